From an optimization exercise on the open Yosys and OpenROAD flow, aimed at small area; shortcuts taken in it are not production practice.
In this exercise RTL edits were held to simulation tests only and were not proved equivalent to the original.
The runs stand in the order in which they began. Some may have run side by side, so a run need not build on the results above it, and the first need not be the original design.
The series may have gaps, and a smaller design here may also do less where the tests do not look.

==> flow/run.sh <==
#!/bin/bash
# synth_recipe.tcl (not shown) runs the flow's synth.tcl, then flattens the netlist and writes it again
# the make line also repeats each setting of config.mk as NAME=value (left out here)
make -C /OpenROAD-flow-scripts/flow DESIGN_CONFIG=/design/flow/config.mk WORK_HOME=/design/flow/orfs CLKGATE_MAP_FILE= SYNTH_SCRIPT=/design/flow/synth_recipe.tcl finish
==> flow/config.mk <==
export PLATFORM = sky130hd
export DESIGN_NAME = audio_core
export DESIGN_NICKNAME = audio_core
export VERILOG_FILES = /design/flow/design.v
export SDC_FILE = /design/flow/constraint.sdc
export NUM_CORES = 4
export LEC_CHECK = 0
export CAP_MARGIN = 20
export CORE_MARGIN = 2
export CORE_UTILIZATION = 40
export SLEW_MARGIN = 20
==> flow/constraint.sdc <==
create_clock -name core_clock -period 10.0 [get_ports {clk}]
set_input_delay 2.0000 -clock core_clock [delete_from_list [all_inputs] [get_ports {clk}]]
set_output_delay 2.0000 -clock core_clock [all_outputs]
set_load 0.01 [all_outputs]
==> flow/design.v <==
`timescale 1 ns / 1 ns
module DeltaSigma (clk, reset, enb, p, out);
  input clk, reset, enb;
  input signed [14:0] p;
  output out;
  reg signed [21:0] x;
  assign out = ~x[21];
  always @(posedge clk or posedge reset) begin
    if (reset) x <= 22'sd0;
    else if (enb) x <= x + p + (x[21] ? 22'sd4096 : -22'sd4096);
  end
endmodule   
`timescale 1 ns / 1 ns
module osc_c4 (clk, reset, enb, run, force0, forceph, val);
  input clk, reset, enb, run;
  input force0;    
  input forceph;   
  output reg signed [31:0] val;
  reg [5:0] j;
  reg [13:0] cd;
  reg [13:0] nl;
  wire [5:0] vsel = force0 ? 6'd54 : forceph ? 6'd53 : j;
  always @(*) begin
    case (j)
      6'd0: nl = 14'h1d8b;
      6'd1: nl = 14'h1ca9;
      6'd2: nl = 14'h1ca8;
      6'd3: nl = 14'h1d8b;
      6'd4: nl = 14'h1d8c;
      6'd5: nl = 14'h1668;
      6'd6: nl = 14'h1668;
      6'd7: nl = 14'h1d8b;
      6'd8: nl = 14'h1d8b;
      6'd9: nl = 14'h1ca9;
      6'd10: nl = 14'h1ca8;
      6'd11: nl = 14'h1d8b;
      6'd12: nl = 14'h247b;
      6'd13: nl = 14'h1d8b;
      6'd14: nl = 14'h1ca9;
      6'd15: nl = 14'h1ca8;
      6'd16: nl = 14'h1d8b;
      6'd17: nl = 14'h1d8c;
      6'd18: nl = 14'h1668;
      6'd19: nl = 14'h1667;
      6'd20: nl = 14'h1d8c;
      6'd21: nl = 14'h1d8b;
      6'd22: nl = 14'h1ca8;
      6'd23: nl = 14'h1ca9;
      6'd24: nl = 14'h1d8b;
      6'd25: nl = 14'h123d;
      6'd26: nl = 14'h123d;
      6'd27: nl = 14'h1d8b;
      6'd28: nl = 14'h1ca9;
      6'd29: nl = 14'h1ca8;
      6'd30: nl = 14'h1d8b;
      6'd31: nl = 14'h1d8c;
      6'd32: nl = 14'h1667;
      6'd33: nl = 14'h1668;
      6'd34: nl = 14'h1d8c;
      6'd35: nl = 14'h1d8b;
      6'd36: nl = 14'h1ca8;
      6'd37: nl = 14'h1ca9;
      6'd38: nl = 14'h1d8b;
      6'd39: nl = 14'h247b;
      6'd40: nl = 14'h1d8b;
      6'd41: nl = 14'h1ca8;
      6'd42: nl = 14'h1ca9;
      6'd43: nl = 14'h1d8b;
      6'd44: nl = 14'h1d8b;
      6'd45: nl = 14'h1668;
      6'd46: nl = 14'h1668;
      6'd47: nl = 14'h1d8c;
      6'd48: nl = 14'h1d8b;
      6'd49: nl = 14'h1ca8;
      6'd50: nl = 14'h1ca9;
      6'd51: nl = 14'h1d8b;
      6'd52: nl = 14'h123d;
      6'd53: nl = 14'h123d;
      default: nl = 14'h0;
    endcase
  end
  always @(*) begin
    case (vsel)
      6'd0: val = 32'hff0cf0d1;
      6'd1: val = 32'hf726aff2;
      6'd2: val = 32'hef53e0f0;
      6'd3: val = 32'he8438475;
      6'd4: val = 32'he10c4449;
      6'd5: val = 32'hda5d2116;
      6'd6: val = 32'hd4361ae0;
      6'd7: val = 32'hd1533466;
      6'd8: val = 32'hcc3c6826;
      6'd9: val = 32'hc7fb804c;
      6'd10: val = 32'hc4907cd8;
      6'd11: val = 32'hc235b35a;
      6'd12: val = 32'hc09d5c6a;
      6'd13: val = 32'hc001cd93;
      6'd14: val = 32'hc09d5c6a;
      6'd15: val = 32'hc235b35a;
      6'd16: val = 32'hc4907cd9;
      6'd17: val = 32'hc7fb804b;
      6'd18: val = 32'hcc3c6826;
      6'd19: val = 32'hd1533466;
      6'd20: val = 32'hd4361ae0;
      6'd21: val = 32'hda5d2116;
      6'd22: val = 32'he10c4449;
      6'd23: val = 32'he8438475;
      6'd24: val = 32'hef53e0f0;
      6'd25: val = 32'hf726aff2;
      6'd26: val = 32'hff0cf0d1;
      6'd27: val = 32'hf30f2f;
      6'd28: val = 32'h8d9500e;
      6'd29: val = 32'h10ac1f10;
      6'd30: val = 32'h17bc7b8b;
      6'd31: val = 32'h1ef3bbb7;
      6'd32: val = 32'h25a2deea;
      6'd33: val = 32'h2bc9e520;
      6'd34: val = 32'h2eaccb9a;
      6'd35: val = 32'h33c397da;
      6'd36: val = 32'h38047fb4;
      6'd37: val = 32'h3b6f8328;
      6'd38: val = 32'h3dca4ca6;
      6'd39: val = 32'h3f62a396;
      6'd40: val = 32'h3ffe326d;
      6'd41: val = 32'h3f62a396;
      6'd42: val = 32'h3dca4ca6;
      6'd43: val = 32'h3b6f8327;
      6'd44: val = 32'h38047fb5;
      6'd45: val = 32'h33c397da;
      6'd46: val = 32'h2eaccb9a;
      6'd47: val = 32'h2bc9e520;
      6'd48: val = 32'h25a2deea;
      6'd49: val = 32'h1ef3bbb7;
      6'd50: val = 32'h17bc7b8b;
      6'd51: val = 32'h10ac1f10;
      6'd52: val = 32'h8d9500e;
      6'd53: val = 32'hf30f2f;
      6'd54: val = 32'h0;
      default: val = 32'h0;
    endcase
  end
  wire last = (j == 6'd53);
  always @(posedge clk or posedge reset) begin
    if (reset) begin j <= 6'd0; cd <= 14'd4669; end
    else if (enb) begin
      if (!run) begin j <= 6'd0; cd <= 14'd4669; end
      else if (cd == 14'd0) begin j <= last ? 6'd0 : j + 6'd1; cd <= nl; end
      else cd <= cd - 14'd1;
    end
  end
endmodule
module osc_d4 (clk, reset, enb, run, force0, forceph, val);
  input clk, reset, enb, run;
  input force0;    
  input forceph;   
  output reg signed [31:0] val;
  reg [5:0] j;
  reg [13:0] cd;
  reg [13:0] nl;
  wire [5:0] vsel = force0 ? 6'd54 : forceph ? 6'd53 : j;
  always @(*) begin
    case (j)
      6'd0: nl = 14'h1a52;
      6'd1: nl = 14'h1989;
      6'd2: nl = 14'h1988;
      6'd3: nl = 14'h1a53;
      6'd4: nl = 14'h1a52;
      6'd5: nl = 14'h13f7;
      6'd6: nl = 14'h13f6;
      6'd7: nl = 14'h1a53;
      6'd8: nl = 14'h1a53;
      6'd9: nl = 14'h1988;
      6'd10: nl = 14'h1988;
      6'd11: nl = 14'h1a53;
      6'd12: nl = 14'h2081;
      6'd13: nl = 14'h1a52;
      6'd14: nl = 14'h1989;
      6'd15: nl = 14'h1988;
      6'd16: nl = 14'h1a53;
      6'd17: nl = 14'h1a52;
      6'd18: nl = 14'h13f7;
      6'd19: nl = 14'h13f6;
      6'd20: nl = 14'h1a53;
      6'd21: nl = 14'h1a52;
      6'd22: nl = 14'h1989;
      6'd23: nl = 14'h1988;
      6'd24: nl = 14'h1a53;
      6'd25: nl = 14'h103f;
      6'd26: nl = 14'h1040;
      6'd27: nl = 14'h1a53;
      6'd28: nl = 14'h1988;
      6'd29: nl = 14'h1989;
      6'd30: nl = 14'h1a52;
      6'd31: nl = 14'h1a53;
      6'd32: nl = 14'h13f6;
      6'd33: nl = 14'h13f7;
      6'd34: nl = 14'h1a52;
      6'd35: nl = 14'h1a53;
      6'd36: nl = 14'h1988;
      6'd37: nl = 14'h1989;
      6'd38: nl = 14'h1a52;
      6'd39: nl = 14'h2081;
      6'd40: nl = 14'h1a53;
      6'd41: nl = 14'h1988;
      6'd42: nl = 14'h1988;
      6'd43: nl = 14'h1a53;
      6'd44: nl = 14'h1a53;
      6'd45: nl = 14'h13f6;
      6'd46: nl = 14'h13f7;
      6'd47: nl = 14'h1a52;
      6'd48: nl = 14'h1a53;
      6'd49: nl = 14'h1988;
      6'd50: nl = 14'h1989;
      6'd51: nl = 14'h1a52;
      6'd52: nl = 14'h1040;
      6'd53: nl = 14'h1040;
      default: nl = 14'h0;
    endcase
  end
  always @(*) begin
    case (vsel)
      6'd0: val = 32'hff0cf0d1;
      6'd1: val = 32'hf726aff2;
      6'd2: val = 32'hef53e0f0;
      6'd3: val = 32'he8438475;
      6'd4: val = 32'he10c4449;
      6'd5: val = 32'hda5d2116;
      6'd6: val = 32'hd4361ae0;
      6'd7: val = 32'hd1533466;
      6'd8: val = 32'hcc3c6826;
      6'd9: val = 32'hc7fb804c;
      6'd10: val = 32'hc4907cd8;
      6'd11: val = 32'hc235b35a;
      6'd12: val = 32'hc09d5c6a;
      6'd13: val = 32'hc001cd93;
      6'd14: val = 32'hc09d5c6a;
      6'd15: val = 32'hc235b35a;
      6'd16: val = 32'hc4907cd9;
      6'd17: val = 32'hc7fb804b;
      6'd18: val = 32'hcc3c6826;
      6'd19: val = 32'hd1533466;
      6'd20: val = 32'hd4361ae0;
      6'd21: val = 32'hda5d2116;
      6'd22: val = 32'he10c4449;
      6'd23: val = 32'he8438475;
      6'd24: val = 32'hef53e0f0;
      6'd25: val = 32'hf726aff2;
      6'd26: val = 32'hff0cf0d1;
      6'd27: val = 32'hf30f2f;
      6'd28: val = 32'h8d9500e;
      6'd29: val = 32'h10ac1f10;
      6'd30: val = 32'h17bc7b8b;
      6'd31: val = 32'h1ef3bbb7;
      6'd32: val = 32'h25a2deea;
      6'd33: val = 32'h2bc9e520;
      6'd34: val = 32'h2eaccb9a;
      6'd35: val = 32'h33c397da;
      6'd36: val = 32'h38047fb4;
      6'd37: val = 32'h3b6f8328;
      6'd38: val = 32'h3dca4ca6;
      6'd39: val = 32'h3f62a396;
      6'd40: val = 32'h3ffe326d;
      6'd41: val = 32'h3f62a396;
      6'd42: val = 32'h3dca4ca6;
      6'd43: val = 32'h3b6f8327;
      6'd44: val = 32'h38047fb5;
      6'd45: val = 32'h33c397da;
      6'd46: val = 32'h2eaccb9a;
      6'd47: val = 32'h2bc9e520;
      6'd48: val = 32'h25a2deea;
      6'd49: val = 32'h1ef3bbb7;
      6'd50: val = 32'h17bc7b8b;
      6'd51: val = 32'h10ac1f10;
      6'd52: val = 32'h8d9500e;
      6'd53: val = 32'hf30f2f;
      6'd54: val = 32'h0;
      default: val = 32'h0;
    endcase
  end
  wire last = (j == 6'd53);
  always @(posedge clk or posedge reset) begin
    if (reset) begin j <= 6'd0; cd <= 14'd4160; end
    else if (enb) begin
      if (!run) begin j <= 6'd0; cd <= 14'd4160; end
      else if (cd == 14'd0) begin j <= last ? 6'd0 : j + 6'd1; cd <= nl; end
      else cd <= cd - 14'd1;
    end
  end
endmodule
module osc_e4 (clk, reset, enb, run, force0, forceph, val);
  input clk, reset, enb, run;
  input force0;    
  input forceph;   
  output reg signed [31:0] val;
  reg [5:0] j;
  reg [12:0] cd;
  reg [12:0] nl;
  wire [5:0] vsel = force0 ? 6'd54 : forceph ? 6'd53 : j;
  always @(*) begin
    case (j)
      6'd0: nl = 13'h1773;
      6'd1: nl = 13'h16be;
      6'd2: nl = 13'h16bf;
      6'd3: nl = 13'h1773;
      6'd4: nl = 13'h1773;
      6'd5: nl = 13'h11c8;
      6'd6: nl = 13'h11c8;
      6'd7: nl = 13'h1773;
      6'd8: nl = 13'h1773;
      6'd9: nl = 13'h16bf;
      6'd10: nl = 13'h16be;
      6'd11: nl = 13'h1773;
      6'd12: nl = 13'h1cf4;
      6'd13: nl = 13'h1773;
      6'd14: nl = 13'h16bf;
      6'd15: nl = 13'h16bf;
      6'd16: nl = 13'h1772;
      6'd17: nl = 13'h1773;
      6'd18: nl = 13'h11c9;
      6'd19: nl = 13'h11c8;
      6'd20: nl = 13'h1773;
      6'd21: nl = 13'h1773;
      6'd22: nl = 13'h16be;
      6'd23: nl = 13'h16bf;
      6'd24: nl = 13'h1773;
      6'd25: nl = 13'he79;
      6'd26: nl = 13'he7a;
      6'd27: nl = 13'h1773;
      6'd28: nl = 13'h16bf;
      6'd29: nl = 13'h16be;
      6'd30: nl = 13'h1773;
      6'd31: nl = 13'h1773;
      6'd32: nl = 13'h11c8;
      6'd33: nl = 13'h11c9;
      6'd34: nl = 13'h1773;
      6'd35: nl = 13'h1772;
      6'd36: nl = 13'h16bf;
      6'd37: nl = 13'h16bf;
      6'd38: nl = 13'h1773;
      6'd39: nl = 13'h1cf4;
      6'd40: nl = 13'h1773;
      6'd41: nl = 13'h16be;
      6'd42: nl = 13'h16bf;
      6'd43: nl = 13'h1773;
      6'd44: nl = 13'h1773;
      6'd45: nl = 13'h11c8;
      6'd46: nl = 13'h11c8;
      6'd47: nl = 13'h1773;
      6'd48: nl = 13'h1773;
      6'd49: nl = 13'h16bf;
      6'd50: nl = 13'h16be;
      6'd51: nl = 13'h1773;
      6'd52: nl = 13'he7a;
      6'd53: nl = 13'he7a;
      default: nl = 13'h0;
    endcase
  end
  always @(*) begin
    case (vsel)
      6'd0: val = 32'hff0cf0d1;
      6'd1: val = 32'hf726aff2;
      6'd2: val = 32'hef53e0f0;
      6'd3: val = 32'he8438475;
      6'd4: val = 32'he10c4449;
      6'd5: val = 32'hda5d2116;
      6'd6: val = 32'hd4361ae0;
      6'd7: val = 32'hd1533466;
      6'd8: val = 32'hcc3c6826;
      6'd9: val = 32'hc7fb804c;
      6'd10: val = 32'hc4907cd8;
      6'd11: val = 32'hc235b35a;
      6'd12: val = 32'hc09d5c6a;
      6'd13: val = 32'hc001cd93;
      6'd14: val = 32'hc09d5c6a;
      6'd15: val = 32'hc235b35a;
      6'd16: val = 32'hc4907cd9;
      6'd17: val = 32'hc7fb804b;
      6'd18: val = 32'hcc3c6826;
      6'd19: val = 32'hd1533466;
      6'd20: val = 32'hd4361ae0;
      6'd21: val = 32'hda5d2116;
      6'd22: val = 32'he10c4449;
      6'd23: val = 32'he8438475;
      6'd24: val = 32'hef53e0f0;
      6'd25: val = 32'hf726aff2;
      6'd26: val = 32'hff0cf0d1;
      6'd27: val = 32'hf30f2f;
      6'd28: val = 32'h8d9500e;
      6'd29: val = 32'h10ac1f10;
      6'd30: val = 32'h17bc7b8b;
      6'd31: val = 32'h1ef3bbb7;
      6'd32: val = 32'h25a2deea;
      6'd33: val = 32'h2bc9e520;
      6'd34: val = 32'h2eaccb9a;
      6'd35: val = 32'h33c397da;
      6'd36: val = 32'h38047fb4;
      6'd37: val = 32'h3b6f8328;
      6'd38: val = 32'h3dca4ca6;
      6'd39: val = 32'h3f62a396;
      6'd40: val = 32'h3ffe326d;
      6'd41: val = 32'h3f62a396;
      6'd42: val = 32'h3dca4ca6;
      6'd43: val = 32'h3b6f8327;
      6'd44: val = 32'h38047fb5;
      6'd45: val = 32'h33c397da;
      6'd46: val = 32'h2eaccb9a;
      6'd47: val = 32'h2bc9e520;
      6'd48: val = 32'h25a2deea;
      6'd49: val = 32'h1ef3bbb7;
      6'd50: val = 32'h17bc7b8b;
      6'd51: val = 32'h10ac1f10;
      6'd52: val = 32'h8d9500e;
      6'd53: val = 32'hf30f2f;
      6'd54: val = 32'h0;
      default: val = 32'h0;
    endcase
  end
  wire last = (j == 6'd53);
  always @(posedge clk or posedge reset) begin
    if (reset) begin j <= 6'd0; cd <= 13'd3706; end
    else if (enb) begin
      if (!run) begin j <= 6'd0; cd <= 13'd3706; end
      else if (cd == 13'd0) begin j <= last ? 6'd0 : j + 6'd1; cd <= nl; end
      else cd <= cd - 13'd1;
    end
  end
endmodule
module osc_f4 (clk, reset, enb, run, force0, forceph, val);
  input clk, reset, enb, run;
  input force0;    
  input forceph;   
  output reg signed [31:0] val;
  reg [5:0] j;
  reg [12:0] cd;
  reg [12:0] nl;
  wire [5:0] vsel = force0 ? 6'd54 : forceph ? 6'd53 : j;
  always @(*) begin
    case (j)
      6'd0: nl = 13'h1622;
      6'd1: nl = 13'h1579;
      6'd2: nl = 13'h1578;
      6'd3: nl = 13'h1623;
      6'd4: nl = 13'h1622;
      6'd5: nl = 13'h10c9;
      6'd6: nl = 13'h10ca;
      6'd7: nl = 13'h1622;
      6'd8: nl = 13'h1623;
      6'd9: nl = 13'h1578;
      6'd10: nl = 13'h1578;
      6'd11: nl = 13'h1623;
      6'd12: nl = 13'h1b55;
      6'd13: nl = 13'h1622;
      6'd14: nl = 13'h1579;
      6'd15: nl = 13'h1578;
      6'd16: nl = 13'h1622;
      6'd17: nl = 13'h1623;
      6'd18: nl = 13'h10c9;
      6'd19: nl = 13'h10c9;
      6'd20: nl = 13'h1623;
      6'd21: nl = 13'h1622;
      6'd22: nl = 13'h1579;
      6'd23: nl = 13'h1578;
      6'd24: nl = 13'h1623;
      6'd25: nl = 13'hda9;
      6'd26: nl = 13'hdaa;
      6'd27: nl = 13'h1623;
      6'd28: nl = 13'h1578;
      6'd29: nl = 13'h1579;
      6'd30: nl = 13'h1622;
      6'd31: nl = 13'h1623;
      6'd32: nl = 13'h10c9;
      6'd33: nl = 13'h10c9;
      6'd34: nl = 13'h1623;
      6'd35: nl = 13'h1622;
      6'd36: nl = 13'h1578;
      6'd37: nl = 13'h1579;
      6'd38: nl = 13'h1622;
      6'd39: nl = 13'h1b55;
      6'd40: nl = 13'h1623;
      6'd41: nl = 13'h1578;
      6'd42: nl = 13'h1578;
      6'd43: nl = 13'h1623;
      6'd44: nl = 13'h1622;
      6'd45: nl = 13'h10ca;
      6'd46: nl = 13'h10c9;
      6'd47: nl = 13'h1622;
      6'd48: nl = 13'h1623;
      6'd49: nl = 13'h1578;
      6'd50: nl = 13'h1579;
      6'd51: nl = 13'h1622;
      6'd52: nl = 13'hdaa;
      6'd53: nl = 13'hdaa;
      default: nl = 13'h0;
    endcase
  end
  always @(*) begin
    case (vsel)
      6'd0: val = 32'hff0cf0d1;
      6'd1: val = 32'hf726aff2;
      6'd2: val = 32'hef53e0f0;
      6'd3: val = 32'he8438475;
      6'd4: val = 32'he10c4449;
      6'd5: val = 32'hda5d2116;
      6'd6: val = 32'hd4361ae0;
      6'd7: val = 32'hd1533466;
      6'd8: val = 32'hcc3c6826;
      6'd9: val = 32'hc7fb804c;
      6'd10: val = 32'hc4907cd8;
      6'd11: val = 32'hc235b35a;
      6'd12: val = 32'hc09d5c6a;
      6'd13: val = 32'hc001cd93;
      6'd14: val = 32'hc09d5c6a;
      6'd15: val = 32'hc235b35a;
      6'd16: val = 32'hc4907cd9;
      6'd17: val = 32'hc7fb804b;
      6'd18: val = 32'hcc3c6826;
      6'd19: val = 32'hd1533466;
      6'd20: val = 32'hd4361ae0;
      6'd21: val = 32'hda5d2116;
      6'd22: val = 32'he10c4449;
      6'd23: val = 32'he8438475;
      6'd24: val = 32'hef53e0f0;
      6'd25: val = 32'hf726aff2;
      6'd26: val = 32'hff0cf0d1;
      6'd27: val = 32'hf30f2f;
      6'd28: val = 32'h8d9500e;
      6'd29: val = 32'h10ac1f10;
      6'd30: val = 32'h17bc7b8b;
      6'd31: val = 32'h1ef3bbb7;
      6'd32: val = 32'h25a2deea;
      6'd33: val = 32'h2bc9e520;
      6'd34: val = 32'h2eaccb9a;
      6'd35: val = 32'h33c397da;
      6'd36: val = 32'h38047fb4;
      6'd37: val = 32'h3b6f8328;
      6'd38: val = 32'h3dca4ca6;
      6'd39: val = 32'h3f62a396;
      6'd40: val = 32'h3ffe326d;
      6'd41: val = 32'h3f62a396;
      6'd42: val = 32'h3dca4ca6;
      6'd43: val = 32'h3b6f8327;
      6'd44: val = 32'h38047fb5;
      6'd45: val = 32'h33c397da;
      6'd46: val = 32'h2eaccb9a;
      6'd47: val = 32'h2bc9e520;
      6'd48: val = 32'h25a2deea;
      6'd49: val = 32'h1ef3bbb7;
      6'd50: val = 32'h17bc7b8b;
      6'd51: val = 32'h10ac1f10;
      6'd52: val = 32'h8d9500e;
      6'd53: val = 32'hf30f2f;
      6'd54: val = 32'h0;
      default: val = 32'h0;
    endcase
  end
  wire last = (j == 6'd53);
  always @(posedge clk or posedge reset) begin
    if (reset) begin j <= 6'd0; cd <= 13'd3498; end
    else if (enb) begin
      if (!run) begin j <= 6'd0; cd <= 13'd3498; end
      else if (cd == 13'd0) begin j <= last ? 6'd0 : j + 6'd1; cd <= nl; end
      else cd <= cd - 13'd1;
    end
  end
endmodule
`timescale 1 ns / 1 ns
module osc_370 (clk, reset, enb, run, val);
  input clk, reset, enb, run;
  output reg signed [20:0] val;
  reg [5:0] j;
  reg [12:0] cd;
  reg [12:0] nl;
  wire [5:0] vsel = j;
  always @(*) begin
    case (j)
      6'd0: nl = 13'h1538;
      6'd1: nl = 13'h1495;
      6'd2: nl = 13'h1495;
      6'd3: nl = 13'h1538;
      6'd4: nl = 13'h1538;
      6'd5: nl = 13'h1018;
      6'd6: nl = 13'h1018;
      6'd7: nl = 13'h1538;
      6'd8: nl = 13'h1538;
      6'd9: nl = 13'h1495;
      6'd10: nl = 13'h1495;
      6'd11: nl = 13'h1538;
      6'd12: nl = 13'hd1a;
      6'd13: nl = 13'hd19;
      6'd14: nl = 13'h1538;
      6'd15: nl = 13'h1495;
      6'd16: nl = 13'h1495;
      6'd17: nl = 13'h1538;
      6'd18: nl = 13'h1539;
      6'd19: nl = 13'h1017;
      6'd20: nl = 13'h1018;
      6'd21: nl = 13'h1538;
      6'd22: nl = 13'h1538;
      6'd23: nl = 13'h1495;
      6'd24: nl = 13'h1495;
      6'd25: nl = 13'h1539;
      6'd26: nl = 13'hd19;
      6'd27: nl = 13'hd19;
      6'd28: nl = 13'h1538;
      6'd29: nl = 13'h1495;
      6'd30: nl = 13'h1495;
      6'd31: nl = 13'h1539;
      6'd32: nl = 13'h1538;
      6'd33: nl = 13'h1017;
      6'd34: nl = 13'h1018;
      6'd35: nl = 13'h1538;
      6'd36: nl = 13'h1538;
      6'd37: nl = 13'h1495;
      6'd38: nl = 13'h1496;
      6'd39: nl = 13'h1538;
      6'd40: nl = 13'hd19;
      6'd41: nl = 13'hd19;
      6'd42: nl = 13'h1538;
      6'd43: nl = 13'h1495;
      6'd44: nl = 13'h1496;
      6'd45: nl = 13'h1538;
      6'd46: nl = 13'h1538;
      6'd47: nl = 13'h1018;
      6'd48: nl = 13'h1017;
      6'd49: nl = 13'h1538;
      6'd50: nl = 13'h1539;
      6'd51: nl = 13'h1495;
      6'd52: nl = 13'h1495;
      6'd53: nl = 13'h1538;
      6'd54: nl = 13'hd19;
      6'd55: nl = 13'hd1a;
      default: nl = 13'h0;
    endcase
  end
  always @(*) begin
    case (vsel)
      6'd0: val = 21'h1fe19d;
      6'd1: val = 21'h1ee4d4;
      6'd2: val = 21'h1dea7c;
      6'd3: val = 21'h1d0870;
      6'd4: val = 21'h1c2188;
      6'd5: val = 21'h1b4ba4;
      6'd6: val = 21'h1a86c4;
      6'd7: val = 21'h1a2a66;
      6'd8: val = 21'h19878e;
      6'd9: val = 21'h18ff70;
      6'd10: val = 21'h189210;
      6'd11: val = 21'h1846b6;
      6'd12: val = 21'h1813ac;
      6'd13: val = 21'h180039;
      6'd14: val = 21'h18003b;
      6'd15: val = 21'h1813ac;
      6'd16: val = 21'h1846b6;
      6'd17: val = 21'h18920f;
      6'd18: val = 21'h18ff6f;
      6'd19: val = 21'h19878d;
      6'd20: val = 21'h1a2a65;
      6'd21: val = 21'h1a86c4;
      6'd22: val = 21'h1b4ba4;
      6'd23: val = 21'h1c2188;
      6'd24: val = 21'h1d0870;
      6'd25: val = 21'h1dea7b;
      6'd26: val = 21'h1ee4d5;
      6'd27: val = 21'h1fe19d;
      6'd28: val = 21'h1e63;
      6'd29: val = 21'h11b2c;
      6'd30: val = 21'h21584;
      6'd31: val = 21'h2f790;
      6'd32: val = 21'h3de78;
      6'd33: val = 21'h4b45c;
      6'd34: val = 21'h5793c;
      6'd35: val = 21'h5d59a;
      6'd36: val = 21'h67872;
      6'd37: val = 21'h70090;
      6'd38: val = 21'h76df0;
      6'd39: val = 21'h7b94a;
      6'd40: val = 21'h7ec54;
      6'd41: val = 21'h7ffc7;
      6'd42: val = 21'h7ffc5;
      6'd43: val = 21'h7ec54;
      6'd44: val = 21'h7b94a;
      6'd45: val = 21'h76df1;
      6'd46: val = 21'h70091;
      6'd47: val = 21'h67873;
      6'd48: val = 21'h5d59b;
      6'd49: val = 21'h5793c;
      6'd50: val = 21'h4b45c;
      6'd51: val = 21'h3de78;
      6'd52: val = 21'h2f790;
      6'd53: val = 21'h21585;
      6'd54: val = 21'h11b2b;
      6'd55: val = 21'h1e63;
      default: val = 21'h0;
    endcase
  end
  wire last = (j == 6'd55);
  always @(posedge clk or posedge reset) begin
    if (reset) begin j <= 6'd0; cd <= 13'd3354; end
    else if (enb) begin
      if (run) begin
        if (cd == 13'd0) begin j <= last ? 6'd0 : j + 6'd1; cd <= nl; end
        else cd <= cd - 13'd1;
      end
    end
  end
endmodule
`timescale 1 ns / 1 ns
module Drum (clk, reset, enb, run, run2, sum);
  input clk, reset, enb;
  input run;     
  input run2;    
  output [21:0] sum;
  wire signed [20:0] y370;
  osc_370 u_370 (.clk(clk), .reset(reset), .enb(enb), .run(run), .val(y370));
  wire signed [19:0] s370 = y370[20:1];
  reg [24:0] fc;
  wire [18:0] F = fc[24:6];
  wire F_go = run & (F != 19'd0);
  wire [24:0] fc_n = !run ? 25'h1000000 : F_go ? fc - 25'd1 : fc;
  wire [18:0] F_n = fc_n[24:6];
  wire F_dec = F_go & (fc[5:0] == 6'd0);
  reg [18:0] c1, c2;
  reg t1, t2;
  wire z1 = (c1 == 19'd0);
  wire z2 = (c2 == 19'd0);
  wire T1 = t1 ^ z1;               
  wire T2 = t2 ^ z2;
  wire [18:0] c1_n = run2 ? (c1[18] ? 19'd0 : c1 + 19'd1) : c1;
  wire [18:0] c2_n = run2 ? ((c2 == 19'd524286) ? 19'd0 : c2 + 19'd3) : c2;
  wire z1_n = (c1_n == 19'd0);
  wire z2_n = (c2_n == 19'd0);
  wire T1_n = T1 ^ z1_n;
  wire T2_n = T2 ^ z2_n;
  wire [19:0] w1 = {1'b0, c1} - 20'd131072;
  wire [19:0] v1 = T1 ? -w1 : w1;
  wire [19:0] w2 = {1'b0, c2} - 20'd262144;
  wire [19:0] v2 = T2 ? -w2 : w2;
  wire signed [17:0] a1 = v1[18:1];
  wire signed [17:0] a2 = v2[19:2];
  wire up1 = run2 & ~T1 & c1[0];
  wire dn1 = run2 &  T1 & ~c1[0];
  wire up2 = run2 & ~T2 & (c2[1:0] != 2'd0);
  wire dn2 = run2 &  T2 & (c2[1:0] != 2'd1);
  wire signed [17:0] a1_n = a1 + {{17{dn1}}, up1 | dn1};
  wire signed [17:0] a2_n = a2 + {{17{dn2}}, up2 | dn2};
  reg [35:0] q1, q2;
  wire [35:0] Fx = {17'd0, F_n};
  wire [35:0] q1_inc = q1 + (up1 ? Fx : 36'd0) - (dn1 ? Fx : 36'd0)
                          - (F_dec ? {{18{a1[17]}}, a1} : 36'd0);
  wire [35:0] q2_inc = q2 + (up2 ? Fx : 36'd0) - (dn2 ? Fx : 36'd0)
                          - (F_dec ? {{18{a2[17]}}, a2} : 36'd0);
  wire [35:0] q1_n = !run ? (z1_n ? (T1_n ? 36'h400000000 : 36'hc00000000) : {a1_n, 18'd0}) :
                     z1_n ? (T1_n ? {1'b0, F_n, 16'd0} : -{1'b0, F_n, 16'd0}) : q1_inc;
  wire [35:0] q2_n = !run ? (z2_n ? (T2_n ? 36'h400000000 : 36'hc00000000) : {a2_n, 18'd0}) :
                     z2_n ? (T2_n ? {1'b0, F_n, 16'd0} : -{1'b0, F_n, 16'd0}) : q2_inc;
  always @(posedge clk or posedge reset) begin
    if (reset) begin
      fc <= 25'h1000000;
      c1 <= 19'd0; c2 <= 19'd0; t1 <= 1'b1; t2 <= 1'b1;
      q1 <= 36'hc00000000; q2 <= 36'hc00000000;
    end else if (enb) begin
      fc <= fc_n;
      c1 <= c1_n; c2 <= c2_n; t1 <= T1; t2 <= T2;
      q1 <= q1_n; q2 <= q2_n;
    end
  end
  wire sf_w1 = 1'b1 ^ (s370[1] & F[18]);
  wire sf_w2 = 1'b1 & (s370[1] & F[18]);
  wire sf_w3 = (s370[0] & F[13]) ^ (s370[1] & F[12]);
  wire sf_w4 = (s370[0] & F[13]) & (s370[1] & F[12]);
  wire sf_w5 = (s370[0] & F[14]) ^ (s370[1] & F[13]) ^ (s370[2] & F[12]);
  wire sf_w6 = ((s370[0] & F[14]) & (s370[1] & F[13])) | ((s370[0] & F[14]) & (s370[2] & F[12])) | ((s370[1] & F[13]) & (s370[2] & F[12]));
  wire sf_w7 = (s370[3] & F[11]) ^ (s370[4] & F[10]);
  wire sf_w8 = (s370[3] & F[11]) & (s370[4] & F[10]);
  wire sf_w9 = (s370[0] & F[15]) ^ (s370[1] & F[14]) ^ (s370[2] & F[13]);
  wire sf_w10 = ((s370[0] & F[15]) & (s370[1] & F[14])) | ((s370[0] & F[15]) & (s370[2] & F[13])) | ((s370[1] & F[14]) & (s370[2] & F[13]));
  wire sf_w11 = (s370[3] & F[12]) ^ (s370[4] & F[11]) ^ (s370[5] & F[10]);
  wire sf_w12 = ((s370[3] & F[12]) & (s370[4] & F[11])) | ((s370[3] & F[12]) & (s370[5] & F[10])) | ((s370[4] & F[11]) & (s370[5] & F[10]));
  wire sf_w13 = (s370[6] & F[9]) ^ (s370[7] & F[8]);
  wire sf_w14 = (s370[6] & F[9]) & (s370[7] & F[8]);
  wire sf_w15 = (s370[0] & F[16]) ^ (s370[1] & F[15]) ^ (s370[2] & F[14]);
  wire sf_w16 = ((s370[0] & F[16]) & (s370[1] & F[15])) | ((s370[0] & F[16]) & (s370[2] & F[14])) | ((s370[1] & F[15]) & (s370[2] & F[14]));
  wire sf_w17 = (s370[3] & F[13]) ^ (s370[4] & F[12]) ^ (s370[5] & F[11]);
  wire sf_w18 = ((s370[3] & F[13]) & (s370[4] & F[12])) | ((s370[3] & F[13]) & (s370[5] & F[11])) | ((s370[4] & F[12]) & (s370[5] & F[11]));
  wire sf_w19 = (s370[6] & F[10]) ^ (s370[7] & F[9]) ^ (s370[8] & F[8]);
  wire sf_w20 = ((s370[6] & F[10]) & (s370[7] & F[9])) | ((s370[6] & F[10]) & (s370[8] & F[8])) | ((s370[7] & F[9]) & (s370[8] & F[8]));
  wire sf_w21 = (s370[9] & F[7]) ^ (s370[10] & F[6]);
  wire sf_w22 = (s370[9] & F[7]) & (s370[10] & F[6]);
  wire sf_w23 = (s370[0] & F[17]) ^ (s370[1] & F[16]) ^ (s370[2] & F[15]);
  wire sf_w24 = ((s370[0] & F[17]) & (s370[1] & F[16])) | ((s370[0] & F[17]) & (s370[2] & F[15])) | ((s370[1] & F[16]) & (s370[2] & F[15]));
  wire sf_w25 = (s370[3] & F[14]) ^ (s370[4] & F[13]) ^ (s370[5] & F[12]);
  wire sf_w26 = ((s370[3] & F[14]) & (s370[4] & F[13])) | ((s370[3] & F[14]) & (s370[5] & F[12])) | ((s370[4] & F[13]) & (s370[5] & F[12]));
  wire sf_w27 = (s370[6] & F[11]) ^ (s370[7] & F[10]) ^ (s370[8] & F[9]);
  wire sf_w28 = ((s370[6] & F[11]) & (s370[7] & F[10])) | ((s370[6] & F[11]) & (s370[8] & F[9])) | ((s370[7] & F[10]) & (s370[8] & F[9]));
  wire sf_w29 = (s370[9] & F[8]) ^ (s370[10] & F[7]) ^ (s370[11] & F[6]);
  wire sf_w30 = ((s370[9] & F[8]) & (s370[10] & F[7])) | ((s370[9] & F[8]) & (s370[11] & F[6])) | ((s370[10] & F[7]) & (s370[11] & F[6]));
  wire sf_w31 = (s370[12] & F[5]) ^ (s370[13] & F[4]);
  wire sf_w32 = (s370[12] & F[5]) & (s370[13] & F[4]);
  wire sf_w33 = (s370[0] & F[18]) ^ (s370[1] & F[17]) ^ (s370[2] & F[16]);
  wire sf_w34 = ((s370[0] & F[18]) & (s370[1] & F[17])) | ((s370[0] & F[18]) & (s370[2] & F[16])) | ((s370[1] & F[17]) & (s370[2] & F[16]));
  wire sf_w35 = (s370[3] & F[15]) ^ (s370[4] & F[14]) ^ (s370[5] & F[13]);
  wire sf_w36 = ((s370[3] & F[15]) & (s370[4] & F[14])) | ((s370[3] & F[15]) & (s370[5] & F[13])) | ((s370[4] & F[14]) & (s370[5] & F[13]));
  wire sf_w37 = (s370[6] & F[12]) ^ (s370[7] & F[11]) ^ (s370[8] & F[10]);
  wire sf_w38 = ((s370[6] & F[12]) & (s370[7] & F[11])) | ((s370[6] & F[12]) & (s370[8] & F[10])) | ((s370[7] & F[11]) & (s370[8] & F[10]));
  wire sf_w39 = (s370[9] & F[9]) ^ (s370[10] & F[8]) ^ (s370[11] & F[7]);
  wire sf_w40 = ((s370[9] & F[9]) & (s370[10] & F[8])) | ((s370[9] & F[9]) & (s370[11] & F[7])) | ((s370[10] & F[8]) & (s370[11] & F[7]));
  wire sf_w41 = (s370[12] & F[6]) ^ (s370[13] & F[5]) ^ (s370[14] & F[4]);
  wire sf_w42 = ((s370[12] & F[6]) & (s370[13] & F[5])) | ((s370[12] & F[6]) & (s370[14] & F[4])) | ((s370[13] & F[5]) & (s370[14] & F[4]));
  wire sf_w43 = (s370[15] & F[3]) ^ (s370[16] & F[2]);
  wire sf_w44 = (s370[15] & F[3]) & (s370[16] & F[2]);
  wire sf_w45 = sf_w1 ^ (s370[2] & F[17]) ^ (s370[3] & F[16]);
  wire sf_w46 = (sf_w1 & (s370[2] & F[17])) | (sf_w1 & (s370[3] & F[16])) | ((s370[2] & F[17]) & (s370[3] & F[16]));
  wire sf_w47 = (s370[4] & F[15]) ^ (s370[5] & F[14]) ^ (s370[6] & F[13]);
  wire sf_w48 = ((s370[4] & F[15]) & (s370[5] & F[14])) | ((s370[4] & F[15]) & (s370[6] & F[13])) | ((s370[5] & F[14]) & (s370[6] & F[13]));
  wire sf_w49 = (s370[7] & F[12]) ^ (s370[8] & F[11]) ^ (s370[9] & F[10]);
  wire sf_w50 = ((s370[7] & F[12]) & (s370[8] & F[11])) | ((s370[7] & F[12]) & (s370[9] & F[10])) | ((s370[8] & F[11]) & (s370[9] & F[10]));
  wire sf_w51 = (s370[10] & F[9]) ^ (s370[11] & F[8]) ^ (s370[12] & F[7]);
  wire sf_w52 = ((s370[10] & F[9]) & (s370[11] & F[8])) | ((s370[10] & F[9]) & (s370[12] & F[7])) | ((s370[11] & F[8]) & (s370[12] & F[7]));
  wire sf_w53 = (s370[13] & F[6]) ^ (s370[14] & F[5]) ^ (s370[15] & F[4]);
  wire sf_w54 = ((s370[13] & F[6]) & (s370[14] & F[5])) | ((s370[13] & F[6]) & (s370[15] & F[4])) | ((s370[14] & F[5]) & (s370[15] & F[4]));
  wire sf_w55 = (s370[16] & F[3]) ^ (s370[17] & F[2]) ^ (s370[18] & F[1]);
  wire sf_w56 = ((s370[16] & F[3]) & (s370[17] & F[2])) | ((s370[16] & F[3]) & (s370[18] & F[1])) | ((s370[17] & F[2]) & (s370[18] & F[1]));
  wire sf_w57 = sf_w2 ^ (s370[2] & F[18]) ^ (s370[3] & F[17]);
  wire sf_w58 = (sf_w2 & (s370[2] & F[18])) | (sf_w2 & (s370[3] & F[17])) | ((s370[2] & F[18]) & (s370[3] & F[17]));
  wire sf_w59 = (s370[4] & F[16]) ^ (s370[5] & F[15]) ^ (s370[6] & F[14]);
  wire sf_w60 = ((s370[4] & F[16]) & (s370[5] & F[15])) | ((s370[4] & F[16]) & (s370[6] & F[14])) | ((s370[5] & F[15]) & (s370[6] & F[14]));
  wire sf_w61 = (s370[7] & F[13]) ^ (s370[8] & F[12]) ^ (s370[9] & F[11]);
  wire sf_w62 = ((s370[7] & F[13]) & (s370[8] & F[12])) | ((s370[7] & F[13]) & (s370[9] & F[11])) | ((s370[8] & F[12]) & (s370[9] & F[11]));
  wire sf_w63 = (s370[10] & F[10]) ^ (s370[11] & F[9]) ^ (s370[12] & F[8]);
  wire sf_w64 = ((s370[10] & F[10]) & (s370[11] & F[9])) | ((s370[10] & F[10]) & (s370[12] & F[8])) | ((s370[11] & F[9]) & (s370[12] & F[8]));
  wire sf_w65 = (s370[13] & F[7]) ^ (s370[14] & F[6]) ^ (s370[15] & F[5]);
  wire sf_w66 = ((s370[13] & F[7]) & (s370[14] & F[6])) | ((s370[13] & F[7]) & (s370[15] & F[5])) | ((s370[14] & F[6]) & (s370[15] & F[5]));
  wire sf_w67 = (s370[16] & F[4]) ^ (s370[17] & F[3]) ^ (s370[18] & F[2]);
  wire sf_w68 = ((s370[16] & F[4]) & (s370[17] & F[3])) | ((s370[16] & F[4]) & (s370[18] & F[2])) | ((s370[17] & F[3]) & (s370[18] & F[2]));
  wire sf_w69 = (s370[3] & F[18]) ^ (s370[4] & F[17]) ^ (s370[5] & F[16]);
  wire sf_w70 = ((s370[3] & F[18]) & (s370[4] & F[17])) | ((s370[3] & F[18]) & (s370[5] & F[16])) | ((s370[4] & F[17]) & (s370[5] & F[16]));
  wire sf_w71 = (s370[6] & F[15]) ^ (s370[7] & F[14]) ^ (s370[8] & F[13]);
  wire sf_w72 = ((s370[6] & F[15]) & (s370[7] & F[14])) | ((s370[6] & F[15]) & (s370[8] & F[13])) | ((s370[7] & F[14]) & (s370[8] & F[13]));
  wire sf_w73 = (s370[9] & F[12]) ^ (s370[10] & F[11]) ^ (s370[11] & F[10]);
  wire sf_w74 = ((s370[9] & F[12]) & (s370[10] & F[11])) | ((s370[9] & F[12]) & (s370[11] & F[10])) | ((s370[10] & F[11]) & (s370[11] & F[10]));
  wire sf_w75 = (s370[12] & F[9]) ^ (s370[13] & F[8]) ^ (s370[14] & F[7]);
  wire sf_w76 = ((s370[12] & F[9]) & (s370[13] & F[8])) | ((s370[12] & F[9]) & (s370[14] & F[7])) | ((s370[13] & F[8]) & (s370[14] & F[7]));
  wire sf_w77 = (s370[15] & F[6]) ^ (s370[16] & F[5]) ^ (s370[17] & F[4]);
  wire sf_w78 = ((s370[15] & F[6]) & (s370[16] & F[5])) | ((s370[15] & F[6]) & (s370[17] & F[4])) | ((s370[16] & F[5]) & (s370[17] & F[4]));
  wire sf_w79 = (s370[4] & F[18]) ^ (s370[5] & F[17]) ^ (s370[6] & F[16]);
  wire sf_w80 = ((s370[4] & F[18]) & (s370[5] & F[17])) | ((s370[4] & F[18]) & (s370[6] & F[16])) | ((s370[5] & F[17]) & (s370[6] & F[16]));
  wire sf_w81 = (s370[7] & F[15]) ^ (s370[8] & F[14]) ^ (s370[9] & F[13]);
  wire sf_w82 = ((s370[7] & F[15]) & (s370[8] & F[14])) | ((s370[7] & F[15]) & (s370[9] & F[13])) | ((s370[8] & F[14]) & (s370[9] & F[13]));
  wire sf_w83 = (s370[10] & F[12]) ^ (s370[11] & F[11]) ^ (s370[12] & F[10]);
  wire sf_w84 = ((s370[10] & F[12]) & (s370[11] & F[11])) | ((s370[10] & F[12]) & (s370[12] & F[10])) | ((s370[11] & F[11]) & (s370[12] & F[10]));
  wire sf_w85 = (s370[13] & F[9]) ^ (s370[14] & F[8]) ^ (s370[15] & F[7]);
  wire sf_w86 = ((s370[13] & F[9]) & (s370[14] & F[8])) | ((s370[13] & F[9]) & (s370[15] & F[7])) | ((s370[14] & F[8]) & (s370[15] & F[7]));
  wire sf_w87 = (s370[5] & F[18]) ^ (s370[6] & F[17]) ^ (s370[7] & F[16]);
  wire sf_w88 = ((s370[5] & F[18]) & (s370[6] & F[17])) | ((s370[5] & F[18]) & (s370[7] & F[16])) | ((s370[6] & F[17]) & (s370[7] & F[16]));
  wire sf_w89 = (s370[8] & F[15]) ^ (s370[9] & F[14]) ^ (s370[10] & F[13]);
  wire sf_w90 = ((s370[8] & F[15]) & (s370[9] & F[14])) | ((s370[8] & F[15]) & (s370[10] & F[13])) | ((s370[9] & F[14]) & (s370[10] & F[13]));
  wire sf_w91 = (s370[11] & F[12]) ^ (s370[12] & F[11]) ^ (s370[13] & F[10]);
  wire sf_w92 = ((s370[11] & F[12]) & (s370[12] & F[11])) | ((s370[11] & F[12]) & (s370[13] & F[10])) | ((s370[12] & F[11]) & (s370[13] & F[10]));
  wire sf_w93 = (s370[6] & F[18]) ^ (s370[7] & F[17]) ^ (s370[8] & F[16]);
  wire sf_w94 = ((s370[6] & F[18]) & (s370[7] & F[17])) | ((s370[6] & F[18]) & (s370[8] & F[16])) | ((s370[7] & F[17]) & (s370[8] & F[16]));
  wire sf_w95 = (s370[9] & F[15]) ^ (s370[10] & F[14]) ^ (s370[11] & F[13]);
  wire sf_w96 = ((s370[9] & F[15]) & (s370[10] & F[14])) | ((s370[9] & F[15]) & (s370[11] & F[13])) | ((s370[10] & F[14]) & (s370[11] & F[13]));
  wire sf_w97 = (s370[7] & F[18]) ^ (s370[8] & F[17]) ^ (s370[9] & F[16]);
  wire sf_w98 = ((s370[7] & F[18]) & (s370[8] & F[17])) | ((s370[7] & F[18]) & (s370[9] & F[16])) | ((s370[8] & F[17]) & (s370[9] & F[16]));
  wire sf_w99 = (s370[0] & F[9]) ^ (s370[1] & F[8]);
  wire sf_w100 = (s370[0] & F[9]) & (s370[1] & F[8]);
  wire sf_w101 = (s370[0] & F[10]) ^ (s370[1] & F[9]) ^ (s370[2] & F[8]);
  wire sf_w102 = ((s370[0] & F[10]) & (s370[1] & F[9])) | ((s370[0] & F[10]) & (s370[2] & F[8])) | ((s370[1] & F[9]) & (s370[2] & F[8]));
  wire sf_w103 = (s370[3] & F[7]) ^ (s370[4] & F[6]);
  wire sf_w104 = (s370[3] & F[7]) & (s370[4] & F[6]);
  wire sf_w105 = (s370[0] & F[11]) ^ (s370[1] & F[10]) ^ (s370[2] & F[9]);
  wire sf_w106 = ((s370[0] & F[11]) & (s370[1] & F[10])) | ((s370[0] & F[11]) & (s370[2] & F[9])) | ((s370[1] & F[10]) & (s370[2] & F[9]));
  wire sf_w107 = (s370[3] & F[8]) ^ (s370[4] & F[7]) ^ (s370[5] & F[6]);
  wire sf_w108 = ((s370[3] & F[8]) & (s370[4] & F[7])) | ((s370[3] & F[8]) & (s370[5] & F[6])) | ((s370[4] & F[7]) & (s370[5] & F[6]));
  wire sf_w109 = (s370[6] & F[5]) ^ (s370[7] & F[4]);
  wire sf_w110 = (s370[6] & F[5]) & (s370[7] & F[4]);
  wire sf_w111 = (s370[0] & F[12]) ^ (s370[1] & F[11]) ^ (s370[2] & F[10]);
  wire sf_w112 = ((s370[0] & F[12]) & (s370[1] & F[11])) | ((s370[0] & F[12]) & (s370[2] & F[10])) | ((s370[1] & F[11]) & (s370[2] & F[10]));
  wire sf_w113 = (s370[3] & F[9]) ^ (s370[4] & F[8]) ^ (s370[5] & F[7]);
  wire sf_w114 = ((s370[3] & F[9]) & (s370[4] & F[8])) | ((s370[3] & F[9]) & (s370[5] & F[7])) | ((s370[4] & F[8]) & (s370[5] & F[7]));
  wire sf_w115 = (s370[6] & F[6]) ^ (s370[7] & F[5]) ^ (s370[8] & F[4]);
  wire sf_w116 = ((s370[6] & F[6]) & (s370[7] & F[5])) | ((s370[6] & F[6]) & (s370[8] & F[4])) | ((s370[7] & F[5]) & (s370[8] & F[4]));
  wire sf_w117 = (s370[9] & F[3]) ^ (s370[10] & F[2]);
  wire sf_w118 = (s370[9] & F[3]) & (s370[10] & F[2]);
  wire sf_w119 = sf_w3 ^ (s370[2] & F[11]) ^ (s370[3] & F[10]);
  wire sf_w120 = (sf_w3 & (s370[2] & F[11])) | (sf_w3 & (s370[3] & F[10])) | ((s370[2] & F[11]) & (s370[3] & F[10]));
  wire sf_w121 = (s370[4] & F[9]) ^ (s370[5] & F[8]) ^ (s370[6] & F[7]);
  wire sf_w122 = ((s370[4] & F[9]) & (s370[5] & F[8])) | ((s370[4] & F[9]) & (s370[6] & F[7])) | ((s370[5] & F[8]) & (s370[6] & F[7]));
  wire sf_w123 = (s370[7] & F[6]) ^ (s370[8] & F[5]) ^ (s370[9] & F[4]);
  wire sf_w124 = ((s370[7] & F[6]) & (s370[8] & F[5])) | ((s370[7] & F[6]) & (s370[9] & F[4])) | ((s370[8] & F[5]) & (s370[9] & F[4]));
  wire sf_w125 = (s370[10] & F[3]) ^ (s370[11] & F[2]) ^ (s370[12] & F[1]);
  wire sf_w126 = ((s370[10] & F[3]) & (s370[11] & F[2])) | ((s370[10] & F[3]) & (s370[12] & F[1])) | ((s370[11] & F[2]) & (s370[12] & F[1]));
  wire sf_w127 = sf_w7 ^ sf_w5 ^ sf_w4;
  wire sf_w128 = (sf_w7 & sf_w5) | (sf_w7 & sf_w4) | (sf_w5 & sf_w4);
  wire sf_w129 = (s370[5] & F[9]) ^ (s370[6] & F[8]) ^ (s370[7] & F[7]);
  wire sf_w130 = ((s370[5] & F[9]) & (s370[6] & F[8])) | ((s370[5] & F[9]) & (s370[7] & F[7])) | ((s370[6] & F[8]) & (s370[7] & F[7]));
  wire sf_w131 = (s370[8] & F[6]) ^ (s370[9] & F[5]) ^ (s370[10] & F[4]);
  wire sf_w132 = ((s370[8] & F[6]) & (s370[9] & F[5])) | ((s370[8] & F[6]) & (s370[10] & F[4])) | ((s370[9] & F[5]) & (s370[10] & F[4]));
  wire sf_w133 = (s370[11] & F[3]) ^ (s370[12] & F[2]) ^ (s370[13] & F[1]);
  wire sf_w134 = ((s370[11] & F[3]) & (s370[12] & F[2])) | ((s370[11] & F[3]) & (s370[13] & F[1])) | ((s370[12] & F[2]) & (s370[13] & F[1]));
  wire sf_w135 = sf_w13 ^ sf_w11 ^ sf_w9;
  wire sf_w136 = (sf_w13 & sf_w11) | (sf_w13 & sf_w9) | (sf_w11 & sf_w9);
  wire sf_w137 = sf_w8 ^ sf_w6 ^ (s370[8] & F[7]);
  wire sf_w138 = (sf_w8 & sf_w6) | (sf_w8 & (s370[8] & F[7])) | (sf_w6 & (s370[8] & F[7]));
  wire sf_w139 = (s370[9] & F[6]) ^ (s370[10] & F[5]) ^ (s370[11] & F[4]);
  wire sf_w140 = ((s370[9] & F[6]) & (s370[10] & F[5])) | ((s370[9] & F[6]) & (s370[11] & F[4])) | ((s370[10] & F[5]) & (s370[11] & F[4]));
  wire sf_w141 = (s370[12] & F[3]) ^ (s370[13] & F[2]) ^ (s370[14] & F[1]);
  wire sf_w142 = ((s370[12] & F[3]) & (s370[13] & F[2])) | ((s370[12] & F[3]) & (s370[14] & F[1])) | ((s370[13] & F[2]) & (s370[14] & F[1]));
  wire sf_w143 = sf_w21 ^ sf_w19 ^ sf_w17;
  wire sf_w144 = (sf_w21 & sf_w19) | (sf_w21 & sf_w17) | (sf_w19 & sf_w17);
  wire sf_w145 = sf_w15 ^ sf_w14 ^ sf_w12;
  wire sf_w146 = (sf_w15 & sf_w14) | (sf_w15 & sf_w12) | (sf_w14 & sf_w12);
  wire sf_w147 = sf_w10 ^ (s370[11] & F[5]) ^ (s370[12] & F[4]);
  wire sf_w148 = (sf_w10 & (s370[11] & F[5])) | (sf_w10 & (s370[12] & F[4])) | ((s370[11] & F[5]) & (s370[12] & F[4]));
  wire sf_w149 = (s370[13] & F[3]) ^ (s370[14] & F[2]) ^ (s370[15] & F[1]);
  wire sf_w150 = ((s370[13] & F[3]) & (s370[14] & F[2])) | ((s370[13] & F[3]) & (s370[15] & F[1])) | ((s370[14] & F[2]) & (s370[15] & F[1]));
  wire sf_w151 = sf_w31 ^ sf_w29 ^ sf_w27;
  wire sf_w152 = (sf_w31 & sf_w29) | (sf_w31 & sf_w27) | (sf_w29 & sf_w27);
  wire sf_w153 = sf_w25 ^ sf_w23 ^ sf_w22;
  wire sf_w154 = (sf_w25 & sf_w23) | (sf_w25 & sf_w22) | (sf_w23 & sf_w22);
  wire sf_w155 = sf_w20 ^ sf_w18 ^ sf_w16;
  wire sf_w156 = (sf_w20 & sf_w18) | (sf_w20 & sf_w16) | (sf_w18 & sf_w16);
  wire sf_w157 = (s370[14] & F[3]) ^ (s370[15] & F[2]) ^ (s370[16] & F[1]);
  wire sf_w158 = ((s370[14] & F[3]) & (s370[15] & F[2])) | ((s370[14] & F[3]) & (s370[16] & F[1])) | ((s370[15] & F[2]) & (s370[16] & F[1]));
  wire sf_w159 = sf_w43 ^ sf_w41 ^ sf_w39;
  wire sf_w160 = (sf_w43 & sf_w41) | (sf_w43 & sf_w39) | (sf_w41 & sf_w39);
  wire sf_w161 = sf_w37 ^ sf_w35 ^ sf_w33;
  wire sf_w162 = (sf_w37 & sf_w35) | (sf_w37 & sf_w33) | (sf_w35 & sf_w33);
  wire sf_w163 = sf_w32 ^ sf_w30 ^ sf_w28;
  wire sf_w164 = (sf_w32 & sf_w30) | (sf_w32 & sf_w28) | (sf_w30 & sf_w28);
  wire sf_w165 = sf_w26 ^ sf_w24 ^ (s370[17] & F[1]);
  wire sf_w166 = (sf_w26 & sf_w24) | (sf_w26 & (s370[17] & F[1])) | (sf_w24 & (s370[17] & F[1]));
  wire sf_w167 = sf_w55 ^ sf_w53 ^ sf_w51;
  wire sf_w168 = (sf_w55 & sf_w53) | (sf_w55 & sf_w51) | (sf_w53 & sf_w51);
  wire sf_w169 = sf_w49 ^ sf_w47 ^ sf_w45;
  wire sf_w170 = (sf_w49 & sf_w47) | (sf_w49 & sf_w45) | (sf_w47 & sf_w45);
  wire sf_w171 = sf_w44 ^ sf_w42 ^ sf_w40;
  wire sf_w172 = (sf_w44 & sf_w42) | (sf_w44 & sf_w40) | (sf_w42 & sf_w40);
  wire sf_w173 = sf_w38 ^ sf_w36 ^ sf_w34;
  wire sf_w174 = (sf_w38 & sf_w36) | (sf_w38 & sf_w34) | (sf_w36 & sf_w34);
  wire sf_w175 = sf_w67 ^ sf_w65 ^ sf_w63;
  wire sf_w176 = (sf_w67 & sf_w65) | (sf_w67 & sf_w63) | (sf_w65 & sf_w63);
  wire sf_w177 = sf_w61 ^ sf_w59 ^ sf_w57;
  wire sf_w178 = (sf_w61 & sf_w59) | (sf_w61 & sf_w57) | (sf_w59 & sf_w57);
  wire sf_w179 = sf_w56 ^ sf_w54 ^ sf_w52;
  wire sf_w180 = (sf_w56 & sf_w54) | (sf_w56 & sf_w52) | (sf_w54 & sf_w52);
  wire sf_w181 = sf_w50 ^ sf_w48 ^ sf_w46;
  wire sf_w182 = (sf_w50 & sf_w48) | (sf_w50 & sf_w46) | (sf_w48 & sf_w46);
  wire sf_w183 = sf_w77 ^ sf_w75 ^ sf_w73;
  wire sf_w184 = (sf_w77 & sf_w75) | (sf_w77 & sf_w73) | (sf_w75 & sf_w73);
  wire sf_w185 = sf_w71 ^ sf_w69 ^ sf_w68;
  wire sf_w186 = (sf_w71 & sf_w69) | (sf_w71 & sf_w68) | (sf_w69 & sf_w68);
  wire sf_w187 = sf_w66 ^ sf_w64 ^ sf_w62;
  wire sf_w188 = (sf_w66 & sf_w64) | (sf_w66 & sf_w62) | (sf_w64 & sf_w62);
  wire sf_w189 = sf_w60 ^ sf_w58 ^ (s370[18] & F[3]);
  wire sf_w190 = (sf_w60 & sf_w58) | (sf_w60 & (s370[18] & F[3])) | (sf_w58 & (s370[18] & F[3]));
  wire sf_w191 = sf_w85 ^ sf_w83 ^ sf_w81;
  wire sf_w192 = (sf_w85 & sf_w83) | (sf_w85 & sf_w81) | (sf_w83 & sf_w81);
  wire sf_w193 = sf_w79 ^ sf_w78 ^ sf_w76;
  wire sf_w194 = (sf_w79 & sf_w78) | (sf_w79 & sf_w76) | (sf_w78 & sf_w76);
  wire sf_w195 = sf_w74 ^ sf_w72 ^ sf_w70;
  wire sf_w196 = (sf_w74 & sf_w72) | (sf_w74 & sf_w70) | (sf_w72 & sf_w70);
  wire sf_w197 = (s370[16] & F[6]) ^ (s370[17] & F[5]) ^ (s370[18] & F[4]);
  wire sf_w198 = ((s370[16] & F[6]) & (s370[17] & F[5])) | ((s370[16] & F[6]) & (s370[18] & F[4])) | ((s370[17] & F[5]) & (s370[18] & F[4]));
  wire sf_w199 = sf_w91 ^ sf_w89 ^ sf_w87;
  wire sf_w200 = (sf_w91 & sf_w89) | (sf_w91 & sf_w87) | (sf_w89 & sf_w87);
  wire sf_w201 = sf_w86 ^ sf_w84 ^ sf_w82;
  wire sf_w202 = (sf_w86 & sf_w84) | (sf_w86 & sf_w82) | (sf_w84 & sf_w82);
  wire sf_w203 = sf_w80 ^ (s370[14] & F[9]) ^ (s370[15] & F[8]);
  wire sf_w204 = (sf_w80 & (s370[14] & F[9])) | (sf_w80 & (s370[15] & F[8])) | ((s370[14] & F[9]) & (s370[15] & F[8]));
  wire sf_w205 = (s370[16] & F[7]) ^ (s370[17] & F[6]) ^ (s370[18] & F[5]);
  wire sf_w206 = ((s370[16] & F[7]) & (s370[17] & F[6])) | ((s370[16] & F[7]) & (s370[18] & F[5])) | ((s370[17] & F[6]) & (s370[18] & F[5]));
  wire sf_w207 = sf_w95 ^ sf_w93 ^ sf_w92;
  wire sf_w208 = (sf_w95 & sf_w93) | (sf_w95 & sf_w92) | (sf_w93 & sf_w92);
  wire sf_w209 = sf_w90 ^ sf_w88 ^ (s370[12] & F[12]);
  wire sf_w210 = (sf_w90 & sf_w88) | (sf_w90 & (s370[12] & F[12])) | (sf_w88 & (s370[12] & F[12]));
  wire sf_w211 = (s370[13] & F[11]) ^ (s370[14] & F[10]) ^ (s370[15] & F[9]);
  wire sf_w212 = ((s370[13] & F[11]) & (s370[14] & F[10])) | ((s370[13] & F[11]) & (s370[15] & F[9])) | ((s370[14] & F[10]) & (s370[15] & F[9]));
  wire sf_w213 = (s370[16] & F[8]) ^ (s370[17] & F[7]) ^ (s370[18] & F[6]);
  wire sf_w214 = ((s370[16] & F[8]) & (s370[17] & F[7])) | ((s370[16] & F[8]) & (s370[18] & F[6])) | ((s370[17] & F[7]) & (s370[18] & F[6]));
  wire sf_w215 = sf_w97 ^ sf_w96 ^ sf_w94;
  wire sf_w216 = (sf_w97 & sf_w96) | (sf_w97 & sf_w94) | (sf_w96 & sf_w94);
  wire sf_w217 = (s370[10] & F[15]) ^ (s370[11] & F[14]) ^ (s370[12] & F[13]);
  wire sf_w218 = ((s370[10] & F[15]) & (s370[11] & F[14])) | ((s370[10] & F[15]) & (s370[12] & F[13])) | ((s370[11] & F[14]) & (s370[12] & F[13]));
  wire sf_w219 = (s370[13] & F[12]) ^ (s370[14] & F[11]) ^ (s370[15] & F[10]);
  wire sf_w220 = ((s370[13] & F[12]) & (s370[14] & F[11])) | ((s370[13] & F[12]) & (s370[15] & F[10])) | ((s370[14] & F[11]) & (s370[15] & F[10]));
  wire sf_w221 = (s370[16] & F[9]) ^ (s370[17] & F[8]) ^ (s370[18] & F[7]);
  wire sf_w222 = ((s370[16] & F[9]) & (s370[17] & F[8])) | ((s370[16] & F[9]) & (s370[18] & F[7])) | ((s370[17] & F[8]) & (s370[18] & F[7]));
  wire sf_w223 = sf_w98 ^ (s370[8] & F[18]) ^ (s370[9] & F[17]);
  wire sf_w224 = (sf_w98 & (s370[8] & F[18])) | (sf_w98 & (s370[9] & F[17])) | ((s370[8] & F[18]) & (s370[9] & F[17]));
  wire sf_w225 = (s370[10] & F[16]) ^ (s370[11] & F[15]) ^ (s370[12] & F[14]);
  wire sf_w226 = ((s370[10] & F[16]) & (s370[11] & F[15])) | ((s370[10] & F[16]) & (s370[12] & F[14])) | ((s370[11] & F[15]) & (s370[12] & F[14]));
  wire sf_w227 = (s370[13] & F[13]) ^ (s370[14] & F[12]) ^ (s370[15] & F[11]);
  wire sf_w228 = ((s370[13] & F[13]) & (s370[14] & F[12])) | ((s370[13] & F[13]) & (s370[15] & F[11])) | ((s370[14] & F[12]) & (s370[15] & F[11]));
  wire sf_w229 = (s370[16] & F[10]) ^ (s370[17] & F[9]) ^ (s370[18] & F[8]);
  wire sf_w230 = ((s370[16] & F[10]) & (s370[17] & F[9])) | ((s370[16] & F[10]) & (s370[18] & F[8])) | ((s370[17] & F[9]) & (s370[18] & F[8]));
  wire sf_w231 = (s370[9] & F[18]) ^ (s370[10] & F[17]) ^ (s370[11] & F[16]);
  wire sf_w232 = ((s370[9] & F[18]) & (s370[10] & F[17])) | ((s370[9] & F[18]) & (s370[11] & F[16])) | ((s370[10] & F[17]) & (s370[11] & F[16]));
  wire sf_w233 = (s370[12] & F[15]) ^ (s370[13] & F[14]) ^ (s370[14] & F[13]);
  wire sf_w234 = ((s370[12] & F[15]) & (s370[13] & F[14])) | ((s370[12] & F[15]) & (s370[14] & F[13])) | ((s370[13] & F[14]) & (s370[14] & F[13]));
  wire sf_w235 = (s370[15] & F[12]) ^ (s370[16] & F[11]) ^ (s370[17] & F[10]);
  wire sf_w236 = ((s370[15] & F[12]) & (s370[16] & F[11])) | ((s370[15] & F[12]) & (s370[17] & F[10])) | ((s370[16] & F[11]) & (s370[17] & F[10]));
  wire sf_w237 = (s370[10] & F[18]) ^ (s370[11] & F[17]) ^ (s370[12] & F[16]);
  wire sf_w238 = ((s370[10] & F[18]) & (s370[11] & F[17])) | ((s370[10] & F[18]) & (s370[12] & F[16])) | ((s370[11] & F[17]) & (s370[12] & F[16]));
  wire sf_w239 = (s370[13] & F[15]) ^ (s370[14] & F[14]) ^ (s370[15] & F[13]);
  wire sf_w240 = ((s370[13] & F[15]) & (s370[14] & F[14])) | ((s370[13] & F[15]) & (s370[15] & F[13])) | ((s370[14] & F[14]) & (s370[15] & F[13]));
  wire sf_w241 = (s370[11] & F[18]) ^ (s370[12] & F[17]) ^ (s370[13] & F[16]);
  wire sf_w242 = ((s370[11] & F[18]) & (s370[12] & F[17])) | ((s370[11] & F[18]) & (s370[13] & F[16])) | ((s370[12] & F[17]) & (s370[13] & F[16]));
  wire sf_w243 = (s370[0] & F[6]) ^ (s370[1] & F[5]);
  wire sf_w244 = (s370[0] & F[6]) & (s370[1] & F[5]);
  wire sf_w245 = (s370[0] & F[7]) ^ (s370[1] & F[6]) ^ (s370[2] & F[5]);
  wire sf_w246 = ((s370[0] & F[7]) & (s370[1] & F[6])) | ((s370[0] & F[7]) & (s370[2] & F[5])) | ((s370[1] & F[6]) & (s370[2] & F[5]));
  wire sf_w247 = (s370[3] & F[4]) ^ (s370[4] & F[3]);
  wire sf_w248 = (s370[3] & F[4]) & (s370[4] & F[3]);
  wire sf_w249 = (s370[0] & F[8]) ^ (s370[1] & F[7]) ^ (s370[2] & F[6]);
  wire sf_w250 = ((s370[0] & F[8]) & (s370[1] & F[7])) | ((s370[0] & F[8]) & (s370[2] & F[6])) | ((s370[1] & F[7]) & (s370[2] & F[6]));
  wire sf_w251 = (s370[3] & F[5]) ^ (s370[4] & F[4]) ^ (s370[5] & F[3]);
  wire sf_w252 = ((s370[3] & F[5]) & (s370[4] & F[4])) | ((s370[3] & F[5]) & (s370[5] & F[3])) | ((s370[4] & F[4]) & (s370[5] & F[3]));
  wire sf_w253 = (s370[6] & F[2]) ^ (s370[7] & F[1]);
  wire sf_w254 = (s370[6] & F[2]) & (s370[7] & F[1]);
  wire sf_w255 = sf_w99 ^ (s370[2] & F[7]) ^ (s370[3] & F[6]);
  wire sf_w256 = (sf_w99 & (s370[2] & F[7])) | (sf_w99 & (s370[3] & F[6])) | ((s370[2] & F[7]) & (s370[3] & F[6]));
  wire sf_w257 = (s370[4] & F[5]) ^ (s370[5] & F[4]) ^ (s370[6] & F[3]);
  wire sf_w258 = ((s370[4] & F[5]) & (s370[5] & F[4])) | ((s370[4] & F[5]) & (s370[6] & F[3])) | ((s370[5] & F[4]) & (s370[6] & F[3]));
  wire sf_w259 = (s370[7] & F[2]) ^ (s370[8] & F[1]) ^ (s370[9] & F[0]);
  wire sf_w260 = ((s370[7] & F[2]) & (s370[8] & F[1])) | ((s370[7] & F[2]) & (s370[9] & F[0])) | ((s370[8] & F[1]) & (s370[9] & F[0]));
  wire sf_w261 = sf_w103 ^ sf_w101 ^ sf_w100;
  wire sf_w262 = (sf_w103 & sf_w101) | (sf_w103 & sf_w100) | (sf_w101 & sf_w100);
  wire sf_w263 = (s370[5] & F[5]) ^ (s370[6] & F[4]) ^ (s370[7] & F[3]);
  wire sf_w264 = ((s370[5] & F[5]) & (s370[6] & F[4])) | ((s370[5] & F[5]) & (s370[7] & F[3])) | ((s370[6] & F[4]) & (s370[7] & F[3]));
  wire sf_w265 = (s370[8] & F[2]) ^ (s370[9] & F[1]) ^ (s370[10] & F[0]);
  wire sf_w266 = ((s370[8] & F[2]) & (s370[9] & F[1])) | ((s370[8] & F[2]) & (s370[10] & F[0])) | ((s370[9] & F[1]) & (s370[10] & F[0]));
  wire sf_w267 = sf_w109 ^ sf_w107 ^ sf_w105;
  wire sf_w268 = (sf_w109 & sf_w107) | (sf_w109 & sf_w105) | (sf_w107 & sf_w105);
  wire sf_w269 = sf_w104 ^ sf_w102 ^ (s370[8] & F[3]);
  wire sf_w270 = (sf_w104 & sf_w102) | (sf_w104 & (s370[8] & F[3])) | (sf_w102 & (s370[8] & F[3]));
  wire sf_w271 = (s370[9] & F[2]) ^ (s370[10] & F[1]) ^ (s370[11] & F[0]);
  wire sf_w272 = ((s370[9] & F[2]) & (s370[10] & F[1])) | ((s370[9] & F[2]) & (s370[11] & F[0])) | ((s370[10] & F[1]) & (s370[11] & F[0]));
  wire sf_w273 = sf_w117 ^ sf_w115 ^ sf_w113;
  wire sf_w274 = (sf_w117 & sf_w115) | (sf_w117 & sf_w113) | (sf_w115 & sf_w113);
  wire sf_w275 = sf_w111 ^ sf_w110 ^ sf_w108;
  wire sf_w276 = (sf_w111 & sf_w110) | (sf_w111 & sf_w108) | (sf_w110 & sf_w108);
  wire sf_w277 = sf_w106 ^ (s370[11] & F[1]) ^ (s370[12] & F[0]);
  wire sf_w278 = (sf_w106 & (s370[11] & F[1])) | (sf_w106 & (s370[12] & F[0])) | ((s370[11] & F[1]) & (s370[12] & F[0]));
  wire sf_w279 = sf_w125 ^ sf_w123 ^ sf_w121;
  wire sf_w280 = (sf_w125 & sf_w123) | (sf_w125 & sf_w121) | (sf_w123 & sf_w121);
  wire sf_w281 = sf_w119 ^ sf_w118 ^ sf_w116;
  wire sf_w282 = (sf_w119 & sf_w118) | (sf_w119 & sf_w116) | (sf_w118 & sf_w116);
  wire sf_w283 = sf_w114 ^ sf_w112 ^ (s370[13] & F[0]);
  wire sf_w284 = (sf_w114 & sf_w112) | (sf_w114 & (s370[13] & F[0])) | (sf_w112 & (s370[13] & F[0]));
  wire sf_w285 = sf_w133 ^ sf_w131 ^ sf_w129;
  wire sf_w286 = (sf_w133 & sf_w131) | (sf_w133 & sf_w129) | (sf_w131 & sf_w129);
  wire sf_w287 = sf_w127 ^ sf_w126 ^ sf_w124;
  wire sf_w288 = (sf_w127 & sf_w126) | (sf_w127 & sf_w124) | (sf_w126 & sf_w124);
  wire sf_w289 = sf_w122 ^ sf_w120 ^ (s370[14] & F[0]);
  wire sf_w290 = (sf_w122 & sf_w120) | (sf_w122 & (s370[14] & F[0])) | (sf_w120 & (s370[14] & F[0]));
  wire sf_w291 = sf_w141 ^ sf_w139 ^ sf_w137;
  wire sf_w292 = (sf_w141 & sf_w139) | (sf_w141 & sf_w137) | (sf_w139 & sf_w137);
  wire sf_w293 = sf_w135 ^ sf_w134 ^ sf_w132;
  wire sf_w294 = (sf_w135 & sf_w134) | (sf_w135 & sf_w132) | (sf_w134 & sf_w132);
  wire sf_w295 = sf_w130 ^ sf_w128 ^ (s370[15] & F[0]);
  wire sf_w296 = (sf_w130 & sf_w128) | (sf_w130 & (s370[15] & F[0])) | (sf_w128 & (s370[15] & F[0]));
  wire sf_w297 = sf_w149 ^ sf_w147 ^ sf_w145;
  wire sf_w298 = (sf_w149 & sf_w147) | (sf_w149 & sf_w145) | (sf_w147 & sf_w145);
  wire sf_w299 = sf_w143 ^ sf_w142 ^ sf_w140;
  wire sf_w300 = (sf_w143 & sf_w142) | (sf_w143 & sf_w140) | (sf_w142 & sf_w140);
  wire sf_w301 = sf_w138 ^ sf_w136 ^ (s370[16] & F[0]);
  wire sf_w302 = (sf_w138 & sf_w136) | (sf_w138 & (s370[16] & F[0])) | (sf_w136 & (s370[16] & F[0]));
  wire sf_w303 = sf_w157 ^ sf_w155 ^ sf_w153;
  wire sf_w304 = (sf_w157 & sf_w155) | (sf_w157 & sf_w153) | (sf_w155 & sf_w153);
  wire sf_w305 = sf_w151 ^ sf_w150 ^ sf_w148;
  wire sf_w306 = (sf_w151 & sf_w150) | (sf_w151 & sf_w148) | (sf_w150 & sf_w148);
  wire sf_w307 = sf_w146 ^ sf_w144 ^ (s370[17] & F[0]);
  wire sf_w308 = (sf_w146 & sf_w144) | (sf_w146 & (s370[17] & F[0])) | (sf_w144 & (s370[17] & F[0]));
  wire sf_w309 = sf_w165 ^ sf_w163 ^ sf_w161;
  wire sf_w310 = (sf_w165 & sf_w163) | (sf_w165 & sf_w161) | (sf_w163 & sf_w161);
  wire sf_w311 = sf_w159 ^ sf_w158 ^ sf_w156;
  wire sf_w312 = (sf_w159 & sf_w158) | (sf_w159 & sf_w156) | (sf_w158 & sf_w156);
  wire sf_w313 = sf_w154 ^ sf_w152 ^ (s370[18] & F[0]);
  wire sf_w314 = (sf_w154 & sf_w152) | (sf_w154 & (s370[18] & F[0])) | (sf_w152 & (s370[18] & F[0]));
  wire sf_w315 = sf_w173 ^ sf_w171 ^ sf_w169;
  wire sf_w316 = (sf_w173 & sf_w171) | (sf_w173 & sf_w169) | (sf_w171 & sf_w169);
  wire sf_w317 = sf_w167 ^ sf_w166 ^ sf_w164;
  wire sf_w318 = (sf_w167 & sf_w166) | (sf_w167 & sf_w164) | (sf_w166 & sf_w164);
  wire sf_w319 = sf_w162 ^ sf_w160 ^ ~(s370[19] & F[0]);
  wire sf_w320 = (sf_w162 & sf_w160) | (sf_w162 & ~(s370[19] & F[0])) | (sf_w160 & ~(s370[19] & F[0]));
  wire sf_w321 = sf_w181 ^ sf_w179 ^ sf_w177;
  wire sf_w322 = (sf_w181 & sf_w179) | (sf_w181 & sf_w177) | (sf_w179 & sf_w177);
  wire sf_w323 = sf_w175 ^ sf_w174 ^ sf_w172;
  wire sf_w324 = (sf_w175 & sf_w174) | (sf_w175 & sf_w172) | (sf_w174 & sf_w172);
  wire sf_w325 = sf_w170 ^ sf_w168 ^ ~(s370[19] & F[1]);
  wire sf_w326 = (sf_w170 & sf_w168) | (sf_w170 & ~(s370[19] & F[1])) | (sf_w168 & ~(s370[19] & F[1]));
  wire sf_w327 = sf_w189 ^ sf_w187 ^ sf_w185;
  wire sf_w328 = (sf_w189 & sf_w187) | (sf_w189 & sf_w185) | (sf_w187 & sf_w185);
  wire sf_w329 = sf_w183 ^ sf_w182 ^ sf_w180;
  wire sf_w330 = (sf_w183 & sf_w182) | (sf_w183 & sf_w180) | (sf_w182 & sf_w180);
  wire sf_w331 = sf_w178 ^ sf_w176 ^ ~(s370[19] & F[2]);
  wire sf_w332 = (sf_w178 & sf_w176) | (sf_w178 & ~(s370[19] & F[2])) | (sf_w176 & ~(s370[19] & F[2]));
  wire sf_w333 = sf_w197 ^ sf_w195 ^ sf_w193;
  wire sf_w334 = (sf_w197 & sf_w195) | (sf_w197 & sf_w193) | (sf_w195 & sf_w193);
  wire sf_w335 = sf_w191 ^ sf_w190 ^ sf_w188;
  wire sf_w336 = (sf_w191 & sf_w190) | (sf_w191 & sf_w188) | (sf_w190 & sf_w188);
  wire sf_w337 = sf_w186 ^ sf_w184 ^ ~(s370[19] & F[3]);
  wire sf_w338 = (sf_w186 & sf_w184) | (sf_w186 & ~(s370[19] & F[3])) | (sf_w184 & ~(s370[19] & F[3]));
  wire sf_w339 = sf_w205 ^ sf_w203 ^ sf_w201;
  wire sf_w340 = (sf_w205 & sf_w203) | (sf_w205 & sf_w201) | (sf_w203 & sf_w201);
  wire sf_w341 = sf_w199 ^ sf_w198 ^ sf_w196;
  wire sf_w342 = (sf_w199 & sf_w198) | (sf_w199 & sf_w196) | (sf_w198 & sf_w196);
  wire sf_w343 = sf_w194 ^ sf_w192 ^ ~(s370[19] & F[4]);
  wire sf_w344 = (sf_w194 & sf_w192) | (sf_w194 & ~(s370[19] & F[4])) | (sf_w192 & ~(s370[19] & F[4]));
  wire sf_w345 = sf_w213 ^ sf_w211 ^ sf_w209;
  wire sf_w346 = (sf_w213 & sf_w211) | (sf_w213 & sf_w209) | (sf_w211 & sf_w209);
  wire sf_w347 = sf_w207 ^ sf_w206 ^ sf_w204;
  wire sf_w348 = (sf_w207 & sf_w206) | (sf_w207 & sf_w204) | (sf_w206 & sf_w204);
  wire sf_w349 = sf_w202 ^ sf_w200 ^ ~(s370[19] & F[5]);
  wire sf_w350 = (sf_w202 & sf_w200) | (sf_w202 & ~(s370[19] & F[5])) | (sf_w200 & ~(s370[19] & F[5]));
  wire sf_w351 = sf_w221 ^ sf_w219 ^ sf_w217;
  wire sf_w352 = (sf_w221 & sf_w219) | (sf_w221 & sf_w217) | (sf_w219 & sf_w217);
  wire sf_w353 = sf_w215 ^ sf_w214 ^ sf_w212;
  wire sf_w354 = (sf_w215 & sf_w214) | (sf_w215 & sf_w212) | (sf_w214 & sf_w212);
  wire sf_w355 = sf_w210 ^ sf_w208 ^ ~(s370[19] & F[6]);
  wire sf_w356 = (sf_w210 & sf_w208) | (sf_w210 & ~(s370[19] & F[6])) | (sf_w208 & ~(s370[19] & F[6]));
  wire sf_w357 = sf_w229 ^ sf_w227 ^ sf_w225;
  wire sf_w358 = (sf_w229 & sf_w227) | (sf_w229 & sf_w225) | (sf_w227 & sf_w225);
  wire sf_w359 = sf_w223 ^ sf_w222 ^ sf_w220;
  wire sf_w360 = (sf_w223 & sf_w222) | (sf_w223 & sf_w220) | (sf_w222 & sf_w220);
  wire sf_w361 = sf_w218 ^ sf_w216 ^ ~(s370[19] & F[7]);
  wire sf_w362 = (sf_w218 & sf_w216) | (sf_w218 & ~(s370[19] & F[7])) | (sf_w216 & ~(s370[19] & F[7]));
  wire sf_w363 = sf_w235 ^ sf_w233 ^ sf_w231;
  wire sf_w364 = (sf_w235 & sf_w233) | (sf_w235 & sf_w231) | (sf_w233 & sf_w231);
  wire sf_w365 = sf_w230 ^ sf_w228 ^ sf_w226;
  wire sf_w366 = (sf_w230 & sf_w228) | (sf_w230 & sf_w226) | (sf_w228 & sf_w226);
  wire sf_w367 = sf_w224 ^ (s370[18] & F[9]) ^ ~(s370[19] & F[8]);
  wire sf_w368 = (sf_w224 & (s370[18] & F[9])) | (sf_w224 & ~(s370[19] & F[8])) | ((s370[18] & F[9]) & ~(s370[19] & F[8]));
  wire sf_w369 = sf_w239 ^ sf_w237 ^ sf_w236;
  wire sf_w370 = (sf_w239 & sf_w237) | (sf_w239 & sf_w236) | (sf_w237 & sf_w236);
  wire sf_w371 = sf_w234 ^ sf_w232 ^ (s370[16] & F[12]);
  wire sf_w372 = (sf_w234 & sf_w232) | (sf_w234 & (s370[16] & F[12])) | (sf_w232 & (s370[16] & F[12]));
  wire sf_w373 = (s370[17] & F[11]) ^ (s370[18] & F[10]) ^ ~(s370[19] & F[9]);
  wire sf_w374 = ((s370[17] & F[11]) & (s370[18] & F[10])) | ((s370[17] & F[11]) & ~(s370[19] & F[9])) | ((s370[18] & F[10]) & ~(s370[19] & F[9]));
  wire sf_w375 = sf_w241 ^ sf_w240 ^ sf_w238;
  wire sf_w376 = (sf_w241 & sf_w240) | (sf_w241 & sf_w238) | (sf_w240 & sf_w238);
  wire sf_w377 = (s370[14] & F[15]) ^ (s370[15] & F[14]) ^ (s370[16] & F[13]);
  wire sf_w378 = ((s370[14] & F[15]) & (s370[15] & F[14])) | ((s370[14] & F[15]) & (s370[16] & F[13])) | ((s370[15] & F[14]) & (s370[16] & F[13]));
  wire sf_w379 = (s370[17] & F[12]) ^ (s370[18] & F[11]) ^ ~(s370[19] & F[10]);
  wire sf_w380 = ((s370[17] & F[12]) & (s370[18] & F[11])) | ((s370[17] & F[12]) & ~(s370[19] & F[10])) | ((s370[18] & F[11]) & ~(s370[19] & F[10]));
  wire sf_w381 = sf_w242 ^ (s370[12] & F[18]) ^ (s370[13] & F[17]);
  wire sf_w382 = (sf_w242 & (s370[12] & F[18])) | (sf_w242 & (s370[13] & F[17])) | ((s370[12] & F[18]) & (s370[13] & F[17]));
  wire sf_w383 = (s370[14] & F[16]) ^ (s370[15] & F[15]) ^ (s370[16] & F[14]);
  wire sf_w384 = ((s370[14] & F[16]) & (s370[15] & F[15])) | ((s370[14] & F[16]) & (s370[16] & F[14])) | ((s370[15] & F[15]) & (s370[16] & F[14]));
  wire sf_w385 = (s370[17] & F[13]) ^ (s370[18] & F[12]) ^ ~(s370[19] & F[11]);
  wire sf_w386 = ((s370[17] & F[13]) & (s370[18] & F[12])) | ((s370[17] & F[13]) & ~(s370[19] & F[11])) | ((s370[18] & F[12]) & ~(s370[19] & F[11]));
  wire sf_w387 = (s370[13] & F[18]) ^ (s370[14] & F[17]) ^ (s370[15] & F[16]);
  wire sf_w388 = ((s370[13] & F[18]) & (s370[14] & F[17])) | ((s370[13] & F[18]) & (s370[15] & F[16])) | ((s370[14] & F[17]) & (s370[15] & F[16]));
  wire sf_w389 = (s370[16] & F[15]) ^ (s370[17] & F[14]) ^ (s370[18] & F[13]);
  wire sf_w390 = ((s370[16] & F[15]) & (s370[17] & F[14])) | ((s370[16] & F[15]) & (s370[18] & F[13])) | ((s370[17] & F[14]) & (s370[18] & F[13]));
  wire sf_w391 = (s370[14] & F[18]) ^ (s370[15] & F[17]) ^ (s370[16] & F[16]);
  wire sf_w392 = ((s370[14] & F[18]) & (s370[15] & F[17])) | ((s370[14] & F[18]) & (s370[16] & F[16])) | ((s370[15] & F[17]) & (s370[16] & F[16]));
  wire sf_w393 = (s370[0] & F[4]) ^ (s370[1] & F[3]);
  wire sf_w394 = (s370[0] & F[4]) & (s370[1] & F[3]);
  wire sf_w395 = (s370[0] & F[5]) ^ (s370[1] & F[4]) ^ (s370[2] & F[3]);
  wire sf_w396 = ((s370[0] & F[5]) & (s370[1] & F[4])) | ((s370[0] & F[5]) & (s370[2] & F[3])) | ((s370[1] & F[4]) & (s370[2] & F[3]));
  wire sf_w397 = (s370[3] & F[2]) ^ (s370[4] & F[1]);
  wire sf_w398 = (s370[3] & F[2]) & (s370[4] & F[1]);
  wire sf_w399 = sf_w243 ^ (s370[2] & F[4]) ^ (s370[3] & F[3]);
  wire sf_w400 = (sf_w243 & (s370[2] & F[4])) | (sf_w243 & (s370[3] & F[3])) | ((s370[2] & F[4]) & (s370[3] & F[3]));
  wire sf_w401 = (s370[4] & F[2]) ^ (s370[5] & F[1]) ^ (s370[6] & F[0]);
  wire sf_w402 = ((s370[4] & F[2]) & (s370[5] & F[1])) | ((s370[4] & F[2]) & (s370[6] & F[0])) | ((s370[5] & F[1]) & (s370[6] & F[0]));
  wire sf_w403 = sf_w247 ^ sf_w245 ^ sf_w244;
  wire sf_w404 = (sf_w247 & sf_w245) | (sf_w247 & sf_w244) | (sf_w245 & sf_w244);
  wire sf_w405 = (s370[5] & F[2]) ^ (s370[6] & F[1]) ^ (s370[7] & F[0]);
  wire sf_w406 = ((s370[5] & F[2]) & (s370[6] & F[1])) | ((s370[5] & F[2]) & (s370[7] & F[0])) | ((s370[6] & F[1]) & (s370[7] & F[0]));
  wire sf_w407 = sf_w253 ^ sf_w251 ^ sf_w249;
  wire sf_w408 = (sf_w253 & sf_w251) | (sf_w253 & sf_w249) | (sf_w251 & sf_w249);
  wire sf_w409 = sf_w248 ^ sf_w246 ^ (s370[8] & F[0]);
  wire sf_w410 = (sf_w248 & sf_w246) | (sf_w248 & (s370[8] & F[0])) | (sf_w246 & (s370[8] & F[0]));
  wire sf_w411 = sf_w259 ^ sf_w257 ^ sf_w255;
  wire sf_w412 = (sf_w259 & sf_w257) | (sf_w259 & sf_w255) | (sf_w257 & sf_w255);
  wire sf_w413 = sf_w254 ^ sf_w252 ^ sf_w250;
  wire sf_w414 = (sf_w254 & sf_w252) | (sf_w254 & sf_w250) | (sf_w252 & sf_w250);
  wire sf_w415 = sf_w265 ^ sf_w263 ^ sf_w261;
  wire sf_w416 = (sf_w265 & sf_w263) | (sf_w265 & sf_w261) | (sf_w263 & sf_w261);
  wire sf_w417 = sf_w260 ^ sf_w258 ^ sf_w256;
  wire sf_w418 = (sf_w260 & sf_w258) | (sf_w260 & sf_w256) | (sf_w258 & sf_w256);
  wire sf_w419 = sf_w271 ^ sf_w269 ^ sf_w267;
  wire sf_w420 = (sf_w271 & sf_w269) | (sf_w271 & sf_w267) | (sf_w269 & sf_w267);
  wire sf_w421 = sf_w266 ^ sf_w264 ^ sf_w262;
  wire sf_w422 = (sf_w266 & sf_w264) | (sf_w266 & sf_w262) | (sf_w264 & sf_w262);
  wire sf_w423 = sf_w277 ^ sf_w275 ^ sf_w273;
  wire sf_w424 = (sf_w277 & sf_w275) | (sf_w277 & sf_w273) | (sf_w275 & sf_w273);
  wire sf_w425 = sf_w272 ^ sf_w270 ^ sf_w268;
  wire sf_w426 = (sf_w272 & sf_w270) | (sf_w272 & sf_w268) | (sf_w270 & sf_w268);
  wire sf_w427 = sf_w283 ^ sf_w281 ^ sf_w279;
  wire sf_w428 = (sf_w283 & sf_w281) | (sf_w283 & sf_w279) | (sf_w281 & sf_w279);
  wire sf_w429 = sf_w278 ^ sf_w276 ^ sf_w274;
  wire sf_w430 = (sf_w278 & sf_w276) | (sf_w278 & sf_w274) | (sf_w276 & sf_w274);
  wire sf_w431 = sf_w289 ^ sf_w287 ^ sf_w285;
  wire sf_w432 = (sf_w289 & sf_w287) | (sf_w289 & sf_w285) | (sf_w287 & sf_w285);
  wire sf_w433 = sf_w284 ^ sf_w282 ^ sf_w280;
  wire sf_w434 = (sf_w284 & sf_w282) | (sf_w284 & sf_w280) | (sf_w282 & sf_w280);
  wire sf_w435 = sf_w295 ^ sf_w293 ^ sf_w291;
  wire sf_w436 = (sf_w295 & sf_w293) | (sf_w295 & sf_w291) | (sf_w293 & sf_w291);
  wire sf_w437 = sf_w290 ^ sf_w288 ^ sf_w286;
  wire sf_w438 = (sf_w290 & sf_w288) | (sf_w290 & sf_w286) | (sf_w288 & sf_w286);
  wire sf_w439 = sf_w301 ^ sf_w299 ^ sf_w297;
  wire sf_w440 = (sf_w301 & sf_w299) | (sf_w301 & sf_w297) | (sf_w299 & sf_w297);
  wire sf_w441 = sf_w296 ^ sf_w294 ^ sf_w292;
  wire sf_w442 = (sf_w296 & sf_w294) | (sf_w296 & sf_w292) | (sf_w294 & sf_w292);
  wire sf_w443 = sf_w307 ^ sf_w305 ^ sf_w303;
  wire sf_w444 = (sf_w307 & sf_w305) | (sf_w307 & sf_w303) | (sf_w305 & sf_w303);
  wire sf_w445 = sf_w302 ^ sf_w300 ^ sf_w298;
  wire sf_w446 = (sf_w302 & sf_w300) | (sf_w302 & sf_w298) | (sf_w300 & sf_w298);
  wire sf_w447 = sf_w313 ^ sf_w311 ^ sf_w309;
  wire sf_w448 = (sf_w313 & sf_w311) | (sf_w313 & sf_w309) | (sf_w311 & sf_w309);
  wire sf_w449 = sf_w308 ^ sf_w306 ^ sf_w304;
  wire sf_w450 = (sf_w308 & sf_w306) | (sf_w308 & sf_w304) | (sf_w306 & sf_w304);
  wire sf_w451 = sf_w319 ^ sf_w317 ^ sf_w315;
  wire sf_w452 = (sf_w319 & sf_w317) | (sf_w319 & sf_w315) | (sf_w317 & sf_w315);
  wire sf_w453 = sf_w314 ^ sf_w312 ^ sf_w310;
  wire sf_w454 = (sf_w314 & sf_w312) | (sf_w314 & sf_w310) | (sf_w312 & sf_w310);
  wire sf_w455 = sf_w325 ^ sf_w323 ^ sf_w321;
  wire sf_w456 = (sf_w325 & sf_w323) | (sf_w325 & sf_w321) | (sf_w323 & sf_w321);
  wire sf_w457 = sf_w320 ^ sf_w318 ^ sf_w316;
  wire sf_w458 = (sf_w320 & sf_w318) | (sf_w320 & sf_w316) | (sf_w318 & sf_w316);
  wire sf_w459 = sf_w331 ^ sf_w329 ^ sf_w327;
  wire sf_w460 = (sf_w331 & sf_w329) | (sf_w331 & sf_w327) | (sf_w329 & sf_w327);
  wire sf_w461 = sf_w326 ^ sf_w324 ^ sf_w322;
  wire sf_w462 = (sf_w326 & sf_w324) | (sf_w326 & sf_w322) | (sf_w324 & sf_w322);
  wire sf_w463 = sf_w337 ^ sf_w335 ^ sf_w333;
  wire sf_w464 = (sf_w337 & sf_w335) | (sf_w337 & sf_w333) | (sf_w335 & sf_w333);
  wire sf_w465 = sf_w332 ^ sf_w330 ^ sf_w328;
  wire sf_w466 = (sf_w332 & sf_w330) | (sf_w332 & sf_w328) | (sf_w330 & sf_w328);
  wire sf_w467 = sf_w343 ^ sf_w341 ^ sf_w339;
  wire sf_w468 = (sf_w343 & sf_w341) | (sf_w343 & sf_w339) | (sf_w341 & sf_w339);
  wire sf_w469 = sf_w338 ^ sf_w336 ^ sf_w334;
  wire sf_w470 = (sf_w338 & sf_w336) | (sf_w338 & sf_w334) | (sf_w336 & sf_w334);
  wire sf_w471 = sf_w349 ^ sf_w347 ^ sf_w345;
  wire sf_w472 = (sf_w349 & sf_w347) | (sf_w349 & sf_w345) | (sf_w347 & sf_w345);
  wire sf_w473 = sf_w344 ^ sf_w342 ^ sf_w340;
  wire sf_w474 = (sf_w344 & sf_w342) | (sf_w344 & sf_w340) | (sf_w342 & sf_w340);
  wire sf_w475 = sf_w355 ^ sf_w353 ^ sf_w351;
  wire sf_w476 = (sf_w355 & sf_w353) | (sf_w355 & sf_w351) | (sf_w353 & sf_w351);
  wire sf_w477 = sf_w350 ^ sf_w348 ^ sf_w346;
  wire sf_w478 = (sf_w350 & sf_w348) | (sf_w350 & sf_w346) | (sf_w348 & sf_w346);
  wire sf_w479 = sf_w361 ^ sf_w359 ^ sf_w357;
  wire sf_w480 = (sf_w361 & sf_w359) | (sf_w361 & sf_w357) | (sf_w359 & sf_w357);
  wire sf_w481 = sf_w356 ^ sf_w354 ^ sf_w352;
  wire sf_w482 = (sf_w356 & sf_w354) | (sf_w356 & sf_w352) | (sf_w354 & sf_w352);
  wire sf_w483 = sf_w367 ^ sf_w365 ^ sf_w363;
  wire sf_w484 = (sf_w367 & sf_w365) | (sf_w367 & sf_w363) | (sf_w365 & sf_w363);
  wire sf_w485 = sf_w362 ^ sf_w360 ^ sf_w358;
  wire sf_w486 = (sf_w362 & sf_w360) | (sf_w362 & sf_w358) | (sf_w360 & sf_w358);
  wire sf_w487 = sf_w373 ^ sf_w371 ^ sf_w369;
  wire sf_w488 = (sf_w373 & sf_w371) | (sf_w373 & sf_w369) | (sf_w371 & sf_w369);
  wire sf_w489 = sf_w368 ^ sf_w366 ^ sf_w364;
  wire sf_w490 = (sf_w368 & sf_w366) | (sf_w368 & sf_w364) | (sf_w366 & sf_w364);
  wire sf_w491 = sf_w379 ^ sf_w377 ^ sf_w375;
  wire sf_w492 = (sf_w379 & sf_w377) | (sf_w379 & sf_w375) | (sf_w377 & sf_w375);
  wire sf_w493 = sf_w374 ^ sf_w372 ^ sf_w370;
  wire sf_w494 = (sf_w374 & sf_w372) | (sf_w374 & sf_w370) | (sf_w372 & sf_w370);
  wire sf_w495 = sf_w385 ^ sf_w383 ^ sf_w381;
  wire sf_w496 = (sf_w385 & sf_w383) | (sf_w385 & sf_w381) | (sf_w383 & sf_w381);
  wire sf_w497 = sf_w380 ^ sf_w378 ^ sf_w376;
  wire sf_w498 = (sf_w380 & sf_w378) | (sf_w380 & sf_w376) | (sf_w378 & sf_w376);
  wire sf_w499 = sf_w389 ^ sf_w387 ^ sf_w386;
  wire sf_w500 = (sf_w389 & sf_w387) | (sf_w389 & sf_w386) | (sf_w387 & sf_w386);
  wire sf_w501 = sf_w384 ^ sf_w382 ^ ~(s370[19] & F[12]);
  wire sf_w502 = (sf_w384 & sf_w382) | (sf_w384 & ~(s370[19] & F[12])) | (sf_w382 & ~(s370[19] & F[12]));
  wire sf_w503 = sf_w391 ^ sf_w390 ^ sf_w388;
  wire sf_w504 = (sf_w391 & sf_w390) | (sf_w391 & sf_w388) | (sf_w390 & sf_w388);
  wire sf_w505 = (s370[17] & F[15]) ^ (s370[18] & F[14]) ^ ~(s370[19] & F[13]);
  wire sf_w506 = ((s370[17] & F[15]) & (s370[18] & F[14])) | ((s370[17] & F[15]) & ~(s370[19] & F[13])) | ((s370[18] & F[14]) & ~(s370[19] & F[13]));
  wire sf_w507 = sf_w392 ^ (s370[15] & F[18]) ^ (s370[16] & F[17]);
  wire sf_w508 = (sf_w392 & (s370[15] & F[18])) | (sf_w392 & (s370[16] & F[17])) | ((s370[15] & F[18]) & (s370[16] & F[17]));
  wire sf_w509 = (s370[17] & F[16]) ^ (s370[18] & F[15]) ^ ~(s370[19] & F[14]);
  wire sf_w510 = ((s370[17] & F[16]) & (s370[18] & F[15])) | ((s370[17] & F[16]) & ~(s370[19] & F[14])) | ((s370[18] & F[15]) & ~(s370[19] & F[14]));
  wire sf_w511 = (s370[16] & F[18]) ^ (s370[17] & F[17]) ^ (s370[18] & F[16]);
  wire sf_w512 = ((s370[16] & F[18]) & (s370[17] & F[17])) | ((s370[16] & F[18]) & (s370[18] & F[16])) | ((s370[17] & F[17]) & (s370[18] & F[16]));
  wire sf_w513 = (s370[0] & F[3]) ^ (s370[1] & F[2]);
  wire sf_w514 = (s370[0] & F[3]) & (s370[1] & F[2]);
  wire sf_w515 = sf_w393 ^ (s370[2] & F[2]) ^ (s370[3] & F[1]);
  wire sf_w516 = (sf_w393 & (s370[2] & F[2])) | (sf_w393 & (s370[3] & F[1])) | ((s370[2] & F[2]) & (s370[3] & F[1]));
  wire sf_w517 = sf_w397 ^ sf_w395 ^ sf_w394;
  wire sf_w518 = (sf_w397 & sf_w395) | (sf_w397 & sf_w394) | (sf_w395 & sf_w394);
  wire sf_w519 = sf_w401 ^ sf_w399 ^ sf_w398;
  wire sf_w520 = (sf_w401 & sf_w399) | (sf_w401 & sf_w398) | (sf_w399 & sf_w398);
  wire sf_w521 = sf_w405 ^ sf_w403 ^ sf_w402;
  wire sf_w522 = (sf_w405 & sf_w403) | (sf_w405 & sf_w402) | (sf_w403 & sf_w402);
  wire sf_w523 = sf_w409 ^ sf_w407 ^ sf_w406;
  wire sf_w524 = (sf_w409 & sf_w407) | (sf_w409 & sf_w406) | (sf_w407 & sf_w406);
  wire sf_w525 = sf_w413 ^ sf_w411 ^ sf_w410;
  wire sf_w526 = (sf_w413 & sf_w411) | (sf_w413 & sf_w410) | (sf_w411 & sf_w410);
  wire sf_w527 = sf_w417 ^ sf_w415 ^ sf_w414;
  wire sf_w528 = (sf_w417 & sf_w415) | (sf_w417 & sf_w414) | (sf_w415 & sf_w414);
  wire sf_w529 = sf_w421 ^ sf_w419 ^ sf_w418;
  wire sf_w530 = (sf_w421 & sf_w419) | (sf_w421 & sf_w418) | (sf_w419 & sf_w418);
  wire sf_w531 = sf_w425 ^ sf_w423 ^ sf_w422;
  wire sf_w532 = (sf_w425 & sf_w423) | (sf_w425 & sf_w422) | (sf_w423 & sf_w422);
  wire sf_w533 = sf_w429 ^ sf_w427 ^ sf_w426;
  wire sf_w534 = (sf_w429 & sf_w427) | (sf_w429 & sf_w426) | (sf_w427 & sf_w426);
  wire sf_w535 = sf_w433 ^ sf_w431 ^ sf_w430;
  wire sf_w536 = (sf_w433 & sf_w431) | (sf_w433 & sf_w430) | (sf_w431 & sf_w430);
  wire sf_w537 = sf_w437 ^ sf_w435 ^ sf_w434;
  wire sf_w538 = (sf_w437 & sf_w435) | (sf_w437 & sf_w434) | (sf_w435 & sf_w434);
  wire sf_w539 = sf_w441 ^ sf_w439 ^ sf_w438;
  wire sf_w540 = (sf_w441 & sf_w439) | (sf_w441 & sf_w438) | (sf_w439 & sf_w438);
  wire sf_w541 = sf_w445 ^ sf_w443 ^ sf_w442;
  wire sf_w542 = (sf_w445 & sf_w443) | (sf_w445 & sf_w442) | (sf_w443 & sf_w442);
  wire sf_w543 = sf_w449 ^ sf_w447 ^ sf_w446;
  wire sf_w544 = (sf_w449 & sf_w447) | (sf_w449 & sf_w446) | (sf_w447 & sf_w446);
  wire sf_w545 = sf_w453 ^ sf_w451 ^ sf_w450;
  wire sf_w546 = (sf_w453 & sf_w451) | (sf_w453 & sf_w450) | (sf_w451 & sf_w450);
  wire sf_w547 = sf_w457 ^ sf_w455 ^ sf_w454;
  wire sf_w548 = (sf_w457 & sf_w455) | (sf_w457 & sf_w454) | (sf_w455 & sf_w454);
  wire sf_w549 = sf_w461 ^ sf_w459 ^ sf_w458;
  wire sf_w550 = (sf_w461 & sf_w459) | (sf_w461 & sf_w458) | (sf_w459 & sf_w458);
  wire sf_w551 = sf_w465 ^ sf_w463 ^ sf_w462;
  wire sf_w552 = (sf_w465 & sf_w463) | (sf_w465 & sf_w462) | (sf_w463 & sf_w462);
  wire sf_w553 = sf_w469 ^ sf_w467 ^ sf_w466;
  wire sf_w554 = (sf_w469 & sf_w467) | (sf_w469 & sf_w466) | (sf_w467 & sf_w466);
  wire sf_w555 = sf_w473 ^ sf_w471 ^ sf_w470;
  wire sf_w556 = (sf_w473 & sf_w471) | (sf_w473 & sf_w470) | (sf_w471 & sf_w470);
  wire sf_w557 = sf_w477 ^ sf_w475 ^ sf_w474;
  wire sf_w558 = (sf_w477 & sf_w475) | (sf_w477 & sf_w474) | (sf_w475 & sf_w474);
  wire sf_w559 = sf_w481 ^ sf_w479 ^ sf_w478;
  wire sf_w560 = (sf_w481 & sf_w479) | (sf_w481 & sf_w478) | (sf_w479 & sf_w478);
  wire sf_w561 = sf_w485 ^ sf_w483 ^ sf_w482;
  wire sf_w562 = (sf_w485 & sf_w483) | (sf_w485 & sf_w482) | (sf_w483 & sf_w482);
  wire sf_w563 = sf_w489 ^ sf_w487 ^ sf_w486;
  wire sf_w564 = (sf_w489 & sf_w487) | (sf_w489 & sf_w486) | (sf_w487 & sf_w486);
  wire sf_w565 = sf_w493 ^ sf_w491 ^ sf_w490;
  wire sf_w566 = (sf_w493 & sf_w491) | (sf_w493 & sf_w490) | (sf_w491 & sf_w490);
  wire sf_w567 = sf_w497 ^ sf_w495 ^ sf_w494;
  wire sf_w568 = (sf_w497 & sf_w495) | (sf_w497 & sf_w494) | (sf_w495 & sf_w494);
  wire sf_w569 = sf_w501 ^ sf_w499 ^ sf_w498;
  wire sf_w570 = (sf_w501 & sf_w499) | (sf_w501 & sf_w498) | (sf_w499 & sf_w498);
  wire sf_w571 = sf_w505 ^ sf_w503 ^ sf_w502;
  wire sf_w572 = (sf_w505 & sf_w503) | (sf_w505 & sf_w502) | (sf_w503 & sf_w502);
  wire sf_w573 = sf_w509 ^ sf_w507 ^ sf_w506;
  wire sf_w574 = (sf_w509 & sf_w507) | (sf_w509 & sf_w506) | (sf_w507 & sf_w506);
  wire sf_w575 = sf_w511 ^ sf_w510 ^ sf_w508;
  wire sf_w576 = (sf_w511 & sf_w510) | (sf_w511 & sf_w508) | (sf_w510 & sf_w508);
  wire sf_w577 = sf_w512 ^ (s370[17] & F[18]) ^ (s370[18] & F[17]);
  wire sf_w578 = (sf_w512 & (s370[17] & F[18])) | (sf_w512 & (s370[18] & F[17])) | ((s370[17] & F[18]) & (s370[18] & F[17]));
  wire sf_w579 = (s370[0] & F[2]) ^ (s370[1] & F[1]);
  wire sf_w580 = (s370[0] & F[2]) & (s370[1] & F[1]);
  wire sf_w581 = sf_w513 ^ (s370[2] & F[1]) ^ (s370[3] & F[0]);
  wire sf_w582 = (sf_w513 & (s370[2] & F[1])) | (sf_w513 & (s370[3] & F[0])) | ((s370[2] & F[1]) & (s370[3] & F[0]));
  wire sf_w583 = sf_w515 ^ sf_w514 ^ (s370[4] & F[0]);
  wire sf_w584 = (sf_w515 & sf_w514) | (sf_w515 & (s370[4] & F[0])) | (sf_w514 & (s370[4] & F[0]));
  wire sf_w585 = sf_w517 ^ sf_w516 ^ (s370[5] & F[0]);
  wire sf_w586 = (sf_w517 & sf_w516) | (sf_w517 & (s370[5] & F[0])) | (sf_w516 & (s370[5] & F[0]));
  wire sf_w587 = sf_w519 ^ sf_w518 ^ sf_w396;
  wire sf_w588 = (sf_w519 & sf_w518) | (sf_w519 & sf_w396) | (sf_w518 & sf_w396);
  wire sf_w589 = sf_w521 ^ sf_w520 ^ sf_w400;
  wire sf_w590 = (sf_w521 & sf_w520) | (sf_w521 & sf_w400) | (sf_w520 & sf_w400);
  wire sf_w591 = sf_w523 ^ sf_w522 ^ sf_w404;
  wire sf_w592 = (sf_w523 & sf_w522) | (sf_w523 & sf_w404) | (sf_w522 & sf_w404);
  wire sf_w593 = sf_w525 ^ sf_w524 ^ sf_w408;
  wire sf_w594 = (sf_w525 & sf_w524) | (sf_w525 & sf_w408) | (sf_w524 & sf_w408);
  wire sf_w595 = sf_w527 ^ sf_w526 ^ sf_w412;
  wire sf_w596 = (sf_w527 & sf_w526) | (sf_w527 & sf_w412) | (sf_w526 & sf_w412);
  wire sf_w597 = sf_w529 ^ sf_w528 ^ sf_w416;
  wire sf_w598 = (sf_w529 & sf_w528) | (sf_w529 & sf_w416) | (sf_w528 & sf_w416);
  wire sf_w599 = sf_w531 ^ sf_w530 ^ sf_w420;
  wire sf_w600 = (sf_w531 & sf_w530) | (sf_w531 & sf_w420) | (sf_w530 & sf_w420);
  wire sf_w601 = sf_w533 ^ sf_w532 ^ sf_w424;
  wire sf_w602 = (sf_w533 & sf_w532) | (sf_w533 & sf_w424) | (sf_w532 & sf_w424);
  wire sf_w603 = sf_w535 ^ sf_w534 ^ sf_w428;
  wire sf_w604 = (sf_w535 & sf_w534) | (sf_w535 & sf_w428) | (sf_w534 & sf_w428);
  wire sf_w605 = sf_w537 ^ sf_w536 ^ sf_w432;
  wire sf_w606 = (sf_w537 & sf_w536) | (sf_w537 & sf_w432) | (sf_w536 & sf_w432);
  wire sf_w607 = sf_w539 ^ sf_w538 ^ sf_w436;
  wire sf_w608 = (sf_w539 & sf_w538) | (sf_w539 & sf_w436) | (sf_w538 & sf_w436);
  wire sf_w609 = sf_w541 ^ sf_w540 ^ sf_w440;
  wire sf_w610 = (sf_w541 & sf_w540) | (sf_w541 & sf_w440) | (sf_w540 & sf_w440);
  wire sf_w611 = sf_w543 ^ sf_w542 ^ sf_w444;
  wire sf_w612 = (sf_w543 & sf_w542) | (sf_w543 & sf_w444) | (sf_w542 & sf_w444);
  wire sf_w613 = sf_w545 ^ sf_w544 ^ sf_w448;
  wire sf_w614 = (sf_w545 & sf_w544) | (sf_w545 & sf_w448) | (sf_w544 & sf_w448);
  wire sf_w615 = sf_w547 ^ sf_w546 ^ sf_w452;
  wire sf_w616 = (sf_w547 & sf_w546) | (sf_w547 & sf_w452) | (sf_w546 & sf_w452);
  wire sf_w617 = sf_w549 ^ sf_w548 ^ sf_w456;
  wire sf_w618 = (sf_w549 & sf_w548) | (sf_w549 & sf_w456) | (sf_w548 & sf_w456);
  wire sf_w619 = sf_w551 ^ sf_w550 ^ sf_w460;
  wire sf_w620 = (sf_w551 & sf_w550) | (sf_w551 & sf_w460) | (sf_w550 & sf_w460);
  wire sf_w621 = sf_w553 ^ sf_w552 ^ sf_w464;
  wire sf_w622 = (sf_w553 & sf_w552) | (sf_w553 & sf_w464) | (sf_w552 & sf_w464);
  wire sf_w623 = sf_w555 ^ sf_w554 ^ sf_w468;
  wire sf_w624 = (sf_w555 & sf_w554) | (sf_w555 & sf_w468) | (sf_w554 & sf_w468);
  wire sf_w625 = sf_w557 ^ sf_w556 ^ sf_w472;
  wire sf_w626 = (sf_w557 & sf_w556) | (sf_w557 & sf_w472) | (sf_w556 & sf_w472);
  wire sf_w627 = sf_w559 ^ sf_w558 ^ sf_w476;
  wire sf_w628 = (sf_w559 & sf_w558) | (sf_w559 & sf_w476) | (sf_w558 & sf_w476);
  wire sf_w629 = sf_w561 ^ sf_w560 ^ sf_w480;
  wire sf_w630 = (sf_w561 & sf_w560) | (sf_w561 & sf_w480) | (sf_w560 & sf_w480);
  wire sf_w631 = sf_w563 ^ sf_w562 ^ sf_w484;
  wire sf_w632 = (sf_w563 & sf_w562) | (sf_w563 & sf_w484) | (sf_w562 & sf_w484);
  wire sf_w633 = sf_w565 ^ sf_w564 ^ sf_w488;
  wire sf_w634 = (sf_w565 & sf_w564) | (sf_w565 & sf_w488) | (sf_w564 & sf_w488);
  wire sf_w635 = sf_w567 ^ sf_w566 ^ sf_w492;
  wire sf_w636 = (sf_w567 & sf_w566) | (sf_w567 & sf_w492) | (sf_w566 & sf_w492);
  wire sf_w637 = sf_w569 ^ sf_w568 ^ sf_w496;
  wire sf_w638 = (sf_w569 & sf_w568) | (sf_w569 & sf_w496) | (sf_w568 & sf_w496);
  wire sf_w639 = sf_w571 ^ sf_w570 ^ sf_w500;
  wire sf_w640 = (sf_w571 & sf_w570) | (sf_w571 & sf_w500) | (sf_w570 & sf_w500);
  wire sf_w641 = sf_w573 ^ sf_w572 ^ sf_w504;
  wire sf_w642 = (sf_w573 & sf_w572) | (sf_w573 & sf_w504) | (sf_w572 & sf_w504);
  wire sf_w643 = sf_w575 ^ sf_w574 ^ ~(s370[19] & F[15]);
  wire sf_w644 = (sf_w575 & sf_w574) | (sf_w575 & ~(s370[19] & F[15])) | (sf_w574 & ~(s370[19] & F[15]));
  wire sf_w645 = sf_w577 ^ sf_w576 ^ ~(s370[19] & F[16]);
  wire sf_w646 = (sf_w577 & sf_w576) | (sf_w577 & ~(s370[19] & F[16])) | (sf_w576 & ~(s370[19] & F[16]));
  wire sf_w647 = sf_w578 ^ (s370[18] & F[18]) ^ ~(s370[19] & F[17]);
  wire sf_w648 = (sf_w578 & (s370[18] & F[18])) | (sf_w578 & ~(s370[19] & F[17])) | ((s370[18] & F[18]) & ~(s370[19] & F[17]));
  wire [39:0] sf_ra = {1'b1, 1'b1, ~(s370[19] & F[18]), sf_w646, sf_w644, sf_w642, sf_w640, sf_w638, sf_w636, sf_w634, sf_w632, sf_w630, sf_w628, sf_w626, sf_w624, sf_w622, sf_w620, sf_w618, sf_w616, sf_w614, sf_w612, sf_w610, sf_w608, sf_w606, sf_w604, sf_w602, sf_w600, sf_w598, sf_w596, sf_w594, sf_w592, sf_w590, sf_w588, sf_w586, sf_w584, sf_w582, sf_w580, (s370[2] & F[0]), (s370[1] & F[0]), (s370[0] & F[0])};
  wire [39:0] sf_rb = {1'b0, 1'b0, sf_w648, sf_w647, sf_w645, sf_w643, sf_w641, sf_w639, sf_w637, sf_w635, sf_w633, sf_w631, sf_w629, sf_w627, sf_w625, sf_w623, sf_w621, sf_w619, sf_w617, sf_w615, sf_w613, sf_w611, sf_w609, sf_w607, sf_w605, sf_w603, sf_w601, sf_w599, sf_w597, sf_w595, sf_w593, sf_w591, sf_w589, sf_w587, sf_w585, sf_w583, sf_w581, sf_w579, (s370[0] & F[1]), 1'b0};
  wire [18:0] sf_lo = {1'b0, sf_ra[17:0]} + {1'b0, sf_rb[17:0]};
  wire da_w1 = q2[16] ^ q1[16];
  wire da_w2 = q2[16] & q1[16];
  wire da_w3 = q2[17] ^ q1[17];
  wire da_w4 = q2[17] & q1[17];
  wire da_w5 = q2[18] ^ q1[18];
  wire da_w6 = q2[18] & q1[18];
  wire da_w7 = q2[19] ^ q1[19];
  wire da_w8 = q2[19] & q1[19];
  wire da_w9 = q2[20] ^ q1[20];
  wire da_w10 = q2[20] & q1[20];
  wire da_w11 = q2[21] ^ q1[21];
  wire da_w12 = q2[21] & q1[21];
  wire da_w13 = q2[22] ^ q1[22];
  wire da_w14 = q2[22] & q1[22];
  wire da_w15 = q2[23] ^ q1[23];
  wire da_w16 = q2[23] & q1[23];
  wire da_w17 = q2[24] ^ q1[24];
  wire da_w18 = q2[24] & q1[24];
  wire da_w19 = q2[25] ^ q1[25];
  wire da_w20 = q2[25] & q1[25];
  wire da_w21 = q2[26] ^ q1[26];
  wire da_w22 = q2[26] & q1[26];
  wire da_w23 = q2[27] ^ q1[27];
  wire da_w24 = q2[27] & q1[27];
  wire da_w25 = q2[28] ^ q1[28];
  wire da_w26 = q2[28] & q1[28];
  wire da_w27 = q2[29] ^ q1[29];
  wire da_w28 = q2[29] & q1[29];
  wire da_w29 = q2[30] ^ q1[30];
  wire da_w30 = q2[30] & q1[30];
  wire da_w31 = q2[31] ^ q1[31];
  wire da_w32 = q2[31] & q1[31];
  wire da_w33 = q2[32] ^ q1[32];
  wire da_w34 = q2[32] & q1[32];
  wire da_w35 = q2[33] ^ q1[33];
  wire da_w36 = q2[33] & q1[33];
  wire da_w37 = q2[34] ^ q1[34];
  wire da_w38 = q2[34] & q1[34];
  wire da_w39 = q2[35] ^ q1[35];
  wire da_w40 = q2[35] & q1[35];
  wire da_w41 = q2[35] ^ q1[35];
  wire da_w42 = q2[35] & q1[35];
  wire da_w43 = q2[35] ^ q1[35];
  wire da_w44 = q2[35] & q1[35];
  wire da_w45 = da_w1 ^ sf_lo[18];
  wire da_w46 = da_w1 & sf_lo[18];
  wire da_w47 = da_w3 ^ da_w2 ^ sf_rb[19];
  wire da_w48 = (da_w3 & da_w2) | (da_w3 & sf_rb[19]) | (da_w2 & sf_rb[19]);
  wire da_w49 = da_w5 ^ da_w4 ^ sf_rb[20];
  wire da_w50 = (da_w5 & da_w4) | (da_w5 & sf_rb[20]) | (da_w4 & sf_rb[20]);
  wire da_w51 = da_w7 ^ da_w6 ^ sf_rb[21];
  wire da_w52 = (da_w7 & da_w6) | (da_w7 & sf_rb[21]) | (da_w6 & sf_rb[21]);
  wire da_w53 = da_w9 ^ da_w8 ^ sf_rb[22];
  wire da_w54 = (da_w9 & da_w8) | (da_w9 & sf_rb[22]) | (da_w8 & sf_rb[22]);
  wire da_w55 = da_w11 ^ da_w10 ^ sf_rb[23];
  wire da_w56 = (da_w11 & da_w10) | (da_w11 & sf_rb[23]) | (da_w10 & sf_rb[23]);
  wire da_w57 = da_w13 ^ da_w12 ^ sf_rb[24];
  wire da_w58 = (da_w13 & da_w12) | (da_w13 & sf_rb[24]) | (da_w12 & sf_rb[24]);
  wire da_w59 = da_w15 ^ da_w14 ^ sf_rb[25];
  wire da_w60 = (da_w15 & da_w14) | (da_w15 & sf_rb[25]) | (da_w14 & sf_rb[25]);
  wire da_w61 = da_w17 ^ da_w16 ^ sf_rb[26];
  wire da_w62 = (da_w17 & da_w16) | (da_w17 & sf_rb[26]) | (da_w16 & sf_rb[26]);
  wire da_w63 = da_w19 ^ da_w18 ^ sf_rb[27];
  wire da_w64 = (da_w19 & da_w18) | (da_w19 & sf_rb[27]) | (da_w18 & sf_rb[27]);
  wire da_w65 = da_w21 ^ da_w20 ^ sf_rb[28];
  wire da_w66 = (da_w21 & da_w20) | (da_w21 & sf_rb[28]) | (da_w20 & sf_rb[28]);
  wire da_w67 = da_w23 ^ da_w22 ^ sf_rb[29];
  wire da_w68 = (da_w23 & da_w22) | (da_w23 & sf_rb[29]) | (da_w22 & sf_rb[29]);
  wire da_w69 = da_w25 ^ da_w24 ^ sf_rb[30];
  wire da_w70 = (da_w25 & da_w24) | (da_w25 & sf_rb[30]) | (da_w24 & sf_rb[30]);
  wire da_w71 = da_w27 ^ da_w26 ^ sf_rb[31];
  wire da_w72 = (da_w27 & da_w26) | (da_w27 & sf_rb[31]) | (da_w26 & sf_rb[31]);
  wire da_w73 = da_w29 ^ da_w28 ^ sf_rb[32];
  wire da_w74 = (da_w29 & da_w28) | (da_w29 & sf_rb[32]) | (da_w28 & sf_rb[32]);
  wire da_w75 = da_w31 ^ da_w30 ^ sf_rb[33];
  wire da_w76 = (da_w31 & da_w30) | (da_w31 & sf_rb[33]) | (da_w30 & sf_rb[33]);
  wire da_w77 = da_w33 ^ da_w32 ^ sf_rb[34];
  wire da_w78 = (da_w33 & da_w32) | (da_w33 & sf_rb[34]) | (da_w32 & sf_rb[34]);
  wire da_w79 = da_w35 ^ da_w34 ^ sf_rb[35];
  wire da_w80 = (da_w35 & da_w34) | (da_w35 & sf_rb[35]) | (da_w34 & sf_rb[35]);
  wire da_w81 = da_w37 ^ da_w36 ^ sf_rb[36];
  wire da_w82 = (da_w37 & da_w36) | (da_w37 & sf_rb[36]) | (da_w36 & sf_rb[36]);
  wire da_w83 = da_w39 ^ da_w38 ^ sf_rb[37];
  wire da_w84 = (da_w39 & da_w38) | (da_w39 & sf_rb[37]) | (da_w38 & sf_rb[37]);
  wire da_w85 = da_w41 ^ da_w40 ^ sf_rb[38];
  wire da_w86 = (da_w41 & da_w40) | (da_w41 & sf_rb[38]) | (da_w40 & sf_rb[38]);
  wire da_w87 = da_w43 ^ da_w42 ^ sf_rb[39];
  wire da_w88 = (da_w43 & da_w42) | (da_w43 & sf_rb[39]) | (da_w42 & sf_rb[39]);
  wire da_w89 = da_w45 ^ sf_rb[18];
  wire da_w90 = da_w45 & sf_rb[18];
  wire da_w91 = da_w47 ^ da_w46 ^ sf_ra[19];
  wire da_w92 = (da_w47 & da_w46) | (da_w47 & sf_ra[19]) | (da_w46 & sf_ra[19]);
  wire da_w93 = da_w49 ^ da_w48 ^ sf_ra[20];
  wire da_w94 = (da_w49 & da_w48) | (da_w49 & sf_ra[20]) | (da_w48 & sf_ra[20]);
  wire da_w95 = da_w51 ^ da_w50 ^ sf_ra[21];
  wire da_w96 = (da_w51 & da_w50) | (da_w51 & sf_ra[21]) | (da_w50 & sf_ra[21]);
  wire da_w97 = da_w53 ^ da_w52 ^ sf_ra[22];
  wire da_w98 = (da_w53 & da_w52) | (da_w53 & sf_ra[22]) | (da_w52 & sf_ra[22]);
  wire da_w99 = da_w55 ^ da_w54 ^ sf_ra[23];
  wire da_w100 = (da_w55 & da_w54) | (da_w55 & sf_ra[23]) | (da_w54 & sf_ra[23]);
  wire da_w101 = da_w57 ^ da_w56 ^ sf_ra[24];
  wire da_w102 = (da_w57 & da_w56) | (da_w57 & sf_ra[24]) | (da_w56 & sf_ra[24]);
  wire da_w103 = da_w59 ^ da_w58 ^ sf_ra[25];
  wire da_w104 = (da_w59 & da_w58) | (da_w59 & sf_ra[25]) | (da_w58 & sf_ra[25]);
  wire da_w105 = da_w61 ^ da_w60 ^ sf_ra[26];
  wire da_w106 = (da_w61 & da_w60) | (da_w61 & sf_ra[26]) | (da_w60 & sf_ra[26]);
  wire da_w107 = da_w63 ^ da_w62 ^ sf_ra[27];
  wire da_w108 = (da_w63 & da_w62) | (da_w63 & sf_ra[27]) | (da_w62 & sf_ra[27]);
  wire da_w109 = da_w65 ^ da_w64 ^ sf_ra[28];
  wire da_w110 = (da_w65 & da_w64) | (da_w65 & sf_ra[28]) | (da_w64 & sf_ra[28]);
  wire da_w111 = da_w67 ^ da_w66 ^ sf_ra[29];
  wire da_w112 = (da_w67 & da_w66) | (da_w67 & sf_ra[29]) | (da_w66 & sf_ra[29]);
  wire da_w113 = da_w69 ^ da_w68 ^ sf_ra[30];
  wire da_w114 = (da_w69 & da_w68) | (da_w69 & sf_ra[30]) | (da_w68 & sf_ra[30]);
  wire da_w115 = da_w71 ^ da_w70 ^ sf_ra[31];
  wire da_w116 = (da_w71 & da_w70) | (da_w71 & sf_ra[31]) | (da_w70 & sf_ra[31]);
  wire da_w117 = da_w73 ^ da_w72 ^ sf_ra[32];
  wire da_w118 = (da_w73 & da_w72) | (da_w73 & sf_ra[32]) | (da_w72 & sf_ra[32]);
  wire da_w119 = da_w75 ^ da_w74 ^ sf_ra[33];
  wire da_w120 = (da_w75 & da_w74) | (da_w75 & sf_ra[33]) | (da_w74 & sf_ra[33]);
  wire da_w121 = da_w77 ^ da_w76 ^ sf_ra[34];
  wire da_w122 = (da_w77 & da_w76) | (da_w77 & sf_ra[34]) | (da_w76 & sf_ra[34]);
  wire da_w123 = da_w79 ^ da_w78 ^ sf_ra[35];
  wire da_w124 = (da_w79 & da_w78) | (da_w79 & sf_ra[35]) | (da_w78 & sf_ra[35]);
  wire da_w125 = da_w81 ^ da_w80 ^ sf_ra[36];
  wire da_w126 = (da_w81 & da_w80) | (da_w81 & sf_ra[36]) | (da_w80 & sf_ra[36]);
  wire da_w127 = da_w83 ^ da_w82 ^ sf_ra[37];
  wire da_w128 = (da_w83 & da_w82) | (da_w83 & sf_ra[37]) | (da_w82 & sf_ra[37]);
  wire da_w129 = da_w85 ^ da_w84 ^ sf_ra[38];
  wire da_w130 = (da_w85 & da_w84) | (da_w85 & sf_ra[38]) | (da_w84 & sf_ra[38]);
  wire da_w131 = da_w87 ^ da_w86 ^ sf_ra[39];
  wire da_w132 = (da_w87 & da_w86) | (da_w87 & sf_ra[39]) | (da_w86 & sf_ra[39]);
  wire [21:0] da_ra = {da_w130, da_w128, da_w126, da_w124, da_w122, da_w120, da_w118, da_w116, da_w114, da_w112, da_w110, da_w108, da_w106, da_w104, da_w102, da_w100, da_w98, da_w96, da_w94, da_w92, da_w90, sf_ra[18]};
  wire [21:0] da_rb = {da_w131, da_w129, da_w127, da_w125, da_w123, da_w121, da_w119, da_w117, da_w115, da_w113, da_w111, da_w109, da_w107, da_w105, da_w103, da_w101, da_w99, da_w97, da_w95, da_w93, da_w91, da_w89};
  assign sum = da_ra + da_rb;
endmodule   
`timescale 1 ns / 1 ns
module audio_core
          (clk,
           reset,
           clk_enable,
           note_c4,
           note_d4,
           note_e4,
           note_f4,
           run_drum,
           volume_ctrl,
           ce_out,
           out_PDM);
  input   clk;
  input   reset;
  input   clk_enable;
  input   note_c4;
  input   note_d4;
  input   note_e4;
  input   note_f4;
  input   run_drum;
  input   [7:0] volume_ctrl;
  output  ce_out;
  output  out_PDM;
  wire enb = clk_enable;
  assign ce_out = clk_enable;
  reg [10:0] nd_c4, nd_d4, nd_e4, nd_f4;    
  reg [10:0] rdd;                            
  reg [7:0]  vd [0:11];                      
  reg [3:0]  sc;                             
  integer i;
  always @(posedge clk or posedge reset) begin
    if (reset) begin
      nd_c4 <= 11'd0; nd_d4 <= 11'd0; nd_e4 <= 11'd0; nd_f4 <= 11'd0;
      rdd <= 11'd0;
      for (i = 0; i < 12; i = i + 1) vd[i] <= 8'd0;
      sc <= 4'd0;
    end else if (enb) begin
      nd_c4 <= {nd_c4[9:0], note_c4};
      nd_d4 <= {nd_d4[9:0], note_d4};
      nd_e4 <= {nd_e4[9:0], note_e4};
      nd_f4 <= {nd_f4[9:0], note_f4};
      rdd <= {rdd[9:0], run_drum};
      vd[0] <= volume_ctrl;
      for (i = 1; i < 12; i = i + 1) vd[i] <= vd[i-1];
      if (sc != 4'd15) sc <= sc + 4'd1;
    end
  end
  wire force0 = (sc <= 4'd9);
  wire forceph = (sc == 4'd10);
  wire signed [31:0] s_c4, s_d4, s_e4, s_f4;
  osc_c4 u_c4 (.clk(clk), .reset(reset), .enb(enb), .run(nd_c4[10]), .force0(force0), .forceph(forceph), .val(s_c4));
  osc_d4 u_d4 (.clk(clk), .reset(reset), .enb(enb), .run(nd_d4[10]), .force0(force0), .forceph(forceph), .val(s_d4));
  osc_e4 u_e4 (.clk(clk), .reset(reset), .enb(enb), .run(nd_e4[10]), .force0(force0), .forceph(forceph), .val(s_e4));
  osc_f4 u_f4 (.clk(clk), .reset(reset), .enb(enb), .run(nd_f4[10]), .force0(force0), .forceph(forceph), .val(s_f4));
  wire [21:0] ds_next;
  Drum u_Drum (.clk(clk), .reset(reset), .enb(enb), .run(rdd[9]), .run2(rdd[10]),
               .sum(ds_next));
  reg [21:0] ds;
  always @(posedge clk or posedge reset) begin
    if (reset) ds <= 22'd0;
    else if (enb) ds <= ds_next;
  end
  wire [32:0] s1_next;
  wire dg_w1 = ds[0] ^ ds[2];
  wire dg_w2 = ds[0] & ds[2];
  wire dg_w3 = ds[1] ^ ds[3] ^ ds[5];
  wire dg_w4 = (ds[1] & ds[3]) | (ds[1] & ds[5]) | (ds[3] & ds[5]);
  wire dg_w5 = ds[2] ^ ds[4] ^ ds[6];
  wire dg_w6 = (ds[2] & ds[4]) | (ds[2] & ds[6]) | (ds[4] & ds[6]);
  wire dg_w7 = ds[3] ^ ds[5] ^ ds[7];
  wire dg_w8 = (ds[3] & ds[5]) | (ds[3] & ds[7]) | (ds[5] & ds[7]);
  wire dg_w9 = 1'b1 ^ ds[4] ^ ds[6];
  wire dg_w10 = (1'b1 & ds[4]) | (1'b1 & ds[6]) | (ds[4] & ds[6]);
  wire dg_w11 = ds[8] ^ ds[11];
  wire dg_w12 = ds[8] & ds[11];
  wire dg_w13 = 1'b1 ^ ds[5] ^ ds[7];
  wire dg_w14 = (1'b1 & ds[5]) | (1'b1 & ds[7]) | (ds[5] & ds[7]);
  wire dg_w15 = ds[9] ^ ds[12];
  wire dg_w16 = ds[9] & ds[12];
  wire dg_w17 = 1'b1 ^ ds[6] ^ ds[8];
  wire dg_w18 = (1'b1 & ds[6]) | (1'b1 & ds[8]) | (ds[6] & ds[8]);
  wire dg_w19 = ds[10] ^ ds[13];
  wire dg_w20 = ds[10] & ds[13];
  wire dg_w21 = ds[7] ^ ds[9] ^ ds[11];
  wire dg_w22 = (ds[7] & ds[9]) | (ds[7] & ds[11]) | (ds[9] & ds[11]);
  wire dg_w23 = 1'b1 ^ ds[8];
  wire dg_w24 = 1'b1 & ds[8];
  wire dg_w25 = ds[0] ^ ds[3];
  wire dg_w26 = ds[0] & ds[3];
  wire dg_w27 = ds[1] ^ ds[4] ^ ~ds[9];
  wire dg_w28 = (ds[1] & ds[4]) | (ds[1] & ~ds[9]) | (ds[4] & ~ds[9]);
  wire dg_w29 = ds[0] ^ ds[2] ^ ds[5];
  wire dg_w30 = (ds[0] & ds[2]) | (ds[0] & ds[5]) | (ds[2] & ds[5]);
  wire dg_w31 = ~ds[10] ^ ~ds[12];
  wire dg_w32 = ~ds[10] & ~ds[12];
  wire dg_w33 = ds[1] ^ ds[3] ^ ds[6];
  wire dg_w34 = (ds[1] & ds[3]) | (ds[1] & ds[6]) | (ds[3] & ds[6]);
  wire dg_w35 = ~ds[11] ^ ~ds[13] ^ ~ds[16];
  wire dg_w36 = (~ds[11] & ~ds[13]) | (~ds[11] & ~ds[16]) | (~ds[13] & ~ds[16]);
  wire dg_w37 = dg_w1 ^ ds[4] ^ ds[7];
  wire dg_w38 = (dg_w1 & ds[4]) | (dg_w1 & ds[7]) | (ds[4] & ds[7]);
  wire dg_w39 = ~ds[12] ^ ~ds[14] ^ ~ds[17];
  wire dg_w40 = (~ds[12] & ~ds[14]) | (~ds[12] & ~ds[17]) | (~ds[14] & ~ds[17]);
  wire dg_w41 = dg_w3 ^ dg_w2 ^ ds[8];
  wire dg_w42 = (dg_w3 & dg_w2) | (dg_w3 & ds[8]) | (dg_w2 & ds[8]);
  wire dg_w43 = ~ds[13] ^ ~ds[15] ^ ~ds[18];
  wire dg_w44 = (~ds[13] & ~ds[15]) | (~ds[13] & ~ds[18]) | (~ds[15] & ~ds[18]);
  wire dg_w45 = dg_w5 ^ dg_w4 ^ ds[9];
  wire dg_w46 = (dg_w5 & dg_w4) | (dg_w5 & ds[9]) | (dg_w4 & ds[9]);
  wire dg_w47 = ~ds[14] ^ ~ds[16] ^ ~ds[19];
  wire dg_w48 = (~ds[14] & ~ds[16]) | (~ds[14] & ~ds[19]) | (~ds[16] & ~ds[19]);
  wire dg_w49 = dg_w7 ^ dg_w6 ^ ds[10];
  wire dg_w50 = (dg_w7 & dg_w6) | (dg_w7 & ds[10]) | (dg_w6 & ds[10]);
  wire dg_w51 = ~ds[15] ^ ~ds[17] ^ ~ds[20];
  wire dg_w52 = (~ds[15] & ~ds[17]) | (~ds[15] & ~ds[20]) | (~ds[17] & ~ds[20]);
  wire dg_w53 = dg_w11 ^ dg_w9 ^ dg_w8;
  wire dg_w54 = (dg_w11 & dg_w9) | (dg_w11 & dg_w8) | (dg_w9 & dg_w8);
  wire dg_w55 = ~ds[16] ^ ~ds[18] ^ ds[21];
  wire dg_w56 = (~ds[16] & ~ds[18]) | (~ds[16] & ds[21]) | (~ds[18] & ds[21]);
  wire dg_w57 = dg_w15 ^ dg_w13 ^ dg_w12;
  wire dg_w58 = (dg_w15 & dg_w13) | (dg_w15 & dg_w12) | (dg_w13 & dg_w12);
  wire dg_w59 = dg_w10 ^ ~ds[17] ^ ~ds[19];
  wire dg_w60 = (dg_w10 & ~ds[17]) | (dg_w10 & ~ds[19]) | (~ds[17] & ~ds[19]);
  wire dg_w61 = dg_w19 ^ dg_w17 ^ dg_w16;
  wire dg_w62 = (dg_w19 & dg_w17) | (dg_w19 & dg_w16) | (dg_w17 & dg_w16);
  wire dg_w63 = dg_w14 ^ ~ds[18] ^ ~ds[20];
  wire dg_w64 = (dg_w14 & ~ds[18]) | (dg_w14 & ~ds[20]) | (~ds[18] & ~ds[20]);
  wire dg_w65 = dg_w21 ^ dg_w20 ^ dg_w18;
  wire dg_w66 = (dg_w21 & dg_w20) | (dg_w21 & dg_w18) | (dg_w20 & dg_w18);
  wire dg_w67 = ds[14] ^ ~ds[19] ^ ds[21];
  wire dg_w68 = (ds[14] & ~ds[19]) | (ds[14] & ds[21]) | (~ds[19] & ds[21]);
  wire dg_w69 = dg_w23 ^ dg_w22 ^ ds[10];
  wire dg_w70 = (dg_w23 & dg_w22) | (dg_w23 & ds[10]) | (dg_w22 & ds[10]);
  wire dg_w71 = ds[12] ^ ds[15] ^ ~ds[20];
  wire dg_w72 = (ds[12] & ds[15]) | (ds[12] & ~ds[20]) | (ds[15] & ~ds[20]);
  wire dg_w73 = dg_w24 ^ ds[9] ^ ds[11];
  wire dg_w74 = (dg_w24 & ds[9]) | (dg_w24 & ds[11]) | (ds[9] & ds[11]);
  wire dg_w75 = ds[13] ^ ds[16] ^ ds[21];
  wire dg_w76 = (ds[13] & ds[16]) | (ds[13] & ds[21]) | (ds[16] & ds[21]);
  wire dg_w77 = 1'b1 ^ ds[10] ^ ds[12];
  wire dg_w78 = (1'b1 & ds[10]) | (1'b1 & ds[12]) | (ds[10] & ds[12]);
  wire dg_w79 = ds[14] ^ ds[17];
  wire dg_w80 = ds[14] & ds[17];
  wire dg_w81 = 1'b1 ^ ds[11] ^ ds[13];
  wire dg_w82 = (1'b1 & ds[11]) | (1'b1 & ds[13]) | (ds[11] & ds[13]);
  wire dg_w83 = ds[15] ^ ds[18];
  wire dg_w84 = ds[15] & ds[18];
  wire dg_w85 = 1'b1 ^ ds[12] ^ ds[14];
  wire dg_w86 = (1'b1 & ds[12]) | (1'b1 & ds[14]) | (ds[12] & ds[14]);
  wire dg_w87 = ds[16] ^ ds[19];
  wire dg_w88 = ds[16] & ds[19];
  wire dg_w89 = 1'b1 ^ ds[13] ^ ds[15];
  wire dg_w90 = (1'b1 & ds[13]) | (1'b1 & ds[15]) | (ds[13] & ds[15]);
  wire dg_w91 = ds[17] ^ ds[20];
  wire dg_w92 = ds[17] & ds[20];
  wire dg_w93 = ds[14] ^ ds[16] ^ ds[18];
  wire dg_w94 = (ds[14] & ds[16]) | (ds[14] & ds[18]) | (ds[16] & ds[18]);
  wire dg_w95 = 1'b1 ^ ds[15];
  wire dg_w96 = 1'b1 & ds[15];
  wire dg_w97 = 1'b1 ^ ds[16];
  wire dg_w98 = 1'b1 & ds[16];
  wire dg_w99 = 1'b1 ^ ~ds[0];
  wire dg_w100 = 1'b1 & ~ds[0];
  wire dg_w101 = ~ds[1] ^ ~ds[3];
  wire dg_w102 = ~ds[1] & ~ds[3];
  wire dg_w103 = ~ds[2] ^ ~ds[4];
  wire dg_w104 = ~ds[2] & ~ds[4];
  wire dg_w105 = ~ds[3] ^ ~ds[5];
  wire dg_w106 = ~ds[3] & ~ds[5];
  wire dg_w107 = ~ds[4] ^ ~ds[6];
  wire dg_w108 = ~ds[4] & ~ds[6];
  wire dg_w109 = ds[0] ^ ~ds[5] ^ ~ds[7];
  wire dg_w110 = (ds[0] & ~ds[5]) | (ds[0] & ~ds[7]) | (~ds[5] & ~ds[7]);
  wire dg_w111 = ds[1] ^ ~ds[6] ^ ~ds[8];
  wire dg_w112 = (ds[1] & ~ds[6]) | (ds[1] & ~ds[8]) | (~ds[6] & ~ds[8]);
  wire dg_w113 = ds[2] ^ ~ds[7] ^ ~ds[9];
  wire dg_w114 = (ds[2] & ~ds[7]) | (ds[2] & ~ds[9]) | (~ds[7] & ~ds[9]);
  wire dg_w115 = dg_w25 ^ ~ds[8] ^ ~ds[10];
  wire dg_w116 = (dg_w25 & ~ds[8]) | (dg_w25 & ~ds[10]) | (~ds[8] & ~ds[10]);
  wire dg_w117 = dg_w27 ^ dg_w26 ^ ~ds[11];
  wire dg_w118 = (dg_w27 & dg_w26) | (dg_w27 & ~ds[11]) | (dg_w26 & ~ds[11]);
  wire dg_w119 = dg_w31 ^ dg_w29 ^ dg_w28;
  wire dg_w120 = (dg_w31 & dg_w29) | (dg_w31 & dg_w28) | (dg_w29 & dg_w28);
  wire dg_w121 = dg_w35 ^ dg_w33 ^ dg_w32;
  wire dg_w122 = (dg_w35 & dg_w33) | (dg_w35 & dg_w32) | (dg_w33 & dg_w32);
  wire dg_w123 = dg_w39 ^ dg_w37 ^ dg_w36;
  wire dg_w124 = (dg_w39 & dg_w37) | (dg_w39 & dg_w36) | (dg_w37 & dg_w36);
  wire dg_w125 = dg_w43 ^ dg_w41 ^ dg_w40;
  wire dg_w126 = (dg_w43 & dg_w41) | (dg_w43 & dg_w40) | (dg_w41 & dg_w40);
  wire dg_w127 = dg_w47 ^ dg_w45 ^ dg_w44;
  wire dg_w128 = (dg_w47 & dg_w45) | (dg_w47 & dg_w44) | (dg_w45 & dg_w44);
  wire dg_w129 = dg_w51 ^ dg_w49 ^ dg_w48;
  wire dg_w130 = (dg_w51 & dg_w49) | (dg_w51 & dg_w48) | (dg_w49 & dg_w48);
  wire dg_w131 = dg_w55 ^ dg_w53 ^ dg_w52;
  wire dg_w132 = (dg_w55 & dg_w53) | (dg_w55 & dg_w52) | (dg_w53 & dg_w52);
  wire dg_w133 = dg_w59 ^ dg_w57 ^ dg_w56;
  wire dg_w134 = (dg_w59 & dg_w57) | (dg_w59 & dg_w56) | (dg_w57 & dg_w56);
  wire dg_w135 = dg_w63 ^ dg_w61 ^ dg_w60;
  wire dg_w136 = (dg_w63 & dg_w61) | (dg_w63 & dg_w60) | (dg_w61 & dg_w60);
  wire dg_w137 = dg_w67 ^ dg_w65 ^ dg_w64;
  wire dg_w138 = (dg_w67 & dg_w65) | (dg_w67 & dg_w64) | (dg_w65 & dg_w64);
  wire dg_w139 = dg_w71 ^ dg_w69 ^ dg_w68;
  wire dg_w140 = (dg_w71 & dg_w69) | (dg_w71 & dg_w68) | (dg_w69 & dg_w68);
  wire dg_w141 = dg_w75 ^ dg_w73 ^ dg_w72;
  wire dg_w142 = (dg_w75 & dg_w73) | (dg_w75 & dg_w72) | (dg_w73 & dg_w72);
  wire dg_w143 = dg_w79 ^ dg_w77 ^ dg_w76;
  wire dg_w144 = (dg_w79 & dg_w77) | (dg_w79 & dg_w76) | (dg_w77 & dg_w76);
  wire dg_w145 = dg_w83 ^ dg_w81 ^ dg_w80;
  wire dg_w146 = (dg_w83 & dg_w81) | (dg_w83 & dg_w80) | (dg_w81 & dg_w80);
  wire dg_w147 = dg_w87 ^ dg_w85 ^ dg_w84;
  wire dg_w148 = (dg_w87 & dg_w85) | (dg_w87 & dg_w84) | (dg_w85 & dg_w84);
  wire dg_w149 = dg_w91 ^ dg_w89 ^ dg_w88;
  wire dg_w150 = (dg_w91 & dg_w89) | (dg_w91 & dg_w88) | (dg_w89 & dg_w88);
  wire dg_w151 = dg_w93 ^ dg_w92 ^ dg_w90;
  wire dg_w152 = (dg_w93 & dg_w92) | (dg_w93 & dg_w90) | (dg_w92 & dg_w90);
  wire dg_w153 = dg_w95 ^ dg_w94 ^ ds[17];
  wire dg_w154 = (dg_w95 & dg_w94) | (dg_w95 & ds[17]) | (dg_w94 & ds[17]);
  wire dg_w155 = dg_w97 ^ dg_w96 ^ ds[18];
  wire dg_w156 = (dg_w97 & dg_w96) | (dg_w97 & ds[18]) | (dg_w96 & ds[18]);
  wire dg_w157 = dg_w98 ^ ds[17] ^ ds[19];
  wire dg_w158 = (dg_w98 & ds[17]) | (dg_w98 & ds[19]) | (ds[17] & ds[19]);
  wire dg_w159 = 1'b1 ^ ds[18];
  wire dg_w160 = 1'b1 & ds[18];
  wire dg_w161 = 1'b1 ^ ~ds[0];
  wire dg_w162 = 1'b1 & ~ds[0];
  wire dg_w163 = ~ds[1] ^ ~ds[4];
  wire dg_w164 = ~ds[1] & ~ds[4];
  wire dg_w165 = dg_w99 ^ ~ds[2] ^ ~ds[5];
  wire dg_w166 = (dg_w99 & ~ds[2]) | (dg_w99 & ~ds[5]) | (~ds[2] & ~ds[5]);
  wire dg_w167 = dg_w101 ^ dg_w100 ^ ~ds[6];
  wire dg_w168 = (dg_w101 & dg_w100) | (dg_w101 & ~ds[6]) | (dg_w100 & ~ds[6]);
  wire dg_w169 = dg_w103 ^ dg_w102 ^ ~ds[7];
  wire dg_w170 = (dg_w103 & dg_w102) | (dg_w103 & ~ds[7]) | (dg_w102 & ~ds[7]);
  wire dg_w171 = dg_w105 ^ dg_w104 ^ ~ds[8];
  wire dg_w172 = (dg_w105 & dg_w104) | (dg_w105 & ~ds[8]) | (dg_w104 & ~ds[8]);
  wire dg_w173 = dg_w107 ^ dg_w106 ^ ~ds[9];
  wire dg_w174 = (dg_w107 & dg_w106) | (dg_w107 & ~ds[9]) | (dg_w106 & ~ds[9]);
  wire dg_w175 = dg_w109 ^ dg_w108 ^ ~ds[10];
  wire dg_w176 = (dg_w109 & dg_w108) | (dg_w109 & ~ds[10]) | (dg_w108 & ~ds[10]);
  wire dg_w177 = dg_w111 ^ dg_w110 ^ ~ds[11];
  wire dg_w178 = (dg_w111 & dg_w110) | (dg_w111 & ~ds[11]) | (dg_w110 & ~ds[11]);
  wire dg_w179 = dg_w113 ^ dg_w112 ^ ~ds[12];
  wire dg_w180 = (dg_w113 & dg_w112) | (dg_w113 & ~ds[12]) | (dg_w112 & ~ds[12]);
  wire dg_w181 = dg_w115 ^ dg_w114 ^ ~ds[13];
  wire dg_w182 = (dg_w115 & dg_w114) | (dg_w115 & ~ds[13]) | (dg_w114 & ~ds[13]);
  wire dg_w183 = dg_w117 ^ dg_w116 ^ ~ds[14];
  wire dg_w184 = (dg_w117 & dg_w116) | (dg_w117 & ~ds[14]) | (dg_w116 & ~ds[14]);
  wire dg_w185 = dg_w119 ^ dg_w118 ^ ~ds[15];
  wire dg_w186 = (dg_w119 & dg_w118) | (dg_w119 & ~ds[15]) | (dg_w118 & ~ds[15]);
  wire dg_w187 = dg_w121 ^ dg_w120 ^ dg_w30;
  wire dg_w188 = (dg_w121 & dg_w120) | (dg_w121 & dg_w30) | (dg_w120 & dg_w30);
  wire dg_w189 = dg_w123 ^ dg_w122 ^ dg_w34;
  wire dg_w190 = (dg_w123 & dg_w122) | (dg_w123 & dg_w34) | (dg_w122 & dg_w34);
  wire dg_w191 = dg_w125 ^ dg_w124 ^ dg_w38;
  wire dg_w192 = (dg_w125 & dg_w124) | (dg_w125 & dg_w38) | (dg_w124 & dg_w38);
  wire dg_w193 = dg_w127 ^ dg_w126 ^ dg_w42;
  wire dg_w194 = (dg_w127 & dg_w126) | (dg_w127 & dg_w42) | (dg_w126 & dg_w42);
  wire dg_w195 = dg_w129 ^ dg_w128 ^ dg_w46;
  wire dg_w196 = (dg_w129 & dg_w128) | (dg_w129 & dg_w46) | (dg_w128 & dg_w46);
  wire dg_w197 = dg_w131 ^ dg_w130 ^ dg_w50;
  wire dg_w198 = (dg_w131 & dg_w130) | (dg_w131 & dg_w50) | (dg_w130 & dg_w50);
  wire dg_w199 = dg_w133 ^ dg_w132 ^ dg_w54;
  wire dg_w200 = (dg_w133 & dg_w132) | (dg_w133 & dg_w54) | (dg_w132 & dg_w54);
  wire dg_w201 = dg_w135 ^ dg_w134 ^ dg_w58;
  wire dg_w202 = (dg_w135 & dg_w134) | (dg_w135 & dg_w58) | (dg_w134 & dg_w58);
  wire dg_w203 = dg_w137 ^ dg_w136 ^ dg_w62;
  wire dg_w204 = (dg_w137 & dg_w136) | (dg_w137 & dg_w62) | (dg_w136 & dg_w62);
  wire dg_w205 = dg_w139 ^ dg_w138 ^ dg_w66;
  wire dg_w206 = (dg_w139 & dg_w138) | (dg_w139 & dg_w66) | (dg_w138 & dg_w66);
  wire dg_w207 = dg_w141 ^ dg_w140 ^ dg_w70;
  wire dg_w208 = (dg_w141 & dg_w140) | (dg_w141 & dg_w70) | (dg_w140 & dg_w70);
  wire dg_w209 = dg_w143 ^ dg_w142 ^ dg_w74;
  wire dg_w210 = (dg_w143 & dg_w142) | (dg_w143 & dg_w74) | (dg_w142 & dg_w74);
  wire dg_w211 = dg_w145 ^ dg_w144 ^ dg_w78;
  wire dg_w212 = (dg_w145 & dg_w144) | (dg_w145 & dg_w78) | (dg_w144 & dg_w78);
  wire dg_w213 = dg_w147 ^ dg_w146 ^ dg_w82;
  wire dg_w214 = (dg_w147 & dg_w146) | (dg_w147 & dg_w82) | (dg_w146 & dg_w82);
  wire dg_w215 = dg_w149 ^ dg_w148 ^ dg_w86;
  wire dg_w216 = (dg_w149 & dg_w148) | (dg_w149 & dg_w86) | (dg_w148 & dg_w86);
  wire dg_w217 = dg_w151 ^ dg_w150 ^ ~ds[21];
  wire dg_w218 = (dg_w151 & dg_w150) | (dg_w151 & ~ds[21]) | (dg_w150 & ~ds[21]);
  wire dg_w219 = dg_w153 ^ dg_w152 ^ ds[19];
  wire dg_w220 = (dg_w153 & dg_w152) | (dg_w153 & ds[19]) | (dg_w152 & ds[19]);
  wire dg_w221 = dg_w155 ^ dg_w154 ^ ds[20];
  wire dg_w222 = (dg_w155 & dg_w154) | (dg_w155 & ds[20]) | (dg_w154 & ds[20]);
  wire dg_w223 = dg_w157 ^ dg_w156 ^ ~ds[21];
  wire dg_w224 = (dg_w157 & dg_w156) | (dg_w157 & ~ds[21]) | (dg_w156 & ~ds[21]);
  wire dg_w225 = dg_w159 ^ dg_w158 ^ ds[20];
  wire dg_w226 = (dg_w159 & dg_w158) | (dg_w159 & ds[20]) | (dg_w158 & ds[20]);
  wire dg_w227 = dg_w160 ^ ds[19] ^ ~ds[21];
  wire dg_w228 = (dg_w160 & ds[19]) | (dg_w160 & ~ds[21]) | (ds[19] & ~ds[21]);
  wire dg_w229 = 1'b1 ^ ds[20];
  wire dg_w230 = 1'b1 & ds[20];
  wire [42:0] dg_ra = {1'b1, ~ds[21], dg_w228, dg_w226, dg_w224, dg_w222, dg_w220, dg_w218, dg_w216, dg_w214, dg_w212, dg_w210, dg_w208, dg_w206, dg_w204, dg_w202, dg_w200, dg_w198, dg_w196, dg_w194, dg_w192, dg_w190, dg_w188, dg_w186, dg_w184, dg_w182, dg_w180, dg_w178, dg_w176, dg_w174, dg_w172, dg_w170, dg_w168, dg_w166, dg_w164, dg_w162, ~ds[3], ~ds[2], ~ds[1], ~ds[0], 1'b0, 1'b0, 1'b0};
  wire [42:0] dg_rb = {1'b0, dg_w230, dg_w229, dg_w227, dg_w225, dg_w223, dg_w221, dg_w219, dg_w217, dg_w215, dg_w213, dg_w211, dg_w209, dg_w207, dg_w205, dg_w203, dg_w201, dg_w199, dg_w197, dg_w195, dg_w193, dg_w191, dg_w189, dg_w187, dg_w185, dg_w183, dg_w181, dg_w179, dg_w177, dg_w175, dg_w173, dg_w171, dg_w169, dg_w167, dg_w165, dg_w163, dg_w161, 1'b0, 1'b0, 1'b1, 1'b0, 1'b0, 1'b0};
  wire [10:0] dg_lo = {1'b0, dg_ra[9:0]} + {1'b0, dg_rb[9:0]};
  wire dm = rdd[10];   
  wire [32:0] dA = dm ? dg_ra[42:10] : 33'd0;
  wire [32:0] dB = dm ? dg_rb[42:10] : 33'd0;
  wire dC = dm & dg_lo[10];
  wire ns_w1 = s_f4[0] ^ s_e4[0];
  wire ns_w2 = s_f4[0] & s_e4[0];
  wire ns_w3 = s_f4[1] ^ s_e4[1] ^ s_d4[1];
  wire ns_w4 = (s_f4[1] & s_e4[1]) | (s_f4[1] & s_d4[1]) | (s_e4[1] & s_d4[1]);
  wire ns_w5 = s_f4[2] ^ s_e4[2] ^ s_d4[2];
  wire ns_w6 = (s_f4[2] & s_e4[2]) | (s_f4[2] & s_d4[2]) | (s_e4[2] & s_d4[2]);
  wire ns_w7 = s_f4[3] ^ s_e4[3] ^ s_d4[3];
  wire ns_w8 = (s_f4[3] & s_e4[3]) | (s_f4[3] & s_d4[3]) | (s_e4[3] & s_d4[3]);
  wire ns_w9 = s_f4[4] ^ s_e4[4] ^ s_d4[4];
  wire ns_w10 = (s_f4[4] & s_e4[4]) | (s_f4[4] & s_d4[4]) | (s_e4[4] & s_d4[4]);
  wire ns_w11 = s_f4[5] ^ s_e4[5] ^ s_d4[5];
  wire ns_w12 = (s_f4[5] & s_e4[5]) | (s_f4[5] & s_d4[5]) | (s_e4[5] & s_d4[5]);
  wire ns_w13 = s_f4[6] ^ s_e4[6] ^ s_d4[6];
  wire ns_w14 = (s_f4[6] & s_e4[6]) | (s_f4[6] & s_d4[6]) | (s_e4[6] & s_d4[6]);
  wire ns_w15 = s_f4[7] ^ s_e4[7] ^ s_d4[7];
  wire ns_w16 = (s_f4[7] & s_e4[7]) | (s_f4[7] & s_d4[7]) | (s_e4[7] & s_d4[7]);
  wire ns_w17 = s_f4[8] ^ s_e4[8] ^ s_d4[8];
  wire ns_w18 = (s_f4[8] & s_e4[8]) | (s_f4[8] & s_d4[8]) | (s_e4[8] & s_d4[8]);
  wire ns_w19 = s_f4[9] ^ s_e4[9] ^ s_d4[9];
  wire ns_w20 = (s_f4[9] & s_e4[9]) | (s_f4[9] & s_d4[9]) | (s_e4[9] & s_d4[9]);
  wire ns_w21 = s_f4[10] ^ s_e4[10] ^ s_d4[10];
  wire ns_w22 = (s_f4[10] & s_e4[10]) | (s_f4[10] & s_d4[10]) | (s_e4[10] & s_d4[10]);
  wire ns_w23 = s_f4[11] ^ s_e4[11] ^ s_d4[11];
  wire ns_w24 = (s_f4[11] & s_e4[11]) | (s_f4[11] & s_d4[11]) | (s_e4[11] & s_d4[11]);
  wire ns_w25 = s_f4[12] ^ s_e4[12] ^ s_d4[12];
  wire ns_w26 = (s_f4[12] & s_e4[12]) | (s_f4[12] & s_d4[12]) | (s_e4[12] & s_d4[12]);
  wire ns_w27 = s_f4[13] ^ s_e4[13] ^ s_d4[13];
  wire ns_w28 = (s_f4[13] & s_e4[13]) | (s_f4[13] & s_d4[13]) | (s_e4[13] & s_d4[13]);
  wire ns_w29 = s_f4[14] ^ s_e4[14] ^ s_d4[14];
  wire ns_w30 = (s_f4[14] & s_e4[14]) | (s_f4[14] & s_d4[14]) | (s_e4[14] & s_d4[14]);
  wire ns_w31 = s_f4[15] ^ s_e4[15] ^ s_d4[15];
  wire ns_w32 = (s_f4[15] & s_e4[15]) | (s_f4[15] & s_d4[15]) | (s_e4[15] & s_d4[15]);
  wire ns_w33 = s_f4[16] ^ s_e4[16] ^ s_d4[16];
  wire ns_w34 = (s_f4[16] & s_e4[16]) | (s_f4[16] & s_d4[16]) | (s_e4[16] & s_d4[16]);
  wire ns_w35 = s_f4[17] ^ s_e4[17] ^ s_d4[17];
  wire ns_w36 = (s_f4[17] & s_e4[17]) | (s_f4[17] & s_d4[17]) | (s_e4[17] & s_d4[17]);
  wire ns_w37 = s_f4[18] ^ s_e4[18] ^ s_d4[18];
  wire ns_w38 = (s_f4[18] & s_e4[18]) | (s_f4[18] & s_d4[18]) | (s_e4[18] & s_d4[18]);
  wire ns_w39 = s_f4[19] ^ s_e4[19] ^ s_d4[19];
  wire ns_w40 = (s_f4[19] & s_e4[19]) | (s_f4[19] & s_d4[19]) | (s_e4[19] & s_d4[19]);
  wire ns_w41 = s_f4[20] ^ s_e4[20] ^ s_d4[20];
  wire ns_w42 = (s_f4[20] & s_e4[20]) | (s_f4[20] & s_d4[20]) | (s_e4[20] & s_d4[20]);
  wire ns_w43 = s_f4[21] ^ s_e4[21] ^ s_d4[21];
  wire ns_w44 = (s_f4[21] & s_e4[21]) | (s_f4[21] & s_d4[21]) | (s_e4[21] & s_d4[21]);
  wire ns_w45 = s_f4[22] ^ s_e4[22] ^ s_d4[22];
  wire ns_w46 = (s_f4[22] & s_e4[22]) | (s_f4[22] & s_d4[22]) | (s_e4[22] & s_d4[22]);
  wire ns_w47 = s_f4[23] ^ s_e4[23] ^ s_d4[23];
  wire ns_w48 = (s_f4[23] & s_e4[23]) | (s_f4[23] & s_d4[23]) | (s_e4[23] & s_d4[23]);
  wire ns_w49 = s_f4[24] ^ s_e4[24] ^ s_d4[24];
  wire ns_w50 = (s_f4[24] & s_e4[24]) | (s_f4[24] & s_d4[24]) | (s_e4[24] & s_d4[24]);
  wire ns_w51 = s_f4[25] ^ s_e4[25] ^ s_d4[25];
  wire ns_w52 = (s_f4[25] & s_e4[25]) | (s_f4[25] & s_d4[25]) | (s_e4[25] & s_d4[25]);
  wire ns_w53 = s_f4[26] ^ s_e4[26] ^ s_d4[26];
  wire ns_w54 = (s_f4[26] & s_e4[26]) | (s_f4[26] & s_d4[26]) | (s_e4[26] & s_d4[26]);
  wire ns_w55 = s_f4[27] ^ s_e4[27] ^ s_d4[27];
  wire ns_w56 = (s_f4[27] & s_e4[27]) | (s_f4[27] & s_d4[27]) | (s_e4[27] & s_d4[27]);
  wire ns_w57 = s_f4[28] ^ s_e4[28] ^ s_d4[28];
  wire ns_w58 = (s_f4[28] & s_e4[28]) | (s_f4[28] & s_d4[28]) | (s_e4[28] & s_d4[28]);
  wire ns_w59 = s_f4[29] ^ s_e4[29] ^ s_d4[29];
  wire ns_w60 = (s_f4[29] & s_e4[29]) | (s_f4[29] & s_d4[29]) | (s_e4[29] & s_d4[29]);
  wire ns_w61 = s_f4[30] ^ s_e4[30] ^ s_d4[30];
  wire ns_w62 = (s_f4[30] & s_e4[30]) | (s_f4[30] & s_d4[30]) | (s_e4[30] & s_d4[30]);
  wire ns_w63 = ~s_f4[31] ^ ~s_e4[31] ^ ~s_d4[31];
  wire ns_w64 = (~s_f4[31] & ~s_e4[31]) | (~s_f4[31] & ~s_d4[31]) | (~s_e4[31] & ~s_d4[31]);
  wire ns_w65 = ns_w1 ^ s_d4[0];
  wire ns_w66 = ns_w1 & s_d4[0];
  wire ns_w67 = ns_w3 ^ ns_w2 ^ s_c4[1];
  wire ns_w68 = (ns_w3 & ns_w2) | (ns_w3 & s_c4[1]) | (ns_w2 & s_c4[1]);
  wire ns_w69 = ns_w5 ^ ns_w4 ^ s_c4[2];
  wire ns_w70 = (ns_w5 & ns_w4) | (ns_w5 & s_c4[2]) | (ns_w4 & s_c4[2]);
  wire ns_w71 = ns_w7 ^ ns_w6 ^ s_c4[3];
  wire ns_w72 = (ns_w7 & ns_w6) | (ns_w7 & s_c4[3]) | (ns_w6 & s_c4[3]);
  wire ns_w73 = ns_w9 ^ ns_w8 ^ s_c4[4];
  wire ns_w74 = (ns_w9 & ns_w8) | (ns_w9 & s_c4[4]) | (ns_w8 & s_c4[4]);
  wire ns_w75 = ns_w11 ^ ns_w10 ^ s_c4[5];
  wire ns_w76 = (ns_w11 & ns_w10) | (ns_w11 & s_c4[5]) | (ns_w10 & s_c4[5]);
  wire ns_w77 = ns_w13 ^ ns_w12 ^ s_c4[6];
  wire ns_w78 = (ns_w13 & ns_w12) | (ns_w13 & s_c4[6]) | (ns_w12 & s_c4[6]);
  wire ns_w79 = ns_w15 ^ ns_w14 ^ s_c4[7];
  wire ns_w80 = (ns_w15 & ns_w14) | (ns_w15 & s_c4[7]) | (ns_w14 & s_c4[7]);
  wire ns_w81 = ns_w17 ^ ns_w16 ^ s_c4[8];
  wire ns_w82 = (ns_w17 & ns_w16) | (ns_w17 & s_c4[8]) | (ns_w16 & s_c4[8]);
  wire ns_w83 = ns_w19 ^ ns_w18 ^ s_c4[9];
  wire ns_w84 = (ns_w19 & ns_w18) | (ns_w19 & s_c4[9]) | (ns_w18 & s_c4[9]);
  wire ns_w85 = ns_w21 ^ ns_w20 ^ s_c4[10];
  wire ns_w86 = (ns_w21 & ns_w20) | (ns_w21 & s_c4[10]) | (ns_w20 & s_c4[10]);
  wire ns_w87 = ns_w23 ^ ns_w22 ^ s_c4[11];
  wire ns_w88 = (ns_w23 & ns_w22) | (ns_w23 & s_c4[11]) | (ns_w22 & s_c4[11]);
  wire ns_w89 = ns_w25 ^ ns_w24 ^ s_c4[12];
  wire ns_w90 = (ns_w25 & ns_w24) | (ns_w25 & s_c4[12]) | (ns_w24 & s_c4[12]);
  wire ns_w91 = ns_w27 ^ ns_w26 ^ s_c4[13];
  wire ns_w92 = (ns_w27 & ns_w26) | (ns_w27 & s_c4[13]) | (ns_w26 & s_c4[13]);
  wire ns_w93 = ns_w29 ^ ns_w28 ^ s_c4[14];
  wire ns_w94 = (ns_w29 & ns_w28) | (ns_w29 & s_c4[14]) | (ns_w28 & s_c4[14]);
  wire ns_w95 = ns_w31 ^ ns_w30 ^ s_c4[15];
  wire ns_w96 = (ns_w31 & ns_w30) | (ns_w31 & s_c4[15]) | (ns_w30 & s_c4[15]);
  wire ns_w97 = ns_w33 ^ ns_w32 ^ s_c4[16];
  wire ns_w98 = (ns_w33 & ns_w32) | (ns_w33 & s_c4[16]) | (ns_w32 & s_c4[16]);
  wire ns_w99 = ns_w35 ^ ns_w34 ^ s_c4[17];
  wire ns_w100 = (ns_w35 & ns_w34) | (ns_w35 & s_c4[17]) | (ns_w34 & s_c4[17]);
  wire ns_w101 = ns_w37 ^ ns_w36 ^ s_c4[18];
  wire ns_w102 = (ns_w37 & ns_w36) | (ns_w37 & s_c4[18]) | (ns_w36 & s_c4[18]);
  wire ns_w103 = ns_w39 ^ ns_w38 ^ s_c4[19];
  wire ns_w104 = (ns_w39 & ns_w38) | (ns_w39 & s_c4[19]) | (ns_w38 & s_c4[19]);
  wire ns_w105 = ns_w41 ^ ns_w40 ^ s_c4[20];
  wire ns_w106 = (ns_w41 & ns_w40) | (ns_w41 & s_c4[20]) | (ns_w40 & s_c4[20]);
  wire ns_w107 = ns_w43 ^ ns_w42 ^ s_c4[21];
  wire ns_w108 = (ns_w43 & ns_w42) | (ns_w43 & s_c4[21]) | (ns_w42 & s_c4[21]);
  wire ns_w109 = ns_w45 ^ ns_w44 ^ s_c4[22];
  wire ns_w110 = (ns_w45 & ns_w44) | (ns_w45 & s_c4[22]) | (ns_w44 & s_c4[22]);
  wire ns_w111 = ns_w47 ^ ns_w46 ^ s_c4[23];
  wire ns_w112 = (ns_w47 & ns_w46) | (ns_w47 & s_c4[23]) | (ns_w46 & s_c4[23]);
  wire ns_w113 = ns_w49 ^ ns_w48 ^ s_c4[24];
  wire ns_w114 = (ns_w49 & ns_w48) | (ns_w49 & s_c4[24]) | (ns_w48 & s_c4[24]);
  wire ns_w115 = ns_w51 ^ ns_w50 ^ s_c4[25];
  wire ns_w116 = (ns_w51 & ns_w50) | (ns_w51 & s_c4[25]) | (ns_w50 & s_c4[25]);
  wire ns_w117 = ns_w53 ^ ns_w52 ^ s_c4[26];
  wire ns_w118 = (ns_w53 & ns_w52) | (ns_w53 & s_c4[26]) | (ns_w52 & s_c4[26]);
  wire ns_w119 = ns_w55 ^ ns_w54 ^ s_c4[27];
  wire ns_w120 = (ns_w55 & ns_w54) | (ns_w55 & s_c4[27]) | (ns_w54 & s_c4[27]);
  wire ns_w121 = ns_w57 ^ ns_w56 ^ s_c4[28];
  wire ns_w122 = (ns_w57 & ns_w56) | (ns_w57 & s_c4[28]) | (ns_w56 & s_c4[28]);
  wire ns_w123 = ns_w59 ^ ns_w58 ^ s_c4[29];
  wire ns_w124 = (ns_w59 & ns_w58) | (ns_w59 & s_c4[29]) | (ns_w58 & s_c4[29]);
  wire ns_w125 = ns_w61 ^ ns_w60 ^ s_c4[30];
  wire ns_w126 = (ns_w61 & ns_w60) | (ns_w61 & s_c4[30]) | (ns_w60 & s_c4[30]);
  wire ns_w127 = ns_w63 ^ ns_w62 ^ ~s_c4[31];
  wire ns_w128 = (ns_w63 & ns_w62) | (ns_w63 & ~s_c4[31]) | (ns_w62 & ~s_c4[31]);
  wire [34:0] ns_ra = {1'b1, 1'b1, ns_w64, ns_w126, ns_w124, ns_w122, ns_w120, ns_w118, ns_w116, ns_w114, ns_w112, ns_w110, ns_w108, ns_w106, ns_w104, ns_w102, ns_w100, ns_w98, ns_w96, ns_w94, ns_w92, ns_w90, ns_w88, ns_w86, ns_w84, ns_w82, ns_w80, ns_w78, ns_w76, ns_w74, ns_w72, ns_w70, ns_w68, ns_w66, s_c4[0]};
  wire [34:0] ns_rb = {1'b0, 1'b0, ns_w128, ns_w127, ns_w125, ns_w123, ns_w121, ns_w119, ns_w117, ns_w115, ns_w113, ns_w111, ns_w109, ns_w107, ns_w105, ns_w103, ns_w101, ns_w99, ns_w97, ns_w95, ns_w93, ns_w91, ns_w89, ns_w87, ns_w85, ns_w83, ns_w81, ns_w79, ns_w77, ns_w75, ns_w73, ns_w71, ns_w69, ns_w67, ns_w65};
  wire sb_w1 = (ns_ra[0] & ns_rb[0]) ^ ns_rb[1] ^ ns_ra[1];
  wire sb_w2 = ((ns_ra[0] & ns_rb[0]) & ns_rb[1]) | ((ns_ra[0] & ns_rb[0]) & ns_ra[1]) | (ns_rb[1] & ns_ra[1]);
  wire sb_w3 = ns_rb[2] ^ ns_ra[2];
  wire sb_w4 = ns_rb[2] & ns_ra[2];
  wire sb_w5 = ns_rb[3] ^ ns_ra[3];
  wire sb_w6 = ns_rb[3] & ns_ra[3];
  wire sb_w7 = ns_rb[4] ^ ns_ra[4];
  wire sb_w8 = ns_rb[4] & ns_ra[4];
  wire sb_w9 = ns_rb[5] ^ ns_ra[5];
  wire sb_w10 = ns_rb[5] & ns_ra[5];
  wire sb_w11 = ns_rb[6] ^ ns_ra[6];
  wire sb_w12 = ns_rb[6] & ns_ra[6];
  wire sb_w13 = ns_rb[7] ^ ns_ra[7];
  wire sb_w14 = ns_rb[7] & ns_ra[7];
  wire sb_w15 = ns_rb[8] ^ ns_ra[8];
  wire sb_w16 = ns_rb[8] & ns_ra[8];
  wire sb_w17 = ns_rb[9] ^ ns_ra[9];
  wire sb_w18 = ns_rb[9] & ns_ra[9];
  wire sb_w19 = ns_rb[10] ^ ns_ra[10];
  wire sb_w20 = ns_rb[10] & ns_ra[10];
  wire sb_w21 = ns_rb[11] ^ ns_ra[11];
  wire sb_w22 = ns_rb[11] & ns_ra[11];
  wire sb_w23 = ns_rb[12] ^ ns_ra[12];
  wire sb_w24 = ns_rb[12] & ns_ra[12];
  wire sb_w25 = ns_rb[13] ^ ns_ra[13];
  wire sb_w26 = ns_rb[13] & ns_ra[13];
  wire sb_w27 = ns_rb[14] ^ ns_ra[14];
  wire sb_w28 = ns_rb[14] & ns_ra[14];
  wire sb_w29 = ns_rb[15] ^ ns_ra[15];
  wire sb_w30 = ns_rb[15] & ns_ra[15];
  wire sb_w31 = ns_rb[16] ^ ns_ra[16];
  wire sb_w32 = ns_rb[16] & ns_ra[16];
  wire sb_w33 = ns_rb[17] ^ ns_ra[17];
  wire sb_w34 = ns_rb[17] & ns_ra[17];
  wire sb_w35 = ns_rb[18] ^ ns_ra[18];
  wire sb_w36 = ns_rb[18] & ns_ra[18];
  wire sb_w37 = ns_rb[19] ^ ns_ra[19];
  wire sb_w38 = ns_rb[19] & ns_ra[19];
  wire sb_w39 = ns_rb[20] ^ ns_ra[20];
  wire sb_w40 = ns_rb[20] & ns_ra[20];
  wire sb_w41 = ns_rb[21] ^ ns_ra[21];
  wire sb_w42 = ns_rb[21] & ns_ra[21];
  wire sb_w43 = ns_rb[22] ^ ns_ra[22];
  wire sb_w44 = ns_rb[22] & ns_ra[22];
  wire sb_w45 = ns_rb[23] ^ ns_ra[23];
  wire sb_w46 = ns_rb[23] & ns_ra[23];
  wire sb_w47 = ns_rb[24] ^ ns_ra[24];
  wire sb_w48 = ns_rb[24] & ns_ra[24];
  wire sb_w49 = ns_rb[25] ^ ns_ra[25];
  wire sb_w50 = ns_rb[25] & ns_ra[25];
  wire sb_w51 = ns_rb[26] ^ ns_ra[26];
  wire sb_w52 = ns_rb[26] & ns_ra[26];
  wire sb_w53 = ns_rb[27] ^ ns_ra[27];
  wire sb_w54 = ns_rb[27] & ns_ra[27];
  wire sb_w55 = ns_rb[28] ^ ns_ra[28];
  wire sb_w56 = ns_rb[28] & ns_ra[28];
  wire sb_w57 = ns_rb[29] ^ ns_ra[29];
  wire sb_w58 = ns_rb[29] & ns_ra[29];
  wire sb_w59 = ns_rb[30] ^ ns_ra[30];
  wire sb_w60 = ns_rb[30] & ns_ra[30];
  wire sb_w61 = ns_rb[31] ^ ns_ra[31];
  wire sb_w62 = ns_rb[31] & ns_ra[31];
  wire sb_w63 = ns_rb[32] ^ ns_ra[32];
  wire sb_w64 = ns_rb[32] & ns_ra[32];
  wire sb_w65 = ns_rb[33] ^ ns_ra[33];
  wire sb_w66 = ns_rb[33] & ns_ra[33];
  wire sb_w67 = sb_w1 ^ dC;
  wire sb_w68 = sb_w1 & dC;
  wire sb_w69 = sb_w3 ^ sb_w2 ^ dB[1];
  wire sb_w70 = (sb_w3 & sb_w2) | (sb_w3 & dB[1]) | (sb_w2 & dB[1]);
  wire sb_w71 = sb_w5 ^ sb_w4 ^ dB[2];
  wire sb_w72 = (sb_w5 & sb_w4) | (sb_w5 & dB[2]) | (sb_w4 & dB[2]);
  wire sb_w73 = sb_w7 ^ sb_w6 ^ dB[3];
  wire sb_w74 = (sb_w7 & sb_w6) | (sb_w7 & dB[3]) | (sb_w6 & dB[3]);
  wire sb_w75 = sb_w9 ^ sb_w8 ^ dB[4];
  wire sb_w76 = (sb_w9 & sb_w8) | (sb_w9 & dB[4]) | (sb_w8 & dB[4]);
  wire sb_w77 = sb_w11 ^ sb_w10 ^ dB[5];
  wire sb_w78 = (sb_w11 & sb_w10) | (sb_w11 & dB[5]) | (sb_w10 & dB[5]);
  wire sb_w79 = sb_w13 ^ sb_w12 ^ dB[6];
  wire sb_w80 = (sb_w13 & sb_w12) | (sb_w13 & dB[6]) | (sb_w12 & dB[6]);
  wire sb_w81 = sb_w15 ^ sb_w14 ^ dB[7];
  wire sb_w82 = (sb_w15 & sb_w14) | (sb_w15 & dB[7]) | (sb_w14 & dB[7]);
  wire sb_w83 = sb_w17 ^ sb_w16 ^ dB[8];
  wire sb_w84 = (sb_w17 & sb_w16) | (sb_w17 & dB[8]) | (sb_w16 & dB[8]);
  wire sb_w85 = sb_w19 ^ sb_w18 ^ dB[9];
  wire sb_w86 = (sb_w19 & sb_w18) | (sb_w19 & dB[9]) | (sb_w18 & dB[9]);
  wire sb_w87 = sb_w21 ^ sb_w20 ^ dB[10];
  wire sb_w88 = (sb_w21 & sb_w20) | (sb_w21 & dB[10]) | (sb_w20 & dB[10]);
  wire sb_w89 = sb_w23 ^ sb_w22 ^ dB[11];
  wire sb_w90 = (sb_w23 & sb_w22) | (sb_w23 & dB[11]) | (sb_w22 & dB[11]);
  wire sb_w91 = sb_w25 ^ sb_w24 ^ dB[12];
  wire sb_w92 = (sb_w25 & sb_w24) | (sb_w25 & dB[12]) | (sb_w24 & dB[12]);
  wire sb_w93 = sb_w27 ^ sb_w26 ^ dB[13];
  wire sb_w94 = (sb_w27 & sb_w26) | (sb_w27 & dB[13]) | (sb_w26 & dB[13]);
  wire sb_w95 = sb_w29 ^ sb_w28 ^ dB[14];
  wire sb_w96 = (sb_w29 & sb_w28) | (sb_w29 & dB[14]) | (sb_w28 & dB[14]);
  wire sb_w97 = sb_w31 ^ sb_w30 ^ dB[15];
  wire sb_w98 = (sb_w31 & sb_w30) | (sb_w31 & dB[15]) | (sb_w30 & dB[15]);
  wire sb_w99 = sb_w33 ^ sb_w32 ^ dB[16];
  wire sb_w100 = (sb_w33 & sb_w32) | (sb_w33 & dB[16]) | (sb_w32 & dB[16]);
  wire sb_w101 = sb_w35 ^ sb_w34 ^ dB[17];
  wire sb_w102 = (sb_w35 & sb_w34) | (sb_w35 & dB[17]) | (sb_w34 & dB[17]);
  wire sb_w103 = sb_w37 ^ sb_w36 ^ dB[18];
  wire sb_w104 = (sb_w37 & sb_w36) | (sb_w37 & dB[18]) | (sb_w36 & dB[18]);
  wire sb_w105 = sb_w39 ^ sb_w38 ^ dB[19];
  wire sb_w106 = (sb_w39 & sb_w38) | (sb_w39 & dB[19]) | (sb_w38 & dB[19]);
  wire sb_w107 = sb_w41 ^ sb_w40 ^ dB[20];
  wire sb_w108 = (sb_w41 & sb_w40) | (sb_w41 & dB[20]) | (sb_w40 & dB[20]);
  wire sb_w109 = sb_w43 ^ sb_w42 ^ dB[21];
  wire sb_w110 = (sb_w43 & sb_w42) | (sb_w43 & dB[21]) | (sb_w42 & dB[21]);
  wire sb_w111 = sb_w45 ^ sb_w44 ^ dB[22];
  wire sb_w112 = (sb_w45 & sb_w44) | (sb_w45 & dB[22]) | (sb_w44 & dB[22]);
  wire sb_w113 = sb_w47 ^ sb_w46 ^ dB[23];
  wire sb_w114 = (sb_w47 & sb_w46) | (sb_w47 & dB[23]) | (sb_w46 & dB[23]);
  wire sb_w115 = sb_w49 ^ sb_w48 ^ dB[24];
  wire sb_w116 = (sb_w49 & sb_w48) | (sb_w49 & dB[24]) | (sb_w48 & dB[24]);
  wire sb_w117 = sb_w51 ^ sb_w50 ^ dB[25];
  wire sb_w118 = (sb_w51 & sb_w50) | (sb_w51 & dB[25]) | (sb_w50 & dB[25]);
  wire sb_w119 = sb_w53 ^ sb_w52 ^ dB[26];
  wire sb_w120 = (sb_w53 & sb_w52) | (sb_w53 & dB[26]) | (sb_w52 & dB[26]);
  wire sb_w121 = sb_w55 ^ sb_w54 ^ dB[27];
  wire sb_w122 = (sb_w55 & sb_w54) | (sb_w55 & dB[27]) | (sb_w54 & dB[27]);
  wire sb_w123 = sb_w57 ^ sb_w56 ^ dB[28];
  wire sb_w124 = (sb_w57 & sb_w56) | (sb_w57 & dB[28]) | (sb_w56 & dB[28]);
  wire sb_w125 = sb_w59 ^ sb_w58 ^ dB[29];
  wire sb_w126 = (sb_w59 & sb_w58) | (sb_w59 & dB[29]) | (sb_w58 & dB[29]);
  wire sb_w127 = sb_w61 ^ sb_w60 ^ dB[30];
  wire sb_w128 = (sb_w61 & sb_w60) | (sb_w61 & dB[30]) | (sb_w60 & dB[30]);
  wire sb_w129 = sb_w63 ^ sb_w62 ^ dB[31];
  wire sb_w130 = (sb_w63 & sb_w62) | (sb_w63 & dB[31]) | (sb_w62 & dB[31]);
  wire sb_w131 = sb_w65 ^ sb_w64 ^ dB[32];
  wire sb_w132 = (sb_w65 & sb_w64) | (sb_w65 & dB[32]) | (sb_w64 & dB[32]);
  wire sb_w133 = sb_w67 ^ dB[0];
  wire sb_w134 = sb_w67 & dB[0];
  wire sb_w135 = sb_w69 ^ sb_w68 ^ dA[1];
  wire sb_w136 = (sb_w69 & sb_w68) | (sb_w69 & dA[1]) | (sb_w68 & dA[1]);
  wire sb_w137 = sb_w71 ^ sb_w70 ^ dA[2];
  wire sb_w138 = (sb_w71 & sb_w70) | (sb_w71 & dA[2]) | (sb_w70 & dA[2]);
  wire sb_w139 = sb_w73 ^ sb_w72 ^ dA[3];
  wire sb_w140 = (sb_w73 & sb_w72) | (sb_w73 & dA[3]) | (sb_w72 & dA[3]);
  wire sb_w141 = sb_w75 ^ sb_w74 ^ dA[4];
  wire sb_w142 = (sb_w75 & sb_w74) | (sb_w75 & dA[4]) | (sb_w74 & dA[4]);
  wire sb_w143 = sb_w77 ^ sb_w76 ^ dA[5];
  wire sb_w144 = (sb_w77 & sb_w76) | (sb_w77 & dA[5]) | (sb_w76 & dA[5]);
  wire sb_w145 = sb_w79 ^ sb_w78 ^ dA[6];
  wire sb_w146 = (sb_w79 & sb_w78) | (sb_w79 & dA[6]) | (sb_w78 & dA[6]);
  wire sb_w147 = sb_w81 ^ sb_w80 ^ dA[7];
  wire sb_w148 = (sb_w81 & sb_w80) | (sb_w81 & dA[7]) | (sb_w80 & dA[7]);
  wire sb_w149 = sb_w83 ^ sb_w82 ^ dA[8];
  wire sb_w150 = (sb_w83 & sb_w82) | (sb_w83 & dA[8]) | (sb_w82 & dA[8]);
  wire sb_w151 = sb_w85 ^ sb_w84 ^ dA[9];
  wire sb_w152 = (sb_w85 & sb_w84) | (sb_w85 & dA[9]) | (sb_w84 & dA[9]);
  wire sb_w153 = sb_w87 ^ sb_w86 ^ dA[10];
  wire sb_w154 = (sb_w87 & sb_w86) | (sb_w87 & dA[10]) | (sb_w86 & dA[10]);
  wire sb_w155 = sb_w89 ^ sb_w88 ^ dA[11];
  wire sb_w156 = (sb_w89 & sb_w88) | (sb_w89 & dA[11]) | (sb_w88 & dA[11]);
  wire sb_w157 = sb_w91 ^ sb_w90 ^ dA[12];
  wire sb_w158 = (sb_w91 & sb_w90) | (sb_w91 & dA[12]) | (sb_w90 & dA[12]);
  wire sb_w159 = sb_w93 ^ sb_w92 ^ dA[13];
  wire sb_w160 = (sb_w93 & sb_w92) | (sb_w93 & dA[13]) | (sb_w92 & dA[13]);
  wire sb_w161 = sb_w95 ^ sb_w94 ^ dA[14];
  wire sb_w162 = (sb_w95 & sb_w94) | (sb_w95 & dA[14]) | (sb_w94 & dA[14]);
  wire sb_w163 = sb_w97 ^ sb_w96 ^ dA[15];
  wire sb_w164 = (sb_w97 & sb_w96) | (sb_w97 & dA[15]) | (sb_w96 & dA[15]);
  wire sb_w165 = sb_w99 ^ sb_w98 ^ dA[16];
  wire sb_w166 = (sb_w99 & sb_w98) | (sb_w99 & dA[16]) | (sb_w98 & dA[16]);
  wire sb_w167 = sb_w101 ^ sb_w100 ^ dA[17];
  wire sb_w168 = (sb_w101 & sb_w100) | (sb_w101 & dA[17]) | (sb_w100 & dA[17]);
  wire sb_w169 = sb_w103 ^ sb_w102 ^ dA[18];
  wire sb_w170 = (sb_w103 & sb_w102) | (sb_w103 & dA[18]) | (sb_w102 & dA[18]);
  wire sb_w171 = sb_w105 ^ sb_w104 ^ dA[19];
  wire sb_w172 = (sb_w105 & sb_w104) | (sb_w105 & dA[19]) | (sb_w104 & dA[19]);
  wire sb_w173 = sb_w107 ^ sb_w106 ^ dA[20];
  wire sb_w174 = (sb_w107 & sb_w106) | (sb_w107 & dA[20]) | (sb_w106 & dA[20]);
  wire sb_w175 = sb_w109 ^ sb_w108 ^ dA[21];
  wire sb_w176 = (sb_w109 & sb_w108) | (sb_w109 & dA[21]) | (sb_w108 & dA[21]);
  wire sb_w177 = sb_w111 ^ sb_w110 ^ dA[22];
  wire sb_w178 = (sb_w111 & sb_w110) | (sb_w111 & dA[22]) | (sb_w110 & dA[22]);
  wire sb_w179 = sb_w113 ^ sb_w112 ^ dA[23];
  wire sb_w180 = (sb_w113 & sb_w112) | (sb_w113 & dA[23]) | (sb_w112 & dA[23]);
  wire sb_w181 = sb_w115 ^ sb_w114 ^ dA[24];
  wire sb_w182 = (sb_w115 & sb_w114) | (sb_w115 & dA[24]) | (sb_w114 & dA[24]);
  wire sb_w183 = sb_w117 ^ sb_w116 ^ dA[25];
  wire sb_w184 = (sb_w117 & sb_w116) | (sb_w117 & dA[25]) | (sb_w116 & dA[25]);
  wire sb_w185 = sb_w119 ^ sb_w118 ^ dA[26];
  wire sb_w186 = (sb_w119 & sb_w118) | (sb_w119 & dA[26]) | (sb_w118 & dA[26]);
  wire sb_w187 = sb_w121 ^ sb_w120 ^ dA[27];
  wire sb_w188 = (sb_w121 & sb_w120) | (sb_w121 & dA[27]) | (sb_w120 & dA[27]);
  wire sb_w189 = sb_w123 ^ sb_w122 ^ dA[28];
  wire sb_w190 = (sb_w123 & sb_w122) | (sb_w123 & dA[28]) | (sb_w122 & dA[28]);
  wire sb_w191 = sb_w125 ^ sb_w124 ^ dA[29];
  wire sb_w192 = (sb_w125 & sb_w124) | (sb_w125 & dA[29]) | (sb_w124 & dA[29]);
  wire sb_w193 = sb_w127 ^ sb_w126 ^ dA[30];
  wire sb_w194 = (sb_w127 & sb_w126) | (sb_w127 & dA[30]) | (sb_w126 & dA[30]);
  wire sb_w195 = sb_w129 ^ sb_w128 ^ dA[31];
  wire sb_w196 = (sb_w129 & sb_w128) | (sb_w129 & dA[31]) | (sb_w128 & dA[31]);
  wire sb_w197 = sb_w131 ^ sb_w130 ^ dA[32];
  wire sb_w198 = (sb_w131 & sb_w130) | (sb_w131 & dA[32]) | (sb_w130 & dA[32]);
  wire [32:0] sb_ra = {sb_w196, sb_w194, sb_w192, sb_w190, sb_w188, sb_w186, sb_w184, sb_w182, sb_w180, sb_w178, sb_w176, sb_w174, sb_w172, sb_w170, sb_w168, sb_w166, sb_w164, sb_w162, sb_w160, sb_w158, sb_w156, sb_w154, sb_w152, sb_w150, sb_w148, sb_w146, sb_w144, sb_w142, sb_w140, sb_w138, sb_w136, sb_w134, dA[0]};
  wire [32:0] sb_rb = {sb_w197, sb_w195, sb_w193, sb_w191, sb_w189, sb_w187, sb_w185, sb_w183, sb_w181, sb_w179, sb_w177, sb_w175, sb_w173, sb_w171, sb_w169, sb_w167, sb_w165, sb_w163, sb_w161, sb_w159, sb_w157, sb_w155, sb_w153, sb_w151, sb_w149, sb_w147, sb_w145, sb_w143, sb_w141, sb_w139, sb_w137, sb_w135, sb_w133};
  assign s1_next = sb_ra + sb_rb;
  reg [32:0] s1;
  always @(posedge clk or posedge reset) begin
    if (reset) s1 <= 33'd0;
    else if (enb) s1 <= s1_next;
  end
  wire [7:0] vol = vd[11];
  wire [40:0] m_next;
  wire mv_w1 = (s1[0] & vol[6]) ^ (s1[1] & vol[5]);
  wire mv_w2 = (s1[0] & vol[6]) & (s1[1] & vol[5]);
  wire mv_w3 = (s1[0] & vol[7]) ^ (s1[1] & vol[6]) ^ (s1[2] & vol[5]);
  wire mv_w4 = ((s1[0] & vol[7]) & (s1[1] & vol[6])) | ((s1[0] & vol[7]) & (s1[2] & vol[5])) | ((s1[1] & vol[6]) & (s1[2] & vol[5]));
  wire mv_w5 = (s1[3] & vol[4]) ^ (s1[4] & vol[3]);
  wire mv_w6 = (s1[3] & vol[4]) & (s1[4] & vol[3]);
  wire mv_w7 = (s1[1] & vol[7]) ^ (s1[2] & vol[6]) ^ (s1[3] & vol[5]);
  wire mv_w8 = ((s1[1] & vol[7]) & (s1[2] & vol[6])) | ((s1[1] & vol[7]) & (s1[3] & vol[5])) | ((s1[2] & vol[6]) & (s1[3] & vol[5]));
  wire mv_w9 = (s1[4] & vol[4]) ^ (s1[5] & vol[3]) ^ (s1[6] & vol[2]);
  wire mv_w10 = ((s1[4] & vol[4]) & (s1[5] & vol[3])) | ((s1[4] & vol[4]) & (s1[6] & vol[2])) | ((s1[5] & vol[3]) & (s1[6] & vol[2]));
  wire mv_w11 = (s1[2] & vol[7]) ^ (s1[3] & vol[6]) ^ (s1[4] & vol[5]);
  wire mv_w12 = ((s1[2] & vol[7]) & (s1[3] & vol[6])) | ((s1[2] & vol[7]) & (s1[4] & vol[5])) | ((s1[3] & vol[6]) & (s1[4] & vol[5]));
  wire mv_w13 = (s1[5] & vol[4]) ^ (s1[6] & vol[3]) ^ (s1[7] & vol[2]);
  wire mv_w14 = ((s1[5] & vol[4]) & (s1[6] & vol[3])) | ((s1[5] & vol[4]) & (s1[7] & vol[2])) | ((s1[6] & vol[3]) & (s1[7] & vol[2]));
  wire mv_w15 = (s1[3] & vol[7]) ^ (s1[4] & vol[6]) ^ (s1[5] & vol[5]);
  wire mv_w16 = ((s1[3] & vol[7]) & (s1[4] & vol[6])) | ((s1[3] & vol[7]) & (s1[5] & vol[5])) | ((s1[4] & vol[6]) & (s1[5] & vol[5]));
  wire mv_w17 = (s1[6] & vol[4]) ^ (s1[7] & vol[3]) ^ (s1[8] & vol[2]);
  wire mv_w18 = ((s1[6] & vol[4]) & (s1[7] & vol[3])) | ((s1[6] & vol[4]) & (s1[8] & vol[2])) | ((s1[7] & vol[3]) & (s1[8] & vol[2]));
  wire mv_w19 = (s1[4] & vol[7]) ^ (s1[5] & vol[6]) ^ (s1[6] & vol[5]);
  wire mv_w20 = ((s1[4] & vol[7]) & (s1[5] & vol[6])) | ((s1[4] & vol[7]) & (s1[6] & vol[5])) | ((s1[5] & vol[6]) & (s1[6] & vol[5]));
  wire mv_w21 = (s1[7] & vol[4]) ^ (s1[8] & vol[3]) ^ (s1[9] & vol[2]);
  wire mv_w22 = ((s1[7] & vol[4]) & (s1[8] & vol[3])) | ((s1[7] & vol[4]) & (s1[9] & vol[2])) | ((s1[8] & vol[3]) & (s1[9] & vol[2]));
  wire mv_w23 = (s1[5] & vol[7]) ^ (s1[6] & vol[6]) ^ (s1[7] & vol[5]);
  wire mv_w24 = ((s1[5] & vol[7]) & (s1[6] & vol[6])) | ((s1[5] & vol[7]) & (s1[7] & vol[5])) | ((s1[6] & vol[6]) & (s1[7] & vol[5]));
  wire mv_w25 = (s1[8] & vol[4]) ^ (s1[9] & vol[3]) ^ (s1[10] & vol[2]);
  wire mv_w26 = ((s1[8] & vol[4]) & (s1[9] & vol[3])) | ((s1[8] & vol[4]) & (s1[10] & vol[2])) | ((s1[9] & vol[3]) & (s1[10] & vol[2]));
  wire mv_w27 = (s1[6] & vol[7]) ^ (s1[7] & vol[6]) ^ (s1[8] & vol[5]);
  wire mv_w28 = ((s1[6] & vol[7]) & (s1[7] & vol[6])) | ((s1[6] & vol[7]) & (s1[8] & vol[5])) | ((s1[7] & vol[6]) & (s1[8] & vol[5]));
  wire mv_w29 = (s1[9] & vol[4]) ^ (s1[10] & vol[3]) ^ (s1[11] & vol[2]);
  wire mv_w30 = ((s1[9] & vol[4]) & (s1[10] & vol[3])) | ((s1[9] & vol[4]) & (s1[11] & vol[2])) | ((s1[10] & vol[3]) & (s1[11] & vol[2]));
  wire mv_w31 = (s1[7] & vol[7]) ^ (s1[8] & vol[6]) ^ (s1[9] & vol[5]);
  wire mv_w32 = ((s1[7] & vol[7]) & (s1[8] & vol[6])) | ((s1[7] & vol[7]) & (s1[9] & vol[5])) | ((s1[8] & vol[6]) & (s1[9] & vol[5]));
  wire mv_w33 = (s1[10] & vol[4]) ^ (s1[11] & vol[3]) ^ (s1[12] & vol[2]);
  wire mv_w34 = ((s1[10] & vol[4]) & (s1[11] & vol[3])) | ((s1[10] & vol[4]) & (s1[12] & vol[2])) | ((s1[11] & vol[3]) & (s1[12] & vol[2]));
  wire mv_w35 = (s1[8] & vol[7]) ^ (s1[9] & vol[6]) ^ (s1[10] & vol[5]);
  wire mv_w36 = ((s1[8] & vol[7]) & (s1[9] & vol[6])) | ((s1[8] & vol[7]) & (s1[10] & vol[5])) | ((s1[9] & vol[6]) & (s1[10] & vol[5]));
  wire mv_w37 = (s1[11] & vol[4]) ^ (s1[12] & vol[3]) ^ (s1[13] & vol[2]);
  wire mv_w38 = ((s1[11] & vol[4]) & (s1[12] & vol[3])) | ((s1[11] & vol[4]) & (s1[13] & vol[2])) | ((s1[12] & vol[3]) & (s1[13] & vol[2]));
  wire mv_w39 = (s1[9] & vol[7]) ^ (s1[10] & vol[6]) ^ (s1[11] & vol[5]);
  wire mv_w40 = ((s1[9] & vol[7]) & (s1[10] & vol[6])) | ((s1[9] & vol[7]) & (s1[11] & vol[5])) | ((s1[10] & vol[6]) & (s1[11] & vol[5]));
  wire mv_w41 = (s1[12] & vol[4]) ^ (s1[13] & vol[3]) ^ (s1[14] & vol[2]);
  wire mv_w42 = ((s1[12] & vol[4]) & (s1[13] & vol[3])) | ((s1[12] & vol[4]) & (s1[14] & vol[2])) | ((s1[13] & vol[3]) & (s1[14] & vol[2]));
  wire mv_w43 = (s1[10] & vol[7]) ^ (s1[11] & vol[6]) ^ (s1[12] & vol[5]);
  wire mv_w44 = ((s1[10] & vol[7]) & (s1[11] & vol[6])) | ((s1[10] & vol[7]) & (s1[12] & vol[5])) | ((s1[11] & vol[6]) & (s1[12] & vol[5]));
  wire mv_w45 = (s1[13] & vol[4]) ^ (s1[14] & vol[3]) ^ (s1[15] & vol[2]);
  wire mv_w46 = ((s1[13] & vol[4]) & (s1[14] & vol[3])) | ((s1[13] & vol[4]) & (s1[15] & vol[2])) | ((s1[14] & vol[3]) & (s1[15] & vol[2]));
  wire mv_w47 = (s1[11] & vol[7]) ^ (s1[12] & vol[6]) ^ (s1[13] & vol[5]);
  wire mv_w48 = ((s1[11] & vol[7]) & (s1[12] & vol[6])) | ((s1[11] & vol[7]) & (s1[13] & vol[5])) | ((s1[12] & vol[6]) & (s1[13] & vol[5]));
  wire mv_w49 = (s1[14] & vol[4]) ^ (s1[15] & vol[3]) ^ (s1[16] & vol[2]);
  wire mv_w50 = ((s1[14] & vol[4]) & (s1[15] & vol[3])) | ((s1[14] & vol[4]) & (s1[16] & vol[2])) | ((s1[15] & vol[3]) & (s1[16] & vol[2]));
  wire mv_w51 = (s1[12] & vol[7]) ^ (s1[13] & vol[6]) ^ (s1[14] & vol[5]);
  wire mv_w52 = ((s1[12] & vol[7]) & (s1[13] & vol[6])) | ((s1[12] & vol[7]) & (s1[14] & vol[5])) | ((s1[13] & vol[6]) & (s1[14] & vol[5]));
  wire mv_w53 = (s1[15] & vol[4]) ^ (s1[16] & vol[3]) ^ (s1[17] & vol[2]);
  wire mv_w54 = ((s1[15] & vol[4]) & (s1[16] & vol[3])) | ((s1[15] & vol[4]) & (s1[17] & vol[2])) | ((s1[16] & vol[3]) & (s1[17] & vol[2]));
  wire mv_w55 = (s1[13] & vol[7]) ^ (s1[14] & vol[6]) ^ (s1[15] & vol[5]);
  wire mv_w56 = ((s1[13] & vol[7]) & (s1[14] & vol[6])) | ((s1[13] & vol[7]) & (s1[15] & vol[5])) | ((s1[14] & vol[6]) & (s1[15] & vol[5]));
  wire mv_w57 = (s1[16] & vol[4]) ^ (s1[17] & vol[3]) ^ (s1[18] & vol[2]);
  wire mv_w58 = ((s1[16] & vol[4]) & (s1[17] & vol[3])) | ((s1[16] & vol[4]) & (s1[18] & vol[2])) | ((s1[17] & vol[3]) & (s1[18] & vol[2]));
  wire mv_w59 = (s1[14] & vol[7]) ^ (s1[15] & vol[6]) ^ (s1[16] & vol[5]);
  wire mv_w60 = ((s1[14] & vol[7]) & (s1[15] & vol[6])) | ((s1[14] & vol[7]) & (s1[16] & vol[5])) | ((s1[15] & vol[6]) & (s1[16] & vol[5]));
  wire mv_w61 = (s1[17] & vol[4]) ^ (s1[18] & vol[3]) ^ (s1[19] & vol[2]);
  wire mv_w62 = ((s1[17] & vol[4]) & (s1[18] & vol[3])) | ((s1[17] & vol[4]) & (s1[19] & vol[2])) | ((s1[18] & vol[3]) & (s1[19] & vol[2]));
  wire mv_w63 = (s1[15] & vol[7]) ^ (s1[16] & vol[6]) ^ (s1[17] & vol[5]);
  wire mv_w64 = ((s1[15] & vol[7]) & (s1[16] & vol[6])) | ((s1[15] & vol[7]) & (s1[17] & vol[5])) | ((s1[16] & vol[6]) & (s1[17] & vol[5]));
  wire mv_w65 = (s1[18] & vol[4]) ^ (s1[19] & vol[3]) ^ (s1[20] & vol[2]);
  wire mv_w66 = ((s1[18] & vol[4]) & (s1[19] & vol[3])) | ((s1[18] & vol[4]) & (s1[20] & vol[2])) | ((s1[19] & vol[3]) & (s1[20] & vol[2]));
  wire mv_w67 = (s1[16] & vol[7]) ^ (s1[17] & vol[6]) ^ (s1[18] & vol[5]);
  wire mv_w68 = ((s1[16] & vol[7]) & (s1[17] & vol[6])) | ((s1[16] & vol[7]) & (s1[18] & vol[5])) | ((s1[17] & vol[6]) & (s1[18] & vol[5]));
  wire mv_w69 = (s1[19] & vol[4]) ^ (s1[20] & vol[3]) ^ (s1[21] & vol[2]);
  wire mv_w70 = ((s1[19] & vol[4]) & (s1[20] & vol[3])) | ((s1[19] & vol[4]) & (s1[21] & vol[2])) | ((s1[20] & vol[3]) & (s1[21] & vol[2]));
  wire mv_w71 = (s1[17] & vol[7]) ^ (s1[18] & vol[6]) ^ (s1[19] & vol[5]);
  wire mv_w72 = ((s1[17] & vol[7]) & (s1[18] & vol[6])) | ((s1[17] & vol[7]) & (s1[19] & vol[5])) | ((s1[18] & vol[6]) & (s1[19] & vol[5]));
  wire mv_w73 = (s1[20] & vol[4]) ^ (s1[21] & vol[3]) ^ (s1[22] & vol[2]);
  wire mv_w74 = ((s1[20] & vol[4]) & (s1[21] & vol[3])) | ((s1[20] & vol[4]) & (s1[22] & vol[2])) | ((s1[21] & vol[3]) & (s1[22] & vol[2]));
  wire mv_w75 = (s1[18] & vol[7]) ^ (s1[19] & vol[6]) ^ (s1[20] & vol[5]);
  wire mv_w76 = ((s1[18] & vol[7]) & (s1[19] & vol[6])) | ((s1[18] & vol[7]) & (s1[20] & vol[5])) | ((s1[19] & vol[6]) & (s1[20] & vol[5]));
  wire mv_w77 = (s1[21] & vol[4]) ^ (s1[22] & vol[3]) ^ (s1[23] & vol[2]);
  wire mv_w78 = ((s1[21] & vol[4]) & (s1[22] & vol[3])) | ((s1[21] & vol[4]) & (s1[23] & vol[2])) | ((s1[22] & vol[3]) & (s1[23] & vol[2]));
  wire mv_w79 = (s1[19] & vol[7]) ^ (s1[20] & vol[6]) ^ (s1[21] & vol[5]);
  wire mv_w80 = ((s1[19] & vol[7]) & (s1[20] & vol[6])) | ((s1[19] & vol[7]) & (s1[21] & vol[5])) | ((s1[20] & vol[6]) & (s1[21] & vol[5]));
  wire mv_w81 = (s1[22] & vol[4]) ^ (s1[23] & vol[3]) ^ (s1[24] & vol[2]);
  wire mv_w82 = ((s1[22] & vol[4]) & (s1[23] & vol[3])) | ((s1[22] & vol[4]) & (s1[24] & vol[2])) | ((s1[23] & vol[3]) & (s1[24] & vol[2]));
  wire mv_w83 = (s1[20] & vol[7]) ^ (s1[21] & vol[6]) ^ (s1[22] & vol[5]);
  wire mv_w84 = ((s1[20] & vol[7]) & (s1[21] & vol[6])) | ((s1[20] & vol[7]) & (s1[22] & vol[5])) | ((s1[21] & vol[6]) & (s1[22] & vol[5]));
  wire mv_w85 = (s1[23] & vol[4]) ^ (s1[24] & vol[3]) ^ (s1[25] & vol[2]);
  wire mv_w86 = ((s1[23] & vol[4]) & (s1[24] & vol[3])) | ((s1[23] & vol[4]) & (s1[25] & vol[2])) | ((s1[24] & vol[3]) & (s1[25] & vol[2]));
  wire mv_w87 = (s1[21] & vol[7]) ^ (s1[22] & vol[6]) ^ (s1[23] & vol[5]);
  wire mv_w88 = ((s1[21] & vol[7]) & (s1[22] & vol[6])) | ((s1[21] & vol[7]) & (s1[23] & vol[5])) | ((s1[22] & vol[6]) & (s1[23] & vol[5]));
  wire mv_w89 = (s1[24] & vol[4]) ^ (s1[25] & vol[3]) ^ (s1[26] & vol[2]);
  wire mv_w90 = ((s1[24] & vol[4]) & (s1[25] & vol[3])) | ((s1[24] & vol[4]) & (s1[26] & vol[2])) | ((s1[25] & vol[3]) & (s1[26] & vol[2]));
  wire mv_w91 = (s1[22] & vol[7]) ^ (s1[23] & vol[6]) ^ (s1[24] & vol[5]);
  wire mv_w92 = ((s1[22] & vol[7]) & (s1[23] & vol[6])) | ((s1[22] & vol[7]) & (s1[24] & vol[5])) | ((s1[23] & vol[6]) & (s1[24] & vol[5]));
  wire mv_w93 = (s1[25] & vol[4]) ^ (s1[26] & vol[3]) ^ (s1[27] & vol[2]);
  wire mv_w94 = ((s1[25] & vol[4]) & (s1[26] & vol[3])) | ((s1[25] & vol[4]) & (s1[27] & vol[2])) | ((s1[26] & vol[3]) & (s1[27] & vol[2]));
  wire mv_w95 = (s1[23] & vol[7]) ^ (s1[24] & vol[6]) ^ (s1[25] & vol[5]);
  wire mv_w96 = ((s1[23] & vol[7]) & (s1[24] & vol[6])) | ((s1[23] & vol[7]) & (s1[25] & vol[5])) | ((s1[24] & vol[6]) & (s1[25] & vol[5]));
  wire mv_w97 = (s1[26] & vol[4]) ^ (s1[27] & vol[3]) ^ (s1[28] & vol[2]);
  wire mv_w98 = ((s1[26] & vol[4]) & (s1[27] & vol[3])) | ((s1[26] & vol[4]) & (s1[28] & vol[2])) | ((s1[27] & vol[3]) & (s1[28] & vol[2]));
  wire mv_w99 = (s1[24] & vol[7]) ^ (s1[25] & vol[6]) ^ (s1[26] & vol[5]);
  wire mv_w100 = ((s1[24] & vol[7]) & (s1[25] & vol[6])) | ((s1[24] & vol[7]) & (s1[26] & vol[5])) | ((s1[25] & vol[6]) & (s1[26] & vol[5]));
  wire mv_w101 = (s1[27] & vol[4]) ^ (s1[28] & vol[3]) ^ (s1[29] & vol[2]);
  wire mv_w102 = ((s1[27] & vol[4]) & (s1[28] & vol[3])) | ((s1[27] & vol[4]) & (s1[29] & vol[2])) | ((s1[28] & vol[3]) & (s1[29] & vol[2]));
  wire mv_w103 = 1'b1 ^ (s1[25] & vol[7]) ^ (s1[26] & vol[6]);
  wire mv_w104 = (1'b1 & (s1[25] & vol[7])) | (1'b1 & (s1[26] & vol[6])) | ((s1[25] & vol[7]) & (s1[26] & vol[6]));
  wire mv_w105 = (s1[27] & vol[5]) ^ (s1[28] & vol[4]) ^ (s1[29] & vol[3]);
  wire mv_w106 = ((s1[27] & vol[5]) & (s1[28] & vol[4])) | ((s1[27] & vol[5]) & (s1[29] & vol[3])) | ((s1[28] & vol[4]) & (s1[29] & vol[3]));
  wire mv_w107 = (s1[30] & vol[2]) ^ (s1[31] & vol[1]);
  wire mv_w108 = (s1[30] & vol[2]) & (s1[31] & vol[1]);
  wire mv_w109 = (s1[26] & vol[7]) ^ (s1[27] & vol[6]) ^ (s1[28] & vol[5]);
  wire mv_w110 = ((s1[26] & vol[7]) & (s1[27] & vol[6])) | ((s1[26] & vol[7]) & (s1[28] & vol[5])) | ((s1[27] & vol[6]) & (s1[28] & vol[5]));
  wire mv_w111 = (s1[29] & vol[4]) ^ (s1[30] & vol[3]) ^ (s1[31] & vol[2]);
  wire mv_w112 = ((s1[29] & vol[4]) & (s1[30] & vol[3])) | ((s1[29] & vol[4]) & (s1[31] & vol[2])) | ((s1[30] & vol[3]) & (s1[31] & vol[2]));
  wire mv_w113 = (s1[27] & vol[7]) ^ (s1[28] & vol[6]) ^ (s1[29] & vol[5]);
  wire mv_w114 = ((s1[27] & vol[7]) & (s1[28] & vol[6])) | ((s1[27] & vol[7]) & (s1[29] & vol[5])) | ((s1[28] & vol[6]) & (s1[29] & vol[5]));
  wire mv_w115 = (s1[0] & vol[4]) ^ (s1[1] & vol[3]);
  wire mv_w116 = (s1[0] & vol[4]) & (s1[1] & vol[3]);
  wire mv_w117 = (s1[0] & vol[5]) ^ (s1[1] & vol[4]) ^ (s1[2] & vol[3]);
  wire mv_w118 = ((s1[0] & vol[5]) & (s1[1] & vol[4])) | ((s1[0] & vol[5]) & (s1[2] & vol[3])) | ((s1[1] & vol[4]) & (s1[2] & vol[3]));
  wire mv_w119 = (s1[3] & vol[2]) ^ (s1[4] & vol[1]);
  wire mv_w120 = (s1[3] & vol[2]) & (s1[4] & vol[1]);
  wire mv_w121 = mv_w1 ^ (s1[2] & vol[4]) ^ (s1[3] & vol[3]);
  wire mv_w122 = (mv_w1 & (s1[2] & vol[4])) | (mv_w1 & (s1[3] & vol[3])) | ((s1[2] & vol[4]) & (s1[3] & vol[3]));
  wire mv_w123 = (s1[4] & vol[2]) ^ (s1[5] & vol[1]) ^ (s1[6] & vol[0]);
  wire mv_w124 = ((s1[4] & vol[2]) & (s1[5] & vol[1])) | ((s1[4] & vol[2]) & (s1[6] & vol[0])) | ((s1[5] & vol[1]) & (s1[6] & vol[0]));
  wire mv_w125 = mv_w5 ^ mv_w3 ^ mv_w2;
  wire mv_w126 = (mv_w5 & mv_w3) | (mv_w5 & mv_w2) | (mv_w3 & mv_w2);
  wire mv_w127 = (s1[5] & vol[2]) ^ (s1[6] & vol[1]) ^ (s1[7] & vol[0]);
  wire mv_w128 = ((s1[5] & vol[2]) & (s1[6] & vol[1])) | ((s1[5] & vol[2]) & (s1[7] & vol[0])) | ((s1[6] & vol[1]) & (s1[7] & vol[0]));
  wire mv_w129 = mv_w9 ^ mv_w7 ^ mv_w6;
  wire mv_w130 = (mv_w9 & mv_w7) | (mv_w9 & mv_w6) | (mv_w7 & mv_w6);
  wire mv_w131 = mv_w4 ^ (s1[7] & vol[1]) ^ (s1[8] & vol[0]);
  wire mv_w132 = (mv_w4 & (s1[7] & vol[1])) | (mv_w4 & (s1[8] & vol[0])) | ((s1[7] & vol[1]) & (s1[8] & vol[0]));
  wire mv_w133 = mv_w13 ^ mv_w11 ^ mv_w10;
  wire mv_w134 = (mv_w13 & mv_w11) | (mv_w13 & mv_w10) | (mv_w11 & mv_w10);
  wire mv_w135 = mv_w8 ^ (s1[8] & vol[1]) ^ (s1[9] & vol[0]);
  wire mv_w136 = (mv_w8 & (s1[8] & vol[1])) | (mv_w8 & (s1[9] & vol[0])) | ((s1[8] & vol[1]) & (s1[9] & vol[0]));
  wire mv_w137 = mv_w17 ^ mv_w15 ^ mv_w14;
  wire mv_w138 = (mv_w17 & mv_w15) | (mv_w17 & mv_w14) | (mv_w15 & mv_w14);
  wire mv_w139 = mv_w12 ^ (s1[9] & vol[1]) ^ (s1[10] & vol[0]);
  wire mv_w140 = (mv_w12 & (s1[9] & vol[1])) | (mv_w12 & (s1[10] & vol[0])) | ((s1[9] & vol[1]) & (s1[10] & vol[0]));
  wire mv_w141 = mv_w21 ^ mv_w19 ^ mv_w18;
  wire mv_w142 = (mv_w21 & mv_w19) | (mv_w21 & mv_w18) | (mv_w19 & mv_w18);
  wire mv_w143 = mv_w16 ^ (s1[10] & vol[1]) ^ (s1[11] & vol[0]);
  wire mv_w144 = (mv_w16 & (s1[10] & vol[1])) | (mv_w16 & (s1[11] & vol[0])) | ((s1[10] & vol[1]) & (s1[11] & vol[0]));
  wire mv_w145 = mv_w25 ^ mv_w23 ^ mv_w22;
  wire mv_w146 = (mv_w25 & mv_w23) | (mv_w25 & mv_w22) | (mv_w23 & mv_w22);
  wire mv_w147 = mv_w20 ^ (s1[11] & vol[1]) ^ (s1[12] & vol[0]);
  wire mv_w148 = (mv_w20 & (s1[11] & vol[1])) | (mv_w20 & (s1[12] & vol[0])) | ((s1[11] & vol[1]) & (s1[12] & vol[0]));
  wire mv_w149 = mv_w29 ^ mv_w27 ^ mv_w26;
  wire mv_w150 = (mv_w29 & mv_w27) | (mv_w29 & mv_w26) | (mv_w27 & mv_w26);
  wire mv_w151 = mv_w24 ^ (s1[12] & vol[1]) ^ (s1[13] & vol[0]);
  wire mv_w152 = (mv_w24 & (s1[12] & vol[1])) | (mv_w24 & (s1[13] & vol[0])) | ((s1[12] & vol[1]) & (s1[13] & vol[0]));
  wire mv_w153 = mv_w33 ^ mv_w31 ^ mv_w30;
  wire mv_w154 = (mv_w33 & mv_w31) | (mv_w33 & mv_w30) | (mv_w31 & mv_w30);
  wire mv_w155 = mv_w28 ^ (s1[13] & vol[1]) ^ (s1[14] & vol[0]);
  wire mv_w156 = (mv_w28 & (s1[13] & vol[1])) | (mv_w28 & (s1[14] & vol[0])) | ((s1[13] & vol[1]) & (s1[14] & vol[0]));
  wire mv_w157 = mv_w37 ^ mv_w35 ^ mv_w34;
  wire mv_w158 = (mv_w37 & mv_w35) | (mv_w37 & mv_w34) | (mv_w35 & mv_w34);
  wire mv_w159 = mv_w32 ^ (s1[14] & vol[1]) ^ (s1[15] & vol[0]);
  wire mv_w160 = (mv_w32 & (s1[14] & vol[1])) | (mv_w32 & (s1[15] & vol[0])) | ((s1[14] & vol[1]) & (s1[15] & vol[0]));
  wire mv_w161 = mv_w41 ^ mv_w39 ^ mv_w38;
  wire mv_w162 = (mv_w41 & mv_w39) | (mv_w41 & mv_w38) | (mv_w39 & mv_w38);
  wire mv_w163 = mv_w36 ^ (s1[15] & vol[1]) ^ (s1[16] & vol[0]);
  wire mv_w164 = (mv_w36 & (s1[15] & vol[1])) | (mv_w36 & (s1[16] & vol[0])) | ((s1[15] & vol[1]) & (s1[16] & vol[0]));
  wire mv_w165 = mv_w45 ^ mv_w43 ^ mv_w42;
  wire mv_w166 = (mv_w45 & mv_w43) | (mv_w45 & mv_w42) | (mv_w43 & mv_w42);
  wire mv_w167 = mv_w40 ^ (s1[16] & vol[1]) ^ (s1[17] & vol[0]);
  wire mv_w168 = (mv_w40 & (s1[16] & vol[1])) | (mv_w40 & (s1[17] & vol[0])) | ((s1[16] & vol[1]) & (s1[17] & vol[0]));
  wire mv_w169 = mv_w49 ^ mv_w47 ^ mv_w46;
  wire mv_w170 = (mv_w49 & mv_w47) | (mv_w49 & mv_w46) | (mv_w47 & mv_w46);
  wire mv_w171 = mv_w44 ^ (s1[17] & vol[1]) ^ (s1[18] & vol[0]);
  wire mv_w172 = (mv_w44 & (s1[17] & vol[1])) | (mv_w44 & (s1[18] & vol[0])) | ((s1[17] & vol[1]) & (s1[18] & vol[0]));
  wire mv_w173 = mv_w53 ^ mv_w51 ^ mv_w50;
  wire mv_w174 = (mv_w53 & mv_w51) | (mv_w53 & mv_w50) | (mv_w51 & mv_w50);
  wire mv_w175 = mv_w48 ^ (s1[18] & vol[1]) ^ (s1[19] & vol[0]);
  wire mv_w176 = (mv_w48 & (s1[18] & vol[1])) | (mv_w48 & (s1[19] & vol[0])) | ((s1[18] & vol[1]) & (s1[19] & vol[0]));
  wire mv_w177 = mv_w57 ^ mv_w55 ^ mv_w54;
  wire mv_w178 = (mv_w57 & mv_w55) | (mv_w57 & mv_w54) | (mv_w55 & mv_w54);
  wire mv_w179 = mv_w52 ^ (s1[19] & vol[1]) ^ (s1[20] & vol[0]);
  wire mv_w180 = (mv_w52 & (s1[19] & vol[1])) | (mv_w52 & (s1[20] & vol[0])) | ((s1[19] & vol[1]) & (s1[20] & vol[0]));
  wire mv_w181 = mv_w61 ^ mv_w59 ^ mv_w58;
  wire mv_w182 = (mv_w61 & mv_w59) | (mv_w61 & mv_w58) | (mv_w59 & mv_w58);
  wire mv_w183 = mv_w56 ^ (s1[20] & vol[1]) ^ (s1[21] & vol[0]);
  wire mv_w184 = (mv_w56 & (s1[20] & vol[1])) | (mv_w56 & (s1[21] & vol[0])) | ((s1[20] & vol[1]) & (s1[21] & vol[0]));
  wire mv_w185 = mv_w65 ^ mv_w63 ^ mv_w62;
  wire mv_w186 = (mv_w65 & mv_w63) | (mv_w65 & mv_w62) | (mv_w63 & mv_w62);
  wire mv_w187 = mv_w60 ^ (s1[21] & vol[1]) ^ (s1[22] & vol[0]);
  wire mv_w188 = (mv_w60 & (s1[21] & vol[1])) | (mv_w60 & (s1[22] & vol[0])) | ((s1[21] & vol[1]) & (s1[22] & vol[0]));
  wire mv_w189 = mv_w69 ^ mv_w67 ^ mv_w66;
  wire mv_w190 = (mv_w69 & mv_w67) | (mv_w69 & mv_w66) | (mv_w67 & mv_w66);
  wire mv_w191 = mv_w64 ^ (s1[22] & vol[1]) ^ (s1[23] & vol[0]);
  wire mv_w192 = (mv_w64 & (s1[22] & vol[1])) | (mv_w64 & (s1[23] & vol[0])) | ((s1[22] & vol[1]) & (s1[23] & vol[0]));
  wire mv_w193 = mv_w73 ^ mv_w71 ^ mv_w70;
  wire mv_w194 = (mv_w73 & mv_w71) | (mv_w73 & mv_w70) | (mv_w71 & mv_w70);
  wire mv_w195 = mv_w68 ^ (s1[23] & vol[1]) ^ (s1[24] & vol[0]);
  wire mv_w196 = (mv_w68 & (s1[23] & vol[1])) | (mv_w68 & (s1[24] & vol[0])) | ((s1[23] & vol[1]) & (s1[24] & vol[0]));
  wire mv_w197 = mv_w77 ^ mv_w75 ^ mv_w74;
  wire mv_w198 = (mv_w77 & mv_w75) | (mv_w77 & mv_w74) | (mv_w75 & mv_w74);
  wire mv_w199 = mv_w72 ^ (s1[24] & vol[1]) ^ (s1[25] & vol[0]);
  wire mv_w200 = (mv_w72 & (s1[24] & vol[1])) | (mv_w72 & (s1[25] & vol[0])) | ((s1[24] & vol[1]) & (s1[25] & vol[0]));
  wire mv_w201 = mv_w81 ^ mv_w79 ^ mv_w78;
  wire mv_w202 = (mv_w81 & mv_w79) | (mv_w81 & mv_w78) | (mv_w79 & mv_w78);
  wire mv_w203 = mv_w76 ^ (s1[25] & vol[1]) ^ (s1[26] & vol[0]);
  wire mv_w204 = (mv_w76 & (s1[25] & vol[1])) | (mv_w76 & (s1[26] & vol[0])) | ((s1[25] & vol[1]) & (s1[26] & vol[0]));
  wire mv_w205 = mv_w85 ^ mv_w83 ^ mv_w82;
  wire mv_w206 = (mv_w85 & mv_w83) | (mv_w85 & mv_w82) | (mv_w83 & mv_w82);
  wire mv_w207 = mv_w80 ^ (s1[26] & vol[1]) ^ (s1[27] & vol[0]);
  wire mv_w208 = (mv_w80 & (s1[26] & vol[1])) | (mv_w80 & (s1[27] & vol[0])) | ((s1[26] & vol[1]) & (s1[27] & vol[0]));
  wire mv_w209 = mv_w89 ^ mv_w87 ^ mv_w86;
  wire mv_w210 = (mv_w89 & mv_w87) | (mv_w89 & mv_w86) | (mv_w87 & mv_w86);
  wire mv_w211 = mv_w84 ^ (s1[27] & vol[1]) ^ (s1[28] & vol[0]);
  wire mv_w212 = (mv_w84 & (s1[27] & vol[1])) | (mv_w84 & (s1[28] & vol[0])) | ((s1[27] & vol[1]) & (s1[28] & vol[0]));
  wire mv_w213 = mv_w93 ^ mv_w91 ^ mv_w90;
  wire mv_w214 = (mv_w93 & mv_w91) | (mv_w93 & mv_w90) | (mv_w91 & mv_w90);
  wire mv_w215 = mv_w88 ^ (s1[28] & vol[1]) ^ (s1[29] & vol[0]);
  wire mv_w216 = (mv_w88 & (s1[28] & vol[1])) | (mv_w88 & (s1[29] & vol[0])) | ((s1[28] & vol[1]) & (s1[29] & vol[0]));
  wire mv_w217 = mv_w97 ^ mv_w95 ^ mv_w94;
  wire mv_w218 = (mv_w97 & mv_w95) | (mv_w97 & mv_w94) | (mv_w95 & mv_w94);
  wire mv_w219 = mv_w92 ^ (s1[29] & vol[1]) ^ (s1[30] & vol[0]);
  wire mv_w220 = (mv_w92 & (s1[29] & vol[1])) | (mv_w92 & (s1[30] & vol[0])) | ((s1[29] & vol[1]) & (s1[30] & vol[0]));
  wire mv_w221 = mv_w101 ^ mv_w99 ^ mv_w98;
  wire mv_w222 = (mv_w101 & mv_w99) | (mv_w101 & mv_w98) | (mv_w99 & mv_w98);
  wire mv_w223 = mv_w96 ^ (s1[30] & vol[1]) ^ (s1[31] & vol[0]);
  wire mv_w224 = (mv_w96 & (s1[30] & vol[1])) | (mv_w96 & (s1[31] & vol[0])) | ((s1[30] & vol[1]) & (s1[31] & vol[0]));
  wire mv_w225 = mv_w107 ^ mv_w105 ^ mv_w103;
  wire mv_w226 = (mv_w107 & mv_w105) | (mv_w107 & mv_w103) | (mv_w105 & mv_w103);
  wire mv_w227 = mv_w102 ^ mv_w100 ^ ~(s1[32] & vol[0]);
  wire mv_w228 = (mv_w102 & mv_w100) | (mv_w102 & ~(s1[32] & vol[0])) | (mv_w100 & ~(s1[32] & vol[0]));
  wire mv_w229 = mv_w111 ^ mv_w109 ^ mv_w108;
  wire mv_w230 = (mv_w111 & mv_w109) | (mv_w111 & mv_w108) | (mv_w109 & mv_w108);
  wire mv_w231 = mv_w106 ^ mv_w104 ^ ~(s1[32] & vol[1]);
  wire mv_w232 = (mv_w106 & mv_w104) | (mv_w106 & ~(s1[32] & vol[1])) | (mv_w104 & ~(s1[32] & vol[1]));
  wire mv_w233 = mv_w113 ^ mv_w112 ^ mv_w110;
  wire mv_w234 = (mv_w113 & mv_w112) | (mv_w113 & mv_w110) | (mv_w112 & mv_w110);
  wire mv_w235 = (s1[30] & vol[4]) ^ (s1[31] & vol[3]) ^ ~(s1[32] & vol[2]);
  wire mv_w236 = ((s1[30] & vol[4]) & (s1[31] & vol[3])) | ((s1[30] & vol[4]) & ~(s1[32] & vol[2])) | ((s1[31] & vol[3]) & ~(s1[32] & vol[2]));
  wire mv_w237 = mv_w114 ^ (s1[28] & vol[7]) ^ (s1[29] & vol[6]);
  wire mv_w238 = (mv_w114 & (s1[28] & vol[7])) | (mv_w114 & (s1[29] & vol[6])) | ((s1[28] & vol[7]) & (s1[29] & vol[6]));
  wire mv_w239 = (s1[30] & vol[5]) ^ (s1[31] & vol[4]) ^ ~(s1[32] & vol[3]);
  wire mv_w240 = ((s1[30] & vol[5]) & (s1[31] & vol[4])) | ((s1[30] & vol[5]) & ~(s1[32] & vol[3])) | ((s1[31] & vol[4]) & ~(s1[32] & vol[3]));
  wire mv_w241 = (s1[29] & vol[7]) ^ (s1[30] & vol[6]) ^ (s1[31] & vol[5]);
  wire mv_w242 = ((s1[29] & vol[7]) & (s1[30] & vol[6])) | ((s1[29] & vol[7]) & (s1[31] & vol[5])) | ((s1[30] & vol[6]) & (s1[31] & vol[5]));
  wire mv_w243 = (s1[0] & vol[3]) ^ (s1[1] & vol[2]);
  wire mv_w244 = (s1[0] & vol[3]) & (s1[1] & vol[2]);
  wire mv_w245 = mv_w115 ^ (s1[2] & vol[2]) ^ (s1[3] & vol[1]);
  wire mv_w246 = (mv_w115 & (s1[2] & vol[2])) | (mv_w115 & (s1[3] & vol[1])) | ((s1[2] & vol[2]) & (s1[3] & vol[1]));
  wire mv_w247 = mv_w119 ^ mv_w117 ^ mv_w116;
  wire mv_w248 = (mv_w119 & mv_w117) | (mv_w119 & mv_w116) | (mv_w117 & mv_w116);
  wire mv_w249 = mv_w123 ^ mv_w121 ^ mv_w120;
  wire mv_w250 = (mv_w123 & mv_w121) | (mv_w123 & mv_w120) | (mv_w121 & mv_w120);
  wire mv_w251 = mv_w127 ^ mv_w125 ^ mv_w124;
  wire mv_w252 = (mv_w127 & mv_w125) | (mv_w127 & mv_w124) | (mv_w125 & mv_w124);
  wire mv_w253 = mv_w131 ^ mv_w129 ^ mv_w128;
  wire mv_w254 = (mv_w131 & mv_w129) | (mv_w131 & mv_w128) | (mv_w129 & mv_w128);
  wire mv_w255 = mv_w135 ^ mv_w133 ^ mv_w132;
  wire mv_w256 = (mv_w135 & mv_w133) | (mv_w135 & mv_w132) | (mv_w133 & mv_w132);
  wire mv_w257 = mv_w139 ^ mv_w137 ^ mv_w136;
  wire mv_w258 = (mv_w139 & mv_w137) | (mv_w139 & mv_w136) | (mv_w137 & mv_w136);
  wire mv_w259 = mv_w143 ^ mv_w141 ^ mv_w140;
  wire mv_w260 = (mv_w143 & mv_w141) | (mv_w143 & mv_w140) | (mv_w141 & mv_w140);
  wire mv_w261 = mv_w147 ^ mv_w145 ^ mv_w144;
  wire mv_w262 = (mv_w147 & mv_w145) | (mv_w147 & mv_w144) | (mv_w145 & mv_w144);
  wire mv_w263 = mv_w151 ^ mv_w149 ^ mv_w148;
  wire mv_w264 = (mv_w151 & mv_w149) | (mv_w151 & mv_w148) | (mv_w149 & mv_w148);
  wire mv_w265 = mv_w155 ^ mv_w153 ^ mv_w152;
  wire mv_w266 = (mv_w155 & mv_w153) | (mv_w155 & mv_w152) | (mv_w153 & mv_w152);
  wire mv_w267 = mv_w159 ^ mv_w157 ^ mv_w156;
  wire mv_w268 = (mv_w159 & mv_w157) | (mv_w159 & mv_w156) | (mv_w157 & mv_w156);
  wire mv_w269 = mv_w163 ^ mv_w161 ^ mv_w160;
  wire mv_w270 = (mv_w163 & mv_w161) | (mv_w163 & mv_w160) | (mv_w161 & mv_w160);
  wire mv_w271 = mv_w167 ^ mv_w165 ^ mv_w164;
  wire mv_w272 = (mv_w167 & mv_w165) | (mv_w167 & mv_w164) | (mv_w165 & mv_w164);
  wire mv_w273 = mv_w171 ^ mv_w169 ^ mv_w168;
  wire mv_w274 = (mv_w171 & mv_w169) | (mv_w171 & mv_w168) | (mv_w169 & mv_w168);
  wire mv_w275 = mv_w175 ^ mv_w173 ^ mv_w172;
  wire mv_w276 = (mv_w175 & mv_w173) | (mv_w175 & mv_w172) | (mv_w173 & mv_w172);
  wire mv_w277 = mv_w179 ^ mv_w177 ^ mv_w176;
  wire mv_w278 = (mv_w179 & mv_w177) | (mv_w179 & mv_w176) | (mv_w177 & mv_w176);
  wire mv_w279 = mv_w183 ^ mv_w181 ^ mv_w180;
  wire mv_w280 = (mv_w183 & mv_w181) | (mv_w183 & mv_w180) | (mv_w181 & mv_w180);
  wire mv_w281 = mv_w187 ^ mv_w185 ^ mv_w184;
  wire mv_w282 = (mv_w187 & mv_w185) | (mv_w187 & mv_w184) | (mv_w185 & mv_w184);
  wire mv_w283 = mv_w191 ^ mv_w189 ^ mv_w188;
  wire mv_w284 = (mv_w191 & mv_w189) | (mv_w191 & mv_w188) | (mv_w189 & mv_w188);
  wire mv_w285 = mv_w195 ^ mv_w193 ^ mv_w192;
  wire mv_w286 = (mv_w195 & mv_w193) | (mv_w195 & mv_w192) | (mv_w193 & mv_w192);
  wire mv_w287 = mv_w199 ^ mv_w197 ^ mv_w196;
  wire mv_w288 = (mv_w199 & mv_w197) | (mv_w199 & mv_w196) | (mv_w197 & mv_w196);
  wire mv_w289 = mv_w203 ^ mv_w201 ^ mv_w200;
  wire mv_w290 = (mv_w203 & mv_w201) | (mv_w203 & mv_w200) | (mv_w201 & mv_w200);
  wire mv_w291 = mv_w207 ^ mv_w205 ^ mv_w204;
  wire mv_w292 = (mv_w207 & mv_w205) | (mv_w207 & mv_w204) | (mv_w205 & mv_w204);
  wire mv_w293 = mv_w211 ^ mv_w209 ^ mv_w208;
  wire mv_w294 = (mv_w211 & mv_w209) | (mv_w211 & mv_w208) | (mv_w209 & mv_w208);
  wire mv_w295 = mv_w215 ^ mv_w213 ^ mv_w212;
  wire mv_w296 = (mv_w215 & mv_w213) | (mv_w215 & mv_w212) | (mv_w213 & mv_w212);
  wire mv_w297 = mv_w219 ^ mv_w217 ^ mv_w216;
  wire mv_w298 = (mv_w219 & mv_w217) | (mv_w219 & mv_w216) | (mv_w217 & mv_w216);
  wire mv_w299 = mv_w223 ^ mv_w221 ^ mv_w220;
  wire mv_w300 = (mv_w223 & mv_w221) | (mv_w223 & mv_w220) | (mv_w221 & mv_w220);
  wire mv_w301 = mv_w227 ^ mv_w225 ^ mv_w224;
  wire mv_w302 = (mv_w227 & mv_w225) | (mv_w227 & mv_w224) | (mv_w225 & mv_w224);
  wire mv_w303 = mv_w231 ^ mv_w229 ^ mv_w228;
  wire mv_w304 = (mv_w231 & mv_w229) | (mv_w231 & mv_w228) | (mv_w229 & mv_w228);
  wire mv_w305 = mv_w235 ^ mv_w233 ^ mv_w232;
  wire mv_w306 = (mv_w235 & mv_w233) | (mv_w235 & mv_w232) | (mv_w233 & mv_w232);
  wire mv_w307 = mv_w239 ^ mv_w237 ^ mv_w236;
  wire mv_w308 = (mv_w239 & mv_w237) | (mv_w239 & mv_w236) | (mv_w237 & mv_w236);
  wire mv_w309 = mv_w241 ^ mv_w240 ^ mv_w238;
  wire mv_w310 = (mv_w241 & mv_w240) | (mv_w241 & mv_w238) | (mv_w240 & mv_w238);
  wire mv_w311 = mv_w242 ^ (s1[30] & vol[7]) ^ (s1[31] & vol[6]);
  wire mv_w312 = (mv_w242 & (s1[30] & vol[7])) | (mv_w242 & (s1[31] & vol[6])) | ((s1[30] & vol[7]) & (s1[31] & vol[6]));
  wire mv_w313 = (s1[0] & vol[2]) ^ (s1[1] & vol[1]);
  wire mv_w314 = (s1[0] & vol[2]) & (s1[1] & vol[1]);
  wire mv_w315 = mv_w243 ^ (s1[2] & vol[1]) ^ (s1[3] & vol[0]);
  wire mv_w316 = (mv_w243 & (s1[2] & vol[1])) | (mv_w243 & (s1[3] & vol[0])) | ((s1[2] & vol[1]) & (s1[3] & vol[0]));
  wire mv_w317 = mv_w245 ^ mv_w244 ^ (s1[4] & vol[0]);
  wire mv_w318 = (mv_w245 & mv_w244) | (mv_w245 & (s1[4] & vol[0])) | (mv_w244 & (s1[4] & vol[0]));
  wire mv_w319 = mv_w247 ^ mv_w246 ^ (s1[5] & vol[0]);
  wire mv_w320 = (mv_w247 & mv_w246) | (mv_w247 & (s1[5] & vol[0])) | (mv_w246 & (s1[5] & vol[0]));
  wire mv_w321 = mv_w249 ^ mv_w248 ^ mv_w118;
  wire mv_w322 = (mv_w249 & mv_w248) | (mv_w249 & mv_w118) | (mv_w248 & mv_w118);
  wire mv_w323 = mv_w251 ^ mv_w250 ^ mv_w122;
  wire mv_w324 = (mv_w251 & mv_w250) | (mv_w251 & mv_w122) | (mv_w250 & mv_w122);
  wire mv_w325 = mv_w253 ^ mv_w252 ^ mv_w126;
  wire mv_w326 = (mv_w253 & mv_w252) | (mv_w253 & mv_w126) | (mv_w252 & mv_w126);
  wire mv_w327 = mv_w255 ^ mv_w254 ^ mv_w130;
  wire mv_w328 = (mv_w255 & mv_w254) | (mv_w255 & mv_w130) | (mv_w254 & mv_w130);
  wire mv_w329 = mv_w257 ^ mv_w256 ^ mv_w134;
  wire mv_w330 = (mv_w257 & mv_w256) | (mv_w257 & mv_w134) | (mv_w256 & mv_w134);
  wire mv_w331 = mv_w259 ^ mv_w258 ^ mv_w138;
  wire mv_w332 = (mv_w259 & mv_w258) | (mv_w259 & mv_w138) | (mv_w258 & mv_w138);
  wire mv_w333 = mv_w261 ^ mv_w260 ^ mv_w142;
  wire mv_w334 = (mv_w261 & mv_w260) | (mv_w261 & mv_w142) | (mv_w260 & mv_w142);
  wire mv_w335 = mv_w263 ^ mv_w262 ^ mv_w146;
  wire mv_w336 = (mv_w263 & mv_w262) | (mv_w263 & mv_w146) | (mv_w262 & mv_w146);
  wire mv_w337 = mv_w265 ^ mv_w264 ^ mv_w150;
  wire mv_w338 = (mv_w265 & mv_w264) | (mv_w265 & mv_w150) | (mv_w264 & mv_w150);
  wire mv_w339 = mv_w267 ^ mv_w266 ^ mv_w154;
  wire mv_w340 = (mv_w267 & mv_w266) | (mv_w267 & mv_w154) | (mv_w266 & mv_w154);
  wire mv_w341 = mv_w269 ^ mv_w268 ^ mv_w158;
  wire mv_w342 = (mv_w269 & mv_w268) | (mv_w269 & mv_w158) | (mv_w268 & mv_w158);
  wire mv_w343 = mv_w271 ^ mv_w270 ^ mv_w162;
  wire mv_w344 = (mv_w271 & mv_w270) | (mv_w271 & mv_w162) | (mv_w270 & mv_w162);
  wire mv_w345 = mv_w273 ^ mv_w272 ^ mv_w166;
  wire mv_w346 = (mv_w273 & mv_w272) | (mv_w273 & mv_w166) | (mv_w272 & mv_w166);
  wire mv_w347 = mv_w275 ^ mv_w274 ^ mv_w170;
  wire mv_w348 = (mv_w275 & mv_w274) | (mv_w275 & mv_w170) | (mv_w274 & mv_w170);
  wire mv_w349 = mv_w277 ^ mv_w276 ^ mv_w174;
  wire mv_w350 = (mv_w277 & mv_w276) | (mv_w277 & mv_w174) | (mv_w276 & mv_w174);
  wire mv_w351 = mv_w279 ^ mv_w278 ^ mv_w178;
  wire mv_w352 = (mv_w279 & mv_w278) | (mv_w279 & mv_w178) | (mv_w278 & mv_w178);
  wire mv_w353 = mv_w281 ^ mv_w280 ^ mv_w182;
  wire mv_w354 = (mv_w281 & mv_w280) | (mv_w281 & mv_w182) | (mv_w280 & mv_w182);
  wire mv_w355 = mv_w283 ^ mv_w282 ^ mv_w186;
  wire mv_w356 = (mv_w283 & mv_w282) | (mv_w283 & mv_w186) | (mv_w282 & mv_w186);
  wire mv_w357 = mv_w285 ^ mv_w284 ^ mv_w190;
  wire mv_w358 = (mv_w285 & mv_w284) | (mv_w285 & mv_w190) | (mv_w284 & mv_w190);
  wire mv_w359 = mv_w287 ^ mv_w286 ^ mv_w194;
  wire mv_w360 = (mv_w287 & mv_w286) | (mv_w287 & mv_w194) | (mv_w286 & mv_w194);
  wire mv_w361 = mv_w289 ^ mv_w288 ^ mv_w198;
  wire mv_w362 = (mv_w289 & mv_w288) | (mv_w289 & mv_w198) | (mv_w288 & mv_w198);
  wire mv_w363 = mv_w291 ^ mv_w290 ^ mv_w202;
  wire mv_w364 = (mv_w291 & mv_w290) | (mv_w291 & mv_w202) | (mv_w290 & mv_w202);
  wire mv_w365 = mv_w293 ^ mv_w292 ^ mv_w206;
  wire mv_w366 = (mv_w293 & mv_w292) | (mv_w293 & mv_w206) | (mv_w292 & mv_w206);
  wire mv_w367 = mv_w295 ^ mv_w294 ^ mv_w210;
  wire mv_w368 = (mv_w295 & mv_w294) | (mv_w295 & mv_w210) | (mv_w294 & mv_w210);
  wire mv_w369 = mv_w297 ^ mv_w296 ^ mv_w214;
  wire mv_w370 = (mv_w297 & mv_w296) | (mv_w297 & mv_w214) | (mv_w296 & mv_w214);
  wire mv_w371 = mv_w299 ^ mv_w298 ^ mv_w218;
  wire mv_w372 = (mv_w299 & mv_w298) | (mv_w299 & mv_w218) | (mv_w298 & mv_w218);
  wire mv_w373 = mv_w301 ^ mv_w300 ^ mv_w222;
  wire mv_w374 = (mv_w301 & mv_w300) | (mv_w301 & mv_w222) | (mv_w300 & mv_w222);
  wire mv_w375 = mv_w303 ^ mv_w302 ^ mv_w226;
  wire mv_w376 = (mv_w303 & mv_w302) | (mv_w303 & mv_w226) | (mv_w302 & mv_w226);
  wire mv_w377 = mv_w305 ^ mv_w304 ^ mv_w230;
  wire mv_w378 = (mv_w305 & mv_w304) | (mv_w305 & mv_w230) | (mv_w304 & mv_w230);
  wire mv_w379 = mv_w307 ^ mv_w306 ^ mv_w234;
  wire mv_w380 = (mv_w307 & mv_w306) | (mv_w307 & mv_w234) | (mv_w306 & mv_w234);
  wire mv_w381 = mv_w309 ^ mv_w308 ^ ~(s1[32] & vol[4]);
  wire mv_w382 = (mv_w309 & mv_w308) | (mv_w309 & ~(s1[32] & vol[4])) | (mv_w308 & ~(s1[32] & vol[4]));
  wire mv_w383 = mv_w311 ^ mv_w310 ^ ~(s1[32] & vol[5]);
  wire mv_w384 = (mv_w311 & mv_w310) | (mv_w311 & ~(s1[32] & vol[5])) | (mv_w310 & ~(s1[32] & vol[5]));
  wire mv_w385 = mv_w312 ^ (s1[31] & vol[7]) ^ ~(s1[32] & vol[6]);
  wire mv_w386 = (mv_w312 & (s1[31] & vol[7])) | (mv_w312 & ~(s1[32] & vol[6])) | ((s1[31] & vol[7]) & ~(s1[32] & vol[6]));
  wire [40:0] mv_ra = {1'b1, ~(s1[32] & vol[7]), mv_w384, mv_w382, mv_w380, mv_w378, mv_w376, mv_w374, mv_w372, mv_w370, mv_w368, mv_w366, mv_w364, mv_w362, mv_w360, mv_w358, mv_w356, mv_w354, mv_w352, mv_w350, mv_w348, mv_w346, mv_w344, mv_w342, mv_w340, mv_w338, mv_w336, mv_w334, mv_w332, mv_w330, mv_w328, mv_w326, mv_w324, mv_w322, mv_w320, mv_w318, mv_w316, mv_w314, (s1[2] & vol[0]), (s1[1] & vol[0]), (s1[0] & vol[0])};
  wire [40:0] mv_rb = {1'b0, mv_w386, mv_w385, mv_w383, mv_w381, mv_w379, mv_w377, mv_w375, mv_w373, mv_w371, mv_w369, mv_w367, mv_w365, mv_w363, mv_w361, mv_w359, mv_w357, mv_w355, mv_w353, mv_w351, mv_w349, mv_w347, mv_w345, mv_w343, mv_w341, mv_w339, mv_w337, mv_w335, mv_w333, mv_w331, mv_w329, mv_w327, mv_w325, mv_w323, mv_w321, mv_w319, mv_w317, mv_w315, mv_w313, (s1[0] & vol[1]), 1'b0};
  assign m_next = mv_ra + mv_rb;
  reg [40:0] m;
  always @(posedge clk or posedge reset) begin
    if (reset) m <= 41'd0;
    else if (enb) m <= m_next;
  end
  wire mk_w1 = m[0] ^ m[2];
  wire mk_w2 = m[0] & m[2];
  wire mk_w3 = m[1] ^ m[3] ^ m[6];
  wire mk_w4 = (m[1] & m[3]) | (m[1] & m[6]) | (m[3] & m[6]);
  wire mk_w5 = m[0] ^ m[2] ^ m[4];
  wire mk_w6 = (m[0] & m[2]) | (m[0] & m[4]) | (m[2] & m[4]);
  wire mk_w7 = m[7] ^ ~m[12];
  wire mk_w8 = m[7] & ~m[12];
  wire mk_w9 = m[1] ^ m[3] ^ m[5];
  wire mk_w10 = (m[1] & m[3]) | (m[1] & m[5]) | (m[3] & m[5]);
  wire mk_w11 = m[8] ^ ~m[13] ^ ~m[15];
  wire mk_w12 = (m[8] & ~m[13]) | (m[8] & ~m[15]) | (~m[13] & ~m[15]);
  wire mk_w13 = m[2] ^ m[4] ^ m[6];
  wire mk_w14 = (m[2] & m[4]) | (m[2] & m[6]) | (m[4] & m[6]);
  wire mk_w15 = m[9] ^ ~m[14] ^ ~m[16];
  wire mk_w16 = (m[9] & ~m[14]) | (m[9] & ~m[16]) | (~m[14] & ~m[16]);
  wire mk_w17 = m[3] ^ m[5] ^ m[7];
  wire mk_w18 = (m[3] & m[5]) | (m[3] & m[7]) | (m[5] & m[7]);
  wire mk_w19 = m[10] ^ ~m[15] ^ ~m[17];
  wire mk_w20 = (m[10] & ~m[15]) | (m[10] & ~m[17]) | (~m[15] & ~m[17]);
  wire mk_w21 = m[4] ^ m[6] ^ m[8];
  wire mk_w22 = (m[4] & m[6]) | (m[4] & m[8]) | (m[6] & m[8]);
  wire mk_w23 = m[11] ^ ~m[16] ^ ~m[18];
  wire mk_w24 = (m[11] & ~m[16]) | (m[11] & ~m[18]) | (~m[16] & ~m[18]);
  wire mk_w25 = m[5] ^ m[7] ^ m[9];
  wire mk_w26 = (m[5] & m[7]) | (m[5] & m[9]) | (m[7] & m[9]);
  wire mk_w27 = m[12] ^ ~m[17] ^ ~m[19];
  wire mk_w28 = (m[12] & ~m[17]) | (m[12] & ~m[19]) | (~m[17] & ~m[19]);
  wire mk_w29 = m[6] ^ m[8] ^ m[10];
  wire mk_w30 = (m[6] & m[8]) | (m[6] & m[10]) | (m[8] & m[10]);
  wire mk_w31 = m[13] ^ ~m[18] ^ ~m[20];
  wire mk_w32 = (m[13] & ~m[18]) | (m[13] & ~m[20]) | (~m[18] & ~m[20]);
  wire mk_w33 = m[7] ^ m[9] ^ m[11];
  wire mk_w34 = (m[7] & m[9]) | (m[7] & m[11]) | (m[9] & m[11]);
  wire mk_w35 = m[14] ^ ~m[19] ^ ~m[21];
  wire mk_w36 = (m[14] & ~m[19]) | (m[14] & ~m[21]) | (~m[19] & ~m[21]);
  wire mk_w37 = m[8] ^ m[10] ^ m[12];
  wire mk_w38 = (m[8] & m[10]) | (m[8] & m[12]) | (m[10] & m[12]);
  wire mk_w39 = m[15] ^ ~m[20] ^ ~m[22];
  wire mk_w40 = (m[15] & ~m[20]) | (m[15] & ~m[22]) | (~m[20] & ~m[22]);
  wire mk_w41 = 1'b1 ^ m[9] ^ m[11];
  wire mk_w42 = (1'b1 & m[9]) | (1'b1 & m[11]) | (m[9] & m[11]);
  wire mk_w43 = m[13] ^ m[16] ^ ~m[21];
  wire mk_w44 = (m[13] & m[16]) | (m[13] & ~m[21]) | (m[16] & ~m[21]);
  wire mk_w45 = ~m[23] ^ ~m[26];
  wire mk_w46 = ~m[23] & ~m[26];
  wire mk_w47 = 1'b1 ^ m[10] ^ m[12];
  wire mk_w48 = (1'b1 & m[10]) | (1'b1 & m[12]) | (m[10] & m[12]);
  wire mk_w49 = m[14] ^ m[17] ^ ~m[22];
  wire mk_w50 = (m[14] & m[17]) | (m[14] & ~m[22]) | (m[17] & ~m[22]);
  wire mk_w51 = ~m[24] ^ ~m[27];
  wire mk_w52 = ~m[24] & ~m[27];
  wire mk_w53 = 1'b1 ^ m[11] ^ m[13];
  wire mk_w54 = (1'b1 & m[11]) | (1'b1 & m[13]) | (m[11] & m[13]);
  wire mk_w55 = m[15] ^ m[18] ^ ~m[23];
  wire mk_w56 = (m[15] & m[18]) | (m[15] & ~m[23]) | (m[18] & ~m[23]);
  wire mk_w57 = ~m[25] ^ ~m[28];
  wire mk_w58 = ~m[25] & ~m[28];
  wire mk_w59 = 1'b1 ^ m[12] ^ m[14];
  wire mk_w60 = (1'b1 & m[12]) | (1'b1 & m[14]) | (m[12] & m[14]);
  wire mk_w61 = m[16] ^ m[19] ^ ~m[24];
  wire mk_w62 = (m[16] & m[19]) | (m[16] & ~m[24]) | (m[19] & ~m[24]);
  wire mk_w63 = ~m[26] ^ ~m[29];
  wire mk_w64 = ~m[26] & ~m[29];
  wire mk_w65 = m[13] ^ m[15] ^ m[17];
  wire mk_w66 = (m[13] & m[15]) | (m[13] & m[17]) | (m[15] & m[17]);
  wire mk_w67 = m[20] ^ ~m[25] ^ ~m[27];
  wire mk_w68 = (m[20] & ~m[25]) | (m[20] & ~m[27]) | (~m[25] & ~m[27]);
  wire mk_w69 = 1'b1 ^ m[14] ^ m[16];
  wire mk_w70 = (1'b1 & m[14]) | (1'b1 & m[16]) | (m[14] & m[16]);
  wire mk_w71 = m[18] ^ m[21];
  wire mk_w72 = m[18] & m[21];
  wire mk_w73 = 1'b1 ^ m[15] ^ m[17];
  wire mk_w74 = (1'b1 & m[15]) | (1'b1 & m[17]) | (m[15] & m[17]);
  wire mk_w75 = m[19] ^ m[22];
  wire mk_w76 = m[19] & m[22];
  wire mk_w77 = m[16] ^ m[18] ^ m[20];
  wire mk_w78 = (m[16] & m[18]) | (m[16] & m[20]) | (m[18] & m[20]);
  wire mk_w79 = 1'b1 ^ m[17];
  wire mk_w80 = 1'b1 & m[17];
  wire mk_w81 = 1'b1 ^ ~m[0];
  wire mk_w82 = 1'b1 & ~m[0];
  wire mk_w83 = ~m[1] ^ ~m[4];
  wire mk_w84 = ~m[1] & ~m[4];
  wire mk_w85 = 1'b1 ^ ~m[0] ^ ~m[2];
  wire mk_w86 = (1'b1 & ~m[0]) | (1'b1 & ~m[2]) | (~m[0] & ~m[2]);
  wire mk_w87 = ~m[5] ^ m[10];
  wire mk_w88 = ~m[5] & m[10];
  wire mk_w89 = ~m[1] ^ ~m[3] ^ ~m[6];
  wire mk_w90 = (~m[1] & ~m[3]) | (~m[1] & ~m[6]) | (~m[3] & ~m[6]);
  wire mk_w91 = m[11] ^ m[13];
  wire mk_w92 = m[11] & m[13];
  wire mk_w93 = ~m[2] ^ ~m[4] ^ ~m[7];
  wire mk_w94 = (~m[2] & ~m[4]) | (~m[2] & ~m[7]) | (~m[4] & ~m[7]);
  wire mk_w95 = m[12] ^ m[14];
  wire mk_w96 = m[12] & m[14];
  wire mk_w97 = ~m[3] ^ ~m[5] ^ ~m[8];
  wire mk_w98 = (~m[3] & ~m[5]) | (~m[3] & ~m[8]) | (~m[5] & ~m[8]);
  wire mk_w99 = m[13] ^ m[15];
  wire mk_w100 = m[13] & m[15];
  wire mk_w101 = ~m[4] ^ ~m[6] ^ ~m[9];
  wire mk_w102 = (~m[4] & ~m[6]) | (~m[4] & ~m[9]) | (~m[6] & ~m[9]);
  wire mk_w103 = m[14] ^ m[16];
  wire mk_w104 = m[14] & m[16];
  wire mk_w105 = m[0] ^ ~m[5] ^ ~m[7];
  wire mk_w106 = (m[0] & ~m[5]) | (m[0] & ~m[7]) | (~m[5] & ~m[7]);
  wire mk_w107 = ~m[10] ^ m[15] ^ m[17];
  wire mk_w108 = (~m[10] & m[15]) | (~m[10] & m[17]) | (m[15] & m[17]);
  wire mk_w109 = m[1] ^ ~m[6] ^ ~m[8];
  wire mk_w110 = (m[1] & ~m[6]) | (m[1] & ~m[8]) | (~m[6] & ~m[8]);
  wire mk_w111 = ~m[11] ^ m[16] ^ m[18];
  wire mk_w112 = (~m[11] & m[16]) | (~m[11] & m[18]) | (m[16] & m[18]);
  wire mk_w113 = m[2] ^ ~m[7] ^ ~m[9];
  wire mk_w114 = (m[2] & ~m[7]) | (m[2] & ~m[9]) | (~m[7] & ~m[9]);
  wire mk_w115 = ~m[12] ^ m[17] ^ m[19];
  wire mk_w116 = (~m[12] & m[17]) | (~m[12] & m[19]) | (m[17] & m[19]);
  wire mk_w117 = m[0] ^ m[3] ^ ~m[8];
  wire mk_w118 = (m[0] & m[3]) | (m[0] & ~m[8]) | (m[3] & ~m[8]);
  wire mk_w119 = ~m[10] ^ ~m[13] ^ m[18];
  wire mk_w120 = (~m[10] & ~m[13]) | (~m[10] & m[18]) | (~m[13] & m[18]);
  wire mk_w121 = m[20] ^ m[23];
  wire mk_w122 = m[20] & m[23];
  wire mk_w123 = m[1] ^ m[4] ^ ~m[9];
  wire mk_w124 = (m[1] & m[4]) | (m[1] & ~m[9]) | (m[4] & ~m[9]);
  wire mk_w125 = ~m[11] ^ ~m[14] ^ m[19];
  wire mk_w126 = (~m[11] & ~m[14]) | (~m[11] & m[19]) | (~m[14] & m[19]);
  wire mk_w127 = m[21] ^ m[24] ^ ~m[28];
  wire mk_w128 = (m[21] & m[24]) | (m[21] & ~m[28]) | (m[24] & ~m[28]);
  wire mk_w129 = mk_w1 ^ m[5] ^ ~m[10];
  wire mk_w130 = (mk_w1 & m[5]) | (mk_w1 & ~m[10]) | (m[5] & ~m[10]);
  wire mk_w131 = ~m[12] ^ ~m[15] ^ m[20];
  wire mk_w132 = (~m[12] & ~m[15]) | (~m[12] & m[20]) | (~m[15] & m[20]);
  wire mk_w133 = m[22] ^ m[25] ^ ~m[29];
  wire mk_w134 = (m[22] & m[25]) | (m[22] & ~m[29]) | (m[25] & ~m[29]);
  wire mk_w135 = mk_w3 ^ mk_w2 ^ ~m[11];
  wire mk_w136 = (mk_w3 & mk_w2) | (mk_w3 & ~m[11]) | (mk_w2 & ~m[11]);
  wire mk_w137 = ~m[13] ^ ~m[16] ^ m[21];
  wire mk_w138 = (~m[13] & ~m[16]) | (~m[13] & m[21]) | (~m[16] & m[21]);
  wire mk_w139 = m[23] ^ m[26] ^ ~m[30];
  wire mk_w140 = (m[23] & m[26]) | (m[23] & ~m[30]) | (m[26] & ~m[30]);
  wire mk_w141 = mk_w7 ^ mk_w5 ^ mk_w4;
  wire mk_w142 = (mk_w7 & mk_w5) | (mk_w7 & mk_w4) | (mk_w5 & mk_w4);
  wire mk_w143 = ~m[14] ^ ~m[17] ^ m[22];
  wire mk_w144 = (~m[14] & ~m[17]) | (~m[14] & m[22]) | (~m[17] & m[22]);
  wire mk_w145 = m[24] ^ m[27] ^ ~m[31];
  wire mk_w146 = (m[24] & m[27]) | (m[24] & ~m[31]) | (m[27] & ~m[31]);
  wire mk_w147 = mk_w11 ^ mk_w9 ^ mk_w8;
  wire mk_w148 = (mk_w11 & mk_w9) | (mk_w11 & mk_w8) | (mk_w9 & mk_w8);
  wire mk_w149 = mk_w6 ^ ~m[18] ^ m[23];
  wire mk_w150 = (mk_w6 & ~m[18]) | (mk_w6 & m[23]) | (~m[18] & m[23]);
  wire mk_w151 = m[25] ^ m[28] ^ ~m[32];
  wire mk_w152 = (m[25] & m[28]) | (m[25] & ~m[32]) | (m[28] & ~m[32]);
  wire mk_w153 = mk_w15 ^ mk_w13 ^ mk_w12;
  wire mk_w154 = (mk_w15 & mk_w13) | (mk_w15 & mk_w12) | (mk_w13 & mk_w12);
  wire mk_w155 = mk_w10 ^ ~m[19] ^ m[24];
  wire mk_w156 = (mk_w10 & ~m[19]) | (mk_w10 & m[24]) | (~m[19] & m[24]);
  wire mk_w157 = m[26] ^ m[29] ^ ~m[33];
  wire mk_w158 = (m[26] & m[29]) | (m[26] & ~m[33]) | (m[29] & ~m[33]);
  wire mk_w159 = mk_w19 ^ mk_w17 ^ mk_w16;
  wire mk_w160 = (mk_w19 & mk_w17) | (mk_w19 & mk_w16) | (mk_w17 & mk_w16);
  wire mk_w161 = mk_w14 ^ ~m[20] ^ m[25];
  wire mk_w162 = (mk_w14 & ~m[20]) | (mk_w14 & m[25]) | (~m[20] & m[25]);
  wire mk_w163 = m[27] ^ m[30] ^ ~m[34];
  wire mk_w164 = (m[27] & m[30]) | (m[27] & ~m[34]) | (m[30] & ~m[34]);
  wire mk_w165 = mk_w23 ^ mk_w21 ^ mk_w20;
  wire mk_w166 = (mk_w23 & mk_w21) | (mk_w23 & mk_w20) | (mk_w21 & mk_w20);
  wire mk_w167 = mk_w18 ^ ~m[21] ^ m[26];
  wire mk_w168 = (mk_w18 & ~m[21]) | (mk_w18 & m[26]) | (~m[21] & m[26]);
  wire mk_w169 = m[28] ^ m[31] ^ ~m[35];
  wire mk_w170 = (m[28] & m[31]) | (m[28] & ~m[35]) | (m[31] & ~m[35]);
  wire mk_w171 = mk_w27 ^ mk_w25 ^ mk_w24;
  wire mk_w172 = (mk_w27 & mk_w25) | (mk_w27 & mk_w24) | (mk_w25 & mk_w24);
  wire mk_w173 = mk_w22 ^ ~m[22] ^ m[27];
  wire mk_w174 = (mk_w22 & ~m[22]) | (mk_w22 & m[27]) | (~m[22] & m[27]);
  wire mk_w175 = m[29] ^ m[32] ^ ~m[36];
  wire mk_w176 = (m[29] & m[32]) | (m[29] & ~m[36]) | (m[32] & ~m[36]);
  wire mk_w177 = mk_w31 ^ mk_w29 ^ mk_w28;
  wire mk_w178 = (mk_w31 & mk_w29) | (mk_w31 & mk_w28) | (mk_w29 & mk_w28);
  wire mk_w179 = mk_w26 ^ ~m[23] ^ m[28];
  wire mk_w180 = (mk_w26 & ~m[23]) | (mk_w26 & m[28]) | (~m[23] & m[28]);
  wire mk_w181 = m[30] ^ m[33] ^ ~m[37];
  wire mk_w182 = (m[30] & m[33]) | (m[30] & ~m[37]) | (m[33] & ~m[37]);
  wire mk_w183 = mk_w35 ^ mk_w33 ^ mk_w32;
  wire mk_w184 = (mk_w35 & mk_w33) | (mk_w35 & mk_w32) | (mk_w33 & mk_w32);
  wire mk_w185 = mk_w30 ^ ~m[24] ^ m[29];
  wire mk_w186 = (mk_w30 & ~m[24]) | (mk_w30 & m[29]) | (~m[24] & m[29]);
  wire mk_w187 = m[31] ^ m[34] ^ ~m[38];
  wire mk_w188 = (m[31] & m[34]) | (m[31] & ~m[38]) | (m[34] & ~m[38]);
  wire mk_w189 = mk_w39 ^ mk_w37 ^ mk_w36;
  wire mk_w190 = (mk_w39 & mk_w37) | (mk_w39 & mk_w36) | (mk_w37 & mk_w36);
  wire mk_w191 = mk_w34 ^ ~m[25] ^ m[30];
  wire mk_w192 = (mk_w34 & ~m[25]) | (mk_w34 & m[30]) | (~m[25] & m[30]);
  wire mk_w193 = m[32] ^ m[35] ^ ~m[39];
  wire mk_w194 = (m[32] & m[35]) | (m[32] & ~m[39]) | (m[35] & ~m[39]);
  wire mk_w195 = mk_w45 ^ mk_w43 ^ mk_w41;
  wire mk_w196 = (mk_w45 & mk_w43) | (mk_w45 & mk_w41) | (mk_w43 & mk_w41);
  wire mk_w197 = mk_w40 ^ mk_w38 ^ m[31];
  wire mk_w198 = (mk_w40 & mk_w38) | (mk_w40 & m[31]) | (mk_w38 & m[31]);
  wire mk_w199 = m[33] ^ m[36] ^ m[40];
  wire mk_w200 = (m[33] & m[36]) | (m[33] & m[40]) | (m[36] & m[40]);
  wire mk_w201 = mk_w51 ^ mk_w49 ^ mk_w47;
  wire mk_w202 = (mk_w51 & mk_w49) | (mk_w51 & mk_w47) | (mk_w49 & mk_w47);
  wire mk_w203 = mk_w46 ^ mk_w44 ^ mk_w42;
  wire mk_w204 = (mk_w46 & mk_w44) | (mk_w46 & mk_w42) | (mk_w44 & mk_w42);
  wire mk_w205 = m[32] ^ m[34] ^ m[37];
  wire mk_w206 = (m[32] & m[34]) | (m[32] & m[37]) | (m[34] & m[37]);
  wire mk_w207 = mk_w57 ^ mk_w55 ^ mk_w53;
  wire mk_w208 = (mk_w57 & mk_w55) | (mk_w57 & mk_w53) | (mk_w55 & mk_w53);
  wire mk_w209 = mk_w52 ^ mk_w50 ^ mk_w48;
  wire mk_w210 = (mk_w52 & mk_w50) | (mk_w52 & mk_w48) | (mk_w50 & mk_w48);
  wire mk_w211 = m[33] ^ m[35] ^ m[38];
  wire mk_w212 = (m[33] & m[35]) | (m[33] & m[38]) | (m[35] & m[38]);
  wire mk_w213 = mk_w63 ^ mk_w61 ^ mk_w59;
  wire mk_w214 = (mk_w63 & mk_w61) | (mk_w63 & mk_w59) | (mk_w61 & mk_w59);
  wire mk_w215 = mk_w58 ^ mk_w56 ^ mk_w54;
  wire mk_w216 = (mk_w58 & mk_w56) | (mk_w58 & mk_w54) | (mk_w56 & mk_w54);
  wire mk_w217 = m[34] ^ m[36] ^ m[39];
  wire mk_w218 = (m[34] & m[36]) | (m[34] & m[39]) | (m[36] & m[39]);
  wire mk_w219 = mk_w67 ^ mk_w65 ^ mk_w64;
  wire mk_w220 = (mk_w67 & mk_w65) | (mk_w67 & mk_w64) | (mk_w65 & mk_w64);
  wire mk_w221 = mk_w62 ^ mk_w60 ^ ~m[30];
  wire mk_w222 = (mk_w62 & mk_w60) | (mk_w62 & ~m[30]) | (mk_w60 & ~m[30]);
  wire mk_w223 = m[35] ^ m[37] ^ ~m[40];
  wire mk_w224 = (m[35] & m[37]) | (m[35] & ~m[40]) | (m[37] & ~m[40]);
  wire mk_w225 = mk_w71 ^ mk_w69 ^ mk_w68;
  wire mk_w226 = (mk_w71 & mk_w69) | (mk_w71 & mk_w68) | (mk_w69 & mk_w68);
  wire mk_w227 = mk_w66 ^ ~m[26] ^ ~m[28];
  wire mk_w228 = (mk_w66 & ~m[26]) | (mk_w66 & ~m[28]) | (~m[26] & ~m[28]);
  wire mk_w229 = ~m[31] ^ m[36] ^ m[38];
  wire mk_w230 = (~m[31] & m[36]) | (~m[31] & m[38]) | (m[36] & m[38]);
  wire mk_w231 = mk_w75 ^ mk_w73 ^ mk_w72;
  wire mk_w232 = (mk_w75 & mk_w73) | (mk_w75 & mk_w72) | (mk_w73 & mk_w72);
  wire mk_w233 = mk_w70 ^ ~m[27] ^ ~m[29];
  wire mk_w234 = (mk_w70 & ~m[27]) | (mk_w70 & ~m[29]) | (~m[27] & ~m[29]);
  wire mk_w235 = ~m[32] ^ m[37] ^ m[39];
  wire mk_w236 = (~m[32] & m[37]) | (~m[32] & m[39]) | (m[37] & m[39]);
  wire mk_w237 = mk_w77 ^ mk_w76 ^ mk_w74;
  wire mk_w238 = (mk_w77 & mk_w76) | (mk_w77 & mk_w74) | (mk_w76 & mk_w74);
  wire mk_w239 = m[23] ^ ~m[28] ^ ~m[30];
  wire mk_w240 = (m[23] & ~m[28]) | (m[23] & ~m[30]) | (~m[28] & ~m[30]);
  wire mk_w241 = ~m[33] ^ m[38] ^ ~m[40];
  wire mk_w242 = (~m[33] & m[38]) | (~m[33] & ~m[40]) | (m[38] & ~m[40]);
  wire mk_w243 = mk_w79 ^ mk_w78 ^ m[19];
  wire mk_w244 = (mk_w79 & mk_w78) | (mk_w79 & m[19]) | (mk_w78 & m[19]);
  wire mk_w245 = m[21] ^ m[24] ^ ~m[29];
  wire mk_w246 = (m[21] & m[24]) | (m[21] & ~m[29]) | (m[24] & ~m[29]);
  wire mk_w247 = ~m[31] ^ ~m[34] ^ m[39];
  wire mk_w248 = (~m[31] & ~m[34]) | (~m[31] & m[39]) | (~m[34] & m[39]);
  wire mk_w249 = mk_w80 ^ m[18] ^ m[20];
  wire mk_w250 = (mk_w80 & m[18]) | (mk_w80 & m[20]) | (m[18] & m[20]);
  wire mk_w251 = m[22] ^ m[25] ^ ~m[30];
  wire mk_w252 = (m[22] & m[25]) | (m[22] & ~m[30]) | (m[25] & ~m[30]);
  wire mk_w253 = ~m[32] ^ ~m[35] ^ ~m[40];
  wire mk_w254 = (~m[32] & ~m[35]) | (~m[32] & ~m[40]) | (~m[35] & ~m[40]);
  wire mk_w255 = 1'b1 ^ m[19] ^ m[21];
  wire mk_w256 = (1'b1 & m[19]) | (1'b1 & m[21]) | (m[19] & m[21]);
  wire mk_w257 = m[23] ^ m[26] ^ ~m[31];
  wire mk_w258 = (m[23] & m[26]) | (m[23] & ~m[31]) | (m[26] & ~m[31]);
  wire mk_w259 = ~m[33] ^ ~m[36];
  wire mk_w260 = ~m[33] & ~m[36];
  wire mk_w261 = 1'b1 ^ m[20] ^ m[22];
  wire mk_w262 = (1'b1 & m[20]) | (1'b1 & m[22]) | (m[20] & m[22]);
  wire mk_w263 = m[24] ^ m[27] ^ ~m[32];
  wire mk_w264 = (m[24] & m[27]) | (m[24] & ~m[32]) | (m[27] & ~m[32]);
  wire mk_w265 = ~m[34] ^ ~m[37];
  wire mk_w266 = ~m[34] & ~m[37];
  wire mk_w267 = 1'b1 ^ m[21] ^ m[23];
  wire mk_w268 = (1'b1 & m[21]) | (1'b1 & m[23]) | (m[21] & m[23]);
  wire mk_w269 = m[25] ^ m[28] ^ ~m[33];
  wire mk_w270 = (m[25] & m[28]) | (m[25] & ~m[33]) | (m[28] & ~m[33]);
  wire mk_w271 = ~m[35] ^ ~m[38];
  wire mk_w272 = ~m[35] & ~m[38];
  wire mk_w273 = 1'b1 ^ m[22] ^ m[24];
  wire mk_w274 = (1'b1 & m[22]) | (1'b1 & m[24]) | (m[22] & m[24]);
  wire mk_w275 = m[26] ^ m[29] ^ ~m[34];
  wire mk_w276 = (m[26] & m[29]) | (m[26] & ~m[34]) | (m[29] & ~m[34]);
  wire mk_w277 = ~m[36] ^ ~m[39];
  wire mk_w278 = ~m[36] & ~m[39];
  wire mk_w279 = m[23] ^ m[25] ^ m[27];
  wire mk_w280 = (m[23] & m[25]) | (m[23] & m[27]) | (m[25] & m[27]);
  wire mk_w281 = m[30] ^ ~m[35] ^ ~m[37];
  wire mk_w282 = (m[30] & ~m[35]) | (m[30] & ~m[37]) | (~m[35] & ~m[37]);
  wire mk_w283 = 1'b1 ^ m[24] ^ m[26];
  wire mk_w284 = (1'b1 & m[24]) | (1'b1 & m[26]) | (m[24] & m[26]);
  wire mk_w285 = m[28] ^ m[31];
  wire mk_w286 = m[28] & m[31];
  wire mk_w287 = 1'b1 ^ m[25] ^ m[27];
  wire mk_w288 = (1'b1 & m[25]) | (1'b1 & m[27]) | (m[25] & m[27]);
  wire mk_w289 = m[29] ^ m[32];
  wire mk_w290 = m[29] & m[32];
  wire mk_w291 = m[26] ^ m[28] ^ m[30];
  wire mk_w292 = (m[26] & m[28]) | (m[26] & m[30]) | (m[28] & m[30]);
  wire mk_w293 = 1'b1 ^ m[27];
  wire mk_w294 = 1'b1 & m[27];
  wire mk_w295 = 1'b1 ^ ~m[0] ^ m[5];
  wire mk_w296 = (1'b1 & ~m[0]) | (1'b1 & m[5]) | (~m[0] & m[5]);
  wire mk_w297 = ~m[1] ^ m[6] ^ m[8];
  wire mk_w298 = (~m[1] & m[6]) | (~m[1] & m[8]) | (m[6] & m[8]);
  wire mk_w299 = ~m[2] ^ m[7] ^ m[9];
  wire mk_w300 = (~m[2] & m[7]) | (~m[2] & m[9]) | (m[7] & m[9]);
  wire mk_w301 = mk_w81 ^ ~m[3] ^ m[8];
  wire mk_w302 = (mk_w81 & ~m[3]) | (mk_w81 & m[8]) | (~m[3] & m[8]);
  wire mk_w303 = m[10] ^ m[13];
  wire mk_w304 = m[10] & m[13];
  wire mk_w305 = mk_w83 ^ mk_w82 ^ m[9];
  wire mk_w306 = (mk_w83 & mk_w82) | (mk_w83 & m[9]) | (mk_w82 & m[9]);
  wire mk_w307 = m[11] ^ m[14] ^ ~m[18];
  wire mk_w308 = (m[11] & m[14]) | (m[11] & ~m[18]) | (m[14] & ~m[18]);
  wire mk_w309 = mk_w87 ^ mk_w85 ^ mk_w84;
  wire mk_w310 = (mk_w87 & mk_w85) | (mk_w87 & mk_w84) | (mk_w85 & mk_w84);
  wire mk_w311 = m[12] ^ m[15] ^ ~m[19];
  wire mk_w312 = (m[12] & m[15]) | (m[12] & ~m[19]) | (m[15] & ~m[19]);
  wire mk_w313 = mk_w91 ^ mk_w89 ^ mk_w88;
  wire mk_w314 = (mk_w91 & mk_w89) | (mk_w91 & mk_w88) | (mk_w89 & mk_w88);
  wire mk_w315 = mk_w86 ^ m[16] ^ ~m[20];
  wire mk_w316 = (mk_w86 & m[16]) | (mk_w86 & ~m[20]) | (m[16] & ~m[20]);
  wire mk_w317 = mk_w95 ^ mk_w93 ^ mk_w92;
  wire mk_w318 = (mk_w95 & mk_w93) | (mk_w95 & mk_w92) | (mk_w93 & mk_w92);
  wire mk_w319 = mk_w90 ^ m[17] ^ ~m[21];
  wire mk_w320 = (mk_w90 & m[17]) | (mk_w90 & ~m[21]) | (m[17] & ~m[21]);
  wire mk_w321 = mk_w99 ^ mk_w97 ^ mk_w96;
  wire mk_w322 = (mk_w99 & mk_w97) | (mk_w99 & mk_w96) | (mk_w97 & mk_w96);
  wire mk_w323 = mk_w94 ^ m[18] ^ ~m[22];
  wire mk_w324 = (mk_w94 & m[18]) | (mk_w94 & ~m[22]) | (m[18] & ~m[22]);
  wire mk_w325 = mk_w103 ^ mk_w101 ^ mk_w100;
  wire mk_w326 = (mk_w103 & mk_w101) | (mk_w103 & mk_w100) | (mk_w101 & mk_w100);
  wire mk_w327 = mk_w98 ^ m[19] ^ ~m[23];
  wire mk_w328 = (mk_w98 & m[19]) | (mk_w98 & ~m[23]) | (m[19] & ~m[23]);
  wire mk_w329 = mk_w107 ^ mk_w105 ^ mk_w104;
  wire mk_w330 = (mk_w107 & mk_w105) | (mk_w107 & mk_w104) | (mk_w105 & mk_w104);
  wire mk_w331 = mk_w102 ^ m[20] ^ ~m[24];
  wire mk_w332 = (mk_w102 & m[20]) | (mk_w102 & ~m[24]) | (m[20] & ~m[24]);
  wire mk_w333 = mk_w111 ^ mk_w109 ^ mk_w108;
  wire mk_w334 = (mk_w111 & mk_w109) | (mk_w111 & mk_w108) | (mk_w109 & mk_w108);
  wire mk_w335 = mk_w106 ^ m[21] ^ ~m[25];
  wire mk_w336 = (mk_w106 & m[21]) | (mk_w106 & ~m[25]) | (m[21] & ~m[25]);
  wire mk_w337 = mk_w115 ^ mk_w113 ^ mk_w112;
  wire mk_w338 = (mk_w115 & mk_w113) | (mk_w115 & mk_w112) | (mk_w113 & mk_w112);
  wire mk_w339 = mk_w110 ^ m[22] ^ ~m[26];
  wire mk_w340 = (mk_w110 & m[22]) | (mk_w110 & ~m[26]) | (m[22] & ~m[26]);
  wire mk_w341 = mk_w121 ^ mk_w119 ^ mk_w117;
  wire mk_w342 = (mk_w121 & mk_w119) | (mk_w121 & mk_w117) | (mk_w119 & mk_w117);
  wire mk_w343 = mk_w116 ^ mk_w114 ^ ~m[27];
  wire mk_w344 = (mk_w116 & mk_w114) | (mk_w116 & ~m[27]) | (mk_w114 & ~m[27]);
  wire mk_w345 = mk_w127 ^ mk_w125 ^ mk_w123;
  wire mk_w346 = (mk_w127 & mk_w125) | (mk_w127 & mk_w123) | (mk_w125 & mk_w123);
  wire mk_w347 = mk_w122 ^ mk_w120 ^ mk_w118;
  wire mk_w348 = (mk_w122 & mk_w120) | (mk_w122 & mk_w118) | (mk_w120 & mk_w118);
  wire mk_w349 = mk_w133 ^ mk_w131 ^ mk_w129;
  wire mk_w350 = (mk_w133 & mk_w131) | (mk_w133 & mk_w129) | (mk_w131 & mk_w129);
  wire mk_w351 = mk_w128 ^ mk_w126 ^ mk_w124;
  wire mk_w352 = (mk_w128 & mk_w126) | (mk_w128 & mk_w124) | (mk_w126 & mk_w124);
  wire mk_w353 = mk_w139 ^ mk_w137 ^ mk_w135;
  wire mk_w354 = (mk_w139 & mk_w137) | (mk_w139 & mk_w135) | (mk_w137 & mk_w135);
  wire mk_w355 = mk_w134 ^ mk_w132 ^ mk_w130;
  wire mk_w356 = (mk_w134 & mk_w132) | (mk_w134 & mk_w130) | (mk_w132 & mk_w130);
  wire mk_w357 = mk_w145 ^ mk_w143 ^ mk_w141;
  wire mk_w358 = (mk_w145 & mk_w143) | (mk_w145 & mk_w141) | (mk_w143 & mk_w141);
  wire mk_w359 = mk_w140 ^ mk_w138 ^ mk_w136;
  wire mk_w360 = (mk_w140 & mk_w138) | (mk_w140 & mk_w136) | (mk_w138 & mk_w136);
  wire mk_w361 = mk_w151 ^ mk_w149 ^ mk_w147;
  wire mk_w362 = (mk_w151 & mk_w149) | (mk_w151 & mk_w147) | (mk_w149 & mk_w147);
  wire mk_w363 = mk_w146 ^ mk_w144 ^ mk_w142;
  wire mk_w364 = (mk_w146 & mk_w144) | (mk_w146 & mk_w142) | (mk_w144 & mk_w142);
  wire mk_w365 = mk_w157 ^ mk_w155 ^ mk_w153;
  wire mk_w366 = (mk_w157 & mk_w155) | (mk_w157 & mk_w153) | (mk_w155 & mk_w153);
  wire mk_w367 = mk_w152 ^ mk_w150 ^ mk_w148;
  wire mk_w368 = (mk_w152 & mk_w150) | (mk_w152 & mk_w148) | (mk_w150 & mk_w148);
  wire mk_w369 = mk_w163 ^ mk_w161 ^ mk_w159;
  wire mk_w370 = (mk_w163 & mk_w161) | (mk_w163 & mk_w159) | (mk_w161 & mk_w159);
  wire mk_w371 = mk_w158 ^ mk_w156 ^ mk_w154;
  wire mk_w372 = (mk_w158 & mk_w156) | (mk_w158 & mk_w154) | (mk_w156 & mk_w154);
  wire mk_w373 = mk_w169 ^ mk_w167 ^ mk_w165;
  wire mk_w374 = (mk_w169 & mk_w167) | (mk_w169 & mk_w165) | (mk_w167 & mk_w165);
  wire mk_w375 = mk_w164 ^ mk_w162 ^ mk_w160;
  wire mk_w376 = (mk_w164 & mk_w162) | (mk_w164 & mk_w160) | (mk_w162 & mk_w160);
  wire mk_w377 = mk_w175 ^ mk_w173 ^ mk_w171;
  wire mk_w378 = (mk_w175 & mk_w173) | (mk_w175 & mk_w171) | (mk_w173 & mk_w171);
  wire mk_w379 = mk_w170 ^ mk_w168 ^ mk_w166;
  wire mk_w380 = (mk_w170 & mk_w168) | (mk_w170 & mk_w166) | (mk_w168 & mk_w166);
  wire mk_w381 = mk_w181 ^ mk_w179 ^ mk_w177;
  wire mk_w382 = (mk_w181 & mk_w179) | (mk_w181 & mk_w177) | (mk_w179 & mk_w177);
  wire mk_w383 = mk_w176 ^ mk_w174 ^ mk_w172;
  wire mk_w384 = (mk_w176 & mk_w174) | (mk_w176 & mk_w172) | (mk_w174 & mk_w172);
  wire mk_w385 = mk_w187 ^ mk_w185 ^ mk_w183;
  wire mk_w386 = (mk_w187 & mk_w185) | (mk_w187 & mk_w183) | (mk_w185 & mk_w183);
  wire mk_w387 = mk_w182 ^ mk_w180 ^ mk_w178;
  wire mk_w388 = (mk_w182 & mk_w180) | (mk_w182 & mk_w178) | (mk_w180 & mk_w178);
  wire mk_w389 = mk_w193 ^ mk_w191 ^ mk_w189;
  wire mk_w390 = (mk_w193 & mk_w191) | (mk_w193 & mk_w189) | (mk_w191 & mk_w189);
  wire mk_w391 = mk_w188 ^ mk_w186 ^ mk_w184;
  wire mk_w392 = (mk_w188 & mk_w186) | (mk_w188 & mk_w184) | (mk_w186 & mk_w184);
  wire mk_w393 = mk_w199 ^ mk_w197 ^ mk_w195;
  wire mk_w394 = (mk_w199 & mk_w197) | (mk_w199 & mk_w195) | (mk_w197 & mk_w195);
  wire mk_w395 = mk_w194 ^ mk_w192 ^ mk_w190;
  wire mk_w396 = (mk_w194 & mk_w192) | (mk_w194 & mk_w190) | (mk_w192 & mk_w190);
  wire mk_w397 = mk_w205 ^ mk_w203 ^ mk_w201;
  wire mk_w398 = (mk_w205 & mk_w203) | (mk_w205 & mk_w201) | (mk_w203 & mk_w201);
  wire mk_w399 = mk_w200 ^ mk_w198 ^ mk_w196;
  wire mk_w400 = (mk_w200 & mk_w198) | (mk_w200 & mk_w196) | (mk_w198 & mk_w196);
  wire mk_w401 = mk_w211 ^ mk_w209 ^ mk_w207;
  wire mk_w402 = (mk_w211 & mk_w209) | (mk_w211 & mk_w207) | (mk_w209 & mk_w207);
  wire mk_w403 = mk_w206 ^ mk_w204 ^ mk_w202;
  wire mk_w404 = (mk_w206 & mk_w204) | (mk_w206 & mk_w202) | (mk_w204 & mk_w202);
  wire mk_w405 = mk_w217 ^ mk_w215 ^ mk_w213;
  wire mk_w406 = (mk_w217 & mk_w215) | (mk_w217 & mk_w213) | (mk_w215 & mk_w213);
  wire mk_w407 = mk_w212 ^ mk_w210 ^ mk_w208;
  wire mk_w408 = (mk_w212 & mk_w210) | (mk_w212 & mk_w208) | (mk_w210 & mk_w208);
  wire mk_w409 = mk_w223 ^ mk_w221 ^ mk_w219;
  wire mk_w410 = (mk_w223 & mk_w221) | (mk_w223 & mk_w219) | (mk_w221 & mk_w219);
  wire mk_w411 = mk_w218 ^ mk_w216 ^ mk_w214;
  wire mk_w412 = (mk_w218 & mk_w216) | (mk_w218 & mk_w214) | (mk_w216 & mk_w214);
  wire mk_w413 = mk_w229 ^ mk_w227 ^ mk_w225;
  wire mk_w414 = (mk_w229 & mk_w227) | (mk_w229 & mk_w225) | (mk_w227 & mk_w225);
  wire mk_w415 = mk_w224 ^ mk_w222 ^ mk_w220;
  wire mk_w416 = (mk_w224 & mk_w222) | (mk_w224 & mk_w220) | (mk_w222 & mk_w220);
  wire mk_w417 = mk_w235 ^ mk_w233 ^ mk_w231;
  wire mk_w418 = (mk_w235 & mk_w233) | (mk_w235 & mk_w231) | (mk_w233 & mk_w231);
  wire mk_w419 = mk_w230 ^ mk_w228 ^ mk_w226;
  wire mk_w420 = (mk_w230 & mk_w228) | (mk_w230 & mk_w226) | (mk_w228 & mk_w226);
  wire mk_w421 = mk_w241 ^ mk_w239 ^ mk_w237;
  wire mk_w422 = (mk_w241 & mk_w239) | (mk_w241 & mk_w237) | (mk_w239 & mk_w237);
  wire mk_w423 = mk_w236 ^ mk_w234 ^ mk_w232;
  wire mk_w424 = (mk_w236 & mk_w234) | (mk_w236 & mk_w232) | (mk_w234 & mk_w232);
  wire mk_w425 = mk_w247 ^ mk_w245 ^ mk_w243;
  wire mk_w426 = (mk_w247 & mk_w245) | (mk_w247 & mk_w243) | (mk_w245 & mk_w243);
  wire mk_w427 = mk_w242 ^ mk_w240 ^ mk_w238;
  wire mk_w428 = (mk_w242 & mk_w240) | (mk_w242 & mk_w238) | (mk_w240 & mk_w238);
  wire mk_w429 = mk_w253 ^ mk_w251 ^ mk_w249;
  wire mk_w430 = (mk_w253 & mk_w251) | (mk_w253 & mk_w249) | (mk_w251 & mk_w249);
  wire mk_w431 = mk_w248 ^ mk_w246 ^ mk_w244;
  wire mk_w432 = (mk_w248 & mk_w246) | (mk_w248 & mk_w244) | (mk_w246 & mk_w244);
  wire mk_w433 = mk_w259 ^ mk_w257 ^ mk_w255;
  wire mk_w434 = (mk_w259 & mk_w257) | (mk_w259 & mk_w255) | (mk_w257 & mk_w255);
  wire mk_w435 = mk_w254 ^ mk_w252 ^ mk_w250;
  wire mk_w436 = (mk_w254 & mk_w252) | (mk_w254 & mk_w250) | (mk_w252 & mk_w250);
  wire mk_w437 = mk_w265 ^ mk_w263 ^ mk_w261;
  wire mk_w438 = (mk_w265 & mk_w263) | (mk_w265 & mk_w261) | (mk_w263 & mk_w261);
  wire mk_w439 = mk_w260 ^ mk_w258 ^ mk_w256;
  wire mk_w440 = (mk_w260 & mk_w258) | (mk_w260 & mk_w256) | (mk_w258 & mk_w256);
  wire mk_w441 = mk_w271 ^ mk_w269 ^ mk_w267;
  wire mk_w442 = (mk_w271 & mk_w269) | (mk_w271 & mk_w267) | (mk_w269 & mk_w267);
  wire mk_w443 = mk_w266 ^ mk_w264 ^ mk_w262;
  wire mk_w444 = (mk_w266 & mk_w264) | (mk_w266 & mk_w262) | (mk_w264 & mk_w262);
  wire mk_w445 = mk_w277 ^ mk_w275 ^ mk_w273;
  wire mk_w446 = (mk_w277 & mk_w275) | (mk_w277 & mk_w273) | (mk_w275 & mk_w273);
  wire mk_w447 = mk_w272 ^ mk_w270 ^ mk_w268;
  wire mk_w448 = (mk_w272 & mk_w270) | (mk_w272 & mk_w268) | (mk_w270 & mk_w268);
  wire mk_w449 = mk_w281 ^ mk_w279 ^ mk_w278;
  wire mk_w450 = (mk_w281 & mk_w279) | (mk_w281 & mk_w278) | (mk_w279 & mk_w278);
  wire mk_w451 = mk_w276 ^ mk_w274 ^ m[40];
  wire mk_w452 = (mk_w276 & mk_w274) | (mk_w276 & m[40]) | (mk_w274 & m[40]);
  wire mk_w453 = mk_w285 ^ mk_w283 ^ mk_w282;
  wire mk_w454 = (mk_w285 & mk_w283) | (mk_w285 & mk_w282) | (mk_w283 & mk_w282);
  wire mk_w455 = mk_w280 ^ ~m[36] ^ ~m[38];
  wire mk_w456 = (mk_w280 & ~m[36]) | (mk_w280 & ~m[38]) | (~m[36] & ~m[38]);
  wire mk_w457 = mk_w289 ^ mk_w287 ^ mk_w286;
  wire mk_w458 = (mk_w289 & mk_w287) | (mk_w289 & mk_w286) | (mk_w287 & mk_w286);
  wire mk_w459 = mk_w284 ^ ~m[37] ^ ~m[39];
  wire mk_w460 = (mk_w284 & ~m[37]) | (mk_w284 & ~m[39]) | (~m[37] & ~m[39]);
  wire mk_w461 = mk_w291 ^ mk_w290 ^ mk_w288;
  wire mk_w462 = (mk_w291 & mk_w290) | (mk_w291 & mk_w288) | (mk_w290 & mk_w288);
  wire mk_w463 = m[33] ^ ~m[38] ^ m[40];
  wire mk_w464 = (m[33] & ~m[38]) | (m[33] & m[40]) | (~m[38] & m[40]);
  wire mk_w465 = mk_w293 ^ mk_w292 ^ m[29];
  wire mk_w466 = (mk_w293 & mk_w292) | (mk_w293 & m[29]) | (mk_w292 & m[29]);
  wire mk_w467 = m[31] ^ m[34] ^ ~m[39];
  wire mk_w468 = (m[31] & m[34]) | (m[31] & ~m[39]) | (m[34] & ~m[39]);
  wire mk_w469 = mk_w294 ^ m[28] ^ m[30];
  wire mk_w470 = (mk_w294 & m[28]) | (mk_w294 & m[30]) | (m[28] & m[30]);
  wire mk_w471 = m[32] ^ m[35] ^ m[40];
  wire mk_w472 = (m[32] & m[35]) | (m[32] & m[40]) | (m[35] & m[40]);
  wire mk_w473 = 1'b1 ^ m[29] ^ m[31];
  wire mk_w474 = (1'b1 & m[29]) | (1'b1 & m[31]) | (m[29] & m[31]);
  wire mk_w475 = m[33] ^ m[36];
  wire mk_w476 = m[33] & m[36];
  wire mk_w477 = 1'b1 ^ m[30] ^ m[32];
  wire mk_w478 = (1'b1 & m[30]) | (1'b1 & m[32]) | (m[30] & m[32]);
  wire mk_w479 = m[34] ^ m[37];
  wire mk_w480 = m[34] & m[37];
  wire mk_w481 = 1'b1 ^ m[31] ^ m[33];
  wire mk_w482 = (1'b1 & m[31]) | (1'b1 & m[33]) | (m[31] & m[33]);
  wire mk_w483 = m[35] ^ m[38];
  wire mk_w484 = m[35] & m[38];
  wire mk_w485 = 1'b1 ^ m[32] ^ m[34];
  wire mk_w486 = (1'b1 & m[32]) | (1'b1 & m[34]) | (m[32] & m[34]);
  wire mk_w487 = m[36] ^ m[39];
  wire mk_w488 = m[36] & m[39];
  wire mk_w489 = m[33] ^ m[35] ^ m[37];
  wire mk_w490 = (m[33] & m[35]) | (m[33] & m[37]) | (m[35] & m[37]);
  wire mk_w491 = 1'b1 ^ m[34];
  wire mk_w492 = 1'b1 & m[34];
  wire mk_w493 = 1'b1 ^ m[35];
  wire mk_w494 = 1'b1 & m[35];
  wire mk_w495 = m[0] ^ m[2];
  wire mk_w496 = m[0] & m[2];
  wire mk_w497 = m[1] ^ m[3] ^ m[6];
  wire mk_w498 = (m[1] & m[3]) | (m[1] & m[6]) | (m[3] & m[6]);
  wire mk_w499 = m[2] ^ m[4] ^ m[7];
  wire mk_w500 = (m[2] & m[4]) | (m[2] & m[7]) | (m[4] & m[7]);
  wire mk_w501 = m[3] ^ m[5] ^ m[8];
  wire mk_w502 = (m[3] & m[5]) | (m[3] & m[8]) | (m[5] & m[8]);
  wire mk_w503 = m[4] ^ m[6] ^ m[9];
  wire mk_w504 = (m[4] & m[6]) | (m[4] & m[9]) | (m[6] & m[9]);
  wire mk_w505 = mk_w295 ^ m[7] ^ m[10];
  wire mk_w506 = (mk_w295 & m[7]) | (mk_w295 & m[10]) | (m[7] & m[10]);
  wire mk_w507 = mk_w297 ^ mk_w296 ^ m[11];
  wire mk_w508 = (mk_w297 & mk_w296) | (mk_w297 & m[11]) | (mk_w296 & m[11]);
  wire mk_w509 = mk_w299 ^ mk_w298 ^ m[12];
  wire mk_w510 = (mk_w299 & mk_w298) | (mk_w299 & m[12]) | (mk_w298 & m[12]);
  wire mk_w511 = mk_w303 ^ mk_w301 ^ mk_w300;
  wire mk_w512 = (mk_w303 & mk_w301) | (mk_w303 & mk_w300) | (mk_w301 & mk_w300);
  wire mk_w513 = mk_w307 ^ mk_w305 ^ mk_w304;
  wire mk_w514 = (mk_w307 & mk_w305) | (mk_w307 & mk_w304) | (mk_w305 & mk_w304);
  wire mk_w515 = mk_w311 ^ mk_w309 ^ mk_w308;
  wire mk_w516 = (mk_w311 & mk_w309) | (mk_w311 & mk_w308) | (mk_w309 & mk_w308);
  wire mk_w517 = mk_w315 ^ mk_w313 ^ mk_w312;
  wire mk_w518 = (mk_w315 & mk_w313) | (mk_w315 & mk_w312) | (mk_w313 & mk_w312);
  wire mk_w519 = mk_w319 ^ mk_w317 ^ mk_w316;
  wire mk_w520 = (mk_w319 & mk_w317) | (mk_w319 & mk_w316) | (mk_w317 & mk_w316);
  wire mk_w521 = mk_w323 ^ mk_w321 ^ mk_w320;
  wire mk_w522 = (mk_w323 & mk_w321) | (mk_w323 & mk_w320) | (mk_w321 & mk_w320);
  wire mk_w523 = mk_w327 ^ mk_w325 ^ mk_w324;
  wire mk_w524 = (mk_w327 & mk_w325) | (mk_w327 & mk_w324) | (mk_w325 & mk_w324);
  wire mk_w525 = mk_w331 ^ mk_w329 ^ mk_w328;
  wire mk_w526 = (mk_w331 & mk_w329) | (mk_w331 & mk_w328) | (mk_w329 & mk_w328);
  wire mk_w527 = mk_w335 ^ mk_w333 ^ mk_w332;
  wire mk_w528 = (mk_w335 & mk_w333) | (mk_w335 & mk_w332) | (mk_w333 & mk_w332);
  wire mk_w529 = mk_w339 ^ mk_w337 ^ mk_w336;
  wire mk_w530 = (mk_w339 & mk_w337) | (mk_w339 & mk_w336) | (mk_w337 & mk_w336);
  wire mk_w531 = mk_w343 ^ mk_w341 ^ mk_w340;
  wire mk_w532 = (mk_w343 & mk_w341) | (mk_w343 & mk_w340) | (mk_w341 & mk_w340);
  wire mk_w533 = mk_w347 ^ mk_w345 ^ mk_w344;
  wire mk_w534 = (mk_w347 & mk_w345) | (mk_w347 & mk_w344) | (mk_w345 & mk_w344);
  wire mk_w535 = mk_w351 ^ mk_w349 ^ mk_w348;
  wire mk_w536 = (mk_w351 & mk_w349) | (mk_w351 & mk_w348) | (mk_w349 & mk_w348);
  wire mk_w537 = mk_w355 ^ mk_w353 ^ mk_w352;
  wire mk_w538 = (mk_w355 & mk_w353) | (mk_w355 & mk_w352) | (mk_w353 & mk_w352);
  wire mk_w539 = mk_w359 ^ mk_w357 ^ mk_w356;
  wire mk_w540 = (mk_w359 & mk_w357) | (mk_w359 & mk_w356) | (mk_w357 & mk_w356);
  wire mk_w541 = mk_w363 ^ mk_w361 ^ mk_w360;
  wire mk_w542 = (mk_w363 & mk_w361) | (mk_w363 & mk_w360) | (mk_w361 & mk_w360);
  wire mk_w543 = mk_w367 ^ mk_w365 ^ mk_w364;
  wire mk_w544 = (mk_w367 & mk_w365) | (mk_w367 & mk_w364) | (mk_w365 & mk_w364);
  wire mk_w545 = mk_w371 ^ mk_w369 ^ mk_w368;
  wire mk_w546 = (mk_w371 & mk_w369) | (mk_w371 & mk_w368) | (mk_w369 & mk_w368);
  wire mk_w547 = mk_w375 ^ mk_w373 ^ mk_w372;
  wire mk_w548 = (mk_w375 & mk_w373) | (mk_w375 & mk_w372) | (mk_w373 & mk_w372);
  wire mk_w549 = mk_w379 ^ mk_w377 ^ mk_w376;
  wire mk_w550 = (mk_w379 & mk_w377) | (mk_w379 & mk_w376) | (mk_w377 & mk_w376);
  wire mk_w551 = mk_w383 ^ mk_w381 ^ mk_w380;
  wire mk_w552 = (mk_w383 & mk_w381) | (mk_w383 & mk_w380) | (mk_w381 & mk_w380);
  wire mk_w553 = mk_w387 ^ mk_w385 ^ mk_w384;
  wire mk_w554 = (mk_w387 & mk_w385) | (mk_w387 & mk_w384) | (mk_w385 & mk_w384);
  wire mk_w555 = mk_w391 ^ mk_w389 ^ mk_w388;
  wire mk_w556 = (mk_w391 & mk_w389) | (mk_w391 & mk_w388) | (mk_w389 & mk_w388);
  wire mk_w557 = mk_w395 ^ mk_w393 ^ mk_w392;
  wire mk_w558 = (mk_w395 & mk_w393) | (mk_w395 & mk_w392) | (mk_w393 & mk_w392);
  wire mk_w559 = mk_w399 ^ mk_w397 ^ mk_w396;
  wire mk_w560 = (mk_w399 & mk_w397) | (mk_w399 & mk_w396) | (mk_w397 & mk_w396);
  wire mk_w561 = mk_w403 ^ mk_w401 ^ mk_w400;
  wire mk_w562 = (mk_w403 & mk_w401) | (mk_w403 & mk_w400) | (mk_w401 & mk_w400);
  wire mk_w563 = mk_w407 ^ mk_w405 ^ mk_w404;
  wire mk_w564 = (mk_w407 & mk_w405) | (mk_w407 & mk_w404) | (mk_w405 & mk_w404);
  wire mk_w565 = mk_w411 ^ mk_w409 ^ mk_w408;
  wire mk_w566 = (mk_w411 & mk_w409) | (mk_w411 & mk_w408) | (mk_w409 & mk_w408);
  wire mk_w567 = mk_w415 ^ mk_w413 ^ mk_w412;
  wire mk_w568 = (mk_w415 & mk_w413) | (mk_w415 & mk_w412) | (mk_w413 & mk_w412);
  wire mk_w569 = mk_w419 ^ mk_w417 ^ mk_w416;
  wire mk_w570 = (mk_w419 & mk_w417) | (mk_w419 & mk_w416) | (mk_w417 & mk_w416);
  wire mk_w571 = mk_w423 ^ mk_w421 ^ mk_w420;
  wire mk_w572 = (mk_w423 & mk_w421) | (mk_w423 & mk_w420) | (mk_w421 & mk_w420);
  wire mk_w573 = mk_w427 ^ mk_w425 ^ mk_w424;
  wire mk_w574 = (mk_w427 & mk_w425) | (mk_w427 & mk_w424) | (mk_w425 & mk_w424);
  wire mk_w575 = mk_w431 ^ mk_w429 ^ mk_w428;
  wire mk_w576 = (mk_w431 & mk_w429) | (mk_w431 & mk_w428) | (mk_w429 & mk_w428);
  wire mk_w577 = mk_w435 ^ mk_w433 ^ mk_w432;
  wire mk_w578 = (mk_w435 & mk_w433) | (mk_w435 & mk_w432) | (mk_w433 & mk_w432);
  wire mk_w579 = mk_w439 ^ mk_w437 ^ mk_w436;
  wire mk_w580 = (mk_w439 & mk_w437) | (mk_w439 & mk_w436) | (mk_w437 & mk_w436);
  wire mk_w581 = mk_w443 ^ mk_w441 ^ mk_w440;
  wire mk_w582 = (mk_w443 & mk_w441) | (mk_w443 & mk_w440) | (mk_w441 & mk_w440);
  wire mk_w583 = mk_w447 ^ mk_w445 ^ mk_w444;
  wire mk_w584 = (mk_w447 & mk_w445) | (mk_w447 & mk_w444) | (mk_w445 & mk_w444);
  wire mk_w585 = mk_w451 ^ mk_w449 ^ mk_w448;
  wire mk_w586 = (mk_w451 & mk_w449) | (mk_w451 & mk_w448) | (mk_w449 & mk_w448);
  wire mk_w587 = mk_w455 ^ mk_w453 ^ mk_w452;
  wire mk_w588 = (mk_w455 & mk_w453) | (mk_w455 & mk_w452) | (mk_w453 & mk_w452);
  wire mk_w589 = mk_w459 ^ mk_w457 ^ mk_w456;
  wire mk_w590 = (mk_w459 & mk_w457) | (mk_w459 & mk_w456) | (mk_w457 & mk_w456);
  wire mk_w591 = mk_w463 ^ mk_w461 ^ mk_w460;
  wire mk_w592 = (mk_w463 & mk_w461) | (mk_w463 & mk_w460) | (mk_w461 & mk_w460);
  wire mk_w593 = mk_w467 ^ mk_w465 ^ mk_w464;
  wire mk_w594 = (mk_w467 & mk_w465) | (mk_w467 & mk_w464) | (mk_w465 & mk_w464);
  wire mk_w595 = mk_w471 ^ mk_w469 ^ mk_w468;
  wire mk_w596 = (mk_w471 & mk_w469) | (mk_w471 & mk_w468) | (mk_w469 & mk_w468);
  wire mk_w597 = mk_w475 ^ mk_w473 ^ mk_w472;
  wire mk_w598 = (mk_w475 & mk_w473) | (mk_w475 & mk_w472) | (mk_w473 & mk_w472);
  wire mk_w599 = mk_w479 ^ mk_w477 ^ mk_w476;
  wire mk_w600 = (mk_w479 & mk_w477) | (mk_w479 & mk_w476) | (mk_w477 & mk_w476);
  wire mk_w601 = mk_w483 ^ mk_w481 ^ mk_w480;
  wire mk_w602 = (mk_w483 & mk_w481) | (mk_w483 & mk_w480) | (mk_w481 & mk_w480);
  wire mk_w603 = mk_w487 ^ mk_w485 ^ mk_w484;
  wire mk_w604 = (mk_w487 & mk_w485) | (mk_w487 & mk_w484) | (mk_w485 & mk_w484);
  wire mk_w605 = mk_w489 ^ mk_w488 ^ mk_w486;
  wire mk_w606 = (mk_w489 & mk_w488) | (mk_w489 & mk_w486) | (mk_w488 & mk_w486);
  wire mk_w607 = mk_w491 ^ mk_w490 ^ m[36];
  wire mk_w608 = (mk_w491 & mk_w490) | (mk_w491 & m[36]) | (mk_w490 & m[36]);
  wire mk_w609 = mk_w493 ^ mk_w492 ^ m[37];
  wire mk_w610 = (mk_w493 & mk_w492) | (mk_w493 & m[37]) | (mk_w492 & m[37]);
  wire mk_w611 = mk_w494 ^ m[36] ^ m[38];
  wire mk_w612 = (mk_w494 & m[36]) | (mk_w494 & m[38]) | (m[36] & m[38]);
  wire mk_w613 = 1'b1 ^ m[37];
  wire mk_w614 = 1'b1 & m[37];
  wire mk_w615 = m[0] ^ m[3];
  wire mk_w616 = m[0] & m[3];
  wire mk_w617 = m[1] ^ m[4] ^ ~m[8];
  wire mk_w618 = (m[1] & m[4]) | (m[1] & ~m[8]) | (m[4] & ~m[8]);
  wire mk_w619 = mk_w495 ^ m[5] ^ ~m[9];
  wire mk_w620 = (mk_w495 & m[5]) | (mk_w495 & ~m[9]) | (m[5] & ~m[9]);
  wire mk_w621 = mk_w497 ^ mk_w496 ^ ~m[10];
  wire mk_w622 = (mk_w497 & mk_w496) | (mk_w497 & ~m[10]) | (mk_w496 & ~m[10]);
  wire mk_w623 = mk_w499 ^ mk_w498 ^ ~m[11];
  wire mk_w624 = (mk_w499 & mk_w498) | (mk_w499 & ~m[11]) | (mk_w498 & ~m[11]);
  wire mk_w625 = mk_w501 ^ mk_w500 ^ ~m[12];
  wire mk_w626 = (mk_w501 & mk_w500) | (mk_w501 & ~m[12]) | (mk_w500 & ~m[12]);
  wire mk_w627 = mk_w503 ^ mk_w502 ^ ~m[13];
  wire mk_w628 = (mk_w503 & mk_w502) | (mk_w503 & ~m[13]) | (mk_w502 & ~m[13]);
  wire mk_w629 = mk_w505 ^ mk_w504 ^ ~m[14];
  wire mk_w630 = (mk_w505 & mk_w504) | (mk_w505 & ~m[14]) | (mk_w504 & ~m[14]);
  wire mk_w631 = mk_w507 ^ mk_w506 ^ ~m[15];
  wire mk_w632 = (mk_w507 & mk_w506) | (mk_w507 & ~m[15]) | (mk_w506 & ~m[15]);
  wire mk_w633 = mk_w509 ^ mk_w508 ^ ~m[16];
  wire mk_w634 = (mk_w509 & mk_w508) | (mk_w509 & ~m[16]) | (mk_w508 & ~m[16]);
  wire mk_w635 = mk_w511 ^ mk_w510 ^ ~m[17];
  wire mk_w636 = (mk_w511 & mk_w510) | (mk_w511 & ~m[17]) | (mk_w510 & ~m[17]);
  wire mk_w637 = mk_w513 ^ mk_w512 ^ mk_w302;
  wire mk_w638 = (mk_w513 & mk_w512) | (mk_w513 & mk_w302) | (mk_w512 & mk_w302);
  wire mk_w639 = mk_w515 ^ mk_w514 ^ mk_w306;
  wire mk_w640 = (mk_w515 & mk_w514) | (mk_w515 & mk_w306) | (mk_w514 & mk_w306);
  wire mk_w641 = mk_w517 ^ mk_w516 ^ mk_w310;
  wire mk_w642 = (mk_w517 & mk_w516) | (mk_w517 & mk_w310) | (mk_w516 & mk_w310);
  wire mk_w643 = mk_w519 ^ mk_w518 ^ mk_w314;
  wire mk_w644 = (mk_w519 & mk_w518) | (mk_w519 & mk_w314) | (mk_w518 & mk_w314);
  wire mk_w645 = mk_w521 ^ mk_w520 ^ mk_w318;
  wire mk_w646 = (mk_w521 & mk_w520) | (mk_w521 & mk_w318) | (mk_w520 & mk_w318);
  wire mk_w647 = mk_w523 ^ mk_w522 ^ mk_w322;
  wire mk_w648 = (mk_w523 & mk_w522) | (mk_w523 & mk_w322) | (mk_w522 & mk_w322);
  wire mk_w649 = mk_w525 ^ mk_w524 ^ mk_w326;
  wire mk_w650 = (mk_w525 & mk_w524) | (mk_w525 & mk_w326) | (mk_w524 & mk_w326);
  wire mk_w651 = mk_w527 ^ mk_w526 ^ mk_w330;
  wire mk_w652 = (mk_w527 & mk_w526) | (mk_w527 & mk_w330) | (mk_w526 & mk_w330);
  wire mk_w653 = mk_w529 ^ mk_w528 ^ mk_w334;
  wire mk_w654 = (mk_w529 & mk_w528) | (mk_w529 & mk_w334) | (mk_w528 & mk_w334);
  wire mk_w655 = mk_w531 ^ mk_w530 ^ mk_w338;
  wire mk_w656 = (mk_w531 & mk_w530) | (mk_w531 & mk_w338) | (mk_w530 & mk_w338);
  wire mk_w657 = mk_w533 ^ mk_w532 ^ mk_w342;
  wire mk_w658 = (mk_w533 & mk_w532) | (mk_w533 & mk_w342) | (mk_w532 & mk_w342);
  wire mk_w659 = mk_w535 ^ mk_w534 ^ mk_w346;
  wire mk_w660 = (mk_w535 & mk_w534) | (mk_w535 & mk_w346) | (mk_w534 & mk_w346);
  wire mk_w661 = mk_w537 ^ mk_w536 ^ mk_w350;
  wire mk_w662 = (mk_w537 & mk_w536) | (mk_w537 & mk_w350) | (mk_w536 & mk_w350);
  wire mk_w663 = mk_w539 ^ mk_w538 ^ mk_w354;
  wire mk_w664 = (mk_w539 & mk_w538) | (mk_w539 & mk_w354) | (mk_w538 & mk_w354);
  wire mk_w665 = mk_w541 ^ mk_w540 ^ mk_w358;
  wire mk_w666 = (mk_w541 & mk_w540) | (mk_w541 & mk_w358) | (mk_w540 & mk_w358);
  wire mk_w667 = mk_w543 ^ mk_w542 ^ mk_w362;
  wire mk_w668 = (mk_w543 & mk_w542) | (mk_w543 & mk_w362) | (mk_w542 & mk_w362);
  wire mk_w669 = mk_w545 ^ mk_w544 ^ mk_w366;
  wire mk_w670 = (mk_w545 & mk_w544) | (mk_w545 & mk_w366) | (mk_w544 & mk_w366);
  wire mk_w671 = mk_w547 ^ mk_w546 ^ mk_w370;
  wire mk_w672 = (mk_w547 & mk_w546) | (mk_w547 & mk_w370) | (mk_w546 & mk_w370);
  wire mk_w673 = mk_w549 ^ mk_w548 ^ mk_w374;
  wire mk_w674 = (mk_w549 & mk_w548) | (mk_w549 & mk_w374) | (mk_w548 & mk_w374);
  wire mk_w675 = mk_w551 ^ mk_w550 ^ mk_w378;
  wire mk_w676 = (mk_w551 & mk_w550) | (mk_w551 & mk_w378) | (mk_w550 & mk_w378);
  wire mk_w677 = mk_w553 ^ mk_w552 ^ mk_w382;
  wire mk_w678 = (mk_w553 & mk_w552) | (mk_w553 & mk_w382) | (mk_w552 & mk_w382);
  wire mk_w679 = mk_w555 ^ mk_w554 ^ mk_w386;
  wire mk_w680 = (mk_w555 & mk_w554) | (mk_w555 & mk_w386) | (mk_w554 & mk_w386);
  wire mk_w681 = mk_w557 ^ mk_w556 ^ mk_w390;
  wire mk_w682 = (mk_w557 & mk_w556) | (mk_w557 & mk_w390) | (mk_w556 & mk_w390);
  wire mk_w683 = mk_w559 ^ mk_w558 ^ mk_w394;
  wire mk_w684 = (mk_w559 & mk_w558) | (mk_w559 & mk_w394) | (mk_w558 & mk_w394);
  wire mk_w685 = mk_w561 ^ mk_w560 ^ mk_w398;
  wire mk_w686 = (mk_w561 & mk_w560) | (mk_w561 & mk_w398) | (mk_w560 & mk_w398);
  wire mk_w687 = mk_w563 ^ mk_w562 ^ mk_w402;
  wire mk_w688 = (mk_w563 & mk_w562) | (mk_w563 & mk_w402) | (mk_w562 & mk_w402);
  wire mk_w689 = mk_w565 ^ mk_w564 ^ mk_w406;
  wire mk_w690 = (mk_w565 & mk_w564) | (mk_w565 & mk_w406) | (mk_w564 & mk_w406);
  wire mk_w691 = mk_w567 ^ mk_w566 ^ mk_w410;
  wire mk_w692 = (mk_w567 & mk_w566) | (mk_w567 & mk_w410) | (mk_w566 & mk_w410);
  wire mk_w693 = mk_w569 ^ mk_w568 ^ mk_w414;
  wire mk_w694 = (mk_w569 & mk_w568) | (mk_w569 & mk_w414) | (mk_w568 & mk_w414);
  wire mk_w695 = mk_w571 ^ mk_w570 ^ mk_w418;
  wire mk_w696 = (mk_w571 & mk_w570) | (mk_w571 & mk_w418) | (mk_w570 & mk_w418);
  wire mk_w697 = mk_w573 ^ mk_w572 ^ mk_w422;
  wire mk_w698 = (mk_w573 & mk_w572) | (mk_w573 & mk_w422) | (mk_w572 & mk_w422);
  wire mk_w699 = mk_w575 ^ mk_w574 ^ mk_w426;
  wire mk_w700 = (mk_w575 & mk_w574) | (mk_w575 & mk_w426) | (mk_w574 & mk_w426);
  wire mk_w701 = mk_w577 ^ mk_w576 ^ mk_w430;
  wire mk_w702 = (mk_w577 & mk_w576) | (mk_w577 & mk_w430) | (mk_w576 & mk_w430);
  wire mk_w703 = mk_w579 ^ mk_w578 ^ mk_w434;
  wire mk_w704 = (mk_w579 & mk_w578) | (mk_w579 & mk_w434) | (mk_w578 & mk_w434);
  wire mk_w705 = mk_w581 ^ mk_w580 ^ mk_w438;
  wire mk_w706 = (mk_w581 & mk_w580) | (mk_w581 & mk_w438) | (mk_w580 & mk_w438);
  wire mk_w707 = mk_w583 ^ mk_w582 ^ mk_w442;
  wire mk_w708 = (mk_w583 & mk_w582) | (mk_w583 & mk_w442) | (mk_w582 & mk_w442);
  wire mk_w709 = mk_w585 ^ mk_w584 ^ mk_w446;
  wire mk_w710 = (mk_w585 & mk_w584) | (mk_w585 & mk_w446) | (mk_w584 & mk_w446);
  wire mk_w711 = mk_w587 ^ mk_w586 ^ mk_w450;
  wire mk_w712 = (mk_w587 & mk_w586) | (mk_w587 & mk_w450) | (mk_w586 & mk_w450);
  wire mk_w713 = mk_w589 ^ mk_w588 ^ mk_w454;
  wire mk_w714 = (mk_w589 & mk_w588) | (mk_w589 & mk_w454) | (mk_w588 & mk_w454);
  wire mk_w715 = mk_w591 ^ mk_w590 ^ mk_w458;
  wire mk_w716 = (mk_w591 & mk_w590) | (mk_w591 & mk_w458) | (mk_w590 & mk_w458);
  wire mk_w717 = mk_w593 ^ mk_w592 ^ mk_w462;
  wire mk_w718 = (mk_w593 & mk_w592) | (mk_w593 & mk_w462) | (mk_w592 & mk_w462);
  wire mk_w719 = mk_w595 ^ mk_w594 ^ mk_w466;
  wire mk_w720 = (mk_w595 & mk_w594) | (mk_w595 & mk_w466) | (mk_w594 & mk_w466);
  wire mk_w721 = mk_w597 ^ mk_w596 ^ mk_w470;
  wire mk_w722 = (mk_w597 & mk_w596) | (mk_w597 & mk_w470) | (mk_w596 & mk_w470);
  wire mk_w723 = mk_w599 ^ mk_w598 ^ mk_w474;
  wire mk_w724 = (mk_w599 & mk_w598) | (mk_w599 & mk_w474) | (mk_w598 & mk_w474);
  wire mk_w725 = mk_w601 ^ mk_w600 ^ mk_w478;
  wire mk_w726 = (mk_w601 & mk_w600) | (mk_w601 & mk_w478) | (mk_w600 & mk_w478);
  wire mk_w727 = mk_w603 ^ mk_w602 ^ mk_w482;
  wire mk_w728 = (mk_w603 & mk_w602) | (mk_w603 & mk_w482) | (mk_w602 & mk_w482);
  wire mk_w729 = mk_w605 ^ mk_w604 ^ ~m[40];
  wire mk_w730 = (mk_w605 & mk_w604) | (mk_w605 & ~m[40]) | (mk_w604 & ~m[40]);
  wire mk_w731 = mk_w607 ^ mk_w606 ^ m[38];
  wire mk_w732 = (mk_w607 & mk_w606) | (mk_w607 & m[38]) | (mk_w606 & m[38]);
  wire mk_w733 = mk_w609 ^ mk_w608 ^ m[39];
  wire mk_w734 = (mk_w609 & mk_w608) | (mk_w609 & m[39]) | (mk_w608 & m[39]);
  wire mk_w735 = mk_w611 ^ mk_w610 ^ ~m[40];
  wire mk_w736 = (mk_w611 & mk_w610) | (mk_w611 & ~m[40]) | (mk_w610 & ~m[40]);
  wire mk_w737 = mk_w613 ^ mk_w612 ^ m[39];
  wire mk_w738 = (mk_w613 & mk_w612) | (mk_w613 & m[39]) | (mk_w612 & m[39]);
  wire mk_w739 = mk_w614 ^ m[38] ^ ~m[40];
  wire mk_w740 = (mk_w614 & m[38]) | (mk_w614 & ~m[40]) | (m[38] & ~m[40]);
  wire mk_w741 = 1'b1 ^ m[39];
  wire mk_w742 = 1'b1 & m[39];
  wire [73:0] mk_ra = {1'b1, 1'b1, ~m[40], mk_w740, mk_w738, mk_w736, mk_w734, mk_w732, mk_w730, mk_w728, mk_w726, mk_w724, mk_w722, mk_w720, mk_w718, mk_w716, mk_w714, mk_w712, mk_w710, mk_w708, mk_w706, mk_w704, mk_w702, mk_w700, mk_w698, mk_w696, mk_w694, mk_w692, mk_w690, mk_w688, mk_w686, mk_w684, mk_w682, mk_w680, mk_w678, mk_w676, mk_w674, mk_w672, mk_w670, mk_w668, mk_w666, mk_w664, mk_w662, mk_w660, mk_w658, mk_w656, mk_w654, mk_w652, mk_w650, mk_w648, mk_w646, mk_w644, mk_w642, mk_w640, mk_w638, mk_w636, mk_w634, mk_w632, mk_w630, mk_w628, mk_w626, mk_w624, mk_w622, mk_w620, mk_w618, mk_w616, ~m[7], ~m[6], ~m[5], ~m[4], ~m[3], ~m[2], ~m[1], ~m[0]};
  wire [73:0] mk_rb = {1'b0, 1'b0, mk_w742, mk_w741, mk_w739, mk_w737, mk_w735, mk_w733, mk_w731, mk_w729, mk_w727, mk_w725, mk_w723, mk_w721, mk_w719, mk_w717, mk_w715, mk_w713, mk_w711, mk_w709, mk_w707, mk_w705, mk_w703, mk_w701, mk_w699, mk_w697, mk_w695, mk_w693, mk_w691, mk_w689, mk_w687, mk_w685, mk_w683, mk_w681, mk_w679, mk_w677, mk_w675, mk_w673, mk_w671, mk_w669, mk_w667, mk_w665, mk_w663, mk_w661, mk_w659, mk_w657, mk_w655, mk_w653, mk_w651, mk_w649, mk_w647, mk_w645, mk_w643, mk_w641, mk_w639, mk_w637, mk_w635, mk_w633, mk_w631, mk_w629, mk_w627, mk_w625, mk_w623, mk_w621, mk_w619, mk_w617, mk_w615, m[2], m[1], m[0], 1'b0, 1'b0, 1'b0, 1'b1};
  wire [59:0] mk_lo = {1'b0, mk_ra[58:0]} + {1'b0, mk_rb[58:0]};
  wire [14:0] pr_next = mk_ra[73:59] + mk_rb[73:59] + {14'd0, mk_lo[59]};
  reg [14:0] pr;
  always @(posedge clk or posedge reset) begin
    if (reset) pr <= 15'd0;
    else if (enb) pr <= pr_next;
  end
  DeltaSigma u_DeltaSigma (.clk(clk), .reset(reset), .enb(enb), .p(pr), .out(out_PDM));
endmodule   
==> summary.txt, run 1 <==
outcome: timing/DRC/antenna clean
met2 GRT Util: 41.4%
RSZ-0062 raised after global routing: false
GRT overflow: 0
share of post-route cells with drive strength above 1: 9.21%
hold buffers post-CTS: 0
Unique masters post-synth: 99
routed wire length per instance: 21.8 um
most frequent cells after synthesis: 1497 x inv_1, 1134 x fa_1, 1054 x nand2_1
CTS tree: done
count leader, synth: inv_1
syn avg cell area: 8.47 sq um
Post-DRT Antenna Nets: 0
endpoints failing hold: 0
setup ws final: 0.492 ns
Synth Area in Compound Gates: 17.6%
clock latency (worst-skew pair): 0.72 ns
antenna violations before repair: 1
row count: 169
Arr. time, crit path: 10.06 ns
CTS Buffer Depth: 3
Crit Path Class: flip-flop to flip-flop
global-route wire length before repair: 446000 um
All-Layer GR Usage: 26.0%
Clock transition at path regs: 0.06 ns
Num CTS Buffers: 72
Crit path largest cell delay: 0.58 ns
register area share after synthesis: 15.3%
DRC: 0
final design utilization: 44.0%
final setup skew: 0.0397 ns
minimum clock period: 9.51 ns
First-pass DRT Iterations: 8
Final #Nets: 11900
CP max stage cell: or4_1
initial DRC count: 6914
final cycle utilization of the critical path: 95.1%
Final setup viols: 0
P&R area growth vs syn: 9.15%
wirelength, routed: 282000 um
Synth Cell Area: 85700 sq um
crit start category: flip-flop
I/O pins: 18
gr busiest metal: met2
Slew HR: 21.3%
port bufs: 17
chip width: 467 um
top cell type's share of synthesized area: 26.5%
vias post-DR: 74000
Die Y: 467 um
Starting Density: 40.3%
Floorplan Core Area: 213000 sq um
Max Slew Vio Count: 0
reg2reg setup slack: 0.49 ns
cell family with most CP delay: adder cells
EDFF count, synth: 0
antenna cells: 0
Max-Cap Viols: 0
Synth Area in Simple Gates: 15.2%
dominant cells by area after synthesis: fa_1 26%, dfrtp_1 14%, ha_1 9.8%
Post-Synth XOR/XNOR Area: 3.07%
largest net degree at the start of global routing: 153
WP buf/inv: 11
CP Capture Type: flip-flop
die area: 218000 sq um
Worst path most repeated cell: fa_1
CP max FO: 14
Clock H-tree levels: 3
FFs w/ async S/R, synth: 100%
HPWL after DPL: 219000 um
largest family of logic cells by synthesized area: adder cells
#FFs+latches synth: 522
count of clock tree sinks: 522
warnings from Yosys: 9
worst slew pin tran: 1.17 ns
mux share of post-synthesis cell area: 3.44%
Synth Area in Adders: 36.3%
dpl ws: 0.177 ns
Root Buffer: clkbuf_16
gpl congestion: 0.988
vias in the first global route: 74800
Synth Flop Type: dfrtp_1
Cells after Synth: 10100
Min Hold Slack: 0.479 ns
grt met3 use: 3.53%
Synth area leader: fa_1
Worst Hold Class: flip-flop to flip-flop
Req. time, crit path: 10.56 ns
Fmax achieved: 105 MHz
TNS Setup: 0 ns
GR Layer Usage met1: 36.4%
DR vias/cell: 5.71
==> path summary, 6_finish.rpt <==
| check | from | to | cells after the start |
|---|---|---|---|
| min reg2reg | u_c4.cd[12]$_DFFE_PP1P_ | u_c4.cd[12]$_DFFE_PP1P_ | 2 |
| max reg2reg | u_Drum.u_370.j[0]$_DFFE_PP0P_ | ds[21]$_DFFE_PP0P_ | 37 |
| min | u_c4.cd[12]$_DFFE_PP1P_ | u_c4.cd[12]$_DFFE_PP1P_ | 2 |
| max | u_Drum.u_370.j[0]$_DFFE_PP0P_ | ds[21]$_DFFE_PP0P_ | 37 |
| min in group asynchronous | reset | u_Drum.u_370.j[2]$_DFFE_PP0P_ | 3 |
| max in group asynchronous | reset | m[6]$_DFFE_PP0P_ | 4 |
==> timing repair <==
action / 4_1_cts / 5_1_grt
resized for setup: 0 / 28
setup endpoints to repair: 0 / 9
setup buffers: 0 / 1
==> through the flow <==
| step | cells | area (sq um) |
|---|---|---|
| global route | 13000 | 93500 |
| CTS | 13000 | 93400 |
| global placement | 12800 | 90800 |
| detailed placement | 12800 | 90800 |
| finish | 13000 | 93500 |
| floorplan | 10100 | 85700 |
==> tightest hold or removal path: stages (launching register included) <==
cell and delay [ns]:
dfstp_2 0.36, o31ai_1 0.05, nand2_1 0.06
==> routing by layer <==
| metal | up-vias | share of wire, % |
|---|---|---|
| met5 | - | 0 |
| met4 | 0 | 3.4 |
| met3 | 463 | 6.3 |
| met2 | 2731 | 46 |
| met1 | 37100 | 44 |
| li1 | 33700 | - |
==> cell families (layout without fill, tap and decap cells) <==
family / Yosys count / after routing
adder cells (fa/ha/maj): 1806 / 1806
XOR/XNOR: 300 / 300
flip-flops: 522 / 522
AND/OR/NAND/NOR: 2777 / 2777
buffers and inverters: 2078 / 2094
AO/OA/AOI/OAI: 2377 / 2377
multiplexers: 263 / 263
==> layout make-up <==
cell class / instances / area [sq um]
fill: 21100 / 119000
multi-input combinational: 7523 / 64900
sequential: 522 / 13100
inverter: 1506 / 5670
timing repair buffer: 456 / 3660
tap: 2821 / 3530
clock buffer: 93 / 2020
clock inverter: 39 / 611
==> cell usage in the layout, fill, tap and decap left out, types with 210 or more instances in the layout <==
cell     instances
mux2_2         216
buf_4          423
ha_1           668
xnor2_1        210
and2_1         379
a21oi_1        617
dfrtp_1        478
o21ai_0        646
inv_1         1495
fa_1          1134
nor2_1         604
nand2_1       1053
==> registers in the layout (all words and copies together) (netlist names), 14 cells and up <==
signal          flops
pr                 15
u_Drum.fc          25
ds                 22
s1                 33
u_c4.cd            14
vd                 96
u_Drum.q2          36
u_DeltaSigma.x     22
u_Drum.c2          19
u_d4.cd            14
m                  41
u_Drum.q1          36
u_Drum.c1          19
Power of run 1 is left out: the tool's default activity adds up to more than one toggle a clock period on the data nets, which glitch-free logic cannot reach.
==> run 2: too many edits to list; what changed since run 1 <==
flow/design.v: 3339 -> 3311 lines; modules unchanged: 1
  osc_c4: edited, 138 -> 124 lines
  osc_d4: edited, 138 -> 124 lines
  osc_e4: edited, 138 -> 124 lines
  osc_f4: edited, 138 -> 124 lines
  osc_370: edited, 140 -> 139 lines
  Drum: edited, 846 -> 812 lines, shown in part
  audio_core: edited, 1785 -> 1848 lines, not shown
==> module osc_c4 as of run 2 <==
module osc_c4 (clk, reset, enb, run, force0, forceph, pos, mag);
  input clk, reset, enb, run;
  input force0;    
  input forceph;   
  output pos;               
  output reg [29:0] mag;
  reg h;                    
  reg [4:0] q;              
  reg [13:0] cd;
  reg [13:0] nl;
  wire [4:0] msel = force0 ? 5'd27 : forceph ? 5'd26 : q;
  assign pos = forceph | h;
  always @(*) begin
    case ({h, q})
      6'd0: nl = 14'h1d8b;
      6'd1: nl = 14'h1ca9;
      6'd2: nl = 14'h1ca8;
      6'd3: nl = 14'h1d8b;
      6'd4: nl = 14'h1d8c;
      6'd5: nl = 14'h1668;
      6'd6: nl = 14'h1668;
      6'd7: nl = 14'h1d8b;
      6'd8: nl = 14'h1d8b;
      6'd9: nl = 14'h1ca9;
      6'd10: nl = 14'h1ca8;
      6'd11: nl = 14'h1d8b;
      6'd12: nl = 14'h247b;
      6'd13: nl = 14'h1d8b;
      6'd14: nl = 14'h1ca9;
      6'd15: nl = 14'h1ca8;
      6'd16: nl = 14'h1d8b;
      6'd17: nl = 14'h1d8c;
      6'd18: nl = 14'h1668;
      6'd19: nl = 14'h1667;
      6'd20: nl = 14'h1d8c;
      6'd21: nl = 14'h1d8b;
      6'd22: nl = 14'h1ca8;
      6'd23: nl = 14'h1ca9;
      6'd24: nl = 14'h1d8b;
      6'd25: nl = 14'h123d;
      6'd26: nl = 14'h123d;
      6'd27: nl = 14'h0;
      6'd28: nl = 14'h0;
      6'd29: nl = 14'h0;
      6'd30: nl = 14'h0;
      6'd31: nl = 14'h0;
      6'd32: nl = 14'h1d8b;
      6'd33: nl = 14'h1ca9;
      6'd34: nl = 14'h1ca8;
      6'd35: nl = 14'h1d8b;
      6'd36: nl = 14'h1d8c;
      6'd37: nl = 14'h1667;
      6'd38: nl = 14'h1668;
      6'd39: nl = 14'h1d8c;
      6'd40: nl = 14'h1d8b;
      6'd41: nl = 14'h1ca8;
      6'd42: nl = 14'h1ca9;
      6'd43: nl = 14'h1d8b;
      6'd44: nl = 14'h247b;
      6'd45: nl = 14'h1d8b;
      6'd46: nl = 14'h1ca8;
      6'd47: nl = 14'h1ca9;
      6'd48: nl = 14'h1d8b;
      6'd49: nl = 14'h1d8b;
      6'd50: nl = 14'h1668;
      6'd51: nl = 14'h1668;
      6'd52: nl = 14'h1d8c;
      6'd53: nl = 14'h1d8b;
      6'd54: nl = 14'h1ca8;
      6'd55: nl = 14'h1ca9;
      6'd56: nl = 14'h1d8b;
      6'd57: nl = 14'h123d;
      6'd58: nl = 14'h123d;
      6'd59: nl = 14'h0;
      6'd60: nl = 14'h0;
      6'd61: nl = 14'h0;
      6'd62: nl = 14'h0;
      6'd63: nl = 14'h0;
      default: nl = 14'h0;
    endcase
  end
  always @(*) begin
    case (msel)
      5'd0: mag = 30'hf30f2f;
      5'd1: mag = 30'h8d9500e;
      5'd2: mag = 30'h10ac1f10;
      5'd3: mag = 30'h17bc7b8b;
      5'd4: mag = 30'h1ef3bbb7;
      5'd5: mag = 30'h25a2deea;
      5'd6: mag = 30'h2bc9e520;
      5'd7: mag = 30'h2eaccb9a;
      5'd8: mag = 30'h33c397da;
      5'd9: mag = 30'h38047fb4;
      5'd10: mag = 30'h3b6f8328;
      5'd11: mag = 30'h3dca4ca6;
      5'd12: mag = 30'h3f62a396;
      5'd13: mag = 30'h3ffe326d;
      5'd14: mag = 30'h3f62a396;
      5'd15: mag = 30'h3dca4ca6;
      5'd16: mag = 30'h3b6f8327;
      5'd17: mag = 30'h38047fb5;
      5'd18: mag = 30'h33c397da;
      5'd19: mag = 30'h2eaccb9a;
      5'd20: mag = 30'h2bc9e520;
      5'd21: mag = 30'h25a2deea;
      5'd22: mag = 30'h1ef3bbb7;
      5'd23: mag = 30'h17bc7b8b;
      5'd24: mag = 30'h10ac1f10;
      5'd25: mag = 30'h8d9500e;
      5'd26: mag = 30'hf30f2f;
      5'd27: mag = 30'h0;
      default: mag = 30'h0;
    endcase
  end
  wire qlast = (q == 5'd26);
  always @(posedge clk or posedge reset) begin
    if (reset) begin h <= 1'b0; q <= 5'd0; cd <= 14'd4669; end
    else if (enb) begin
      if (!run) begin h <= 1'b0; q <= 5'd0; cd <= 14'd4669; end
      else if (cd == 14'd0) begin q <= qlast ? 5'd0 : q + 5'd1; h <= h ^ qlast; cd <= nl; end
      else cd <= cd - 14'd1;
    end
  end
endmodule
==> module osc_d4 as of run 2 <==
module osc_d4 (clk, reset, enb, run, force0, forceph, pos, mag);
  input clk, reset, enb, run;
  input force0;    
  input forceph;   
  output pos;               
  output reg [29:0] mag;
  reg h;                    
  reg [4:0] q;              
  reg [13:0] cd;
  reg [13:0] nl;
  wire [4:0] msel = force0 ? 5'd27 : forceph ? 5'd26 : q;
  assign pos = forceph | h;
  always @(*) begin
    case ({h, q})
      6'd0: nl = 14'h1a52;
      6'd1: nl = 14'h1989;
      6'd2: nl = 14'h1988;
      6'd3: nl = 14'h1a53;
      6'd4: nl = 14'h1a52;
      6'd5: nl = 14'h13f7;
      6'd6: nl = 14'h13f6;
      6'd7: nl = 14'h1a53;
      6'd8: nl = 14'h1a53;
      6'd9: nl = 14'h1988;
      6'd10: nl = 14'h1988;
      6'd11: nl = 14'h1a53;
      6'd12: nl = 14'h2081;
      6'd13: nl = 14'h1a52;
      6'd14: nl = 14'h1989;
      6'd15: nl = 14'h1988;
      6'd16: nl = 14'h1a53;
      6'd17: nl = 14'h1a52;
      6'd18: nl = 14'h13f7;
      6'd19: nl = 14'h13f6;
      6'd20: nl = 14'h1a53;
      6'd21: nl = 14'h1a52;
      6'd22: nl = 14'h1989;
      6'd23: nl = 14'h1988;
      6'd24: nl = 14'h1a53;
      6'd25: nl = 14'h103f;
      6'd26: nl = 14'h1040;
      6'd27: nl = 14'h0;
      6'd28: nl = 14'h0;
      6'd29: nl = 14'h0;
      6'd30: nl = 14'h0;
      6'd31: nl = 14'h0;
      6'd32: nl = 14'h1a53;
      6'd33: nl = 14'h1988;
      6'd34: nl = 14'h1989;
      6'd35: nl = 14'h1a52;
      6'd36: nl = 14'h1a53;
      6'd37: nl = 14'h13f6;
      6'd38: nl = 14'h13f7;
      6'd39: nl = 14'h1a52;
      6'd40: nl = 14'h1a53;
      6'd41: nl = 14'h1988;
      6'd42: nl = 14'h1989;
      6'd43: nl = 14'h1a52;
      6'd44: nl = 14'h2081;
      6'd45: nl = 14'h1a53;
      6'd46: nl = 14'h1988;
      6'd47: nl = 14'h1988;
      6'd48: nl = 14'h1a53;
      6'd49: nl = 14'h1a53;
      6'd50: nl = 14'h13f6;
      6'd51: nl = 14'h13f7;
      6'd52: nl = 14'h1a52;
      6'd53: nl = 14'h1a53;
      6'd54: nl = 14'h1988;
      6'd55: nl = 14'h1989;
      6'd56: nl = 14'h1a52;
      6'd57: nl = 14'h1040;
      6'd58: nl = 14'h1040;
      6'd59: nl = 14'h0;
      6'd60: nl = 14'h0;
      6'd61: nl = 14'h0;
      6'd62: nl = 14'h0;
      6'd63: nl = 14'h0;
      default: nl = 14'h0;
    endcase
  end
  always @(*) begin
    case (msel)
      5'd0: mag = 30'hf30f2f;
      5'd1: mag = 30'h8d9500e;
      5'd2: mag = 30'h10ac1f10;
      5'd3: mag = 30'h17bc7b8b;
      5'd4: mag = 30'h1ef3bbb7;
      5'd5: mag = 30'h25a2deea;
      5'd6: mag = 30'h2bc9e520;
      5'd7: mag = 30'h2eaccb9a;
      5'd8: mag = 30'h33c397da;
      5'd9: mag = 30'h38047fb4;
      5'd10: mag = 30'h3b6f8328;
      5'd11: mag = 30'h3dca4ca6;
      5'd12: mag = 30'h3f62a396;
      5'd13: mag = 30'h3ffe326d;
      5'd14: mag = 30'h3f62a396;
      5'd15: mag = 30'h3dca4ca6;
      5'd16: mag = 30'h3b6f8327;
      5'd17: mag = 30'h38047fb5;
      5'd18: mag = 30'h33c397da;
      5'd19: mag = 30'h2eaccb9a;
      5'd20: mag = 30'h2bc9e520;
      5'd21: mag = 30'h25a2deea;
      5'd22: mag = 30'h1ef3bbb7;
      5'd23: mag = 30'h17bc7b8b;
      5'd24: mag = 30'h10ac1f10;
      5'd25: mag = 30'h8d9500e;
      5'd26: mag = 30'hf30f2f;
      5'd27: mag = 30'h0;
      default: mag = 30'h0;
    endcase
  end
  wire qlast = (q == 5'd26);
  always @(posedge clk or posedge reset) begin
    if (reset) begin h <= 1'b0; q <= 5'd0; cd <= 14'd4160; end
    else if (enb) begin
      if (!run) begin h <= 1'b0; q <= 5'd0; cd <= 14'd4160; end
      else if (cd == 14'd0) begin q <= qlast ? 5'd0 : q + 5'd1; h <= h ^ qlast; cd <= nl; end
      else cd <= cd - 14'd1;
    end
  end
endmodule
==> module osc_e4 as of run 2 <==
module osc_e4 (clk, reset, enb, run, force0, forceph, pos, mag);
  input clk, reset, enb, run;
  input force0;    
  input forceph;   
  output pos;               
  output reg [29:0] mag;
  reg h;                    
  reg [4:0] q;              
  reg [12:0] cd;
  reg [12:0] nl;
  wire [4:0] msel = force0 ? 5'd27 : forceph ? 5'd26 : q;
  assign pos = forceph | h;
  always @(*) begin
    case ({h, q})
      6'd0: nl = 13'h1773;
      6'd1: nl = 13'h16be;
      6'd2: nl = 13'h16bf;
      6'd3: nl = 13'h1773;
      6'd4: nl = 13'h1773;
      6'd5: nl = 13'h11c8;
      6'd6: nl = 13'h11c8;
      6'd7: nl = 13'h1773;
      6'd8: nl = 13'h1773;
      6'd9: nl = 13'h16bf;
      6'd10: nl = 13'h16be;
      6'd11: nl = 13'h1773;
      6'd12: nl = 13'h1cf4;
      6'd13: nl = 13'h1773;
      6'd14: nl = 13'h16bf;
      6'd15: nl = 13'h16bf;
      6'd16: nl = 13'h1772;
      6'd17: nl = 13'h1773;
      6'd18: nl = 13'h11c9;
      6'd19: nl = 13'h11c8;
      6'd20: nl = 13'h1773;
      6'd21: nl = 13'h1773;
      6'd22: nl = 13'h16be;
      6'd23: nl = 13'h16bf;
      6'd24: nl = 13'h1773;
      6'd25: nl = 13'he79;
      6'd26: nl = 13'he7a;
      6'd27: nl = 13'h0;
      6'd28: nl = 13'h0;
      6'd29: nl = 13'h0;
      6'd30: nl = 13'h0;
      6'd31: nl = 13'h0;
      6'd32: nl = 13'h1773;
      6'd33: nl = 13'h16bf;
      6'd34: nl = 13'h16be;
      6'd35: nl = 13'h1773;
      6'd36: nl = 13'h1773;
      6'd37: nl = 13'h11c8;
      6'd38: nl = 13'h11c9;
      6'd39: nl = 13'h1773;
      6'd40: nl = 13'h1772;
      6'd41: nl = 13'h16bf;
      6'd42: nl = 13'h16bf;
      6'd43: nl = 13'h1773;
      6'd44: nl = 13'h1cf4;
      6'd45: nl = 13'h1773;
      6'd46: nl = 13'h16be;
      6'd47: nl = 13'h16bf;
      6'd48: nl = 13'h1773;
      6'd49: nl = 13'h1773;
      6'd50: nl = 13'h11c8;
      6'd51: nl = 13'h11c8;
      6'd52: nl = 13'h1773;
      6'd53: nl = 13'h1773;
      6'd54: nl = 13'h16bf;
      6'd55: nl = 13'h16be;
      6'd56: nl = 13'h1773;
      6'd57: nl = 13'he7a;
      6'd58: nl = 13'he7a;
      6'd59: nl = 13'h0;
      6'd60: nl = 13'h0;
      6'd61: nl = 13'h0;
      6'd62: nl = 13'h0;
      6'd63: nl = 13'h0;
      default: nl = 13'h0;
    endcase
  end
  always @(*) begin
    case (msel)
      5'd0: mag = 30'hf30f2f;
      5'd1: mag = 30'h8d9500e;
      5'd2: mag = 30'h10ac1f10;
      5'd3: mag = 30'h17bc7b8b;
      5'd4: mag = 30'h1ef3bbb7;
      5'd5: mag = 30'h25a2deea;
      5'd6: mag = 30'h2bc9e520;
      5'd7: mag = 30'h2eaccb9a;
      5'd8: mag = 30'h33c397da;
      5'd9: mag = 30'h38047fb4;
      5'd10: mag = 30'h3b6f8328;
      5'd11: mag = 30'h3dca4ca6;
      5'd12: mag = 30'h3f62a396;
      5'd13: mag = 30'h3ffe326d;
      5'd14: mag = 30'h3f62a396;
      5'd15: mag = 30'h3dca4ca6;
      5'd16: mag = 30'h3b6f8327;
      5'd17: mag = 30'h38047fb5;
      5'd18: mag = 30'h33c397da;
      5'd19: mag = 30'h2eaccb9a;
      5'd20: mag = 30'h2bc9e520;
      5'd21: mag = 30'h25a2deea;
      5'd22: mag = 30'h1ef3bbb7;
      5'd23: mag = 30'h17bc7b8b;
      5'd24: mag = 30'h10ac1f10;
      5'd25: mag = 30'h8d9500e;
      5'd26: mag = 30'hf30f2f;
      5'd27: mag = 30'h0;
      default: mag = 30'h0;
    endcase
  end
  wire qlast = (q == 5'd26);
  always @(posedge clk or posedge reset) begin
    if (reset) begin h <= 1'b0; q <= 5'd0; cd <= 13'd3706; end
    else if (enb) begin
      if (!run) begin h <= 1'b0; q <= 5'd0; cd <= 13'd3706; end
      else if (cd == 13'd0) begin q <= qlast ? 5'd0 : q + 5'd1; h <= h ^ qlast; cd <= nl; end
      else cd <= cd - 13'd1;
    end
  end
endmodule
==> module osc_f4 as of run 2 <==
module osc_f4 (clk, reset, enb, run, force0, forceph, pos, mag);
  input clk, reset, enb, run;
  input force0;    
  input forceph;   
  output pos;               
  output reg [29:0] mag;
  reg h;                    
  reg [4:0] q;              
  reg [12:0] cd;
  reg [12:0] nl;
  wire [4:0] msel = force0 ? 5'd27 : forceph ? 5'd26 : q;
  assign pos = forceph | h;
  always @(*) begin
    case ({h, q})
      6'd0: nl = 13'h1622;
      6'd1: nl = 13'h1579;
      6'd2: nl = 13'h1578;
      6'd3: nl = 13'h1623;
      6'd4: nl = 13'h1622;
      6'd5: nl = 13'h10c9;
      6'd6: nl = 13'h10ca;
      6'd7: nl = 13'h1622;
      6'd8: nl = 13'h1623;
      6'd9: nl = 13'h1578;
      6'd10: nl = 13'h1578;
      6'd11: nl = 13'h1623;
      6'd12: nl = 13'h1b55;
      6'd13: nl = 13'h1622;
      6'd14: nl = 13'h1579;
      6'd15: nl = 13'h1578;
      6'd16: nl = 13'h1622;
      6'd17: nl = 13'h1623;
      6'd18: nl = 13'h10c9;
      6'd19: nl = 13'h10c9;
      6'd20: nl = 13'h1623;
      6'd21: nl = 13'h1622;
      6'd22: nl = 13'h1579;
      6'd23: nl = 13'h1578;
      6'd24: nl = 13'h1623;
      6'd25: nl = 13'hda9;
      6'd26: nl = 13'hdaa;
      6'd27: nl = 13'h0;
      6'd28: nl = 13'h0;
      6'd29: nl = 13'h0;
      6'd30: nl = 13'h0;
      6'd31: nl = 13'h0;
      6'd32: nl = 13'h1623;
      6'd33: nl = 13'h1578;
      6'd34: nl = 13'h1579;
      6'd35: nl = 13'h1622;
      6'd36: nl = 13'h1623;
      6'd37: nl = 13'h10c9;
      6'd38: nl = 13'h10c9;
      6'd39: nl = 13'h1623;
      6'd40: nl = 13'h1622;
      6'd41: nl = 13'h1578;
      6'd42: nl = 13'h1579;
      6'd43: nl = 13'h1622;
      6'd44: nl = 13'h1b55;
      6'd45: nl = 13'h1623;
      6'd46: nl = 13'h1578;
      6'd47: nl = 13'h1578;
      6'd48: nl = 13'h1623;
      6'd49: nl = 13'h1622;
      6'd50: nl = 13'h10ca;
      6'd51: nl = 13'h10c9;
      6'd52: nl = 13'h1622;
      6'd53: nl = 13'h1623;
      6'd54: nl = 13'h1578;
      6'd55: nl = 13'h1579;
      6'd56: nl = 13'h1622;
      6'd57: nl = 13'hdaa;
      6'd58: nl = 13'hdaa;
      6'd59: nl = 13'h0;
      6'd60: nl = 13'h0;
      6'd61: nl = 13'h0;
      6'd62: nl = 13'h0;
      6'd63: nl = 13'h0;
      default: nl = 13'h0;
    endcase
  end
  always @(*) begin
    case (msel)
      5'd0: mag = 30'hf30f2f;
      5'd1: mag = 30'h8d9500e;
      5'd2: mag = 30'h10ac1f10;
      5'd3: mag = 30'h17bc7b8b;
      5'd4: mag = 30'h1ef3bbb7;
      5'd5: mag = 30'h25a2deea;
      5'd6: mag = 30'h2bc9e520;
      5'd7: mag = 30'h2eaccb9a;
      5'd8: mag = 30'h33c397da;
      5'd9: mag = 30'h38047fb4;
      5'd10: mag = 30'h3b6f8328;
      5'd11: mag = 30'h3dca4ca6;
      5'd12: mag = 30'h3f62a396;
      5'd13: mag = 30'h3ffe326d;
      5'd14: mag = 30'h3f62a396;
      5'd15: mag = 30'h3dca4ca6;
      5'd16: mag = 30'h3b6f8327;
      5'd17: mag = 30'h38047fb5;
      5'd18: mag = 30'h33c397da;
      5'd19: mag = 30'h2eaccb9a;
      5'd20: mag = 30'h2bc9e520;
      5'd21: mag = 30'h25a2deea;
      5'd22: mag = 30'h1ef3bbb7;
      5'd23: mag = 30'h17bc7b8b;
      5'd24: mag = 30'h10ac1f10;
      5'd25: mag = 30'h8d9500e;
      5'd26: mag = 30'hf30f2f;
      5'd27: mag = 30'h0;
      default: mag = 30'h0;
    endcase
  end
  wire qlast = (q == 5'd26);
  always @(posedge clk or posedge reset) begin
    if (reset) begin h <= 1'b0; q <= 5'd0; cd <= 13'd3498; end
    else if (enb) begin
      if (!run) begin h <= 1'b0; q <= 5'd0; cd <= 13'd3498; end
      else if (cd == 13'd0) begin q <= qlast ? 5'd0 : q + 5'd1; h <= h ^ qlast; cd <= nl; end
      else cd <= cd - 13'd1;
    end
  end
endmodule
==> module osc_370, changes in run 2 <==
@@ -4,7 +4,6 @@
   reg [5:0] j;
   reg [12:0] cd;
   reg [12:0] nl;
-  wire [5:0] vsel = j;
   always @(*) begin
     case (j)
       6'd0: nl = 13'h1538;
@@ -67,7 +66,7 @@
     endcase
   end
   always @(*) begin
-    case (vsel)
+    case (j)
       6'd0: val = 21'h1fe19d;
       6'd1: val = 21'h1ee4d4;
       6'd2: val = 21'h1dea7c;
==> module Drum, changes in run 2, first 36 of 1231 lines <==
@@ -5,7 +5,7 @@
   output [21:0] sum;
   wire signed [20:0] y370;
   osc_370 u_370 (.clk(clk), .reset(reset), .enb(enb), .run(run), .val(y370));
-  wire signed [19:0] s370 = y370[20:1];
+  wire signed [18:0] s370 = y370[19:1];    
   reg [24:0] fc;
   wire [18:0] F = fc[24:6];
   wire F_go = run & (F != 19'd0);
@@ -38,10 +38,10 @@
   wire signed [17:0] a2_n = a2 + {{17{dn2}}, up2 | dn2};
   reg [35:0] q1, q2;
   wire [35:0] Fx = {17'd0, F_n};
-  wire [35:0] q1_inc = q1 + (up1 ? Fx : 36'd0) - (dn1 ? Fx : 36'd0)
-                          - (F_dec ? {{18{a1[17]}}, a1} : 36'd0);
-  wire [35:0] q2_inc = q2 + (up2 ? Fx : 36'd0) - (dn2 ? Fx : 36'd0)
-                          - (F_dec ? {{18{a2[17]}}, a2} : 36'd0);
+  wire [35:0] q1_inc = q1 + ((up1 | dn1) ? (Fx ^ {36{dn1}}) : 36'd0) + (F_dec ? ~{{18{a1[17]}}, a1} : 36'd0)
+                          + {34'd0, dn1} + {34'd0, F_dec};
+  wire [35:0] q2_inc = q2 + ((up2 | dn2) ? (Fx ^ {36{dn2}}) : 36'd0) + (F_dec ? ~{{18{a2[17]}}, a2} : 36'd0)
+                          + {34'd0, dn2} + {34'd0, F_dec};
   wire [35:0] q1_n = !run ? (z1_n ? (T1_n ? 36'h400000000 : 36'hc00000000) : {a1_n, 18'd0}) :
                      z1_n ? (T1_n ? {1'b0, F_n, 16'd0} : -{1'b0, F_n, 16'd0}) : q1_inc;
   wire [35:0] q2_n = !run ? (z2_n ? (T2_n ? 36'h400000000 : 36'hc00000000) : {a2_n, 18'd0}) :
@@ -57,8 +57,8 @@
       q1 <= q1_n; q2 <= q2_n;
     end
   end
-  wire sf_w1 = 1'b1 ^ (s370[1] & F[18]);
-  wire sf_w2 = 1'b1 & (s370[1] & F[18]);
+  wire sf_w1 = 1'b1 ^ (s370[0] & F[18]);
+  wire sf_w2 = 1'b1 & (s370[0] & F[18]);
   wire sf_w3 = (s370[0] & F[13]) ^ (s370[1] & F[12]);
   wire sf_w4 = (s370[0] & F[13]) & (s370[1] & F[12]);
   wire sf_w5 = (s370[0] & F[14]) ^ (s370[1] & F[13]) ^ (s370[2] & F[12]);
@@ -89,8 +89,8 @@
--- a/flow/config.mk
+++ b/flow/config.mk
@@ -7,5 +7,6 @@
 export LEC_CHECK = 0
 export CAP_MARGIN = 20
 export CORE_MARGIN = 2
-export CORE_UTILIZATION = 40
+export CORE_UTILIZATION = 65
+export PLACE_DENSITY = 0.75
 export SLEW_MARGIN = 20
==> run 2 against run 1 <==
Effect of this change:
- still clean on timing, DRC and antenna
- register-to-register slack worse by 0.25 ns
- design area is 7.2% lower
- clock skew grew 0.0089 ns
- utilization rose by 26 points
- sequential share of layout area increased by 1.1 points
- die area decreased by 41%
- critical path type unchanged
==> summary.txt, run 2 <==
register area share after synthesis: 16.1% (+0.84 points)
footprint of the multi-input gates: 60700 sq um (-6.5%)
HPWL after DPL: 179000 um (-18%)
number of cells on the critical path: 40 (+8.1%)
Filler Cell Count: 9790 (-54%)
Die Y: 358 um (-23%)
P&R area growth vs syn: 6.90%
RSZ-0062 raised after global routing: true
vias post-DR: 67100 (-9.3%)
Num CTS Buffers: 67 (-6.9%)
Crit path largest cell delay: 0.56 ns (-0.02 ns)
antenna violations before repair: 2 (+1)
Synth Cell Area: 81200 sq um (-5.2%)
minimum clock period: 9.76 ns (+0.251 ns)
setup ws final: 0.241 ns (-0.251 ns)
Clock transition at path regs: 0.07 ns (about the same)
Synth area leader: fa_1
DP Cell Count: 10800 (-15%)
CP max FO: 13 (-1)
worst slew pin tran: 1.11 ns (-0.0567 ns)
Slew HR: 25.2% (+3.8 points)
share of post-route cells with drive strength above 1: 8.81% (-0.40 points)
CTS tree: done
register area: 13100 sq um (about the same)
Max Slew Vio Count: 0 (unchanged)
hold path depth: 1 (-1)
Finished Layout Cells: 11000 (-15%)
Req. time, crit path: 10.53 ns (-0.03 ns)
Synth Area in Simple Gates: 14.2% (-0.96 points)
reg2reg path depth: 40 (+8.1%)
Cells after Synth: 9391 (-7.2%)
port bufs: 17 (unchanged)
dominant cells by area after synthesis: fa_1 28%, dfrtp_1 15%, ha_1 9.3%
count leader, synth: inv_1
mux share of post-synthesis cell area: 3.77% (+0.33 points)
wirelength, routed: 232000 um (-18%)
initial DRC count: 6677 (-3.4%)
Unique masters post-synth: 98 (-1.0%)
Post-Synth XOR/XNOR Area: 4.23% (+1.2 points)
cell family with most CP delay: adder cells
endpoints failing hold: 0 (unchanged)
global-route wire length before repair: 371000 um (-17%)
most frequent cells after synthesis: 1614 x inv_1, 1116 x fa_1, 924 x nand2_1
chip width: 358 um (-23%)
Largest register FFs: 96 (unchanged)
most frequent cells in the layout: 1605 x inv_1, 1116 x fa_1, 916 x nand2_1
Max-Cap Viols: 0 (unchanged)
Crit Path Class: flip-flop to flip-flop
final setup skew: 0.0485 ns (+0.00885 ns)
syn avg cell area: 8.65 sq um (+2.2%)
TNS Setup: 0 ns (unchanged)
Clock H-tree levels: 3 (unchanged)
top cell type's share of synthesized area: 27.5% (+1.0 points)
clock latency (worst-skew pair): 0.72 ns (about the same)
I/O pins: 18 (unchanged)
CP Capture Type: flip-flop
post-place instance area: 83800 sq um (-7.7%)
Top reg by flops: vd
Synth Area in Adders: 36.8% (+0.54 points)
CTS Buffer Depth: 3 (unchanged)
FFs w/ async S/R, synth: 100% (unchanged)
die area: 128000 sq um (-41%)
Top Registers: vd: 96 flops, m: 41 flops
Starting Density: 65.6% (+25 points)
CP max stage cell: fa_1
post-route cell area: 86800 sq um (-7.2%)
Arr. time, crit path: 10.28 ns (+0.22 ns)
All-Layer GR Usage: 36.8% (+11 points)
Synth Flop Type: dfrtp_1
Synth Area in Compound Gates: 15.1% (-2.5 points)
hold buffers post-CTS: 0 (unchanged)
routed wire length per instance: 21.1 um (-3.2%)
gpl congestion: 1.04 (+5.0%)
DRC: 0 (unchanged)
Worst path most repeated cell: fa_1
largest net degree at the start of global routing: 187 (+22%)
Final #Nets: 11000 (-7.3%)
dpl ws: -0.286 ns (-0.463 ns)
final cycle utilization of the critical path: 97.6% (+2.5 points)
#FFs+latches synth: 522 (unchanged)
Final setup viols: 0 (unchanged)
crit start category: flip-flop
largest family of logic cells by synthesized area: adder cells
row count: 129 (-24%)
EDFF count, synth: 0 (unchanged)
most common cell after layout, fill and taps aside: inv_1
antenna cells: 0 (unchanged)
WP buf/inv: 7 (-4)
Worst Hold Class: flip-flop to flip-flop
outcome: timing/DRC/antenna clean
Post-DRT Antenna Nets: 0 (unchanged)
DR vias/cell: 6.10 (+6.9%)
Root Buffer: clkbuf_16
warnings from Yosys: 9 (unchanged)
Floorplan Core Area: 124000 sq um (-42%)
vias in the first global route: 67900 (-9.3%)
First-pass DRT Iterations: 9 (+1)
count of clock tree sinks: 522 (unchanged)
Fmax achieved: 102 MHz (-2.6%)
GRT overflow: 0 (unchanged)
## run 2: timing repair
| item | CTS | global route |
|---|---|---|
| setup buffers | 1 | 16 |
| gates cloned | 0 | 1 |
| setup endpoints to repair | 7 | 8 |
| resized for setup | 16 | 98 |
| pin swaps | 10 | 61 |
## run 2: final timing paths
kind | startpoint | end | slack, ns
max | u_Drum.u_370.j[1]$_DFFE_PP0P_ | ds[20]$_DFFE_PP0P_ | 0.24
min | u_DeltaSigma.x[18]$_DFFE_PP0P_ | u_DeltaSigma.x[18]$_DFFE_PP0P_ | 0.48
max reg2reg | u_Drum.u_370.j[1]$_DFFE_PP0P_ | ds[20]$_DFFE_PP0P_ | 0.24
min reg2reg | u_DeltaSigma.x[18]$_DFFE_PP0P_ | u_DeltaSigma.x[18]$_DFFE_PP0P_ | 0.48
max in group asynchronous | reset | nd_c4[8]$_DFFE_PP0P_ | 6.49
min in group asynchronous | reset | u_Drum.q2[0]$_DFFE_PP0P_ | 1.69
## run 2: logic make-up (layout without fill, tap and decap cells)
family,after synthesis,in the layout
AOI/OAI and AO/OA,1968,1968
xor gates and xnor gates,392,392
adders and majority gates,1722,1722
buffers and inverters,2090,2049
DFF,522,522
muxes,272,272
and+or+nand+nor,2425,2425
## run 2: final cells by class
type                    instances  area share, %
clock inverters                34          0.548
multi-input cells            6779           69.9
well taps                    1637           2.36
inverters                    1624           7.03
flip-flops and latches        522           15.1
repair buffers                301           2.85
clock buffers                  90           2.18
## run 2: routing by layer
| metal | global-route usage, % | wire length, um | up-vias |
|---|---|---|---|
| li1 | - | - | 30500 |
| met2 | 58.9 | 108000 | 2873 |
| met1 | 49.7 | 94300 | 33100 |
| met5 | 0 | 15 | - |
| met3 | 6.16 | 18600 | 602 |
| met4 | 15.7 | 11100 | 2 |
## run 2: metrics by stage
stage               hold slack, ns  util, %
floorplan                    0.449        -
global placement             0.463     67.7
detailed placement           0.469     67.7
CTS                          0.480     69.7
global route                 0.499     70.1
finish                       0.479     70.1
Power of run 2 is left out for the same reason.
--- run 3: outline of the changes from run 2 ---
flow/design.v: 3311 -> 3322 lines; modules unchanged: 0
  csa_fa: new, 6 lines
  audio_core: edited, 1848 -> 3314 lines, shown in part
  removed: DeltaSigma, osc_c4, osc_d4, osc_e4, osc_f4, osc_370, Drum
  code outside the modules changed too, not shown
==> module csa_fa as of run 3 <==
module csa_fa (a, b, c, s, co);
  input a, b, c;
  output s, co;
  assign s = a ^ b ^ c;
  assign co = (a & b) | (a & c) | (b & c);
endmodule
==> module audio_core, changes in run 3, first 45 of 4546 lines <==
@@ -49,13 +49,1468 @@
   wire forceph = (sc == 4'd10);
   wire p_c4, p_d4, p_e4, p_f4;
   wire [29:0] m_c4, m_d4, m_e4, m_f4;
-  osc_c4 u_c4 (.clk(clk), .reset(reset), .enb(enb), .run(nd_c4[10]), .force0(force0), .forceph(forceph), .pos(p_c4), .mag(m_c4));
-  osc_d4 u_d4 (.clk(clk), .reset(reset), .enb(enb), .run(nd_d4[10]), .force0(force0), .forceph(forceph), .pos(p_d4), .mag(m_d4));
-  osc_e4 u_e4 (.clk(clk), .reset(reset), .enb(enb), .run(nd_e4[10]), .force0(force0), .forceph(forceph), .pos(p_e4), .mag(m_e4));
-  osc_f4 u_f4 (.clk(clk), .reset(reset), .enb(enb), .run(nd_f4[10]), .force0(force0), .forceph(forceph), .pos(p_f4), .mag(m_f4));
+  wire oc4_clk = clk;
+  wire oc4_reset = reset;
+  wire oc4_enb = enb;
+  wire oc4_run = nd_c4[10];
+  wire oc4_force0 = force0;
+  wire oc4_forceph = forceph;
+  wire oc4_pos;
+  assign p_c4 = oc4_pos;
+  reg [29:0] oc4_mag;
+  assign m_c4 = oc4_mag;
+  reg oc4_h;                    
+  reg [4:0] oc4_q;              
+  reg [13:0] oc4_cd;
+  reg [13:0] oc4_nl;
+  wire [4:0] oc4_msel = oc4_force0 ? 5'd27 : oc4_forceph ? 5'd26 : oc4_q;
+  assign oc4_pos = oc4_forceph | oc4_h;
+  always @(*) begin
+    case ({oc4_h, oc4_q})
+      6'd0: oc4_nl = 14'h1d8b;
+      6'd1: oc4_nl = 14'h1ca9;
+      6'd2: oc4_nl = 14'h1ca8;
+      6'd3: oc4_nl = 14'h1d8b;
+      6'd4: oc4_nl = 14'h1d8c;
+      6'd5: oc4_nl = 14'h1668;
+      6'd6: oc4_nl = 14'h1668;
+      6'd7: oc4_nl = 14'h1d8b;
+      6'd8: oc4_nl = 14'h1d8b;
+      6'd9: oc4_nl = 14'h1ca9;
+      6'd10: oc4_nl = 14'h1ca8;
+      6'd11: oc4_nl = 14'h1d8b;
+      6'd12: oc4_nl = 14'h247b;
+      6'd13: oc4_nl = 14'h1d8b;
+      6'd14: oc4_nl = 14'h1ca9;
+      6'd15: oc4_nl = 14'h1ca8;
+      6'd16: oc4_nl = 14'h1d8b;
+      6'd17: oc4_nl = 14'h1d8c;
+      6'd18: oc4_nl = 14'h1668;
--- a/flow/config.mk
+++ b/flow/config.mk
@@ -7,6 +7,8 @@
 export LEC_CHECK = 0
 export CAP_MARGIN = 20
 export CORE_MARGIN = 2
-export CORE_UTILIZATION = 65
-export PLACE_DENSITY = 0.75
+export CORE_UTILIZATION = 70
+export PLACE_DENSITY = 0.8
 export SLEW_MARGIN = 20
+export SYNTH_HIERARCHICAL = 1
+export SYNTH_MINIMUM_KEEP_SIZE = 0
==> run 3 against run 2 <==
Effect of this change:
- hold slack improved by 0.013 ns
- largest cell class unchanged
- clock skew shrank 0.0036 ns
- design area shrank 5.1%
- fmax rose by 0.40%
- final cell count fell by 12%
- via count decreased by 3.7%
- critical endpoint unchanged
- critical path depth decreased by 5
- synthesized area fell by 4.3%
- global-route usage increased by 4.5 points
- synthesized cell count fell by 13%
- utilization up 4.6 points
==> summary.txt, run 3 <==
post-place instance area: 80000 sq um (-4.6%)
chip width: 337 um (-5.7%)
vias in the first global route: 65600 (-3.4%)
Req. time, crit path: 10.55 ns (+0.02 ns)
Arr. time, crit path: 10.27 ns (about the same)
antenna violations before repair: 8 (+6)
Largest register FFs: 96 (unchanged)
Max Slew Vio Count: 0 (unchanged)
Clock H-tree levels: 3 (unchanged)
endpoints failing hold: 0 (unchanged)
Slew HR: 28.8% (+3.6 points)
P&R area growth vs syn: 6.06%
Filler Cell Count: 7889 (-19%)
Worst path most repeated cell: fa_1
number of cells on the critical path: 35 (-13%)
Cells after Synth: 8210 (-13%)
syn avg cell area: 9.47 sq um (+9.5%)
Synth Cell Area: 77700 sq um (-4.3%)
die area: 114000 sq um (-11%)
First-pass DRT Iterations: 8 (-1)
Die Y: 337 um (-5.7%)
DR vias/cell: 6.71 (+10%)
outcome: timing/DRC/antenna clean
CP max FO: 30 (+17)
final cycle utilization of the critical path: 97.2% (-0.39 points)
CP Capture Type: flip-flop
CP endpoint: ds[20]$_DFFE_PP0P_
row count: 122 (-5.4%)
worst reg2reg startpoint: o370_j[1]$_DFFE_PP0P_
minimum clock period: 9.72 ns (-0.0389 ns)
Max-Cap Viols: 0 (unchanged)
Root Buffer: clkbuf_16
DP Cell Count: 9498 (-12%)
warnings from Yosys: 8 (-1)
CTS Buffer Depth: 3 (unchanged)
#FFs+latches synth: 522 (unchanged)
Final setup viols: 0 (unchanged)
cell family with most CP delay: adder cells
Synth Area in Simple Gates: 16.3% (+2.1 points)
Synth Area in Compound Gates: 15.9% (+0.80 points)
routed wire length per instance: 24.0 um (+14%)
Crit Path Class: flip-flop to flip-flop
largest net degree at the start of global routing: 184 (-1.6%)
Synth Flop Type: dfrtp_1
WP buf/inv: 4 (-3)
I/O pins: 18 (unchanged)
post-route cell area: 82400 sq um (-5.1%)
Top reg by flops: vd
most frequent cells after synthesis: 1138 x fa_1, 665 x nand2_1, 616 x and2_1
clock latency (worst-skew pair): 0.69 ns (-0.03 ns)
CP startpoint: o370_j[1]$_DFFE_PP0P_
Final #Nets: 9824 (-11%)
count leader, synth: fa_1
CP max stage cell: fa_1
top cell type's share of synthesized area: 29.3% (+1.8 points)
Synth Area in Adders: 38.8% (+2.0 points)
All-Layer GR Usage: 41.3% (+4.5 points)
reg2reg setup slack: 0.28 ns (+0.04 ns)
register area share after synthesis: 16.9% (+0.73 points)
TNS Setup: 0 ns (unchanged)
GRT overflow: 0 (unchanged)
HPWL after DPL: 174000 um (-2.8%)
Floorplan Core Area: 110000 sq um (-11%)
EDFF count, synth: 0 (unchanged)
CTS tree: done
hold buffers post-CTS: 0 (unchanged)
wirelength, routed: 231000 um (-0.21%)
Top Registers: vd: 96 flops, m: 41 flops
final design utilization: 74.7% (+4.6 points)
port bufs: 17 (unchanged)
share of post-route cells with drive strength above 1: 8.27% (-0.54 points)
final setup skew: 0.0449 ns (-0.00362 ns)
Post-DRT Antenna Nets: 0 (unchanged)
vias post-DR: 64600 (-3.7%)
FFs w/ async S/R, synth: 100% (unchanged)
reg2reg path depth: 35 (-13%)
Starting Density: 70.4% (+4.8 points)
Clock transition at path regs: 0.06 ns (about the same)
Fmax achieved: 103 MHz (+0.40%)
gpl congestion: 1.02 (-2.0%)
mux share of post-synthesis cell area: 3.73% (-0.033 points)
Crit path largest cell delay: 0.58 ns (+0.02 ns)
largest family of logic cells by synthesized area: adder cells
Post-Synth XOR/XNOR Area: 4.48% (+0.26 points)
worst slew pin tran: 1.05 ns (-0.0581 ns)
count of clock tree sinks: 522 (unchanged)
dominant cells by area after synthesis: fa_1 29%, dfrtp_1 16%, ha_1 9.5%
RSZ-0062 raised after global routing: true
DRC: 0 (unchanged)
global-route wire length before repair: 366000 um (-1.3%)
Finished Layout Cells: 9622 (-12%)
Unique masters post-synth: 98 (unchanged)
Worst Hold Class: flip-flop to flip-flop
R2R Path End: ds[20]$_DFFE_PP0P_
initial DRC count: 6408 (-4.0%)
Synth area leader: fa_1
Num CTS Buffers: 66 (-1.5%)
crit start category: flip-flop
most frequent cells in the layout: 1137 x fa_1, 665 x nand2_1, 616 x and2_1
most common cell after layout, fill and taps aside: fa_1
## run 3: routing by layer
| metal | share of wire (%) | track usage (%) |
|---|---|---|
| met1 | 39 | 54.8 |
| met2 | 46 | 64.4 |
| met3 | 9.8 | 8.66 |
| met4 | 5.7 | 21.0 |
| met5 | 0.029 | 0 |
## run 3: logic make-up (layout without fill, tap and decap cells)
logic type	Yosys count	after routing
xor+xnor	398	398
other cells	2	9
compound gates	1969	1969
simple gates	2527	2527
flops	522	522
mux	262	262
buf+inv	801	718
fa+ha+maj	1729	1729
## run 3: per-module statistics from Yosys (local to each module, per instance)
module      area (sq um)  cells
audio_core         56700   7162
csa_fa              20.0      1
## run 3: area by class of cell
cell class | instances | area (sq um) | area share, %
antenna | 1 | 2.50 | 0.00304
clock buffer | 93 | 1880 | 2.28
clock inverter | 28 | 472 | 0.572
inverter | 343 | 1300 | 1.57
multi-input combinational | 6893 | 61700 | 74.9
sequential | 522 | 13100 | 15.9
tap | 1488 | 1860 | 2.26
timing repair buffer | 254 | 2100 | 2.55
## run 3: worst min path at each step
stage / from / endpoint / slack (ns) / cells past startpoint
finish: vd[3][7]$_DFFE_PP0P_ / vd[4][7]$_DFFE_PP0P_ / 0.49 / 1
global route: oc4_cd[7]$_DFFE_PP0P_ / oc4_cd[7]$_DFFE_PP0P_ / 0.51 / 1
floorplan: nd_f4[9]$_DFFE_PP0P_ / nd_f4[10]$_DFFE_PP0P_ / 0.45 / 2
detailed placement: pr[4]$_DFFE_PP0P_ / pr[4]$_DFFE_PP0P_ / 0.48 / 1
global placement: oc4_cd[5]$_DFFE_PP1P_ / oc4_cd[5]$_DFFE_PP1P_ / 0.46 / 2
CTS: oc4_cd[5]$_DFFE_PP1P_ / oc4_cd[5]$_DFFE_PP1P_ / 0.49 / 2
## run 3: timing repair
item | 4_1_cts | 5_1_grt
buffers inserted | 0 | 2
resized for setup | 1 | 16
pin swaps | 0 | 5
endpoints found under the setup margin | 1 | 17
## run 3: stage by stage
stage | hold slack (ns) | worst slack (ns)
final | 0.491 | 0.280
after global routing | 0.513 | -0.00576
after CTS | 0.493 | 0.00949
after detailed placement | 0.481 | 0.0190
after global placement | 0.464 | 0.119
after floorplan | 0.449 | 0.0869
Power of run 3 is left out for the same reason.
==> run 4: too many edits to list; what changed since run 3 <==
flow/design.v: 3322 -> 3485 lines; modules unchanged: 1
  csa_ha: new, 6 lines
  audio_core: edited, 3314 -> 3471 lines, shown in part
==> module csa_ha as of run 4 <==
module csa_ha (a, b, s, co);
  input a, b;
  output s, co;
  assign s = a ^ b;
  assign co = a & b;
endmodule
==> module audio_core, changes in run 4, first 57 of 2053 lines <==
@@ -28,13 +28,8 @@
   reg [7:0]  vd [0:11];                      
   reg [3:0]  sc;                             
   integer i;
-  always @(posedge clk or posedge reset) begin
-    if (reset) begin
-      nd_c4 <= 11'd0; nd_d4 <= 11'd0; nd_e4 <= 11'd0; nd_f4 <= 11'd0;
-      rdd <= 11'd0;
-      for (i = 0; i < 12; i = i + 1) vd[i] <= 8'd0;
-      sc <= 4'd0;
-    end else if (enb) begin
+  always @(posedge clk) begin
+    if (enb) begin
       nd_c4 <= {nd_c4[9:0], note_c4};
       nd_d4 <= {nd_d4[9:0], note_d4};
       nd_e4 <= {nd_e4[9:0], note_e4};
@@ -42,9 +37,21 @@
       rdd <= {rdd[9:0], run_drum};
       vd[0] <= volume_ctrl;
       for (i = 1; i < 12; i = i + 1) vd[i] <= vd[i-1];
-      if (sc != 4'd15) sc <= sc + 4'd1;
     end
   end
+  always @(posedge clk or posedge reset) begin
+    if (reset) sc <= 4'd0;
+    else if (enb && sc != 4'd15) sc <= sc + 4'd1;
+  end
+  wire ok10 = (sc >= 4'd10);    
+  wire ok11 = (sc >= 4'd11);    
+  wire ok13 = (sc >= 4'd13);    
+  wire run_c4 = nd_c4[10] & ok11;
+  wire run_d4 = nd_d4[10] & ok11;
+  wire run_e4 = nd_e4[10] & ok11;
+  wire run_f4 = nd_f4[10] & ok11;
+  wire rd10 = rdd[9] & ok10;
+  wire rd11 = rdd[10] & ok11;
   wire force0 = (sc <= 4'd9);
   wire forceph = (sc == 4'd10);
   wire p_c4, p_d4, p_e4, p_f4;
@@ -52,7 +59,7 @@
   wire oc4_clk = clk;
   wire oc4_reset = reset;
   wire oc4_enb = enb;
-  wire oc4_run = nd_c4[10];
+  wire oc4_run = run_c4;
   wire oc4_force0 = force0;
   wire oc4_forceph = forceph;
   wire oc4_pos;
@@ -67,65 +74,65 @@
   assign oc4_pos = oc4_forceph | oc4_h;
   always @(*) begin
     case ({oc4_h, oc4_q})
-      6'd0: oc4_nl = 14'h1d8b;
-      6'd1: oc4_nl = 14'h1ca9;
-      6'd2: oc4_nl = 14'h1ca8;
-      6'd3: oc4_nl = 14'h1d8b;
-      6'd4: oc4_nl = 14'h1d8c;
==> run 4 against run 3 <==
Effect of this change:
- sequential share of layout area up 2.2 points
- fmax about the same
- design area down 3.8%
- first-iteration DRC count up 4.1%
- global-route usage down 0.56 points
- non-clock buffer count up 24
- critical path type unchanged
- sequential cell count unchanged
- die area down 4.2%
- clock-buffer cell count down 20
==> summary.txt, run 4 <==
outcome: timing/DRC/antenna clean
final cycle utilization of the critical path: 97.2% (about the same)
Setup Fix Bufs, Post-CTS: 0 (unchanged)
GRT overflow: 0 (unchanged)
HPWL after DPL: 165000 um (-5.2%)
gpl congestion: 1.01 (-1.1%)
Largest register FFs: 96 (unchanged)
top cell type's share of synthesized area: 30.6% (+1.3 points)
DP Cell Count: 8823 (-7.1%)
Synth area leader: fa_1
Arr. time, crit path: 10.19 ns (-0.08 ns)
most frequent cells after synthesis: 1139 x fa_1, 845 x nor2_1, 705 x ha_1
vias post-DR: 60500 (-6.4%)
Synth Flop Type: edfxtp_1
final setup skew: 0.0465 ns (+0.00157 ns)
dominant cells by area after synthesis: fa_1 31%, ha_1 12%, edfxtp_1 10%
Finished Layout Cells: 8939 (-7.1%)
Floorplan Core Area: 105000 sq um (-4.5%)
most frequent cells in the layout: 1139 x fa_1, 833 x nor2_1, 696 x ha_1
I/O pins: 18 (unchanged)
Synth Area in Simple Gates: 14.1% (-2.2 points)
R2R Path End: ds[21]$_DFFE_PP_
wirelength, routed: 218000 um (-5.9%)
Final #Nets: 9356 (-4.8%)
Worst Hold Class: flip-flop to flip-flop
reg2reg path depth: 34 (-2.9%)
footprint of the multi-input gates: 57600 sq um (-6.7%)
endpoints failing hold: 0 (unchanged)
crit start category: flip-flop
most common cell after layout, fill and taps aside: fa_1
count leader, synth: fa_1
Top Registers: vd: 96 flops, m: 41 flops
Crit path largest cell delay: 0.62 ns (+0.04 ns)
#FFs+latches synth: 522 (unchanged)
P&R area growth vs syn: 6.56%
RSZ-0062 raised after global routing: true
Die Y: 330 um (-2.1%)
global-route wire length before repair: 347000 um (-5.2%)
port bufs: 17 (unchanged)
Worst path most repeated cell: fa_1
start point of the worst min-delay path: vd[10][4]$_DFFE_PP_
Root Buffer: clkbuf_16
Max Slew Vio Count: 0 (unchanged)
register area share after synthesis: 19.3% (+2.5 points)
largest net degree at the start of global routing: 147 (-20%)
Clock transition at path regs: 0.06 ns (about the same)
Starting Density: 70.6% (+0.19 points)
Synth Area in Adders: 42.5% (+3.7 points)
All-Layer GR Usage: 40.7% (-0.56 points)
worst reg2reg startpoint: o370_j[1]$_DFFE_PP0P_
count of clock tree sinks: 522 (unchanged)
Num CTS Buffers: 61 (-7.6%)
register area: 14400 sq um (+9.7%)
Top reg by flops: vd
CP Capture Type: flip-flop
antenna violations before repair: 3 (-5)
Req. time, crit path: 10.47 ns (-0.08 ns)
worst slew pin tran: 1.20 ns (+0.145 ns)
share of post-route cells with drive strength above 1: 7.31% (-0.96 points)
Synth Area in Compound Gates: 14.9% (-0.93 points)
Slew HR: 20.0% (-8.8 points)
minimum clock period: 9.72 ns (-0.00473 ns)
Post-Synth XOR/XNOR Area: 4.57% (+0.090 points)
chip width: 330 um (-2.1%)
initial DRC count: 6669 (+4.1%)
hold path depth: 0 (-1)
vias in the first global route: 62500 (-4.7%)
CP max FO: 8 (-73%)
CTS Buffer Depth: 3 (unchanged)
First-pass DRT Iterations: 19 (+11)
EDFF count, synth: 247 (+247)
reg2reg setup slack: 0.28 ns (about the same)
Unique masters post-synth: 96 (-2.0%)
DRC: 0 (unchanged)
routed wire length per instance: 24.3 um (+1.3%)
Filler Cell Count: 7201 (-8.7%)
CTS tree: done
FFs w/ async S/R, synth: 52.7% (-47 points)
Final setup viols: 0 (unchanged)
Max-Cap Viols: 0 (unchanged)
Post-DRT Antenna Nets: 0 (unchanged)
Fmax achieved: 103 MHz (about the same)
row count: 119 (-2.5%)
Clock H-tree levels: 2 (-1)
clock latency (worst-skew pair): 0.72 ns (+0.03 ns)
hold endpoint: vd[11][4]$_DFFE_PP_
mux share of post-synthesis cell area: 0.797% (-2.9 points)
syn avg cell area: 9.87 sq um (+4.3%)
Cells after Synth: 7542 (-8.1%)
die area: 109000 sq um (-4.2%)
antenna cells: 0 (-1)
Crit Path Class: flip-flop to flip-flop
CP max stage cell: mux4_2
largest family of logic cells by synthesized area: adder cells
Synth Cell Area: 74400 sq um (-4.2%)
warnings from Yosys: 8 (unchanged)
DR vias/cell: 6.77 (+0.79%)
## run 4: through the flow
stage	setup WS (ns)	hold WS, ns	setup TNS [ns]	cell area, sq um	utilization, %
6_report	0.285	0.415	0	79300	75.3
5_1_grt	-0.0930	0.422	-0.0930	79300	75.3
4_1_cts	0.0626	0.417	0	79100	75.1
3_5_place_dp	0.103	0.405	0	77000	73.0
3_3_place_gp	0.302	0.400	0	77000	73.0
2_1_floorplan	0.0150	0.400	0	74500	-
## run 4: repair_timing
action	in CTS	in global routing
hold buffers	0	0
resized for setup	0	55
endpoints found under the setup margin	0	20
hold endpoints to repair	0	0
## run 4: logic make-up (layout without fill, tap and decap cells)
kind of cell | Yosys count | count (layout)
muxes | 52 | 52
AOI/OAI and AO/OA | 1765 | 1765
other | 2 | 8
DFF | 522 | 522
xor gates and xnor gates | 385 | 385
and+or+nand+nor | 2248 | 2248
adders and majority gates | 1846 | 1846
buffers and inverters | 722 | 722
## run 4: cell type report
| class | instances | area share (%) |
|---|---|---|
| multi-input cells | 6304 | 72.6 |
| flip-flops and latches | 522 | 18.1 |
| repair buffers | 278 | 2.81 |
| well taps | 1391 | 2.19 |
| clock buffers | 73 | 2.11 |
| inverters | 329 | 1.57 |
| clock inverters | 42 | 0.574 |
## run 4: critical path: cells and delay by family, from the launching register on
family	cells	cell delay, ns
multiplexers	1	0.62
flip-flops	1	0.40
buffers and inverters	4	0.71
AND/OR/NAND/NOR	5	1.01
AO/OA/AOI/OAI	12	2.06
adder cells (fa/ha/maj)	11	4.53
XOR/XNOR	1	0.10
## run 4: Yosys stat by module, one instance, submodules excluded
module / area [sq um] / flops+latches / cells
csa_fa: 20.0 / 0 / 1
csa_ha: 12.5 / 0 / 1
audio_core: 51900 / 522 / 6369
## run 4: worst max path at each step
stage / startpoint / endpoint / slack, ns / cells past startpoint
6_report: o370_j[1]$_DFFE_PP0P_ / ds[21]$_DFFE_PP_ / 0.28 / 34
5_1_grt: o370_j[0]$_DFFE_PP0P_ / ds[21]$_DFFE_PP_ / -0.09 / 41
4_1_cts: sc[0]$_DFFE_PP0P_ / dr_q2[34]$_DFFE_PP1P_ / 0.06 / 45
3_5_place_dp: o370_j[1]$_DFFE_PP0P_ / ds[21]$_DFFE_PP_ / 0.10 / 36
3_3_place_gp: o370_j[1]$_DFFE_PP0P_ / ds[21]$_DFFE_PP_ / 0.30 / 34
2_1_floorplan: o370_j[1]$_DFFE_PP0P_ / ds[21]$_DFFE_PP_ / 0.01 / 41
## run 4: per-layer routing
layer | track usage (%) | wire length [um] | vias up
met3 | 8.02 | 20600 | 789
met4 | 18.0 | 11100 | 8
li1 | - | - | 26200
met2 | 65.8 | 103000 | 3565
met5 | 0.261 | 80 | -
met1 | 53.7 | 83000 | 29900
Power of run 4 is left out for the same reason.
==> inputs of run 5 (changes only) <==
--- a/flow/design.v
+++ b/flow/design.v
@@ -845,73 +845,29 @@
   wire [24:0] dr_ufc_n = !dr_run ? 25'h0ffffff : dr_ufc_inc;
   wire [18:0] dr_F_n = ~dr_ufc_n[24:6];
   wire dr_F_dec = dr_F_go & (&dr_ufc[5:0]);
-  reg [18:0] dr_c1, dr_c2;
-  reg dr_t1, dr_t2;
-  wire dr_z1 = (dr_c1 == 19'd0);
-  wire dr_z2 = (dr_c2 == 19'd0);
-  wire dr_T1 = dr_t1 ^ dr_z1;               
-  wire dr_T2 = dr_t2 ^ dr_z2;
-  wire [18:0] dr_c1_inc;
-  wire [19:0] dr_c1_inc_c;
-  assign dr_c1_inc_c[0] = dr_run2;
-  csa_ha dr_c1_inc_h0 (.a(dr_c1[0]), .b(dr_c1_inc_c[0]), .s(dr_c1_inc[0]), .co(dr_c1_inc_c[1]));
-  csa_ha dr_c1_inc_h1 (.a(dr_c1[1]), .b(dr_c1_inc_c[1]), .s(dr_c1_inc[1]), .co(dr_c1_inc_c[2]));
-  csa_ha dr_c1_inc_h2 (.a(dr_c1[2]), .b(dr_c1_inc_c[2]), .s(dr_c1_inc[2]), .co(dr_c1_inc_c[3]));
-  csa_ha dr_c1_inc_h3 (.a(dr_c1[3]), .b(dr_c1_inc_c[3]), .s(dr_c1_inc[3]), .co(dr_c1_inc_c[4]));
-  csa_ha dr_c1_inc_h4 (.a(dr_c1[4]), .b(dr_c1_inc_c[4]), .s(dr_c1_inc[4]), .co(dr_c1_inc_c[5]));
-  csa_ha dr_c1_inc_h5 (.a(dr_c1[5]), .b(dr_c1_inc_c[5]), .s(dr_c1_inc[5]), .co(dr_c1_inc_c[6]));
-  csa_ha dr_c1_inc_h6 (.a(dr_c1[6]), .b(dr_c1_inc_c[6]), .s(dr_c1_inc[6]), .co(dr_c1_inc_c[7]));
-  csa_ha dr_c1_inc_h7 (.a(dr_c1[7]), .b(dr_c1_inc_c[7]), .s(dr_c1_inc[7]), .co(dr_c1_inc_c[8]));
-  csa_ha dr_c1_inc_h8 (.a(dr_c1[8]), .b(dr_c1_inc_c[8]), .s(dr_c1_inc[8]), .co(dr_c1_inc_c[9]));
-  csa_ha dr_c1_inc_h9 (.a(dr_c1[9]), .b(dr_c1_inc_c[9]), .s(dr_c1_inc[9]), .co(dr_c1_inc_c[10]));
-  csa_ha dr_c1_inc_h10 (.a(dr_c1[10]), .b(dr_c1_inc_c[10]), .s(dr_c1_inc[10]), .co(dr_c1_inc_c[11]));
-  csa_ha dr_c1_inc_h11 (.a(dr_c1[11]), .b(dr_c1_inc_c[11]), .s(dr_c1_inc[11]), .co(dr_c1_inc_c[12]));
-  csa_ha dr_c1_inc_h12 (.a(dr_c1[12]), .b(dr_c1_inc_c[12]), .s(dr_c1_inc[12]), .co(dr_c1_inc_c[13]));
-  csa_ha dr_c1_inc_h13 (.a(dr_c1[13]), .b(dr_c1_inc_c[13]), .s(dr_c1_inc[13]), .co(dr_c1_inc_c[14]));
-  csa_ha dr_c1_inc_h14 (.a(dr_c1[14]), .b(dr_c1_inc_c[14]), .s(dr_c1_inc[14]), .co(dr_c1_inc_c[15]));
-  csa_ha dr_c1_inc_h15 (.a(dr_c1[15]), .b(dr_c1_inc_c[15]), .s(dr_c1_inc[15]), .co(dr_c1_inc_c[16]));
-  csa_ha dr_c1_inc_h16 (.a(dr_c1[16]), .b(dr_c1_inc_c[16]), .s(dr_c1_inc[16]), .co(dr_c1_inc_c[17]));
-  csa_ha dr_c1_inc_h17 (.a(dr_c1[17]), .b(dr_c1_inc_c[17]), .s(dr_c1_inc[17]), .co(dr_c1_inc_c[18]));
-  csa_ha dr_c1_inc_h18 (.a(dr_c1[18]), .b(dr_c1_inc_c[18]), .s(dr_c1_inc[18]), .co(dr_c1_inc_c[19]));
-  wire [18:0] dr_c1_n = (dr_run2 & dr_c1[18]) ? 19'd0 : dr_c1_inc;
-  wire [18:0] dr_c2_inc;
-  wire [19:0] dr_c2_k;
-  csa_ha dr_c2_h0 (.a(dr_c2[0]), .b(dr_run2), .s(dr_c2_inc[0]), .co(dr_c2_k[1]));
-  csa_fa dr_c2_f1 (.a(dr_c2[1]), .b(dr_run2), .c(dr_c2_k[1]), .s(dr_c2_inc[1]), .co(dr_c2_k[2]));
-  csa_ha dr_c2_h2 (.a(dr_c2[2]), .b(dr_c2_k[2]), .s(dr_c2_inc[2]), .co(dr_c2_k[3]));
-  csa_ha dr_c2_h3 (.a(dr_c2[3]), .b(dr_c2_k[3]), .s(dr_c2_inc[3]), .co(dr_c2_k[4]));
-  csa_ha dr_c2_h4 (.a(dr_c2[4]), .b(dr_c2_k[4]), .s(dr_c2_inc[4]), .co(dr_c2_k[5]));
-  csa_ha dr_c2_h5 (.a(dr_c2[5]), .b(dr_c2_k[5]), .s(dr_c2_inc[5]), .co(dr_c2_k[6]));
-  csa_ha dr_c2_h6 (.a(dr_c2[6]), .b(dr_c2_k[6]), .s(dr_c2_inc[6]), .co(dr_c2_k[7]));
-  csa_ha dr_c2_h7 (.a(dr_c2[7]), .b(dr_c2_k[7]), .s(dr_c2_inc[7]), .co(dr_c2_k[8]));
-  csa_ha dr_c2_h8 (.a(dr_c2[8]), .b(dr_c2_k[8]), .s(dr_c2_inc[8]), .co(dr_c2_k[9]));
-  csa_ha dr_c2_h9 (.a(dr_c2[9]), .b(dr_c2_k[9]), .s(dr_c2_inc[9]), .co(dr_c2_k[10]));
-  csa_ha dr_c2_h10 (.a(dr_c2[10]), .b(dr_c2_k[10]), .s(dr_c2_inc[10]), .co(dr_c2_k[11]));
-  csa_ha dr_c2_h11 (.a(dr_c2[11]), .b(dr_c2_k[11]), .s(dr_c2_inc[11]), .co(dr_c2_k[12]));
-  csa_ha dr_c2_h12 (.a(dr_c2[12]), .b(dr_c2_k[12]), .s(dr_c2_inc[12]), .co(dr_c2_k[13]));
-  csa_ha dr_c2_h13 (.a(dr_c2[13]), .b(dr_c2_k[13]), .s(dr_c2_inc[13]), .co(dr_c2_k[14]));
-  csa_ha dr_c2_h14 (.a(dr_c2[14]), .b(dr_c2_k[14]), .s(dr_c2_inc[14]), .co(dr_c2_k[15]));
-  csa_ha dr_c2_h15 (.a(dr_c2[15]), .b(dr_c2_k[15]), .s(dr_c2_inc[15]), .co(dr_c2_k[16]));
-  csa_ha dr_c2_h16 (.a(dr_c2[16]), .b(dr_c2_k[16]), .s(dr_c2_inc[16]), .co(dr_c2_k[17]));
-  csa_ha dr_c2_h17 (.a(dr_c2[17]), .b(dr_c2_k[17]), .s(dr_c2_inc[17]), .co(dr_c2_k[18]));
-  csa_ha dr_c2_h18 (.a(dr_c2[18]), .b(dr_c2_k[18]), .s(dr_c2_inc[18]), .co(dr_c2_k[19]));
-  wire [18:0] dr_c2_n = (dr_run2 & (dr_c2 == 19'd524286)) ? 19'd0 : dr_c2_inc;
-  wire dr_z1_n = (dr_c1_n == 19'd0);
-  wire dr_z2_n = (dr_c2_n == 19'd0);
+  reg signed [18:0] dr_v1;
+  reg signed [19:0] dr_v2;
+  reg dr_T1, dr_T2;
+  wire dr_c1max = dr_T1 ? (dr_v1 == -19'sd131072) : (dr_v1 == 19'sd131072);    
+  wire dr_c1min = dr_T1 ? (dr_v1 == 19'sd131072) : (dr_v1 == -19'sd131072);    
+  wire dr_c2max = dr_T2 ? (dr_v2 == -20'sd262142) : (dr_v2 == 20'sd262142);    
+  wire dr_c2min = dr_T2 ? (dr_v2 == 20'sd262144) : (dr_v2 == -20'sd262144);    
+  wire dr_z1_n = dr_run2 ? dr_c1max : dr_c1min;    
+  wire dr_z2_n = dr_run2 ? dr_c2max : dr_c2min;
   wire dr_T1_n = dr_T1 ^ dr_z1_n;
   wire dr_T2_n = dr_T2 ^ dr_z2_n;
-  wire [19:0] dr_w1 = {1'b0, dr_c1} - 20'd131072;
-  wire [19:0] dr_v1 = dr_T1 ? -dr_w1 : dr_w1;
-  wire [19:0] dr_w2 = {1'b0, dr_c2} - 20'd262144;
-  wire [19:0] dr_v2 = dr_T2 ? -dr_w2 : dr_w2;
+  wire signed [18:0] dr_v1_step = dr_v1 + (dr_run2 ? (dr_T1 ? -19'sd1 : 19'sd1) : 19'sd0);
+  wire signed [19:0] dr_v2_step = dr_v2 + (dr_run2 ? (dr_T2 ? -20'sd3 : 20'sd3) : 20'sd0);
+  wire signed [18:0] dr_v1_n = dr_z1_n ? (dr_T1_n ? 19'sd131072 : -19'sd131072) : dr_v1_step;
+  wire signed [19:0] dr_v2_n = dr_z2_n ? (dr_T2_n ? 20'sd262144 : -20'sd262144) : dr_v2_step;
   wire signed [17:0] dr_a1 = dr_v1[18:1];
   wire signed [17:0] dr_a2 = dr_v2[19:2];
-  wire dr_up1 = dr_run2 & ~dr_T1 & dr_c1[0];
-  wire dr_dn1 = dr_run2 &  dr_T1 & ~dr_c1[0];
-  wire dr_up2 = dr_run2 & ~dr_T2 & (dr_c2[1:0] != 2'd0);
-  wire dr_dn2 = dr_run2 &  dr_T2 & (dr_c2[1:0] != 2'd1);
-  wire signed [17:0] dr_a1_n = dr_a1 + {{17{dr_dn1}}, dr_up1 | dr_dn1};
-  wire signed [17:0] dr_a2_n = dr_a2 + {{17{dr_dn2}}, dr_up2 | dr_dn2};
+  wire signed [17:0] dr_a1_n = dr_v1_n[18:1];
+  wire signed [17:0] dr_a2_n = dr_v2_n[19:2];
+  wire dr_up1 = dr_run2 & ~dr_T1 & dr_v1[0];
+  wire dr_dn1 = dr_run2 &  dr_T1 & ~dr_v1[0];
+  wire dr_up2 = dr_run2 & ~dr_T2 & (dr_v2[1:0] != 2'd0);
+  wire dr_dn2 = dr_run2 &  dr_T2 & (dr_v2[1:0] != 2'd3);
   reg [35:0] dr_q1, dr_q2;
   wire [35:0] dr_Fx = {17'd0, dr_F_n};
   wire [35:0] q1_inc = dr_q1 + ((dr_up1 | dr_dn1) ? (dr_Fx ^ {36{dr_dn1}}) : 36'd0) + (dr_F_dec ? ~{{18{dr_a1[17]}}, dr_a1} : 36'd0)
@@ -925,11 +881,11 @@
   always @(posedge dr_clk or posedge dr_reset) begin
     if (dr_reset) begin
       dr_ufc <= 25'h0ffffff;
-      dr_c1 <= 19'd0; dr_c2 <= 19'd0; dr_t1 <= 1'b1; dr_t2 <= 1'b1;
+      dr_v1 <= -19'sd131072; dr_v2 <= -20'sd262144; dr_T1 <= 1'b0; dr_T2 <= 1'b0;
       dr_q1 <= 36'hc00000000; dr_q2 <= 36'hc00000000;
     end else if (dr_enb) begin
       dr_ufc <= dr_ufc_n;
-      dr_c1 <= dr_c1_n; dr_c2 <= dr_c2_n; dr_t1 <= dr_T1; dr_t2 <= dr_T2;
+      dr_v1 <= dr_v1_n; dr_v2 <= dr_v2_n; dr_T1 <= dr_T1_n; dr_T2 <= dr_T2_n;
       dr_q1 <= q1_n; dr_q2 <= q2_n;
     end
   end
==> run 5 against run 4 <==
Effect of this change:
- clock skew shrank 0.010 ns
- clock-buffer cell count grew 15
- first-iteration DRC count grew 4.7%
- critical path type unchanged
- critical path depth shrank 5
- final cell count shrank 1.2%
- critical endpoint is now s1[31]$_DFFE_PP_
- synthesized area shrank 0.75%
- via count shrank 0.92%
- register-to-register slack gained 0.16 ns
- die area shrank 0.74%
- utilization shrank 0.59 points
- setup slack gained 0.16 ns
==> summary.txt, run 5 <==
Top reg by flops: vd
HPWL after DPL: 164000 um (-0.92%)
CTS tree: done
number of cells on the critical path: 29 (-15%)
warnings from Yosys: 8 (unchanged)
Req. time, crit path: 10.40 ns (-0.07 ns)
Post-DRT Antenna Nets: 0 (unchanged)
Crit Path Class: flip-flop to flip-flop
Num CTS Buffers: 67 (+9.8%)
setup ws final: 0.443 ns (+0.158 ns)
most frequent cells after synthesis: 1138 x fa_1, 824 x nor2_1, 671 x ha_1
CP Capture Type: flip-flop
gpl congestion: 1.00 (-0.32%)
global-route wire length before repair: 345000 um (-0.55%)
routed length on met3: 21700 um (+5.3%)
minimum clock period: 9.56 ns (-0.158 ns)
DRC: 0 (unchanged)
#FFs+latches synth: 523 (+0.19%)
Cells after Synth: 7503 (-0.52%)
outcome: timing/DRC/antenna clean
antenna violations before repair: 1 (-2)
register area share after synthesis: 19.5% (+0.18 points)
Max Slew Vio Count: 0 (unchanged)
syn avg cell area: 9.85 sq um (-0.23%)
die area: 108000 sq um (-0.74%)
hold path depth: 0 (unchanged)
WP buf/inv: 3 (-1)
wire length on met1: 83400 um (+0.53%)
Floorplan Core Area: 105000 sq um (-0.42%)
count leader, synth: fa_1
I/O pins: 18 (unchanged)
FFs w/ async S/R, synth: 52.8% (+0.090 points)
Min Hold Slack: 0.413 ns (-0.00176 ns)
cell family with most CP delay: adder cells
share of post-route cells with drive strength above 1: 6.16% (-1.2 points)
Fmax achieved: 105 MHz (+1.7%)
chip width: 329 um (-0.37%)
Clock H-tree levels: 3 (+1)
First-pass DRT Iterations: 9 (-10)
most frequent cells in the layout: 1138 x fa_1, 819 x nor2_1, 670 x ha_1
Synth Flop Type: edfxtp_1
Slew HR: 25.1% (+5.1 points)
GRT overflow: 0 (unchanged)
count of clock tree sinks: 523 (+0.19%)
Max-Cap Viols: 0 (unchanged)
CTS Buffer Depth: 3 (unchanged)
P&R area growth vs syn: 6.07%
Largest register FFs: 96 (unchanged)
Routed met2 length: 100000 um (-2.7%)
dpl ws: 0.194 ns (+0.0905 ns)
CP max stage cell: a311oi_1
dominant cells by area after synthesis: fa_1 31%, ha_1 11%, edfxtp_1 10%
initial DRC count: 6982 (+4.7%)
CP max FO: 7 (-1)
port bufs: 17 (unchanged)
endpoints failing hold: 0 (unchanged)
Final #Nets: 9209 (-1.6%)
reg2reg path depth: 29 (-15%)
worst slew pin tran: 1.12 ns (-0.0768 ns)
largest net degree at the start of global routing: 137 (-6.8%)
Die Y: 329 um (-0.37%)
Clock transition at path regs: 0.06 ns (about the same)
Final setup viols: 0 (unchanged)
Synth area leader: fa_1
Crit path largest cell delay: 0.54 ns (-0.08 ns)
final setup skew: 0.0361 ns (-0.0104 ns)
final cycle utilization of the critical path: 95.6% (-1.6 points)
Unique masters post-synth: 93 (-3.1%)
crit start category: flip-flop
Worst Hold Class: flip-flop to flip-flop
Root Buffer: clkbuf_16
Starting Density: 70.4% (-0.23 points)
routed wire length per instance: 24.6 um (+0.95%)
highest routed layer: met4
vias in the first global route: 61600 (-1.4%)
DR vias/cell: 6.79 (+0.32%)
Top Registers: vd: 96 flops, m: 41 flops
clock latency (worst-skew pair): 0.68 ns (-0.04 ns)
vias post-DR: 59900 (-0.92%)
All-Layer GR Usage: 41.1% (+0.38 points)
row count: 119 (unchanged)
EDFF count, synth: 247 (unchanged)
most common cell after layout, fill and taps aside: fa_1
final design utilization: 74.7% (-0.59 points)
antenna cells: 0 (unchanged)
wirelength, routed: 217000 um (-0.29%)
Arr. time, crit path: 9.96 ns (-0.23 ns)
top cell type's share of synthesized area: 30.8% (+0.20 points)
Synth Cell Area: 73900 sq um (-0.75%)
Worst path most repeated cell: fa_1
run 5: cell families after synthesis:
kind of cell,synth area share [%]
other,0.0102
flip-flops,19.5
adder cells (fa/ha/maj),42.2
buffers and inverters,3.73
multiplexers,0.980
AO/OA/AOI/OAI,15.4
XOR/XNOR,4.23
AND/OR/NAND/NOR,14.0
run 5: worst register-to-register path, delay by kind of cell, from the launching register on:
family	cells	cell delay, ns
adders and majority gates	9	3.91
xor gates and xnor gates	2	0.55
and+or+nand+nor	4	0.65
AOI/OAI and AO/OA	11	3.15
buffers and inverters	3	0.53
DFF	1	0.49
run 5: Yosys stat by module, one instance, submodules excluded:
module / cell area (sq um) / flip-flops and latches / copies in the design / cells
audio_core: 51800 / 523 / 1 / 6368
csa_fa: 20.0 / 0 / 1048 / 1
csa_ha: 12.5 / 0 / 87 / 1
run 5: repair_timing:
item / 4_1_cts / 5_1_grt
setup buffers: 0 / 12
hold buffers: 0 / 0
endpoints found under the hold margin: 0 / 0
setup endpoints to repair: 0 / 11
resized for setup: 0 / 26
run 5: cell type report:
class	count	area, sq um
fillers	7328	26600
clock buffers	88	1870
repair buffers	209	1830
clock inverters	35	375
inverters	323	1230
well taps	1391	1740
flip-flops and latches	523	14400
multi-input cells	6260	56900
run 5: worst paths after layout:
path                                    start               endpoint  slack [ns]
min in group asynchronous               reset  oe4_cd[4]$_DFFE_PP0P_        1.81
max in group asynchronous               reset      pr[5]$_DFFE_PP0P_        6.14
hold reg to reg            vd[4][6]$_DFFE_PP_     vd[5][6]$_DFFE_PP_        0.41
setup / recovery            sc[1]$_DFFE_PP0P_       s1[31]$_DFFE_PP_        0.44
hold / removal             vd[4][6]$_DFFE_PP_     vd[5][6]$_DFFE_PP_        0.41
setup reg to reg            sc[1]$_DFFE_PP0P_       s1[31]$_DFFE_PP_        0.44
run 5: metrics by stage:
stage,setup TNS [ns],std cells,area (sq um)
after floorplan,0,7509,73900
after global placement,0,8688,75800
after detailed placement,0,8689,75800
after CTS,0,8812,78100
after global routing,-0.00993,8829,78400
final,0,8829,78400
run 5: layer usage:
metal	vias up	track usage, %
met1	29800	55.5
met5	-	0
met4	0	19.2
met2	3489	64.3
li1	25900	-
met3	714	8.26
Power of run 5 is left out for the same reason.
==> inputs of run 6 (changes only) <==
--- a/flow/config.mk
+++ b/flow/config.mk
@@ -8,6 +8,8 @@
 export CAP_MARGIN = 20
 export CORE_MARGIN = 2
 export CORE_UTILIZATION = 70
+export CTS_CLUSTER_DIAMETER = 100
+export CTS_CLUSTER_SIZE = 20
 export PLACE_DENSITY = 0.8
 export SLEW_MARGIN = 20
 export SYNTH_HIERARCHICAL = 1
==> run 6 against run 5 <==
Effect of this change:
- largest cell class unchanged
- final cell count fell by 0.59%
- critical path type unchanged
- highest routed layer unchanged
- routed wire length fell by 0.92%
- die area did not move
- clock skew barely moved
- non-clock buffer count fell by 1
- hold slack barely moved
- design area fell by 1.2%
- still clean on timing, DRC and antenna
- global-route usage fell by 0.42 points
- sequential cell count did not move
- synthesized cell count did not move
- synthesized area did not move
==> summary.txt, run 6 <==
outcome: timing/DRC/antenna clean
FFs w/ async S/R, synth: 52.8% (unchanged)
vias post-DR: 59600 (-0.60%)
initial DRC count: 7247 (+3.8%)
Synth Flop Type: edfxtp_1
First-pass DRT Iterations: 8 (-1)
crit start category: flip-flop
Unique masters post-synth: 93 (unchanged)
register area share after synthesis: 19.5% (unchanged)
DRC: 0 (unchanged)
setup ws final: 0.454 ns (+0.0107 ns)
Worst Hold Class: flip-flop to flip-flop
DR vias/cell: 6.79 (about the same)
CTS Buffer Depth: 3 (unchanged)
Crit Path Class: flip-flop to flip-flop
most frequent cells in the layout: 1138 x fa_1, 819 x nor2_1, 670 x ha_1
final design utilization: 73.8% (-0.87 points)
P&R area growth vs syn: 4.83%
Num CTS Buffers: 39 (-42%)
largest net degree at the start of global routing: 137 (unchanged)
Req. time, crit path: 10.40 ns (about the same)
Synth Cell Area: 73900 sq um (unchanged)
Cells after Synth: 7503 (unchanged)
I/O pins: 18 (unchanged)
Final #Nets: 9180 (-0.31%)
Clock H-tree levels: 2 (-1)
Max-Cap Viols: 0 (unchanged)
Starting Density: 70.4% (unchanged)
endpoints failing hold: 0 (unchanged)
Slew HR: 25.5% (+0.38 points)
met2 GRT Util: 63.7% (-0.58 points)
CTS tree: done
worst slew pin tran: 1.12 ns (-0.00575 ns)
Max Slew Vio Count: 0 (unchanged)
CP max stage cell: fa_1
Final setup viols: 0 (unchanged)
reg2reg setup slack: 0.45 ns (about the same)
Clock transition at path regs: 0.09 ns (+0.03 ns)
CP max FO: 28 (+21)
Largest register FFs: 96 (unchanged)
vias in the first global route: 61100 (-0.88%)
All-Layer GR Usage: 40.7% (-0.42 points)
minimum clock period: 9.55 ns (-0.0107 ns)
most frequent cells after synthesis: 1138 x fa_1, 824 x nor2_1, 671 x ha_1
Fmax achieved: 105 MHz (+0.11%)
top cell type's share of synthesized area: 30.8% (unchanged)
antenna cells: 0 (unchanged)
Die Y: 329 um (unchanged)
global-route wire length before repair: 342000 um (-0.82%)
Synth area leader: fa_1
row count: 119 (unchanged)
die area: 108000 sq um (unchanged)
Top Registers: vd: 96 flops, m: 41 flops
Floorplan Core Area: 105000 sq um (unchanged)
clock latency (worst-skew pair): 0.66 ns (-0.02 ns)
share of post-route cells with drive strength above 1: 5.56% (-0.59 points)
chip width: 329 um (unchanged)
EDFF count, synth: 247 (unchanged)
gr busiest metal: met2
#FFs+latches synth: 523 (unchanged)
Crit path largest cell delay: 0.56 ns (+0.02 ns)
antenna violations before repair: 1 (unchanged)
wirelength, routed: 215000 um (-0.92%)
count of clock tree sinks: 523 (unchanged)
Worst path most repeated cell: fa_1
HPWL after DPL: 164000 um (unchanged)
Post-DRT Antenna Nets: 0 (unchanged)
most common cell after layout, fill and taps aside: fa_1
Top reg by flops: vd
count leader, synth: fa_1
port bufs: 17 (unchanged)
Arr. time, crit path: 9.94 ns (-0.02 ns)
dominant cells by area after synthesis: fa_1 31%, ha_1 11%, edfxtp_1 10%
dpl ws: 0.194 ns (unchanged)
final cycle utilization of the critical path: 95.5% (-0.11 points)
GRT overflow: 0 (unchanged)
syn avg cell area: 9.85 sq um (unchanged)
warnings from Yosys: 8 (unchanged)
routed wire length per instance: 24.5 um (-0.33%)
GR Layer Usage met1: 55.4% (-0.097 points)
final setup skew: 0.0361 ns (+0.0000148 ns)
CP Capture Type: flip-flop
grt met3 use: 7.74% (-0.52 points)
Root Buffer: clkbuf_16
gpl congestion: 1.00 (unchanged)
==> run 6: metal layers <==
metal	wire [um]	vias to the layer above
met1	83300	29700
li1	-	25800
met4	11800	0
met3	20900	721
met5	0	-
met2	99000	3303
==> run 6: worst max-delay path: cells and delay by family (launching register included) <==
kind | cells | cell delay, ns
XOR/XNOR | 1 | 0.09
AND/OR/NAND/NOR | 5 | 0.77
AO/OA/AOI/OAI | 12 | 3.03
buffers and inverters | 4 | 0.78
flip-flops | 1 | 0.42
adder cells (fa/ha/maj) | 10 | 4.19
==> run 6: final timing paths <==
check,startpoint,end,depth (start not counted)
worst max-delay path,o370_j[1]$_DFFE_PP0P_,ds[15]$_DFFE_PP_,32
worst max register to register,o370_j[1]$_DFFE_PP0P_,ds[15]$_DFFE_PP_,32
min in group asynchronous,reset,oe4_cd[9]$_DFFE_PP0P_,2
worst min-delay path,vd[0][2]$_DFFE_PP_,vd[1][2]$_DFFE_PP_,0
max in group asynchronous,reset,pr[6]$_DFFE_PP0P_,4
worst min register to register,vd[0][2]$_DFFE_PP_,vd[1][2]$_DFFE_PP_,0
==> run 6: per-module statistics from Yosys, one instance, submodules excluded <==
| module | cell area [sq um] | times used | flops+latches | cells |
|---|---|---|---|---|
| csa_fa | 20.0 | 1048 | 0 | 1 |
| audio_core | 51800 | 1 | 523 | 6368 |
| csa_ha | 12.5 | 87 | 0 | 1 |
==> run 6: final cells by class <==
| type | count | area (sq um) |
|---|---|---|
| Timing Repair Buffer | 208 | 1840 |
| Fill cell | 7465 | 27500 |
| Tap cell | 1391 | 1740 |
| Sequential cell | 523 | 14400 |
| Clock buffer | 53 | 1070 |
| Clock inverter | 19 | 258 |
| Inverter | 323 | 1230 |
| Multi-Input combinational cell | 6260 | 56900 |
==> run 6: per-stage QoR <==
stage | hold slack, ns | TNS (ns) | std cells | instance area (sq um)
floorplan | 0.400 | 0 | 7509 | 73900
global placement | 0.401 | 0 | 8688 | 75800
detailed placement | 0.405 | 0 | 8689 | 75800
CTS | 0.412 | 0 | 8761 | 77200
global route | 0.412 | -0.00563 | 8777 | 77500
finish | 0.413 | 0 | 8777 | 77500
==> run 6: logic make-up (layout without fill, tap and decap cells) <==
family | count (synthesis) | after routing | synth area share, %
AOI/OAI and AO/OA | 1794 | 1794 | 15.4
xor gates and xnor gates | 357 | 357 | 4.23
adders and majority gates | 1811 | 1811 | 42.2
buffers and inverters | 726 | 603 | 3.73
DFF | 523 | 523 | 19.5
muxes | 66 | 66 | 0.980
other | 2 | 8 | 0.0102
and+or+nand+nor | 2224 | 2224 | 14.0
==> run 6: timing repair <==
item | in CTS | in global routing
hold buffers | 0 | 0
endpoints found under the setup margin | 0 | 11
setup buffers | 0 | 11
resized for setup | 0 | 27
hold endpoints to repair | 0 | 0
Power of run 6 is left out for the same reason.
==> inputs of run 7 (changes only) <==
--- a/flow/config.mk
+++ b/flow/config.mk
@@ -8,8 +8,8 @@
 export CAP_MARGIN = 20
 export CORE_MARGIN = 2
 export CORE_UTILIZATION = 70
-export CTS_CLUSTER_DIAMETER = 100
-export CTS_CLUSTER_SIZE = 20
+export CTS_CLUSTER_DIAMETER = 70
+export CTS_CLUSTER_SIZE = 25
 export PLACE_DENSITY = 0.8
 export SLEW_MARGIN = 20
 export SYNTH_HIERARCHICAL = 1
==> run 7 against run 6 <==
Effect of this change:
- still clean
- non-clock buffer count is 4 higher
- via count is 0.48% higher
- clock-buffer cell count rose by 2
- die area did not move
- critical path depth rose by 8
- synthesized area unchanged
- highest routed layer unchanged
==> summary.txt, run 7 <==
antenna violations before repair: 1 (unchanged)
Min Hold Slack: 0.416 ns (+0.00294 ns)
Top Registers: vd: 96 flops, m: 41 flops
most frequent cells after synthesis: 1138 x fa_1, 824 x nor2_1, 671 x ha_1
endpoints failing hold: 0 (unchanged)
largest family of logic cells by synthesized area: adder cells
hold buffers post-CTS: 0 (unchanged)
setup ws final: 0.442 ns (-0.0118 ns)
Crit Path Class: flip-flop to flip-flop
CTS Buffer Depth: 3 (unchanged)
Unique masters post-synth: 93 (unchanged)
Root Buffer: clkbuf_16
TNS Setup: 0 ns (unchanged)
reg2reg setup slack: 0.44 ns (about the same)
Clock transition at path regs: 0.08 ns (about the same)
CP startpoint: sc[0]$_DFFE_PP0P_
WP buf/inv: 1 (-3)
hold endpoint: rdd[5]$_DFFE_PP_
initial DRC count: 7356 (+1.5%)
Final #Nets: 9198 (+0.20%)
Max-Cap Viols: 0 (unchanged)
register area: 14400 sq um (about the same)
Num CTS Buffers: 53 (+36%)
Worst Hold Class: flip-flop to flip-flop
EDFF count, synth: 247 (unchanged)
Req. time, crit path: 10.61 ns (+0.21 ns)
dpl ws: 0.194 ns (unchanged)
final cycle utilization of the critical path: 95.6% (+0.12 points)
count of clock tree sinks: 523 (unchanged)
Routed met2 length: 100000 um (+1.1%)
vias in the first global route: 61300 (+0.32%)
All-Layer GR Usage: 40.8% (+0.11 points)
CP Capture Type: flip-flop
Fmax achieved: 105 MHz (-0.12%)
clock latency (worst-skew pair): 0.71 ns (+0.05 ns)
CTS tree: done
Crit path largest cell delay: 0.47 ns (-0.09 ns)
Filler Cell Count: 7352 (-1.5%)
worst reg2reg startpoint: sc[0]$_DFFE_PP0P_
die area: 108000 sq um (unchanged)
DR vias/cell: 6.79 (+0.10%)
Synth Cell Area: 73900 sq um (unchanged)
syn avg cell area: 9.85 sq um (unchanged)
start point of the worst min-delay path: rdd[4]$_DFFE_PP_
vias post-DR: 59900 (+0.48%)
crit start category: flip-flop
most common cell after layout, fill and taps aside: fa_1
number of cells on the critical path: 40 (+25%)
FFs w/ async S/R, synth: 52.8% (unchanged)
P&R area growth vs syn: 5.98%
hold path depth: 0 (unchanged)
row count: 119 (unchanged)
Cells after Synth: 7503 (unchanged)
warnings from Yosys: 8 (unchanged)
CP max stage cell: a2111oi_0
register area share after synthesis: 19.5% (unchanged)
top cell type's share of synthesized area: 30.8% (unchanged)
Largest register FFs: 96 (unchanged)
largest net degree at the start of global routing: 137 (unchanged)
share of post-route cells with drive strength above 1: 6.17% (+0.61 points)
GRT overflow: 0 (unchanged)
Synth Flop Type: edfxtp_1
Post-Synth XOR/XNOR Area: 4.23% (unchanged)
routed wire length per instance: 24.6 um (+0.38%)
DRC: 0 (unchanged)
Post-DRT Antenna Nets: 0 (unchanged)
port bufs: 17 (unchanged)
Top reg by flops: vd
reg2reg path depth: 40 (+25%)
cell family with most CP delay: adder cells
dominant cells by area after synthesis: fa_1 31%, ha_1 11%, edfxtp_1 10%
worst slew pin tran: 1.17 ns (+0.0499 ns)
wirelength, routed: 217000 um (+0.76%)
wire length on met1: 83300 um (about the same)
Arr. time, crit path: 10.17 ns (+0.23 ns)
CP max FO: 7 (-75%)
HPWL after DPL: 164000 um (unchanged)
Max Slew Vio Count: 0 (unchanged)
minimum clock period: 9.56 ns (+0.0118 ns)
Synth Area in Adders: 42.2% (unchanged)
Starting Density: 70.4% (unchanged)
Clock H-tree levels: 2 (unchanged)
final design utilization: 74.6% (+0.81 points)
footprint of the multi-input gates: 56900 sq um (about the same)
count leader, synth: fa_1
global-route wire length before repair: 344000 um (+0.35%)
final setup skew: 0.0787 ns (+0.0426 ns)
gpl congestion: 1.00 (unchanged)
R2R Path End: dr_q1[34]$_DFFE_PP1P_
chip width: 329 um (unchanged)
mux share of post-synthesis cell area: 0.980% (unchanged)
Synth Area in Simple Gates: 14.0% (unchanged)
highest routed layer: met4
Slew HR: 22.2% (-3.3 points)
Worst path most repeated cell: ha_1
Die Y: 329 um (unchanged)
most frequent cells in the layout: 1138 x fa_1, 819 x nor2_1, 670 x ha_1
outcome: timing/DRC/antenna clean
I/O pins: 18 (unchanged)
First-pass DRT Iterations: 8 (unchanged)
Floorplan Core Area: 105000 sq um (unchanged)
routed length on met3: 21600 um (+3.3%)
Synth Area in Compound Gates: 15.4% (unchanged)
Final setup viols: 0 (unchanged)
Synth area leader: fa_1
#FFs+latches synth: 523 (unchanged)
## run 7: what timing repair did
action,in CTS,in global routing
setup buffers,0,14
endpoints found under the setup margin,0,14
gates resized for setup,0,35
## run 7: cell families (layout without fill, tap and decap cells)
group                    Yosys count  after routing
AND/OR/NAND/NOR                 2224           2224
adder cells (fa/ha/maj)         1811           1811
AO/OA/AOI/OAI                   1794           1794
buffers and inverters            726            635
flip-flops                       523            523
XOR/XNOR                         357            357
multiplexers                      66             66
other                              2              9
## run 7: worst max-delay path by stage
stage | slack [ns] | end
finish | 0.44 | dr_q1[34]$_DFFE_PP1P_
global route | -0.02 | ds[14]$_DFFE_PP_
CTS | 0.12 | ds[14]$_DFFE_PP_
detailed placement | 0.19 | ds[20]$_DFFE_PP_
global placement | 0.33 | s1[32]$_DFFE_PP_
floorplan | 0.49 | ds[20]$_DFFE_PP_
## run 7: metrics by stage
| stage | cells | instance area [sq um] |
|---|---|---|
| after floorplan | 7509 | 73900 |
| after global placement | 8688 | 75800 |
| after detailed placement | 8689 | 75800 |
| after CTS | 8789 | 77900 |
| after global routing | 8809 | 78300 |
| final | 8810 | 78300 |
## run 7: layer usage
| layer | vias up | GRT usage, % |
|---|---|---|
| met3 | 703 | 7.71 |
| li1 | 25900 | - |
| met2 | 3506 | 64.2 |
| met5 | - | 0 |
| met4 | 0 | 18.2 |
| met1 | 29800 | 55.5 |
## run 7: cell type report
| type | count | share of cell area [%] |
|---|---|---|
| inverter | 323 | 1.57 |
| sequential | 523 | 18.4 |
| tap | 1391 | 2.22 |
| clock buffer | 55 | 1.76 |
| multi-input combinational | 6260 | 72.7 |
| timing repair buffer | 212 | 2.43 |
| antenna | 1 | 0.00320 |
| clock inverter | 45 | 0.900 |
## run 7: per-module statistics from Yosys, one instance, submodules excluded
module      flops+latches  times used
csa_ha                  0          87
csa_fa                  0        1048
audio_core            523           1
Power of run 7 is left out for the same reason.
==> inputs of run 8 (changes only) <==
--- a/flow/config.mk
+++ b/flow/config.mk
@@ -8,8 +8,8 @@
 export CAP_MARGIN = 20
 export CORE_MARGIN = 2
 export CORE_UTILIZATION = 70
-export CTS_CLUSTER_DIAMETER = 70
-export CTS_CLUSTER_SIZE = 25
+export CTS_CLUSTER_DIAMETER = 110
+export CTS_CLUSTER_SIZE = 24
 export PLACE_DENSITY = 0.8
 export SLEW_MARGIN = 20
 export SYNTH_HIERARCHICAL = 1
==> run 8 against run 7 <==
Effect of this change:
- register-to-register slack better by 0.04 ns
- utilization shrank 0.90 points
- via count down 0.47%
- setup slack improved by 0.043 ns
- hold slack better by 0.0023 ns
- global-route usage decreased by 0.094 points
- clock skew decreased by 0.049 ns
- critical endpoint is now dr_q2[33]$_DFFE_PP0P_
==> summary.txt, run 8 <==
outcome: timing/DRC/antenna clean
Top Registers: vd: 96 flops, m: 41 flops
top cell type's share of synthesized area: 30.8% (unchanged)
clock latency (worst-skew pair): 0.66 ns (-0.05 ns)
worst slew pin tran: 1.14 ns (-0.0294 ns)
CP startpoint: sc[0]$_DFFE_PP0P_
initial DRC count: 7267 (-1.2%)
DRC: 0 (unchanged)
Filler Cell Count: 7472 (+1.6%)
hold buffers post-CTS: 0 (unchanged)
Fmax achieved: 105 MHz (+0.45%)
Final #Nets: 9177 (-0.23%)
Crit path largest cell delay: 0.48 ns (about the same)
HPWL after DPL: 164000 um (unchanged)
footprint of the multi-input gates: 56900 sq um (about the same)
CP Capture Type: flip-flop
Clock H-tree levels: 2 (unchanged)
register area: 14400 sq um (about the same)
GRT overflow: 0 (unchanged)
CTS Buffer Depth: 3 (unchanged)
post-place instance area: 75800 sq um (unchanged)
Largest register FFs: 96 (unchanged)
count of clock tree sinks: 523 (unchanged)
CP max FO: 6 (-1)
dominant cells by area after synthesis: fa_1 31%, ha_1 11%, edfxtp_1 10%
chip width: 329 um (unchanged)
CTS tree: done
final setup skew: 0.0295 ns (-0.0492 ns)
I/O pins: 18 (unchanged)
most common cell after layout, fill and taps aside: fa_1
port bufs: 17 (unchanged)
reg2reg path depth: 41 (+2.5%)
Post-DRT Antenna Nets: 0 (unchanged)
routed wire length per instance: 24.6 um (about the same)
endpoints failing hold: 0 (unchanged)
Num CTS Buffers: 35 (-34%)
register area share after synthesis: 19.5% (unchanged)
cell family with most CP delay: adder cells
antenna cells: 0 (-1)
most frequent cells in the layout: 1138 x fa_1, 819 x nor2_1, 670 x ha_1
Starting Density: 70.4% (unchanged)
CP max stage cell: fa_1
worst reg2reg startpoint: sc[0]$_DFFE_PP0P_
minimum clock period: 9.52 ns (-0.0425 ns)
First-pass DRT Iterations: 9 (+1)
DR vias/cell: 6.79 (about the same)
share of post-route cells with drive strength above 1: 5.53% (-0.64 points)
post-route cell area: 77400 sq um (-1.2%)
CP endpoint: dr_q2[33]$_DFFE_PP0P_
Die Y: 329 um (unchanged)
WP buf/inv: 1 (unchanged)
most frequent cells after synthesis: 1138 x fa_1, 824 x nor2_1, 671 x ha_1
Synth Cell Area: 73900 sq um (unchanged)
R2R Path End: dr_q2[33]$_DFFE_PP0P_
DP Cell Count: 8689 (unchanged)
Crit Path Class: flip-flop to flip-flop
Finished Layout Cells: 8770 (-0.45%)
gpl congestion: 1.00 (unchanged)
Final setup viols: 0 (unchanged)
Cells after Synth: 7503 (unchanged)
reg2reg setup slack: 0.48 ns (+0.04 ns)
Max-Cap Viols: 0 (unchanged)
syn avg cell area: 9.85 sq um (unchanged)
Synth Flop Type: edfxtp_1
Clock transition at path regs: 0.10 ns (+0.02 ns)
Max Slew Vio Count: 0 (unchanged)
antenna violations before repair: 0 (-1)
die area: 108000 sq um (unchanged)
vias in the first global route: 61000 (-0.43%)
All-Layer GR Usage: 40.7% (-0.094 points)
vias post-DR: 59600 (-0.47%)
number of cells on the critical path: 41 (+2.5%)
Root Buffer: clkbuf_16
FFs w/ async S/R, synth: 52.8% (unchanged)
final cycle utilization of the critical path: 95.2% (-0.43 points)
Arr. time, crit path: 10.07 ns (-0.10 ns)
Slew HR: 24.2% (+2.0 points)
Worst path most repeated cell: ha_1
global-route wire length before repair: 342000 um (-0.37%)
wirelength, routed: 216000 um (-0.42%)
Req. time, crit path: 10.55 ns (-0.06 ns)
Top reg by flops: vd
crit start category: flip-flop
warnings from Yosys: 8 (unchanged)
row count: 119 (unchanged)
Floorplan Core Area: 105000 sq um (unchanged)
P&R area growth vs syn: 4.70%
count leader, synth: fa_1
#FFs+latches synth: 523 (unchanged)
Unique masters post-synth: 93 (unchanged)
Worst Hold Class: flip-flop to flip-flop
Synth area leader: fa_1
EDFF count, synth: 247 (unchanged)
Min Hold Slack: 0.419 ns (+0.00227 ns)
largest net degree at the start of global routing: 137 (unchanged)
TNS Setup: 0 ns (unchanged)
==> run 8: worst register-to-register path: cells and delay by family (launching register included) <==
kind / cells / cell delay, ns
buf+inv: 1 / 0.09
xor+xnor: 1 / 0.20
compound gates: 9 / 2.32
simple gates: 2 / 0.35
fa+ha+maj: 28 / 6.04
flops: 1 / 0.44
==> run 8: cells by family (layout without fill, tap and decap cells) <==
logic type	count (synthesis)	after routing	share of synthesized area, %
AND/OR/NAND/NOR	2224	2224	14.0
XOR/XNOR	357	357	4.23
multiplexers	66	66	0.980
other	2	8	0.0102
flip-flops	523	523	19.5
adder cells (fa/ha/maj)	1811	1811	42.2
AO/OA/AOI/OAI	1794	1794	15.4
buffers and inverters	726	596	3.73
==> run 8: modules after synthesis, one instance, submodules excluded <==
module,cells,area [sq um],flops+latches,copies in the design
audio_core,6368,51800,523,1
csa_fa,1,20.0,0,1048
csa_ha,1,12.5,0,87
==> run 8: metal layers <==
metal	global-route usage (%)	vias up	part of all wire (%)
met5	0	-	0
met2	63.8	3406	46
met3	7.90	713	9.7
met1	55.3	29600	39
li1	-	25800	-
met4	18.4	0	5.5
==> run 8: cell type report <==
| class | count | area share, % |
|---|---|---|
| repair buffers | 209 | 2.37 |
| inverters | 323 | 1.59 |
| multi-input cells | 6260 | 73.6 |
| clock inverters | 21 | 0.416 |
| well taps | 1391 | 2.25 |
| clock buffers | 43 | 1.17 |
| flip-flops and latches | 523 | 18.6 |
==> run 8: how the worst min path moves through the flow <==
stage	startpoint	end	slack, ns	depth (start not counted)
6_report	vd[10][2]$_DFFE_PP_	vd[11][2]$_DFFE_PP_	0.42	0
5_1_grt	vd[7][7]$_DFFE_PP_	vd[8][7]$_DFFE_PP_	0.42	0
4_1_cts	vd[10][2]$_DFFE_PP_	vd[11][2]$_DFFE_PP_	0.43	0
3_5_place_dp	nd_c4[8]$_DFFE_PP_	nd_c4[9]$_DFFE_PP_	0.40	0
3_3_place_gp	nd_c4[9]$_DFFE_PP_	nd_c4[10]$_DFFE_PP_	0.40	0
2_1_floorplan	nd_c4[9]$_DFFE_PP_	nd_c4[10]$_DFFE_PP_	0.40	0
==> run 8: repair_timing <==
action,4_1_cts,5_1_grt
setup endpoints to repair,0,11
setup buffers,0,12
resized for setup,0,27
==> run 8: metrics by stage <==
step | worst slack (ns) | utilization (%)
floorplan | 0.492 | -
global placement | 0.330 | 72.2
detailed placement | 0.194 | 72.2
CTS | 0.136 | 73.4
global route | -0.00633 | 73.7
finish | 0.484 | 73.7
Power of run 8 is left out for the same reason.

==> separate check: timing with driven ports <==
The results above use ideal ports. As a check the final layouts listed here were re-extracted and re-timed, cells and wires unchanged.
Step 1 assumes that a clkbuf_16 drives the clock port and a buf_2 every other input.
Step 2 also shifts input and output timing later by t, the mid clock arrival at the registers, as if the neighbouring blocks saw the same clock.
Slacks: ideal / step 1 / step 2; pairs: ideal / step 1.
run	t, ns	setup WS [ns]	worst setup path at the end	clock arrival spread, ns	worst register clock-pin slew, ns
run 1	0.789	0.492 / 0.492 / 0.492	register to register	0.045 / 0.046	0.07 / 0.07
run 2	0.773	0.241 / 0.241 / 0.241	register to register	0.050 / 0.050	0.07 / 0.07
run 3	0.744	0.280 / 0.280 / 0.280	register to register	0.045 / 0.045	0.07 / 0.07
run 4	0.777	0.285 / 0.285 / 0.285	register to register	0.052 / 0.052	0.07 / 0.07
run 5	0.750	0.443 / 0.443 / 0.443	register to register	0.058 / 0.058	0.07 / 0.07
run 6	0.722	0.454 / 0.454 / 0.454	register to register	0.037 / 0.037	0.09 / 0.09
run 7	0.745	0.442 / 0.442 / 0.442	register to register	0.090 / 0.090	0.10 / 0.10
run 8	0.732	0.484 / 0.484 / 0.484	register to register	0.032 / 0.032	0.10 / 0.10
After both steps setup and hold are still met in every run listed.
